Background: an optimization exercise with open tools, aiming at small area, a short achievable clock period and few clock cycles. Do not read the settings as production practice. Where RTL was checked, it was by simulation tests only, not by an equivalence proof against the original. Runs are listed by start time; runs that overlapped did not see each other's results, and the first one shown may already differ from the original design. Not every run is shown, and edits may drop behaviour that the tests do not exercise. Function not checked in runs 8, 9, 11 to 15, 20 and 27: the RTL went through the layout flow alone.

[design/flow/config.mk]
export PLATFORM = sky130hd
export DESIGN_NAME = JAM
export DESIGN_NICKNAME = JAM
export VERILOG_FILES = /design/flow/design.v
export SDC_FILE = /design/flow/constraint.sdc
export NUM_CORES = 4
export LEC_CHECK = 0
export CAP_MARGIN = 20
export CORE_MARGIN = 2
export CORE_UTILIZATION = 40
export SLEW_MARGIN = 20
[design/flow/constraint.sdc]
create_clock -name core_clock -period 6.0 [get_ports {CLK}]
set_input_delay 1.2000 -clock core_clock [delete_from_list [all_inputs] [get_ports {CLK}]]
set_output_delay 1.2000 -clock core_clock [all_outputs]
set_load 0.01 [all_outputs]
[design/flow/design.v]
module sort (
input CLK, input RST,
input req,
output reg [31:0] sequence_o,
output busy,
output reg done );
reg [3:0]  seq [7:0];
reg [3:0]  cnt;
reg [2:0]  pos;
reg [3:0]  num;
reg [3:0]  com_num;
reg [2:0]  com_pos;
integer i;
reg       [2:0] cs, ns;
parameter [2:0] IDLE    = 3'h0,
                SORT_1  = 3'h1,
                SORT_2  = 3'h2,
                SORT_3  = 3'h3,
                SORT_4  = 3'h4,
                SEQ_OUT = 3'h5;
assign busy = (cs == IDLE) ? 1'h1 : 1'h0;
always @(posedge CLK or posedge RST)begin
    if(RST)begin
        cs <= IDLE;
    end
    else begin
        cs <= ns;
    end
end
always @(*)begin
    case(cs)
        IDLE:begin
            if(req) ns <= SORT_1;
            else    ns <= IDLE;
        end
        SORT_1: ns <= SORT_2;
        SORT_2:begin
            if(cnt == (pos - 4'h1))begin
                ns <= SORT_3;
            end
            else begin
                ns <= SORT_2;
            end
        end
        SORT_3: ns <= SORT_4;
        SORT_4: ns <= SEQ_OUT;
        default:ns <= IDLE;
    endcase
end
always @(posedge CLK or posedge RST)begin
    if(RST)begin
        cnt <= 4'h0;
    end
    else begin
        case(cs)
            SORT_2:begin
                if(cnt == pos)begin
                    cnt <= 4'h0;
                end
                else begin
                    cnt <= cnt + 4'h1;
                end
            end
            default:begin
                cnt <= 4'h0;
            end
        endcase
    end
end
always @(posedge CLK or posedge RST)begin
    if(RST)begin
        pos     <= 3'h0;
        num     <= 4'h0;
        com_pos <= 3'h0;
        com_num <= 4'h9;
        done    <= 1'h0;
        for(i=0;i<8;i=i+1)begin
            seq[i] <= 7-i;
        end
    end
    else begin
        case(cs)
            SORT_1:begin
                if(seq[0] > seq[1])begin
                    pos <= 3'd1;
                    num <= seq[1];
                end
                else if(seq[1] > seq[2])begin
                    pos <= 3'd2;
                    num <= seq[2];
                end
                else if(seq[2] > seq[3])begin
                    pos <= 3'd3;
                    num <= seq[3];
                end
                else if(seq[3] > seq[4])begin
                    pos <= 3'd4;
                    num <= seq[4];
                end
                else if(seq[4] > seq[5])begin
                    pos <= 3'd5;
                    num <= seq[5];
                end
                else if(seq[5] > seq[6])begin
                    pos <= 3'd6;
                    num <= seq[6];
                end
                else if(seq[6] > seq[7])begin
                    pos <= 3'd7;
                    num <= seq[7];
                end
                else begin
                    pos <= 5'd0;
                    num <= 4'h0;
                    done <= 1'h1;
                end
            end
            SORT_2:begin
                case(pos)
                    3'h1:begin
                        seq[0] <= seq[1];
                        seq[1] <= seq[0];
                    end
                    3'h2, 3'h3, 3'h4, 3'h5, 3'h6, 3'h7:begin
                        if(seq[cnt] > seq[pos])begin
                            if(com_num > seq[cnt])begin
                                com_num <= seq[cnt];
                                com_pos <= cnt;
                            end
                        end
                    end
                endcase
            end
            SORT_3:begin
                case(pos)
                    3'h2, 3'h3, 3'h4, 3'h5, 3'h6, 3'h7:begin
                        seq[pos]     <= seq[com_pos];
                        seq[com_pos] <= seq[pos];
                    end
                endcase
                com_pos <= 3'h0;
                com_num <= 4'h9;
            end
            SORT_4:begin
                case(pos)
                    3'h2:begin
                        seq[0] <= seq[1];
                        seq[1] <= seq[0];
                    end
                    3'h3:begin
                        seq[0] <= seq[2];
                        seq[1] <= seq[1];
                        seq[2] <= seq[0];
                    end
                    3'h4:begin
                        seq[0] <= seq[3];
                        seq[1] <= seq[2];
                        seq[2] <= seq[1];
                        seq[3] <= seq[0];
                    end
                    3'h5:begin
                        seq[0] <= seq[4];
                        seq[1] <= seq[3];
                        seq[2] <= seq[2];
                        seq[3] <= seq[1];
                        seq[4] <= seq[0];
                    end
                    3'h6:begin
                        seq[0] <= seq[5];
                        seq[1] <= seq[4];
                        seq[2] <= seq[3];
                        seq[3] <= seq[2];
                        seq[4] <= seq[1];
                        seq[5] <= seq[0];
                    end
                    3'h7:begin
                        seq[0] <= seq[6];
                        seq[1] <= seq[5];
                        seq[2] <= seq[4];
                        seq[3] <= seq[3];
                        seq[4] <= seq[2];
                        seq[5] <= seq[1];
                        seq[6] <= seq[0];
                    end
                endcase
            end
        endcase
    end
end
always @(posedge CLK or posedge RST)begin
    if(RST)begin
        sequence_o <= 32'h01234567;
    end
    else begin
        if(cs == SEQ_OUT)begin
            sequence_o <= {seq[7], seq[6], seq[5], seq[4], seq[3], seq[2], seq[1], seq[0]};
        end
    end
end
endmodule
module JAM (
input CLK,
input RST,
output reg [2:0] W,
output reg [2:0] J,
input [6:0] Cost,
output reg [3:0] MatchCount,
output reg [9:0] MinCost,
output reg Valid );
reg req;
reg [3:0] cnt;
reg [9:0] sum;
reg [3:0] seq [7:0];
integer i;
reg [2:0] cs, ns;
parameter [2:0] IDLE        = 3'h0,
                CAL_COST    = 3'h1,
                JUDGE       = 3'h2,
                WAIT        = 3'h3,
                DONE        = 3'h4;
wire done;
wire busy;
wire sort_busy;
wire [31:0] sequence_o;
assign busy = (cs == WAIT) ? 1'h1 : 1'h0;
sort SORT0( .CLK(CLK), .RST(RST), .req(req), .sequence_o(sequence_o), .busy(sort_busy), .done(done));
always @(posedge CLK or posedge RST)begin
    if(RST)begin
        cs <= WAIT;
    end
    else begin
        cs <= ns;
    end
end
always @(*)begin
    case(cs)
        IDLE:begin
            ns <= CAL_COST;
        end
        CAL_COST:begin
            if(cnt == 4'h8)begin
                ns <= WAIT;
            end
            else begin
                ns <= CAL_COST;
            end
        end
        JUDGE:   ns <= WAIT;
        WAIT:begin
            if(done && busy)begin
                ns <= DONE;
            end
            else if(busy && sort_busy)begin
                ns <= CAL_COST;
            end
            else begin
                ns <= WAIT;
            end
        end
        DONE:    ns <= DONE;
        default: ns <= IDLE;
    endcase
end
always @(posedge CLK or posedge RST)begin
    if(RST)begin
       req <= 1'h0;
    end
    else begin
        case(cs)
            WAIT:begin
                req <= 1'h1;
            end
            default:begin
                req <= 1'h0;
            end
        endcase
    end
end
always @(posedge CLK or posedge RST)begin
    if(RST)begin
        cnt <= 4'h0;
    end
    else begin
        case(cs)
            CAL_COST:begin
                if(cnt == 4'h8)begin
                    cnt <= 4'h0;
                end
                else begin
                    cnt <= cnt + 4'h1;
                end
            end
            default:begin
                cnt <= 4'h0;
            end
        endcase
    end
end
always @(posedge CLK or posedge RST)begin
    if(RST)begin
        for(i=0;i<8;i=i+1)begin
            seq[i] <= 7-i;
        end
    end
    else begin
        if(cs == WAIT)begin
            seq[0] <= sequence_o[3:0];
            seq[1] <= sequence_o[7:4];
            seq[2] <= sequence_o[11:8];
            seq[3] <= sequence_o[15:12];
            seq[4] <= sequence_o[19:16];
            seq[5] <= sequence_o[23:20];
            seq[6] <= sequence_o[27:24];
            seq[7] <= sequence_o[31:28];
        end
    end
end
wire [9:0] sum_ = sum + Cost;
always @(posedge CLK or posedge RST)begin
    if(RST)begin
        Valid <= 1'h0;
        MatchCount <= 4'h1;
        MinCost <= 10'd1023;
        sum <= 10'h0;
    end
    else begin
        case(cs)
            CAL_COST:begin
                if((cnt >= 4'h1) && (cnt <= 4'h8))begin
                    sum <= sum_;
                end
                if(cnt == 8) begin
                    if(MinCost > sum_)begin
                        MinCost <= sum_;
                        MatchCount <= 4'h1;
                    end
                    else if(MinCost == sum_)begin
                        MatchCount <= MatchCount + 4'h1;
                    end
                end
            end
            JUDGE:begin
            end
            DONE:begin
                Valid <= 1'h1;
            end
            default:    sum <= 10'h0;
        endcase
    end
end
always @(*)begin
    if(cs == CAL_COST)begin
        if(cnt <= 4'h7)begin
            W <= cnt;
            J <= seq[cnt];
        end
        else begin
            W <= 3'h0;
            J <= 3'h0;
        end
    end
    else begin
        W <= 3'h0;
        J <= 3'h0;
    end
end
endmodule
[design/flow/run.sh]
#!/bin/bash
# synth_recipe.tcl (not shown) runs the flow's synth.tcl, then flattens the netlist and writes it again
# the make line also repeats each setting of config.mk as NAME=value (left out here)
make -C /OpenROAD-flow-scripts/flow DESIGN_CONFIG=/design/flow/config.mk WORK_HOME=/design/flow/orfs CLKGATE_MAP_FILE= SYNTH_SCRIPT=/design/flow/synth_recipe.tcl finish
==> out/qor.yml, run 1 <==
outcome:
  status: "timing/DRC/antenna clean"
synthesis:
  synthTopCellsByArea: "dfrtp_1, dfstp_2, ha_1"
  synth_seq_cells: 131
  yosysTopAreaCellShare_pct: 21.8
  synth_warnings: 4
  ys.flop_type: "dfrtp_1"
  synth_edf_count: 0
  synthCells: 1047
  syn_area_um2: 9190
  synth_top_area_cell: "dfrtp_1"
  yosysUniqueCellTypes: 79
  synth-seq-area-share_pct: 36.4
  ys_async_sr_fraction_pct: 100
  synth_fp_nets: 1129
  synth_area_per_cell_um2: 8.78
die:
  core_um2: 22600
  row_count: 55
  die_y_um: 156
  io_pins: 30
  die-width_um: 156
  fp.dieArea_um2: 24200
  start_util_pct: 40.7
clock_network:
  clk_path_buf_depth: 2
  cts.repair.resized: 0
  cts_tree: "built"
  cts.sinks: 131
  post_cts_buffers: 0
  cts_buffers: 17
  cts.clk_slew.worst_paths_ps: 60
  clock_latency_ps: 440
  root_buffer: "clkbuf_16"
  holdBufCountCts: 0
  ctsHtreeMaxLevel: 4
sta:
  worst_slew_margin_rel_pct: 35.9
  fin_worst_skew_ps: 13.4
  max_freq_ghz: 0.205
  finalCritPeriodShare_pct: 81.1
  fin_tns_setup_ps: 0
  setup_violations: 0
  report.final.slew_viol_count: 0
  worstMarginPinSlew_ps: 959
  final-hold-violation-count: 0
  rsz0062_at_grt: "no"
  fin_crit_ps: 4870
routing:
  dr.pass1.iters: 8
  drt_iter0_markers: 904
  avgRoutedWirePerCell_um: 21.1
  finalWirelength_um: 28400
  ant_nets: 0
  route.detailed.drc: 0
  detail_route.vias_per_cell: 6.09
  via_count: 8209
setup_path:
  start_kind: "input port"
  critPathKind: "in2reg"
  crit_path_max_fanout: 9
  critical_path_arrival_ps: 5230
  crit_path_top_delay_cell: "nor4b_1"
  cpPeakStageDelay_ps: 520
  end_kind: "flop"
  worstPathCellList: "clkdlybuf4s50_1 -> ha_1 -> inv_1 -> fa_1 -> nor2b_1 -> o21ai_1 -> a21oi_1 -> nor4b_1 -> nor4b_1 -> ha_1 -> and4_1 -> nand4_1 -> nand3_1 -> nor2_2 -> mux2_1"
  cp_data_required_time_ps: 6360
  rrSetupSlack_ps: 1940
global_routing:
  grt_pass1_wl_um: 45100
  antenna_found_initial: 0
  grt_pass1_vias: 7859
  gr-total-overflow: 0
  gr-usage-all-layers_pct: 24.1
  grt_max_degree: 97
cells_and_area:
  layout_common_cells: "nand2_1, dfrtp_1, o21ai_0"
  layout_commonest_cell: "nand2_1"
  drive_gt1_share_pct: 12.5
  num-fill-cells: 2200
  syn_to_final_growth_pct: 11.2
  post-route-util_pct: 45.3
  antenna_cells: 0
  final_nets: 1131
flow_run:
  maxCapViolCount: 0
placed_design:
  port-buffer-count: 29
  gp_congestion: 0.978
  dp_hpwl_um: 19500
hold_path:
  hold_class: "reg2reg"
-- layer usage --
metal / wire [um] / track usage (%)
met5: 0 / 0
met1: 12600 / 33.7
met3: 2410 / 5.50
met2: 12500 / 36.3
met4: 972 / 9.31
-- worst max-delay path: cells and delay by family --
kind                       cells  cell delay, ps
and+or+nand+nor                7            1840
adders and majority gates      3             940
buffers and inverters          2             520
muxes                          1             370
AOI/OAI and AO/OA              2             340
-- cell families after synthesis --
group / count (synthesis) / synth area share (%)
AO/OA/AOI/OAI: 320 / 23.5
XOR/XNOR: 14 / 1.33
adder cells (fa/ha/maj): 73 / 10.0
buffers and inverters: 126 / 5.59
flip-flops: 131 / 36.4
multiplexers: 49 / 5.99
AND/OR/NAND/NOR: 334 / 17.2
-- synthesized netlist by cell type (10+ instances only) --
library cell	number
o21ai_1	13
a222oi_1	13
a21o_1	13
o21ai_0	74
inv_1	66
clkbuf_1	37
ha_1	72
a221oi_1	16
nor3_1	13
mux2i_1	28
nor2_1	70
a31oi_1	14
o211ai_1	10
nand2_1	157
buf_2	14
dfrtp_1	80
dfstp_2	51
a22oi_1	13
a211oi_1	23
a21oi_1	56
nor2b_1	18
a22o_1	14
nand3_1	18
-- flip-flops by register name (all words and copies together) (netlist names) --
| signal | count |
|---|---|
| MatchCount | 4 |
| MinCost | 10 |
| SORT0.cnt | 4 |
| SORT0.com_num | 4 |
| SORT0.com_pos | 3 |
| SORT0.cs | 3 |
| SORT0.done | 1 |
| SORT0.pos | 3 |
| SORT0.seq | 32 |
| SORT0.sequence_o | 24 |
| Valid | 1 |
| cnt | 4 |
| cs | 3 |
| req | 1 |
| seq | 24 |
| sum | 10 |
-- per-stage QoR --
stage | cells | instance area [um^2] | setup WS (ps) | hold WS (ps)
floorplan | 1047 | 9190 | 1390 | 432
global placement | 1315 | 9670 | 727 | 442
detailed placement | 1315 | 9670 | 660 | 450
CTS | 1347 | 10200 | 1120 | 454
global route | 1347 | 10200 | 743 | 475
finish | 1347 | 10200 | 1130 | 447
-- layout make-up --
type | count | area, um^2 | share of cell area [%]
Multi-Input combinational cell | 790 | 5340 | 52.2
Sequential cell | 131 | 3340 | 32.7
Clock buffer | 20 | 437 | 4.27
Timing Repair Buffer | 40 | 373 | 3.65
Tap cell | 285 | 357 | 3.49
Inverter | 69 | 264 | 2.58
Clock inverter | 12 | 109 | 1.07
-- worst paths after layout --
kind / start / to / cells past startpoint
worst max-delay path: Cost[0] / MinCost[2]$_DFFE_PP1P_ / 15
worst min-delay path: SORT0.sequence_o[8]$_DFFE_PP1N_ / seq[2][0]$_DFFE_PP1P_ / 2
worst min register to register: SORT0.sequence_o[8]$_DFFE_PP1N_ / seq[2][0]$_DFFE_PP1P_ / 2
worst max register to register: SORT0.pos[1]$_DFFE_PP0N_ / SORT0.com_pos[0]$_DFFE_PP0P_ / 13
max in group asynchronous: RST / SORT0.sequence_o[6]$_DFFE_PP1N_ / 3
min in group asynchronous: RST / SORT0.seq[6][3]$_DFFE_PP0P_ / 2
Testbench counts, summed over its fixed seeds: cycles 4,843,188.
Power of run 1 is not shown: the default activity estimate is doubtful for this run.
==> run 2, diff against run 1 <==
==> design/flow/design.v (replaced) <==
module JAM (
input CLK,
input RST,
output reg [2:0] W,
output reg [2:0] J,
input [6:0] Cost,
output reg [3:0] MatchCount,
output reg [9:0] MinCost,
output reg Valid );
localparam [2:0] PH_HUNG = 3'd0, PH_AUG = 3'd1, PH_TIGHT = 3'd2, PH_RYS = 3'd3, PH_DONE = 3'd4;
localparam [3:0] ROOT = 4'b1000;
integer k;
reg [2:0] ph;
reg       s0v, s0k, s0first, s0last, s0trr, s0lazy, s0zero, s0t, s0rf, s0rl;
reg [7:0] rem;
reg [2:0] i;             
reg [3:0] j0;            
reg [7:0] used, usedprev;
reg [6:0] Dprev;
reg [8:0] K;
reg [7:0] bestD;         
reg [2:0] bj, bp;
reg       bpv;
reg [7:0] tmask;
reg [2:0] ja;
reg [7:0] M   [0:7];     
reg [6:0] w   [0:7];     
reg [3:0] way [0:7];
reg [2:0] p   [0:7];
reg [7:0] pv;
reg       s1v, s1k, s1first, s1last, s1trr, s1lazy, s1zero, s1t, s1rf, s1rl;
reg [2:0] s1c, s1r;
reg       s2v, s2k, s2first, s2last, s2trr, s2t, s2rf, s2rl;
reg [2:0] s2c, s2r;
reg [6:0] cost_q, wq;
reg [7:0] Mq1;
reg       s3v, s3k, s3first, s3last, s3trr, s3t, s3rf, s3rl;
reg [2:0] s3c, s3r;
reg [7:0] yq, Mq2;
reg [2:0] pq;
reg       pvq;
reg [6:0] rs;
reg [3:0] r [0:7];
reg       rlast;
reg       pvld, plast, ppar;
reg [3:0] prd;
wire [6:0] rx = rs + 7'd1;
reg  [2:0] rb;
always @(*) begin
    rb = 3'd6;
    for (k = 5; k >= 0; k = k - 1) if (rx[k]) rb = k;
end
wire [2:0] rg   = rb + 3'd1;
wire [7:0] rxs  = {1'b0, rx};
wire       radd = ~rxs[rb + 3'd1];
wire [2:0] mra = (ph == PH_RYS) ? rg : s1c;
wire [7:0] mr  = M[mra];
wire [6:0] wr  = w[s1c];
wire [7:0] wlz = {1'b0, wr} + {1'b0, Dprev} - mr;
wire [6:0] wl  = s1zero ? 7'd0 : (s1lazy & usedprev[s1c]) ? wlz[6:0] : wr;
wire [7:0] sum8  = {1'b0, cost_q} + {1'b0, wq};
wire [8:0] yfull = {1'b0, sum8} + K;
wire [7:0] ysat  = (yfull[8] | yfull[7]) ? 8'h80 : {1'b0, yfull[6:0]};
wire [8:0] knew  = {1'b0, bestD} - {1'b0, sum8};
wire       upd  = s3first | (yq < Mq2);
wire [7:0] Mn   = upd ? yq : Mq2;
wire       take = s3trr | (Mn < bestD);
wire [7:0] nD   = take ? Mn  : bestD;
wire [2:0] nj   = take ? s3c : bj;
wire [2:0] np   = take ? pq  : bp;
wire       npv  = take ? pvq : bpv;
wire       hscan = s3v & ~s3k & ~s3t;
wire [7:0] c3bit = 8'd1 << s3c;
wire       tlt   = s3rf | (yq < bestD);
wire       teq   = (yq == bestD);
wire [7:0] nmask = tlt ? c3bit : teq ? (tmask | c3bit) : tmask;
wire [7:0] rlow  = rem & (~rem + 8'd1);
reg  [2:0] rlowi;
always @(*) begin
    rlowi = 3'd0;
    for (k = 7; k >= 0; k = k - 1) if (rlow[k]) rlowi = k;
end
wire [7:0] remn = rem & ~rlow;
wire [3:0] jw = way[ja];
reg [3:0] pa, pb;
always @(*) begin
    pa = r[0];
    pb = r[0] + {3'd0, M[0][0]};
    for (k = 1; k < 8; k = k + 1) begin
        pa = pa * r[k];
        pb = pb * (r[k] + {3'd0, M[0][k]});
    end
end
always @(posedge CLK) begin
    cost_q <= Cost;
    wq     <= wl;
    Mq1    <= mr;
    if (s1v & (s1zero | s1lazy)) w[s1c] <= wl;
    yq  <= ysat;
    Mq2 <= Mq1;
    pq  <= p[s2c];
    pvq <= pv[s2c];
    if (hscan) begin
        if (upd) begin
            M[s3c]   <= yq;
            way[s3c] <= j0;
        end
        bestD <= nD;
        bj    <= nj;
        bp    <= np;
        bpv   <= npv;
    end
    if (s3v & s3t) begin
        bestD <= tlt ? yq : bestD;
        tmask <= nmask;
        if (s3rl)
            for (k = 0; k < 8; k = k + 1) M[k][s3r] <= nmask[k];
    end
    if (ph == PH_AUG)
        p[ja] <= jw[3] ? i : p[jw[2:0]];
    if (ph == PH_TIGHT & s3v & s3rl & (s3r == 3'd7)) begin
        for (k = 0; k < 8; k = k + 1) r[k] <= 4'd0;
    end else if (ph == PH_RYS & ~rlast) begin
        for (k = 0; k < 8; k = k + 1)
            if (mr[k]) r[k] <= radd ? r[k] + 4'd1 : r[k] - 4'd1;
    end
    prd  <= pa - pb;
    ppar <= rs[0];
end
always @(posedge CLK or posedge RST) begin
    if (RST) begin
        ph <= PH_HUNG;
        W <= 3'd0; J <= 3'd0;
        s0v <= 1'b1; s0k <= 1'b0; s0first <= 1'b1; s0last <= 1'b0; s0trr <= 1'b1;
        s0lazy <= 1'b0; s0zero <= 1'b1; s0t <= 1'b0; s0rf <= 1'b0; s0rl <= 1'b0;
        rem <= 8'hFE;
        i <= 3'd0; j0 <= ROOT;
        used <= 8'd0; usedprev <= 8'd0; Dprev <= 7'd0;
        pv <= 8'd0; ja <= 3'd0;
        s1v <= 1'b0; s2v <= 1'b0; s3v <= 1'b0;
        s1k <= 1'b0; s1first <= 1'b0; s1last <= 1'b0; s1trr <= 1'b0; s1lazy <= 1'b0;
        s1zero <= 1'b0; s1t <= 1'b0; s1rf <= 1'b0; s1rl <= 1'b0; s1c <= 3'd0; s1r <= 3'd0;
        s2k <= 1'b0; s2first <= 1'b0; s2last <= 1'b0; s2trr <= 1'b0; s2t <= 1'b0;
        s2rf <= 1'b0; s2rl <= 1'b0; s2c <= 3'd0; s2r <= 3'd0;
        s3k <= 1'b0; s3first <= 1'b0; s3last <= 1'b0; s3trr <= 1'b0; s3t <= 1'b0;
        s3rf <= 1'b0; s3rl <= 1'b0; s3c <= 3'd0; s3r <= 3'd0;
        rs <= 7'd0; rlast <= 1'b0; pvld <= 1'b0; plast <= 1'b0;
        MinCost <= 10'd0; MatchCount <= 4'd0; Valid <= 1'b0;
        K <= 9'd0;
    end else begin
        s1v <= s0v; s1k <= s0k; s1first <= s0first; s1last <= s0last; s1trr <= s0trr;
        s1lazy <= s0lazy; s1zero <= s0zero; s1t <= s0t; s1rf <= s0rf; s1rl <= s0rl;
        s1c <= J; s1r <= W;
        s2v <= s1v; s2k <= s1k; s2first <= s1first; s2last <= s1last; s2trr <= s1trr;
        s2t <= s1t; s2rf <= s1rf; s2rl <= s1rl; s2c <= s1c; s2r <= s1r;
        s3v <= s2v; s3k <= s2k; s3first <= s2first; s3last <= s2last; s3trr <= s2trr;
        s3t <= s2t; s3rf <= s2rf; s3rl <= s2rl; s3c <= s2c; s3r <= s2r;
        if (s2v & s2k) K <= knew;
        if (s0v) begin
            if (s0t) begin
                if ((W == 3'd7) & (J == 3'd7)) begin
                    s0v <= 1'b0;
                end else begin
                    J <= J + 3'd1;
                    if (J == 3'd7) W <= W + 3'd1;
                    s0rf <= (J == 3'd7);
                    s0rl <= (J == 3'd6);
                    s0lazy <= s0lazy & (J != 3'd7);
                end
            end else if (rem == 8'd0) begin
                s0v <= 1'b0;
            end else begin
                J <= rlowi;
                rem <= remn;
                s0k <= 1'b0;
                s0trr <= s0k;
                s0last <= (remn == 8'd0);
            end
        end
        case (ph)
        PH_HUNG: begin
            if (hscan & s3last) begin
                if (npv) begin
                    used <= used | (8'd1 << nj);
                    j0 <= {1'b0, nj};
                    W <= np; J <= nj;
                    rem <= ~used & ~(8'd1 << nj);
                    s0v <= 1'b1; s0k <= 1'b1; s0first <= 1'b0; s0last <= 1'b0; s0trr <= 1'b0;
                    s0lazy <= 1'b0; s0zero <= 1'b0;
                end else begin
                    MinCost <= MinCost + {2'd0, nD};
                    ja <= nj;
                    ph <= PH_AUG;
                end
            end
        end
        PH_AUG: begin
            pv[ja] <= 1'b1;
            if (jw[3]) begin
                usedprev <= used; Dprev <= bestD[6:0]; used <= 8'd0;
                K <= 9'd0;
                j0 <= ROOT;
                W <= (i == 3'd7) ? 3'd0 : i + 3'd1;
                J <= 3'd0;
                s0v <= 1'b1; s0k <= 1'b0; s0first <= 1'b1; s0last <= 1'b0; s0trr <= 1'b1;
                s0lazy <= 1'b1; s0zero <= 1'b0;
                rem <= 8'hFE;
                if (i == 3'd7) begin
                    ph <= PH_TIGHT;
                    s0t <= 1'b1; s0rf <= 1'b1; s0rl <= 1'b0; s0first <= 1'b0; s0trr <= 1'b0;
                end else begin
                    ph <= PH_HUNG;
                    i <= i + 3'd1;
                end
            end else begin
                ja <= jw[2:0];
            end
        end
        PH_TIGHT: begin
            if (s3v & s3rl & (s3r == 3'd7)) begin
                ph <= PH_RYS;
                rs <= 7'd0;
                rlast <= 1'b0;
                pvld <= 1'b0;
                MatchCount <= 4'd0;
            end
        end
        PH_RYS: begin
            pvld  <= ~rlast;
            plast <= ~rlast & (rs == 7'd127);
            if (rs == 7'd127) rlast <= 1'b1;
            else rs <= rx;
            if (pvld) MatchCount <= MatchCount + (ppar ? (4'd0 - prd) : prd);
            if (plast) begin
                ph <= PH_DONE;
                Valid <= 1'b1;
            end
        end
        default: ;
        endcase
    end
end
endmodule
==> run 2 against run 1 <==
Against the previous run: the layout now fails its checks (negative setup slack); routed wire length rose by 93%; worst setup slack got worse by 3300 ps; area after synthesis up 150%; clock skew up 11 ps; final cell count is 120% higher; global-route usage down 5.3 points; cell area rose to 2.6 times the previous value; via count up 95%; die area up 140%; flip-flop and latch count is 293 higher; critical endpoint is now prd[3]$_DFF_P_; largest cell class unchanged; highest routed layer unchanged.
==> out/qor.yml, run 2 <==
outcome:
  status: "finished with violations"
  check.faults: "negative setup slack"
clock_network:
  cts.sinks: 424
  clock_latency_ps: 580
  cts_buffers: 45
  ctsHtreeMaxLevel: 2
  cts.clk_slew.worst_paths_ps: 60
  cts_tree: "built"
  root_buffer: "clkbuf_16"
  clk_path_buf_depth: 3
  holdBufCountCts: 0
routing:
  avgRoutedWirePerCell_um: 18.2
  top_layer_used: "met4"
  finalWirelength_um: 55000
  wl_met3_um: 2680
  dr.pass1.iters: 6
  ant_nets: 0
  detail_route.vias_per_cell: 5.30
  wl_met1_um: 25700
  drt_iter0_markers: 1068
  route.detailed.drc: 0
  wl_met2_um: 25400
  via_count: 16000
setup_path:
  reg2reg_depth: 39
  rrSetupSlack_ps: -2130
  cpPeakStageDelay_ps: 540
  cp_data_required_time_ps: 6460
  timing.rr.end: "prd[3]$_DFF_P_"
  end_kind: "flop"
  crit_path_top_delay_cell: "fa_1"
  r2r_start: "M[0][1]$_DFFE_PP_"
  crit_top_cell: "ha_4"
  critPathKind: "reg2reg"
  crit_path_max_fanout: 2
  critical_path_arrival_ps: 8590
  start_kind: "flop"
synthesis:
  synth_fp_nets: 2314
  synthTopCellsByCount: "nand2_1, edfxtp_1, nor2_1"
  yosysMostFrequentCell: "nand2_1"
  synth_top_area_cell: "edfxtp_1"
  yosysUniqueCellTypes: 71
  syn_area_um2: 22900
  synth_seq_cells: 424
  synth_edf_count: 199
  synthCells: 2118
  synth_area_per_cell_um2: 10.8
  ys_async_sr_fraction_pct: 34.4
  yosysTopAreaCellShare_pct: 26.1
  synth-seq-area-share_pct: 49.0
  synthTopCellsByArea: "edfxtp_1, dfrtp_1, ha_1"
  ys.flop_type: "edfxtp_1"
  synth_warnings: 2
cells_and_area:
  layout_common_cells: "nand2_1, edfxtp_1, nor2_1"
  largest-register: "M"
  largest_reg_flops: 64
  drive_gt1_share_pct: 14.2
  syn_to_final_growth_pct: 15.5
  layout_commonest_cell: "nand2_1"
  reg.largest.list: "M x64, w x56"
  final_nets: 2418
  final_area_um2: 26500
sta:
  hold_ws_ps: 328
  final-hold-violation-count: 0
  fin_tns_setup_ps: -3310
  finalCritPeriodShare_pct: 136
  setup_ws_ps: -2130
  rsz0062_at_grt: "yes"
  fin_crit_ps: 8130
  setup_violations: 2
  fin_worst_skew_ps: 24.4
  max_freq_ghz: 0.123
  worstMarginPinSlew_ps: 1200
  worst_slew_margin_rel_pct: 20.3
  report.final.slew_viol_count: 0
global_routing:
  gr-total-overflow: 0
  gr-usage-all-layers_pct: 18.8
  grt_pass1_wl_um: 88400
  grt_max_degree: 111
  antenna_found_initial: 1
  grt_pass1_vias: 16100
die:
  row_count: 87
  die_y_um: 243
  start_util_pct: 40.6
  fp.dieArea_um2: 59200
  die-width_um: 243
  core_um2: 56500
  io_pins: 30
hold_path:
  holdPathEnd: "Mq2[6]$_DFF_P_"
  holdPathStages: 0
  hold_start: "Mq1[6]$_DFF_P_"
  hold_class: "reg2reg"
placed_design:
  gp_congestion: 0.866
  post_dp_cell_area_um2: 24700
  dp_hpwl_um: 39700
  place_ws_ps: -2910
  port-buffer-count: 29
flow_run:
  maxCapViolCount: 0
run 2: cell types whose count changed after synthesis, sizes merged, moves of 47 or more:
cell / before / now
ha: 72 / 164
dfxtp: 0 / 79
a21oi: 56 / 154
dfrtp: 80 / 134
xor2: 6 / 53
nand2: 157 / 231
xnor2: 8 / 100
edfxtp: 0 / 199
nor2: 77 / 191
and2: 5 / 66
run 2: worst max path at each step:
| stage | startpoint | endpoint | slack (ps) | depth (start not counted) |
|---|---|---|---|---|
| 5_1_grt | M[0][1]$_DFFE_PP_ | prd[3]$_DFF_P_ | -2390 | 39 |
| 3_5_place_dp | M[0][1]$_DFFE_PP_ | prd[3]$_DFF_P_ | -2910 | 39 |
| 2_1_floorplan | M[0][1]$_DFFE_PP_ | prd[3]$_DFF_P_ | -2410 | 39 |
| 4_1_cts | M[0][1]$_DFFE_PP_ | prd[3]$_DFF_P_ | -2250 | 39 |
| 6_report | M[0][1]$_DFFE_PP_ | prd[3]$_DFF_P_ | -2130 | 39 |
| 3_3_place_gp | M[0][1]$_DFFE_PP_ | prd[3]$_DFF_P_ | -2720 | 39 |
run 2: worst max-delay path: cells and delay by family (launching register included):
family,cells,cell delay [ps]
XOR/XNOR,8,1150
adder cells (fa/ha/maj),20,5370
AND/OR/NAND/NOR,7,910
flip-flops,1,450
buffers and inverters,4,170
run 2: metrics by stage:
step           instances  util, %
2_1_floorplan       2118        -
3_3_place_gp        2925     43.7
3_5_place_dp        2927     43.7
4_1_cts             3010     46.7
5_1_grt             3014     46.8
6_report            3015     46.8
run 2: per-layer routing:
metal,track usage [%],up-vias
met4,5.29,0
met2,30.1,377
met1,26.4,7823
li1,-,7703
met5,0,-
met3,2.90,78
run 2: logic make-up (layout without fill, tap and decap cells):
group	after synthesis	count (layout)	share of synthesized area, %
AO/OA/AOI/OAI	389	389	10.4
adder cells (fa/ha/maj)	188	188	11.0
multiplexers	123	123	7.19
buffers and inverters	180	320	2.96
other	0	1	0
XOR/XNOR	158	158	6.35
flip-flops	424	424	49.0
AND/OR/NAND/NOR	656	656	13.1
run 2: timing repair:
item	4_1_cts	5_1_grt
gates resized for setup	28	9
setup endpoints to repair	10	15
setup buffers	0	2
pin swaps	27	14
run 2: final cells by class:
type	count	area [um^2]
Clock inverter	18	125
Fill cell	5120	30000
Clock buffer	65	1320
Inverter	105	402
Tap cell	756	946
Timing Repair Buffer	132	1100
Multi-Input combinational cell	1514	11300
Sequential cell	424	11200
Antenna cell	1	2.50
Testbench counts for the RTL of run 2, summed over its fixed seeds: cycles 4,894.
Power of run 2 is not shown: the default activity estimate is doubtful for this run.
==> run 3, diff against run 2 <==
--- a/design/flow/design.v
+++ b/design/flow/design.v
@@ -39,20 +39,74 @@
 reg [7:0] yq, Mq2;
 reg [2:0] pq;
 reg       pvq;
-reg [6:0] rs;
+reg [6:0] rc;
 reg [3:0] r [0:7];
 reg       rlast;
 reg       pvld, plast, ppar;
-reg [3:0] prd;
-wire [6:0] rx = rs + 7'd1;
+reg [3:0] P00, P01, P10, P11;
 reg  [2:0] rb;
 always @(*) begin
     rb = 3'd6;
-    for (k = 5; k >= 0; k = k - 1) if (rx[k]) rb = k;
-end
-wire [2:0] rg   = rb + 3'd1;
-wire [7:0] rxs  = {1'b0, rx};
-wire       radd = ~rxs[rb + 3'd1];
+    for (k = 5; k >= 0; k = k - 1) if (rc[k]) rb = k;
+end
+wire [2:0] rg   = rb + 3'd2;
+wire       radd = ~rc[rb + 3'd1];
+function [5:0] lg;
+    input [3:0] v;
+    case (v)
+        4'd1:    lg = 6'b0_00_0_00;
+        4'd2:    lg = 6'b0_01_0_00;
+        4'd3:    lg = 6'b0_00_1_11;
+        4'd4:    lg = 6'b0_10_0_00;
+        4'd5:    lg = 6'b0_00_0_01;
+        4'd6:    lg = 6'b0_01_1_11;
+        4'd7:    lg = 6'b0_00_1_10;
+        4'd8:    lg = 6'b0_11_0_00;
+        4'd9:    lg = 6'b0_00_0_10;
+        4'd10:   lg = 6'b0_01_0_01;
+        default: lg = 6'b1_00_0_00;
+    endcase
+endfunction
+function [3:0] prod8;
+    input [31:0] f;
+    reg [5:0] l;
+    reg       z, sg;
+    reg [4:0] e;
+    reg [1:0] kk;
+    reg [3:0] od;
+    integer   n;
+    begin
+        z = 1'b0; sg = 1'b0; e = 5'd0; kk = 2'd0;
+        for (n = 0; n < 8; n = n + 1) begin
+            l  = lg(f[4*n +: 4]);
+            z  = z | l[5];
+            e  = e + {3'd0, l[4:3]};
+            sg = sg ^ l[2];
+            kk = kk + l[1:0];
+        end
+        case ({sg, kk})
+            3'b000: od = 4'd1;
+            3'b001: od = 4'd5;
+            3'b010: od = 4'd9;
+            3'b011: od = 4'd13;
+            3'b100: od = 4'd15;
+            3'b101: od = 4'd11;
+            3'b110: od = 4'd7;
+            default: od = 4'd3;
+        endcase
+        prod8 = (z | (e > 5'd3)) ? 4'd0 : (od << e[1:0]);
+    end
+endfunction
+reg [31:0] f00, f01, f10, f11;
+always @(*) begin
+    for (k = 0; k < 8; k = k + 1) begin
+        f00[4*k +: 4] = r[k];
+        f01[4*k +: 4] = r[k] + {3'd0, M[0][k]};
+        f10[4*k +: 4] = r[k] + {3'd0, M[1][k]};
+        f11[4*k +: 4] = r[k] + {3'd0, M[0][k]} + {3'd0, M[1][k]};
+    end
+end
+wire [3:0] d4 = P00 - P01 - P10 + P11;
 wire [2:0] mra = (ph == PH_RYS) ? rg : s1c;
 wire [7:0] mr  = M[mra];
 wire [6:0] wr  = w[s1c];
@@ -82,16 +136,14 @@
 end
 wire [7:0] remn = rem & ~rlow;
 wire [3:0] jw = way[ja];
-reg [3:0] pa, pb;
-always @(*) begin
-    pa = r[0];
-    pb = r[0] + {3'd0, M[0][0]};
-    for (k = 1; k < 8; k = k + 1) begin
-        pa = pa * r[k];
-        pb = pb * (r[k] + {3'd0, M[0][k]});
-    end
-end
 always @(posedge CLK) begin
+    s1k <= s0k; s1first <= s0first; s1last <= s0last; s1trr <= s0trr;
+    s1lazy <= s0lazy; s1zero <= s0zero; s1t <= s0t; s1rf <= s0rf; s1rl <= s0rl;
+    s1c <= J; s1r <= W;
+    s2k <= s1k; s2first <= s1first; s2last <= s1last; s2trr <= s1trr;
+    s2t <= s1t; s2rf <= s1rf; s2rl <= s1rl; s2c <= s1c; s2r <= s1r;
+    s3k <= s2k; s3first <= s2first; s3last <= s2last; s3trr <= s2trr;
+    s3t <= s2t; s3rf <= s2rf; s3rl <= s2rl; s3c <= s2c; s3r <= s2r;
     cost_q <= Cost;
     wq     <= wl;
     Mq1    <= mr;
@@ -124,8 +176,11 @@
         for (k = 0; k < 8; k = k + 1)
             if (mr[k]) r[k] <= radd ? r[k] + 4'd1 : r[k] - 4'd1;
     end
-    prd  <= pa - pb;
-    ppar <= rs[0];
+    P00  <= prod8(f00);
+    P01  <= prod8(f01);
+    P10  <= prod8(f10);
+    P11  <= prod8(f11);
+    ppar <= ~rc[0];
 end
 always @(posedge CLK or posedge RST) begin
     if (RST) begin
@@ -138,23 +193,11 @@
         used <= 8'd0; usedprev <= 8'd0; Dprev <= 7'd0;
         pv <= 8'd0; ja <= 3'd0;
         s1v <= 1'b0; s2v <= 1'b0; s3v <= 1'b0;
-        s1k <= 1'b0; s1first <= 1'b0; s1last <= 1'b0; s1trr <= 1'b0; s1lazy <= 1'b0;
-        s1zero <= 1'b0; s1t <= 1'b0; s1rf <= 1'b0; s1rl <= 1'b0; s1c <= 3'd0; s1r <= 3'd0;
-        s2k <= 1'b0; s2first <= 1'b0; s2last <= 1'b0; s2trr <= 1'b0; s2t <= 1'b0;
-        s2rf <= 1'b0; s2rl <= 1'b0; s2c <= 3'd0; s2r <= 3'd0;
-        s3k <= 1'b0; s3first <= 1'b0; s3last <= 1'b0; s3trr <= 1'b0; s3t <= 1'b0;
-        s3rf <= 1'b0; s3rl <= 1'b0; s3c <= 3'd0; s3r <= 3'd0;
-        rs <= 7'd0; rlast <= 1'b0; pvld <= 1'b0; plast <= 1'b0;
+        rc <= 7'd1; rlast <= 1'b0; pvld <= 1'b0; plast <= 1'b0;
         MinCost <= 10'd0; MatchCount <= 4'd0; Valid <= 1'b0;
         K <= 9'd0;
     end else begin
-        s1v <= s0v; s1k <= s0k; s1first <= s0first; s1last <= s0last; s1trr <= s0trr;
-        s1lazy <= s0lazy; s1zero <= s0zero; s1t <= s0t; s1rf <= s0rf; s1rl <= s0rl;
-        s1c <= J; s1r <= W;
-        s2v <= s1v; s2k <= s1k; s2first <= s1first; s2last <= s1last; s2trr <= s1trr;
-        s2t <= s1t; s2rf <= s1rf; s2rl <= s1rl; s2c <= s1c; s2r <= s1r;
-        s3v <= s2v; s3k <= s2k; s3first <= s2first; s3last <= s2last; s3trr <= s2trr;
-        s3t <= s2t; s3rf <= s2rf; s3rl <= s2rl; s3c <= s2c; s3r <= s2r;
+        s1v <= s0v; s2v <= s1v; s3v <= s2v;
         if (s2v & s2k) K <= knew;
         if (s0v) begin
             if (s0t) begin
@@ -219,7 +262,7 @@
         PH_TIGHT: begin
             if (s3v & s3rl & (s3r == 3'd7)) begin
                 ph <= PH_RYS;
-                rs <= 7'd0;
+                rc <= 7'd1;
                 rlast <= 1'b0;
                 pvld <= 1'b0;
                 MatchCount <= 4'd0;
@@ -227,10 +270,10 @@
         end
         PH_RYS: begin
             pvld  <= ~rlast;
-            plast <= ~rlast & (rs == 7'd127);
-            if (rs == 7'd127) rlast <= 1'b1;
-            else rs <= rx;
-            if (pvld) MatchCount <= MatchCount + (ppar ? (4'd0 - prd) : prd);
+            plast <= ~rlast & rc[6];
+            if (rc[6]) rlast <= 1'b1;
+            else rc <= rc + 7'd1;
+            if (pvld) MatchCount <= MatchCount + (ppar ? (4'd0 - d4) : d4);
             if (plast) begin
                 ph <= PH_DONE;
                 Valid <= 1'b1;
==> run 3 against run 2 <==
Against the previous run: global-route usage up 1.6 points; critical path depth down 16; via count up 48%; the run now finishes clean; register-to-register slack better by 2200 ps; clock skew up 19 ps; clock-buffer cell count up 4; synthesized cell count up 50%; worst hold slack worse by 6.7 ps; non-clock buffer count up 129; flip-flop and latch count up 60; highest routed layer unchanged; core utilization up 0.56 points; die area up 38%.
==> out/qor.yml, run 3 <==
clock_network:
  cts_buffers: 53
  holdBufCountCts: 0
  ctsHtreeMaxLevel: 2
  cts_tree: "built"
  clk_path_buf_depth: 3
  root_buffer: "clkbuf_16"
  cts.sinks: 484
  cts.clk_slew.worst_paths_ps: 60
  clock_latency_ps: 640
die:
  io_pins: 30
  row_count: 103
  core_um2: 78900
  die_y_um: 286
  start_util_pct: 40.4
  fp.dieArea_um2: 81900
  die-width_um: 286
setup_path:
  cp-startpoint: "M[0][3]$_DFFE_PP_"
  worstPathCellList: "ha_4 -> ha_4 -> xor2_4 -> nand3_2 -> xor2_4 -> and2_1 -> o21a_1 -> fa_1 -> fa_1 -> fa_1 -> inv_2 -> fa_1 -> inv_1 -> ha_2 -> inv_2 -> fa_2 -> a2111oi_4 -> a21oi_2 -> nor4b_2 -> nand4_1 -> or4_4 -> nand2b_4 -> nor2_2"
  critical_path_arrival_ps: 6490
  rrSetupSlack_ps: 70
  start_kind: "flop"
  end_kind: "flop"
  crit_path_top_delay_cell: "fa_1"
  cp.depth: 23
  cpPeakStageDelay_ps: 570
  crit_path_max_fanout: 6
  critPathKind: "reg2reg"
  cp_data_required_time_ps: 6560
  timing.rr.end: "P11[1]$_SDFF_PP0_"
  reg2reg_depth: 23
  cp.buffers_inverters: 3
  crit_top_cell: "fa_1"
  r2r_start: "M[0][3]$_DFFE_PP_"
  crit_family: "adder cells"
placed_design:
  dp_hpwl_um: 64100
  port-buffer-count: 29
  gp_congestion: 0.899
  dpl.cell_count: 4359
  post_dp_cell_area_um2: 34500
hold_path:
  holdPathEnd: "s2r[0]$_DFF_P_"
  hold_class: "reg2reg"
  holdPathStages: 0
  hold_start: "s1r[0]$_DFF_P_"
cells_and_area:
  layout_common_cells: "nand2_1, inv_1, ha_1"
  reg.largest.list: "M x64, w x56"
  drive_gt1_share_pct: 17.8
  final_area_um2: 37400
  layout_commonest_cell: "nand2_1"
  largest-register: "M"
  largest_reg_flops: 64
  syn_to_final_growth_pct: 17.3
  final_nets: 3787
  fin_cells: 4491
  antenna_cells: 0
synthesis:
  yosysUniqueCellTypes: 105
  yosysTopAreaCellShare_pct: 18.8
  syn_area_um2: 31900
  synth_seq_cells: 484
  synth_fp_nets: 3569
  synth_top_area_cell: "edfxtp_1"
  synth_compound_area_share_pct: 14.8
  synth-seq-area-share_pct: 38.4
  ys_async_sr_fraction_pct: 21.7
  synth_edf_count: 199
  synth_xor_area_share_pct: 6.75
  synth_area_per_cell_um2: 10.0
  synthAdderAreaFrac_pct: 17.0
  yosysMostFrequentCell: "ha_1"
  synthMuxAreaShare_pct: 5.52
  synth_warnings: 2
  synthTopCellsByCount: "ha_1, nand2_1, inv_1"
  yosys.area_share.simple_pct: 12.2
  synthCells: 3178
  synth_top_family_by_area: "adder cells"
  ys.flop_type: "edfxtp_1"
  synthTopCellsByArea: "edfxtp_1, ha_1, dfxtp_1"
sta:
  rsz0062_at_grt: "yes"
  worstMarginPinSlew_ps: 1220
  hold_ws_ps: 322
  setup_violations: 0
  worst_slew_margin_rel_pct: 19.0
  fin_worst_skew_ps: 43.1
  final-hold-violation-count: 0
  finalCritPeriodShare_pct: 98.9
  max_freq_ghz: 0.169
  fin_crit_ps: 5930
  report.final.slew_viol_count: 0
flow_run:
  maxCapViolCount: 0
routing:
  finalWirelength_um: 84400
  detail_route.vias_per_cell: 5.27
  via_count: 23700
  ant_nets: 0
  drt_iter0_markers: 1357
  route.detailed.drc: 0
  dr.pass1.iters: 6
  avgRoutedWirePerCell_um: 18.8
global_routing:
  grt_max_degree: 48
  grt_pass1_wl_um: 131000
  gr-total-overflow: 0
  antenna_found_initial: 1
  gr-usage-all-layers_pct: 20.4
  grt_pass1_vias: 23100
outcome:
  status: "timing/DRC/antenna clean"
run 3: cell type report:
| cell class | count | area, um^2 |
|---|---|---|
| sequential | 484 | 12200 |
| inverter | 285 | 1070 |
| fill | 7395 | 41500 |
| clock buffer | 69 | 1540 |
| tap | 1050 | 1310 |
| clock inverter | 31 | 344 |
| multi-input combinational | 2311 | 18800 |
| timing repair buffer | 261 | 2100 |
run 3: kinds of logic after synthesis:
logic type	Yosys count
AO/OA/AOI/OAI	716
AND/OR/NAND/NOR	843
flip-flops	484
XOR/XNOR	219
adder cells (fa/ha/maj)	383
buffers and inverters	383
multiplexers	150
run 3: stage by stage:
stage | setup slack, ps | util (%) | TNS, ps
after CTS | 8.98 | 46.5 | 0
after detailed placement | -198 | 43.8 | -747
final | 68.5 | 47.4 | 0
after global placement | -108 | 43.8 | -212
after global routing | -185 | 47.4 | -659
after floorplan | 33.5 | - | 0
run 3: timing repair:
| action | in CTS | in global routing |
|---|---|---|
| pin swaps | 14 | 38 |
| setup endpoints to repair | 11 | 13 |
| resized for setup | 38 | 94 |
| setup buffers | 9 | 24 |
run 3: layer usage:
metal	track usage (%)	wire [um]	vias to the layer above
li1	-	-	11600
met1	27.9	38800	11400
met2	34.0	39700	532
met3	2.15	3480	116
met4	6.14	2370	0
met5	0	0	-
run 3: worst max path at each step:
stage | end | slack (ps)
after global routing | P11[1]$_SDFF_PP0_ | -190
after CTS | P10[1]$_SDFF_PP0_ | 9
after floorplan | P11[1]$_SDFF_PP0_ | 30
after detailed placement | P11[1]$_SDFF_PP0_ | -200
final | P11[1]$_SDFF_PP0_ | 70
after global placement | P11[1]$_SDFF_PP0_ | -110
Testbench counts for the RTL of run 3, summed over its fixed seeds: cycles 4,126.
Power of run 3 is not shown: the default activity estimate is doubtful for this run.
==> run 4, diff against run 3 <==
--- a/design/flow/design.v
+++ b/design/flow/design.v
@@ -7,7 +7,7 @@
 output reg [3:0] MatchCount,
 output reg [9:0] MinCost,
 output reg Valid );
-localparam [2:0] PH_HUNG = 3'd0, PH_AUG = 3'd1, PH_TIGHT = 3'd2, PH_RYS = 3'd3, PH_DONE = 3'd4;
+localparam [2:0] PH_HUNG = 3'd0, PH_AUG = 3'd1, PH_TIGHT = 3'd2, PH_RES = 3'd5, PH_RYS = 3'd3, PH_DONE = 3'd4;
 localparam [3:0] ROOT = 4'b1000;
 integer k;
 reg [2:0] ph;
@@ -39,76 +39,43 @@
 reg [7:0] yq, Mq2;
 reg [2:0] pq;
 reg       pvq;
-reg [6:0] rc;
+reg [7:0] Rm, Cm, xq, tq, Sq;
+reg       spar, sgnk;
 reg [3:0] r [0:7];
 reg       rlast;
 reg       pvld, plast, ppar;
-reg [3:0] P00, P01, P10, P11;
-reg  [2:0] rb;
+reg [3:0] P;
+reg  [7:0] rowb [0:7];
+reg  [7:0] F, Fcols;
 always @(*) begin
-    rb = 3'd6;
-    for (k = 5; k >= 0; k = k - 1) if (rc[k]) rb = k;
-end
-wire [2:0] rg   = rb + 3'd2;
-wire       radd = ~rc[rb + 3'd1];
-function [5:0] lg;
-    input [3:0] v;
-    case (v)
-        4'd1:    lg = 6'b0_00_0_00;
-        4'd2:    lg = 6'b0_01_0_00;
-        4'd3:    lg = 6'b0_00_1_11;
-        4'd4:    lg = 6'b0_10_0_00;
-        4'd5:    lg = 6'b0_00_0_01;
-        4'd6:    lg = 6'b0_01_1_11;
-        4'd7:    lg = 6'b0_00_1_10;
-        4'd8:    lg = 6'b0_11_0_00;
-        4'd9:    lg = 6'b0_00_0_10;
-        4'd10:   lg = 6'b0_01_0_01;
-        default: lg = 6'b1_00_0_00;
-    endcase
-endfunction
-function [3:0] prod8;
-    input [31:0] f;
-    reg [5:0] l;
-    reg       z, sg;
-    reg [4:0] e;
-    reg [1:0] kk;
-    reg [3:0] od;
-    integer   n;
-    begin
-        z = 1'b0; sg = 1'b0; e = 5'd0; kk = 2'd0;
-        for (n = 0; n < 8; n = n + 1) begin
-            l  = lg(f[4*n +: 4]);
-            z  = z | l[5];
-            e  = e + {3'd0, l[4:3]};
-            sg = sg ^ l[2];
-            kk = kk + l[1:0];
-        end
-        case ({sg, kk})
-            3'b000: od = 4'd1;
-            3'b001: od = 4'd5;
-            3'b010: od = 4'd9;
-            3'b011: od = 4'd13;
-            3'b100: od = 4'd15;
-            3'b101: od = 4'd11;
-            3'b110: od = 4'd7;
-            default: od = 4'd3;
-        endcase
-        prod8 = (z | (e > 5'd3)) ? 4'd0 : (od << e[1:0]);
-    end
-endfunction
-reg [31:0] f00, f01, f10, f11;
+    F = 8'd0; Fcols = 8'd0;
+    for (k = 0; k < 8; k = k + 1) begin
+        rowb[k] = {M[7][k], M[6][k], M[5][k], M[4][k], M[3][k], M[2][k], M[1][k], M[0][k]} & Cm;
+        if (Rm[k] & (rowb[k] != 8'd0) & ((rowb[k] & (rowb[k] - 8'd1)) == 8'd0)) begin
+            F[k] = 1'b1;
+            Fcols = Fcols | rowb[k];
+        end
+    end
+end
+wire [7:0] xn   = ((xq | ~Cm) + 8'd1) & Cm;
+wire [7:0] tn   = xn & (~xn + 8'd1);
+wire [7:0] x1   = Cm & (~Cm + 8'd1);
+reg  [7:0] tcol;
 always @(*) begin
-    for (k = 0; k < 8; k = k + 1) begin
-        f00[4*k +: 4] = r[k];
-        f01[4*k +: 4] = r[k] + {3'd0, M[0][k]};
-        f10[4*k +: 4] = r[k] + {3'd0, M[1][k]};
-        f11[4*k +: 4] = r[k] + {3'd0, M[0][k]} + {3'd0, M[1][k]};
-    end
-end
-wire [3:0] d4 = P00 - P01 - P10 + P11;
-wire [2:0] mra = (ph == PH_RYS) ? rg : s1c;
-wire [7:0] mr  = M[mra];
+    tcol = 8'd0;
+    for (k = 0; k < 8; k = k + 1) if (tq[k]) tcol = tcol | M[k];
+end
+wire       radd = ~|(Sq & tq);
+reg [3:0] fac [0:7];
+always @(*) for (k = 0; k < 8; k = k + 1) fac[k] = Rm[k] ? r[k] : 4'd1;
+wire [3:0] pr01 = fac[0] * fac[1];
+wire [3:0] pr23 = fac[2] * fac[3];
+wire [3:0] pr45 = fac[4] * fac[5];
+wire [3:0] pr67 = fac[6] * fac[7];
+wire [3:0] pr03 = pr01 * pr23;
+wire [3:0] pr47 = pr45 * pr67;
+wire [3:0] prod = pr03 * pr47;
+wire [7:0] mr  = M[s1c];
 wire [6:0] wr  = w[s1c];
 wire [7:0] wlz = {1'b0, wr} + {1'b0, Dprev} - mr;
 wire [6:0] wl  = s1zero ? 7'd0 : (s1lazy & usedprev[s1c]) ? wlz[6:0] : wr;
@@ -171,16 +138,27 @@
     if (ph == PH_AUG)
         p[ja] <= jw[3] ? i : p[jw[2:0]];
     if (ph == PH_TIGHT & s3v & s3rl & (s3r == 3'd7)) begin
+        Rm <= 8'hFF;
+        Cm <= 8'hFF;
+    end else if (ph == PH_RES) begin
+        Rm <= Rm & ~F;
+        Cm <= Cm & ~Fcols;
         for (k = 0; k < 8; k = k + 1) r[k] <= 4'd0;
+        xq   <= x1;
+        tq   <= x1;
+        Sq   <= 8'd0;
+        spar <= 1'b0;
+        sgnk <= ^Cm;
     end else if (ph == PH_RYS & ~rlast) begin
         for (k = 0; k < 8; k = k + 1)
-            if (mr[k]) r[k] <= radd ? r[k] + 4'd1 : r[k] - 4'd1;
-    end
-    P00  <= prod8(f00);
-    P01  <= prod8(f01);
-    P10  <= prod8(f10);
-    P11  <= prod8(f11);
-    ppar <= ~rc[0];
+            if (tcol[k]) r[k] <= radd ? r[k] + 4'd1 : r[k] - 4'd1;
+        xq   <= xn;
+        tq   <= tn;
+        Sq   <= Sq ^ tq;
+        spar <= ~spar;
+    end
+    P    <= prod;
+    ppar <= spar ^ sgnk;
 end
 always @(posedge CLK or posedge RST) begin
     if (RST) begin
@@ -193,7 +171,7 @@
         used <= 8'd0; usedprev <= 8'd0; Dprev <= 7'd0;
         pv <= 8'd0; ja <= 3'd0;
         s1v <= 1'b0; s2v <= 1'b0; s3v <= 1'b0;
-        rc <= 7'd1; rlast <= 1'b0; pvld <= 1'b0; plast <= 1'b0;
+        rlast <= 1'b0; pvld <= 1'b0; plast <= 1'b0;
         MinCost <= 10'd0; MatchCount <= 4'd0; Valid <= 1'b0;
         K <= 9'd0;
     end else begin
@@ -261,8 +239,12 @@
         end
         PH_TIGHT: begin
             if (s3v & s3rl & (s3r == 3'd7)) begin
+                ph <= PH_RES;
+            end
+        end
+        PH_RES: begin
+            if (F == 8'd0) begin
                 ph <= PH_RYS;
-                rc <= 7'd1;
                 rlast <= 1'b0;
                 pvld <= 1'b0;
                 MatchCount <= 4'd0;
@@ -270,10 +252,9 @@
         end
         PH_RYS: begin
             pvld  <= ~rlast;
-            plast <= ~rlast & rc[6];
-            if (rc[6]) rlast <= 1'b1;
-            else rc <= rc + 7'd1;
-            if (pvld) MatchCount <= MatchCount + (ppar ? (4'd0 - d4) : d4);
+            plast <= ~rlast & (xq == 8'd0);
+            if (xq == 8'd0) rlast <= 1'b1;
+            if (pvld) MatchCount <= MatchCount + (ppar ? (4'd0 - P) : P);
             if (plast) begin
                 ph <= PH_DONE;
                 Valid <= 1'b1;
==> run 4 against run 3 <==
Against the previous run: still clean; final cell count down 29%; routed wire length shrank 16%; critical path depth grew 4; non-clock buffer count down 176; cell area fell by 26%; clock skew fell by 18 ps; sequential share of layout area up 12 points.
==> out/qor.yml, run 4 <==
synthesis:
  synth_area_per_cell_um2: 10.6
  yosysMostFrequentCell: "nand2_1"
  ys.flop_type: "edfxtp_1"
  synth_top_area_cell: "edfxtp_1"
  synthTopCellsByArea: "edfxtp_1, dfrtp_1, dfxtp_1"
  synth_edf_count: 256
  yosysUniqueCellTypes: 83
  yosysTopAreaCellShare_pct: 31.4
  synth-seq-area-share_pct: 50.0
  synth_seq_cells: 458
  synth_fp_nets: 2476
  ys_async_sr_fraction_pct: 21.4
  synth_warnings: 4
  synthTopCellsByCount: "nand2_1, edfxtp_1, a21oi_1"
  synthCells: 2316
  syn_area_um2: 24500
cells_and_area:
  drive_gt1_share_pct: 8.96
  multiInputGateArea_um2: 11500
  layout_commonest_cell: "nand2_1"
  syn_to_final_growth_pct: 12.6
  num-fill-cells: 5575
  layout_common_cells: "nand2_1, edfxtp_1, a21oi_1"
  final_nets: 2517
  reg.largest.list: "M x64, w x56"
  fin_cells: 3181
  antenna_cells: 0
  largest_reg_flops: 64
  post-route-util_pct: 45.6
  largest-register: "M"
  seq_area_um2: 12200
global_routing:
  gr-total-overflow: 0
  gr-usage-all-layers_pct: 22.3
  antenna_found_initial: 0
  grt_max_degree: 54
  grt_pass1_vias: 18800
  grt_pass1_wl_um: 110000
hold_path:
  holdPathStages: 0
  hold_start: "s2t$_DFF_P_"
  hold_class: "reg2reg"
  holdPathEnd: "s3t$_DFF_P_"
flow_run:
  maxCapViolCount: 0
die:
  row_count: 90
  io_pins: 30
  die-width_um: 251
  fp.dieArea_um2: 63200
  die_y_um: 251
  start_util_pct: 40.5
  core_um2: 60500
setup_path:
  critical_path_arrival_ps: 5990
  start_kind: "flop"
  timing.rr.end: "MinCost[8]$_DFFE_PP0P_"
  reg2reg_depth: 27
  rrSetupSlack_ps: 500
  cp_data_required_time_ps: 6490
  crit_family: "compound AO/OA/AOI/OAI gates"
  end_kind: "flop"
  crit_path_top_delay_cell: "a2111oi_0"
  critPathKind: "reg2reg"
  cpPeakStageDelay_ps: 540
  cp.buffers_inverters: 3
  crit_path_max_fanout: 10
  r2r_start: "Mq2[4]$_DFF_P_"
clock_network:
  cts.clk_slew.worst_paths_ps: 60
  cts_buffers: 50
  cts.sinks: 458
  post_cts_buffers: 0
  ctsHtreeMaxLevel: 2
  clk_path_buf_depth: 3
  root_buffer: "clkbuf_16"
  cts_tree: "built"
  clock_latency_ps: 620
sta:
  report.final.slew_viol_count: 0
  finalCritPeriodShare_pct: 91.6
  max_freq_ghz: 0.182
  rsz0062_at_grt: "no"
  fin_tns_setup_ps: 0
  final-hold-violation-count: 0
  worstMarginPinSlew_ps: 1260
  fin_worst_skew_ps: 25.4
  fin_crit_ps: 5500
  setup_violations: 0
  worst_slew_margin_rel_pct: 15.7
routing:
  finalWirelength_um: 70700
  route.detailed.drc: 0
  dr.pass1.iters: 7
  ant_nets: 0
  via_count: 18800
  drt_iter0_markers: 1623
  avgRoutedWirePerCell_um: 22.2
  detail_route.vias_per_cell: 5.91
placed_design:
  dp_hpwl_um: 50000
  port-buffer-count: 29
  dpl.cell_count: 3086
  gp_congestion: 0.945
outcome:
  status: "timing/DRC/antenna clean"
## run 4: layer usage
layer	track usage [%]	routed length, um	vias to the layer above
met5	0	0	-
met4	9.90	2980	0
met3	3.13	4510	205
met2	36.3	32800	754
met1	29.6	30400	9156
li1	-	-	8677
## run 4: worst max-delay path by stage
stage	depth (start not counted)	end	slack, ps	start
floorplan	27	MinCost[8]$_DFFE_PP0P_	320	Mq2[4]$_DFF_P_
global route	26	MinCost[9]$_DFFE_PP0P_	50	Mq2[1]$_DFF_P_
CTS	25	MinCost[9]$_DFFE_PP0P_	90	Mq2[4]$_DFF_P_
finish	27	MinCost[8]$_DFFE_PP0P_	500	Mq2[4]$_DFF_P_
detailed placement	25	MinCost[9]$_DFFE_PP0P_	120	Mq2[4]$_DFF_P_
global placement	25	MinCost[9]$_DFFE_PP0P_	220	Mq2[1]$_DFF_P_
## run 4: cell families (layout without fill, tap and decap cells)
family | count (synthesis) | count (layout) | share of synthesized area, %
flip-flops | 458 | 458 | 50.0
AO/OA/AOI/OAI | 592 | 592 | 16.4
buffers and inverters | 213 | 296 | 3.32
XOR/XNOR | 110 | 110 | 4.10
adder cells (fa/ha/maj) | 156 | 156 | 8.50
multiplexers | 74 | 74 | 3.80
AND/OR/NAND/NOR | 713 | 713 | 13.8
## run 4: worst register-to-register path: stages (launching register included)
cell,delay [ps]
dfxtp_1,410
inv_1,70
ha_1,290
a21o_1,180
a21oi_1,190
o21ai_1,90
a21o_1,210
a21oi_2,200
nor2_2,130
mux2_1,340
ha_1,300
a21o_1,180
a21o_1,160
a21oi_1,290
nor2_2,100
buf_4,190
a2111oi_0,540
a221oi_2,130
ha_1,310
inv_1,100
nor2_1,60
nor2_1,150
o21bai_1,90
a21oi_1,230
nor2b_1,70
o21ai_0,140
a21oi_1,100
xnor2_1,170
## run 4: layout make-up
cell class | count | share of cell area, %
clock buffer | 68 | 5.12
clock inverter | 26 | 0.863
inverter | 117 | 1.60
multi-input combinational | 1645 | 41.8
sequential | 458 | 44.4
tap | 782 | 3.55
timing repair buffer | 85 | 2.61
## run 4: timing repair
action,in CTS,in global routing
gates resized for setup,0,12
hold buffers,0,0
setup endpoints to repair,0,4
## run 4: per-stage QoR
step                area [um^2]  setup WS [ps]  hold slack, ps
finish                    27600            503             321
global route              27600           54.6             332
CTS                       27500           92.8             326
detailed placement        25800            118             312
global placement          25800            217             314
floorplan                 24500            321             310
Testbench counts for the RTL of run 4, summed over its fixed seeds: cycles 3,717.
Power of run 4 is not shown: the default activity estimate is doubtful for this run.
==> run 5, diff against run 4 <==
--- a/design/flow/design.v
+++ b/design/flow/design.v
@@ -7,7 +7,8 @@
 output reg [3:0] MatchCount,
 output reg [9:0] MinCost,
 output reg Valid );
-localparam [2:0] PH_HUNG = 3'd0, PH_AUG = 3'd1, PH_TIGHT = 3'd2, PH_RES = 3'd5, PH_RYS = 3'd3, PH_DONE = 3'd4;
+localparam [2:0] PH_HUNG = 3'd0, PH_AUG = 3'd1, PH_TIGHT = 3'd2, PH_RES = 3'd3,
+                 PH_RYS = 3'd4, PH_DONE = 3'd5;
 localparam [3:0] ROOT = 4'b1000;
 integer k;
 reg [2:0] ph;
@@ -28,6 +29,8 @@
 reg [3:0] way [0:7];
 reg [2:0] p   [0:7];
 reg [7:0] pv;
+reg [7:0] mrd;
+reg [6:0] wrd;
 reg       s1v, s1k, s1first, s1last, s1trr, s1lazy, s1zero, s1t, s1rf, s1rl;
 reg [2:0] s1c, s1r;
 reg       s2v, s2k, s2first, s2last, s2trr, s2t, s2rf, s2rl;
@@ -44,7 +47,7 @@
 reg [3:0] r [0:7];
 reg       rlast;
 reg       pvld, plast, ppar;
-reg [3:0] P;
+reg [3:0] pq03, pq47;
 reg  [7:0] rowb [0:7];
 reg  [7:0] F, Fcols;
 always @(*) begin
@@ -74,27 +77,29 @@
 wire [3:0] pr67 = fac[6] * fac[7];
 wire [3:0] pr03 = pr01 * pr23;
 wire [3:0] pr47 = pr45 * pr67;
-wire [3:0] prod = pr03 * pr47;
-wire [7:0] mr  = M[s1c];
-wire [6:0] wr  = w[s1c];
-wire [7:0] wlz = {1'b0, wr} + {1'b0, Dprev} - mr;
-wire [6:0] wl  = s1zero ? 7'd0 : (s1lazy & usedprev[s1c]) ? wlz[6:0] : wr;
+wire [3:0] prod = pq03 * pq47;
+wire [7:0] wlz = {1'b0, wrd} + {1'b0, Dprev} - mrd;
+wire [6:0] wl  = s1zero ? 7'd0 : (s1lazy & usedprev[s1c]) ? wlz[6:0] : wrd;
 wire [7:0] sum8  = {1'b0, cost_q} + {1'b0, wq};
 wire [8:0] yfull = {1'b0, sum8} + K;
 wire [7:0] ysat  = (yfull[8] | yfull[7]) ? 8'h80 : {1'b0, yfull[6:0]};
 wire [8:0] knew  = {1'b0, bestD} - {1'b0, sum8};
-wire       upd  = s3first | (yq < Mq2);
-wire [7:0] Mn   = upd ? yq : Mq2;
-wire       take = s3trr | (Mn < bestD);
-wire [7:0] nD   = take ? Mn  : bestD;
+wire       c_yM = yq < Mq2;
+wire       c_yB = yq < bestD;
+wire       c_MB = Mq2 < bestD;
+wire       upd  = s3first | c_yM;
+wire       take = s3trr | (upd ? c_yB : c_MB);
+wire [7:0] nD   = take ? (upd ? yq : Mq2) : bestD;
 wire [2:0] nj   = take ? s3c : bj;
 wire [2:0] np   = take ? pq  : bp;
 wire       npv  = take ? pvq : bpv;
 wire       hscan = s3v & ~s3k & ~s3t;
+wire       hend  = hscan & s3last;
 wire [7:0] c3bit = 8'd1 << s3c;
-wire       tlt   = s3rf | (yq < bestD);
+wire       tlt   = s3rf | c_yB;
 wire       teq   = (yq == bestD);
 wire [7:0] nmask = tlt ? c3bit : teq ? (tmask | c3bit) : tmask;
+wire       tend  = s3v & s3t & s3rl & (s3r == 3'd7);
 wire [7:0] rlow  = rem & (~rem + 8'd1);
 reg  [2:0] rlowi;
 always @(*) begin
@@ -102,7 +107,8 @@
     for (k = 7; k >= 0; k = k - 1) if (rlow[k]) rlowi = k;
 end
 wire [7:0] remn = rem & ~rlow;
-wire [3:0] jw = way[ja];
+wire [3:0] jw   = way[ja];
+wire       augd = (ph == PH_AUG) & jw[3];
 always @(posedge CLK) begin
     s1k <= s0k; s1first <= s0first; s1last <= s0last; s1trr <= s0trr;
     s1lazy <= s0lazy; s1zero <= s0zero; s1t <= s0t; s1rf <= s0rf; s1rl <= s0rl;
@@ -111,9 +117,11 @@
     s2t <= s1t; s2rf <= s1rf; s2rl <= s1rl; s2c <= s1c; s2r <= s1r;
     s3k <= s2k; s3first <= s2first; s3last <= s2last; s3trr <= s2trr;
     s3t <= s2t; s3rf <= s2rf; s3rl <= s2rl; s3c <= s2c; s3r <= s2r;
+    mrd <= M[J];
+    wrd <= w[J];
     cost_q <= Cost;
     wq     <= wl;
-    Mq1    <= mr;
+    Mq1    <= mrd;
     if (s1v & (s1zero | s1lazy)) w[s1c] <= wl;
     yq  <= ysat;
     Mq2 <= Mq1;
@@ -129,35 +137,55 @@
         bp    <= np;
         bpv   <= npv;
     end
+    if (hend) ja <= nj;
     if (s3v & s3t) begin
-        bestD <= tlt ? yq : bestD;
+        if (tlt) bestD <= yq;
         tmask <= nmask;
         if (s3rl)
             for (k = 0; k < 8; k = k + 1) M[k][s3r] <= nmask[k];
     end
-    if (ph == PH_AUG)
+    if (ph == PH_AUG) begin
         p[ja] <= jw[3] ? i : p[jw[2:0]];
-    if (ph == PH_TIGHT & s3v & s3rl & (s3r == 3'd7)) begin
+        ja    <= jw[2:0];
+    end
+    if (augd) begin
+        usedprev <= used;
+        Dprev    <= bestD[6:0];
+    end
+    if (tend) begin
         Rm <= 8'hFF;
         Cm <= 8'hFF;
-    end else if (ph == PH_RES) begin
+    end
+    if (ph == PH_RES) begin
         Rm <= Rm & ~F;
         Cm <= Cm & ~Fcols;
         for (k = 0; k < 8; k = k + 1) r[k] <= 4'd0;
-        xq   <= x1;
-        tq   <= x1;
-        Sq   <= 8'd0;
-        spar <= 1'b0;
-        sgnk <= ^Cm;
-    end else if (ph == PH_RYS & ~rlast) begin
-        for (k = 0; k < 8; k = k + 1)
-            if (tcol[k]) r[k] <= radd ? r[k] + 4'd1 : r[k] - 4'd1;
-        xq   <= xn;
-        tq   <= tn;
-        Sq   <= Sq ^ tq;
-        spar <= ~spar;
-    end
-    P    <= prod;
+        xq    <= x1;
+        tq    <= x1;
+        Sq    <= 8'd0;
+        spar  <= 1'b0;
+        sgnk  <= ^Cm;
+        rlast <= 1'b0;
+        pvld  <= 1'b0;
+        plast <= 1'b0;
+        MatchCount <= 4'd0;
+    end
+    if (ph == PH_RYS) begin
+        if (~rlast) begin
+            for (k = 0; k < 8; k = k + 1)
+                if (tcol[k]) r[k] <= radd ? r[k] + 4'd1 : r[k] - 4'd1;
+            xq   <= xn;
+            tq   <= tn;
+            Sq   <= Sq ^ tq;
+            spar <= ~spar;
+        end
+        if (xq == 8'd0) rlast <= 1'b1;
+        pvld  <= ~rlast;
+        plast <= ~rlast & (xq == 8'd0);
+        if (pvld) MatchCount <= MatchCount + (ppar ? (4'd0 - prod) : prod);
+    end
+    pq03 <= pr03;
+    pq47 <= pr47;
     ppar <= spar ^ sgnk;
 end
 always @(posedge CLK or posedge RST) begin
@@ -168,11 +196,10 @@
         s0lazy <= 1'b0; s0zero <= 1'b1; s0t <= 1'b0; s0rf <= 1'b0; s0rl <= 1'b0;
         rem <= 8'hFE;
         i <= 3'd0; j0 <= ROOT;
-        used <= 8'd0; usedprev <= 8'd0; Dprev <= 7'd0;
-        pv <= 8'd0; ja <= 3'd0;
+        used <= 8'd0;
+        pv <= 8'd0;
         s1v <= 1'b0; s2v <= 1'b0; s3v <= 1'b0;
-        rlast <= 1'b0; pvld <= 1'b0; plast <= 1'b0;
-        MinCost <= 10'd0; MatchCount <= 4'd0; Valid <= 1'b0;
+        MinCost <= 10'd0; Valid <= 1'b0;
         K <= 9'd0;
     end else begin
         s1v <= s0v; s2v <= s1v; s3v <= s2v;
@@ -200,7 +227,7 @@
         end
         case (ph)
         PH_HUNG: begin
-            if (hscan & s3last) begin
+            if (hend) begin
                 if (npv) begin
                     used <= used | (8'd1 << nj);
                     j0 <= {1'b0, nj};
@@ -209,8 +236,6 @@
                     s0v <= 1'b1; s0k <= 1'b1; s0first <= 1'b0; s0last <= 1'b0; s0trr <= 1'b0;
                     s0lazy <= 1'b0; s0zero <= 1'b0;
                 end else begin
-                    MinCost <= MinCost + {2'd0, nD};
-                    ja <= nj;
                     ph <= PH_AUG;
                 end
             end
@@ -218,7 +243,8 @@
         PH_AUG: begin
             pv[ja] <= 1'b1;
             if (jw[3]) begin
-                usedprev <= used; Dprev <= bestD[6:0]; used <= 8'd0;
+                MinCost <= MinCost + {2'd0, bestD};
+                used <= 8'd0;
                 K <= 9'd0;
                 j0 <= ROOT;
                 W <= (i == 3'd7) ? 3'd0 : i + 3'd1;
@@ -233,28 +259,15 @@
                     ph <= PH_HUNG;
                     i <= i + 3'd1;
                 end
-            end else begin
-                ja <= jw[2:0];
             end
         end
         PH_TIGHT: begin
-            if (s3v & s3rl & (s3r == 3'd7)) begin
-                ph <= PH_RES;
-            end
+            if (tend) ph <= PH_RES;
         end
         PH_RES: begin
-            if (F == 8'd0) begin
-                ph <= PH_RYS;
-                rlast <= 1'b0;
-                pvld <= 1'b0;
-                MatchCount <= 4'd0;
-            end
+            if (F == 8'd0) ph <= PH_RYS;
         end
         PH_RYS: begin
-            pvld  <= ~rlast;
-            plast <= ~rlast & (xq == 8'd0);
-            if (xq == 8'd0) rlast <= 1'b1;
-            if (pvld) MatchCount <= MatchCount + (ppar ? (4'd0 - P) : P);
             if (plast) begin
                 ph <= PH_DONE;
                 Valid <= 1'b1;
==> run 5 against run 4 <==
Against the previous run: first-iteration DRC count is 0.74% higher; sequential share of layout area rose by 0.44 points; die area is 0.12% higher; final cell count is 2.0% lower; worst hold slack gained 3.9 ps; area after synthesis rose by 0.12%; clock-buffer cell count did not move; register-to-register slack improved by 1900 ps; core utilization shrank 0.24 points; via count fell by 5.0%; global-route usage down 1.7 points; synthesized cell count is 1.9% lower; largest cell class unchanged.
==> out/qor.yml, run 5 <==
cells_and_area:
  num-fill-cells: 5487
  antenna_cells: 0
  layout_commonest_cell: "nand2_1"
  final_nets: 2449
  drive_gt1_share_pct: 10.0
  largest-register: "M"
  reg.largest.list: "M x64, w x56"
  fin_cells: 3117
  layout_common_cells: "nand2_1, edfxtp_1, dfxtp_1"
  final_area_um2: 27400
  largest_reg_flops: 64
  syn_to_final_growth_pct: 11.8
die:
  core_um2: 60500
  die_y_um: 252
  die-width_um: 252
  start_util_pct: 40.5
  fp.dieArea_um2: 63300
  io_pins: 30
  row_count: 90
placed_design:
  port-buffer-count: 29
  dp_hpwl_um: 45600
  dpl.cell_count: 3016
  place_ws_ps: 2480
  post_dp_cell_area_um2: 25600
  gp_congestion: 0.903
clock_network:
  cts_buffers: 53
  cts.clk_slew.worst_paths_ps: 70
  cts.sinks: 481
  post_cts_buffers: 0
  holdBufCountCts: 0
  ctsHtreeMaxLevel: 2
  root_buffer: "clkbuf_16"
  clk_path_buf_depth: 3
  clock_latency_ps: 630
  cts.repair.resized: 0
  cts_tree: "built"
sta:
  report.final.slew_viol_count: 0
  fin_crit_ps: 3570
  fin_tns_setup_ps: 0
  rsz0062_at_grt: "no"
  fin_worst_skew_ps: 36.2
  final-hold-violation-count: 0
  max_freq_ghz: 0.280
  worstMarginPinSlew_ps: 1190
  setup_violations: 0
  worst_slew_margin_rel_pct: 20.9
  finalCritPeriodShare_pct: 59.6
  setup_ws_ps: 2430
setup_path:
  crit_family: "compound AO/OA/AOI/OAI gates"
  timing.rr.end: "s0v$_DFF_PP1_"
  cp.buffers_inverters: 2
  r2r_start: "Mq2[2]$_DFF_P_"
  end_kind: "flop"
  rrSetupSlack_ps: 2430
  crit_path_max_fanout: 21
  start_kind: "flop"
  cp_data_required_time_ps: 6540
  critPathKind: "reg2reg"
  reg2reg_depth: 11
  crit_path_top_delay_cell: "mux2_2"
  critical_path_arrival_ps: 4110
  cpPeakStageDelay_ps: 470
  worstPathCellList: "inv_1 -> ha_1 -> a211oi_1 -> o21ai_0 -> a21oi_2 -> a2111oi_2 -> a211oi_4 -> buf_4 -> mux2_2 -> nand2_1 -> or3_1"
global_routing:
  grt_pass1_wl_um: 102000
  gr-total-overflow: 0
  grt_pass1_vias: 17700
  gr-usage-all-layers_pct: 20.6
  antenna_found_initial: 0
  grt_max_degree: 64
synthesis:
  synth-seq-area-share_pct: 50.2
  synth_seq_cells: 481
  synth_area_per_cell_um2: 10.8
  synthCells: 2273
  yosysUniqueCellTypes: 76
  synth_edf_count: 228
  ys_async_sr_fraction_pct: 15.2
  synth_fp_nets: 2432
  synth_top_area_cell: "edfxtp_1"
  ys.flop_type: "edfxtp_1"
  yosysMostFrequentCell: "nand2_1"
  synth_warnings: 4
  syn_area_um2: 24500
  synthTopCellsByCount: "nand2_1, edfxtp_1, dfxtp_1"
  yosysTopAreaCellShare_pct: 27.9
  synthTopCellsByArea: "edfxtp_1, dfxtp_1, ha_1"
routing:
  route.detailed.drc: 0
  finalWirelength_um: 64600
  drt_iter0_markers: 1635
  avgRoutedWirePerCell_um: 20.7
  ant_nets: 0
  dr.pass1.iters: 9
  detail_route.vias_per_cell: 5.73
  via_count: 17800
hold_path:
  hold_start: "s1k$_DFF_P_"
  hold_class: "reg2reg"
  holdPathStages: 0
  holdPathEnd: "s2k$_DFF_P_"
outcome:
  status: "timing/DRC/antenna clean"
flow_run:
  maxCapViolCount: 0
## run 5: worst max-delay path by stage
stage,start,end,slack (ps),cells after the start
floorplan,r[2][0]$_DFF_P_,pq03[3]$_DFF_P_,2720,14
global placement,flop,ph[0]$_DFFE_PP0P_,2520,9
detailed placement,flop,j0[1]$_DFFE_PP0P_,2480,9
CTS,flop,j0[1]$_DFFE_PP0P_,2450,9
global route,flop,ph[0]$_DFFE_PP0P_,2140,9
finish,Mq2[2]$_DFF_P_,s0v$_DFF_PP1_,2430,11
## run 5: worst register-to-register path, delay by kind of cell (launching register included)
family | cells | cell delay (ps)
AO/OA/AOI/OAI | 5 | 1300
AND/OR/NAND/NOR | 2 | 640
multiplexers | 1 | 480
buffers and inverters | 2 | 410
flip-flops | 1 | 360
adder cells (fa/ha/maj) | 1 | 300
## run 5: layout make-up
cell class | count | area (um^2) | area share (%)
clock inverters | 32 | 318 | 1.16
clock buffers | 68 | 1510 | 5.50
repair buffers | 49 | 438 | 1.60
well taps | 782 | 978 | 3.57
inverters | 125 | 470 | 1.72
multi-input cells | 1580 | 11400 | 41.6
flip-flops and latches | 481 | 12300 | 44.8
## run 5: cell families after synthesis
| logic type | after synthesis | share of synthesized area [%] |
|---|---|---|
| AOI/OAI and AO/OA | 495 | 13.2 |
| xor gates and xnor gates | 108 | 3.86 |
| adders and majority gates | 152 | 8.32 |
| buffers and inverters | 212 | 3.37 |
| DFF | 481 | 50.2 |
| muxes | 125 | 8.10 |
| and+or+nand+nor | 700 | 13.0 |
## run 5: per-stage QoR
| stage | utilization (%) | hold slack (ps) |
|---|---|---|
| final | 45.3 | 324 |
| after global routing | 45.3 | 330 |
| after global placement | 42.3 | 312 |
| after CTS | 45.3 | 326 |
| after floorplan | - | 310 |
| after detailed placement | 42.3 | 312 |
## run 5: layer usage
layer / wire length, um / share of wire [%] / vias up / global-route usage, %
met1: 29300 / 45 / 8799 / 29.0
met5: 0 / 0 / - / 0
met2: 29600 / 46 / 600 / 32.7
met4: 1710 / 2.6 / 0 / 6.62
met3: 4070 / 6.3 / 128 / 2.95
li1: - / - / 8322 / -
Testbench counts for the RTL of run 5, summed over its fixed seeds: cycles 3,717.
Power of run 5 is not shown: the default activity estimate is doubtful for this run.
==> run 6, diff against run 5 <==
--- a/design/flow/config.mk
+++ b/design/flow/config.mk
@@ -5,7 +5,9 @@
 export SDC_FILE = /design/flow/constraint.sdc
 export NUM_CORES = 4
 export LEC_CHECK = 0
+export ABC_CLOCK_PERIOD_IN_PS = 2500
 export CAP_MARGIN = 20
 export CORE_MARGIN = 2
 export CORE_UTILIZATION = 40
+export SETUP_SLACK_MARGIN = 3.0
 export SLEW_MARGIN = 20
==> run 6 against run 5 <==
Against the previous run: still clean on timing, DRC and antenna; worst hold slack lost 0.88 ps; routed wire length grew 6.3%; die area is the same; flip-flop and latch count is the same; clock skew shrank 4.5 ps; clock-buffer cell count is the same; fmax grew 16%; via count grew 3.1%; first-iteration DRC count grew 21%; synthesized cell count is the same; register-to-register slack gained 490 ps; largest cell class unchanged.
==> out/qor.yml, run 6 <==
outcome:
  status: "timing/DRC/antenna clean"
synthesis:
  yosysUniqueCellTypes: 76
  synth_fp_nets: 2432
  yosysMostFrequentCell: "nand2_1"
  synthTopCellsByArea: "edfxtp_1, dfxtp_1, ha_1"
  ys.flop_type: "edfxtp_1"
  syn_area_um2: 24500
  ys_async_sr_fraction_pct: 15.2
  synthCells: 2273
  synth-seq-area-share_pct: 50.2
  yosysTopAreaCellShare_pct: 27.9
  synthTopCellsByCount: "nand2_1, edfxtp_1, dfxtp_1"
  synth_seq_cells: 481
  synth_area_per_cell_um2: 10.8
  synth_edf_count: 228
  synth_top_area_cell: "edfxtp_1"
  synth_warnings: 4
global_routing:
  grt_pass1_wl_um: 105000
  grt_max_degree: 51
  grt_pass1_vias: 18100
  gr-total-overflow: 0
  antenna_found_initial: 0
  gr-usage-all-layers_pct: 21.2
cells_and_area:
  drive_gt1_share_pct: 17.4
  seq_area_um2: 12300
  multiInputGateArea_um2: 12100
  largest-register: "M"
  num-fill-cells: 5439
  layout_common_cells: "nand2_1, edfxtp_1, dfxtp_1"
  largest_reg_flops: 64
  antenna_cells: 0
  final_nets: 2523
  syn_to_final_growth_pct: 17.7
  layout_commonest_cell: "nand2_1"
  reg.largest.list: "M x64, w x56"
routing:
  ant_nets: 0
  drt_iter0_markers: 1979
  via_count: 18400
  finalWirelength_um: 68700
  dr.pass1.iters: 7
  detail_route.vias_per_cell: 5.76
  route.detailed.drc: 0
  avgRoutedWirePerCell_um: 21.5
die:
  die-width_um: 252
  io_pins: 30
  start_util_pct: 40.5
  row_count: 90
  fp.dieArea_um2: 63300
  die_y_um: 252
  core_um2: 60500
setup_path:
  timing.rr.end: "pq03[3]$_DFF_P_"
  r2r_start: "Rm[2]$_SDFFCE_PN1P_"
  crit_top_cell: "ha_4"
  reg2reg_depth: 14
  crit_path_max_fanout: 5
  end_kind: "flop"
  rrSetupSlack_ps: 2910
  critPathKind: "reg2reg"
  start_kind: "flop"
  critical_path_arrival_ps: 3620
  cp.buffers_inverters: 0
  crit_family: "adder cells"
  cp-startpoint: "Rm[2]$_SDFFCE_PN1P_"
  worstPathCellList: "nand2b_4 -> and3_4 -> ha_4 -> ha_4 -> ha_4 -> and2_4 -> ha_4 -> ha_4 -> ha_4 -> xor2_2 -> xnor2_1 -> xnor2_1 -> xnor2_1 -> xnor2_1"
  cp_data_required_time_ps: 6540
  crit_path_top_delay_cell: "edfxtp_1"
  cpPeakStageDelay_ps: 520
sta:
  fin_tns_setup_ps: 0
  worstMarginPinSlew_ps: 986
  final-hold-violation-count: 0
  fin_worst_skew_ps: 31.7
  setup_violations: 0
  rsz0062_at_grt: "yes"
  fin_crit_ps: 3090
  report.final.slew_viol_count: 0
  finalCritPeriodShare_pct: 51.5
  max_freq_ghz: 0.324
  worst_slew_margin_rel_pct: 34.0
placed_design:
  gp_congestion: 0.906
  port-buffer-count: 29
  dp_hpwl_um: 45900
clock_network:
  cts.clk_slew.worst_paths_ps: 60
  cts.sinks: 481
  holdBufCountCts: 0
  cts_tree: "built"
  ctsHtreeMaxLevel: 2
  clock_latency_ps: 630
  root_buffer: "clkbuf_16"
  cts_buffers: 53
  clk_path_buf_depth: 3
hold_path:
  holdPathEnd: "s2r[0]$_DFF_P_"
  hold_start: "s1r[0]$_DFF_P_"
  holdPathStages: 0
  hold_class: "reg2reg"
flow_run:
  maxCapViolCount: 0
-- run 6: cell counts after synthesis --
Identical to the previous run, type by type.
-- run 6: layout make-up --
| cell class | instances | share of cell area, % |
|---|---|---|
| clock inverters | 32 | 1.30 |
| multi-input cells | 1582 | 42.1 |
| well taps | 782 | 3.39 |
| clock buffers | 68 | 5.12 |
| repair buffers | 119 | 3.73 |
| inverters | 125 | 1.69 |
| flip-flops and latches | 481 | 42.7 |
| repair inverters | 2 | 0.0347 |
-- run 6: worst max-delay path by stage --
stage | cells after the start | endpoint | slack [ps]
after floorplan | 15 | pq03[3]$_DFF_P_ | 3010
after global placement | 11 | s0v$_DFF_PP1_ | 2430
after detailed placement | 11 | s0v$_DFF_PP1_ | 2410
after CTS | 14 | pq03[3]$_DFF_P_ | 2850
after global routing | 14 | pq03[3]$_DFF_P_ | 2770
final | 14 | pq03[3]$_DFF_P_ | 2910
-- run 6: repair_timing --
item,CTS,global route
pin swaps,40,47
resized for setup,73,73
setup buffers,28,41
cloned,2,3
endpoints found under the setup margin,192,252
-- run 6: logic make-up after synthesis --
kind of cell	Yosys count	share of synthesized area, %
XOR/XNOR	108	3.86
AO/OA/AOI/OAI	495	13.2
AND/OR/NAND/NOR	700	13.0
multiplexers	125	8.10
flip-flops	481	50.2
buffers and inverters	212	3.37
adder cells (fa/ha/maj)	152	8.32
-- run 6: per-layer routing --
layer / global-route usage [%] / up-vias / share of wire (%)
met1: 29.0 / 9005 / 44
met2: 34.1 / 733 / 46
li1: - / 8473 / -
met3: 3.54 / 185 / 6.9
met4: 7.47 / 0 / 3.4
met5: 0 / - / 0
-- run 6: metrics by stage --
step / instance area [um^2] / instances / worst slack (ps) / util, % / hold WS (ps)
floorplan: 24600 / 2273 / 3010 / - / 310
global placement: 25600 / 3015 / 2430 / 42.4 / 310
detailed placement: 25700 / 3016 / 2410 / 42.4 / 312
CTS: 28200 / 3146 / 2850 / 46.6 / 323
global route: 28800 / 3191 / 2770 / 47.7 / 327
finish: 28800 / 3191 / 2910 / 47.7 / 324
Power of run 6 is not shown: the default activity estimate is doubtful for this run.
==> run 7, diff against run 6 <==
==> design/flow/config.mk (replaced) <==
export PLATFORM = sky130hd
export DESIGN_NAME = JAM
export DESIGN_NICKNAME = JAM
export VERILOG_FILES = /design/flow/design.v
export SDC_FILE = /design/flow/constraint.sdc
export NUM_CORES = 4
export LEC_CHECK = 0
export ABC_CLOCK_PERIOD_IN_PS = 2000
export CAP_MARGIN = 20
export CORE_MARGIN = 2
export CORE_UTILIZATION = 40
export SETUP_SLACK_MARGIN = 4.0
export SLEW_MARGIN = 20
==> run 7 against run 6 <==
Against the previous run: clock-buffer cell count increased by 6; largest cell class is now multi-input combinational cells; non-clock buffer count increased by 266; critical path depth unchanged; global-route usage increased by 3.1 points; synthesized cell count unchanged; worst setup slack got worse by 52 ps; die area unchanged; clock skew increased by 4.5 ps; final cell count increased by 8.9%.
==> out/qor.yml, run 7 <==
outcome:
  status: "timing/DRC/antenna clean"
die:
  fp.dieArea_um2: 63300
  die_y_um: 252
  core_um2: 60500
  io_pins: 30
  die-width_um: 252
  row_count: 90
  start_util_pct: 40.5
synthesis:
  synthTopCellsByCount: "nand2_1, edfxtp_1, dfxtp_1"
  yosysMostFrequentCell: "nand2_1"
  ys_async_sr_fraction_pct: 15.2
  synth_warnings: 4
  synth_top_area_cell: "edfxtp_1"
  synth_seq_cells: 481
  synthCells: 2273
  ys.flop_type: "edfxtp_1"
  synth-seq-area-share_pct: 50.2
  synth_fp_nets: 2432
  synth_area_per_cell_um2: 10.8
  syn_area_um2: 24500
  yosysTopAreaCellShare_pct: 27.9
  yosysUniqueCellTypes: 76
  synthTopCellsByArea: "edfxtp_1, dfxtp_1, ha_1"
  synth_edf_count: 228
setup_path:
  critPathKind: "reg2reg"
  crit_top_cell: "ha_4"
  start_kind: "flop"
  cpPeakStageDelay_ps: 530
  end_kind: "flop"
  cp_data_required_time_ps: 6520
  crit_path_max_fanout: 5
  rrSetupSlack_ps: 2860
  critical_path_arrival_ps: 3660
  crit_path_top_delay_cell: "edfxtp_1"
  worstPathCellList: "nand2b_4 -> and3_4 -> ha_4 -> ha_4 -> ha_4 -> and2_4 -> ha_4 -> ha_4 -> ha_4 -> xor2_2 -> xnor2_2 -> xnor2_1 -> xnor2_1 -> xnor2_1"
clock_network:
  cts_tree: "built"
  cts_buffers: 52
  cts.clk_slew.worst_paths_ps: 60
  root_buffer: "clkbuf_16"
  cts.sinks: 481
  ctsHtreeMaxLevel: 2
  clk_path_buf_depth: 3
  clock_latency_ps: 640
routing:
  drt_iter0_markers: 1895
  ant_nets: 0
  finalWirelength_um: 81100
  via_count: 20400
  route.detailed.drc: 0
  detail_route.vias_per_cell: 5.86
  dr.pass1.iters: 6
  avgRoutedWirePerCell_um: 23.3
sta:
  report.final.slew_viol_count: 0
  finalCritPeriodShare_pct: 52.3
  fin_crit_ps: 3140
  final-hold-violation-count: 0
  fin_worst_skew_ps: 36.2
  max_freq_ghz: 0.318
  fin_tns_setup_ps: 0
  worst_slew_margin_rel_pct: 25.5
  setup_violations: 0
  rsz0062_at_grt: "yes"
  worstMarginPinSlew_ps: 1120
global_routing:
  grt_pass1_wl_um: 119000
  gr-total-overflow: 0
  gr-usage-all-layers_pct: 24.4
  grt_pass1_vias: 20000
  antenna_found_initial: 1
  grt_max_degree: 48
flow_run:
  maxCapViolCount: 0
cells_and_area:
  largest_reg_flops: 64
  largest-register: "M"
  syn_to_final_growth_pct: 42.8
  layout_common_cells: "nand2_1, edfxtp_1, buf_4"
  num-fill-cells: 4702
  drive_gt1_share_pct: 45.5
  final_nets: 2807
  antenna_cells: 0
  layout_commonest_cell: "nand2_1"
  reg.largest.list: "M x64, w x56"
placed_design:
  dp_hpwl_um: 47200
  port-buffer-count: 29
  gp_congestion: 0.935
hold_path:
  hold_class: "reg2reg"
run 7: cell counts after synthesis:
No cell type changed its count.
run 7: logic make-up (layout without fill, tap and decap cells):
logic type | after synthesis | after routing | synth area share (%)
compound gates | 495 | 497 | 13.2
mux | 125 | 128 | 8.10
flops | 481 | 481 | 50.2
fa+ha+maj | 152 | 152 | 8.32
xor+xnor | 108 | 108 | 3.86
simple gates | 700 | 715 | 13.0
buf+inv | 212 | 611 | 3.37
run 7: layout make-up:
type	instances	area [um^2]	area share, %
clock inverters	24	293	0.837
repair buffers	385	4120	11.8
inverters	125	569	1.63
multi-input cells	1600	15100	43.1
clock buffers	74	1480	4.23
flip-flops and latches	481	12400	35.5
well taps	782	978	2.80
repair inverters	3	20.0	0.0572
run 7: worst paths after layout:
path                                      from                endpoint  cells after the start
hold / removal                  s1r[2]$_DFF_P_          s2r[2]$_DFF_P_                      0
min in group asynchronous                  RST          J[0]$_DFF_PP0_                      2
setup / recovery           Rm[2]$_SDFFCE_PN1P_         pq03[3]$_DFF_P_                     14
setup reg to reg           Rm[2]$_SDFFCE_PN1P_         pq03[3]$_DFF_P_                     14
hold reg to reg                 s1r[2]$_DFF_P_          s2r[2]$_DFF_P_                      0
max in group asynchronous                  RST  MinCost[1]$_DFFE_PP0P_                      3
run 7: stage by stage:
stage	utilization (%)	std cells	hold slack [ps]	cell area (um^2)	worst slack, ps
after global routing	57.9	3474	324	35000	2730
after CTS	54.3	3374	317	32800	2850
after floorplan	-	2273	310	25600	3050
after detailed placement	43.9	3012	312	26600	2440
after global placement	43.9	3012	310	26600	2460
final	57.9	3474	307	35000	2860
run 7: layer usage:
layer | track usage [%] | wire length (um) | vias to the layer above
met4 | 9.61 | 3450 | 0
met3 | 3.54 | 5250 | 235
li1 | - | - | 9088
met2 | 40.3 | 38900 | 897
met5 | 0 | 0 | -
met1 | 32.3 | 33500 | 10100
run 7: critical path: cells and delay by family, from the launching register on:
kind          cells  cell delay (ps)
xor+xnor          5              800
fa+ha+maj         6             1270
flops             1              530
simple gates      3              460
run 7: what timing repair did:
action	in CTS	in global routing
setup endpoints to repair	608	517
gates cloned	29	13
hold buffers	0	0
pin swaps	167	179
gates resized for setup	600	290
buffers inserted	235	87
Power of run 7 is not shown: the default activity estimate is doubtful for this run.
==> run 8, diff against run 7 <==
--- a/design/flow/design.v
+++ b/design/flow/design.v
@@ -35,7 +35,8 @@
 reg [2:0] s1c, s1r;
 reg       s2v, s2k, s2first, s2last, s2trr, s2t, s2rf, s2rl;
 reg [2:0] s2c, s2r;
-reg [6:0] cost_q, wq;
+reg [6:0] cost_q, dmq;
+reg [8:0] wq;
 reg [7:0] Mq1;
 reg       s3v, s3k, s3first, s3last, s3trr, s3t, s3rf, s3rl;
 reg [2:0] s3c, s3r;
@@ -47,7 +48,8 @@
 reg [3:0] r [0:7];
 reg       rlast;
 reg       pvld, plast, ppar;
-reg [3:0] pq03, pq47;
+reg [3:0] pq01, pq23, pq45, pq67, pq03, pq47;
+reg       pvld2, plast2, ppar2;
 reg  [7:0] rowb [0:7];
 reg  [7:0] F, Fcols;
 always @(*) begin
@@ -75,15 +77,16 @@
 wire [3:0] pr23 = fac[2] * fac[3];
 wire [3:0] pr45 = fac[4] * fac[5];
 wire [3:0] pr67 = fac[6] * fac[7];
-wire [3:0] pr03 = pr01 * pr23;
-wire [3:0] pr47 = pr45 * pr67;
+wire [3:0] pr03 = pq01 * pq23;
+wire [3:0] pr47 = pq45 * pq67;
 wire [3:0] prod = pq03 * pq47;
-wire [7:0] wlz = {1'b0, wrd} + {1'b0, Dprev} - mrd;
-wire [6:0] wl  = s1zero ? 7'd0 : (s1lazy & usedprev[s1c]) ? wlz[6:0] : wrd;
-wire [7:0] sum8  = {1'b0, cost_q} + {1'b0, wq};
-wire [8:0] yfull = {1'b0, sum8} + K;
+wire [6:0] mrd0 = M[J][6:0];
+wire [6:0] dm0  = (s0lazy & usedprev[J]) ? (Dprev - mrd0) : 7'd0;
+wire [6:0] wl    = wrd + dmq;
+wire [8:0] wk    = (s1k | s1first | s1t) ? {2'b00, wl} : ({2'b00, wrd} + K);
+wire [8:0] knew  = {1'b0, bestD} - {2'b00, Cost} - {2'b00, wrd};
+wire [8:0] yfull = {2'b00, cost_q} + wq;
 wire [7:0] ysat  = (yfull[8] | yfull[7]) ? 8'h80 : {1'b0, yfull[6:0]};
-wire [8:0] knew  = {1'b0, bestD} - {1'b0, sum8};
 wire       c_yM = yq < Mq2;
 wire       c_yB = yq < bestD;
 wire       c_MB = Mq2 < bestD;
@@ -118,9 +121,10 @@
     s3k <= s2k; s3first <= s2first; s3last <= s2last; s3trr <= s2trr;
     s3t <= s2t; s3rf <= s2rf; s3rl <= s2rl; s3c <= s2c; s3r <= s2r;
     mrd <= M[J];
-    wrd <= w[J];
+    wrd <= s0zero ? 7'd0 : w[J];
+    dmq <= dm0;
     cost_q <= Cost;
-    wq     <= wl;
+    wq     <= wk;
     Mq1    <= mrd;
     if (s1v & (s1zero | s1lazy)) w[s1c] <= wl;
     yq  <= ysat;
@@ -168,6 +172,8 @@
         rlast <= 1'b0;
         pvld  <= 1'b0;
         plast <= 1'b0;
+        pvld2  <= 1'b0;
+        plast2 <= 1'b0;
         MatchCount <= 4'd0;
     end
     if (ph == PH_RYS) begin
@@ -180,13 +186,20 @@
             spar <= ~spar;
         end
         if (xq == 8'd0) rlast <= 1'b1;
-        pvld  <= ~rlast;
-        plast <= ~rlast & (xq == 8'd0);
-        if (pvld) MatchCount <= MatchCount + (ppar ? (4'd0 - prod) : prod);
-    end
+        pvld   <= ~rlast;
+        plast  <= ~rlast & (xq == 8'd0);
+        pvld2  <= pvld;
+        plast2 <= plast;
+        if (pvld2) MatchCount <= MatchCount + (ppar2 ? (4'd0 - prod) : prod);
+    end
+    pq01 <= pr01;
+    pq23 <= pr23;
+    pq45 <= pr45;
+    pq67 <= pr67;
     pq03 <= pr03;
     pq47 <= pr47;
-    ppar <= spar ^ sgnk;
+    ppar  <= spar ^ sgnk;
+    ppar2 <= ppar;
 end
 always @(posedge CLK or posedge RST) begin
     if (RST) begin
@@ -203,7 +216,7 @@
         K <= 9'd0;
     end else begin
         s1v <= s0v; s2v <= s1v; s3v <= s2v;
-        if (s2v & s2k) K <= knew;
+        if (s1v & s1k) K <= knew;
         if (s0v) begin
             if (s0t) begin
                 if ((W == 3'd7) & (J == 3'd7)) begin
@@ -268,7 +281,7 @@
             if (F == 8'd0) ph <= PH_RYS;
         end
         PH_RYS: begin
-            if (plast) begin
+            if (plast2) begin
                 ph <= PH_DONE;
                 Valid <= 1'b1;
             end
==> design/flow/config.mk (replaced) <==
export PLATFORM = sky130hd
export DESIGN_NAME = JAM
export DESIGN_NICKNAME = JAM
export VERILOG_FILES = /design/flow/design.v
export SDC_FILE = /design/flow/constraint.sdc
export NUM_CORES = 4
export LEC_CHECK = 0
export ABC_CLOCK_PERIOD_IN_PS = 2500
export CAP_MARGIN = 20
export CORE_MARGIN = 2
export CORE_UTILIZATION = 40
export SETUP_SLACK_MARGIN = 3.0
export SLEW_MARGIN = 20
==> run 8 against run 7 <==
Against the previous run: routed wire length is 15% lower; critical path depth decreased by 6; core utilization down 11 points; clock-buffer cell count up 2; critical path type unchanged; cell area fell by 16%; final cell count down 4.2%; global-route usage fell by 3.6 points; flip-flop and latch count is 28 higher.
==> out/qor.yml, run 8 <==
setup_path:
  critPathKind: "reg2reg"
  start_kind: "flop"
  crit_top_cell: "a22oi_1"
  cpPeakStageDelay_ps: 620
  critical_path_arrival_ps: 3450
  crit_path_max_fanout: 11
  end_kind: "flop"
  crit_path_top_delay_cell: "edfxtp_1"
  cp_data_required_time_ps: 6520
  worstPathCellList: "a22oi_1 -> maj3_1 -> a22oi_1 -> a211oi_4 -> or4_4 -> o32ai_4 -> o21ai_1 -> a22o_1"
routing:
  via_count: 19100
  avgRoutedWirePerCell_um: 20.8
  ant_nets: 0
  finalWirelength_um: 69300
  drt_iter0_markers: 1974
  detail_route.vias_per_cell: 5.74
  dr.pass1.iters: 10
  route.detailed.drc: 0
synthesis:
  synth_fp_nets: 2525
  synth_warnings: 4
  synthTopCellsByArea: "edfxtp_1, dfxtp_1, ha_1"
  synth_seq_cells: 509
  ys_async_sr_fraction_pct: 14.3
  synth_area_per_cell_um2: 10.7
  syn_area_um2: 25300
  ys.flop_type: "edfxtp_1"
  synth-seq-area-share_pct: 50.8
  synthTopCellsByCount: "nand2_1, edfxtp_1, dfxtp_1"
  synthCells: 2358
  synth_edf_count: 230
  yosysTopAreaCellShare_pct: 27.3
  yosysUniqueCellTypes: 89
  synth_top_area_cell: "edfxtp_1"
  yosysMostFrequentCell: "nand2_1"
placed_design:
  gp_congestion: 0.919
  port-buffer-count: 29
  dp_hpwl_um: 48100
clock_network:
  cts.sinks: 509
  cts_tree: "built"
  root_buffer: "clkbuf_16"
  clock_latency_ps: 640
  cts.clk_slew.worst_paths_ps: 60
  clk_path_buf_depth: 3
  ctsHtreeMaxLevel: 2
  cts_buffers: 54
sta:
  worstMarginPinSlew_ps: 934
  final-hold-violation-count: 0
  report.final.slew_viol_count: 0
  finalCritPeriodShare_pct: 48.8
  fin_crit_ps: 2930
  setup_violations: 0
  fin_worst_skew_ps: 38.0
  rsz0062_at_grt: "yes"
  fin_tns_setup_ps: 0
  worst_slew_margin_rel_pct: 37.7
  max_freq_ghz: 0.342
cells_and_area:
  reg.largest.list: "M x64, w x56"
  syn_to_final_growth_pct: 15.9
  largest-register: "M"
  drive_gt1_share_pct: 13.9
  antenna_cells: 0
  largest_reg_flops: 64
  layout_common_cells: "nand2_1, edfxtp_1, dfxtp_1"
  layout_commonest_cell: "nand2_1"
  final_nets: 2603
global_routing:
  gr-usage-all-layers_pct: 20.8
  antenna_found_initial: 0
  grt_pass1_vias: 18600
  grt_pass1_wl_um: 108000
  gr-total-overflow: 0
  grt_max_degree: 67
die:
  die_y_um: 256
  die-width_um: 256
  io_pins: 30
  row_count: 92
  start_util_pct: 40.3
  core_um2: 62900
  fp.dieArea_um2: 65400
hold_path:
  hold_class: "reg2reg"
flow_run:
  maxCapViolCount: 0
outcome:
  status: "timing/DRC/antenna clean"
## run 8: cell families (layout without fill, tap and decap cells)
group	after synthesis	after routing	share of synthesized area (%)
fa+ha+maj	162	162	8.58
xor+xnor	107	107	3.75
compound gates	526	526	13.6
flops	509	509	50.8
mux	109	109	6.79
buf+inv	206	329	3.20
simple gates	739	739	13.2
## run 8: layer usage
layer | vias up | GRT usage [%] | share of wire (%)
met5 | - | 0 | 0
met4 | 0 | 7.34 | 3.5
met3 | 178 | 3.27 | 6.7
met2 | 784 | 34.0 | 47
met1 | 9395 | 28.1 | 43
li1 | 8746 | - | -
## run 8: area by class of cell
class	instances	area (um^2)
fillers	5776	33500
flip-flops and latches	509	12900
multi-input cells	1643	12000
clock buffers	76	1640
repair buffers	113	1060
well taps	846	1060
inverters	115	435
clock inverters	25	302
## run 8: through the flow
stage / cell area (um^2) / hold slack (ps) / util [%] / setup WS (ps) / std cells
CTS: 28900 / 323 / 46.1 / 2810 / 3302
detailed placement: 26500 / 312 / 42.1 / 2330 / 3160
global route: 29400 / 337 / 46.8 / 2960 / 3327
finish: 29400 / 324 / 46.8 / 3070 / 3327
floorplan: 25400 / 310 / - / 3000 / 2358
global placement: 26500 / 310 / 42.1 / 2320 / 3159
## run 8: final timing paths
path	startpoint	endpoint	slack, ps	depth (start not counted)
worst max register to register	Cm[0]$_SDFFCE_PN1P_	ph[1]$_DFFE_PP0P_	3070	8
worst min register to register	mrd[4]$_DFF_P_	Mq1[4]$_DFF_P_	320	0
worst min-delay path	mrd[4]$_DFF_P_	Mq1[4]$_DFF_P_	320	0
min in group asynchronous	RST	MinCost[9]$_DFFE_PP0P_	970	2
worst max-delay path	Cm[0]$_SDFFCE_PN1P_	ph[1]$_DFFE_PP0P_	3070	8
max in group asynchronous	RST	J[0]$_DFF_PP0_	3900	3
## run 8: critical path, delay by kind of cell, from the launching register on
family	cells	cell delay (ps)
compound gates	6	1280
fa+ha+maj	1	390
flops	1	620
simple gates	1	550
## run 8: what timing repair did
action	CTS	global route
hold buffers	0	0
gates cloned	0	1
pin swaps	11	23
resized for setup	46	55
setup buffers	41	24
setup endpoints to repair	184	121
Power of run 8 is not shown: the default activity estimate is doubtful for this run.
==> run 9, diff against run 8 <==
--- a/design/flow/config.mk
+++ b/design/flow/config.mk
@@ -9,5 +9,5 @@
 export CAP_MARGIN = 20
 export CORE_MARGIN = 2
 export CORE_UTILIZATION = 40
-export SETUP_SLACK_MARGIN = 3.0
+export SETUP_SLACK_MARGIN = 3.5
 export SLEW_MARGIN = 20
==> run 9 against run 8 <==
Against the previous run: area after synthesis stayed put; worst hold slack better by 1.9 ps; critical path type unchanged; register-to-register slack worse by 40 ps; worst setup slack worse by 45 ps; global-route usage is 1.5 points higher; still clean; routed wire length is 10% higher.
==> out/qor.yml, run 9 <==
routing:
  avgRoutedWirePerCell_um: 22.0
  drt_iter0_markers: 2179
  dr.pass1.iters: 7
  finalWirelength_um: 76400
  route.detailed.drc: 0
  detail_route.vias_per_cell: 5.78
  via_count: 20100
  ant_nets: 0
sta:
  fin_tns_setup_ps: 0
  setup_violations: 0
  final-hold-violation-count: 0
  worstMarginPinSlew_ps: 1170
  fin_crit_ps: 2970
  max_freq_ghz: 0.336
  report.final.slew_viol_count: 0
  finalCritPeriodShare_pct: 49.5
  worst_slew_margin_rel_pct: 21.8
  fin_worst_skew_ps: 34.7
  rsz0062_at_grt: "yes"
clock_network:
  cts.clk_slew.worst_paths_ps: 60
  ctsHtreeMaxLevel: 2
  cts.sinks: 509
  clock_latency_ps: 640
  cts_buffers: 54
  clk_path_buf_depth: 3
  root_buffer: "clkbuf_16"
  cts_tree: "built"
die:
  start_util_pct: 40.3
  die-width_um: 256
  die_y_um: 256
  fp.dieArea_um2: 65400
  core_um2: 62900
  row_count: 92
  io_pins: 30
cells_and_area:
  layout_commonest_cell: "nand2_1"
  fin_cells: 3473
  final_nets: 2748
  largest-register: "M"
  layout_common_cells: "nand2_1, edfxtp_1, dfxtp_1"
  drive_gt1_share_pct: 29.1
  num-fill-cells: 5412
  syn_to_final_growth_pct: 27.4
  antenna_cells: 0
  reg.largest.list: "M x64, w x56"
  largest_reg_flops: 64
global_routing:
  antenna_found_initial: 0
  gr-total-overflow: 0
  grt_max_degree: 67
  grt_pass1_wl_um: 114000
  use_met2_pct: 36.8
  gr-usage-met1_pct: 28.9
  met3_usage_pct: 4.30
  gr-usage-all-layers_pct: 22.3
  busiest_layer: "met2"
  grt_pass1_vias: 19800
setup_path:
  critical_path_arrival_ps: 3480
  crit_path_max_fanout: 6
  cp.buffers_inverters: 1
  crit_family: "multiplexers"
  cpPeakStageDelay_ps: 490
  end_kind: "flop"
  start_kind: "flop"
  worstPathCellList: "buf_12 -> mux4_2 -> mux2_4 -> ha_4 -> fa_2 -> nor2b_2 -> o21ai_1 -> nand2b_1 -> a21o_1 -> a21oi_2 -> xnor3_1 -> nor2_1"
  cp_data_required_time_ps: 6510
  crit_path_top_delay_cell: "mux4_2"
  critPathKind: "reg2reg"
synthesis:
  ys.flop_type: "edfxtp_1"
  ys_async_sr_fraction_pct: 14.3
  synth_edf_count: 230
  synth-seq-area-share_pct: 50.8
  synthTopCellsByCount: "nand2_1, edfxtp_1, dfxtp_1"
  synth_seq_cells: 509
  syn_area_um2: 25300
  synthCells: 2358
  synth_area_per_cell_um2: 10.7
  synthTopCellsByArea: "edfxtp_1, dfxtp_1, ha_1"
  synth_warnings: 4
  yosysMostFrequentCell: "nand2_1"
  yosysUniqueCellTypes: 89
  synth_top_area_cell: "edfxtp_1"
  synth_fp_nets: 2525
  yosysTopAreaCellShare_pct: 27.3
placed_design:
  dpl.cell_count: 3156
  dp_hpwl_um: 48300
  gp_congestion: 0.924
  port-buffer-count: 29
outcome:
  status: "timing/DRC/antenna clean"
flow_run:
  maxCapViolCount: 0
hold_path:
  hold_class: "reg2reg"
[run 9: stage by stage]
step | setup WS [ps] | utilization, % | hold slack (ps) | cell area [um^2]
2_1_floorplan | 3120 | - | 310 | 25500
3_3_place_gp | 2330 | 42.3 | 312 | 26600
3_5_place_dp | 2290 | 42.3 | 312 | 26600
4_1_cts | 3010 | 49.1 | 325 | 30900
5_1_grt | 2930 | 51.4 | 323 | 32300
6_report | 3030 | 51.4 | 326 | 32300
[run 9: final timing paths]
| path | start | endpoint | slack (ps) | cells past startpoint |
|---|---|---|---|---|
| setup / recovery | J[0]$_DFF_PP0_ | dmq[6]$_SDFF_PN0_ | 3030 | 12 |
| hold / removal | mrd[3]$_DFF_P_ | Mq1[3]$_DFF_P_ | 330 | 0 |
| setup reg to reg | J[0]$_DFF_PP0_ | dmq[6]$_SDFF_PN0_ | 3030 | 12 |
| hold reg to reg | mrd[3]$_DFF_P_ | Mq1[3]$_DFF_P_ | 330 | 0 |
| max in group asynchronous | RST | J[1]$_DFF_PP0_ | 3830 | 3 |
| min in group asynchronous | RST | MinCost[9]$_DFFE_PP0P_ | 940 | 2 |
[run 9: cell families (layout without fill, tap and decap cells)]
family          Yosys count  in the layout  synth area share [%]
compound gates          526            526                  13.6
xor+xnor                107            107                  3.75
fa+ha+maj               162            162                  8.58
buf+inv                 206            473                  3.20
flops                   509            509                  50.8
mux                     109            109                  6.79
simple gates            739            741                  13.2
[run 9: layout make-up]
class | instances | area, um^2 | share of cell area [%]
timing repair inverter | 1 | 5.00 | 0.0155
sequential | 509 | 13000 | 40.2
multi-input combinational | 1645 | 13400 | 41.4
clock buffer | 77 | 1610 | 4.98
inverter | 115 | 467 | 1.45
clock inverter | 25 | 289 | 0.895
timing repair buffer | 255 | 2500 | 7.76
tap | 846 | 1060 | 3.28
[run 9: routing by layer]
metal  up-vias  wire, um
met3       254      5550
li1       9053         -
met2       896     36300
met4         0      3580
met5         -         0
met1      9875     30900
[run 9: what timing repair did]
action / 4_1_cts / 5_1_grt
endpoints found under the setup margin: 397 / 317
buffers inserted: 151 / 54
hold buffers: 0 / 0
pin swaps: 96 / 92
gates cloned: 6 / 4
resized for setup: 337 / 258
endpoints found under the hold margin: 0 / 0
Power of run 9 is not shown: the default activity estimate is doubtful for this run.
==> run 10, diff against run 9 <==
--- a/design/flow/design.v
+++ b/design/flow/design.v
@@ -12,7 +12,8 @@
 localparam [3:0] ROOT = 4'b1000;
 integer k;
 reg [2:0] ph;
-reg       s0v, s0k, s0first, s0last, s0trr, s0lazy, s0zero, s0t, s0rf, s0rl;
+reg       s0v, s0k, s0first, s0last, s0trr, s0lazy, s0zero, s0t, s0rf, s0rl, s0pen;
+reg       spec;            
 reg [7:0] rem;
 reg [2:0] i;             
 reg [3:0] j0;            
@@ -31,14 +32,14 @@
 reg [7:0] pv;
 reg [7:0] mrd;
 reg [6:0] wrd;
-reg       s1v, s1k, s1first, s1last, s1trr, s1lazy, s1zero, s1t, s1rf, s1rl;
+reg       s1v, s1k, s1first, s1last, s1trr, s1lazy, s1zero, s1t, s1rf, s1rl, s1pen;
 reg [2:0] s1c, s1r;
-reg       s2v, s2k, s2first, s2last, s2trr, s2t, s2rf, s2rl;
+reg       s2v, s2k, s2first, s2last, s2trr, s2t, s2rf, s2rl, s2pen;
 reg [2:0] s2c, s2r;
 reg [6:0] cost_q, dmq;
 reg [8:0] wq;
 reg [7:0] Mq1;
-reg       s3v, s3k, s3first, s3last, s3trr, s3t, s3rf, s3rl;
+reg       s3v, s3k, s3first, s3last, s3trr, s3t, s3rf, s3rl, s3pen;
 reg [2:0] s3c, s3r;
 reg [7:0] yq, Mq2;
 reg [2:0] pq;
@@ -98,6 +99,8 @@
 wire       npv  = take ? pvq : bpv;
 wire       hscan = s3v & ~s3k & ~s3t;
 wire       hend  = hscan & s3last;
+wire       hpen  = hscan & s3pen;
+wire       specok = spec & ~take & bpv;
 wire [7:0] c3bit = 8'd1 << s3c;
 wire       tlt   = s3rf | c_yB;
 wire       teq   = (yq == bestD);
@@ -115,11 +118,11 @@
 always @(posedge CLK) begin
     s1k <= s0k; s1first <= s0first; s1last <= s0last; s1trr <= s0trr;
     s1lazy <= s0lazy; s1zero <= s0zero; s1t <= s0t; s1rf <= s0rf; s1rl <= s0rl;
-    s1c <= J; s1r <= W;
+    s1c <= J; s1r <= W; s1pen <= s0pen;
     s2k <= s1k; s2first <= s1first; s2last <= s1last; s2trr <= s1trr;
-    s2t <= s1t; s2rf <= s1rf; s2rl <= s1rl; s2c <= s1c; s2r <= s1r;
+    s2t <= s1t; s2rf <= s1rf; s2rl <= s1rl; s2c <= s1c; s2r <= s1r; s2pen <= s1pen;
     s3k <= s2k; s3first <= s2first; s3last <= s2last; s3trr <= s2trr;
-    s3t <= s2t; s3rf <= s2rf; s3rl <= s2rl; s3c <= s2c; s3r <= s2r;
+    s3t <= s2t; s3rf <= s2rf; s3rl <= s2rl; s3c <= s2c; s3r <= s2r; s3pen <= s2pen;
     mrd <= M[J];
     wrd <= s0zero ? 7'd0 : w[J];
     dmq <= dm0;
@@ -207,6 +210,7 @@
         W <= 3'd0; J <= 3'd0;
         s0v <= 1'b1; s0k <= 1'b0; s0first <= 1'b1; s0last <= 1'b0; s0trr <= 1'b1;
         s0lazy <= 1'b0; s0zero <= 1'b1; s0t <= 1'b0; s0rf <= 1'b0; s0rl <= 1'b0;
+        s0pen <= 1'b0; spec <= 1'b0;
         rem <= 8'hFE;
         i <= 3'd0; j0 <= ROOT;
         used <= 8'd0;
@@ -236,19 +240,33 @@
                 s0k <= 1'b0;
                 s0trr <= s0k;
                 s0last <= (remn == 8'd0);
+                s0pen <= (remn != 8'd0) & ((remn & (remn - 8'd1)) == 8'd0);
             end
         end
         case (ph)
         PH_HUNG: begin
-            if (hend) begin
+            if (hpen & npv) begin
+                W <= np; J <= nj;
+                rem <= ~used & ~(8'd1 << nj);
+                s0v <= 1'b1; s0k <= 1'b1; s0first <= 1'b0; s0last <= 1'b0; s0trr <= 1'b0;
+                s0lazy <= 1'b0; s0zero <= 1'b0; s0pen <= 1'b0;
+                spec <= 1'b1;
+            end
+            if (hend) spec <= 1'b0;
+            if (hend & specok) begin
+                used <= used | (8'd1 << bj);
+                j0 <= {1'b0, bj};
+            end else if (hend) begin
+                if (spec) s1v <= 1'b0;
                 if (npv) begin
                     used <= used | (8'd1 << nj);
                     j0 <= {1'b0, nj};
                     W <= np; J <= nj;
                     rem <= ~used & ~(8'd1 << nj);
                     s0v <= 1'b1; s0k <= 1'b1; s0first <= 1'b0; s0last <= 1'b0; s0trr <= 1'b0;
-                    s0lazy <= 1'b0; s0zero <= 1'b0;
+                    s0lazy <= 1'b0; s0zero <= 1'b0; s0pen <= 1'b0;
                 end else begin
+                    s0v <= 1'b0;
                     ph <= PH_AUG;
                 end
             end
@@ -263,7 +281,7 @@
                 W <= (i == 3'd7) ? 3'd0 : i + 3'd1;
                 J <= 3'd0;
                 s0v <= 1'b1; s0k <= 1'b0; s0first <= 1'b1; s0last <= 1'b0; s0trr <= 1'b1;
-                s0lazy <= 1'b1; s0zero <= 1'b0;
+                s0lazy <= 1'b1; s0zero <= 1'b0; s0pen <= 1'b0;
                 rem <= 8'hFE;
                 if (i == 3'd7) begin
                     ph <= PH_TIGHT;
--- a/design/flow/config.mk
+++ b/design/flow/config.mk
@@ -9,5 +9,5 @@
 export CAP_MARGIN = 20
 export CORE_MARGIN = 2
 export CORE_UTILIZATION = 40
-export SETUP_SLACK_MARGIN = 3.5
+export SETUP_SLACK_MARGIN = 3.0
 export SLEW_MARGIN = 20
==> run 10 against run 9 <==
Against the previous run: non-clock buffer count shrank 159; final cell count shrank 3.7%; routed wire length shrank 6.3%; flip-flop and latch count grew 5; sequential share of layout area grew 3.6 points; critical path type unchanged.
==> out/qor.yml, run 10 <==
cells_and_area:
  syn_to_final_growth_pct: 15.7
  largest_reg_flops: 64
  final_area_um2: 29700
  layout_commonest_cell: "nand2_1"
  fin_cells: 3346
  final_nets: 2620
  layout_common_cells: "nand2_1, edfxtp_1, dfxtp_1"
  num-fill-cells: 5808
  multiInputGateArea_um2: 12400
  seq_area_um2: 13000
  antenna_cells: 0
  reg.largest.list: "M x64, w x56"
  drive_gt1_share_pct: 13.9
  largest-register: "M"
synthesis:
  yosysTopAreaCellShare_pct: 26.9
  ys_async_sr_fraction_pct: 14.6
  synth_compound_area_share_pct: 13.7
  synth_seq_cells: 514
  synthTopCellsByCount: "nand2_1, edfxtp_1, dfxtp_1"
  synth_top_area_cell: "edfxtp_1"
  yosys.area_share.simple_pct: 13.0
  synth_top_family_by_area: "compound AO/OA/AOI/OAI gates"
  syn_area_um2: 25700
  yosysUniqueCellTypes: 80
  synth_area_per_cell_um2: 10.7
  synth_xor_area_share_pct: 3.94
  synth_fp_nets: 2568
  yosysMostFrequentCell: "nand2_1"
  synthTopCellsByArea: "edfxtp_1, dfxtp_1, ha_1"
  synth_edf_count: 230
  ys.flop_type: "edfxtp_1"
  synth_warnings: 4
  synthCells: 2401
  synthAdderAreaFrac_pct: 8.54
  synthMuxAreaShare_pct: 7.10
  synth-seq-area-share_pct: 50.5
setup_path:
  cp-startpoint: "J[0]$_DFF_PP0_"
  crit_path_max_fanout: 10
  end_kind: "flop"
  crit_path_top_delay_cell: "mux4_2"
  critical_path_arrival_ps: 3540
  cpPeakStageDelay_ps: 510
  r2r_start: "J[0]$_DFF_PP0_"
  start_kind: "flop"
  cp_data_required_time_ps: 6490
  cp.buffers_inverters: 1
  crit_family: "multiplexers"
  worstPathCellList: "buf_6 -> mux4_2 -> mux2_2 -> ha_1 -> fa_1 -> nor2b_1 -> o21ai_0 -> nand2b_1 -> a21o_1 -> a21oi_1 -> xnor3_1 -> nor2_1"
  critPathKind: "reg2reg"
routing:
  detail_route.vias_per_cell: 5.75
  dr.pass1.iters: 8
  route.detailed.drc: 0
  finalWirelength_um: 71600
  avgRoutedWirePerCell_um: 21.4
  drt_iter0_markers: 2016
  via_count: 19300
  ant_nets: 0
sta:
  setup_ws_ps: 2950
  fin_crit_ps: 3050
  report.final.slew_viol_count: 0
  fin_tns_setup_ps: 0
  rsz0062_at_grt: "yes"
  worstMarginPinSlew_ps: 992
  setup_violations: 0
  max_freq_ghz: 0.328
  final-hold-violation-count: 0
  fin_worst_skew_ps: 43.0
  worst_slew_margin_rel_pct: 33.3
  finalCritPeriodShare_pct: 50.8
global_routing:
  gr-total-overflow: 0
  grt_pass1_vias: 18700
  antenna_found_initial: 0
  gr-usage-all-layers_pct: 21.1
  grt_max_degree: 66
  grt_pass1_wl_um: 109000
outcome:
  status: "timing/DRC/antenna clean"
clock_network:
  clock_latency_ps: 650
  clk_path_buf_depth: 3
  cts.clk_slew.worst_paths_ps: 60
  holdBufCountCts: 0
  cts_tree: "built"
  ctsHtreeMaxLevel: 2
  cts_buffers: 55
  cts.sinks: 514
  root_buffer: "clkbuf_16"
die:
  start_util_pct: 40.6
  die-width_um: 257
  die_y_um: 257
  core_um2: 63300
  io_pins: 30
  row_count: 92
  fp.dieArea_um2: 66300
placed_design:
  dpl.cell_count: 3187
  place_ws_ps: 2180
  port-buffer-count: 29
  dp_hpwl_um: 48800
  gp_congestion: 0.916
  post_dp_cell_area_um2: 26800
hold_path:
  hold_start: "Mq1[5]$_DFF_P_"
  hold_class: "reg2reg"
flow_run:
  maxCapViolCount: 0
-- run 10: cell type report --
class	instances	area share (%)
Timing Repair Buffer	96	3.26
Clock inverter	24	0.892
Tap cell	846	3.56
Sequential cell	514	43.8
Multi-Input combinational cell	1676	41.6
Clock buffer	80	5.44
Inverter	110	1.42
-- run 10: path summary, 6_finish.rpt --
path	end	slack, ps	cells past startpoint
max	dmq[6]$_SDFF_PN0_	2950	12
min	Mq2[5]$_DFF_P_	320	0
max reg2reg	dmq[6]$_SDFF_PN0_	2950	12
min reg2reg	Mq2[5]$_DFF_P_	320	0
max in group asynchronous	J[0]$_DFF_PP0_	3840	3
min in group asynchronous	MinCost[8]$_DFFE_PP0P_	940	2
-- run 10: per-stage QoR --
step	hold slack, ps	util [%]
6_report	316	47.0
5_1_grt	323	47.0
4_1_cts	319	46.4
3_5_place_dp	312	42.3
3_3_place_gp	313	42.3
2_1_floorplan	310	-
-- run 10: cells by family after synthesis --
family                   after synthesis
XOR/XNOR                             114
buffers and inverters                213
multiplexers                         119
flip-flops                           514
AO/OA/AOI/OAI                        537
AND/OR/NAND/NOR                      740
adder cells (fa/ha/maj)              164
-- run 10: timing repair --
| action | 4_1_cts | 5_1_grt |
|---|---|---|
| gates resized for setup | 66 | 60 |
| cloned | 5 | 0 |
| pin swaps | 14 | 19 |
| endpoints found under the setup margin | 192 | 184 |
| buffers inserted | 32 | 18 |
-- run 10: per-layer routing --
metal  share of wire [%]  routed length [um]  GRT usage, %
met3                 6.7                4800          3.51
met4                 3.0                2150          6.90
met2                  46               33200          33.8
met1                  44               31500          29.1
met5                   0                   0             0
-- run 10: worst register-to-register path, delay by kind of cell, from the launching register on --
family	cells	cell delay, ps
multiplexers	2	860
adder cells (fa/ha/maj)	2	630
flip-flops	1	430
AND/OR/NAND/NOR	3	320
AO/OA/AOI/OAI	3	290
buffers and inverters	1	190
XOR/XNOR	1	190
Testbench counts for the RTL of run 10, summed over its fixed seeds: cycles 3,596.
Power of run 10 is not shown: the default activity estimate is doubtful for this run.
==> run 11, diff against run 10 <==
--- a/design/flow/design.v
+++ b/design/flow/design.v
@@ -12,7 +12,7 @@
 localparam [3:0] ROOT = 4'b1000;
 integer k;
 reg [2:0] ph;
-reg       s0v, s0k, s0first, s0last, s0trr, s0lazy, s0zero, s0t, s0rf, s0rl, s0pen;
+reg       s0v, s0k, s0first, s0last, s0trr, s0lazy, s0zero, s0t, s0pen;
 reg       spec;            
 reg [7:0] rem;
 reg [2:0] i;             
@@ -27,26 +27,27 @@
 reg [2:0] ja;
 reg [7:0] M   [0:7];     
 reg [6:0] w   [0:7];     
-reg [3:0] way [0:7];
+reg [2:0] way [0:7];     
 reg [2:0] p   [0:7];
 reg [7:0] pv;
 reg [7:0] mrd;
 reg [6:0] wrd;
-reg       s1v, s1k, s1first, s1last, s1trr, s1lazy, s1zero, s1t, s1rf, s1rl, s1pen;
-reg [2:0] s1c, s1r;
-reg       s2v, s2k, s2first, s2last, s2trr, s2t, s2rf, s2rl, s2pen;
-reg [2:0] s2c, s2r;
+reg       s1v, s1k, s1first, s1last, s1trr, s1lazy, s1zero, s1t, s1pen;
+reg [2:0] s1c;
+reg       s2v, s2k, s2first, s2last, s2trr, s2t, s2pen;
+reg [2:0] s2c;
 reg [6:0] cost_q, dmq;
 reg [8:0] wq;
 reg [7:0] Mq1;
-reg       s3v, s3k, s3first, s3last, s3trr, s3t, s3rf, s3rl, s3pen;
-reg [2:0] s3c, s3r;
+reg       s3v, s3k, s3first, s3last, s3trr, s3t, s3pen;
+reg [2:0] s3c;
+wire      s3rf = (s3c == 3'd0);
+wire      s3rl = (s3c == 3'd7);
 reg [7:0] yq, Mq2;
 reg [2:0] pq;
 reg       pvq;
-reg [7:0] Rm, Cm, xq, tq, Sq;
-reg       spar, sgnk;
-reg [3:0] r [0:7];
+reg [7:0] Rm, Cm, xq;
+reg       sgnk;
 reg       rlast;
 reg       pvld, plast, ppar;
 reg [3:0] pq01, pq23, pq45, pq67, pq03, pq47;
@@ -64,16 +65,15 @@
     end
 end
 wire [7:0] xn   = ((xq | ~Cm) + 8'd1) & Cm;
-wire [7:0] tn   = xn & (~xn + 8'd1);
-wire [7:0] x1   = Cm & (~Cm + 8'd1);
-reg  [7:0] tcol;
+reg [3:0] fac [0:7];
+integer   kk;
 always @(*) begin
-    tcol = 8'd0;
-    for (k = 0; k < 8; k = k + 1) if (tq[k]) tcol = tcol | M[k];
+    for (k = 0; k < 8; k = k + 1) begin
+        fac[k] = 4'd0;
+        for (kk = 0; kk < 8; kk = kk + 1) fac[k] = fac[k] + {3'd0, M[kk][k] & xq[kk]};
+        if (~Rm[k]) fac[k] = 4'd1;
+    end
 end
-wire       radd = ~|(Sq & tq);
-reg [3:0] fac [0:7];
-always @(*) for (k = 0; k < 8; k = k + 1) fac[k] = Rm[k] ? r[k] : 4'd1;
 wire [3:0] pr01 = fac[0] * fac[1];
 wire [3:0] pr23 = fac[2] * fac[3];
 wire [3:0] pr45 = fac[4] * fac[5];
@@ -105,7 +105,7 @@
 wire       tlt   = s3rf | c_yB;
 wire       teq   = (yq == bestD);
 wire [7:0] nmask = tlt ? c3bit : teq ? (tmask | c3bit) : tmask;
-wire       tend  = s3v & s3t & s3rl & (s3r == 3'd7);
+wire       tend  = s3v & s3t & s3rl & (W == 3'd7) & ~s0v;
 wire [7:0] rlow  = rem & (~rem + 8'd1);
 reg  [2:0] rlowi;
 always @(*) begin
@@ -113,16 +113,17 @@
     for (k = 7; k >= 0; k = k - 1) if (rlow[k]) rlowi = k;
 end
 wire [7:0] remn = rem & ~rlow;
-wire [3:0] jw   = way[ja];
+wire [2:0] jwc  = way[ja];
+wire [3:0] jw   = {jwc == ja, jwc};
 wire       augd = (ph == PH_AUG) & jw[3];
 always @(posedge CLK) begin
     s1k <= s0k; s1first <= s0first; s1last <= s0last; s1trr <= s0trr;
-    s1lazy <= s0lazy; s1zero <= s0zero; s1t <= s0t; s1rf <= s0rf; s1rl <= s0rl;
-    s1c <= J; s1r <= W; s1pen <= s0pen;
+    s1lazy <= s0lazy; s1zero <= s0zero; s1t <= s0t;
+    s1c <= J; s1pen <= s0pen;
     s2k <= s1k; s2first <= s1first; s2last <= s1last; s2trr <= s1trr;
-    s2t <= s1t; s2rf <= s1rf; s2rl <= s1rl; s2c <= s1c; s2r <= s1r; s2pen <= s1pen;
+    s2t <= s1t; s2c <= s1c; s2pen <= s1pen;
     s3k <= s2k; s3first <= s2first; s3last <= s2last; s3trr <= s2trr;
-    s3t <= s2t; s3rf <= s2rf; s3rl <= s2rl; s3c <= s2c; s3r <= s2r; s3pen <= s2pen;
+    s3t <= s2t; s3c <= s2c; s3pen <= s2pen;
     mrd <= M[J];
     wrd <= s0zero ? 7'd0 : w[J];
     dmq <= dm0;
@@ -137,7 +138,7 @@
     if (hscan) begin
         if (upd) begin
             M[s3c]   <= yq;
-            way[s3c] <= j0;
+            way[s3c] <= j0[3] ? s3c : j0[2:0];
         end
         bestD <= nD;
         bj    <= nj;
@@ -149,7 +150,7 @@
         if (tlt) bestD <= yq;
         tmask <= nmask;
         if (s3rl)
-            for (k = 0; k < 8; k = k + 1) M[k][s3r] <= nmask[k];
+            for (k = 0; k < 8; k = k + 1) M[k] <= {M[k][6:0], nmask[k]};
     end
     if (ph == PH_AUG) begin
         p[ja] <= jw[3] ? i : p[jw[2:0]];
@@ -166,11 +167,7 @@
     if (ph == PH_RES) begin
         Rm <= Rm & ~F;
         Cm <= Cm & ~Fcols;
-        for (k = 0; k < 8; k = k + 1) r[k] <= 4'd0;
-        xq    <= x1;
-        tq    <= x1;
-        Sq    <= 8'd0;
-        spar  <= 1'b0;
+        xq    <= 8'd0;
         sgnk  <= ^Cm;
         rlast <= 1'b0;
         pvld  <= 1'b0;
@@ -180,17 +177,10 @@
         MatchCount <= 4'd0;
     end
     if (ph == PH_RYS) begin
-        if (~rlast) begin
-            for (k = 0; k < 8; k = k + 1)
-                if (tcol[k]) r[k] <= radd ? r[k] + 4'd1 : r[k] - 4'd1;
-            xq   <= xn;
-            tq   <= tn;
-            Sq   <= Sq ^ tq;
-            spar <= ~spar;
-        end
-        if (xq == 8'd0) rlast <= 1'b1;
+        if (~rlast) xq <= xn;
+        if (xq == Cm) rlast <= 1'b1;
         pvld   <= ~rlast;
-        plast  <= ~rlast & (xq == 8'd0);
+        plast  <= ~rlast & (xq == Cm);
         pvld2  <= pvld;
         plast2 <= plast;
         if (pvld2) MatchCount <= MatchCount + (ppar2 ? (4'd0 - prod) : prod);
@@ -201,7 +191,7 @@
     pq67 <= pr67;
     pq03 <= pr03;
     pq47 <= pr47;
-    ppar  <= spar ^ sgnk;
+    ppar  <= (^xq) ^ sgnk;
     ppar2 <= ppar;
 end
 always @(posedge CLK or posedge RST) begin
@@ -209,7 +199,7 @@
         ph <= PH_HUNG;
         W <= 3'd0; J <= 3'd0;
         s0v <= 1'b1; s0k <= 1'b0; s0first <= 1'b1; s0last <= 1'b0; s0trr <= 1'b1;
-        s0lazy <= 1'b0; s0zero <= 1'b1; s0t <= 1'b0; s0rf <= 1'b0; s0rl <= 1'b0;
+        s0lazy <= 1'b0; s0zero <= 1'b1; s0t <= 1'b0;
         s0pen <= 1'b0; spec <= 1'b0;
         rem <= 8'hFE;
         i <= 3'd0; j0 <= ROOT;
@@ -228,8 +218,6 @@
                 end else begin
                     J <= J + 3'd1;
                     if (J == 3'd7) W <= W + 3'd1;
-                    s0rf <= (J == 3'd7);
-                    s0rl <= (J == 3'd6);
                     s0lazy <= s0lazy & (J != 3'd7);
                 end
             end else if (rem == 8'd0) begin
@@ -285,7 +273,7 @@
                 rem <= 8'hFE;
                 if (i == 3'd7) begin
                     ph <= PH_TIGHT;
-                    s0t <= 1'b1; s0rf <= 1'b1; s0rl <= 1'b0; s0first <= 1'b0; s0trr <= 1'b0;
+                    s0t <= 1'b1; s0first <= 1'b0; s0trr <= 1'b0;
                 end else begin
                     ph <= PH_HUNG;
                     i <= i + 3'd1;
==> run 11 against run 10 <==
Against the previous run: still clean on timing, DRC and antenna; register-to-register slack lost 1500 ps; global-route usage is 0.17 points lower; worst hold slack gained 0.59 ps; worst setup slack worse by 1500 ps; flip-flop and latch count fell by 74; critical path type unchanged; non-clock buffer count grew 61; critical path depth rose by 6; cell area shrank 5.3%; core utilization grew 0.93 points.
==> out/qor.yml, run 11 <==
synthesis:
  ys_async_sr_fraction_pct: 16.6
  synth_seq_cells: 440
  synthTopCellsByCount: "nand2_1, edfxtp_1, dfxtp_1"
  ys.flop_type: "edfxtp_1"
  yosysTopAreaCellShare_pct: 28.1
  synth_edf_count: 222
  synth_area_per_cell_um2: 11.0
  yosysUniqueCellTypes: 79
  yosys.area_share.simple_pct: 12.3
  synth-seq-area-share_pct: 48.2
  synth_top_family_by_area: "compound AO/OA/AOI/OAI gates"
  synthTopCellsByArea: "edfxtp_1, dfxtp_1, ha_1"
  synthCells: 2155
  synth_warnings: 3
  synthAdderAreaFrac_pct: 11.3
  synth_xor_area_share_pct: 4.53
  synth_top_area_cell: "edfxtp_1"
  synthMuxAreaShare_pct: 7.23
  synth_fp_nets: 2349
  synth_compound_area_share_pct: 12.8
  yosysMostFrequentCell: "nand2_1"
  syn_area_um2: 23700
sta:
  setup_violations: 0
  rsz0062_at_grt: "yes"
  worstMarginPinSlew_ps: 1000
  max_freq_ghz: 0.219
  finalCritPeriodShare_pct: 76.0
  fin_tns_setup_ps: 0
  fin_worst_skew_ps: 32.0
  report.final.slew_viol_count: 0
  worst_slew_margin_rel_pct: 33.0
  fin_crit_ps: 4560
  final-hold-violation-count: 0
cells_and_area:
  drive_gt1_share_pct: 19.4
  antenna_cells: 0
  largest_reg_flops: 64
  layout_commonest_cell: "edfxtp_1"
  layout_common_cells: "edfxtp_1, nand2_1, dfxtp_1"
  largest-register: "M"
  reg.largest.list: "M x64, w x56"
  final_nets: 2467
  syn_to_final_growth_pct: 18.8
die:
  io_pins: 30
  row_count: 89
  die-width_um: 247
  core_um2: 58800
  start_util_pct: 40.3
  fp.dieArea_um2: 61200
  die_y_um: 247
setup_path:
  end_kind: "flop"
  r2r_start: "M[0][1]$_DFFE_PP_"
  reg2reg_depth: 18
  critPathKind: "reg2reg"
  rrSetupSlack_ps: 1440
  start_kind: "flop"
  cp_data_required_time_ps: 6470
  crit_path_max_fanout: 3
  critical_path_arrival_ps: 5030
  timing.rr.end: "pq01[3]$_DFF_P_"
global_routing:
  grt_max_degree: 67
  grt_pass1_wl_um: 98600
  gr-total-overflow: 0
  gr-usage-all-layers_pct: 20.9
  antenna_found_initial: 0
  grt_pass1_vias: 17200
hold_path:
  hold_class: "reg2reg"
  holdPathStages: 0
  holdPathEnd: "Mq2[2]$_DFF_P_"
  hold_start: "Mq1[2]$_DFF_P_"
clock_network:
  cts.clk_slew.worst_paths_ps: 70
  holdBufCountCts: 0
  clk_path_buf_depth: 3
  ctsHtreeMaxLevel: 2
  clock_latency_ps: 610
  cts_buffers: 48
  root_buffer: "clkbuf_16"
  cts.sinks: 440
  cts_tree: "built"
routing:
  dr.pass1.iters: 9
  ant_nets: 0
  finalWirelength_um: 64400
  drt_iter0_markers: 1691
  detail_route.vias_per_cell: 5.62
  route.detailed.drc: 0
  via_count: 17300
  avgRoutedWirePerCell_um: 20.9
placed_design:
  port-buffer-count: 29
  gp_congestion: 0.914
  dp_hpwl_um: 44200
flow_run:
  maxCapViolCount: 0
outcome:
  status: "timing/DRC/antenna clean"
[run 11: cell types whose count changed after synthesis, sizes merged, moves of 23 or more]
cell	previous run	this run
nand2	346	227
a21oi	163	97
dfxtp	209	145
a21o	32	78
and2	28	68
inv	108	134
nand3	68	43
fa	21	45
a22oi	45	22
[run 11: metrics by stage]
| stage | worst slack, ps | utilization, % | hold slack, ps | instances | instance area [um^2] |
|---|---|---|---|---|---|
| after floorplan | 1520 | - | 310 | 2155 | 23900 |
| after global placement | 1290 | 42.5 | 311 | 2889 | 25000 |
| after detailed placement | 1240 | 42.5 | 312 | 2889 | 25000 |
| after CTS | 1420 | 46.8 | 307 | 3053 | 27500 |
| after global routing | 1280 | 47.9 | 309 | 3086 | 28200 |
| final | 1440 | 47.9 | 317 | 3086 | 28200 |
[run 11: what timing repair did]
action                                  CTS  global route
endpoints found under the setup margin  167           142
setup buffers                            72            30
pin swaps                                40            50
gates resized for setup                  75            98
gates cloned                              2             3
[run 11: routing by layer]
layer | up-vias | wire length [um] | GRT usage (%)
met2 | 591 | 30100 | 33.6
li1 | 7987 | - | -
met1 | 8620 | 28300 | 28.2
met3 | 132 | 4000 | 3.70
met5 | - | 0 | 0
met4 | 0 | 2000 | 8.03
[run 11: layout make-up]
type                       instances  area (um^2)
fill                            5286        30600
multi-input combinational       1491        12100
sequential                       440        11500
timing repair buffer             157         1430
clock buffer                      67         1360
tap                              773          967
inverter                         135          519
clock inverter                    23          280
[run 11: kinds of logic (layout without fill, tap and decap cells)]
group / count (synthesis) / after routing
AO/OA/AOI/OAI: 451 / 451
XOR/XNOR: 121 / 121
adder cells (fa/ha/maj): 187 / 187
buffers and inverters: 225 / 382
flip-flops: 440 / 440
multiplexers: 107 / 107
AND/OR/NAND/NOR: 624 / 625
[run 11: how the worst max path moves through the flow]
stage | start | endpoint | slack [ps] | depth (start not counted)
after floorplan | M[0][1]$_DFFE_PP_ | pq01[3]$_DFF_P_ | 1520 | 18
after global placement | xq[1]$_DFF_P_ | pq01[3]$_DFF_P_ | 1290 | 18
after detailed placement | xq[1]$_DFF_P_ | pq67[3]$_DFF_P_ | 1240 | 18
after CTS | xq[0]$_DFF_P_ | pq01[3]$_DFF_P_ | 1420 | 19
after global routing | M[0][1]$_DFFE_PP_ | pq01[3]$_DFF_P_ | 1280 | 19
final | M[0][1]$_DFFE_PP_ | pq01[3]$_DFF_P_ | 1440 | 18
[run 11: critical path, cell delays in order (launching register included)]
cell	delay, ps
edfxtp_1	410
and2_4	180
fa_1	520
inv_1	50
fa_1	450
fa_1	490
inv_1	40
ha_2	180
fa_2	520
nand2_2	80
nor2_2	120
ha_1	260
ha_4	260
ha_4	150
xor2_2	140
xnor2_1	160
xnor2_1	150
xnor2_1	90
xor2_1	160
Power of run 11 is not shown: the default activity estimate is doubtful for this run.
==> run 12, diff against run 11 <==
--- a/design/flow/design.v
+++ b/design/flow/design.v
@@ -36,7 +36,8 @@
 reg [2:0] s1c;
 reg       s2v, s2k, s2first, s2last, s2trr, s2t, s2pen;
 reg [2:0] s2c;
-reg [6:0] cost_q, dmq;
+reg [6:0] cost_q;
+reg       upq, cyM;
 reg [8:0] wq;
 reg [7:0] Mq1;
 reg       s3v, s3k, s3first, s3last, s3trr, s3t, s3pen;
@@ -51,7 +52,7 @@
 reg       rlast;
 reg       pvld, plast, ppar;
 reg [3:0] pq01, pq23, pq45, pq67, pq03, pq47;
-reg       pvld2, plast2, ppar2;
+reg       pvld2, plast2, ppar2, pvld3, plast3, ppar3;
 reg  [7:0] rowb [0:7];
 reg  [7:0] F, Fcols;
 always @(*) begin
@@ -65,43 +66,51 @@
     end
 end
 wire [7:0] xn   = ((xq | ~Cm) + 8'd1) & Cm;
+function [3:0] pop8;
+    input [7:0] b;
+    reg [1:0] a0, a1, a2, a3;
+    reg [2:0] c0, c1;
+    begin
+        a0 = b[0] + b[1]; a1 = b[2] + b[3]; a2 = b[4] + b[5]; a3 = b[6] + b[7];
+        c0 = a0 + a1; c1 = a2 + a3;
+        pop8 = c0 + c1;
+    end
+endfunction
 reg [3:0] fac [0:7];
-integer   kk;
+reg [3:0] fq  [0:7];
 always @(*) begin
-    for (k = 0; k < 8; k = k + 1) begin
-        fac[k] = 4'd0;
-        for (kk = 0; kk < 8; kk = kk + 1) fac[k] = fac[k] + {3'd0, M[kk][k] & xq[kk]};
-        if (~Rm[k]) fac[k] = 4'd1;
-    end
+    for (k = 0; k < 8; k = k + 1)
+        fac[k] = Rm[k] ? pop8({M[7][k], M[6][k], M[5][k], M[4][k], M[3][k], M[2][k], M[1][k], M[0][k]} & xq) : 4'd1;
 end
-wire [3:0] pr01 = fac[0] * fac[1];
-wire [3:0] pr23 = fac[2] * fac[3];
-wire [3:0] pr45 = fac[4] * fac[5];
-wire [3:0] pr67 = fac[6] * fac[7];
+wire [3:0] pr01 = fq[0] * fq[1];
+wire [3:0] pr23 = fq[2] * fq[3];
+wire [3:0] pr45 = fq[4] * fq[5];
+wire [3:0] pr67 = fq[6] * fq[7];
 wire [3:0] pr03 = pq01 * pq23;
 wire [3:0] pr47 = pq45 * pq67;
 wire [3:0] prod = pq03 * pq47;
-wire [6:0] mrd0 = M[J][6:0];
-wire [6:0] dm0  = (s0lazy & usedprev[J]) ? (Dprev - mrd0) : 7'd0;
-wire [6:0] wl    = wrd + dmq;
+wire [6:0] wl    = upq ? (wrd + Dprev - mrd[6:0]) : wrd;
 wire [8:0] wk    = (s1k | s1first | s1t) ? {2'b00, wl} : ({2'b00, wrd} + K);
 wire [8:0] knew  = {1'b0, bestD} - {2'b00, Cost} - {2'b00, wrd};
 wire [8:0] yfull = {2'b00, cost_q} + wq;
 wire [7:0] ysat  = (yfull[8] | yfull[7]) ? 8'h80 : {1'b0, yfull[6:0]};
-wire       c_yM = yq < Mq2;
 wire       c_yB = yq < bestD;
 wire       c_MB = Mq2 < bestD;
-wire       upd  = s3first | c_yM;
+wire       upd  = s3first | cyM;
 wire       take = s3trr | (upd ? c_yB : c_MB);
 wire [7:0] nD   = take ? (upd ? yq : Mq2) : bestD;
+wire [7:0] c3bit = 8'd1 << s3c;
 wire [2:0] nj   = take ? s3c : bj;
+wire [7:0] bjbit  = 8'd1 << bj;
+wire [7:0] nbit   = take ? c3bit : bjbit;
+wire [7:0] nused  = take ? (used | c3bit) : (used | bjbit);
+wire [7:0] nrem   = take ? (~used & ~c3bit) : (~used & ~bjbit);
 wire [2:0] np   = take ? pq  : bp;
 wire       npv  = take ? pvq : bpv;
 wire       hscan = s3v & ~s3k & ~s3t;
 wire       hend  = hscan & s3last;
 wire       hpen  = hscan & s3pen;
 wire       specok = spec & ~take & bpv;
-wire [7:0] c3bit = 8'd1 << s3c;
 wire       tlt   = s3rf | c_yB;
 wire       teq   = (yq == bestD);
 wire [7:0] nmask = tlt ? c3bit : teq ? (tmask | c3bit) : tmask;
@@ -126,12 +135,13 @@
     s3t <= s2t; s3c <= s2c; s3pen <= s2pen;
     mrd <= M[J];
     wrd <= s0zero ? 7'd0 : w[J];
-    dmq <= dm0;
+    upq <= s0lazy & usedprev[J];
     cost_q <= Cost;
     wq     <= wk;
     Mq1    <= mrd;
     if (s1v & (s1zero | s1lazy)) w[s1c] <= wl;
     yq  <= ysat;
+    cyM <= ysat < Mq1;
     Mq2 <= Mq1;
     pq  <= p[s2c];
     pvq <= pv[s2c];
@@ -174,6 +184,8 @@
         plast <= 1'b0;
         pvld2  <= 1'b0;
         plast2 <= 1'b0;
+        pvld3  <= 1'b0;
+        plast3 <= 1'b0;
         MatchCount <= 4'd0;
     end
     if (ph == PH_RYS) begin
@@ -183,8 +195,11 @@
         plast  <= ~rlast & (xq == Cm);
         pvld2  <= pvld;
         plast2 <= plast;
-        if (pvld2) MatchCount <= MatchCount + (ppar2 ? (4'd0 - prod) : prod);
+        pvld3  <= pvld2;
+        plast3 <= plast2;
+        if (pvld3) MatchCount <= MatchCount + (ppar3 ? (4'd0 - prod) : prod);
     end
+    for (k = 0; k < 8; k = k + 1) fq[k] <= fac[k];
     pq01 <= pr01;
     pq23 <= pr23;
     pq45 <= pr45;
@@ -193,6 +208,7 @@
     pq47 <= pr47;
     ppar  <= (^xq) ^ sgnk;
     ppar2 <= ppar;
+    ppar3 <= ppar2;
 end
 always @(posedge CLK or posedge RST) begin
     if (RST) begin
@@ -235,22 +251,22 @@
         PH_HUNG: begin
             if (hpen & npv) begin
                 W <= np; J <= nj;
-                rem <= ~used & ~(8'd1 << nj);
+                rem <= nrem;
                 s0v <= 1'b1; s0k <= 1'b1; s0first <= 1'b0; s0last <= 1'b0; s0trr <= 1'b0;
                 s0lazy <= 1'b0; s0zero <= 1'b0; s0pen <= 1'b0;
                 spec <= 1'b1;
             end
             if (hend) spec <= 1'b0;
             if (hend & specok) begin
-                used <= used | (8'd1 << bj);
+                used <= used | bjbit;
                 j0 <= {1'b0, bj};
             end else if (hend) begin
                 if (spec) s1v <= 1'b0;
                 if (npv) begin
-                    used <= used | (8'd1 << nj);
+                    used <= nused;
                     j0 <= {1'b0, nj};
                     W <= np; J <= nj;
-                    rem <= ~used & ~(8'd1 << nj);
+                    rem <= nrem;
                     s0v <= 1'b1; s0k <= 1'b1; s0first <= 1'b0; s0last <= 1'b0; s0trr <= 1'b0;
                     s0lazy <= 1'b0; s0zero <= 1'b0; s0pen <= 1'b0;
                 end else begin
@@ -287,7 +303,7 @@
             if (F == 8'd0) ph <= PH_RYS;
         end
         PH_RYS: begin
-            if (plast2) begin
+            if (plast3) begin
                 ph <= PH_DONE;
                 Valid <= 1'b1;
             end
--- a/design/flow/config.mk
+++ b/design/flow/config.mk
@@ -9,5 +9,5 @@
 export CAP_MARGIN = 20
 export CORE_MARGIN = 2
 export CORE_UTILIZATION = 40
-export SETUP_SLACK_MARGIN = 3.0
+export SETUP_SLACK_MARGIN = 3.4
 export SLEW_MARGIN = 20
==> run 12 against run 11 <==
Against the previous run: largest cell class unchanged; still clean on timing, DRC and antenna; worst setup slack better by 1300 ps; cell area up 7.9%; core utilization up 2.5 points; non-clock buffer count up 67; first-iteration DRC count up 4.2%; final cell count up 3.8%.
==> out/qor.yml, run 12 <==
cells_and_area:
  reg.largest.list: "M x64, w x56, fq x32"
  post-route-util_pct: 50.4
  syn_to_final_growth_pct: 24.7
  num-fill-cells: 5194
  layout_commonest_cell: "nand2_1"
  layout_common_cells: "nand2_1, edfxtp_1, dfxtp_1"
  drive_gt1_share_pct: 26.1
  antenna_cells: 0
  largest_reg_flops: 64
  largest-register: "M"
  final_nets: 2573
global_routing:
  grt_pass1_wl_um: 105000
  grt_max_degree: 60
  grt_pass1_vias: 18100
  antenna_found_initial: 0
  gr-total-overflow: 0
  gr-usage-all-layers_pct: 21.4
synthesis:
  synth_top_area_cell: "edfxtp_1"
  synth_fp_nets: 2379
  ys_async_sr_fraction_pct: 15.5
  synth_warnings: 4
  synthTopCellsByCount: "nand2_1, edfxtp_1, dfxtp_1"
  synthCells: 2185
  synth_area_per_cell_um2: 11.1
  ys.flop_type: "edfxtp_1"
  syn_area_um2: 24400
  yosysTopAreaCellShare_pct: 27.6
  synthTopCellsByArea: "edfxtp_1, dfxtp_1, ha_1"
  synth_edf_count: 224
  yosysUniqueCellTypes: 84
  synth-seq-area-share_pct: 49.4
  yosysMostFrequentCell: "nand2_1"
  synth_seq_cells: 470
placed_design:
  gp_congestion: 0.913
  dp_hpwl_um: 44700
  place_ws_ps: 2180
  port-buffer-count: 29
die:
  die-width_um: 251
  core_um2: 60200
  start_util_pct: 40.4
  fp.dieArea_um2: 62900
  io_pins: 30
  die_y_um: 251
  row_count: 90
sta:
  report.final.slew_viol_count: 0
  setup_ws_ps: 2700
  setup_violations: 0
  finalCritPeriodShare_pct: 55.0
  fin_worst_skew_ps: 45.0
  hold_ws_ps: 313
  max_freq_ghz: 0.303
  final-hold-violation-count: 0
  rsz0062_at_grt: "yes"
  fin_tns_setup_ps: 0
  worstMarginPinSlew_ps: 907
  fin_crit_ps: 3300
  worst_slew_margin_rel_pct: 37.8
flow_run:
  maxCapViolCount: 0
routing:
  route.detailed.drc: 0
  ant_nets: 0
  via_count: 18000
  avgRoutedWirePerCell_um: 21.4
  drt_iter0_markers: 1762
  detail_route.vias_per_cell: 5.63
  dr.pass1.iters: 10
  finalWirelength_um: 68400
clock_network:
  ctsHtreeMaxLevel: 2
  cts_tree: "built"
  clk_path_buf_depth: 3
  cts_buffers: 50
  clock_latency_ps: 630
  root_buffer: "clkbuf_16"
  cts.sinks: 470
  cts.clk_slew.worst_paths_ps: 60
setup_path:
  critical_path_arrival_ps: 3820
  end_kind: "flop"
  start_kind: "flop"
  critPathKind: "reg2reg"
  crit_path_max_fanout: 5
  cp_data_required_time_ps: 6520
hold_path:
  hold_class: "reg2reg"
outcome:
  status: "timing/DRC/antenna clean"
-- run 12: changes by cell type after synthesis, moves of 9 or more --
| cell | delta |
|---|---|
| clkbuf_1 | -12 |
| a31oi_1 | -12 |
| o211ai_1 | -11 |
| o22a_1 | -9 |
| mux2i_1 | +11 |
| inv_1 | +18 |
| a21o_1 | +11 |
| a22o_1 | -10 |
| xnor2_1 | +11 |
| and2_1 | +23 |
| o21a_1 | -9 |
| xor2_1 | -11 |
| dfxtp_1 | +28 |
-- run 12: layer usage --
metal	vias up	global-route usage, %	share of wire [%]
li1	8183	-	-
met2	725	35.1	47
met1	8949	28.5	42
met3	156	3.59	7.5
met4	0	7.82	3.5
met5	-	0	0
-- run 12: worst max-delay path, stage by stage (launching register included) --
cell	delay, ps
dfxtp_2	340
ha_4	160
fa_2	340
a21o_1	180
a21oi_2	140
o21bai_1	80
a21oi_2	210
o21bai_2	100
a221oi_4	360
nor2_2	90
ha_1	300
a21o_1	160
a21o_1	180
a211oi_2	210
nand3b_1	150
o21ai_2	190
-- run 12: area by class of cell --
type | count | area [um^2] | area share, %
clock buffers | 68 | 1410 | 4.65
inverters | 151 | 599 | 1.97
clock inverters | 25 | 335 | 1.10
repair buffers | 224 | 2160 | 7.11
flip-flops and latches | 470 | 12100 | 39.8
well taps | 782 | 978 | 3.22
multi-input cells | 1482 | 12800 | 42.1
-- run 12: final timing paths --
kind | slack, ps | endpoint | cells after the start | start
worst max-delay path | 2700 | cyM$_DFF_P_ | 15 | cost_q[0]$_DFF_P_
worst min-delay path | 310 | s3trr$_DFF_P_ | 0 | s2trr$_DFF_P_
worst max register to register | 2700 | cyM$_DFF_P_ | 15 | cost_q[0]$_DFF_P_
worst min register to register | 310 | s3trr$_DFF_P_ | 0 | s2trr$_DFF_P_
max in group asynchronous | 3850 | J[1]$_DFF_PP0_ | 3 | RST
min in group asynchronous | 970 | K[0]$_DFF_PP0_ | 2 | RST
-- run 12: cell families (layout without fill, tap and decap cells) --
family | count (synthesis) | in the layout | share of synthesized area [%]
AOI/OAI and AO/OA | 408 | 408 | 11.2
muxes | 117 | 118 | 7.30
buffers and inverters | 237 | 468 | 3.80
xor gates and xnor gates | 120 | 120 | 4.32
and+or+nand+nor | 645 | 648 | 12.9
adders and majority gates | 188 | 188 | 11.1
DFF | 470 | 470 | 49.4
-- run 12: what timing repair did --
item | 4_1_cts | 5_1_grt
resized for setup | 262 | 122
pin swaps | 86 | 75
setup buffers | 150 | 22
gates cloned | 8 | 4
endpoints found under the setup margin | 244 | 230
hold buffers | 0 | 0
-- run 12: metrics by stage --
step / instances / cell area, um^2
CTS: 3176 / 29600
global placement: 2925 / 25600
finish: 3202 / 30400
global route: 3202 / 30400
floorplan: 2185 / 24600
detailed placement: 2925 / 25600
Power of run 12 is not shown: the default activity estimate is doubtful for this run.
==> run 13, diff against run 12 <==
--- a/design/flow/config.mk
+++ b/design/flow/config.mk
@@ -9,5 +9,5 @@
 export CAP_MARGIN = 20
 export CORE_MARGIN = 2
 export CORE_UTILIZATION = 40
-export SETUP_SLACK_MARGIN = 3.4
+export SETUP_SLACK_MARGIN = 3.0
 export SLEW_MARGIN = 20
==> run 13 against run 12 <==
Against the previous run: still clean on timing, DRC and antenna; flip-flop and latch count is the same; cell area down 4.6%; worst setup slack improved by 89 ps; via count decreased by 2.2%; non-clock buffer count decreased by 39; sequential share of layout area up 1.9 points; first-iteration DRC count up 0.23%; clock-buffer cell count down 4; core utilization is 2.3 points lower; critical endpoint is now fq[4][2]$_SDFF_PN0_; largest cell class is now flip-flops and latches.
==> out/qor.yml, run 13 <==
outcome:
  status: "timing/DRC/antenna clean"
placed_design:
  gp_congestion: 0.907
  port-buffer-count: 29
  dp_hpwl_um: 44200
  dpl.cell_count: 2924
  place_ws_ps: 1660
routing:
  drt_iter0_markers: 1766
  dr.pass1.iters: 9
  via_count: 17600
  route.detailed.drc: 0
  avgRoutedWirePerCell_um: 21.0
  detail_route.vias_per_cell: 5.57
  ant_nets: 0
  finalWirelength_um: 66500
synthesis:
  yosysUniqueCellTypes: 84
  synth_top_family_by_area: "simple AND/OR/NAND/NOR gates"
  yosysTopAreaCellShare_pct: 27.6
  synthTopCellsByArea: "edfxtp_1, dfxtp_1, ha_1"
  synth_fp_nets: 2379
  synth_warnings: 4
  synth_seq_cells: 470
  ys_async_sr_fraction_pct: 15.5
  yosys.area_share.simple_pct: 12.9
  synth_area_per_cell_um2: 11.1
  synth-seq-area-share_pct: 49.4
  yosysMostFrequentCell: "nand2_1"
  synthMuxAreaShare_pct: 7.30
  synth_compound_area_share_pct: 11.2
  synthCells: 2185
  synth_top_area_cell: "edfxtp_1"
  synthAdderAreaFrac_pct: 11.1
  synth_xor_area_share_pct: 4.32
  synth_edf_count: 224
  synthTopCellsByCount: "nand2_1, edfxtp_1, dfxtp_1"
  syn_area_um2: 24400
  ys.flop_type: "edfxtp_1"
sta:
  fin_crit_ps: 3210
  fin_tns_setup_ps: 0
  max_freq_ghz: 0.311
  worstMarginPinSlew_ps: 1060
  worst_slew_margin_rel_pct: 28.9
  rsz0062_at_grt: "yes"
  fin_worst_skew_ps: 31.0
  setup_ws_ps: 2790
  setup_violations: 0
  report.final.slew_viol_count: 0
  final-hold-violation-count: 0
  finalCritPeriodShare_pct: 53.5
cells_and_area:
  reg.largest.list: "M x64, w x56, fq x32"
  final_nets: 2534
  drive_gt1_share_pct: 19.6
  fin_cells: 3166
  largest_reg_flops: 64
  num-fill-cells: 5343
  post-route-util_pct: 48.1
  layout_common_cells: "nand2_1, edfxtp_1, dfxtp_1"
  largest-register: "M"
  syn_to_final_growth_pct: 19.0
  layout_commonest_cell: "nand2_1"
clock_network:
  cts_tree: "built"
  holdBufCountCts: 0
  root_buffer: "clkbuf_16"
  clk_path_buf_depth: 3
  ctsHtreeMaxLevel: 2
  cts.sinks: 470
  cts.clk_slew.worst_paths_ps: 70
  clock_latency_ps: 620
  cts_buffers: 51
setup_path:
  critical_path_arrival_ps: 3700
  critPathKind: "reg2reg"
  cp_data_required_time_ps: 6490
  crit_path_max_fanout: 3
  end_kind: "flop"
  start_kind: "flop"
die:
  die_y_um: 251
  die-width_um: 251
  io_pins: 30
  row_count: 90
  fp.dieArea_um2: 62900
  start_util_pct: 40.4
  core_um2: 60200
global_routing:
  gr-usage-all-layers_pct: 20.8
  grt_pass1_wl_um: 102000
  antenna_found_initial: 2
  grt_pass1_vias: 17700
  gr-total-overflow: 0
  grt_max_degree: 60
hold_path:
  hold_class: "reg2reg"
flow_run:
  maxCapViolCount: 0
## run 13: final cells by class
class / count / area, um^2 / share of cell area, %
sequential: 470 / 12100 / 41.7
multi-input combinational: 1481 / 11900 / 41.2
timing repair buffer: 185 / 1590 / 5.48
clock buffer: 64 / 1430 / 4.93
tap: 782 / 978 / 3.38
inverter: 151 / 576 / 1.99
clock inverter: 32 / 385 / 1.33
antenna: 1 / 2.50 / 0.00864
## run 13: what timing repair did
item	in CTS	in global routing
cloned	2	3
endpoints found under the setup margin	158	124
gates resized for setup	92	63
setup buffers	117	23
pin swaps	52	39
## run 13: metal layers
layer  routed length, um  up-vias  track usage [%]
met5                   0        -                0
met4                2000        0             6.71
met3                4760      149             3.28
met2               31500      706             34.8
met1               28200     8659             27.7
li1                    -     8111                -
## run 13: worst paths after layout
| check | start | cells past startpoint | slack, ps | endpoint |
|---|---|---|---|---|
| max | M[0][4]$_DFFE_PP_ | 12 | 2790 | fq[4][2]$_SDFF_PN0_ |
| min | s1trr$_DFF_P_ | 0 | 320 | s2trr$_DFF_P_ |
| max reg2reg | M[0][4]$_DFFE_PP_ | 12 | 2790 | fq[4][2]$_SDFF_PN0_ |
| min reg2reg | s1trr$_DFF_P_ | 0 | 320 | s2trr$_DFF_P_ |
| max in group asynchronous | RST | 3 | 3820 | J[0]$_DFF_PP0_ |
| min in group asynchronous | RST | 2 | 1070 | K[6]$_DFF_PP0_ |
## run 13: through the flow
stage / hold WS, ps / cell area (um^2)
after global routing: 335 / 29000
after floorplan: 310 / 24400
final: 322 / 29000
after detailed placement: 314 / 25500
after CTS: 321 / 28500
after global placement: 311 / 25500
## run 13: worst max-delay path, cell delays in order (launching register included)
cell	delay, ps
edfxtp_1	430
inv_2	120
nor2_2	50
fa_1	550
inv_2	40
fa_1	500
fa_1	480
inv_1	90
ha_2	190
inv_2	40
fa_2	330
xnor2_1	120
and2_1	150
## run 13: logic make-up after synthesis
family	count (synthesis)
adders and majority gates	188
buffers and inverters	237
muxes	117
AOI/OAI and AO/OA	408
and+or+nand+nor	645
xor gates and xnor gates	120
DFF	470
Power of run 13 is not shown: the default activity estimate is doubtful for this run.
==> run 14, diff against run 13 <==
--- a/design/flow/design.v
+++ b/design/flow/design.v
@@ -37,7 +37,7 @@
 reg       s2v, s2k, s2first, s2last, s2trr, s2t, s2pen;
 reg [2:0] s2c;
 reg [6:0] cost_q;
-reg       upq, cyM;
+reg       upq;
 reg [8:0] wq;
 reg [7:0] Mq1;
 reg       s3v, s3k, s3first, s3last, s3trr, s3t, s3pen;
@@ -96,7 +96,8 @@
 wire [7:0] ysat  = (yfull[8] | yfull[7]) ? 8'h80 : {1'b0, yfull[6:0]};
 wire       c_yB = yq < bestD;
 wire       c_MB = Mq2 < bestD;
-wire       upd  = s3first | cyM;
+wire       c_yM = yq < Mq2;
+wire       upd  = s3first | c_yM;
 wire       take = s3trr | (upd ? c_yB : c_MB);
 wire [7:0] nD   = take ? (upd ? yq : Mq2) : bestD;
 wire [7:0] c3bit = 8'd1 << s3c;
@@ -141,7 +142,6 @@
     Mq1    <= mrd;
     if (s1v & (s1zero | s1lazy)) w[s1c] <= wl;
     yq  <= ysat;
-    cyM <= ysat < Mq1;
     Mq2 <= Mq1;
     pq  <= p[s2c];
     pvq <= pv[s2c];
--- a/design/flow/config.mk
+++ b/design/flow/config.mk
@@ -8,6 +8,6 @@
 export ABC_CLOCK_PERIOD_IN_PS = 2500
 export CAP_MARGIN = 20
 export CORE_MARGIN = 2
-export CORE_UTILIZATION = 40
+export CORE_UTILIZATION = 55
 export SETUP_SLACK_MARGIN = 3.0
 export SLEW_MARGIN = 20
==> run 14 against run 13 <==
Against the previous run: largest cell class is now multi-input combinational cells; register-to-register slack gained 80 ps; clock-buffer cell count grew 7; cell area shrank 1.7%; sequential share of layout area grew 0.59 points; still clean; flip-flop and latch count shrank 1.
==> out/qor.yml, run 14 <==
outcome:
  status: "timing/DRC/antenna clean"
routing:
  ant_nets: 0
  finalWirelength_um: 68800
  route.detailed.drc: 0
  via_count: 18100
  detail_route.vias_per_cell: 6.11
  dr.pass1.iters: 7
  drt_iter0_markers: 1904
  avgRoutedWirePerCell_um: 23.2
synthesis:
  synth_edf_count: 224
  synthMuxAreaShare_pct: 6.61
  synth_compound_area_share_pct: 12.5
  synth-seq-area-share_pct: 48.6
  synth_area_per_cell_um2: 11.0
  yosysTopAreaCellShare_pct: 27.2
  yosysMostFrequentCell: "nand2_1"
  synthTopCellsByArea: "edfxtp_1, dfxtp_1, ha_1"
  synth_warnings: 4
  ys_async_sr_fraction_pct: 15.6
  yosys.area_share.simple_pct: 13.2
  synthCells: 2242
  synthAdderAreaFrac_pct: 11.0
  yosysUniqueCellTypes: 88
  ys.flop_type: "edfxtp_1"
  syn_area_um2: 24700
  synth_fp_nets: 2435
  synth_seq_cells: 469
  synth_xor_area_share_pct: 4.04
  synth_top_area_cell: "edfxtp_1"
  synth_top_family_by_area: "simple AND/OR/NAND/NOR gates"
  synthTopCellsByCount: "nand2_1, edfxtp_1, dfxtp_1"
setup_path:
  crit_family: "adder cells"
  cp.buffers_inverters: 3
  crit_top_cell: "fa_1"
  critical_path_arrival_ps: 3620
  crit_path_top_delay_cell: "fa_1"
  cpPeakStageDelay_ps: 490
  cp_data_required_time_ps: 6490
  start_kind: "flop"
  critPathKind: "reg2reg"
  crit_path_max_fanout: 4
  worstPathCellList: "and2_4 -> fa_1 -> inv_1 -> fa_1 -> fa_1 -> inv_1 -> ha_2 -> inv_2 -> fa_2 -> xor2_1 -> nor2_1"
  end_kind: "flop"
clock_network:
  clock_latency_ps: 600
  cts_buffers: 50
  cts.sinks: 469
  ctsHtreeMaxLevel: 2
  holdBufCountCts: 0
  cts.clk_slew.worst_paths_ps: 60
  root_buffer: "clkbuf_16"
  clk_path_buf_depth: 3
  cts_tree: "built"
global_routing:
  gr-total-overflow: 0
  gr-usage-all-layers_pct: 29.5
  antenna_found_initial: 1
  grt_pass1_wl_um: 105000
  grt_max_degree: 59
  grt_pass1_vias: 17800
cells_and_area:
  largest_reg_flops: 64
  fin_cells: 2967
  syn_to_final_growth_pct: 15.3
  final_nets: 2526
  layout_common_cells: "nand2_1, edfxtp_1, dfxtp_1"
  largest-register: "M"
  drive_gt1_share_pct: 18.1
  reg.largest.list: "M x64, w x56, fq x32"
  layout_commonest_cell: "nand2_1"
sta:
  worst_slew_margin_rel_pct: 21.2
  fin_worst_skew_ps: 25.5
  finalCritPeriodShare_pct: 52.1
  final-hold-violation-count: 0
  fin_crit_ps: 3130
  report.final.slew_viol_count: 0
  max_freq_ghz: 0.320
  worstMarginPinSlew_ps: 1170
  setup_violations: 0
  rsz0062_at_grt: "yes"
  fin_tns_setup_ps: 0
die:
  row_count: 77
  core_um2: 44300
  die-width_um: 216
  start_util_pct: 55.8
  fp.dieArea_um2: 46600
  io_pins: 30
  die_y_um: 216
placed_design:
  dpl.cell_count: 2766
  dp_hpwl_um: 46000
  gp_congestion: 0.913
  port-buffer-count: 29
hold_path:
  hold_class: "reg2reg"
flow_run:
  maxCapViolCount: 0
## run 14: cell types whose count changed in the layout (fill, tap and decap cells not counted), sizes merged, moves of 11 or more
cell	delta
a21o	-11
a31oi	+18
nor2	-24
nand3	+14
nand2	+13
buf	-46
mux2i	-14
a22oi	+13
a31o	+12
## run 14: path summary, 6_finish.rpt
path | start | to | slack, ps | depth (start not counted)
max | M[1][7]$_DFFE_PP_ | fq[7][2]$_SDFF_PN0_ | 2870 | 11
min | Mq1[0]$_DFF_P_ | Mq2[0]$_DFF_P_ | 320 | 0
max reg2reg | M[1][7]$_DFFE_PP_ | fq[7][2]$_SDFF_PN0_ | 2870 | 11
min reg2reg | Mq1[0]$_DFF_P_ | Mq2[0]$_DFF_P_ | 320 | 0
max in group asynchronous | RST | J[2]$_DFF_PP0_ | 3800 | 3
min in group asynchronous | RST | K[7]$_DFF_PP0_ | 1120 | 2
## run 14: what timing repair did
action	4_1_cts	5_1_grt
pin swaps	20	35
endpoints found under the hold margin	0	0
buffers inserted	62	34
gates cloned	4	5
setup endpoints to repair	204	187
gates resized for setup	54	67
## run 14: metal layers
layer	up-vias	routed length [um]	track usage, %
li1	8213	-	-
met1	8928	29200	40.9
met2	806	31100	45.7
met3	176	5810	5.93
met4	0	2740	11.7
met5	-	0	0
## run 14: cell families (layout without fill, tap and decap cells)
family          Yosys count  after routing
compound gates          449            451
other cells               0              1
simple gates            667            669
fa+ha+maj               188            188
xor+xnor                114            114
mux                     101            102
buf+inv                 254            381
flops                   469            469
## run 14: final cells by class
class | count | area (um^2)
multi-input combinational | 1524 | 12100
inverter | 145 | 568
timing repair buffer | 140 | 1180
tap | 592 | 741
antenna | 1 | 2.50
timing repair inverter | 3 | 22.5
clock inverter | 22 | 285
sequential | 469 | 12000
fill | 3553 | 15800
clock buffer | 71 | 1500
## run 14: metrics by stage
stage | utilization (%) | area (um^2) | worst slack [ps] | hold slack (ps)
after CTS | 63.0 | 27900 | 2860 | 324
after global routing | 64.3 | 28500 | 2780 | 333
after global placement | 57.4 | 25400 | 2310 | 312
after floorplan | - | 24800 | 3000 | 310
final | 64.3 | 28500 | 2870 | 323
after detailed placement | 57.4 | 25500 | 2190 | 312
Power of run 14 is not shown: the default activity estimate is doubtful for this run.
==> run 15, diff against run 14 <==
--- a/design/flow/config.mk
+++ b/design/flow/config.mk
@@ -8,6 +8,6 @@
 export ABC_CLOCK_PERIOD_IN_PS = 2500
 export CAP_MARGIN = 20
 export CORE_MARGIN = 2
-export CORE_UTILIZATION = 55
+export CORE_UTILIZATION = 40
 export SETUP_SLACK_MARGIN = 3.0
 export SLEW_MARGIN = 20
==> run 15 against run 14 <==
Against the previous run: still clean on timing, DRC and antenna; flip-flop and latch count did not move; cell area is 1.5% higher; synthesized cell count is the same; worst setup slack better by 25 ps; core utilization down 17 points; worst hold slack improved by 2.5 ps; final cell count is 7.0% higher; via count down 0.61%.
==> out/qor.yml, run 15 <==
synthesis:
  synth_fp_nets: 2435
  synthCells: 2242
  ys.flop_type: "edfxtp_1"
  synth_edf_count: 224
  yosysMostFrequentCell: "nand2_1"
  synth_compound_area_share_pct: 12.5
  synth_top_area_cell: "edfxtp_1"
  synth-seq-area-share_pct: 48.6
  ys_async_sr_fraction_pct: 15.6
  yosys.area_share.simple_pct: 13.2
  synth_top_family_by_area: "simple AND/OR/NAND/NOR gates"
  synthMuxAreaShare_pct: 6.61
  synth_seq_cells: 469
  yosysTopAreaCellShare_pct: 27.2
  synth_area_per_cell_um2: 11.0
  synthTopCellsByArea: "edfxtp_1, dfxtp_1, ha_1"
  synth_xor_area_share_pct: 4.04
  syn_area_um2: 24700
  synth_warnings: 4
  yosysUniqueCellTypes: 88
  synthTopCellsByCount: "nand2_1, edfxtp_1, dfxtp_1"
  synthAdderAreaFrac_pct: 11.0
cells_and_area:
  drive_gt1_share_pct: 18.9
  layout_commonest_cell: "nand2_1"
  largest_reg_flops: 64
  reg.largest.list: "M x64, w x56, fq x32"
  syn_to_final_growth_pct: 17.0
  multiInputGateArea_um2: 12200
  num-fill-cells: 5524
  seq_area_um2: 12000
  final_nets: 2533
  largest-register: "M"
  layout_common_cells: "nand2_1, edfxtp_1, dfxtp_1"
die:
  core_um2: 61400
  row_count: 91
  io_pins: 30
  fp.dieArea_um2: 63800
  die_y_um: 253
  die-width_um: 253
  start_util_pct: 40.3
setup_path:
  start_kind: "flop"
  cp_data_required_time_ps: 6520
  critPathKind: "reg2reg"
  reg2reg_depth: 10
  crit_path_max_fanout: 2
  end_kind: "flop"
  critical_path_arrival_ps: 3620
  rrSetupSlack_ps: 2900
sta:
  fin_tns_setup_ps: 0
  fin_crit_ps: 3100
  rsz0062_at_grt: "yes"
  finalCritPeriodShare_pct: 51.7
  fin_worst_skew_ps: 37.6
  max_freq_ghz: 0.322
  setup_violations: 0
  worstMarginPinSlew_ps: 1110
  worst_slew_margin_rel_pct: 25.1
  report.final.slew_viol_count: 0
  final-hold-violation-count: 0
routing:
  finalWirelength_um: 69800
  avgRoutedWirePerCell_um: 22.0
  dr.pass1.iters: 6
  detail_route.vias_per_cell: 5.67
  drt_iter0_markers: 1779
  route.detailed.drc: 0
  ant_nets: 0
  via_count: 18000
hold_path:
  hold_class: "reg2reg"
  holdPathStages: 0
flow_run:
  maxCapViolCount: 0
global_routing:
  antenna_found_initial: 1
  grt_pass1_vias: 18200
  grt_pass1_wl_um: 108000
  gr-total-overflow: 0
  gr-usage-all-layers_pct: 22.0
  grt_max_degree: 63
clock_network:
  root_buffer: "clkbuf_16"
  cts_tree: "built"
  cts_buffers: 52
  cts.clk_slew.worst_paths_ps: 60
  clock_latency_ps: 630
  clk_path_buf_depth: 3
  ctsHtreeMaxLevel: 2
  cts.sinks: 469
placed_design:
  port-buffer-count: 29
  gp_congestion: 0.919
  dp_hpwl_um: 47200
outcome:
  status: "timing/DRC/antenna clean"
run 15: cell types whose count changed in the layout (fill, tap and decap cells not counted), sizes merged:
| cell | before | now |
|---|---|---|
| xnor2 | 95 | 96 |
| bufinv | 6 | 5 |
| clkinv | 9 | 11 |
| clkbuf | 72 | 71 |
| and2 | 94 | 93 |
| clkinvlp | 5 | 7 |
| a21bo | 3 | 1 |
| nand2 | 245 | 244 |
| inv | 150 | 151 |
| buf | 109 | 120 |
| mux2 | 19 | 18 |
run 15: what timing repair did:
action,in CTS,in global routing
hold buffers,0,0
cloned,4,0
hold endpoints to repair,0,0
pin swaps,33,36
resized for setup,61,74
setup endpoints to repair,200,159
setup buffers,69,32
run 15: kinds of logic after synthesis:
kind of cell,count (synthesis)
simple gates,667
flops,469
compound gates,449
buf+inv,254
fa+ha+maj,188
xor+xnor,114
mux,101
run 15: final timing paths:
kind,from,end
setup / recovery,M[0][5]$_DFFE_PP_,fq[5][1]$_SDFF_PN0_
hold / removal,Mq1[0]$_DFF_P_,Mq2[0]$_DFF_P_
setup reg to reg,M[0][5]$_DFFE_PP_,fq[5][1]$_SDFF_PN0_
hold reg to reg,Mq1[0]$_DFF_P_,Mq2[0]$_DFF_P_
max in group asynchronous,RST,J[2]$_DFF_PP0_
min in group asynchronous,RST,MinCost[0]$_DFFE_PP0P_
run 15: worst max-delay path, cell delays in order, from the launching register on:
cell and delay, ps:
edfxtp_1 470, and2_4 210, fa_1 530, inv_1 50, fa_1 490, fa_1 420, inv_1 70, ha_2 180
inv_2 40, fa_2 510, nor2_1 40
run 15: routing by layer:
| layer | routed length [um] | track usage [%] |
|---|---|---|
| met5 | 0 | 0 |
| met4 | 2240 | 7.40 |
| met3 | 5190 | 3.54 |
| met2 | 31800 | 35.0 |
| met1 | 30500 | 30.7 |
run 15: layout make-up:
type / count / share of cell area [%]
Timing Repair inverter: 2 / 0.0563
Multi-Input combinational cell: 1520 / 42.1
Tap cell: 790 / 3.42
Inverter: 145 / 1.97
Clock buffer: 71 / 5.25
Clock inverter: 27 / 1.10
Timing Repair Buffer: 150 / 4.42
Sequential cell: 469 / 41.7
Antenna cell: 1 / 0.00866
run 15: metrics by stage:
stage	std cells	hold slack (ps)	util [%]	setup slack, ps	area [um^2]
floorplan	2242	310	-	3000	24800
global placement	2971	311	42.0	2310	25700
detailed placement	2971	312	42.0	2210	25700
CTS	3142	324	46.3	2860	28400
global route	3174	328	47.1	2800	28900
finish	3175	325	47.1	2900	28900
Power of run 15 is not shown: the default activity estimate is doubtful for this run.
==> run 16, diff against run 15 <==
--- a/design/flow/design.v
+++ b/design/flow/design.v
@@ -12,8 +12,9 @@
 localparam [3:0] ROOT = 4'b1000;
 integer k;
 reg [2:0] ph;
-reg       s0v, s0k, s0first, s0last, s0trr, s0lazy, s0zero, s0t, s0pen;
+reg       s0v, s0k, s0first, s0last, s0trr, s0lazy, s0zero, s0t, s0pen, s0ante;
 reg       spec;            
+reg [2:0] specj;
 reg [7:0] rem;
 reg [2:0] i;             
 reg [3:0] j0;            
@@ -32,15 +33,15 @@
 reg [7:0] pv;
 reg [7:0] mrd;
 reg [6:0] wrd;
-reg       s1v, s1k, s1first, s1last, s1trr, s1lazy, s1zero, s1t, s1pen;
+reg       s1v, s1k, s1first, s1last, s1trr, s1lazy, s1zero, s1t, s1pen, s1ante;
 reg [2:0] s1c;
-reg       s2v, s2k, s2first, s2last, s2trr, s2t, s2pen;
+reg       s2v, s2k, s2first, s2last, s2trr, s2t, s2pen, s2ante;
 reg [2:0] s2c;
 reg [6:0] cost_q;
 reg       upq;
 reg [8:0] wq;
 reg [7:0] Mq1;
-reg       s3v, s3k, s3first, s3last, s3trr, s3t, s3pen;
+reg       s3v, s3k, s3first, s3last, s3trr, s3t, s3pen, s3ante;
 reg [2:0] s3c;
 wire      s3rf = (s3c == 3'd0);
 wire      s3rl = (s3c == 3'd7);
@@ -68,12 +69,16 @@
 wire [7:0] xn   = ((xq | ~Cm) + 8'd1) & Cm;
 function [3:0] pop8;
     input [7:0] b;
-    reg [1:0] a0, a1, a2, a3;
-    reg [2:0] c0, c1;
+    reg [1:0] f0, f1, h0, f2, f3, h1, h2;
     begin
-        a0 = b[0] + b[1]; a1 = b[2] + b[3]; a2 = b[4] + b[5]; a3 = b[6] + b[7];
-        c0 = a0 + a1; c1 = a2 + a3;
-        pop8 = c0 + c1;
+        f0 = b[0] + b[1] + b[2];             
+        f1 = b[3] + b[4] + b[5];
+        h0 = b[6] + b[7];
+        f2 = f0[0] + f1[0] + h0[0];          
+        f3 = f0[1] + f1[1] + h0[1];          
+        h1 = f2[1] + f3[0];                  
+        h2 = f3[1] + h1[1];                  
+        pop8 = {h2[1], h2[0], h1[0], f2[0]};
     end
 endfunction
 reg [3:0] fac [0:7];
@@ -111,7 +116,8 @@
 wire       hscan = s3v & ~s3k & ~s3t;
 wire       hend  = hscan & s3last;
 wire       hpen  = hscan & s3pen;
-wire       specok = spec & ~take & bpv;
+wire       hante = hscan & s3ante;
+wire       specok = spec & npv & (nj == specj);
 wire       tlt   = s3rf | c_yB;
 wire       teq   = (yq == bestD);
 wire [7:0] nmask = tlt ? c3bit : teq ? (tmask | c3bit) : tmask;
@@ -129,11 +135,11 @@
 always @(posedge CLK) begin
     s1k <= s0k; s1first <= s0first; s1last <= s0last; s1trr <= s0trr;
     s1lazy <= s0lazy; s1zero <= s0zero; s1t <= s0t;
-    s1c <= J; s1pen <= s0pen;
+    s1c <= J; s1pen <= s0pen; s1ante <= s0ante;
     s2k <= s1k; s2first <= s1first; s2last <= s1last; s2trr <= s1trr;
-    s2t <= s1t; s2c <= s1c; s2pen <= s1pen;
+    s2t <= s1t; s2c <= s1c; s2pen <= s1pen; s2ante <= s1ante;
     s3k <= s2k; s3first <= s2first; s3last <= s2last; s3trr <= s2trr;
-    s3t <= s2t; s3c <= s2c; s3pen <= s2pen;
+    s3t <= s2t; s3c <= s2c; s3pen <= s2pen; s3ante <= s2ante;
     mrd <= M[J];
     wrd <= s0zero ? 7'd0 : w[J];
     upq <= s0lazy & usedprev[J];
@@ -216,7 +222,7 @@
         W <= 3'd0; J <= 3'd0;
         s0v <= 1'b1; s0k <= 1'b0; s0first <= 1'b1; s0last <= 1'b0; s0trr <= 1'b1;
         s0lazy <= 1'b0; s0zero <= 1'b1; s0t <= 1'b0;
-        s0pen <= 1'b0; spec <= 1'b0;
+        s0pen <= 1'b0; s0ante <= 1'b0; spec <= 1'b0;
         rem <= 8'hFE;
         i <= 3'd0; j0 <= ROOT;
         used <= 8'd0;
@@ -245,30 +251,36 @@
                 s0trr <= s0k;
                 s0last <= (remn == 8'd0);
                 s0pen <= (remn != 8'd0) & ((remn & (remn - 8'd1)) == 8'd0);
+                s0ante <= (remn != 8'd0) & ((remn & (remn - 8'd1)) != 8'd0) &
+                          (((remn & (remn - 8'd1)) & ((remn & (remn - 8'd1)) - 8'd1)) == 8'd0);
             end
         end
         case (ph)
         PH_HUNG: begin
-            if (hpen & npv) begin
+            if ((hante | (hpen & ~spec)) & npv) begin
                 W <= np; J <= nj;
                 rem <= nrem;
                 s0v <= 1'b1; s0k <= 1'b1; s0first <= 1'b0; s0last <= 1'b0; s0trr <= 1'b0;
-                s0lazy <= 1'b0; s0zero <= 1'b0; s0pen <= 1'b0;
+                s0lazy <= 1'b0; s0zero <= 1'b0; s0pen <= 1'b0; s0ante <= 1'b0;
                 spec <= 1'b1;
+                specj <= nj;
             end
             if (hend) spec <= 1'b0;
             if (hend & specok) begin
-                used <= used | bjbit;
-                j0 <= {1'b0, bj};
+                used <= nused;
+                j0 <= {1'b0, nj};
             end else if (hend) begin
-                if (spec) s1v <= 1'b0;
+                if (spec) begin
+                    s1v <= 1'b0;
+                    s2v <= 1'b0;
+                end
                 if (npv) begin
                     used <= nused;
                     j0 <= {1'b0, nj};
                     W <= np; J <= nj;
                     rem <= nrem;
                     s0v <= 1'b1; s0k <= 1'b1; s0first <= 1'b0; s0last <= 1'b0; s0trr <= 1'b0;
-                    s0lazy <= 1'b0; s0zero <= 1'b0; s0pen <= 1'b0;
+                    s0lazy <= 1'b0; s0zero <= 1'b0; s0pen <= 1'b0; s0ante <= 1'b0;
                 end else begin
                     s0v <= 1'b0;
                     ph <= PH_AUG;
@@ -285,7 +297,7 @@
                 W <= (i == 3'd7) ? 3'd0 : i + 3'd1;
                 J <= 3'd0;
                 s0v <= 1'b1; s0k <= 1'b0; s0first <= 1'b1; s0last <= 1'b0; s0trr <= 1'b1;
-                s0lazy <= 1'b1; s0zero <= 1'b0; s0pen <= 1'b0;
+                s0lazy <= 1'b1; s0zero <= 1'b0; s0pen <= 1'b0; s0ante <= 1'b0;
                 rem <= 8'hFE;
                 if (i == 3'd7) begin
                     ph <= PH_TIGHT;
==> run 16 against run 15 <==
Against the previous run: still clean on timing, DRC and antenna; core utilization grew 0.77 points; cell area is 1.6% higher; die area about the same; global-route usage is 1.1 points lower; routed wire length shrank 3.3%; critical path depth increased by 1; clock-buffer cell count shrank 2; worst hold slack worse by 5.8 ps; flip-flop and latch count grew 7; clock skew is 9.1 ps higher; area after synthesis about the same; largest cell class unchanged.
==> out/qor.yml, run 16 <==
synthesis:
  synthCells: 2244
  synth_area_per_cell_um2: 11.0
  synth_fp_nets: 2437
  synthTopCellsByCount: "nand2_1, edfxtp_1, dfxtp_1"
  synth_seq_cells: 476
  ys.flop_type: "edfxtp_1"
  synthTopCellsByArea: "edfxtp_1, dfxtp_1, ha_1"
  synth_warnings: 4
  yosysUniqueCellTypes: 78
  syn_area_um2: 24700
  yosysMostFrequentCell: "nand2_1"
  ys_async_sr_fraction_pct: 15.5
  synth-seq-area-share_pct: 49.4
  synth_top_area_cell: "edfxtp_1"
  yosysTopAreaCellShare_pct: 27.6
  synth_edf_count: 227
routing:
  via_count: 17900
  dr.pass1.iters: 8
  finalWirelength_um: 67500
  drt_iter0_markers: 1722
  avgRoutedWirePerCell_um: 21.1
  ant_nets: 0
  detail_route.vias_per_cell: 5.61
  route.detailed.drc: 0
setup_path:
  end_kind: "flop"
  start_kind: "flop"
  rrSetupSlack_ps: 2880
  crit_path_max_fanout: 6
  critPathKind: "reg2reg"
  critical_path_arrival_ps: 3630
  cp_data_required_time_ps: 6510
global_routing:
  grt_pass1_wl_um: 104000
  grt_max_degree: 75
  gr-total-overflow: 0
  antenna_found_initial: 1
  gr-usage-all-layers_pct: 21.0
  grt_pass1_vias: 18000
placed_design:
  gp_congestion: 0.921
  port-buffer-count: 29
  dp_hpwl_um: 45800
die:
  core_um2: 61400
  die_y_um: 252
  die-width_um: 252
  row_count: 91
  start_util_pct: 40.2
  io_pins: 30
  fp.dieArea_um2: 63700
clock_network:
  ctsHtreeMaxLevel: 2
  cts.clk_slew.worst_paths_ps: 60
  cts.sinks: 476
  cts_tree: "built"
  clock_latency_ps: 650
  clk_path_buf_depth: 3
  holdBufCountCts: 0
  root_buffer: "clkbuf_16"
  cts_buffers: 53
sta:
  fin_worst_skew_ps: 46.6
  setup_violations: 0
  rsz0062_at_grt: "yes"
  finalCritPeriodShare_pct: 52.0
  worst_slew_margin_rel_pct: 24.2
  fin_tns_setup_ps: 0
  report.final.slew_viol_count: 0
  worstMarginPinSlew_ps: 1120
  fin_crit_ps: 3120
  hold_ws_ps: 320
  max_freq_ghz: 0.320
  final-hold-violation-count: 0
cells_and_area:
  reg.largest.list: "M x64, w x56, fq x32"
  final_nets: 2552
  largest_reg_flops: 64
  syn_to_final_growth_pct: 19.0
  drive_gt1_share_pct: 17.9
  post-route-util_pct: 47.9
  largest-register: "M"
  layout_commonest_cell: "edfxtp_1"
  layout_common_cells: "edfxtp_1, nand2_1, dfxtp_1"
outcome:
  status: "timing/DRC/antenna clean"
hold_path:
  hold_class: "reg2reg"
flow_run:
  maxCapViolCount: 0
run 16: cell count changes after synthesis, sizes merged, moves of 15 or more:
cell   previous run  this run
a31oi            26         9
and2             93       122
buf              34        19
inv             145       129
nor2            116       134
run 16: layout make-up:
type	count	area [um^2]
antenna	2	5.00
clock buffer	69	1470
clock inverter	31	332
fill	5478	32000
inverter	130	507
multi-input combinational	1542	12400
sequential	476	12200
tap	790	988
timing repair buffer	156	1420
run 16: timing repair:
item	in CTS	in global routing
buffers inserted	68	34
gates resized for setup	123	53
cloned	6	2
setup endpoints to repair	242	80
pin swaps	36	46
run 16: final timing paths:
path,cells after the start,endpoint,startpoint
max in group asynchronous,4,s0zero$_DFFE_PP1P_,RST
worst min-delay path,0,Mq2[7]$_DFF_P_,Mq1[7]$_DFF_P_
min in group asynchronous,3,used[1]$_DFFE_PP0P_,RST
worst max-delay path,11,ph[0]$_DFFE_PP0P_,M[1][1]$_DFFE_PP_
worst min register to register,0,Mq2[7]$_DFF_P_,Mq1[7]$_DFF_P_
worst max register to register,11,ph[0]$_DFFE_PP0P_,M[1][1]$_DFFE_PP_
run 16: cells by family (layout without fill, tap and decap cells):
kind of cell | count (synthesis) | after routing | synth area share [%]
other | 0 | 2 | 0
and+or+nand+nor | 699 | 700 | 13.7
adders and majority gates | 190 | 190 | 11.1
xor gates and xnor gates | 112 | 113 | 3.97
DFF | 476 | 476 | 49.4
AOI/OAI and AO/OA | 445 | 447 | 12.2
buffers and inverters | 231 | 386 | 3.56
muxes | 91 | 92 | 6.16
run 16: worst max-delay path, stage by stage (launching register included):
cell      delay [ps]
edfxtp_1         500
a222oi_1         530
and3_1           300
mux2i_1          200
a211oi_1          90
buf_4            140
nor2_1            90
or4b_4           480
o41ai_4          220
buf_6            190
nand2b_4          60
o31a_1           230
run 16: layer usage:
layer / vias up / track usage (%) / share of wire [%]
li1: 8275 / - / -
met1: 8883 / 28.6 / 44
met2: 643 / 34.6 / 48
met3: 133 / 2.96 / 5.8
met4: 0 / 6.54 / 2.5
met5: - / 0 / 0
run 16: per-stage QoR:
step | instance area (um^2) | cells | setup slack, ps
2_1_floorplan | 24800 | 2244 | 2810
3_3_place_gp | 25800 | 2983 | 1920
3_5_place_dp | 25800 | 2983 | 1800
4_1_cts | 28800 | 3157 | 2850
5_1_grt | 29400 | 3194 | 2680
6_report | 29400 | 3196 | 2880
Testbench counts for the RTL of run 16, summed over its fixed seeds: cycles 3,501.
Power of run 16 is not shown: the default activity estimate is doubtful for this run.
==> run 17, diff against run 16 <==
==> design/flow/config.mk (replaced) <==
export PLATFORM = sky130hd
export DESIGN_NAME = JAM
export DESIGN_NICKNAME = JAM
export VERILOG_FILES = /design/flow/design.v
export SDC_FILE = /design/flow/constraint.sdc
export NUM_CORES = 4
export LEC_CHECK = 0
export ABC_CLOCK_PERIOD_IN_PS = 2000
export CAP_MARGIN = 20
export CORE_MARGIN = 2
export CORE_UTILIZATION = 40
export SETUP_SLACK_MARGIN = 3.3
export SLEW_MARGIN = 20
==> run 17 against run 16 <==
Against the previous run: still clean; area after synthesis stayed put; worst setup slack worse by 6.2 ps; via count is 1.5% higher; fmax is 0.20% lower; worst hold slack better by 5.6 ps; global-route usage is 0.13 points higher; critical path depth stayed put; final cell count is 1.0% higher; clock skew is 15 ps lower; highest routed layer unchanged.
==> out/qor.yml, run 17 <==
sta:
  fin_worst_skew_ps: 31.4
  finalCritPeriodShare_pct: 52.1
  report.final.slew_viol_count: 0
  final-hold-violation-count: 0
  fin_crit_ps: 3130
  max_freq_ghz: 0.320
  worst_slew_margin_rel_pct: 28.8
  setup_violations: 0
  rsz0062_at_grt: "yes"
  hold_ws_ps: 325
  worstMarginPinSlew_ps: 1060
  fin_tns_setup_ps: 0
placed_design:
  port-buffer-count: 29
  dp_hpwl_um: 45700
  gp_congestion: 0.930
  post_dp_cell_area_um2: 26000
die:
  die_y_um: 252
  io_pins: 30
  row_count: 91
  die-width_um: 252
  start_util_pct: 40.2
  fp.dieArea_um2: 63700
  core_um2: 61400
global_routing:
  grt_pass1_wl_um: 104000
  antenna_found_initial: 0
  gr-usage-all-layers_pct: 21.1
  gr-total-overflow: 0
  grt_pass1_vias: 18000
  grt_max_degree: 64
synthesis:
  synth_area_per_cell_um2: 11.0
  synthTopCellsByArea: "edfxtp_1, dfxtp_1, ha_1"
  synth_edf_count: 227
  synth_warnings: 4
  syn_area_um2: 24700
  synthCells: 2244
  synth_top_area_cell: "edfxtp_1"
  yosysUniqueCellTypes: 78
  yosysMostFrequentCell: "nand2_1"
  synth_seq_cells: 476
  synth_fp_nets: 2437
  ys.flop_type: "edfxtp_1"
  yosysTopAreaCellShare_pct: 27.6
  ys_async_sr_fraction_pct: 15.5
  synth-seq-area-share_pct: 49.4
  synthTopCellsByCount: "nand2_1, edfxtp_1, dfxtp_1"
cells_and_area:
  syn_to_final_growth_pct: 22.5
  layout_common_cells: "edfxtp_1, nand2_1, dfxtp_1"
  num-fill-cells: 5382
  final_nets: 2588
  reg.largest.list: "M x64, w x56, fq x32"
  layout_commonest_cell: "edfxtp_1"
  largest-register: "M"
  post-route-util_pct: 49.3
  antenna_cells: 0
  largest_reg_flops: 64
  final_area_um2: 30200
  drive_gt1_share_pct: 22.1
routing:
  route.detailed.drc: 0
  avgRoutedWirePerCell_um: 21.3
  finalWirelength_um: 68800
  via_count: 18200
  dr.pass1.iters: 6
  ant_nets: 0
  drt_iter0_markers: 1639
  detail_route.vias_per_cell: 5.64
setup_path:
  crit_top_cell: "buf_6"
  crit_path_top_delay_cell: "or4b_4"
  crit_path_max_fanout: 4
  cp.buffers_inverters: 2
  critical_path_arrival_ps: 3630
  end_kind: "flop"
  reg2reg_depth: 11
  crit_family: "compound AO/OA/AOI/OAI gates"
  cp.depth: 11
  cp_data_required_time_ps: 6500
  critPathKind: "reg2reg"
  cp-startpoint: "Cm[1]$_SDFFCE_PN1P_"
  r2r_start: "Cm[1]$_SDFFCE_PN1P_"
  start_kind: "flop"
  worstPathCellList: "buf_6 -> a222oi_1 -> and3_1 -> mux2i_2 -> a211oi_4 -> nor2_1 -> or4b_4 -> o41ai_4 -> buf_6 -> nand2b_4 -> o31a_1"
  cpPeakStageDelay_ps: 470
hold_path:
  hold_class: "reg2reg"
  holdPathStages: 0
  hold_start: "s1ante$_DFF_P_"
clock_network:
  clk_path_buf_depth: 3
  clock_latency_ps: 620
  cts.sinks: 476
  cts.clk_slew.worst_paths_ps: 60
  cts_buffers: 51
  holdBufCountCts: 0
  root_buffer: "clkbuf_16"
  ctsHtreeMaxLevel: 2
  cts_tree: "built"
flow_run:
  maxCapViolCount: 0
outcome:
  status: "timing/DRC/antenna clean"
-- run 17: cell count changes in the layout (fill, tap and decap cells not counted), moves of 6 or more --
cell and change:
clkdlybuf4s50_1 -22, dlygate4sd2_1 +21, a21oi_1 -11, nor2_1 -8, clkbuf_1 +6, o21ai_1 +7, a21oi_2 +10, clkinv_1 -7
o21ai_4 +11, buf_6 +21, buf_12 +7, buf_4 +9, o21ai_0 -18
-- run 17: final cells by class --
type                            instances  area, um^2  area share (%)
Timing Repair Buffer                  194        1830            6.05
Inverter                              130         522            1.73
Tap cell                              790         988            3.27
Multi-Input combinational cell       1541       12900            42.7
Timing Repair inverter                  1        8.76          0.0290
Sequential cell                       476       12200            40.4
Clock inverter                         14         170           0.563
Clock buffer                           82        1580            5.21
-- run 17: per-layer routing --
layer	GRT usage (%)	vias to the layer above	part of all wire [%]
met5	0	-	0
met2	34.4	622	48
met3	3.29	147	5.6
met4	7.13	0	3.1
li1	-	8334	-
met1	28.7	9108	44
-- run 17: worst reg2reg max path, delay by kind of cell, from the launching register on --
kind / cells / cell delay (ps)
mux: 1 / 280
simple gates: 4 / 910
compound gates: 4 / 1060
buf+inv: 2 / 350
flops: 1 / 430
-- run 17: kinds of logic after synthesis --
| group | after synthesis | synth area share (%) |
|---|---|---|
| and+or+nand+nor | 699 | 13.7 |
| DFF | 476 | 49.4 |
| AOI/OAI and AO/OA | 445 | 12.2 |
| buffers and inverters | 231 | 3.56 |
| adders and majority gates | 190 | 11.1 |
| xor gates and xnor gates | 112 | 3.97 |
| muxes | 91 | 6.16 |
-- run 17: final timing paths --
check | to | slack, ps
worst max-delay path | ph[0]$_DFFE_PP0P_ | 2870
worst min-delay path | s2ante$_DFF_P_ | 330
worst max register to register | ph[0]$_DFFE_PP0P_ | 2870
worst min register to register | s2ante$_DFF_P_ | 330
max in group asynchronous | J[2]$_DFF_PP0_ | 3760
min in group asynchronous | J[0]$_DFF_PP0_ | 1140
-- run 17: timing repair --
action	in CTS	in global routing
gates resized for setup	180	136
buffers inserted	89	54
setup endpoints to repair	299	259
pin swaps	56	68
cloned	7	2
-- run 17: through the flow --
stage / setup WS [ps] / std cells
6_report: 2870 / 3228
5_1_grt: 2770 / 3228
3_5_place_dp: 2060 / 2980
3_3_place_gp: 2120 / 2980
4_1_cts: 2920 / 3172
2_1_floorplan: 2930 / 2244
Power of run 17 is not shown: the default activity estimate is doubtful for this run.
==> run 18, diff against run 17 <==
--- a/design/flow/design.v
+++ b/design/flow/design.v
@@ -52,8 +52,8 @@
 reg       sgnk;
 reg       rlast;
 reg       pvld, plast, ppar;
-reg [3:0] pq01, pq23, pq45, pq67, pq03, pq47;
-reg       pvld2, plast2, ppar2, pvld3, plast3, ppar3;
+reg [3:0] pq03, pq47;
+reg       pvld2, plast2, ppar2;
 reg  [7:0] rowb [0:7];
 reg  [7:0] F, Fcols;
 always @(*) begin
@@ -91,8 +91,8 @@
 wire [3:0] pr23 = fq[2] * fq[3];
 wire [3:0] pr45 = fq[4] * fq[5];
 wire [3:0] pr67 = fq[6] * fq[7];
-wire [3:0] pr03 = pq01 * pq23;
-wire [3:0] pr47 = pq45 * pq67;
+wire [3:0] pr03 = pr01 * pr23;
+wire [3:0] pr47 = pr45 * pr67;
 wire [3:0] prod = pq03 * pq47;
 wire [6:0] wl    = upq ? (wrd + Dprev - mrd[6:0]) : wrd;
 wire [8:0] wk    = (s1k | s1first | s1t) ? {2'b00, wl} : ({2'b00, wrd} + K);
@@ -144,6 +144,7 @@
     wrd <= s0zero ? 7'd0 : w[J];
     upq <= s0lazy & usedprev[J];
     cost_q <= Cost;
+    if (s1v & s1k) K <= knew;
     wq     <= wk;
     Mq1    <= mrd;
     if (s1v & (s1zero | s1lazy)) w[s1c] <= wl;
@@ -190,8 +191,6 @@
         plast <= 1'b0;
         pvld2  <= 1'b0;
         plast2 <= 1'b0;
-        pvld3  <= 1'b0;
-        plast3 <= 1'b0;
         MatchCount <= 4'd0;
     end
     if (ph == PH_RYS) begin
@@ -201,20 +200,13 @@
         plast  <= ~rlast & (xq == Cm);
         pvld2  <= pvld;
         plast2 <= plast;
-        pvld3  <= pvld2;
-        plast3 <= plast2;
-        if (pvld3) MatchCount <= MatchCount + (ppar3 ? (4'd0 - prod) : prod);
+        if (pvld2) MatchCount <= MatchCount + (ppar2 ? (4'd0 - prod) : prod);
     end
     for (k = 0; k < 8; k = k + 1) fq[k] <= fac[k];
-    pq01 <= pr01;
-    pq23 <= pr23;
-    pq45 <= pr45;
-    pq67 <= pr67;
     pq03 <= pr03;
     pq47 <= pr47;
     ppar  <= (^xq) ^ sgnk;
     ppar2 <= ppar;
-    ppar3 <= ppar2;
 end
 always @(posedge CLK or posedge RST) begin
     if (RST) begin
@@ -229,10 +221,8 @@
         pv <= 8'd0;
         s1v <= 1'b0; s2v <= 1'b0; s3v <= 1'b0;
         MinCost <= 10'd0; Valid <= 1'b0;
-        K <= 9'd0;
     end else begin
         s1v <= s0v; s2v <= s1v; s3v <= s2v;
-        if (s1v & s1k) K <= knew;
         if (s0v) begin
             if (s0t) begin
                 if ((W == 3'd7) & (J == 3'd7)) begin
@@ -292,7 +282,6 @@
             if (jw[3]) begin
                 MinCost <= MinCost + {2'd0, bestD};
                 used <= 8'd0;
-                K <= 9'd0;
                 j0 <= ROOT;
                 W <= (i == 3'd7) ? 3'd0 : i + 3'd1;
                 J <= 3'd0;
@@ -315,7 +304,7 @@
             if (F == 8'd0) ph <= PH_RYS;
         end
         PH_RYS: begin
-            if (plast3) begin
+            if (plast2) begin
                 ph <= PH_DONE;
                 Valid <= 1'b1;
             end
==> design/flow/config.mk (replaced) <==
export PLATFORM = sky130hd
export DESIGN_NAME = JAM
export DESIGN_NICKNAME = JAM
export VERILOG_FILES = /design/flow/design.v
export SDC_FILE = /design/flow/constraint.sdc
export NUM_CORES = 4
export LEC_CHECK = 0
export ABC_CLOCK_PERIOD_IN_PS = 2500
export CAP_MARGIN = 20
export CORE_MARGIN = 2
export CORE_UTILIZATION = 40
export SETUP_SLACK_MARGIN = 3.0
export SLEW_MARGIN = 20
==> run 18 against run 17 <==
Against the previous run: first-iteration DRC count is 13% lower; clock skew is 13 ps lower; global-route usage is 0.75 points lower; register-to-register slack better by 190 ps; clock-buffer cell count is 3 lower; fmax is 6.5% higher; cell area is 8.1% lower; via count is 7.0% lower; final cell count is 7.1% lower; area after synthesis is 2.2% lower; synthesized cell count is 5.9% lower; largest cell class unchanged.
==> out/qor.yml, run 18 <==
cells_and_area:
  largest_reg_flops: 64
  antenna_cells: 0
  layout_common_cells: "edfxtp_1, nand2_1, dfxtp_1"
  largest-register: "M"
  final_nets: 2370
  drive_gt1_share_pct: 15.5
  final_area_um2: 27800
  layout_commonest_cell: "edfxtp_1"
  multiInputGateArea_um2: 11900
  seq_area_um2: 11900
  num-fill-cells: 5413
  syn_to_final_growth_pct: 15.1
  fin_cells: 3000
  reg.largest.list: "M x64, w x56, fq x32"
sta:
  fin_tns_setup_ps: 0
  rsz0062_at_grt: "yes"
  finalCritPeriodShare_pct: 49.0
  final-hold-violation-count: 0
  setup_violations: 0
  fin_worst_skew_ps: 18.3
  worst_slew_margin_rel_pct: 25.6
  report.final.slew_viol_count: 0
  max_freq_ghz: 0.340
  worstMarginPinSlew_ps: 1110
  hold_ws_ps: 321
  fin_crit_ps: 2940
die:
  die_y_um: 250
  die-width_um: 250
  io_pins: 30
  core_um2: 60000
  start_util_pct: 40.2
  fp.dieArea_um2: 62400
  row_count: 90
clock_network:
  cts_buffers: 50
  cts.sinks: 457
  cts_tree: "built"
  cts.clk_slew.worst_paths_ps: 60
  clock_latency_ps: 610
  clk_path_buf_depth: 3
  ctsHtreeMaxLevel: 2
  holdBufCountCts: 0
  root_buffer: "clkbuf_16"
global_routing:
  grt_max_degree: 57
  gr-usage-all-layers_pct: 20.3
  gr-total-overflow: 0
  grt_pass1_vias: 17100
  grt_pass1_wl_um: 98700
  antenna_found_initial: 0
setup_path:
  crit_path_max_fanout: 16
  rrSetupSlack_ps: 3060
  start_kind: "flop"
  cp_data_required_time_ps: 6240
  critical_path_arrival_ps: 3180
  end_kind: "flop"
  critPathKind: "reg2reg"
synthesis:
  yosysTopAreaCellShare_pct: 29.1
  yosys.area_share.simple_pct: 12.1
  synthTopCellsByArea: "edfxtp_1, dfxtp_1, ha_1"
  synth_seq_cells: 457
  synth_fp_nets: 2306
  syn_area_um2: 24200
  synth_edf_count: 234
  synth_xor_area_share_pct: 4.21
  synth_top_family_by_area: "compound AO/OA/AOI/OAI gates"
  synth_compound_area_share_pct: 12.5
  yosysUniqueCellTypes: 80
  synthCells: 2112
  synth_warnings: 4
  synthTopCellsByCount: "edfxtp_1, nand2_1, dfxtp_1"
  synth_top_area_cell: "edfxtp_1"
  synthAdderAreaFrac_pct: 11.3
  synth-seq-area-share_pct: 49.0
  synthMuxAreaShare_pct: 7.42
  synth_area_per_cell_um2: 11.4
  ys.flop_type: "edfxtp_1"
  yosysMostFrequentCell: "edfxtp_1"
  ys_async_sr_fraction_pct: 14.2
flow_run:
  maxCapViolCount: 0
placed_design:
  gp_congestion: 0.896
  port-buffer-count: 29
  dp_hpwl_um: 44200
  dpl.cell_count: 2842
  post_dp_cell_area_um2: 25200
outcome:
  status: "timing/DRC/antenna clean"
routing:
  avgRoutedWirePerCell_um: 21.3
  ant_nets: 0
  finalWirelength_um: 64000
  route.detailed.drc: 0
  drt_iter0_markers: 1433
  via_count: 16900
  dr.pass1.iters: 6
  detail_route.vias_per_cell: 5.64
hold_path:
  hold_class: "reg2reg"
[run 18: metrics by stage]
stage / setup slack, ps / utilization [%]
5_1_grt: 2870 / 46.3
6_report: 3060 / 46.3
3_3_place_gp: 2110 / 42.0
4_1_cts: 2930 / 45.6
2_1_floorplan: 2900 / -
3_5_place_dp: 2110 / 42.0
[run 18: cell type report]
class | instances | share of cell area, %
Multi-Input combinational cell | 1442 | 42.9
Sequential cell | 457 | 42.7
Clock buffer | 79 | 5.29
Timing Repair Buffer | 109 | 3.52
Tap cell | 782 | 3.52
Inverter | 116 | 1.63
Clock inverter | 15 | 0.468
[run 18: worst max-delay path, stage by stage (launching register included)]
cell	delay (ps)
dfxtp_1	360
inv_1	50
ha_1	280
a211oi_1	230
o21ai_1	160
a21oi_4	220
buf_4	210
nand2_1	400
o21ai_2	650
[run 18: cell families after synthesis]
group	Yosys count
AOI/OAI and AO/OA	437
xor gates and xnor gates	116
adders and majority gates	189
buffers and inverters	215
DFF	457
muxes	115
and+or+nand+nor	583
[run 18: final timing paths]
check	to	from	cells after the start
min in group asynchronous	pv[3]$_DFFE_PP0P_	RST	2
max	M[3][3]$_DFFE_PP_	Mq2[2]$_DFF_P_	8
max reg2reg	M[3][3]$_DFFE_PP_	Mq2[2]$_DFF_P_	8
min	s3last$_DFF_P_	s2last$_DFF_P_	0
min reg2reg	s3last$_DFF_P_	s2last$_DFF_P_	0
max in group asynchronous	rem[6]$_DFF_PP1_	RST	3
[run 18: what timing repair did]
action / CTS / global route
endpoints found under the setup margin: 193 / 172
resized for setup: 47 / 62
pin swaps: 23 / 29
cloned: 3 / 2
setup buffers: 35 / 23
[run 18: routing by layer]
layer	vias up	global-route usage (%)	part of all wire, %
met2	650	33.0	46
met1	8332	27.0	43
li1	7798	-	-
met5	-	0	0
met4	0	7.37	3.3
met3	148	4.14	7.4
Testbench counts for the RTL of run 18, summed over its fixed seeds: cycles 3,489.
Power of run 18 is not shown: the default activity estimate is doubtful for this run.
==> run 19, diff against run 18 <==
--- a/design/flow/config.mk
+++ b/design/flow/config.mk
@@ -9,5 +9,5 @@
 export CAP_MARGIN = 20
 export CORE_MARGIN = 2
 export CORE_UTILIZATION = 40
-export SETUP_SLACK_MARGIN = 3.0
+export SETUP_SLACK_MARGIN = 2.5
 export SLEW_MARGIN = 20
==> run 19 against run 18 <==
Against the previous run: final cell count decreased by 2.0%; flip-flop and latch count unchanged; still clean; first-iteration DRC count decreased by 4.0%; worst hold slack improved by 1.2 ps; sequential share of layout area increased by 1.2 points; via count decreased by 1.9%; critical path depth increased by 5; core utilization decreased by 1.4 points; cell area decreased by 3.0%.
==> out/qor.yml, run 19 <==
global_routing:
  gr-usage-all-layers_pct: 19.2
  grt_max_degree: 57
  antenna_found_initial: 0
  gr-total-overflow: 0
  grt_pass1_vias: 16700
  grt_pass1_wl_um: 94700
synthesis:
  yosysUniqueCellTypes: 80
  synthCells: 2112
  syn_area_um2: 24200
  synth_seq_cells: 457
  synth_warnings: 4
  synth-seq-area-share_pct: 49.0
  yosysMostFrequentCell: "edfxtp_1"
  ys_async_sr_fraction_pct: 14.2
  synthTopCellsByArea: "edfxtp_1, dfxtp_1, ha_1"
  synth_fp_nets: 2306
  synthTopCellsByCount: "edfxtp_1, nand2_1, dfxtp_1"
  synth_edf_count: 234
  synth_top_area_cell: "edfxtp_1"
  ys.flop_type: "edfxtp_1"
  synth_area_per_cell_um2: 11.4
  yosysTopAreaCellShare_pct: 29.1
routing:
  ant_nets: 0
  finalWirelength_um: 60000
  route.detailed.drc: 0
  via_count: 16600
  detail_route.vias_per_cell: 5.65
  drt_iter0_markers: 1376
  avgRoutedWirePerCell_um: 20.4
  dr.pass1.iters: 7
clock_network:
  cts.sinks: 457
  clock_latency_ps: 620
  ctsHtreeMaxLevel: 2
  root_buffer: "clkbuf_16"
  cts_tree: "built"
  clk_path_buf_depth: 3
  cts_buffers: 50
  cts.clk_slew.worst_paths_ps: 60
  holdBufCountCts: 0
die:
  io_pins: 30
  core_um2: 60000
  die-width_um: 250
  start_util_pct: 40.2
  row_count: 90
  fp.dieArea_um2: 62400
  die_y_um: 250
cells_and_area:
  drive_gt1_share_pct: 10.5
  fin_cells: 2939
  final_nets: 2309
  seq_area_um2: 11800
  layout_commonest_cell: "edfxtp_1"
  layout_common_cells: "edfxtp_1, nand2_1, dfxtp_1"
  multiInputGateArea_um2: 11500
  antenna_cells: 0
  largest_reg_flops: 64
  reg.largest.list: "M x64, w x56, fq x32"
  num-fill-cells: 5472
  syn_to_final_growth_pct: 11.6
  largest-register: "M"
setup_path:
  worstPathCellList: "clkdlybuf4s50_1 -> inv_1 -> fa_1 -> inv_1 -> ha_1 -> o21a_1 -> o21ai_1 -> a21boi_0 -> o21ai_0 -> nand2b_1 -> a21o_1 -> a21oi_1 -> xnor2_1"
  end_kind: "flop"
  critPathKind: "in2reg"
  critical_path_arrival_ps: 3770
  crit_path_max_fanout: 2
  crit_path_top_delay_cell: "fa_1"
  crit_top_cell: "inv_1"
  cpPeakStageDelay_ps: 570
  cp_data_required_time_ps: 6360
  start_kind: "input port"
outcome:
  status: "timing/DRC/antenna clean"
sta:
  final-hold-violation-count: 0
  max_freq_ghz: 0.294
  hold_ws_ps: 322
  rsz0062_at_grt: "no"
  worst_slew_margin_rel_pct: 23.8
  fin_crit_ps: 3400
  finalCritPeriodShare_pct: 56.7
  report.final.slew_viol_count: 0
  worstMarginPinSlew_ps: 1130
  fin_tns_setup_ps: 0
  setup_violations: 0
  fin_worst_skew_ps: 45.4
hold_path:
  hold_class: "reg2reg"
flow_run:
  maxCapViolCount: 0
placed_design:
  dpl.cell_count: 2842
  gp_congestion: 0.912
  dp_hpwl_um: 42900
  port-buffer-count: 29
run 19: changes by cell type in the layout (fill, tap and decap cells not counted), sizes merged:
| cell | change |
|---|---|
| a211o | -1 |
| buf | -58 |
| bufbuf | -1 |
| bufinv | +3 |
| clkbuf | -11 |
| clkdlybuf4s50 | +4 |
| clkinv | +7 |
| clkinvlp | -1 |
| dlygate4sd2 | -2 |
| dlymetal6s2s | -1 |
| inv | +1 |
| xnor2 | -1 |
run 19: through the flow:
step	cell area [um^2]	setup slack, ps	utilization [%]
final	27000	2600	44.9
after detailed placement	25200	1930	42.0
after global routing	27000	2490	44.9
after CTS	26900	2550	44.8
after global placement	25200	1900	41.9
after floorplan	24200	2670	-
run 19: cells by family after synthesis:
group / Yosys count / synth area share (%)
and+or+nand+nor: 583 / 12.1
DFF: 457 / 49.0
AOI/OAI and AO/OA: 437 / 12.5
buffers and inverters: 215 / 3.47
adders and majority gates: 189 / 11.3
xor gates and xnor gates: 116 / 4.21
muxes: 115 / 7.42
run 19: worst paths after layout:
| check | slack (ps) | end | from | cells past startpoint |
|---|---|---|---|---|
| min in group asynchronous | 980 | i[0]$_DFFE_PP0P_ | RST | 2 |
| min | 320 | ppar2$_DFF_P_ | ppar$_DFF_P_ | 0 |
| max reg2reg | 2660 | ph[0]$_DFFE_PP0P_ | Cm[1]$_SDFFCE_PN1P_ | 9 |
| max | 2600 | K[7]$_DFFE_PP_ | Cost[0] | 13 |
| max in group asynchronous | 3960 | J[1]$_DFF_PP0_ | RST | 3 |
| min reg2reg | 320 | ppar2$_DFF_P_ | ppar$_DFF_P_ | 0 |
run 19: cell type report:
class	count	share of cell area (%)
clock inverter	25	1.03
inverter	116	1.62
sequential	457	43.9
clock buffer	69	5.36
tap	782	3.63
multi-input combinational	1440	42.8
timing repair buffer	50	1.66
run 19: worst max-delay path: cells and delay by family:
kind            cells  cell delay [ps]
xor+xnor            1               80
simple gates        1              110
fa+ha+maj           2              740
compound gates      6             1010
buf+inv             3              620
run 19: timing repair:
action	CTS	global route
pin swaps	0	1
setup endpoints to repair	11	24
buffers inserted	0	3
resized for setup	2	8
run 19: per-layer routing:
layer	track usage, %	part of all wire [%]
met1	26.4	46
met2	31.4	46
met3	2.87	5.5
met4	5.63	2.9
met5	0	0
Power of run 19 is not shown: the default activity estimate is doubtful for this run.
==> run 20, diff against run 19 <==
--- a/design/flow/design.v
+++ b/design/flow/design.v
@@ -99,9 +99,19 @@
 wire [8:0] knew  = {1'b0, bestD} - {2'b00, Cost} - {2'b00, wrd};
 wire [8:0] yfull = {2'b00, cost_q} + wq;
 wire [7:0] ysat  = (yfull[8] | yfull[7]) ? 8'h80 : {1'b0, yfull[6:0]};
-wire       c_yB = yq < bestD;
-wire       c_MB = Mq2 < bestD;
-wire       c_yM = yq < Mq2;
+function lt8;
+    input [7:0] x, y;
+    reg         l;
+    integer     n;
+    begin
+        l = 1'b0;
+        for (n = 0; n < 8; n = n + 1) l = (~x[n] & y[n]) | (~(x[n] & ~y[n]) & l);
+        lt8 = l;
+    end
+endfunction
+wire       c_yB = lt8(yq, bestD);
+wire       c_MB = lt8(Mq2, bestD);
+wire       c_yM = lt8(yq, Mq2);
 wire       upd  = s3first | c_yM;
 wire       take = s3trr | (upd ? c_yB : c_MB);
 wire [7:0] nD   = take ? (upd ? yq : Mq2) : bestD;
@@ -122,13 +132,25 @@
 wire       teq   = (yq == bestD);
 wire [7:0] nmask = tlt ? c3bit : teq ? (tmask | c3bit) : tmask;
 wire       tend  = s3v & s3t & s3rl & (W == 3'd7) & ~s0v;
-wire [7:0] rlow  = rem & (~rem + 8'd1);
+reg  [7:0] rlow, remn, q1, q2, q3;
+always @(*) begin
+    q1[0] = rem[0];
+    for (k = 1; k < 8; k = k + 1) q1[k] = q1[k-1] | rem[k];
+    rlow[0] = rem[0];
+    for (k = 1; k < 8; k = k + 1) rlow[k] = rem[k] & ~q1[k-1];
+    remn = rem & ~rlow;
+    q1[0] = remn[0]; q2[0] = 1'b0; q3[0] = 1'b0;
+    for (k = 1; k < 8; k = k + 1) begin
+        q1[k] = q1[k-1] | remn[k];
+        q2[k] = q2[k-1] | (remn[k] & q1[k-1]);
+        q3[k] = q3[k-1] | (remn[k] & q2[k-1]);
+    end
+end
 reg  [2:0] rlowi;
 always @(*) begin
     rlowi = 3'd0;
     for (k = 7; k >= 0; k = k - 1) if (rlow[k]) rlowi = k;
 end
-wire [7:0] remn = rem & ~rlow;
 wire [2:0] jwc  = way[ja];
 wire [3:0] jw   = {jwc == ja, jwc};
 wire       augd = (ph == PH_AUG) & jw[3];
@@ -240,9 +262,8 @@
                 s0k <= 1'b0;
                 s0trr <= s0k;
                 s0last <= (remn == 8'd0);
-                s0pen <= (remn != 8'd0) & ((remn & (remn - 8'd1)) == 8'd0);
-                s0ante <= (remn != 8'd0) & ((remn & (remn - 8'd1)) != 8'd0) &
-                          (((remn & (remn - 8'd1)) & ((remn & (remn - 8'd1)) - 8'd1)) == 8'd0);
+                s0pen <= q1[7] & ~q2[7];
+                s0ante <= q2[7] & ~q3[7];
             end
         end
         case (ph)
--- a/design/flow/config.mk
+++ b/design/flow/config.mk
@@ -9,5 +9,5 @@
 export CAP_MARGIN = 20
 export CORE_MARGIN = 2
 export CORE_UTILIZATION = 40
-export SETUP_SLACK_MARGIN = 2.5
+export SETUP_SLACK_MARGIN = 3.0
 export SLEW_MARGIN = 20
==> run 20 against run 19 <==
Against the previous run: still clean on timing, DRC and antenna; non-clock buffer count grew 51; final cell count grew 3.0%; synthesized cell count grew 0.99%; clock skew shrank 11 ps; global-route usage grew 1.9 points; core utilization grew 1.9 points; first-iteration DRC count grew 29%; via count grew 2.2%; critical path depth is the same.
==> out/qor.yml, run 20 <==
global_routing:
  grt_max_degree: 71
  grt_pass1_vias: 17200
  gr-total-overflow: 0
  antenna_found_initial: 1
  gr-usage-all-layers_pct: 21.1
  grt_pass1_wl_um: 102000
cells_and_area:
  syn_to_final_growth_pct: 16.5
  largest_reg_flops: 64
  num-fill-cells: 5387
  largest-register: "M"
  reg.largest.list: "M x64, w x56, fq x32"
  layout_commonest_cell: "edfxtp_1"
  final_nets: 2390
  drive_gt1_share_pct: 17.6
  antenna_cells: 0
  layout_common_cells: "edfxtp_1, nand2_1, dfxtp_1"
  seq_area_um2: 11900
  multiInputGateArea_um2: 11900
clock_network:
  ctsHtreeMaxLevel: 2
  cts.sinks: 457
  holdBufCountCts: 0
  cts_tree: "built"
  clk_path_buf_depth: 3
  root_buffer: "clkbuf_16"
  cts_buffers: 50
  cts.clk_slew.worst_paths_ps: 60
  clock_latency_ps: 630
die:
  core_um2: 60000
  start_util_pct: 40.2
  fp.dieArea_um2: 62300
  die_y_um: 250
  die-width_um: 250
  row_count: 90
  io_pins: 30
placed_design:
  gp_congestion: 0.911
  dp_hpwl_um: 44700
  port-buffer-count: 29
sta:
  hold_ws_ps: 321
  rsz0062_at_grt: "yes"
  final-hold-violation-count: 0
  setup_violations: 0
  fin_worst_skew_ps: 34.1
  report.final.slew_viol_count: 0
  max_freq_ghz: 0.337
  worstMarginPinSlew_ps: 1000
  finalCritPeriodShare_pct: 49.5
  fin_tns_setup_ps: 0
  fin_crit_ps: 2970
  worst_slew_margin_rel_pct: 33.2
routing:
  route.detailed.drc: 0
  dr.pass1.iters: 7
  finalWirelength_um: 65800
  detail_route.vias_per_cell: 5.61
  via_count: 17000
  drt_iter0_markers: 1781
  avgRoutedWirePerCell_um: 21.7
  ant_nets: 0
flow_run:
  maxCapViolCount: 0
synthesis:
  synthTopCellsByArea: "edfxtp_1, dfxtp_1, ha_1"
  synth_edf_count: 234
  ys_async_sr_fraction_pct: 14.2
  yosysUniqueCellTypes: 87
  ys.flop_type: "edfxtp_1"
  synthTopCellsByCount: "nand2_1, edfxtp_1, dfxtp_1"
  synth_seq_cells: 457
  synthCells: 2133
  synth-seq-area-share_pct: 49.1
  synth_warnings: 4
  yosysMostFrequentCell: "nand2_1"
  syn_area_um2: 24100
  yosysTopAreaCellShare_pct: 29.1
  synth_area_per_cell_um2: 11.3
  synth_fp_nets: 2319
  synth_top_area_cell: "edfxtp_1"
outcome:
  status: "timing/DRC/antenna clean"
setup_path:
  r2r_start: "wrd[2]$_SDFF_PP0_"
  reg2reg_depth: 13
  rrSetupSlack_ps: 3030
  crit_path_max_fanout: 3
  end_kind: "flop"
  cp_data_required_time_ps: 6510
  critical_path_arrival_ps: 3480
  timing.rr.end: "wq[6]$_DFF_P_"
  start_kind: "flop"
  critPathKind: "reg2reg"
hold_path:
  hold_class: "reg2reg"
  holdPathEnd: "Mq2[5]$_DFF_P_"
  hold_start: "Mq1[5]$_DFF_P_"
  holdPathStages: 0
==> run 20: area by class of cell <==
class	count	share of cell area (%)
Clock inverter	30	1.15
Multi-Input combinational cell	1463	42.5
Clock buffer	64	5.31
Sequential cell	457	42.3
Timing Repair Buffer	101	3.40
Inverter	131	1.85
Tap cell	782	3.48
==> run 20: metrics by stage <==
stage	instances	cell area [um^2]	worst slack (ps)	util, %
2_1_floorplan	2133	24100	2650	-
3_3_place_gp	2876	25200	1900	42.0
3_5_place_dp	2876	25200	1840	42.0
4_1_cts	3014	27800	3000	46.3
5_1_grt	3028	28100	2940	46.8
6_report	3028	28100	3030	46.8
==> run 20: logic make-up after synthesis <==
kind of cell,count (synthesis),share of synthesized area (%)
simple gates,628,12.7
fa+ha+maj,184,11.0
flops,457,49.1
mux,108,7.15
buf+inv,216,3.49
compound gates,417,12.1
xor+xnor,123,4.47
==> run 20: worst max path at each step <==
stage                      startpoint           endpoint  slack (ps)  depth (start not counted)
floorplan                     Cost[0]     K[8]$_DFFE_PP_        2650                         13
global placement              Cost[0]     K[8]$_DFFE_PP_        1900                         14
detailed placement            Cost[0]     K[8]$_DFFE_PP_        1840                         14
CTS                  yq[4]$_SDFF_PP0_  ph[0]$_DFFE_PP0P_        3000                         11
global route                  Cost[0]     K[8]$_DFFE_PP_        2940                         14
finish              wrd[2]$_SDFF_PP0_      wq[6]$_DFF_P_        3030                         13
==> run 20: what timing repair did <==
item	4_1_cts	5_1_grt
gates resized for setup	81	54
cloned	5	1
pin swaps	20	30
setup buffers	39	11
endpoints found under the hold margin	0	0
setup endpoints to repair	188	111
==> run 20: worst max-delay path, stage by stage, from the launching register on <==
cell and delay, ps:
dfxtp_1 340, inv_1 140, fa_1 500, inv_1 50, ha_1 330, a21o_1 190
a21oi_2 180, o21bai_1 140, a21oi_2 210, xnor2_1 150, nand2_2 120, xnor2_4 180
buf_4 140, o21a_1 180
==> run 20: layer usage <==
layer	global-route usage (%)	part of all wire, %	vias up
met3	2.91	5.4	151
met2	35.7	48	564
met4	7.40	3.1	2
met1	27.8	43	8468
met5	0	0.020	-
li1	-	-	7788
Power of run 20 is not shown: the default activity estimate is doubtful for this run.
==> run 21, diff against run 20 <==
--- a/design/flow/design.v
+++ b/design/flow/design.v
@@ -99,19 +99,9 @@
 wire [8:0] knew  = {1'b0, bestD} - {2'b00, Cost} - {2'b00, wrd};
 wire [8:0] yfull = {2'b00, cost_q} + wq;
 wire [7:0] ysat  = (yfull[8] | yfull[7]) ? 8'h80 : {1'b0, yfull[6:0]};
-function lt8;
-    input [7:0] x, y;
-    reg         l;
-    integer     n;
-    begin
-        l = 1'b0;
-        for (n = 0; n < 8; n = n + 1) l = (~x[n] & y[n]) | (~(x[n] & ~y[n]) & l);
-        lt8 = l;
-    end
-endfunction
-wire       c_yB = lt8(yq, bestD);
-wire       c_MB = lt8(Mq2, bestD);
-wire       c_yM = lt8(yq, Mq2);
+wire       c_yB = yq < bestD;
+wire       c_MB = Mq2 < bestD;
+wire       c_yM = yq < Mq2;
 wire       upd  = s3first | c_yM;
 wire       take = s3trr | (upd ? c_yB : c_MB);
 wire [7:0] nD   = take ? (upd ? yq : Mq2) : bestD;
@@ -132,25 +122,13 @@
 wire       teq   = (yq == bestD);
 wire [7:0] nmask = tlt ? c3bit : teq ? (tmask | c3bit) : tmask;
 wire       tend  = s3v & s3t & s3rl & (W == 3'd7) & ~s0v;
-reg  [7:0] rlow, remn, q1, q2, q3;
-always @(*) begin
-    q1[0] = rem[0];
-    for (k = 1; k < 8; k = k + 1) q1[k] = q1[k-1] | rem[k];
-    rlow[0] = rem[0];
-    for (k = 1; k < 8; k = k + 1) rlow[k] = rem[k] & ~q1[k-1];
-    remn = rem & ~rlow;
-    q1[0] = remn[0]; q2[0] = 1'b0; q3[0] = 1'b0;
-    for (k = 1; k < 8; k = k + 1) begin
-        q1[k] = q1[k-1] | remn[k];
-        q2[k] = q2[k-1] | (remn[k] & q1[k-1]);
-        q3[k] = q3[k-1] | (remn[k] & q2[k-1]);
-    end
-end
+wire [7:0] rlow  = rem & (~rem + 8'd1);
 reg  [2:0] rlowi;
 always @(*) begin
     rlowi = 3'd0;
     for (k = 7; k >= 0; k = k - 1) if (rlow[k]) rlowi = k;
 end
+wire [7:0] remn = rem & ~rlow;
 wire [2:0] jwc  = way[ja];
 wire [3:0] jw   = {jwc == ja, jwc};
 wire       augd = (ph == PH_AUG) & jw[3];
@@ -262,8 +240,9 @@
                 s0k <= 1'b0;
                 s0trr <= s0k;
                 s0last <= (remn == 8'd0);
-                s0pen <= q1[7] & ~q2[7];
-                s0ante <= q2[7] & ~q3[7];
+                s0pen <= (remn != 8'd0) & ((remn & (remn - 8'd1)) == 8'd0);
+                s0ante <= (remn != 8'd0) & ((remn & (remn - 8'd1)) != 8'd0) &
+                          (((remn & (remn - 8'd1)) & ((remn & (remn - 8'd1)) - 8'd1)) == 8'd0);
             end
         end
         case (ph)
--- a/design/flow/config.mk
+++ b/design/flow/config.mk
@@ -9,5 +9,6 @@
 export CAP_MARGIN = 20
 export CORE_MARGIN = 2
 export CORE_UTILIZATION = 40
+export GPL_TIMING_DRIVEN = 1
 export SETUP_SLACK_MARGIN = 3.0
 export SLEW_MARGIN = 20
==> run 21 against run 20 <==
Against the previous run: global-route usage decreased by 0.75 points; core utilization fell by 0.49 points; via count shrank 0.27%; fmax up 1.1%; first-iteration DRC count decreased by 20%; clock-buffer cell count up 15; highest routed layer is now met4; non-clock buffer count grew 8; register-to-register slack better by 30 ps; critical path depth shrank 5; die area increased by 0.14%; area after synthesis up 0.15%; cell area shrank 1.1%.
==> out/qor.yml, run 21 <==
sta:
  finalCritPeriodShare_pct: 49.0
  setup_violations: 0
  rsz0062_at_grt: "yes"
  worst_slew_margin_rel_pct: 25.6
  max_freq_ghz: 0.340
  fin_worst_skew_ps: 18.3
  report.final.slew_viol_count: 0
  final-hold-violation-count: 0
  hold_ws_ps: 321
  fin_tns_setup_ps: 0
  worstMarginPinSlew_ps: 1110
  fin_crit_ps: 2940
placed_design:
  gp_congestion: 0.896
  port-buffer-count: 29
  dp_hpwl_um: 44200
cells_and_area:
  final_nets: 2370
  layout_common_cells: "edfxtp_1, nand2_1, dfxtp_1"
  syn_to_final_growth_pct: 15.1
  largest_reg_flops: 64
  largest-register: "M"
  multiInputGateArea_um2: 11900
  drive_gt1_share_pct: 15.5
  layout_commonest_cell: "edfxtp_1"
  reg.largest.list: "M x64, w x56, fq x32"
  num-fill-cells: 5413
  antenna_cells: 0
  seq_area_um2: 11900
routing:
  ant_nets: 0
  finalWirelength_um: 64000
  drt_iter0_markers: 1433
  via_count: 16900
  avgRoutedWirePerCell_um: 21.3
  dr.pass1.iters: 6
  detail_route.vias_per_cell: 5.64
  route.detailed.drc: 0
synthesis:
  synth_area_per_cell_um2: 11.4
  syn_area_um2: 24200
  yosysTopAreaCellShare_pct: 29.1
  synthCells: 2112
  synth_top_area_cell: "edfxtp_1"
  yosysMostFrequentCell: "edfxtp_1"
  synthTopCellsByCount: "edfxtp_1, nand2_1, dfxtp_1"
  synth-seq-area-share_pct: 49.0
  synth_edf_count: 234
  ys_async_sr_fraction_pct: 14.2
  synth_seq_cells: 457
  synth_fp_nets: 2306
  yosysUniqueCellTypes: 80
  synth_warnings: 4
  synthTopCellsByArea: "edfxtp_1, dfxtp_1, ha_1"
  ys.flop_type: "edfxtp_1"
hold_path:
  hold_class: "reg2reg"
clock_network:
  clock_latency_ps: 610
  cts_buffers: 50
  holdBufCountCts: 0
  cts.sinks: 457
  clk_path_buf_depth: 3
  cts_tree: "built"
  ctsHtreeMaxLevel: 2
  root_buffer: "clkbuf_16"
  cts.clk_slew.worst_paths_ps: 60
setup_path:
  critPathKind: "reg2reg"
  critical_path_arrival_ps: 3180
  rrSetupSlack_ps: 3060
  end_kind: "flop"
  crit_path_max_fanout: 16
  cp_data_required_time_ps: 6240
  start_kind: "flop"
die:
  die_y_um: 250
  start_util_pct: 40.2
  core_um2: 60000
  die-width_um: 250
  fp.dieArea_um2: 62400
  io_pins: 30
  row_count: 90
global_routing:
  gr-usage-all-layers_pct: 20.3
  grt_pass1_wl_um: 98700
  gr-total-overflow: 0
  grt_pass1_vias: 17100
  antenna_found_initial: 0
  grt_max_degree: 57
outcome:
  status: "timing/DRC/antenna clean"
flow_run:
  maxCapViolCount: 0
-- run 21: cell types whose count changed after synthesis, sizes merged, moves of 14 or more --
cell / previous run / this run
nand2: 237 / 191
a31o: 20 / 1
a21o: 71 / 86
nand3: 53 / 38
nor3: 20 / 35
inv: 130 / 116
-- run 21: layer usage --
metal / global-route usage (%) / routed length, um
met5: 0 / 0
met4: 7.37 / 2120
met3: 4.14 / 4740
met2: 33.0 / 29700
met1: 27.0 / 27400
-- run 21: metrics by stage --
| step | area, um^2 | setup slack, ps | util, % | std cells |
|---|---|---|---|---|
| floorplan | 24200 | 2900 | - | 2112 |
| global placement | 25200 | 2110 | 42.0 | 2842 |
| detailed placement | 25200 | 2110 | 42.0 | 2842 |
| CTS | 27300 | 2930 | 45.6 | 2974 |
| global route | 27800 | 2870 | 46.3 | 3000 |
| finish | 27800 | 3060 | 46.3 | 3000 |
-- run 21: final timing paths --
path | endpoint | depth (start not counted) | startpoint
setup / recovery | M[3][3]$_DFFE_PP_ | 8 | Mq2[2]$_DFF_P_
hold / removal | s3last$_DFF_P_ | 0 | s2last$_DFF_P_
setup reg to reg | M[3][3]$_DFFE_PP_ | 8 | Mq2[2]$_DFF_P_
hold reg to reg | s3last$_DFF_P_ | 0 | s2last$_DFF_P_
max in group asynchronous | rem[6]$_DFF_PP1_ | 3 | RST
min in group asynchronous | pv[3]$_DFFE_PP0P_ | 2 | RST
-- run 21: kinds of logic after synthesis --
family	share of synthesized area, %
simple gates	12.1
compound gates	12.5
fa+ha+maj	11.3
xor+xnor	4.21
mux	7.42
buf+inv	3.47
flops	49.0
-- run 21: final cells by class --
cell class              count  area share (%)
multi-input cells        1442            42.9
inverters                 116            1.63
clock inverters            15           0.468
clock buffers              79            5.29
repair buffers            109            3.52
well taps                 782            3.52
flip-flops and latches    457            42.7
-- run 21: worst max-delay path, cell delays in order (launching register included) --
cell	delay, ps
dfxtp_1	360
inv_1	50
ha_1	280
a211oi_1	230
o21ai_1	160
a21oi_4	220
buf_4	210
nand2_1	400
o21ai_2	650
-- run 21: repair_timing --
action                                  CTS  global route
resized for setup                        47            62
cloned                                    3             2
endpoints found under the setup margin  193           172
pin swaps                                23            29
setup buffers                            35            23
Testbench counts for the RTL of run 21, summed over its fixed seeds: cycles 3,489.
Power of run 21 is not shown: the default activity estimate is doubtful for this run.
==> run 22, diff against run 21 <==
--- a/design/flow/config.mk
+++ b/design/flow/config.mk
@@ -8,7 +8,7 @@
 export ABC_CLOCK_PERIOD_IN_PS = 2500
 export CAP_MARGIN = 20
 export CORE_MARGIN = 2
-export CORE_UTILIZATION = 40
-export GPL_TIMING_DRIVEN = 1
+export CORE_UTILIZATION = 60
+export PLACE_DENSITY = 0.75
 export SETUP_SLACK_MARGIN = 3.0
 export SLEW_MARGIN = 20
==> run 22 against run 21 <==
Against the previous run: clock skew up 6.3 ps; via count up 1.0%; final cell count down 9.4%; sequential share of layout area up 0.74 points; still clean; cell area down 1.7%; critical path type unchanged; non-clock buffer count down 18.
==> out/qor.yml, run 22 <==
hold_path:
  hold_class: "reg2reg"
die:
  die_y_um: 205
  die-width_um: 205
  fp.dieArea_um2: 41900
  io_pins: 30
  start_util_pct: 60.8
  core_um2: 39700
  row_count: 73
global_routing:
  grt_pass1_wl_um: 94200
  antenna_found_initial: 1
  grt_pass1_vias: 16900
  grt_max_degree: 57
  gr-total-overflow: 0
  gr-usage-all-layers_pct: 29.1
synthesis:
  yosysMostFrequentCell: "edfxtp_1"
  synthCells: 2112
  synth_area_per_cell_um2: 11.4
  yosysTopAreaCellShare_pct: 29.1
  synth_warnings: 4
  synth_seq_cells: 457
  yosysUniqueCellTypes: 80
  synth_top_area_cell: "edfxtp_1"
  synthTopCellsByCount: "edfxtp_1, nand2_1, dfxtp_1"
  syn_area_um2: 24200
  synthTopCellsByArea: "edfxtp_1, dfxtp_1, ha_1"
  synth_edf_count: 234
  ys_async_sr_fraction_pct: 14.2
  synth_fp_nets: 2306
  synth-seq-area-share_pct: 49.0
  ys.flop_type: "edfxtp_1"
cells_and_area:
  layout_common_cells: "edfxtp_1, nand2_1, dfxtp_1"
  largest-register: "M"
  syn_to_final_growth_pct: 13.1
  drive_gt1_share_pct: 14.9
  layout_commonest_cell: "edfxtp_1"
  reg.largest.list: "M x64, w x56, fq x32"
  fin_cells: 2719
  final_area_um2: 27300
  final_nets: 2348
  largest_reg_flops: 64
routing:
  dr.pass1.iters: 7
  ant_nets: 0
  finalWirelength_um: 60400
  avgRoutedWirePerCell_um: 22.2
  route.detailed.drc: 0
  drt_iter0_markers: 2146
  via_count: 17100
  detail_route.vias_per_cell: 6.29
setup_path:
  critPathKind: "reg2reg"
  critical_path_arrival_ps: 3360
  crit_path_max_fanout: 8
  end_kind: "flop"
  start_kind: "flop"
  cp_data_required_time_ps: 6350
  rrSetupSlack_ps: 2990
sta:
  worstMarginPinSlew_ps: 1060
  fin_crit_ps: 3010
  max_freq_ghz: 0.332
  worst_slew_margin_rel_pct: 28.8
  finalCritPeriodShare_pct: 50.2
  setup_violations: 0
  rsz0062_at_grt: "yes"
  fin_worst_skew_ps: 24.6
  setup_ws_ps: 2990
  report.final.slew_viol_count: 0
  final-hold-violation-count: 0
  fin_tns_setup_ps: 0
placed_design:
  port-buffer-count: 29
  place_ws_ps: 2070
  post_dp_cell_area_um2: 24900
  dp_hpwl_um: 41600
  gp_congestion: 0.925
  dpl.cell_count: 2584
clock_network:
  cts.clk_slew.worst_paths_ps: 70
  clk_path_buf_depth: 3
  cts_tree: "built"
  root_buffer: "clkbuf_16"
  cts_buffers: 47
  ctsHtreeMaxLevel: 2
  cts.sinks: 457
  clock_latency_ps: 600
flow_run:
  maxCapViolCount: 0
outcome:
  status: "timing/DRC/antenna clean"
run 22: cell counts after synthesis:
Identical to the previous run, type by type.
run 22: cell type report:
class	instances	area [um^2]
fill	2806	12400
multi-input combinational	1441	11900
sequential	457	11900
clock buffer	60	1360
timing repair buffer	91	846
tap	525	657
inverter	116	454
clock inverter	28	273
antenna	1	2.50
run 22: final timing paths:
check,cells after the start,startpoint,to
max in group asynchronous,3,RST,J[0]$_DFF_PP0_
max reg2reg,11,bestD[1]$_DFF_P_,M[6][0]$_DFFE_PP_
min reg2reg,0,Mq1[6]$_DFF_P_,Mq2[6]$_DFF_P_
min in group asynchronous,2,RST,Valid$_DFFE_PP0P_
min,0,Mq1[6]$_DFF_P_,Mq2[6]$_DFF_P_
max,11,bestD[1]$_DFF_P_,M[6][0]$_DFFE_PP_
run 22: worst max-delay path: stages (launching register included):
cell	delay, ps
dfxtp_4	410
clkinvlp_4	210
ha_4	320
nor2b_1	140
o211ai_1	140
a21oi_2	240
nor3_4	90
buf_4	150
nor2_2	300
o21a_1	310
o21ai_0	220
o21a_1	220
run 22: layer usage:
layer | track usage [%] | up-vias | part of all wire [%]
li1 | - | 7750 | -
met1 | 40.4 | 8334 | 41
met2 | 46.9 | 824 | 47
met3 | 4.25 | 189 | 7.9
met4 | 10.6 | 0 | 3.7
met5 | 0 | - | 0
run 22: through the flow:
stage	utilization, %	hold slack (ps)
2_1_floorplan	-	310
3_3_place_gp	62.6	311
3_5_place_dp	62.6	312
4_1_cts	67.8	319
5_1_grt	68.7	322
6_report	68.7	322
run 22: what timing repair did:
item	4_1_cts	5_1_grt
hold buffers	0	0
buffers inserted	19	25
endpoints found under the setup margin	172	146
pin swaps	19	23
gates cloned	1	1
gates resized for setup	51	47
run 22: logic make-up (layout without fill, tap and decap cells):
group	Yosys count	in the layout	synth area share [%]
xor+xnor	116	116	4.21
compound gates	437	438	12.5
flops	457	457	49.0
mux	115	115	7.42
other cells	0	1	0
fa+ha+maj	189	189	11.3
simple gates	583	583	12.1
buf+inv	215	295	3.47
Power of run 22 is not shown: the default activity estimate is doubtful for this run.
==> run 23, diff against run 22 <==
--- a/design/flow/design.v
+++ b/design/flow/design.v
@@ -12,7 +12,7 @@
 localparam [3:0] ROOT = 4'b1000;
 integer k;
 reg [2:0] ph;
-reg       s0v, s0k, s0first, s0last, s0trr, s0lazy, s0zero, s0t, s0pen, s0ante;
+reg       s0v, s0k, s0first, s0last, s0trr, s0lazy, s0zero, s0t, s0pen, s0ante, s0a3;
 reg       spec;            
 reg [2:0] specj;
 reg [7:0] rem;
@@ -33,15 +33,15 @@
 reg [7:0] pv;
 reg [7:0] mrd;
 reg [6:0] wrd;
-reg       s1v, s1k, s1first, s1last, s1trr, s1lazy, s1zero, s1t, s1pen, s1ante;
+reg       s1v, s1k, s1first, s1last, s1trr, s1lazy, s1zero, s1t, s1pen, s1ante, s1a3;
 reg [2:0] s1c;
-reg       s2v, s2k, s2first, s2last, s2trr, s2t, s2pen, s2ante;
+reg       s2v, s2k, s2first, s2last, s2trr, s2t, s2pen, s2ante, s2a3;
 reg [2:0] s2c;
 reg [6:0] cost_q;
 reg       upq;
 reg [8:0] wq;
 reg [7:0] Mq1;
-reg       s3v, s3k, s3first, s3last, s3trr, s3t, s3pen, s3ante;
+reg       s3v, s3k, s3first, s3last, s3trr, s3t, s3pen, s3ante, s3a3;
 reg [2:0] s3c;
 wire      s3rf = (s3c == 3'd0);
 wire      s3rl = (s3c == 3'd7);
@@ -99,9 +99,19 @@
 wire [8:0] knew  = {1'b0, bestD} - {2'b00, Cost} - {2'b00, wrd};
 wire [8:0] yfull = {2'b00, cost_q} + wq;
 wire [7:0] ysat  = (yfull[8] | yfull[7]) ? 8'h80 : {1'b0, yfull[6:0]};
-wire       c_yB = yq < bestD;
-wire       c_MB = Mq2 < bestD;
-wire       c_yM = yq < Mq2;
+function lt8;
+    input [7:0] x, y;
+    reg         l;
+    integer     n;
+    begin
+        l = 1'b0;
+        for (n = 0; n < 8; n = n + 1) l = (~x[n] & y[n]) | (~(x[n] & ~y[n]) & l);
+        lt8 = l;
+    end
+endfunction
+wire       c_yB = lt8(yq, bestD);
+wire       c_MB = lt8(Mq2, bestD);
+wire       c_yM = lt8(yq, Mq2);
 wire       upd  = s3first | c_yM;
 wire       take = s3trr | (upd ? c_yB : c_MB);
 wire [7:0] nD   = take ? (upd ? yq : Mq2) : bestD;
@@ -117,29 +127,43 @@
 wire       hend  = hscan & s3last;
 wire       hpen  = hscan & s3pen;
 wire       hante = hscan & s3ante;
+wire       ha3   = hscan & s3a3;
 wire       specok = spec & npv & (nj == specj);
 wire       tlt   = s3rf | c_yB;
 wire       teq   = (yq == bestD);
 wire [7:0] nmask = tlt ? c3bit : teq ? (tmask | c3bit) : tmask;
 wire       tend  = s3v & s3t & s3rl & (W == 3'd7) & ~s0v;
-wire [7:0] rlow  = rem & (~rem + 8'd1);
+reg  [7:0] rlow, remn, q1, q2, q3, q4;
+always @(*) begin
+    q1[0] = rem[0];
+    for (k = 1; k < 8; k = k + 1) q1[k] = q1[k-1] | rem[k];
+    rlow[0] = rem[0];
+    for (k = 1; k < 8; k = k + 1) rlow[k] = rem[k] & ~q1[k-1];
+    remn = rem & ~rlow;
+    q1[0] = remn[0]; q2[0] = 1'b0; q3[0] = 1'b0; q4[0] = 1'b0;
+    for (k = 1; k < 8; k = k + 1) begin
+        q1[k] = q1[k-1] | remn[k];
+        q2[k] = q2[k-1] | (remn[k] & q1[k-1]);
+        q3[k] = q3[k-1] | (remn[k] & q2[k-1]);
+        q4[k] = q4[k-1] | (remn[k] & q3[k-1]);
+    end
+end
 reg  [2:0] rlowi;
 always @(*) begin
     rlowi = 3'd0;
     for (k = 7; k >= 0; k = k - 1) if (rlow[k]) rlowi = k;
 end
-wire [7:0] remn = rem & ~rlow;
 wire [2:0] jwc  = way[ja];
 wire [3:0] jw   = {jwc == ja, jwc};
 wire       augd = (ph == PH_AUG) & jw[3];
 always @(posedge CLK) begin
     s1k <= s0k; s1first <= s0first; s1last <= s0last; s1trr <= s0trr;
     s1lazy <= s0lazy; s1zero <= s0zero; s1t <= s0t;
-    s1c <= J; s1pen <= s0pen; s1ante <= s0ante;
+    s1c <= J; s1pen <= s0pen; s1ante <= s0ante; s1a3 <= s0a3;
     s2k <= s1k; s2first <= s1first; s2last <= s1last; s2trr <= s1trr;
-    s2t <= s1t; s2c <= s1c; s2pen <= s1pen; s2ante <= s1ante;
+    s2t <= s1t; s2c <= s1c; s2pen <= s1pen; s2ante <= s1ante; s2a3 <= s1a3;
     s3k <= s2k; s3first <= s2first; s3last <= s2last; s3trr <= s2trr;
-    s3t <= s2t; s3c <= s2c; s3pen <= s2pen; s3ante <= s2ante;
+    s3t <= s2t; s3c <= s2c; s3pen <= s2pen; s3ante <= s2ante; s3a3 <= s2a3;
     mrd <= M[J];
     wrd <= s0zero ? 7'd0 : w[J];
     upq <= s0lazy & usedprev[J];
@@ -214,7 +238,7 @@
         W <= 3'd0; J <= 3'd0;
         s0v <= 1'b1; s0k <= 1'b0; s0first <= 1'b1; s0last <= 1'b0; s0trr <= 1'b1;
         s0lazy <= 1'b0; s0zero <= 1'b1; s0t <= 1'b0;
-        s0pen <= 1'b0; s0ante <= 1'b0; spec <= 1'b0;
+        s0pen <= 1'b0; s0ante <= 1'b0; s0a3 <= 1'b0; spec <= 1'b0;
         rem <= 8'hFE;
         i <= 3'd0; j0 <= ROOT;
         used <= 8'd0;
@@ -240,18 +264,18 @@
                 s0k <= 1'b0;
                 s0trr <= s0k;
                 s0last <= (remn == 8'd0);
-                s0pen <= (remn != 8'd0) & ((remn & (remn - 8'd1)) == 8'd0);
-                s0ante <= (remn != 8'd0) & ((remn & (remn - 8'd1)) != 8'd0) &
-                          (((remn & (remn - 8'd1)) & ((remn & (remn - 8'd1)) - 8'd1)) == 8'd0);
+                s0pen <= q1[7] & ~q2[7];
+                s0ante <= q2[7] & ~q3[7];
+                s0a3 <= q3[7] & ~q4[7];
             end
         end
         case (ph)
         PH_HUNG: begin
-            if ((hante | (hpen & ~spec)) & npv) begin
+            if ((ha3 | hante | hpen) & ~spec & npv) begin
                 W <= np; J <= nj;
                 rem <= nrem;
                 s0v <= 1'b1; s0k <= 1'b1; s0first <= 1'b0; s0last <= 1'b0; s0trr <= 1'b0;
-                s0lazy <= 1'b0; s0zero <= 1'b0; s0pen <= 1'b0; s0ante <= 1'b0;
+                s0lazy <= 1'b0; s0zero <= 1'b0; s0pen <= 1'b0; s0ante <= 1'b0; s0a3 <= 1'b0;
                 spec <= 1'b1;
                 specj <= nj;
             end
@@ -263,6 +287,7 @@
                 if (spec) begin
                     s1v <= 1'b0;
                     s2v <= 1'b0;
+                    s3v <= 1'b0;
                 end
                 if (npv) begin
                     used <= nused;
@@ -270,7 +295,7 @@
                     W <= np; J <= nj;
                     rem <= nrem;
                     s0v <= 1'b1; s0k <= 1'b1; s0first <= 1'b0; s0last <= 1'b0; s0trr <= 1'b0;
-                    s0lazy <= 1'b0; s0zero <= 1'b0; s0pen <= 1'b0; s0ante <= 1'b0;
+                    s0lazy <= 1'b0; s0zero <= 1'b0; s0pen <= 1'b0; s0ante <= 1'b0; s0a3 <= 1'b0;
                 end else begin
                     s0v <= 1'b0;
                     ph <= PH_AUG;
@@ -286,7 +311,7 @@
                 W <= (i == 3'd7) ? 3'd0 : i + 3'd1;
                 J <= 3'd0;
                 s0v <= 1'b1; s0k <= 1'b0; s0first <= 1'b1; s0last <= 1'b0; s0trr <= 1'b1;
-                s0lazy <= 1'b1; s0zero <= 1'b0; s0pen <= 1'b0; s0ante <= 1'b0;
+                s0lazy <= 1'b1; s0zero <= 1'b0; s0pen <= 1'b0; s0ante <= 1'b0; s0a3 <= 1'b0;
                 rem <= 8'hFE;
                 if (i == 3'd7) begin
                     ph <= PH_TIGHT;
--- a/design/flow/config.mk
+++ b/design/flow/config.mk
@@ -8,7 +8,6 @@
 export ABC_CLOCK_PERIOD_IN_PS = 2500
 export CAP_MARGIN = 20
 export CORE_MARGIN = 2
-export CORE_UTILIZATION = 60
-export PLACE_DENSITY = 0.75
+export CORE_UTILIZATION = 40
 export SETUP_SLACK_MARGIN = 3.0
 export SLEW_MARGIN = 20
==> run 23 against run 22 <==
Against the previous run: non-clock buffer count up 45; global-route usage shrank 8.7 points; area after synthesis rose by 0.64%; critical path type unchanged; clock skew decreased by 7.3 ps; synthesized cell count grew 1.9%; flip-flop and latch count increased by 4; final cell count is 14% higher; largest cell class unchanged; die area rose by 50%.
==> out/qor.yml, run 23 <==
setup_path:
  cp_data_required_time_ps: 6520
  timing.rr.end: "rem[0]$_DFF_PP0_"
  rrSetupSlack_ps: 2930
  reg2reg_depth: 13
  r2r_start: "yq[5]$_SDFF_PP0_"
  end_kind: "flop"
  crit_path_max_fanout: 9
  critical_path_arrival_ps: 3600
  start_kind: "flop"
  critPathKind: "reg2reg"
placed_design:
  dp_hpwl_um: 44800
  port-buffer-count: 29
  gp_congestion: 0.876
synthesis:
  synth_top_area_cell: "edfxtp_1"
  synth_seq_cells: 461
  synth-seq-area-share_pct: 49.0
  synth_warnings: 4
  synthCells: 2153
  yosysMostFrequentCell: "edfxtp_1"
  yosysTopAreaCellShare_pct: 28.9
  yosysUniqueCellTypes: 92
  synthTopCellsByCount: "edfxtp_1, nand2_1, dfxtp_1"
  synthTopCellsByArea: "edfxtp_1, dfxtp_1, ha_1"
  synth_fp_nets: 2340
  ys_async_sr_fraction_pct: 14.3
  synth_area_per_cell_um2: 11.3
  ys.flop_type: "edfxtp_1"
  syn_area_um2: 24300
  synth_edf_count: 234
clock_network:
  cts.clk_slew.worst_paths_ps: 60
  cts.sinks: 461
  clock_latency_ps: 600
  root_buffer: "clkbuf_16"
  ctsHtreeMaxLevel: 2
  cts_buffers: 50
  cts_tree: "built"
  clk_path_buf_depth: 3
routing:
  avgRoutedWirePerCell_um: 20.9
  via_count: 17200
  ant_nets: 0
  drt_iter0_markers: 1483
  finalWirelength_um: 64400
  route.detailed.drc: 0
  dr.pass1.iters: 7
  detail_route.vias_per_cell: 5.57
hold_path:
  hold_class: "reg2reg"
  holdPathEnd: "s3last$_DFF_P_"
  holdPathStages: 0
  hold_start: "s2last$_DFF_P_"
cells_and_area:
  syn_to_final_growth_pct: 17.5
  drive_gt1_share_pct: 18.6
  largest-register: "M"
  final_nets: 2449
  reg.largest.list: "M x64, w x56, fq x32"
  largest_reg_flops: 64
  layout_common_cells: "edfxtp_1, nand2_1, dfxtp_1"
  num-fill-cells: 5423
  layout_commonest_cell: "edfxtp_1"
global_routing:
  antenna_found_initial: 1
  grt_pass1_vias: 17500
  grt_pass1_wl_um: 100000
  grt_max_degree: 47
  gr-usage-all-layers_pct: 20.4
  gr-total-overflow: 0
flow_run:
  maxCapViolCount: 0
die:
  die_y_um: 251
  die-width_um: 251
  start_util_pct: 40.3
  fp.dieArea_um2: 62800
  io_pins: 30
  row_count: 90
  core_um2: 60200
sta:
  fin_tns_setup_ps: 0
  final-hold-violation-count: 0
  worstMarginPinSlew_ps: 1040
  max_freq_ghz: 0.325
  report.final.slew_viol_count: 0
  rsz0062_at_grt: "yes"
  worst_slew_margin_rel_pct: 30.1
  fin_crit_ps: 3070
  setup_violations: 0
  finalCritPeriodShare_pct: 51.2
  fin_worst_skew_ps: 17.3
outcome:
  status: "timing/DRC/antenna clean"
run 23: changes by cell type after synthesis, moves of 8 or more:
cell and change:
o21a_1 -12, nand2b_1 +8, a22oi_1 -15, nand3_1 +18
buf_2 -8, a31oi_1 -10, nor2_1 +17, inv_1 +20
nand2_1 +15, mux2i_1 +9, a21oi_1 +19
run 23: timing repair:
action / CTS / global route
buffers inserted: 48 / 31
hold buffers: 0 / 0
pin swaps: 36 / 41
gates resized for setup: 89 / 83
endpoints found under the setup margin: 200 / 144
cloned: 1 / 3
run 23: per-layer routing:
layer | wire length (um) | vias up | GRT usage (%) | share of wire [%]
li1 | - | 7976 | - | -
met1 | 28600 | 8530 | 28.0 | 44
met2 | 30500 | 552 | 33.5 | 47
met3 | 3560 | 132 | 2.96 | 5.5
met4 | 1790 | 0 | 6.35 | 2.8
met5 | 0 | - | 0 | 0
run 23: worst max-delay path by stage:
stage	from	end	slack, ps
finish	yq[5]$_SDFF_PP0_	rem[0]$_DFF_PP0_	2930
global route	yq[5]$_SDFF_PP0_	rem[0]$_DFF_PP0_	2860
CTS	yq[0]$_SDFF_PP0_	M[3][7]$_DFFE_PP_	2780
detailed placement	Cost[0]	K[7]$_DFFE_PP_	2080
global placement	Cost[0]	K[7]$_DFFE_PP_	2070
floorplan	Cost[0]	K[7]$_DFFE_PP_	2830
run 23: worst max-delay path, stage by stage, from the launching register on:
cell and delay (ps):
dfxtp_4 370, inv_4 40, ha_4 150, or3_1 340, or3_4 410, o21ai_4 180, o21ai_4 110, or2_4 260
a21oi_4 140, buf_12 140, nor2_1 50, a31o_1 240, or4_1 420, mux2i_1 150
run 23: logic make-up (layout without fill, tap and decap cells):
| kind of cell | Yosys count | in the layout | synth area share [%] |
|---|---|---|---|
| AND/OR/NAND/NOR | 624 | 627 | 12.6 |
| flip-flops | 461 | 461 | 49.0 |
| AO/OA/AOI/OAI | 435 | 435 | 12.5 |
| buffers and inverters | 217 | 365 | 3.47 |
| adder cells (fa/ha/maj) | 189 | 189 | 11.1 |
| XOR/XNOR | 114 | 114 | 4.11 |
| multiplexers | 113 | 113 | 7.16 |
| other | 0 | 1 | 0 |
run 23: area by class of cell:
type	instances	area (um^2)	share of cell area, %
tap	782	978	3.43
sequential	461	12000	41.9
clock inverter	24	190	0.666
timing repair buffer	136	1180	4.14
antenna	1	2.50	0.00876
clock buffer	70	1530	5.35
inverter	135	526	1.84
multi-input combinational	1478	12200	42.7
run 23: stage by stage:
step	setup WS (ps)	utilization, %	instance area, um^2	instances	hold WS (ps)
after global placement	2070	42.2	25400	2906	311
after floorplan	2830	-	24300	2153	310
after CTS	2780	46.3	27900	3051	322
after detailed placement	2080	42.3	25500	2908	312
after global routing	2860	47.4	28600	3086	327
final	2930	47.4	28600	3087	321
Testbench counts for the RTL of run 23, summed over its fixed seeds: cycles 3,418.
Power of run 23 is not shown: the default activity estimate is doubtful for this run.
==> run 24, diff against run 23 <==
==> design/flow/config.mk (replaced) <==
export PLATFORM = sky130hd
export DESIGN_NAME = JAM
export DESIGN_NICKNAME = JAM
export VERILOG_FILES = /design/flow/design.v
export SDC_FILE = /design/flow/constraint.sdc
export NUM_CORES = 4
export LEC_CHECK = 0
export ABC_CLOCK_PERIOD_IN_PS = 3000
export CAP_MARGIN = 20
export CORE_MARGIN = 2
export CORE_UTILIZATION = 40
export SETUP_SLACK_MARGIN = 3.1
export SLEW_MARGIN = 20
==> run 24 against run 23 <==
Against the previous run: still clean; first-iteration DRC count up 3.2%; non-clock buffer count increased by 50; synthesized cell count is the same; via count increased by 2.0%; fmax decreased by 0.86%; cell area is 3.1% higher; global-route usage fell by 0.19 points; die area is the same; worst setup slack got worse by 27 ps; flip-flop and latch count unchanged; register-to-register slack worse by 30 ps; clock-buffer cell count is 3 lower; critical endpoint is now s0lazy$_DFF_PP0_.
==> out/qor.yml, run 24 <==
outcome:
  status: "timing/DRC/antenna clean"
synthesis:
  yosys.area_share.simple_pct: 12.6
  synthTopCellsByCount: "edfxtp_1, nand2_1, dfxtp_1"
  ys_async_sr_fraction_pct: 14.3
  synth_area_per_cell_um2: 11.3
  ys.flop_type: "edfxtp_1"
  synth_seq_cells: 461
  synth_fp_nets: 2340
  synth_edf_count: 234
  yosysUniqueCellTypes: 92
  synth-seq-area-share_pct: 49.0
  synthAdderAreaFrac_pct: 11.1
  yosysMostFrequentCell: "edfxtp_1"
  synthCells: 2153
  synth_xor_area_share_pct: 4.11
  synth_top_family_by_area: "simple AND/OR/NAND/NOR gates"
  synth_warnings: 4
  synthTopCellsByArea: "edfxtp_1, dfxtp_1, ha_1"
  synth_compound_area_share_pct: 12.5
  yosysTopAreaCellShare_pct: 28.9
  synthMuxAreaShare_pct: 7.16
  syn_area_um2: 24300
  synth_top_area_cell: "edfxtp_1"
die:
  die_y_um: 251
  fp.dieArea_um2: 62800
  row_count: 90
  core_um2: 60200
  die-width_um: 251
  start_util_pct: 40.3
  io_pins: 30
sta:
  finalCritPeriodShare_pct: 51.7
  setup_violations: 0
  fin_worst_skew_ps: 58.0
  rsz0062_at_grt: "yes"
  setup_ws_ps: 2900
  fin_tns_setup_ps: 0
  worst_slew_margin_rel_pct: 30.8
  final-hold-violation-count: 0
  max_freq_ghz: 0.322
  fin_crit_ps: 3100
  report.final.slew_viol_count: 0
  worstMarginPinSlew_ps: 1030
setup_path:
  worstPathCellList: "inv_4 -> ha_4 -> or3_1 -> or3_4 -> o21ai_4 -> o21ai_4 -> nor2_4 -> buf_12 -> o21ai_4 -> a221oi_4 -> o21a_4 -> nor2_4 -> buf_6 -> a31o_4"
  crit_top_cell: "o21ai_4"
  end_kind: "flop"
  cp_data_required_time_ps: 6530
  cp.buffers_inverters: 3
  crit_path_top_delay_cell: "or3_4"
  start_kind: "flop"
  cpPeakStageDelay_ps: 390
  critical_path_arrival_ps: 3630
  crit_path_max_fanout: 5
  crit_family: "compound AO/OA/AOI/OAI gates"
  critPathKind: "reg2reg"
global_routing:
  gr-total-overflow: 0
  antenna_found_initial: 0
  grt_pass1_wl_um: 99300
  gr-usage-all-layers_pct: 20.2
  grt_max_degree: 71
  grt_pass1_vias: 17400
flow_run:
  maxCapViolCount: 0
routing:
  route.detailed.drc: 0
  dr.pass1.iters: 7
  drt_iter0_markers: 1531
  ant_nets: 0
  via_count: 17500
  finalWirelength_um: 65200
  avgRoutedWirePerCell_um: 20.8
  detail_route.vias_per_cell: 5.59
clock_network:
  clock_latency_ps: 640
  cts_buffers: 50
  cts.clk_slew.worst_paths_ps: 60
  root_buffer: "clkbuf_16"
  clk_path_buf_depth: 3
  holdBufCountCts: 0
  cts_tree: "built"
  ctsHtreeMaxLevel: 2
  cts.sinks: 461
hold_path:
  hold_class: "reg2reg"
cells_and_area:
  final_nets: 2500
  layout_commonest_cell: "edfxtp_1"
  largest-register: "M"
  syn_to_final_growth_pct: 21.2
  drive_gt1_share_pct: 21.8
  antenna_cells: 0
  reg.largest.list: "M x64, w x56, fq x32"
  layout_common_cells: "edfxtp_1, nand2_1, dfxtp_1"
  largest_reg_flops: 64
placed_design:
  place_ws_ps: 1890
  dp_hpwl_um: 45300
  gp_congestion: 0.894
  port-buffer-count: 29
-- run 24: cell counts after synthesis --
Identical to the previous run, type by type.
-- run 24: repair_timing --
| item | 4_1_cts | 5_1_grt |
|---|---|---|
| endpoints found under the setup margin | 250 | 163 |
| gates resized for setup | 131 | 123 |
| buffers inserted | 83 | 51 |
| hold endpoints to repair | 0 | 0 |
| pin swaps | 47 | 72 |
| cloned | 3 | 4 |
-- run 24: metrics by stage --
stage	hold slack, ps	cell area (um^2)	instances	util [%]
6_report	318	29500	3137	48.9
4_1_cts	323	28400	3081	47.2
5_1_grt	323	29500	3137	48.9
2_1_floorplan	310	24400	2153	-
3_3_place_gp	310	25400	2900	42.2
3_5_place_dp	312	25500	2901	42.3
-- run 24: area by class of cell --
type / count / area [um^2]
fillers: 5281 / 30800
multi-input cells: 1478 / 12500
flip-flops and latches: 461 / 12000
repair buffers: 186 / 1730
clock buffers: 67 / 1360
well taps: 782 / 978
inverters: 135 / 526
clock inverters: 27 / 383
repair inverters: 1 / 7.51
-- run 24: worst register-to-register path, cell delays in order, from the launching register on --
cell,delay [ps]
dfxtp_4,370
inv_4,40
ha_4,140
or3_1,370
or3_4,390
o21ai_4,190
o21ai_4,110
nor2_4,170
buf_12,130
o21ai_4,70
a221oi_4,340
o21a_4,280
nor2_4,60
buf_6,140
a31o_4,200
-- run 24: worst paths after layout --
path / start / end / slack (ps) / cells past startpoint
worst max-delay path: yq[4]$_SDFF_PP0_ / s0lazy$_DFF_PP0_ / 2900 / 14
worst min-delay path: Mq1[1]$_DFF_P_ / Mq2[1]$_DFF_P_ / 320 / 0
worst max register to register: yq[4]$_SDFF_PP0_ / s0lazy$_DFF_PP0_ / 2900 / 14
worst min register to register: Mq1[1]$_DFF_P_ / Mq2[1]$_DFF_P_ / 320 / 0
max in group asynchronous: RST / J[0]$_DFF_PP0_ / 4030 / 3
min in group asynchronous: RST / s0ante$_DFF_PP0_ / 1320 / 3
-- run 24: metal layers --
layer  routed length, um  global-route usage [%]  up-vias
met5                   0                       0        -
met4                2050                    6.62        0
met3                3330                    2.61      159
met2               32100                    35.2      549
met1               27700                    26.1     8745
li1                    -                       -     8081
-- run 24: cell families (layout without fill, tap and decap cells) --
logic type               after synthesis  after routing
XOR/XNOR                             114            114
buffers and inverters                217            416
AND/OR/NAND/NOR                      624            626
adder cells (fa/ha/maj)              189            189
multiplexers                         113            113
flip-flops                           461            461
AO/OA/AOI/OAI                        435            436
Power of run 24 is not shown: the default activity estimate is doubtful for this run.
==> run 25, diff against run 24 <==
--- a/design/flow/design.v
+++ b/design/flow/design.v
@@ -156,6 +156,8 @@
 wire [2:0] jwc  = way[ja];
 wire [3:0] jw   = {jwc == ja, jwc};
 wire       augd = (ph == PH_AUG) & jw[3];
+wire       rowend = (ph == PH_HUNG) & hend & ~specok & ~npv;
+reg        early;
 always @(posedge CLK) begin
     s1k <= s0k; s1first <= s0first; s1last <= s0last; s1trr <= s0trr;
     s1lazy <= s0lazy; s1zero <= s0zero; s1t <= s0t;
@@ -197,8 +199,8 @@
         p[ja] <= jw[3] ? i : p[jw[2:0]];
         ja    <= jw[2:0];
     end
+    if (rowend) usedprev <= used;
     if (augd) begin
-        usedprev <= used;
         Dprev    <= bestD[6:0];
     end
     if (tend) begin
@@ -238,7 +240,7 @@
         W <= 3'd0; J <= 3'd0;
         s0v <= 1'b1; s0k <= 1'b0; s0first <= 1'b1; s0last <= 1'b0; s0trr <= 1'b1;
         s0lazy <= 1'b0; s0zero <= 1'b1; s0t <= 1'b0;
-        s0pen <= 1'b0; s0ante <= 1'b0; s0a3 <= 1'b0; spec <= 1'b0;
+        s0pen <= 1'b0; s0ante <= 1'b0; s0a3 <= 1'b0; spec <= 1'b0; early <= 1'b0;
         rem <= 8'hFE;
         i <= 3'd0; j0 <= ROOT;
         used <= 8'd0;
@@ -297,14 +299,36 @@
                     s0v <= 1'b1; s0k <= 1'b1; s0first <= 1'b0; s0last <= 1'b0; s0trr <= 1'b0;
                     s0lazy <= 1'b0; s0zero <= 1'b0; s0pen <= 1'b0; s0ante <= 1'b0; s0a3 <= 1'b0;
                 end else begin
-                    s0v <= 1'b0;
                     ph <= PH_AUG;
+                    early <= 1'b1;
+                    used <= 8'd0;
+                    j0 <= ROOT;
+                    W <= (i == 3'd7) ? 3'd0 : i + 3'd1;
+                    J <= 3'd0;
+                    s0v <= 1'b1; s0k <= 1'b0; s0first <= 1'b1; s0last <= 1'b0; s0trr <= 1'b1;
+                    s0lazy <= 1'b1; s0zero <= 1'b0; s0pen <= 1'b0; s0ante <= 1'b0; s0a3 <= 1'b0;
+                    rem <= 8'hFE;
+                    if (i == 3'd7) begin
+                        s0t <= 1'b1; s0first <= 1'b0; s0trr <= 1'b0;
+                    end
                 end
             end
         end
         PH_AUG: begin
             pv[ja] <= 1'b1;
-            if (jw[3]) begin
+            early <= 1'b0;
+            if (early & ~jw[3]) begin
+                s0v <= 1'b0;
+                s1v <= 1'b0;
+            end
+            if (jw[3] & early) begin
+                MinCost <= MinCost + {2'd0, bestD};
+                if (i == 3'd7) ph <= PH_TIGHT;
+                else begin
+                    ph <= PH_HUNG;
+                    i <= i + 3'd1;
+                end
+            end else if (jw[3]) begin
                 MinCost <= MinCost + {2'd0, bestD};
                 used <= 8'd0;
                 j0 <= ROOT;
==> design/flow/config.mk (replaced) <==
export PLATFORM = sky130hd
export DESIGN_NAME = JAM
export DESIGN_NICKNAME = JAM
export VERILOG_FILES = /design/flow/design.v
export SDC_FILE = /design/flow/constraint.sdc
export NUM_CORES = 4
export LEC_CHECK = 0
export ABC_CLOCK_PERIOD_IN_PS = 2500
export CAP_MARGIN = 20
export CORE_MARGIN = 2
export CORE_UTILIZATION = 40
export SETUP_SLACK_MARGIN = 3.0
export SLEW_MARGIN = 20
==> run 25 against run 24 <==
Against the previous run: cell area down 2.3%; highest routed layer is now met5; routed wire length up 2.5%; fmax about the same; critical path depth unchanged; synthesized cell count up 1.7%; via count down 0.25%.
==> out/qor.yml, run 25 <==
outcome:
  status: "timing/DRC/antenna clean"
sta:
  fin_worst_skew_ps: 33.6
  worst_slew_margin_rel_pct: 22.5
  fin_tns_setup_ps: 0
  max_freq_ghz: 0.322
  final-hold-violation-count: 0
  setup_violations: 0
  rsz0062_at_grt: "yes"
  setup_ws_ps: 2900
  finalCritPeriodShare_pct: 51.7
  fin_crit_ps: 3100
  report.final.slew_viol_count: 0
  worstMarginPinSlew_ps: 1130
clock_network:
  cts.sinks: 462
  clk_path_buf_depth: 3
  holdBufCountCts: 0
  root_buffer: "clkbuf_16"
  cts_tree: "built"
  ctsHtreeMaxLevel: 2
  cts.clk_slew.worst_paths_ps: 60
  clock_latency_ps: 610
  cts_buffers: 50
setup_path:
  critPathKind: "reg2reg"
  start_kind: "flop"
  rrSetupSlack_ps: 2900
  crit_path_max_fanout: 6
  end_kind: "flop"
  critical_path_arrival_ps: 3610
  cp_data_required_time_ps: 6510
synthesis:
  synth_warnings: 4
  synth_area_per_cell_um2: 11.1
  synth_fp_nets: 2375
  synthCells: 2189
  yosysUniqueCellTypes: 79
  yosysTopAreaCellShare_pct: 28.9
  ys.flop_type: "edfxtp_1"
  synth_top_area_cell: "edfxtp_1"
  synth-seq-area-share_pct: 49.2
  ys_async_sr_fraction_pct: 14.5
  synth_seq_cells: 462
  synthTopCellsByArea: "edfxtp_1, dfxtp_1, ha_1"
  synthTopCellsByCount: "nand2_1, edfxtp_1, dfxtp_1"
  synth_edf_count: 234
  syn_area_um2: 24300
  yosysMostFrequentCell: "nand2_1"
routing:
  finalWirelength_um: 66900
  route.detailed.drc: 0
  dr.pass1.iters: 9
  via_count: 17500
  detail_route.vias_per_cell: 5.61
  ant_nets: 0
  avgRoutedWirePerCell_um: 21.5
  drt_iter0_markers: 1934
placed_design:
  dp_hpwl_um: 45500
  gp_congestion: 0.912
  place_ws_ps: 2020
  port-buffer-count: 29
  post_dp_cell_area_um2: 25500
cells_and_area:
  reg.largest.list: "M x64, w x56, fq x32"
  drive_gt1_share_pct: 17.7
  layout_commonest_cell: "nand2_1"
  syn_to_final_growth_pct: 18.5
  largest_reg_flops: 64
  final_area_um2: 28800
  layout_common_cells: "nand2_1, edfxtp_1, dfxtp_1"
  largest-register: "M"
  final_nets: 2476
  num-fill-cells: 5347
global_routing:
  grt_pass1_vias: 17700
  gr-usage-all-layers_pct: 21.2
  gr-total-overflow: 0
  grt_pass1_wl_um: 103000
  grt_max_degree: 72
  antenna_found_initial: 1
die:
  start_util_pct: 40.3
  row_count: 90
  io_pins: 30
  fp.dieArea_um2: 62700
  die_y_um: 250
  core_um2: 60200
  die-width_um: 250
flow_run:
  maxCapViolCount: 0
hold_path:
  hold_class: "reg2reg"
[run 25: cells by family after synthesis]
logic type | Yosys count | share of synthesized area, %
xor gates and xnor gates | 117 | 4.22
DFF | 462 | 49.2
AOI/OAI and AO/OA | 416 | 11.5
muxes | 114 | 7.26
and+or+nand+nor | 667 | 13.4
adders and majority gates | 184 | 10.9
buffers and inverters | 229 | 3.62
[run 25: routing by layer]
metal | part of all wire (%) | vias to the layer above | GRT usage, %
met5 | 0.019 | - | 0
met2 | 47 | 679 | 34.9
met1 | 43 | 8629 | 28.4
li1 | - | 8048 | -
met3 | 7.3 | 132 | 3.83
met4 | 2.7 | 2 | 6.50
[run 25: layout make-up]
type / instances / area, um^2 / area share, %
sequential: 462 / 12000 / 41.7
timing repair buffer: 137 / 1320 / 4.60
tap: 782 / 978 / 3.40
multi-input combinational: 1499 / 12100 / 42.2
antenna: 1 / 2.50 / 0.00870
clock buffer: 59 / 1340 / 4.64
inverter: 140 / 544 / 1.89
clock inverter: 35 / 454 / 1.58
[run 25: worst paths after layout]
kind / depth (start not counted) / from / to
worst max register to register: 14 / bestD[1]$_DFF_P_ / s0ante$_DFF_PP0_
worst min-delay path: 0 / Mq1[5]$_DFF_P_ / Mq2[5]$_DFF_P_
worst max-delay path: 14 / bestD[1]$_DFF_P_ / s0ante$_DFF_PP0_
worst min register to register: 0 / Mq1[5]$_DFF_P_ / Mq2[5]$_DFF_P_
max in group asynchronous: 3 / RST / J[1]$_DFF_PP0_
min in group asynchronous: 3 / RST / W[0]$_DFF_PP0_
[run 25: through the flow]
| stage | cells | utilization (%) | hold slack (ps) |
|---|---|---|---|
| global placement | 2938 | 42.3 | 311 |
| finish | 3115 | 47.8 | 325 |
| detailed placement | 2938 | 42.3 | 312 |
| floorplan | 2189 | - | 310 |
| global route | 3114 | 47.8 | 330 |
| CTS | 3079 | 46.7 | 326 |
[run 25: critical path, cell delays in order, from the launching register on]
cell and delay (ps):
dfxtp_4 370, buf_6 130, ha_4 130, nor2_2 30
a221o_1 370, a2111oi_4 430, nor4_4 90, mux2i_4 180
buf_12 170, mux2i_4 270, a211o_4 180, a21oi_4 70
buf_6 160, clkbuf_16 150, nor4_2 290
[run 25: timing repair]
item / CTS / global route
setup endpoints to repair: 177 / 147
setup buffers: 42 / 33
cloned: 5 / 2
pin swaps: 39 / 36
gates resized for setup: 100 / 82
Testbench counts for the RTL of run 25, summed over its fixed seeds: cycles 3,348.
Power of run 25 is not shown: the default activity estimate is doubtful for this run.
==> run 26, diff against run 25 <==
--- a/design/flow/config.mk
+++ b/design/flow/config.mk
@@ -8,6 +8,6 @@
 export ABC_CLOCK_PERIOD_IN_PS = 2500
 export CAP_MARGIN = 20
 export CORE_MARGIN = 2
-export CORE_UTILIZATION = 40
+export CORE_UTILIZATION = 45
 export SETUP_SLACK_MARGIN = 3.0
 export SLEW_MARGIN = 20
==> run 26 against run 25 <==
Against the previous run: final cell count decreased by 3.0%; non-clock buffer count decreased by 6; still clean on timing, DRC and antenna; cell area decreased by 1.4%.
==> out/qor.yml, run 26 <==
sta:
  finalCritPeriodShare_pct: 50.3
  setup_violations: 0
  rsz0062_at_grt: "yes"
  worstMarginPinSlew_ps: 1080
  max_freq_ghz: 0.331
  fin_worst_skew_ps: 39.0
  report.final.slew_viol_count: 0
  fin_crit_ps: 3020
  final-hold-violation-count: 0
  fin_tns_setup_ps: 0
  worst_slew_margin_rel_pct: 26.1
hold_path:
  hold_start: "s2pen$_DFF_P_"
  hold_class: "reg2reg"
  holdPathStages: 0
  holdPathEnd: "s3pen$_DFF_P_"
routing:
  avgRoutedWirePerCell_um: 21.5
  ant_nets: 0
  finalWirelength_um: 65000
  detail_route.vias_per_cell: 5.72
  via_count: 17300
  dr.pass1.iters: 9
  route.detailed.drc: 0
  drt_iter0_markers: 1565
cells_and_area:
  final_nets: 2469
  post-route-util_pct: 52.9
  antenna_cells: 0
  num-fill-cells: 4658
  layout_commonest_cell: "nand2_1"
  largest-register: "M"
  reg.largest.list: "M x64, w x56, fq x32"
  layout_common_cells: "nand2_1, edfxtp_1, dfxtp_1"
  syn_to_final_growth_pct: 16.8
  largest_reg_flops: 64
  drive_gt1_share_pct: 17.9
global_routing:
  grt_max_degree: 72
  gr-total-overflow: 0
  gr-usage-all-layers_pct: 23.2
  grt_pass1_wl_um: 101000
  grt_pass1_vias: 17400
  antenna_found_initial: 0
clock_network:
  cts_tree: "built"
  cts_buffers: 50
  ctsHtreeMaxLevel: 2
  root_buffer: "clkbuf_16"
  clk_path_buf_depth: 3
  clock_latency_ps: 620
  cts.sinks: 462
  holdBufCountCts: 0
  cts.clk_slew.worst_paths_ps: 60
synthesis:
  synth_fp_nets: 2375
  syn_area_um2: 24300
  yosysMostFrequentCell: "nand2_1"
  synthCells: 2189
  ys_async_sr_fraction_pct: 14.5
  yosysTopAreaCellShare_pct: 28.9
  synth-seq-area-share_pct: 49.2
  synthTopCellsByCount: "nand2_1, edfxtp_1, dfxtp_1"
  yosysUniqueCellTypes: 79
  synth_edf_count: 234
  ys.flop_type: "edfxtp_1"
  synth_warnings: 4
  synth_top_area_cell: "edfxtp_1"
  synth_area_per_cell_um2: 11.1
  synthTopCellsByArea: "edfxtp_1, dfxtp_1, ha_1"
  synth_seq_cells: 462
setup_path:
  cp-startpoint: "bestD[1]$_DFF_P_"
  reg2reg_depth: 15
  rrSetupSlack_ps: 2980
  crit_path_max_fanout: 5
  start_kind: "flop"
  end_kind: "flop"
  r2r_start: "bestD[1]$_DFF_P_"
  critPathKind: "reg2reg"
  critical_path_arrival_ps: 3580
  cp_data_required_time_ps: 6570
  timing.rr.end: "rem[3]$_DFF_PP1_"
flow_run:
  maxCapViolCount: 0
die:
  die-width_um: 236
  die_y_um: 236
  io_pins: 30
  start_util_pct: 45.3
  row_count: 85
  core_um2: 53600
  fp.dieArea_um2: 55900
placed_design:
  dp_hpwl_um: 46000
  port-buffer-count: 29
  gp_congestion: 0.870
outcome:
  status: "timing/DRC/antenna clean"
## run 26: cell counts after synthesis
No cell type changed its count.
## run 26: worst max path at each step
stage / cells after the start / slack [ps] / end
after floorplan: 12 / 2890 / K[7]$_DFFE_PP_
after global placement: 10 / 1580 / j0[2]$_DFFE_PP0P_
after detailed placement: 10 / 1500 / j0[0]$_DFFE_PP0P_
after CTS: 15 / 2960 / rem[3]$_DFF_PP1_
after global routing: 15 / 2880 / rem[3]$_DFF_PP1_
final: 15 / 2980 / rem[3]$_DFF_PP1_
## run 26: cell families after synthesis
logic type	share of synthesized area (%)
buffers and inverters	3.62
AO/OA/AOI/OAI	11.5
XOR/XNOR	4.22
AND/OR/NAND/NOR	13.4
flip-flops	49.2
adder cells (fa/ha/maj)	10.9
multiplexers	7.26
## run 26: final cells by class
cell class | instances | area (um^2) | area share (%)
timing repair buffer | 131 | 1190 | 4.21
inverter | 140 | 542 | 1.91
multi-input combinational | 1498 | 12100 | 42.6
tap | 696 | 871 | 3.07
clock buffer | 68 | 1440 | 5.07
sequential | 462 | 12000 | 42.3
clock inverter | 26 | 221 | 0.780
## run 26: per-layer routing
metal	vias up	GRT usage (%)	wire length [um]
li1	8027	-	-
met1	8576	32.7	29400
met2	573	36.8	29800
met3	112	3.74	4170
met4	0	6.98	1590
met5	-	0	0
## run 26: stage by stage
step	setup slack [ps]	hold WS, ps	instance area, um^2	cells
after detailed placement	1500	312	25300	2850
after CTS	2960	325	27900	2993
after global routing	2880	326	28400	3021
final	2980	310	28400	3021
after global placement	1580	310	25300	2850
after floorplan	2890	310	24300	2189
## run 26: timing repair
action                     4_1_cts  5_1_grt
gates resized for setup        110       71
buffers inserted                47       28
setup endpoints to repair      180      104
cloned                           2        0
pin swaps                       30       27
## run 26: critical path, cell delays in order (launching register included)
cell	delay (ps)
dfxtp_4	370
inv_6	40
ha_4	140
nand2b_4	130
a221o_1	340
a2111oi_4	350
nor4_2	110
mux2i_4	170
buf_12	160
buf_8	100
mux2_4	320
buf_6	130
a21oi_4	210
buf_6	150
buf_16	120
o22a_1	140
Power of run 26 is not shown: the default activity estimate is doubtful for this run.
==> run 27, diff against run 26 <==
--- a/design/flow/design.v
+++ b/design/flow/design.v
@@ -133,13 +133,14 @@
 wire       teq   = (yq == bestD);
 wire [7:0] nmask = tlt ? c3bit : teq ? (tmask | c3bit) : tmask;
 wire       tend  = s3v & s3t & s3rl & (W == 3'd7) & ~s0v;
+wire [7:0] remx = s0k ? (rem & ~(8'd1 << J)) : rem;
 reg  [7:0] rlow, remn, q1, q2, q3, q4;
 always @(*) begin
-    q1[0] = rem[0];
-    for (k = 1; k < 8; k = k + 1) q1[k] = q1[k-1] | rem[k];
-    rlow[0] = rem[0];
-    for (k = 1; k < 8; k = k + 1) rlow[k] = rem[k] & ~q1[k-1];
-    remn = rem & ~rlow;
+    q1[0] = remx[0];
+    for (k = 1; k < 8; k = k + 1) q1[k] = q1[k-1] | remx[k];
+    rlow[0] = remx[0];
+    for (k = 1; k < 8; k = k + 1) rlow[k] = remx[k] & ~q1[k-1];
+    remn = remx & ~rlow;
     q1[0] = remn[0]; q2[0] = 1'b0; q3[0] = 1'b0; q4[0] = 1'b0;
     for (k = 1; k < 8; k = k + 1) begin
         q1[k] = q1[k-1] | remn[k];
@@ -258,7 +259,7 @@
                     if (J == 3'd7) W <= W + 3'd1;
                     s0lazy <= s0lazy & (J != 3'd7);
                 end
-            end else if (rem == 8'd0) begin
+            end else if (remx == 8'd0) begin
                 s0v <= 1'b0;
             end else begin
                 J <= rlowi;
@@ -275,7 +276,7 @@
         PH_HUNG: begin
             if ((ha3 | hante | hpen) & ~spec & npv) begin
                 W <= np; J <= nj;
-                rem <= nrem;
+                rem <= ~used;
                 s0v <= 1'b1; s0k <= 1'b1; s0first <= 1'b0; s0last <= 1'b0; s0trr <= 1'b0;
                 s0lazy <= 1'b0; s0zero <= 1'b0; s0pen <= 1'b0; s0ante <= 1'b0; s0a3 <= 1'b0;
                 spec <= 1'b1;
@@ -295,7 +296,7 @@
                     used <= nused;
                     j0 <= {1'b0, nj};
                     W <= np; J <= nj;
-                    rem <= nrem;
+                    rem <= ~used;
                     s0v <= 1'b1; s0k <= 1'b1; s0first <= 1'b0; s0last <= 1'b0; s0trr <= 1'b0;
                     s0lazy <= 1'b0; s0zero <= 1'b0; s0pen <= 1'b0; s0ante <= 1'b0; s0a3 <= 1'b0;
                 end else begin
--- a/design/flow/config.mk
+++ b/design/flow/config.mk
@@ -8,6 +8,6 @@
 export ABC_CLOCK_PERIOD_IN_PS = 2500
 export CAP_MARGIN = 20
 export CORE_MARGIN = 2
-export CORE_UTILIZATION = 45
+export CORE_UTILIZATION = 40
 export SETUP_SLACK_MARGIN = 3.0
 export SLEW_MARGIN = 20
==> run 27 against run 26 <==
Against the previous run: worst hold slack improved by 9.0 ps; cell area up 0.93%; fmax fell by 4.2%; sequential share of layout area fell by 0.46 points; critical endpoint is now ph[0]$_DFFE_PP0P_; largest cell class unchanged.
==> out/qor.yml, run 27 <==
outcome:
  status: "timing/DRC/antenna clean"
synthesis:
  yosysUniqueCellTypes: 88
  synth_fp_nets: 2382
  synthTopCellsByArea: "edfxtp_1, dfxtp_1, ha_1"
  ys.flop_type: "edfxtp_1"
  synth_area_per_cell_um2: 11.1
  ys_async_sr_fraction_pct: 14.5
  synthCells: 2192
  yosysMostFrequentCell: "nand2_1"
  synth_warnings: 4
  synth_seq_cells: 462
  synthTopCellsByCount: "nand2_1, edfxtp_1, dfxtp_1"
  synth-seq-area-share_pct: 48.9
  synth_top_area_cell: "edfxtp_1"
  yosysTopAreaCellShare_pct: 28.8
  syn_area_um2: 24400
  synth_edf_count: 234
hold_path:
  holdPathStages: 0
  hold_class: "reg2reg"
  hold_start: "s2last$_DFF_P_"
  holdPathEnd: "s3last$_DFF_P_"
die:
  fp.dieArea_um2: 63100
  row_count: 90
  die_y_um: 251
  io_pins: 30
  die-width_um: 251
  core_um2: 60400
  start_util_pct: 40.5
sta:
  rsz0062_at_grt: "yes"
  worst_slew_margin_rel_pct: 27.4
  finalCritPeriodShare_pct: 52.5
  fin_tns_setup_ps: 0
  worstMarginPinSlew_ps: 1080
  report.final.slew_viol_count: 0
  fin_worst_skew_ps: 38.7
  max_freq_ghz: 0.317
  setup_ws_ps: 2850
  setup_violations: 0
  hold_ws_ps: 319
  final-hold-violation-count: 0
  fin_crit_ps: 3150
global_routing:
  grt_pass1_wl_um: 103000
  gr-usage-all-layers_pct: 21.0
  antenna_found_initial: 0
  grt_pass1_vias: 17500
  gr-total-overflow: 0
  grt_max_degree: 73
routing:
  via_count: 17500
  ant_nets: 0
  finalWirelength_um: 67100
  drt_iter0_markers: 1783
  route.detailed.drc: 0
  avgRoutedWirePerCell_um: 21.6
  detail_route.vias_per_cell: 5.63
  dr.pass1.iters: 8
setup_path:
  r2r_start: "Cm[2]$_SDFFCE_PN1P_"
  cp_data_required_time_ps: 6500
  crit_path_max_fanout: 10
  timing.rr.end: "ph[0]$_DFFE_PP0P_"
  cp-startpoint: "Cm[2]$_SDFFCE_PN1P_"
  start_kind: "flop"
  critPathKind: "reg2reg"
  critical_path_arrival_ps: 3650
  rrSetupSlack_ps: 2850
  reg2reg_depth: 9
  end_kind: "flop"
clock_network:
  cts_tree: "built"
  root_buffer: "clkbuf_16"
  cts.sinks: 462
  clock_latency_ps: 620
  holdBufCountCts: 0
  cts.clk_slew.worst_paths_ps: 60
  ctsHtreeMaxLevel: 2
  cts_buffers: 50
  clk_path_buf_depth: 3
placed_design:
  port-buffer-count: 29
  place_ws_ps: 1740
  dp_hpwl_um: 46500
  gp_congestion: 0.883
cells_and_area:
  layout_commonest_cell: "nand2_1"
  drive_gt1_share_pct: 17.3
  num-fill-cells: 5428
  largest-register: "M"
  syn_to_final_growth_pct: 17.2
  largest_reg_flops: 64
  final_nets: 2476
  antenna_cells: 0
  post-route-util_pct: 47.5
  reg.largest.list: "M x64, w x56, fq x32"
  layout_common_cells: "nand2_1, edfxtp_1, dfxtp_1"
flow_run:
  maxCapViolCount: 0
[run 27: cell count changes after synthesis, sizes merged, moves of 8 or more]
cell	change
a22oi	+10
nor2	-11
mux2i	-8
o21ai	-10
or3	+9
nand4	-10
and2	+8
clkbuf	-12
o22ai	+16
maj3	+9
nand2	+20
nor3	-20
a21o	+13
[run 27: layout make-up]
cell class / count / area (um^2) / share of cell area [%]
clock inverter: 21 / 204 / 0.712
inverter: 140 / 539 / 1.88
timing repair buffer: 120 / 1080 / 3.76
multi-input combinational: 1512 / 12400 / 43.4
sequential: 462 / 12000 / 41.9
clock buffer: 73 / 1420 / 4.95
tap: 782 / 978 / 3.42
[run 27: what timing repair did]
| action | 4_1_cts | 5_1_grt |
|---|---|---|
| endpoints found under the hold margin | 0 | 0 |
| pin swaps | 32 | 51 |
| buffers inserted | 39 | 29 |
| resized for setup | 81 | 104 |
| endpoints found under the setup margin | 200 | 127 |
| cloned | 1 | 2 |
[run 27: metal layers]
layer | part of all wire [%] | vias up | track usage [%]
met5 | 0 | - | 0
met4 | 3.0 | 0 | 6.72
met3 | 6.5 | 160 | 2.79
met2 | 47 | 660 | 34.3
met1 | 44 | 8662 | 29.1
li1 | - | 8034 | -
[run 27: metrics by stage]
step                instance area (um^2)  cells
finish                             28600   3110
global route                       28600   3110
CTS                                27900   3079
detailed placement                 25600   2945
global placement                   25600   2945
floorplan                          24500   2192
[run 27: cell families (layout without fill, tap and decap cells)]
| kind of cell | after synthesis | count (layout) | synth area share [%] |
|---|---|---|---|
| and+or+nand+nor | 653 | 654 | 13.0 |
| DFF | 462 | 462 | 48.9 |
| AOI/OAI and AO/OA | 443 | 443 | 12.4 |
| buffers and inverters | 219 | 354 | 3.44 |
| adders and majority gates | 197 | 197 | 11.4 |
| xor gates and xnor gates | 118 | 118 | 4.23 |
| muxes | 100 | 100 | 6.62 |
[run 27: how the worst max path moves through the flow]
stage | slack (ps) | endpoint
global route | 2780 | ph[0]$_DFFE_PP0P_
detailed placement | 1740 | rem[0]$_DFF_PP0_
CTS | 2950 | rem[1]$_DFF_PP1_
finish | 2850 | ph[0]$_DFFE_PP0P_
global placement | 1860 | rem[0]$_DFF_PP0_
floorplan | 2930 | s0a3$_DFF_PP0_
[run 27: critical path, stage by stage, from the launching register on]
cell	delay [ps]
edfxtp_1	550
a222oi_1	520
nand3_1	170
and3b_1	290
o21ai_0	140
o211a_2	250
or3_4	420
nor4_4	350
mux2i_1	120
o211a_1	220
Power of run 27 is not shown: the default activity estimate is doubtful for this run.
==> run 28, diff against run 27 <==
--- a/design/flow/design.v
+++ b/design/flow/design.v
@@ -99,19 +99,9 @@
 wire [8:0] knew  = {1'b0, bestD} - {2'b00, Cost} - {2'b00, wrd};
 wire [8:0] yfull = {2'b00, cost_q} + wq;
 wire [7:0] ysat  = (yfull[8] | yfull[7]) ? 8'h80 : {1'b0, yfull[6:0]};
-function lt8;
-    input [7:0] x, y;
-    reg         l;
-    integer     n;
-    begin
-        l = 1'b0;
-        for (n = 0; n < 8; n = n + 1) l = (~x[n] & y[n]) | (~(x[n] & ~y[n]) & l);
-        lt8 = l;
-    end
-endfunction
-wire       c_yB = lt8(yq, bestD);
-wire       c_MB = lt8(Mq2, bestD);
-wire       c_yM = lt8(yq, Mq2);
+wire       c_yB = yq < bestD;
+wire       c_MB = Mq2 < bestD;
+wire       c_yM = yq < Mq2;
 wire       upd  = s3first | c_yM;
 wire       take = s3trr | (upd ? c_yB : c_MB);
 wire [7:0] nD   = take ? (upd ? yq : Mq2) : bestD;
@@ -133,14 +123,13 @@
 wire       teq   = (yq == bestD);
 wire [7:0] nmask = tlt ? c3bit : teq ? (tmask | c3bit) : tmask;
 wire       tend  = s3v & s3t & s3rl & (W == 3'd7) & ~s0v;
-wire [7:0] remx = s0k ? (rem & ~(8'd1 << J)) : rem;
 reg  [7:0] rlow, remn, q1, q2, q3, q4;
 always @(*) begin
-    q1[0] = remx[0];
-    for (k = 1; k < 8; k = k + 1) q1[k] = q1[k-1] | remx[k];
-    rlow[0] = remx[0];
-    for (k = 1; k < 8; k = k + 1) rlow[k] = remx[k] & ~q1[k-1];
-    remn = remx & ~rlow;
+    q1[0] = rem[0];
+    for (k = 1; k < 8; k = k + 1) q1[k] = q1[k-1] | rem[k];
+    rlow[0] = rem[0];
+    for (k = 1; k < 8; k = k + 1) rlow[k] = rem[k] & ~q1[k-1];
+    remn = rem & ~rlow;
     q1[0] = remn[0]; q2[0] = 1'b0; q3[0] = 1'b0; q4[0] = 1'b0;
     for (k = 1; k < 8; k = k + 1) begin
         q1[k] = q1[k-1] | remn[k];
@@ -259,7 +248,7 @@
                     if (J == 3'd7) W <= W + 3'd1;
                     s0lazy <= s0lazy & (J != 3'd7);
                 end
-            end else if (remx == 8'd0) begin
+            end else if (rem == 8'd0) begin
                 s0v <= 1'b0;
             end else begin
                 J <= rlowi;
@@ -276,7 +265,7 @@
         PH_HUNG: begin
             if ((ha3 | hante | hpen) & ~spec & npv) begin
                 W <= np; J <= nj;
-                rem <= ~used;
+                rem <= nrem;
                 s0v <= 1'b1; s0k <= 1'b1; s0first <= 1'b0; s0last <= 1'b0; s0trr <= 1'b0;
                 s0lazy <= 1'b0; s0zero <= 1'b0; s0pen <= 1'b0; s0ante <= 1'b0; s0a3 <= 1'b0;
                 spec <= 1'b1;
@@ -296,7 +285,7 @@
                     used <= nused;
                     j0 <= {1'b0, nj};
                     W <= np; J <= nj;
-                    rem <= ~used;
+                    rem <= nrem;
                     s0v <= 1'b1; s0k <= 1'b1; s0first <= 1'b0; s0last <= 1'b0; s0trr <= 1'b0;
                     s0lazy <= 1'b0; s0zero <= 1'b0; s0pen <= 1'b0; s0ante <= 1'b0; s0a3 <= 1'b0;
                 end else begin
==> run 28 against run 27 <==
Against the previous run: still clean; flip-flop and latch count unchanged; clock-buffer cell count down 7; synthesized cell count is 1.1% lower; first-iteration DRC count decreased by 5.4%; routed wire length grew 0.24%; critical path depth up 6; area after synthesis decreased by 0.83%; fmax grew 4.2%; worst setup slack improved by 130 ps; cell area up 0.66%; global-route usage is 0.24 points higher; register-to-register slack improved by 130 ps; largest cell class unchanged.
==> out/qor.yml, run 28 <==
setup_path:
  critical_path_arrival_ps: 3560
  critPathKind: "reg2reg"
  crit_path_max_fanout: 6
  cp-startpoint: "bestD[1]$_DFF_P_"
  start_kind: "flop"
  end_kind: "flop"
  r2r_start: "bestD[1]$_DFF_P_"
  cp_data_required_time_ps: 6540
routing:
  ant_nets: 0
  finalWirelength_um: 67300
  route.detailed.drc: 0
  detail_route.vias_per_cell: 5.67
  dr.pass1.iters: 9
  avgRoutedWirePerCell_um: 21.7
  drt_iter0_markers: 1687
  via_count: 17600
hold_path:
  hold_class: "reg2reg"
  hold_start: "s2a3$_DFF_P_"
clock_network:
  clock_latency_ps: 620
  clk_path_buf_depth: 3
  holdBufCountCts: 0
  cts_buffers: 49
  ctsHtreeMaxLevel: 2
  cts_tree: "built"
  cts.clk_slew.worst_paths_ps: 70
  root_buffer: "clkbuf_16"
  cts.sinks: 462
synthesis:
  synth_top_area_cell: "edfxtp_1"
  ys_async_sr_fraction_pct: 14.5
  synthTopCellsByArea: "edfxtp_1, dfxtp_1, ha_1"
  ys.flop_type: "edfxtp_1"
  synthTopCellsByCount: "nand2_1, edfxtp_1, dfxtp_1"
  yosysTopAreaCellShare_pct: 29.0
  synth_warnings: 4
  synthCells: 2167
  syn_area_um2: 24200
  synth-seq-area-share_pct: 49.3
  yosysMostFrequentCell: "nand2_1"
  synth_fp_nets: 2361
  synth_seq_cells: 462
  yosysUniqueCellTypes: 79
  synth_area_per_cell_um2: 11.2
  synth_edf_count: 234
die:
  row_count: 90
  die_y_um: 250
  core_um2: 60100
  io_pins: 30
  fp.dieArea_um2: 62600
  start_util_pct: 40.3
  die-width_um: 250
placed_design:
  gp_congestion: 0.893
  post_dp_cell_area_um2: 25300
  port-buffer-count: 29
  dpl.cell_count: 2913
  dp_hpwl_um: 44700
cells_and_area:
  fin_cells: 3102
  layout_commonest_cell: "nand2_1"
  largest_reg_flops: 64
  largest-register: "M"
  final_nets: 2472
  drive_gt1_share_pct: 18.6
  reg.largest.list: "M x64, w x56, fq x32"
  syn_to_final_growth_pct: 19.0
  layout_common_cells: "nand2_1, edfxtp_1, dfxtp_1"
  final_area_um2: 28800
  num-fill-cells: 5330
sta:
  fin_tns_setup_ps: 0
  max_freq_ghz: 0.331
  report.final.slew_viol_count: 0
  fin_worst_skew_ps: 32.2
  worst_slew_margin_rel_pct: 20.8
  finalCritPeriodShare_pct: 50.4
  final-hold-violation-count: 0
  fin_crit_ps: 3020
  setup_violations: 0
  worstMarginPinSlew_ps: 1180
  rsz0062_at_grt: "yes"
global_routing:
  grt_max_degree: 71
  grt_pass1_wl_um: 104000
  grt_pass1_vias: 17700
  gr-usage-all-layers_pct: 21.2
  antenna_found_initial: 1
  gr-total-overflow: 0
flow_run:
  maxCapViolCount: 0
outcome:
  status: "timing/DRC/antenna clean"
[run 28: path summary, 6_finish.rpt]
path	endpoint	slack [ps]	cells after the start
setup / recovery	J[0]$_DFF_PP0_	2980	15
hold / removal	s3a3$_DFF_P_	330	0
setup reg to reg	J[0]$_DFF_PP0_	2980	15
hold reg to reg	s3a3$_DFF_P_	330	0
max in group asynchronous	J[1]$_DFF_PP0_	4110	3
min in group asynchronous	W[0]$_DFF_PP0_	1230	3
[run 28: logic make-up (layout without fill, tap and decap cells)]
family | Yosys count | in the layout | synth area share (%)
buf+inv | 214 | 363 | 3.44
other cells | 0 | 1 | 0
mux | 104 | 104 | 6.83
simple gates | 663 | 666 | 13.3
fa+ha+maj | 195 | 195 | 11.5
flops | 462 | 462 | 49.3
compound gates | 415 | 415 | 11.6
xor+xnor | 114 | 114 | 4.12
[run 28: critical path, cell delays in order, from the launching register on]
cell	delay, ps
dfxtp_4	360
clkinvlp_4	120
buf_4	170
ha_1	290
a211o_1	270
o2111ai_2	110
a211oi_2	110
buf_4	170
o211ai_1	190
a21boi_2	110
a311oi_4	300
buf_6	160
buf_6	100
o221ai_4	140
buf_12	190
o22ai_4	150
[run 28: through the flow]
stage          util, %  setup WS (ps)  hold slack, ps
2_1_floorplan        -           2830             310
3_3_place_gp      42.1           2120             310
3_5_place_dp      42.1           2080             312
4_1_cts           46.6           2950             326
5_1_grt           47.9           2830             330
6_report          47.9           2980             325
[run 28: what timing repair did]
action / 4_1_cts / 5_1_grt
pin swaps: 32 / 54
setup endpoints to repair: 190 / 126
buffers inserted: 67 / 21
gates cloned: 4 / 4
resized for setup: 92 / 116
[run 28: final cells by class]
class                      instances  area [um^2]  area share [%]
timing repair buffer             144         1390            4.83
tap                              782          978            3.39
inverter                         127          494            1.71
multi-input combinational       1494        12300            42.5
sequential                       462        12000            41.7
antenna                            1         2.50         0.00868
clock buffer                      66         1360            4.72
clock inverter                    26          329            1.14
[run 28: routing by layer]
metal	GRT usage [%]	wire length [um]	share of wire, %
met1	29.5	29300	43
met2	33.9	31300	47
met3	3.76	4540	6.8
met4	6.62	2100	3.1
met5	0	13	0.019
Testbench counts for the RTL of run 28, summed over its fixed seeds: cycles 3,348.
Power of run 28 is not shown: the default activity estimate is doubtful for this run.
==> run 29, diff against run 28 <==
--- a/design/flow/config.mk
+++ b/design/flow/config.mk
@@ -8,6 +8,6 @@
 export ABC_CLOCK_PERIOD_IN_PS = 2500
 export CAP_MARGIN = 20
 export CORE_MARGIN = 2
-export CORE_UTILIZATION = 40
+export CORE_UTILIZATION = 35
 export SETUP_SLACK_MARGIN = 3.0
 export SLEW_MARGIN = 20
==> run 29 against run 28 <==
Against the previous run: register-to-register slack worse by 140 ps; routed wire length is 0.51% lower; die area is 14% higher; clock-buffer cell count is 1 higher; clock skew is 8.0 ps lower; critical path type unchanged; still clean; flip-flop and latch count stayed put; sequential share of layout area is 0.15 points lower; cell area is 0.10% higher; fmax is 4.3% lower; core utilization is 5.9 points lower.
==> out/qor.yml, run 29 <==
cells_and_area:
  drive_gt1_share_pct: 17.4
  antenna_cells: 0
  layout_commonest_cell: "nand2_1"
  syn_to_final_growth_pct: 19.1
  reg.largest.list: "M x64, w x56, fq x32"
  layout_common_cells: "nand2_1, edfxtp_1, dfxtp_1"
  largest-register: "M"
  largest_reg_flops: 64
  final_nets: 2458
  final_area_um2: 28900
  num-fill-cells: 6339
sta:
  fin_worst_skew_ps: 24.2
  fin_tns_setup_ps: 0
  setup_violations: 0
  worst_slew_margin_rel_pct: 29.2
  report.final.slew_viol_count: 0
  rsz0062_at_grt: "yes"
  worstMarginPinSlew_ps: 1030
  finalCritPeriodShare_pct: 52.7
  max_freq_ghz: 0.316
  final-hold-violation-count: 0
  fin_crit_ps: 3160
routing:
  route.detailed.drc: 0
  dr.pass1.iters: 8
  finalWirelength_um: 66900
  drt_iter0_markers: 1941
  ant_nets: 0
  via_count: 17400
  detail_route.vias_per_cell: 5.38
  avgRoutedWirePerCell_um: 20.7
global_routing:
  grt_max_degree: 70
  grt_pass1_vias: 17600
  gr-usage-all-layers_pct: 18.8
  gr-total-overflow: 0
  grt_pass1_wl_um: 103000
  antenna_found_initial: 0
setup_path:
  crit_path_top_delay_cell: "dfxtp_4"
  critical_path_arrival_ps: 3710
  crit_top_cell: "buf_6"
  end_kind: "flop"
  crit_path_max_fanout: 8
  cp-startpoint: "bestD[1]$_DFF_P_"
  critPathKind: "reg2reg"
  start_kind: "flop"
  r2r_start: "bestD[1]$_DFF_P_"
  reg2reg_depth: 16
  cp_data_required_time_ps: 6550
  cp.buffers_inverters: 6
  crit_family: "compound AO/OA/AOI/OAI gates"
  worstPathCellList: "clkinvlp_4 -> ha_4 -> nor2b_4 -> o211ai_1 -> a21oi_2 -> buf_4 -> o311a_4 -> a211oi_2 -> nor2_2 -> a311oi_4 -> buf_6 -> buf_12 -> buf_6 -> nor3_4 -> buf_6 -> a22o_1"
  cp.depth: 16
  cpPeakStageDelay_ps: 370
synthesis:
  syn_area_um2: 24200
  synth_area_per_cell_um2: 11.2
  ys.flop_type: "edfxtp_1"
  synthCells: 2167
  yosysUniqueCellTypes: 79
  yosysTopAreaCellShare_pct: 29.0
  synth_top_area_cell: "edfxtp_1"
  synthTopCellsByArea: "edfxtp_1, dfxtp_1, ha_1"
  synthTopCellsByCount: "nand2_1, edfxtp_1, dfxtp_1"
  synth_seq_cells: 462
  synth_fp_nets: 2361
  yosysMostFrequentCell: "nand2_1"
  synth-seq-area-share_pct: 49.3
  synth_edf_count: 234
  ys_async_sr_fraction_pct: 14.5
  synth_warnings: 4
placed_design:
  post_dp_cell_area_um2: 25500
  gp_congestion: 0.912
  dp_hpwl_um: 45200
  port-buffer-count: 29
clock_network:
  cts.sinks: 462
  cts_buffers: 49
  clk_path_buf_depth: 3
  clock_latency_ps: 620
  holdBufCountCts: 0
  root_buffer: "clkbuf_16"
  cts_tree: "built"
  cts.clk_slew.worst_paths_ps: 60
  ctsHtreeMaxLevel: 2
die:
  die-width_um: 267
  start_util_pct: 35.3
  die_y_um: 267
  core_um2: 68600
  row_count: 96
  fp.dieArea_um2: 71400
  io_pins: 30
outcome:
  status: "timing/DRC/antenna clean"
hold_path:
  holdPathStages: 0
  hold_class: "reg2reg"
  hold_start: "s2ante$_DFF_P_"
flow_run:
  maxCapViolCount: 0
## run 29: layout make-up
cell class	instances	area (um^2)	share of cell area, %
timing repair buffer	130	1250	4.34
clock inverter	25	342	1.18
tap	931	1160	4.04
inverter	127	484	1.68
sequential	462	12000	41.5
clock buffer	67	1420	4.92
multi-input combinational	1494	12200	42.3
## run 29: worst reg2reg max path: cells and delay by family (launching register included)
family | cells | cell delay [ps]
fa+ha+maj | 1 | 240
compound gates | 6 | 1400
flops | 1 | 370
buf+inv | 6 | 860
simple gates | 3 | 240
## run 29: per-stage QoR
step / hold WS (ps) / utilization, % / cells / setup WS [ps]
floorplan: 310 / - / 2167 / 2830
global placement: 312 / 37.1 / 3055 / 1990
detailed placement: 312 / 37.2 / 3055 / 1860
CTS: 320 / 41.3 / 3212 / 2900
global route: 329 / 42.1 / 3236 / 2750
finish: 321 / 42.1 / 3236 / 2840
## run 29: timing repair
action                                 in CTS  in global routing
gates cloned                                4                  1
pin swaps                                  40                 46
buffers inserted                           61                 23
setup endpoints to repair                 178                113
endpoints found under the hold margin       0                  0
gates resized for setup                   103                 69
## run 29: path summary, 6_finish.rpt
path	end	slack (ps)
hold / removal	s3ante$_DFF_P_	320
max in group asynchronous	J[1]$_DFF_PP0_	4080
min in group asynchronous	W[2]$_DFF_PP0_	1220
setup reg to reg	s0first$_DFFE_PP1P_	2840
hold reg to reg	s3ante$_DFF_P_	320
setup / recovery	s0first$_DFFE_PP1P_	2840
## run 29: kinds of logic after synthesis
logic type / after synthesis / synth area share [%]
adder cells (fa/ha/maj): 195 / 11.5
AND/OR/NAND/NOR: 663 / 13.3
XOR/XNOR: 114 / 4.12
multiplexers: 104 / 6.83
AO/OA/AOI/OAI: 415 / 11.6
buffers and inverters: 214 / 3.44
flip-flops: 462 / 49.3
## run 29: metal layers
metal | global-route usage (%) | part of all wire [%] | vias up
met2 | 31.3 | 47 | 628
met5 | 0 | 0 | -
met3 | 2.68 | 6.2 | 141
li1 | - | - | 7958
met1 | 25.2 | 44 | 8696
met4 | 6.13 | 2.8 | 0
Power of run 29 is not shown: the default activity estimate is doubtful for this run.
==> run 30, diff against run 29 <==
==> design/flow/config.mk (replaced) <==
export PLATFORM = sky130hd
export DESIGN_NAME = JAM
export DESIGN_NICKNAME = JAM
export VERILOG_FILES = /design/flow/design.v
export SDC_FILE = /design/flow/constraint.sdc
export NUM_CORES = 4
export LEC_CHECK = 0
export ABC_CLOCK_PERIOD_IN_PS = 2000
export CAP_MARGIN = 20
export CORE_MARGIN = 2
export CORE_UTILIZATION = 40
export SETUP_SLACK_MARGIN = 3.0
export SLEW_MARGIN = 20
==> run 30 against run 29 <==
Against the previous run: still clean; via count increased by 0.97%; core utilization is 5.9 points higher; worst setup slack gained 140 ps; non-clock buffer count increased by 14; clock-buffer cell count down 1; flip-flop and latch count is the same; routed wire length grew 0.51%; die area decreased by 12%; first-iteration DRC count fell by 13%; final cell count decreased by 4.1%.
==> out/qor.yml, run 30 <==
outcome:
  status: "timing/DRC/antenna clean"
cells_and_area:
  num-fill-cells: 5330
  reg.largest.list: "M x64, w x56, fq x32"
  syn_to_final_growth_pct: 19.0
  multiInputGateArea_um2: 12300
  largest_reg_flops: 64
  seq_area_um2: 12000
  largest-register: "M"
  final_nets: 2472
  drive_gt1_share_pct: 18.6
  layout_commonest_cell: "nand2_1"
  layout_common_cells: "nand2_1, edfxtp_1, dfxtp_1"
sta:
  finalCritPeriodShare_pct: 50.4
  final-hold-violation-count: 0
  report.final.slew_viol_count: 0
  worstMarginPinSlew_ps: 1180
  worst_slew_margin_rel_pct: 20.8
  fin_crit_ps: 3020
  setup_violations: 0
  fin_worst_skew_ps: 32.2
  rsz0062_at_grt: "yes"
  fin_tns_setup_ps: 0
  hold_ws_ps: 325
  max_freq_ghz: 0.331
synthesis:
  synth_warnings: 4
  synth_seq_cells: 462
  synthCells: 2167
  yosysUniqueCellTypes: 79
  synth_edf_count: 234
  ys.flop_type: "edfxtp_1"
  syn_area_um2: 24200
  synth_top_area_cell: "edfxtp_1"
  synthTopCellsByCount: "nand2_1, edfxtp_1, dfxtp_1"
  yosysTopAreaCellShare_pct: 29.0
  yosysMostFrequentCell: "nand2_1"
  synth_area_per_cell_um2: 11.2
  ys_async_sr_fraction_pct: 14.5
  synth-seq-area-share_pct: 49.3
  synthTopCellsByArea: "edfxtp_1, dfxtp_1, ha_1"
  synth_fp_nets: 2361
global_routing:
  grt_max_degree: 71
  grt_pass1_wl_um: 104000
  grt_pass1_vias: 17700
  gr-total-overflow: 0
  gr-usage-all-layers_pct: 21.2
  antenna_found_initial: 1
die:
  die-width_um: 250
  start_util_pct: 40.3
  row_count: 90
  die_y_um: 250
  fp.dieArea_um2: 62600
  io_pins: 30
  core_um2: 60100
setup_path:
  critical_path_arrival_ps: 3560
  cpPeakStageDelay_ps: 360
  worstPathCellList: "clkinvlp_4 -> buf_4 -> ha_1 -> a211o_1 -> o2111ai_2 -> a211oi_2 -> buf_4 -> o211ai_1 -> a21boi_2 -> a311oi_4 -> buf_6 -> buf_6 -> o221ai_4 -> buf_12 -> o22ai_4"
  crit_path_max_fanout: 6
  crit_family: "compound AO/OA/AOI/OAI gates"
  crit_path_top_delay_cell: "dfxtp_4"
  start_kind: "flop"
  critPathKind: "reg2reg"
  end_kind: "flop"
  cp.buffers_inverters: 6
  cp_data_required_time_ps: 6540
clock_network:
  cts_buffers: 49
  cts.clk_slew.worst_paths_ps: 70
  ctsHtreeMaxLevel: 2
  clock_latency_ps: 620
  cts.sinks: 462
  clk_path_buf_depth: 3
  root_buffer: "clkbuf_16"
  cts_tree: "built"
placed_design:
  gp_congestion: 0.893
  dp_hpwl_um: 44700
  port-buffer-count: 29
routing:
  via_count: 17600
  avgRoutedWirePerCell_um: 21.7
  ant_nets: 0
  finalWirelength_um: 67300
  drt_iter0_markers: 1687
  route.detailed.drc: 0
  dr.pass1.iters: 9
  detail_route.vias_per_cell: 5.67
hold_path:
  hold_class: "reg2reg"
flow_run:
  maxCapViolCount: 0
-- run 30: worst paths after layout --
kind / from / endpoint / slack (ps) / cells past startpoint
hold reg to reg: s2a3$_DFF_P_ / s3a3$_DFF_P_ / 330 / 0
hold / removal: s2a3$_DFF_P_ / s3a3$_DFF_P_ / 330 / 0
setup reg to reg: bestD[1]$_DFF_P_ / J[0]$_DFF_PP0_ / 2980 / 15
max in group asynchronous: RST / J[1]$_DFF_PP0_ / 4110 / 3
setup / recovery: bestD[1]$_DFF_P_ / J[0]$_DFF_PP0_ / 2980 / 15
min in group asynchronous: RST / W[0]$_DFF_PP0_ / 1230 / 3
-- run 30: logic make-up (layout without fill, tap and decap cells) --
group | after synthesis | in the layout | share of synthesized area [%]
multiplexers | 104 | 104 | 6.83
XOR/XNOR | 114 | 114 | 4.12
AO/OA/AOI/OAI | 415 | 415 | 11.6
adder cells (fa/ha/maj) | 195 | 195 | 11.5
other | 0 | 1 | 0
buffers and inverters | 214 | 363 | 3.44
flip-flops | 462 | 462 | 49.3
AND/OR/NAND/NOR | 663 | 666 | 13.3
-- run 30: what timing repair did --
action / in CTS / in global routing
hold buffers: 0 / 0
resized for setup: 92 / 116
cloned: 4 / 4
endpoints found under the setup margin: 190 / 126
pin swaps: 32 / 54
buffers inserted: 67 / 21
-- run 30: layout make-up --
cell class,instances,share of cell area (%)
inverters,127,1.71
repair buffers,144,4.83
clock inverters,26,1.14
well taps,782,3.39
multi-input cells,1494,42.5
clock buffers,66,4.72
flip-flops and latches,462,41.7
diodes,1,0.00868
-- run 30: layer usage --
layer | up-vias | GRT usage (%) | part of all wire (%)
met5 | - | 0 | 0.019
met4 | 2 | 6.62 | 3.1
met3 | 147 | 3.76 | 6.8
met2 | 648 | 33.9 | 47
met1 | 8796 | 29.5 | 43
li1 | 7999 | - | -
-- run 30: stage by stage --
step	util (%)	instances	instance area, um^2	setup WS [ps]
after floorplan	-	2167	24200	2830
after global placement	42.1	2913	25300	2120
after detailed placement	42.1	2913	25300	2080
after CTS	46.6	3076	28000	2950
after global routing	47.9	3101	28800	2830
final	47.9	3102	28800	2980
-- run 30: worst register-to-register path: cells and delay by family (launching register included) --
kind,cells,cell delay (ps)
compound gates,8,1380
buf+inv,6,910
fa+ha+maj,1,290
flops,1,360
Power of run 30 is not shown: the default activity estimate is doubtful for this run.
==> run 31, diff against run 30 <==
--- a/design/flow/config.mk
+++ b/design/flow/config.mk
@@ -5,7 +5,8 @@
 export SDC_FILE = /design/flow/constraint.sdc
 export NUM_CORES = 4
 export LEC_CHECK = 0
-export ABC_CLOCK_PERIOD_IN_PS = 2000
+export ABC_AREA = 1
+export ABC_CLOCK_PERIOD_IN_PS = 2500
 export CAP_MARGIN = 20
 export CORE_MARGIN = 2
 export CORE_UTILIZATION = 40
==> run 31 against run 30 <==
Against the previous run: via count up 15%; first-iteration DRC count up 4.7%; clock skew up 33 ps; die area up 3.9%; critical endpoint is now ph[1]$_DFFE_PP0P_.
==> out/qor.yml, run 31 <==
outcome:
  status: "timing/DRC/antenna clean"
setup_path:
  crit_top_cell: "nand2_1"
  crit_path_max_fanout: 12
  cp_data_required_time_ps: 6520
  rrSetupSlack_ps: 3070
  end_kind: "flop"
  cp.buffers_inverters: 1
  start_kind: "flop"
  critPathKind: "reg2reg"
  crit_family: "simple AND/OR/NAND/NOR gates"
  worstPathCellList: "nand2_1 -> nand4_1 -> nand3_1 -> nand2_1 -> nand3b_1 -> nand2_1 -> inv_1 -> nand3_1 -> nand2_1 -> nand2_1 -> nor2_2 -> nand3_1 -> nor2_1 -> nand2_1 -> nand2_1"
  cpPeakStageDelay_ps: 780
  crit_path_top_delay_cell: "edfxtp_1"
  critical_path_arrival_ps: 3450
die:
  row_count: 92
  die_y_um: 255
  io_pins: 30
  fp.dieArea_um2: 65000
  core_um2: 62600
  start_util_pct: 40.2
  die-width_um: 255
synthesis:
  synthAdderAreaFrac_pct: 10.6
  synth_top_family_by_area: "simple AND/OR/NAND/NOR gates"
  yosysMostFrequentCell: "nand2_1"
  synthTopCellsByCount: "nand2_1, inv_1, o21ai_0"
  yosysTopAreaCellShare_pct: 27.9
  synth_fp_nets: 3096
  synthCells: 2902
  ys_async_sr_fraction_pct: 14.5
  ys.flop_type: "edfxtp_1"
  synth_seq_cells: 462
  synth_edf_count: 234
  synth_warnings: 4
  synth_area_per_cell_um2: 8.68
  synthMuxAreaShare_pct: 0.204
  yosys.area_share.simple_pct: 17.7
  synth_xor_area_share_pct: 3.13
  synthTopCellsByArea: "edfxtp_1, dfxtp_1, nand2_1"
  synth-seq-area-share_pct: 47.4
  synth_top_area_cell: "edfxtp_1"
  syn_area_um2: 25200
  synth_compound_area_share_pct: 12.9
  yosysUniqueCellTypes: 64
routing:
  ant_nets: 0
  route.detailed.drc: 0
  wl_met1_um: 30400
  finalWirelength_um: 71100
  top_layer_used: "met4"
  drt_iter0_markers: 1766
  avgRoutedWirePerCell_um: 18.4
  wl_met2_um: 33700
  dr.pass1.iters: 6
  via_count: 20200
  wl_met3_um: 4620
  detail_route.vias_per_cell: 5.24
sta:
  fin_tns_setup_ps: 0
  rsz0062_at_grt: "yes"
  fin_worst_skew_ps: 64.7
  report.final.slew_viol_count: 0
  setup_violations: 0
  max_freq_ghz: 0.342
  finalCritPeriodShare_pct: 48.8
  final-hold-violation-count: 0
  worstMarginPinSlew_ps: 990
  worst_slew_margin_rel_pct: 33.3
  fin_crit_ps: 2930
clock_network:
  cts.clk_slew.worst_paths_ps: 60
  clock_latency_ps: 650
  cts_tree: "built"
  clk_path_buf_depth: 3
  cts.sinks: 462
  root_buffer: "clkbuf_16"
  ctsHtreeMaxLevel: 2
  cts_buffers: 52
cells_and_area:
  antenna_cells: 0
  layout_common_cells: "nand2_1, inv_1, o21ai_0"
  multiInputGateArea_um2: 11500
  drive_gt1_share_pct: 9.75
  final_area_um2: 28800
  largest-register: "M"
  syn_to_final_growth_pct: 14.5
  final_nets: 3156
  reg.largest.list: "M x64, w x56, fq x32"
  seq_area_um2: 12000
  num-fill-cells: 6018
  layout_commonest_cell: "nand2_1"
  largest_reg_flops: 64
placed_design:
  post_dp_cell_area_um2: 26400
  gp_congestion: 0.911
  dp_hpwl_um: 52400
  port-buffer-count: 29
flow_run:
  maxCapViolCount: 0
global_routing:
  antenna_found_initial: 1
  grt_pass1_wl_um: 111000
  grt_max_degree: 70
  gr-total-overflow: 0
  gr-usage-all-layers_pct: 21.9
  grt_pass1_vias: 20000
hold_path:
  hold_class: "reg2reg"
run 31: cell count changes after synthesis, moves of 31 or more:
cell     previous run  this run
mux2i_1            35         4
nor2b_1            31         0
a21o_1             85         4
o21ai_0            89       276
nor2_1            120       249
and2_1             99         2
a21oi_1            75       134
inv_1             127       430
nand2_1           241       635
mux4_2             44         0
xnor2_1            89        48
run 31: routing by layer:
metal / up-vias / track usage, %
met4: 0 / 8.29
li1: 9700 / -
met1: 9669 / 28.4
met5: - / 0
met2: 689 / 36.9
met3: 134 / 3.33
run 31: what timing repair did:
item,4_1_cts,5_1_grt
hold buffers,0,0
buffers inserted,18,17
endpoints found under the setup margin,116,125
cloned,0,2
gates resized for setup,44,46
pin swaps,11,20
run 31: layout make-up:
cell class	instances	area share [%]
multi-input cells	1921	40.0
well taps	846	3.67
clock buffers	69	5.31
flip-flops and latches	462	41.5
inverters	440	5.75
clock inverters	29	1.09
repair buffers	85	2.68
run 31: logic make-up after synthesis:
| group | count (synthesis) |
|---|---|
| AND/OR/NAND/NOR | 1062 |
| AO/OA/AOI/OAI | 578 |
| buffers and inverters | 520 |
| flip-flops | 462 |
| adder cells (fa/ha/maj) | 185 |
| XOR/XNOR | 90 |
| multiplexers | 5 |
run 31: worst paths after layout:
kind,startpoint,endpoint,cells past startpoint
setup reg to reg,Cm[5]$_SDFFCE_PN1P_,ph[1]$_DFFE_PP0P_,15
min in group asynchronous,RST,early$_DFFE_PP0P_,2
hold / removal,s2first$_DFF_P_,s3first$_DFF_P_,0
max in group asynchronous,RST,j0[3]$_DFFE_PP1P_,3
setup / recovery,Cm[5]$_SDFFCE_PN1P_,ph[1]$_DFFE_PP0P_,15
hold reg to reg,s2first$_DFF_P_,s3first$_DFF_P_,0
run 31: through the flow:
stage                     hold WS [ps]  utilization (%)  setup slack, ps  std cells
final                              324             46.1             3070       3852
after global routing               329             46.1             2910       3852
after CTS                          319             45.5             2850       3833
after detailed placement           313             42.1             2340       3717
after global placement             310             42.1             2290       3716
after floorplan                    310                -             3030       2902
run 31: worst register-to-register path: cells and delay by family (launching register included):
kind / cells / cell delay (ps)
DFF: 1 / 780
and+or+nand+nor: 14 / 1990
buffers and inverters: 1 / 100
Power of run 31 is not shown: the default activity estimate is doubtful for this run.
==> run 32, diff against run 31 <==
==> design/flow/design.v: back to that of run 18 <==
==> run 32 against run 31 <==
Against the previous run: synthesized cell count down 4.2%; highest routed layer unchanged; non-clock buffer count down 10; critical endpoint is now J[1]; clock skew down 21 ps; fmax down 0.53%; via count down 4.1%; global-route usage down 0.55 points; die area down 2.4%; critical path depth down 13; area after synthesis down 2.4%; sequential share of layout area up 0.74 points; first-iteration DRC count down 6.1%; final cell count down 5.0%.
==> out/qor.yml, run 32 <==
outcome:
  status: "timing/DRC/antenna clean"
cells_and_area:
  largest_reg_flops: 64
  syn_to_final_growth_pct: 14.1
  layout_commonest_cell: "nand2_1"
  num-fill-cells: 5760
  layout_common_cells: "nand2_1, inv_1, o21ai_0"
  antenna_cells: 0
  final_nets: 3027
  largest-register: "M"
  reg.largest.list: "M x64, w x56, fq x32"
  drive_gt1_share_pct: 9.14
clock_network:
  clock_latency_ps: 630
  cts.sinks: 457
  cts_tree: "built"
  cts.clk_slew.worst_paths_ps: 60
  cts_buffers: 53
  ctsHtreeMaxLevel: 2
  holdBufCountCts: 0
  clk_path_buf_depth: 3
  root_buffer: "clkbuf_16"
global_routing:
  grt_pass1_wl_um: 106000
  gr-total-overflow: 0
  grt_max_degree: 69
  gr-usage-all-layers_pct: 21.3
  antenna_found_initial: 0
  grt_pass1_vias: 19000
synthesis:
  synthTopCellsByArea: "edfxtp_1, dfxtp_1, nand2_1"
  synthTopCellsByCount: "nand2_1, inv_1, o21ai_0"
  ys.flop_type: "edfxtp_1"
  synth_edf_count: 234
  synthCells: 2780
  synth_fp_nets: 2974
  yosysMostFrequentCell: "nand2_1"
  synth_seq_cells: 457
  ys_async_sr_fraction_pct: 14.2
  yosysUniqueCellTypes: 61
  synth_area_per_cell_um2: 8.84
  synth_warnings: 4
  syn_area_um2: 24600
  yosysTopAreaCellShare_pct: 28.6
  synth_top_area_cell: "edfxtp_1"
  synth-seq-area-share_pct: 48.1
setup_path:
  timing.rr.end: "ph[1]$_DFFE_PP0P_"
  rrSetupSlack_ps: 3110
  r2r_start: "Cm[3]$_SDFFCE_PN1P_"
  cp_data_required_time_ps: 4800
  end_kind: "output pin"
  cp-startpoint: "J[1]$_DFF_PP0_"
  start_kind: "flop"
  reg2reg_depth: 14
  critPathKind: "reg2out"
  crit_path_max_fanout: 16
  critical_path_arrival_ps: 1740
  worstSetupEndpoint: "J[1]"
hold_path:
  hold_start: "Mq1[2]$_DFF_P_"
  hold_class: "reg2reg"
routing:
  via_count: 19400
  wl_met2_um: 31800
  ant_nets: 0
  top_layer_used: "met4"
  route.detailed.drc: 0
  detail_route.vias_per_cell: 5.29
  finalWirelength_um: 67900
  wl_met1_um: 30300
  avgRoutedWirePerCell_um: 18.6
  wl_met3_um: 4250
  drt_iter0_markers: 1659
  dr.pass1.iters: 6
die:
  start_util_pct: 40.6
  fp.dieArea_um2: 63500
  die_y_um: 252
  core_um2: 60600
  row_count: 90
  io_pins: 30
  die-width_um: 252
sta:
  fin_crit_ps: 2940
  worst_slew_margin_rel_pct: 30.5
  max_freq_ghz: 0.340
  rsz0062_at_grt: "yes"
  finalCritPeriodShare_pct: 49.0
  fin_tns_setup_ps: 0
  fin_worst_skew_ps: 43.4
  report.final.slew_viol_count: 0
  setup_violations: 0
  final-hold-violation-count: 0
  worstMarginPinSlew_ps: 1030
flow_run:
  maxCapViolCount: 0
placed_design:
  gp_congestion: 0.960
  dp_hpwl_um: 48600
  port-buffer-count: 29
## run 32: changes by cell type after synthesis, sizes merged, moves of 9 or more
cell / change
a21oi: -19
o21ai: -17
inv: -14
o22ai: -9
nand3: +24
nand2: -61
nor2: -9
## run 32: what timing repair did
item / 4_1_cts / 5_1_grt
resized for setup: 31 / 45
endpoints found under the setup margin: 87 / 98
hold endpoints to repair: 0 / 0
pin swaps: 16 / 25
buffers inserted: 15 / 12
gates cloned: 1 / 0
## run 32: critical path, cell delays in order, from the launching register on
cell,delay (ps)
dfrtp_2,380
buf_12,170
clkdlybuf4s50_1,560
## run 32: worst min path at each step
stage,to,cells after the start
after floorplan,Mq1[7]$_DFF_P_,0
after CTS,Mq2[2]$_DFF_P_,0
after global routing,s3k$_DFF_P_,0
after global placement,Mq2[5]$_DFF_P_,0
final,Mq2[2]$_DFF_P_,0
after detailed placement,Mq2[2]$_DFF_P_,0
## run 32: kinds of logic after synthesis
| logic type | synth area share [%] |
|---|---|
| AND/OR/NAND/NOR | 17.4 |
| flip-flops | 48.1 |
| adder cells (fa/ha/maj) | 10.9 |
| XOR/XNOR | 3.31 |
| AO/OA/AOI/OAI | 12.2 |
| buffers and inverters | 7.86 |
| multiplexers | 0.168 |
## run 32: metrics by stage
stage | area, um^2 | setup WS (ps) | hold WS, ps | util, % | instances
after detailed placement | 25700 | 2260 | 312 | 42.4 | 3531
final | 28100 | 3060 | 326 | 46.3 | 3660
after floorplan | 24600 | 2910 | 310 | - | 2780
after global placement | 25700 | 2280 | 311 | 42.4 | 3531
after global routing | 28100 | 2880 | 331 | 46.3 | 3660
after CTS | 27700 | 3000 | 326 | 45.8 | 3647
## run 32: layer usage
| layer | vias up | track usage (%) |
|---|---|---|
| li1 | 9292 | - |
| met2 | 597 | 35.4 |
| met1 | 9354 | 29.2 |
| met5 | - | 0 |
| met3 | 113 | 2.96 |
| met4 | 0 | 6.10 |
## run 32: layout make-up
| type | count | area (um^2) | area share (%) |
|---|---|---|---|
| sequential | 457 | 11900 | 42.3 |
| multi-input combinational | 1819 | 11100 | 39.6 |
| inverter | 427 | 1610 | 5.74 |
| clock buffer | 78 | 1570 | 5.58 |
| tap | 782 | 978 | 3.49 |
| timing repair buffer | 75 | 676 | 2.41 |
| clock inverter | 22 | 248 | 0.883 |
Testbench counts for the RTL of run 32, summed over its fixed seeds: cycles 3,489.
Power of run 32 is not shown: the default activity estimate is doubtful for this run.
==> run 33, diff against run 32 <==
==> design/flow/design.v: back to that of run 28 <==
--- a/design/flow/config.mk
+++ b/design/flow/config.mk
@@ -10,5 +10,5 @@
 export CAP_MARGIN = 20
 export CORE_MARGIN = 2
 export CORE_UTILIZATION = 40
-export SETUP_SLACK_MARGIN = 3.0
+export SETUP_SLACK_MARGIN = 3.25
 export SLEW_MARGIN = 20
==> run 33 against run 32 <==
Against the previous run: worst setup slack improved by 51 ps; clock-buffer cell count fell by 12; critical path depth rose by 12; first-iteration DRC count fell by 0.96%; flip-flop and latch count rose by 5.
==> out/qor.yml, run 33 <==
cells_and_area:
  num-fill-cells: 5869
  syn_to_final_growth_pct: 20.5
  layout_commonest_cell: "nand2_1"
  final_nets: 3223
  drive_gt1_share_pct: 16.7
  layout_common_cells: "nand2_1, inv_1, o21ai_0"
  largest-register: "M"
  final_area_um2: 30400
  antenna_cells: 0
  largest_reg_flops: 64
  reg.largest.list: "M x64, w x56, fq x32"
synthesis:
  yosysTopAreaCellShare_pct: 27.9
  synth-seq-area-share_pct: 47.4
  synthAdderAreaFrac_pct: 10.6
  synth_top_family_by_area: "simple AND/OR/NAND/NOR gates"
  synthMuxAreaShare_pct: 0.204
  synth_edf_count: 234
  synth_fp_nets: 3096
  synth_top_area_cell: "edfxtp_1"
  yosysUniqueCellTypes: 64
  synth_warnings: 4
  synthCells: 2902
  synth_compound_area_share_pct: 12.9
  ys_async_sr_fraction_pct: 14.5
  syn_area_um2: 25200
  synth_area_per_cell_um2: 8.68
  synth_xor_area_share_pct: 3.13
  synth_seq_cells: 462
  yosysMostFrequentCell: "nand2_1"
  synthTopCellsByArea: "edfxtp_1, dfxtp_1, nand2_1"
  yosys.area_share.simple_pct: 17.7
  ys.flop_type: "edfxtp_1"
  synthTopCellsByCount: "nand2_1, inv_1, o21ai_0"
clock_network:
  cts_buffers: 51
  root_buffer: "clkbuf_16"
  holdBufCountCts: 0
  cts_tree: "built"
  cts.sinks: 462
  ctsHtreeMaxLevel: 2
  clk_path_buf_depth: 3
  clock_latency_ps: 640
  cts.clk_slew.worst_paths_ps: 60
sta:
  finalCritPeriodShare_pct: 48.2
  fin_worst_skew_ps: 41.5
  max_freq_ghz: 0.346
  setup_violations: 0
  fin_tns_setup_ps: 0
  fin_crit_ps: 2890
  rsz0062_at_grt: "yes"
  report.final.slew_viol_count: 0
  worst_slew_margin_rel_pct: 34.5
  final-hold-violation-count: 0
  worstMarginPinSlew_ps: 975
die:
  io_pins: 30
  start_util_pct: 40.2
  core_um2: 62600
  fp.dieArea_um2: 65000
  row_count: 92
  die_y_um: 255
  die-width_um: 255
setup_path:
  end_kind: "flop"
  cp.depth: 14
  critical_path_arrival_ps: 3390
  worstPathCellList: "nand2_2 -> inv_2 -> ha_4 -> ha_4 -> ha_4 -> inv_2 -> nor2_2 -> ha_1 -> ha_1 -> ha_2 -> xnor2_2 -> xor2_1 -> xnor2_2 -> xor2_2"
  crit_path_max_fanout: 3
  reg2reg_depth: 14
  cp.buffers_inverters: 2
  crit_path_top_delay_cell: "dfxtp_2"
  cpPeakStageDelay_ps: 330
  crit_family: "adder cells"
  start_kind: "flop"
  critPathKind: "reg2reg"
  cp_data_required_time_ps: 6500
  crit_top_cell: "ha_4"
placed_design:
  dp_hpwl_um: 52500
  post_dp_cell_area_um2: 26400
  gp_congestion: 0.930
  port-buffer-count: 29
routing:
  ant_nets: 0
  finalWirelength_um: 74200
  dr.pass1.iters: 6
  drt_iter0_markers: 1643
  detail_route.vias_per_cell: 5.25
  avgRoutedWirePerCell_um: 18.9
  route.detailed.drc: 0
  via_count: 20600
hold_path:
  holdPathStages: 0
  hold_class: "reg2reg"
global_routing:
  antenna_found_initial: 1
  gr-total-overflow: 0
  grt_max_degree: 53
  grt_pass1_vias: 20200
  grt_pass1_wl_um: 113000
  gr-usage-all-layers_pct: 22.5
outcome:
  status: "timing/DRC/antenna clean"
flow_run:
  maxCapViolCount: 0
-- run 33: changes by cell type after synthesis, moves of 9 or more --
cell | previous run | this run
nand3_2 | 12 | 2
inv_1 | 419 | 430
nand3_1 | 78 | 62
o21ai_0 | 263 | 276
o22ai_1 | 26 | 35
nor2_1 | 238 | 249
nand2_1 | 578 | 635
a21oi_1 | 112 | 134
-- run 33: metrics by stage --
stage	util (%)	cells	hold WS (ps)	worst slack, ps
after detailed placement	42.2	3715	312	2410
final	48.5	3918	325	3110
after global routing	48.5	3918	332	2990
after floorplan	-	2902	310	3130
after CTS	46.3	3868	326	3030
after global placement	42.2	3714	310	2390
-- run 33: repair_timing --
item,CTS,global route
setup endpoints to repair,309,254
setup buffers,52,48
pin swaps,18,101
resized for setup,109,244
cloned,5,2
-- run 33: cells by family after synthesis --
kind of cell | Yosys count
flops | 462
buf+inv | 520
fa+ha+maj | 185
compound gates | 578
xor+xnor | 90
simple gates | 1062
mux | 5
-- run 33: final cells by class --
class                      instances  area [um^2]  share of cell area, %
timing repair inverter             1         8.76                 0.0288
inverter                         440         1720                   5.65
clock buffer                      66         1470                   4.83
multi-input combinational       1924        12400                   40.8
tap                              846         1060                   3.49
sequential                       462        12000                   39.7
timing repair buffer             149         1350                   4.45
clock inverter                    30          327                   1.08
-- run 33: worst paths after layout --
check                                    start          endpoint  slack (ps)
max                        fq[6][1]$_SDFF_PN0_   pq47[3]$_DFF_P_        3110
min                             Mq1[2]$_DFF_P_    Mq2[2]$_DFF_P_         320
max reg2reg                fq[6][1]$_SDFF_PN0_   pq47[3]$_DFF_P_        3110
min reg2reg                     Mq1[2]$_DFF_P_    Mq2[2]$_DFF_P_         320
max in group asynchronous                  RST    J[2]$_DFF_PP0_        3760
min in group asynchronous                  RST  spec$_DFFE_PP0P_        1190
-- run 33: routing by layer --
metal,global-route usage (%),share of wire [%],up-vias
li1,-,-,9837
met1,29.8,43,9833
met2,37.6,47,709
met3,3.23,6.5,173
met4,8.35,3.7,0
met5,0,0,-
Testbench counts for the RTL of run 33, summed over its fixed seeds: cycles 3,348.
Power of run 33 is not shown: the default activity estimate is doubtful for this run.
==> run 34, diff against run 33 <==
--- a/design/flow/config.mk
+++ b/design/flow/config.mk
@@ -10,5 +10,5 @@
 export CAP_MARGIN = 20
 export CORE_MARGIN = 2
 export CORE_UTILIZATION = 40
-export SETUP_SLACK_MARGIN = 3.25
+export SETUP_SLACK_MARGIN = 2.8
 export SLEW_MARGIN = 20
==> run 34 against run 33 <==
Against the previous run: routed wire length fell by 3.9%; highest routed layer unchanged; critical endpoint is now J[0]; non-clock buffer count fell by 68; critical path type is now reg2out; sequential share of layout area rose by 2.1 points; die area did not move; critical path depth fell by 12; area after synthesis did not move; via count fell by 2.2%; still clean; register-to-register slack got worse by 130 ps.
==> out/qor.yml, run 34 <==
clock_network:
  cts_buffers: 52
  clk_path_buf_depth: 3
  root_buffer: "clkbuf_16"
  cts_tree: "built"
  cts.clk_slew.worst_paths_ps: 60
  clock_latency_ps: 630
  cts.sinks: 462
  ctsHtreeMaxLevel: 2
  holdBufCountCts: 0
synthesis:
  synth_seq_cells: 462
  synth_warnings: 4
  synthTopCellsByCount: "nand2_1, inv_1, o21ai_0"
  synth_top_family_by_area: "simple AND/OR/NAND/NOR gates"
  synth_xor_area_share_pct: 3.13
  ys_async_sr_fraction_pct: 14.5
  yosysTopAreaCellShare_pct: 27.9
  yosysMostFrequentCell: "nand2_1"
  synthMuxAreaShare_pct: 0.204
  yosys.area_share.simple_pct: 17.7
  synth_top_area_cell: "edfxtp_1"
  synthCells: 2902
  syn_area_um2: 25200
  synth_edf_count: 234
  synth_compound_area_share_pct: 12.9
  yosysUniqueCellTypes: 64
  synth-seq-area-share_pct: 47.4
  synth_area_per_cell_um2: 8.68
  synthTopCellsByArea: "edfxtp_1, dfxtp_1, nand2_1"
  synth_fp_nets: 3096
  synthAdderAreaFrac_pct: 10.6
  ys.flop_type: "edfxtp_1"
sta:
  setup_violations: 0
  fin_crit_ps: 3140
  report.final.slew_viol_count: 0
  rsz0062_at_grt: "yes"
  final-hold-violation-count: 0
  worst_slew_margin_rel_pct: 23.8
  fin_worst_skew_ps: 41.2
  finalCritPeriodShare_pct: 52.3
  worstMarginPinSlew_ps: 1130
  max_freq_ghz: 0.319
  fin_tns_setup_ps: 0
setup_path:
  end_kind: "output pin"
  critical_path_arrival_ps: 1940
  cpPeakStageDelay_ps: 570
  critPathKind: "reg2out"
  worstPathCellList: "buf_12 -> clkdlybuf4s50_1"
  crit_path_max_fanout: 38
  cp_data_required_time_ps: 4800
  cp.buffers_inverters: 2
  crit_path_top_delay_cell: "clkdlybuf4s50_1"
  crit_family: "buffers and inverters"
  start_kind: "flop"
routing:
  via_count: 20100
  detail_route.vias_per_cell: 5.23
  finalWirelength_um: 71200
  drt_iter0_markers: 1671
  ant_nets: 0
  avgRoutedWirePerCell_um: 18.5
  route.detailed.drc: 0
  dr.pass1.iters: 7
cells_and_area:
  largest-register: "M"
  drive_gt1_share_pct: 8.30
  final_area_um2: 28700
  reg.largest.list: "M x64, w x56, fq x32"
  syn_to_final_growth_pct: 13.8
  final_nets: 3151
  layout_commonest_cell: "nand2_1"
  largest_reg_flops: 64
  layout_common_cells: "nand2_1, inv_1, o21ai_0"
global_routing:
  grt_pass1_wl_um: 111000
  grt_max_degree: 53
  gr-total-overflow: 0
  antenna_found_initial: 0
  gr-usage-all-layers_pct: 22.0
  grt_pass1_vias: 19900
placed_design:
  port-buffer-count: 29
  dp_hpwl_um: 53000
  post_dp_cell_area_um2: 26400
  gp_congestion: 0.957
die:
  die-width_um: 255
  fp.dieArea_um2: 65000
  io_pins: 30
  row_count: 92
  start_util_pct: 40.2
  die_y_um: 255
  core_um2: 62600
hold_path:
  hold_class: "reg2reg"
outcome:
  status: "timing/DRC/antenna clean"
flow_run:
  maxCapViolCount: 0
## run 34: path summary, 6_finish.rpt
kind / start / end / slack (ps) / depth (start not counted)
setup reg to reg: bestD[1]$_DFF_P_ / s0v$_DFF_PP1_ / 2980 / 19
min in group asynchronous: RST / pv[0]$_DFFE_PP0P_ / 1120 / 2
hold reg to reg: Mq1[2]$_DFF_P_ / Mq2[2]$_DFF_P_ / 320 / 0
max in group asynchronous: RST / rem[3]$_DFF_PP1_ / 4090 / 3
hold / removal: Mq1[2]$_DFF_P_ / Mq2[2]$_DFF_P_ / 320 / 0
setup / recovery: J[0]$_DFF_PP0_ / J[0] / 2860 / 2
## run 34: cells by family (layout without fill, tap and decap cells)
group           after synthesis  count (layout)
simple gates               1062            1062
compound gates              578             578
buf+inv                     520             619
flops                       462             462
fa+ha+maj                   185             185
xor+xnor                     90              90
mux                           5               5
other cells                   0               1
## run 34: cell type report
cell class,count,area (um^2)
fillers,6084,33900
clock inverters,23,307
clock buffers,75,1590
multi-input cells,1920,11300
repair buffers,81,754
flip-flops and latches,462,12000
inverters,440,1660
well taps,846,1060
diodes,1,2.50
## run 34: metal layers
layer | GRT usage, % | vias up | routed length, um
li1 | - | 9677 | -
met1 | 28.7 | 9678 | 31000
met2 | 37.3 | 612 | 33800
met3 | 3.22 | 139 | 4100
met4 | 7.87 | 0 | 2290
met5 | 0 | - | 0
## run 34: through the flow
step / setup slack, ps / hold slack (ps) / instances / utilization (%)
2_1_floorplan: 2970 / 310 / 2902 / -
3_3_place_gp: 2250 / 310 / 3718 / 42.1
3_5_place_dp: 2280 / 312 / 3719 / 42.1
4_1_cts: 2690 / 320 / 3823 / 45.3
5_1_grt: 2800 / 330 / 3847 / 45.8
6_report: 2860 / 320 / 3848 / 45.8
## run 34: repair_timing
item / CTS / global route
setup buffers: 6 / 24
pin swaps: 1 / 3
endpoints found under the setup margin: 62 / 95
endpoints found under the hold margin: 0 / 0
gates cloned: 0 / 0
gates resized for setup: 22 / 24
Power of run 34 is not shown: the default activity estimate is doubtful for this run.

==> re-timing with driven ports <==
The results above use ideal ports. As a check the final layouts listed here were re-extracted and re-timed, cells and wires unchanged.
Step 1 assumes that a clkbuf_16 drives the clock port and a buf_2 every other input.
Step 2, shift: input delay + t, output delay - t, t = (earliest + latest rising clock arrival at the registers) / 2. This alone moves slack from input paths to output paths.
Slacks: ideal / step 1 / step 2; pairs: ideal / step 1.
run	t (ns)	setup WS [ns]	worst setup path at the end	worst register clock-pin slew, ns	worst data-port slew with drivers (ns)
run 1	0.478	1.133 / 1.152 / 0.674	input to register	0.07 / 0.07	0.03
run 2	0.627	-2.134 / -2.134 / -2.134	register to register	0.06 / 0.06	0.04
run 3	0.679	0.068 / 0.068 / 0.068	register to register	0.08 / 0.08	0.04
run 4	0.663	0.503 / 0.503 / 0.503	register to register	0.07 / 0.07	0.05
run 5	0.665	2.425 / 2.425 / 2.425	register to register	0.07 / 0.07	0.04
run 6	0.679	2.912 / 2.912 / 2.912	register to register	0.07 / 0.07	0.04
run 7	0.675	2.860 / 2.860 / 2.860	register to register	0.07 / 0.07	0.03
run 8	0.673	3.073 / 3.071 / 2.466	input to register	0.07 / 0.07	0.04
run 9	0.688	3.028 / 3.028 / 2.832	input to register	0.06 / 0.06	0.05
run 10	0.692	2.954 / 2.954 / 2.511	input to register	0.07 / 0.07	0.03
run 11	0.655	1.439 / 1.439 / 1.439	register to register	0.07 / 0.07	0.03
run 12	0.671	2.700 / 2.700 / 2.700	register to register	0.07 / 0.07	0.04
run 13	0.666	2.789 / 2.789 / 2.496	input to register	0.07 / 0.07	0.03
run 14	0.643	2.871 / 2.871 / 2.478	input to register	0.07 / 0.07	0.04
run 15	0.667	2.896 / 2.896 / 2.497	input to register	0.07 / 0.07	0.04
run 16	0.690	2.878 / 2.878 / 2.471	input to register	0.07 / 0.07	0.03
run 17	0.662	2.871 / 2.871 / 2.625	input to register	0.07 / 0.07	0.04
run 18	0.663	3.061 / 3.061 / 2.460	input to register	0.06 / 0.06	0.03
run 19	0.660	2.595 / 2.591 / 1.969	input to register	0.07 / 0.07	0.03
run 20	0.667	3.029 / 3.029 / 2.404	input to register	0.07 / 0.07	0.03
run 21	0.663	3.061 / 3.061 / 2.460	input to register	0.06 / 0.06	0.03
run 22	0.647	2.988 / 2.988 / 2.485	input to register	0.08 / 0.08	0.04
run 23	0.652	2.926 / 2.926 / 2.470	input to register	0.06 / 0.06	0.04
run 24	0.666	2.899 / 2.899 / 2.513	input to register	0.07 / 0.07	0.03
run 25	0.654	2.898 / 2.898 / 2.486	input to register	0.07 / 0.07	0.03
run 26	0.659	2.982 / 2.982 / 2.482	input to register	0.07 / 0.07	0.03
run 27	0.657	2.849 / 2.849 / 2.474	input to register	0.07 / 0.07	0.04
run 28	0.662	2.976 / 2.976 / 2.465	input to register	0.07 / 0.07	0.03
run 29	0.661	2.839 / 2.839 / 2.431	input to register	0.07 / 0.07	0.03
run 30	0.662	2.976 / 2.976 / 2.465	input to register	0.07 / 0.07	0.03
run 31	0.672	3.074 / 3.074 / 2.494	input to register	0.07 / 0.07	0.04
run 32	0.662	3.058 / 3.003 / 2.452	input to register	0.06 / 0.06	0.03
run 33	0.677	3.109 / 3.109 / 2.699	input to register	0.07 / 0.07	0.04
run 34	0.666	2.863 / 2.804 / 2.357	input to register	0.07 / 0.07	0.04
The setup slack of run 19, which loses most, moves by -0.004 ns with the drivers and by -0.626 ns with both steps.
